Context: an optimization exercise on an open-source flow, tuned for small area. The choices shown serve that exercise and are no tape-out recipe.
RTL that was checked went through simulation tests only; none was proved equivalent to the original.
The runs stand in the order in which they began. Some may have run side by side, so a run need not build on the results above it, and the first need not be the original design.
Not every run is shown, and edits may drop behaviour that the tests do not exercise.
Only the layout flow was run in runs 2, 4 to 7, 14, 17, 18, 21, 27 and 29; the RTL was not checked for function there.
No driver is modelled on the clock port, so clocking that relies on it looks cheaper here than on a real chip.
Power and IR drop assume default switching activity.

==> design/flow/design.v <==
module  key_scan(
                 clk    ,
                 rst_n  ,
                 key_col,
               key_row,
                 key_out,
                key_vld   
               );
    parameter      KEY_W  =         4 ;
    parameter      CHK_COL  =   0 ;
    parameter      CHK_ROW  =   1 ;
    parameter      DELAY    =   2 ;
   parameter      WAIT_END =   3 ;
    parameter      COL_CNT  =   16;
  parameter      TIME_20MS=   100;
    input               clk    ;
    input               rst_n  ;
    input  [3:0]        key_col;
    output              key_vld;
   output[3:0]         key_out;
  output[KEY_W-1:0]   key_row;
    reg   [3:0]         key_out;
   reg   [KEY_W-1:0]   key_row;
    reg                 key_vld;
   reg [3:0]           key_col_ff0;
    reg [3:0]           key_col_ff1;
    reg [1:0]           key_col_get;
   wire                shake_flag ;
    reg                 shake_flag_ff0;
    reg[3:0]            state_c;
  reg [6:0]           shake_cnt;
    reg[3:0]            state_n;
    reg [1:0]           row_index;
   reg[15:0]           row_cnt;
   wire                chk_col2chk_row ; 
    wire                chk_row2delay   ;
    wire                delay2wait_end  ;
   wire                wait_end2chk_col;
always  @(posedge clk or negedge rst_n)begin
    if(rst_n==1'b0)begin
       key_col_ff0 <= 4'b1111;
       key_col_ff1 <= 4'b1111;
   end
    else begin
        key_col_ff0 <= key_col    ;
       key_col_ff1 <= key_col_ff0;
    end
end
wire        add_shake_cnt ;
always @(posedge clk or negedge rst_n) begin 
   if (rst_n==0) begin
       shake_cnt <= 0; 
   end
   else if(add_shake_cnt) begin
       if(shake_flag)
            shake_cnt <= 0; 
       else
           shake_cnt <= shake_cnt+1 ;
   end
end
assign add_shake_cnt = key_col_ff1!=4'hf;
assign shake_flag = add_shake_cnt  && shake_cnt == TIME_20MS-1 ;
always  @(posedge clk or negedge rst_n)begin
    if(rst_n==1'b0)begin
       state_c <= CHK_COL;
    end
   else begin
        state_c <= state_n;
    end
end
always  @(*)begin
    case(state_c)
        CHK_COL: begin
                    if(shake_flag && shake_flag_ff0==1'b0)begin
                         state_n = CHK_ROW;
                    end
                     else begin
                         state_n = CHK_COL;
                     end
                 end
        CHK_ROW: begin
                   if(row_index==3 && row_cnt==0)begin
                        state_n = DELAY;
                   end
                     else begin
                       state_n = CHK_ROW;
                   end
                end
        DELAY :  begin
                     if(row_cnt==0)begin
                        state_n = WAIT_END;
                     end
                    else begin
                        state_n = DELAY;
                  end
               end
      WAIT_END: begin
                     if(key_col_ff1==4'hf)begin
                        state_n = CHK_COL;
                   end
                     else begin
                         state_n = WAIT_END;
                     end
                end
       default: state_n = CHK_COL;
    endcase
end
assign chk_col2chk_row = shake_flag && shake_flag_ff0 ==1'b0;
assign chk_row2delay   = row_index==3 && row_cnt==0;
assign delay2wait_end  = row_cnt==0;
assign wait_end2chk_col= key_col_ff1==4'hf;
always  @(posedge clk or negedge rst_n)begin
   if(rst_n==1'b0)begin
        key_row <= 4'b0;
    end
   else if(state_c==CHK_ROW)begin
        key_row <= ~(1'b1 << row_index);
    end
    else begin
        key_row <= 4'b0;
   end
end
always  @(posedge clk or negedge rst_n)begin
    if(rst_n==1'b0)begin
        row_index <= 0;
    end
    else if(state_c==CHK_ROW)begin
       if(row_cnt==0)begin
           if(row_index==3)
               row_index <= 0;
           else
               row_index <= row_index + 1;
       end
  end
    else begin
        row_index <= 0;
    end
end
wire        add_row_cnt ;
wire        end_row_cnt ;
always @(posedge clk or negedge rst_n) begin 
    if (rst_n==0) begin
        row_cnt <= COL_CNT; 
    end
    else if(add_row_cnt) begin
        if(end_row_cnt)
            row_cnt <= COL_CNT; 
        else
            row_cnt <= row_cnt-1 ;
   end
   else begin
       row_cnt <= COL_CNT;
  end
end
assign add_row_cnt = state_c==CHK_ROW || state_c==DELAY;
assign end_row_cnt = add_row_cnt  && row_cnt == 0 ;
always  @(posedge clk or negedge rst_n)begin
   if(rst_n==1'b0)begin
        shake_flag_ff0 <= 1'b0;
  end
    else begin
       shake_flag_ff0 <= shake_flag;
    end
end
always  @(posedge clk or negedge rst_n)begin
    if(rst_n==1'b0)begin
       key_col_get <= 0;
   end
    else if(state_c==CHK_COL && shake_flag==1'b1 && shake_flag_ff0==1'b0) begin
        if(key_col_ff1==4'b1110)
           key_col_get <= 0;
      else if(key_col_ff1==4'b1101)
            key_col_get <= 1;
       else if(key_col_ff1==4'b1011)
          key_col_get <= 2;
       else 
            key_col_get <= 3;
    end
end
always  @(posedge clk or negedge rst_n)begin
    if(rst_n==1'b0)begin
        key_out <= 0;
   end
   else if(state_c==CHK_ROW && row_cnt==0)begin
        key_out <= {row_index,key_col_get};
    end
    else begin
       key_out <= 0;
  end
end
always  @(posedge clk or negedge rst_n)begin
    if(rst_n==1'b0)begin
      key_vld <= 1'b0;
    end
   else if(state_c==CHK_ROW && row_cnt==0 && key_col_ff1[key_col_get]==1'b0)begin
        key_vld <= 1'b1;
   end
    else begin
        key_vld <= 1'b0;
    end
end
endmodule
module control(
    clk             ,
    rst_n           ,
    key_num         ,
    key_vld         ,
    seg_dout        , 
    seg_dout_vld     
    );
   parameter PASSWORD_INI     = 16'h2345    ; 
    parameter CHAR_O           = 5'h10       ; 
    parameter CHAR_P           = 5'h11       ; 
    parameter CHAR_E           = 5'h12       ; 
    parameter CHAR_N           = 5'h13       ; 
    parameter CHAR_L           = 5'h14       ; 
    parameter CHAR_C           = 5'h15       ; 
    parameter CHAR_K           = 5'h16       ; 
    parameter CHAR_D           = 5'h17       ; 
    parameter CHAR_R           = 5'h18       ; 
    parameter NONE_DIS         = 5'h1F       ; 
    parameter C_10S_WID        = 16          ;
    parameter C_10S_NUM        = 50_000      ;
    parameter C_2S_WID         = 14          ;
  parameter C_2S_NUM         = 10_000      ;
    parameter C_PWD_WID        = 3           ;
    input               clk                 ;
    input               rst_n               ;
    input [3:0]         key_num             ;
    input               key_vld             ;
    output[6*5-1:0]     seg_dout            ;
    output[5:0]         seg_dout_vld        ;
   reg   [6*5-1:0]     seg_dout            ;
      wire  [5:0]         seg_dout_vld        ;
    reg   [1:0]         state_c              ;
   reg   [1:0]         state_n             ;
    reg                 lock_stata_flag     ;
    reg                 password_correct_twice  ;
   reg   [C_2S_WID-1:0]    cnt_2s          ; 
    reg   [C_10S_WID-1:0]   cnt_10s_nvld    ;
    reg   [C_PWD_WID-1:0]   cnt_password    ;
   reg   [15:0]            password        ;
    parameter LOCKED    = 2'b00             ;
    parameter OPEN      = 2'b01             ;
    parameter PASSWORD  = 2'b10             ;
    parameter ERROR     = 2'b11             ;
    wire                locked2password_switch  ;
    wire                open2password_switch    ;
    wire                password2locked_switch0 ;
    wire                password2locked_switch1 ;
    wire                password2open_switch0   ;
    wire                password2open_switch1   ;
    wire                password2error_switch   ;
    wire                error2locked_switch0    ;
    wire                add_cnt_10s_nvld        ;
    wire                end_cnt_10s_nvld        ;
    wire                confirm                 ;
    wire                add_cnt_2s              ;
    wire                end_cnt_2s              ;
    wire                add_cnt_password        ;
    wire                end_cnt_password        ;
    always@(posedge clk or negedge rst_n)begin
        if(!rst_n)begin
            state_c <= LOCKED;
        end
        else begin
            state_c <= state_n;   
               end
    end
    always@(*)begin
        case(state_c)
            LOCKED:begin
               if(locked2password_switch)begin
                   state_n = PASSWORD;
                end
                else begin
                   state_n = state_c;
                end
            end
            OPEN:begin
                if(open2password_switch)begin
                  state_n = PASSWORD;
                end
                else begin
                    state_n = state_c;
                end
           end            
            PASSWORD:begin
                if(password2locked_switch0)begin
                   state_n = LOCKED;
                end
                else if(password2open_switch0 || password2open_switch1)begin
                    state_n = OPEN;
                end
                else if(password2error_switch || password2locked_switch1)begin
                    state_n = ERROR;
                end
                else begin
                    state_n = state_c;
                end
            end
            ERROR:begin
                if(error2locked_switch0 )begin
                   state_n = LOCKED;
                end
                else begin
                    state_n = state_c;
                end
            end
            default:begin
              state_n = LOCKED;
            end
        endcase
    end
    assign locked2password_switch    = state_c==LOCKED   &&  lock_stata_flag && key_num<10 && key_vld;
    assign open2password_switch      = state_c==OPEN     && !lock_stata_flag && key_num<10 && key_vld;
    assign password2locked_switch0   = state_c==PASSWORD &&  lock_stata_flag && end_cnt_10s_nvld;
    assign password2locked_switch1   = state_c==PASSWORD &&  lock_stata_flag && confirm && password!=PASSWORD_INI ;
   assign password2open_switch0     = state_c==PASSWORD &&  lock_stata_flag && confirm && password==PASSWORD_INI &&  password_correct_twice;
    assign password2open_switch1     = state_c==PASSWORD && !lock_stata_flag && end_cnt_10s_nvld;
   assign password2error_switch     = state_c==PASSWORD && !lock_stata_flag && confirm && password!=PASSWORD_INI;
    assign error2locked_switch0      = state_c==ERROR    &&  end_cnt_2s;
    always  @(posedge clk or negedge rst_n)begin
      if(rst_n==1'b0)begin
           lock_stata_flag <= 1;
       end
       else if(password2locked_switch0 || password2locked_switch1 || error2locked_switch0)begin
            lock_stata_flag <= 1;
        end
        else if(password2open_switch0 || password2open_switch1 )begin
          lock_stata_flag <= 0;
      end
 end
   always  @(posedge clk or negedge rst_n)begin
       if(rst_n==1'b0)begin
           cnt_10s_nvld <= 0;
       end
        else if(end_cnt_10s_nvld)begin
            cnt_10s_nvld <= 0;
      end
        else if(add_cnt_10s_nvld)begin
            cnt_10s_nvld <= cnt_10s_nvld + 1;
        end
   end
   assign add_cnt_10s_nvld = state_c==PASSWORD;
    assign end_cnt_10s_nvld = add_cnt_10s_nvld && cnt_10s_nvld==C_10S_NUM-1;
   assign confirm = key_num==10 && key_vld;
    always  @(posedge clk or negedge rst_n)begin
        if(rst_n==1'b0)begin
           password_correct_twice <= 0;
       end
       else if(state_c==PASSWORD && lock_stata_flag && confirm && password==PASSWORD_INI && !password_correct_twice)begin
           password_correct_twice <= 1;
      end
       else if(password2locked_switch0 || password2locked_switch1 || password2open_switch0 || password2open_switch1 || password2error_switch)begin
            password_correct_twice <= 0;
      end
    end
   always  @(posedge clk or negedge rst_n)begin
        if(rst_n==1'b0)begin
         cnt_2s <= 0;
        end
       else if(end_cnt_2s )begin
           cnt_2s <= 0;
        end
       else if(add_cnt_2s )begin
           cnt_2s <= cnt_2s + 1;
        end
  end
   assign add_cnt_2s = state_c==ERROR;
    assign end_cnt_2s = add_cnt_2s && cnt_2s==C_2S_NUM-1;
   always  @(posedge clk or negedge rst_n)begin
       if(rst_n==1'b0)begin
           seg_dout <= 0;
       end
      else if(state_c==OPEN)begin
           seg_dout <= {NONE_DIS,NONE_DIS,CHAR_O,CHAR_P,CHAR_E,CHAR_N};
        end
        else if(state_c==LOCKED)begin
            seg_dout <= {CHAR_L,CHAR_O,CHAR_C,CHAR_K,CHAR_E,CHAR_D};
        end
        else if(state_c==ERROR)begin
            seg_dout <= {NONE_DIS,CHAR_E,CHAR_R,CHAR_R,CHAR_O,CHAR_R};
        end
        else if(state_c==PASSWORD)begin
           if(cnt_password==0)
                seg_dout <= {NONE_DIS,NONE_DIS,NONE_DIS,NONE_DIS,NONE_DIS,NONE_DIS};
           else if(cnt_password==1)
               seg_dout <= {NONE_DIS,NONE_DIS,NONE_DIS,NONE_DIS,NONE_DIS,{1'b0,password[3:0]}};
           else if(cnt_password==2)
              seg_dout <= {NONE_DIS,NONE_DIS,NONE_DIS,NONE_DIS,{1'b0,password[7:4]},{1'b0,password[3:0]}};
            else if(cnt_password==3)
                seg_dout <= {NONE_DIS,NONE_DIS,NONE_DIS,{1'b0,password[11:8]},{1'b0,password[7:4]},{1'b0,password[3:0]}};
            else if(cnt_password==4)
                seg_dout <= {NONE_DIS,NONE_DIS,{1'b0,password[15:12]},{1'b0,password[11:8]},{1'b0,password[7:4]},{1'b0,password[3:0]}};
        end
    end
  assign seg_dout_vld = 6'b11_1111;
   always  @(posedge clk or negedge rst_n)begin
       if(rst_n==1'b0)begin
          cnt_password <= 0;
       end
       else if(end_cnt_password)begin
           cnt_password <= 0;
        end
       else if(add_cnt_password)begin
            cnt_password <= cnt_password + 1;
       end
   end
   assign add_cnt_password = state_c!=ERROR && key_num<10 && key_vld && cnt_password<4;
   assign end_cnt_password = confirm || end_cnt_10s_nvld;
   always  @(posedge clk or negedge rst_n)begin
        if(rst_n==1'b0)begin
            password <= 16'h0000;
       end
        else if(add_cnt_password)begin
           password <= {password[11:0],key_num};
       end
   end
  endmodule
module seg_display(
    clk     ,       
   rst_n   ,       
    din     ,       
   din_vld ,      
    segment ,       
    seg_sel         
   );
    parameter SEGMENT_NUM   = 6             ;   
    parameter W_DATA        = 5             ;   
    parameter SEGMENT_WID   = 8             ;   
   parameter TIME_300US    = 20             ;   
    parameter SEG_DATA_0    = 7'b100_0000   ;   
    parameter SEG_DATA_1    = 7'b111_1001   ;
    parameter SEG_DATA_2    = 7'b010_0100   ;
    parameter SEG_DATA_3    = 7'b011_0000   ;
    parameter SEG_DATA_4    = 7'b001_1001   ;
       parameter SEG_DATA_5    = 7'b001_0010   ;
    parameter SEG_DATA_6    = 7'b000_0010   ;
    parameter SEG_DATA_7    = 7'b111_1000   ;
    parameter SEG_DATA_8    = 7'b000_0000   ;
   parameter SEG_DATA_9    = 7'b001_0000   ;  
   parameter SEG_CHAR_O    = 7'b010_0011   ;  
   parameter SEG_CHAR_P    = 7'b000_1100   ;  
    parameter SEG_CHAR_E    = 7'b000_0110   ;  
    parameter SEG_CHAR_N    = 7'b010_1011   ;  
    parameter SEG_CHAR_L    = 7'b100_0111   ;  
   parameter SEG_CHAR_C    = 7'b100_0110   ;  
    parameter SEG_CHAR_K    = 7'b000_0101   ;  
    parameter SEG_CHAR_D    = 7'b010_0001   ;  
    parameter SEG_CHAR_R    = 7'b010_1111   ;  
    parameter SEG_NONE_DIS  = 7'b111_1111   ;  
    input                           clk         ;
    input                           rst_n       ;
    input [SEGMENT_NUM*W_DATA-1:0]  din         ;
    input [SEGMENT_NUM-1:0]         din_vld     ;
   output[SEGMENT_WID-1:0]         segment     ;
    output[SEGMENT_NUM-1:0]         seg_sel     ;
   reg   [SEGMENT_WID-1:0]         segment     ;
    reg   [SEGMENT_NUM-1:0]         seg_sel     ;
    reg   [W_DATA-1:0]              segment_pre ;
    reg   [SEGMENT_NUM*W_DATA-1:0]  din_get     ;
        reg   [4:0]                     cnt_300us   ;
        reg   [2:0]                     cnt_sel     ;
   wire                            dot         ;
wire        add_cnt_300us ;
wire        end_cnt_300us ;
always @(posedge clk or negedge rst_n) begin 
    if (rst_n==0) begin
        cnt_300us <= 0; 
    end
    else if(add_cnt_300us) begin
        if(end_cnt_300us)
           cnt_300us <= 0; 
       else
           cnt_300us <= cnt_300us+1 ;
   end
end
assign add_cnt_300us =1;
assign end_cnt_300us = add_cnt_300us  && cnt_300us == TIME_300US-1 ;
wire        add_cnt_sel ;
wire        end_cnt_sel ;
always @(posedge clk or negedge rst_n) begin 
    if (rst_n==0) begin
        cnt_sel <= 0;   
        end
    else if(add_cnt_sel) begin
        if(end_cnt_sel)          
          cnt_sel <= 0; 
       else
            cnt_sel <= cnt_sel+1 ;
   end
end
assign add_cnt_sel = end_cnt_300us;
assign end_cnt_sel = add_cnt_sel  && cnt_sel == SEGMENT_NUM-1 ;
reg     [SEGMENT_NUM-1:0]   din_vvld;
always  @(posedge clk or negedge rst_n)begin
    if(rst_n==1'b0)begin
        din_vvld <= 0 ;
    end
    else begin
        din_vvld <= din_vld ;
   end
end
reg [ 2:0]  cnt     ;
wire        add_cnt ;
wire        end_cnt ;
always @(posedge clk or negedge rst_n) begin 
    if (rst_n==0) begin
        cnt <= 0; 
    end
    else if(add_cnt) begin
       if(end_cnt)
           cnt <= 0; 
       else
            cnt <= cnt+1 ;
   end
end
assign add_cnt = 1;
assign end_cnt = add_cnt  && cnt == SEGMENT_NUM-1 ;
always  @(posedge clk or negedge rst_n)begin
    if(rst_n==1'b0)begin
        din_get <= 0;
    end
   else if(din_vvld[cnt])begin
        din_get[W_DATA*(cnt+1)-1 -:W_DATA] <= din[W_DATA*(cnt+1)-1 -:W_DATA];
    end
end
    always  @(*)begin
        segment_pre = din_get[W_DATA*(cnt_sel+1)-1 -:W_DATA];
    end
   always  @(posedge clk or negedge rst_n)begin
        if(rst_n==1'b0)begin
           segment <= {dot,SEG_NONE_DIS};
       end
        else if(add_cnt_300us  && cnt_300us ==10-1)begin
           case(segment_pre)
                5'h00: segment <= {dot,SEG_DATA_0};
               5'h01: segment <= {dot,SEG_DATA_1};
                5'h02: segment <= {dot,SEG_DATA_2};
                5'h03: segment <= {dot,SEG_DATA_3};
                5'h04: segment <= {dot,SEG_DATA_4};
               5'h05: segment <= {dot,SEG_DATA_5};
               5'h06: segment <= {dot,SEG_DATA_6};
                5'h07: segment <= {dot,SEG_DATA_7};
                5'h08: segment <= {dot,SEG_DATA_8};
                5'h09: segment <= {dot,SEG_DATA_9};
                5'h10: segment <= {dot,SEG_CHAR_O};
                5'h11: segment <= {dot,SEG_CHAR_P};
                5'h12: segment <= {dot,SEG_CHAR_E};
                5'h13: segment <= {dot,SEG_CHAR_N};
                5'h14: segment <= {dot,SEG_CHAR_L};
              5'h15: segment <= {dot,SEG_CHAR_C};
                5'h16: segment <= {dot,SEG_CHAR_K};
               5'h17: segment <= {dot,SEG_CHAR_D};
                5'h18: segment <= {dot,SEG_CHAR_R};
               5'h1F: segment <= {dot,SEG_NONE_DIS};
             default:segment <= {dot,SEG_NONE_DIS};
           endcase
        end
    end
    assign dot = 1'b1; 
    always@(posedge clk or negedge rst_n)begin
        if(rst_n==1'b0)begin
            seg_sel <= {SEGMENT_NUM{1'b0}};
        end
        else begin
            seg_sel <= ~(1'b1<<cnt_sel);
        end
    end
    endmodule
`timescale 1ns / 1ps
module top(
   clk             ,   
    rst_n           ,   
    key_col         ,
    key_row         ,
    seg_sel         ,   
   segment             
      );
    input               clk                 ;
   input               rst_n               ;
    input [3:0]         key_col             ;
    output[5:0]         seg_sel             ;
   output[7:0]         segment             ;
   output[3:0]         key_row             ;
   wire  [5:0]         seg_sel             ;
    wire  [7:0]         segment             ;
    wire  [3:0]         key_row             ;
    wire  [3:0]         key_out             ;
    wire                key_vld             ;
    wire  [6*5-1:0]     seg_dout            ;
    wire  [5:0]         seg_dout_vld        ;
    key_scan u_key_scan(
        .clk                (clk           ),     
        .rst_n              (rst_n         ),     
      .key_col            (key_col       ),
     .key_row            (key_row       ),
       .key_out            (key_out       ),
       .key_vld            (key_vld       )
    );
   control u_ctrl(
        .clk                (clk            ),      
        .rst_n              (rst_n          ),      
        .key_num            (key_out        ),      
        .key_vld            (key_vld        ),       
        .seg_dout           (seg_dout       ),       
       .seg_dout_vld       (seg_dout_vld   )        
    );
    seg_display u_segment(
      .clk                (clk            ),       
        .rst_n              (rst_n          ),       
      .din                (seg_dout       ),       
       .din_vld            (seg_dout_vld   ),       
      .segment            (segment        ),       
     .seg_sel            (seg_sel        )        
  );
    endmodule
==> design/flow/run.sh <==
#!/bin/bash
# synth_recipe.tcl (not shown) runs the flow's synth.tcl, then flattens the netlist and writes it again
# the make line also repeats each setting of config.mk as NAME=value (left out here)
make -C /OpenROAD-flow-scripts/flow DESIGN_CONFIG=/design/flow/config.mk WORK_HOME=/design/flow/orfs CLKGATE_MAP_FILE= SYNTH_SCRIPT=/design/flow/synth_recipe.tcl finish
==> design/flow/config.mk <==
export PLATFORM = sky130hd
export DESIGN_NAME = top
export DESIGN_NICKNAME = top
export VERILOG_FILES = /design/flow/design.v
export SDC_FILE = /design/flow/constraint.sdc
export NUM_CORES = 4
export LEC_CHECK = 0
export CAP_MARGIN = 20
export CORE_MARGIN = 2
export CORE_UTILIZATION = 40
export SLEW_MARGIN = 20
==> design/flow/constraint.sdc <==
create_clock -name core_clock -period 10.0 [get_ports {clk}]
set_input_delay 2.0000 -clock core_clock [delete_from_list [all_inputs] [get_ports {clk}]]
set_output_delay 2.0000 -clock core_clock [all_outputs]
set_load 0.01 [all_outputs]
==> results of run 1 <==
[where the power goes]
group          internal [W]  leakage [nW]  total, W  switching [W]
clock network      0.000365         0.294  0.000691       0.000327
registers          0.000752          2.25  0.000781      0.0000288
logic             0.0000617          3.12  0.000131      0.0000693
total               0.00118          5.66   0.00160       0.000425
[path summary, 6_finish.rpt]
| check | to | slack (ps) | cells after the start | start |
|---|---|---|---|---|
| max reg2reg | u_segment.din_get[3] | 2610 | 19 | u_segment.cnt[0] |
| min in group asynchronous | u_segment.din_vvld[0] | 1580 | 1 | rst_n |
| max in group asynchronous | u_key_scan.key_col_get[1] | 7100 | 2 | rst_n |
| min | u_key_scan.key_col_ff1[2] | 360 | 0 | u_key_scan.key_col_ff0[2] |
| max | u_segment.din_get[3] | 2610 | 19 | u_segment.cnt[0] |
| min reg2reg | u_key_scan.key_col_ff1[2] | 360 | 0 | u_key_scan.key_col_ff0[2] |
[routing by layer]
metal | part of all wire | vias up
li1 | - | 4654
met1 | 0.47 | 4721
met2 | 0.47 | 248
met3 | 0.048 | 46
met4 | 0.020 | 0
met5 | 0 | -
[cells by family after synthesis]
group,share of synthesized area
and+or+nand+nor,0.1807
AOI/OAI and AO/OA,0.1720
DFF,0.3627
buffers and inverters,0.04411
muxes,0.1332
xor gates and xnor gates,0.04594
adders and majority gates,0.06105
other,0.0003039
[placed cells by master, fill, tap and decap left out, types with 11 or more instances in the layout]
cell and n:
o21ai_0 66, ha_1 55, xnor2_1 34, and2_1 11
clkdlybuf4s50_1 21, mux2i_1 28, and3_1 17, nand3_1 47
o22ai_1 11, nand4_1 26, mux2_2 28, nor2b_1 18
dfstp_2 17, a21oi_1 47, nor3_1 28, nor2_1 114
nand2_1 122, mux4_2 46, o21ai_1 14, xor2_1 21
inv_1 48, clkbuf_16 17, o211ai_1 18, dfrtp_1 161
a31oi_1 25, nand2b_1 17
[registers in the layout, indices dropped and copies added (netlist names), 6 cells and up]
signal	flops
u_ctrl.cnt_2s	14
u_segment.seg_sel	6
u_segment.din_get	30
u_ctrl.password	16
u_key_scan.row_cnt	16
u_ctrl.seg_dout	23
u_key_scan.shake_cnt	7
u_segment.segment	7
u_ctrl.cnt_10s_nvld	16
[cell type report]
| type | count | area share |
|---|---|---|
| clock buffers | 18 | 0.03275 |
| clock inverters | 14 | 0.01288 |
| inverters | 51 | 0.01428 |
| multi-input cells | 974 | 0.5474 |
| flip-flops and latches | 178 | 0.3337 |
| well taps | 396 | 0.03695 |
| repair buffers | 31 | 0.02202 |
[stage by stage]
stage               utilization  hold WS (ps)  cells  setup slack (ps)  total power (W)
floorplan                     -         345.2   1267              4040        0.0008789
global placement         0.4189         346.3   1630              2874        0.0009258
detailed placement       0.4192         347.2   1630              2767        0.0009282
CTS                      0.4392         357.6   1662              2755         0.001625
global route             0.4396         361.1   1662              2040         0.001675
finish                   0.4396         356.6   1662              2608         0.001603
==> flow_summary_export.csv, run 1 <==
group,metric,value,unit
die,die_x,179.6,um
yosys,yosysWarnings,3,
outcome,status,"complete, no violations",
min_path,hold_class,"reg -> reg",
global_route,met2_usage,0.2877,
yosys,synthTopCellsByCount,"dfrtp_1 (161), nand2_1 (122), nor2_1 (114), o21ai_0 (66), ha_1 (57)",
setup_path,worst-endpoint-arrival,7690,ps
cells_and_area,ff_latch_area,0.004476,sq mm
timing,finalCritPeriodShare,0.7392,
die,start_util,0.4044,
setup_path,endpoint_kind,"register",
clock_network,post-cts-setup-buffer-count,0,
clock_network,clock_path_buffers,2,
setup_path,crit_family,"adder cells",
yosys,synthFlopType,"dfrtp_1",
setup_path,required,10300,ps
placement,dpl.hpwl,20400,um
setup_path,worst_path_largest_cell_delay,930,ps
yosys,synth_edf_count,0,
timing,rsz0062_at_grt,"no",
yosys,postSynthAreaPerCell,9.746,sq um
clock_network,path_clk_slew,80,ps
pwr,power_density,119.6,mW/mm^2
clock_network,cts_inserted_buffers,17,
drt,vias,9669,
clock_network,cts_root_buf,"clkbuf_16",
yosys,yosysMostFrequentCell,"dfrtp_1",
drt,via_per_inst,5.818,
clock_network,cts_max_level,4,
yosys,synth_seq_area_share,0.3627,
global_route,met3_usage,0.02897,
die,fp.coreArea,0.03051,sq mm
global_route,grt_max_degree,92,
drt,routed_wl,28650,um
yosys,netlist_top_cells_area,"dfrtp_1 (33%), mux4_2 (8.4%), ha_1 (5.8%)",
clock_network,cts-resized-gates,0,
timing,max_freq,0.1353,GHz
global_route,grt_pass1_vias,9596,
yosys,async_reset_ff_frac,1.000,
global_route,grt_pass1_wl,49190,um
job,cap_viol_max_count,0,
timing,min_period,7392,ps
cells_and_area,fin_nets,1318,
drt,first_pass_iters,5,
drt,drt_iter0_drc,867,
yosys,netlist_area,0.01234,sq mm
cells_and_area,layout-drive-gt1-share,0.1461,
placement,place_area,0.01279,sq mm
placement,gp_congestion,0.8921,
global_route,grt.met1_usage,0.2571,
yosys,yosysTopAreaCell,"dfrtp_1",
drt,wl_per_cell,17.24,um
yosys,yosys_register_bits,178,
setup_path,critPathMaxFanout,52,
setup_path,cp_cell_sequence,"buf_4 -> inv_1 -> ha_2 -> buf_4 -> inv_2 -> a21o_1 -> ha_1 -> a21oi_1 -> nor3b_2 -> or2_2 -> ha_1 -> inv_1 -> nand2_1 -> a21o_1 -> a21oi_2 -> and4_1 -> nand2_1 -> o211ai_1 -> o221ai_1",
timing,maxSlewViolCount,0,
placement,port-buffer-count,22,
pwr,ir_worst_vdd,0.0001109,V
cells_and_area,fin_area,0.01341,sq mm
clock_network,cts_hold_buf,0,
timing,worstMarginPinSlew,1020,ps
global_route,busiest_layer,"met2",
die,fp-row-count,64,
pwr,p_leak,5.661,nW
cells_and_area,areaGrowthSynthToFinish,8.691,%
timing,slew_headroom,0.3166,
timing,skew,11.23,ps
clock_network,clock_latency,440,ps
clock_network,cts_tree,"built",
cells_and_area,num-fill-cells,2948,
setup_path,cp.buffers_inverters,5,
setup_path,crit_type,"reg -> reg",
global_route,antenna_found_initial,0,
drt,ant_nets,0,
cells_and_area,num_antenna_cells,0,
cells_and_area,multi_input_area,0.007341,sq mm
setup_path,critPathLaunchType,"register",
setup_path,crit_slowest_cell,"ha_2",
die,io-pin-count,24,
drt,drc,0,
yosys,synth_top_area_frac,0.3265,
global_route,track_usage,0.1821,
timing,hold_viol,0,
yosys,ys_types,103,
timing,setup-tns-final,0,ps
clock_network,cts.sinks,178,
die,die-area,0.03227,sq mm
global_route,overflow,0,
yosys,synthCells,1266,
die,die_h,179.6,um
timing,setup_viol,0,
==> run 2, diff against run 1 <==
==> design/flow/design.v (replaced) <==
module key_scan(
    input            clk,
    input            rst_n,
    input      [3:0] key_col,
    output     [3:0] key_row,
    output     [3:0] key_out,
    output           key_vld
);
    reg [3:0] col_ff0, col_ff1;
    reg [6:0] shake_cnt;
    reg [2:0] r;
    reg [4:0] s;
    reg [1:0] col_get;
    always @(posedge clk or negedge rst_n)
        if (!rst_n) begin
            col_ff0 <= 4'hf;
            col_ff1 <= 4'hf;
        end else begin
            col_ff0 <= key_col;
            col_ff1 <= col_ff0;
        end
    wire any_low    = ~&col_ff1;
    wire shake_flag = any_low & shake_cnt[6] & shake_cnt[5] & shake_cnt[1] & shake_cnt[0];
    always @(posedge clk or negedge rst_n)
        if (!rst_n)
            shake_cnt <= 7'd0;
        else if (any_low)
            shake_cnt <= shake_flag ? 7'd0 : shake_cnt + 7'd1;
    wire s_end = s[4];              
    wire idle  = r[2] & r[0];       
    wire r_is4 = r[2] & ~r[0];
    always @(posedge clk or negedge rst_n)
        if (!rst_n) begin
            r <= 3'd7;
            s <= 5'd0;
        end else if (s_end) begin
            if (r_is4) begin
                if (!any_low) begin
                    r <= 3'd7;
                    s <= 5'd0;
                end
            end else begin
                r <= r + 3'd1;
                s <= 5'd0;
            end
        end else if (idle) begin
            if (shake_flag)
                s <= 5'd16;
        end else
            s <= s + 5'd1;
    always @(posedge clk)
        if (idle & ~s_end)
            col_get <= (col_ff1 == 4'b1110) ? 2'd0 :
                       (col_ff1 == 4'b1101) ? 2'd1 :
                       (col_ff1 == 4'b1011) ? 2'd2 : 2'd3;
    assign key_row = {~r[2] & (r[1:0] != 2'd3), ~r[2] & (r[1:0] != 2'd2),
                      ~r[2] & (r[1:0] != 2'd1), ~r[2] & (r[1:0] != 2'd0)};
    assign key_vld = ~r[2] & (&s[3:0]) & ~col_ff1[col_get];
    assign key_out = {r[1:0], col_get};
endmodule
module control(
    input            clk,
    input            rst_n,
    input      [3:0] key_num,
    input            key_vld,
    input      [2:0] dsel,
    output reg [4:0] dchar
);
    localparam LOCKED = 2'b00, OPEN = 2'b01, PASSWORD = 2'b10, ERROR = 2'b11;
    localparam CHAR_O = 5'h10, CHAR_P = 5'h11, CHAR_E = 5'h12, CHAR_N = 5'h13,
               CHAR_L = 5'h14, CHAR_C = 5'h15, CHAR_K = 5'h16, CHAR_D = 5'h17,
               CHAR_R = 5'h18, NONE = 5'h1f;
    reg [1:0]  state;
    reg        lock, twice;
    reg [2:0]  cnt_pw;
    reg [15:0] password;
    reg [15:0] cnt_10s;
    reg [10:0] cnt_2s_hi;    
    wire in_pw  = state == PASSWORD;
    wire in_err = state == ERROR;
    wire digit   = key_vld & (key_num < 4'd10);
    wire confirm = key_vld & (key_num == 4'd10);
    wire pw_ok   = password == 16'h2345;
    wire end_10s = in_pw & cnt_10s[15] & cnt_10s[14] & cnt_10s[9] & cnt_10s[8] &
                   cnt_10s[6] & cnt_10s[3] & cnt_10s[2] & cnt_10s[1] & cnt_10s[0];
    wire end_2s  = in_err & cnt_2s_hi[10] & cnt_2s_hi[7] & cnt_2s_hi[6] &
                   cnt_2s_hi[5] & cnt_2s_hi[0] & (&cnt_pw);
    wire to_locked = in_pw & lock & end_10s;
    wire to_open   = in_pw & ((lock & confirm & pw_ok & twice) | (~lock & end_10s));
    wire to_error  = in_pw & confirm & ~pw_ok;
    wire set_twice = in_pw & lock & confirm & pw_ok & ~twice;
    always @(posedge clk or negedge rst_n)
        if (!rst_n) begin
            state <= LOCKED;
            lock  <= 1'b1;
            twice <= 1'b0;
        end else begin
            case (state)
                LOCKED:   if (digit) state <= PASSWORD;
                OPEN:     if (digit) state <= PASSWORD;
                PASSWORD: if (to_locked) state <= LOCKED;
                          else if (to_open) state <= OPEN;
                          else if (to_error) state <= ERROR;
                ERROR:    if (end_2s) state <= LOCKED;
            endcase
            if (to_locked | end_2s | (to_error & lock))
                lock <= 1'b1;
            else if (to_open)
                lock <= 1'b0;
            if (set_twice)
                twice <= 1'b1;
            else if (to_locked | to_open | to_error)
                twice <= 1'b0;
        end
    wire add_pw = ~in_err & digit & ~cnt_pw[2];
    wire end_pw = confirm | end_10s;
    always @(posedge clk or negedge rst_n)
        if (!rst_n)
            cnt_pw <= 3'd0;
        else if (in_err)
            cnt_pw <= cnt_pw + 3'd1;
        else if (end_pw)
            cnt_pw <= 3'd0;
        else if (add_pw)
            cnt_pw <= cnt_pw + 3'd1;
    always @(posedge clk)
        cnt_2s_hi <= in_err ? cnt_2s_hi + {10'd0, &cnt_pw} : 11'd0;
    always @(posedge clk or negedge rst_n)
        if (!rst_n)
            cnt_10s <= 16'd0;
        else if (end_10s)
            cnt_10s <= 16'd0;
        else
            cnt_10s <= cnt_10s + {15'd0, in_pw};
    always @(posedge clk or negedge rst_n)
        if (!rst_n)
            password[3] <= 1'b1;
        else if (add_pw)
            password[3] <= key_num[3];
    always @(posedge clk)
        if (add_pw)
            {password[15:4], password[2:0]} <= {password[11:0], key_num[2:0]};
    always @(*) begin
        dchar = NONE;
        case (state)
            LOCKED: case (dsel)
                3'd0: dchar = CHAR_D; 3'd1: dchar = CHAR_E; 3'd2: dchar = CHAR_K;
                3'd3: dchar = CHAR_C; 3'd4: dchar = CHAR_O; default: dchar = CHAR_L;
            endcase
            OPEN: case (dsel)
                3'd0: dchar = CHAR_N; 3'd1: dchar = CHAR_E; 3'd2: dchar = CHAR_P;
                3'd3: dchar = CHAR_O; default: dchar = NONE;
            endcase
            ERROR: case (dsel)
                3'd0: dchar = CHAR_R; 3'd1: dchar = CHAR_O; 3'd2: dchar = CHAR_R;
                3'd3: dchar = CHAR_R; 3'd4: dchar = CHAR_E; default: dchar = NONE;
            endcase
            PASSWORD: case (dsel)
                3'd0: dchar = (cnt_pw > 3'd0) ? {1'b0, password[3:0]}   : NONE;
                3'd1: dchar = (cnt_pw > 3'd1) ? {1'b0, password[7:4]}   : NONE;
                3'd2: dchar = (cnt_pw > 3'd2) ? {1'b0, password[11:8]}  : NONE;
                3'd3: dchar = (cnt_pw > 3'd3) ? {1'b0, password[15:12]} : NONE;
                default: dchar = NONE;
            endcase
        endcase
    end
endmodule
module seg_display(
    input            clk,
    input            rst_n,
    input      [4:0] dchar,
    output     [2:0] dsel,
    output     [7:0] segment,
    output     [5:0] seg_sel
);
    reg [4:0] cnt_300us;
    reg [2:0] sel;        
    reg [4:0] hold;
    reg [4:0] code;
    wire end_300us = cnt_300us[4] & cnt_300us[1] & cnt_300us[0];
    wire load      = cnt_300us[3] & cnt_300us[0] & ~cnt_300us[2] & ~cnt_300us[1];
    always @(posedge clk or negedge rst_n)
        if (!rst_n)
            cnt_300us <= 5'd0;
        else
            cnt_300us <= end_300us ? 5'd0 : cnt_300us + 5'd1;
    always @(posedge clk or negedge rst_n)
        if (!rst_n)
            sel <= 3'd7;
        else if (cnt_300us == 5'd0)
            sel <= (sel == 3'd5) ? 3'd0 : sel + 3'd1;
    reg [4:0] take_at;
    always @(*)
        case (sel)
            3'd0: take_at = 5'd4;
            3'd1: take_at = 5'd3;
            3'd2: take_at = 5'd2;
            3'd3: take_at = 5'd1;
            3'd4: take_at = 5'd6;
            default: take_at = 5'd5;
        endcase
    assign dsel = sel;
    always @(posedge clk)
        if (cnt_300us == take_at)
            hold <= dchar;
    always @(posedge clk or negedge rst_n)
        if (!rst_n)
            code <= 5'h1f;
        else if (load)
            code <= hold;
    reg [6:0] seg;
    always @(*)
        case (code)
            5'h00: seg = 7'b100_0000;
            5'h01: seg = 7'b111_1001;
            5'h02: seg = 7'b010_0100;
            5'h03: seg = 7'b011_0000;
            5'h04: seg = 7'b001_1001;
            5'h05: seg = 7'b001_0010;
            5'h06: seg = 7'b000_0010;
            5'h07: seg = 7'b111_1000;
            5'h08: seg = 7'b000_0000;
            5'h09: seg = 7'b001_0000;
            5'h10: seg = 7'b010_0011;
            5'h11: seg = 7'b000_1100;
            5'h12: seg = 7'b000_0110;
            5'h13: seg = 7'b010_1011;
            5'h14: seg = 7'b100_0111;
            5'h15: seg = 7'b100_0110;
            5'h16: seg = 7'b000_0101;
            5'h17: seg = 7'b010_0001;
            5'h18: seg = 7'b010_1111;
            default: seg = 7'b111_1111;
        endcase
    assign segment = {1'b1, seg};
    assign seg_sel = (sel == 3'd7) ? 6'b000000 : ~(6'b000001 << sel);
endmodule
module top(
    input        clk,
    input        rst_n,
    input  [3:0] key_col,
    output [3:0] key_row,
    output [5:0] seg_sel,
    output [7:0] segment
);
    wire [3:0] key_out;
    wire       key_vld;
    wire [2:0] dsel;
    wire [4:0] dchar;
    key_scan u_key_scan(.clk(clk), .rst_n(rst_n), .key_col(key_col),
                        .key_row(key_row), .key_out(key_out), .key_vld(key_vld));
    control u_ctrl(.clk(clk), .rst_n(rst_n), .key_num(key_out), .key_vld(key_vld),
                   .dsel(dsel), .dchar(dchar));
    seg_display u_segment(.clk(clk), .rst_n(rst_n), .dchar(dchar), .dsel(dsel),
                          .segment(segment), .seg_sel(seg_sel));
endmodule
==> run 2 against run 1 <==
  * Critical path depth shrank 11
  * Synthesized cell count shrank 59%
  * Still clean on timing, DRC and antenna
  * Synthesized area shrank 59%
  * Final cell count shrank 57%
  * Largest cell class unchanged
  * Routed wire length shrank 66%
  * Core utilization grew 1.9 points
  * Cell area shrank 57%
  * Maximum frequency grew 65%
  * Non-clock buffer count shrank 8
==> flow_summary_export.csv, run 2 <==
group,metric,value,unit
outcome,status,"complete, no violations",
min_path,hp-start,"u_key_scan.col_ff0[3]",
cells_and_area,fin_nets,564,
clock_network,path_clk_slew,60,ps
clock_network,post-cts-setup-buffer-count,0,
timing,hold_viol,0,
setup_path,crit_family,"buffers and inverters",
setup_path,crit_type,"reg -> out",
setup_path,worst_path_largest_cell_delay,590,ps
setup_path,cp_cell_sequence,"inv_1 -> ha_1 -> a21oi_1 -> a21oi_1 -> nor2_1 -> nor2_1 -> a21oi_1 -> clkdlybuf4s50_1",
timing,maxSlewViolCount,0,
yosys,synthFlopType,"dfrtp_1",
die,die_h,116.5,um
pwr,ir_worst_vdd,0.0001119,V
cells_and_area,num-fill-cells,1181,
yosys,synthTopCellsByCount,"nand2_1 (47), nor2_1 (46), dfrtp_1 (39), o21ai_0 (39), a21oi_1 (35)",
setup_path,required,8000,ps
timing,slew_headroom,0.4339,
setup_path,crit_slowest_cell,"dfstp_2",
yosys,synth_top_area_frac,0.1927,
global_route,grt_pass1_vias,3723,
timing,setup-tns-final,0,ps
clock_network,cts_max_level,3,
yosys,yosysTopAreaCell,"dfrtp_1",
pwr,power_frac_seq,0.508,
die,fp.coreArea,0.01247,sq mm
clock_network,clock_path_buffers,2,
min_path,hold_depth,0,
pwr,pwr-share-clk,0.396,
min_path,hold_path_end,"u_key_scan.col_ff1[3]",
die,die-area,0.01357,sq mm
timing,setup_viol,0,
pwr,p_comb_frac,0.096,
setup_path,reg2reg_slack,7110,ps
timing,min_period,4485,ps
yosys,netlist_area,0.005064,sq mm
yosys,synth_seq_area_share,0.4757,
placement,place_area,0.005403,sq mm
global_route,track_usage,0.1594,
cells_and_area,layout_common_cells,"nand2_1 (47), nor2_1 (46), o21ai_0 (39), dfrtp_1 (39), a21oi_1 (35)",
min_path,hold_class,"reg -> reg",
drt,first_pass_iters,5,
setup_path,endpoint_kind,"output port",
pwr,internal_power,0.0006745,W
pwr,switching_share,0.2401,
pwr,netSwitchingPower,0.0002131,W
drt,drc,0,
clock_network,cts.sinks,93,
cells_and_area,multi_input_area,0.002451,sq mm
yosys,postSynthAreaPerCell,9.682,sq um
pwr,p_leak,2.315,nW
timing,worstMarginPinSlew,837.4,ps
setup_path,critPathLaunchType,"register",
yosys,synthCells,523,
job,cap_viol_max_count,0,
setup_path,rr_startpoint,"u_segment.sel[2]",
clock_network,cts_root_buf,"clkbuf_16",
drt,ant_nets,0,
timing,finalCritPeriodShare,0.4485,
die,die_x,116.5,um
die,fp-row-count,41,
cells_and_area,num_antenna_cells,0,
die,io-pin-count,24,
yosys,yosysMostFrequentCell,"nand2_1",
yosys,ys_types,64,
drt,wl_per_cell,13.83,um
global_route,grt_pass1_wl,17320,um
placement,port-buffer-count,22,
timing,max_freq,0.2230,GHz
cells_and_area,final_util,0.4585,
setup_path,worst-endpoint-arrival,2480,ps
setup_path,cp_common_cell,"a21oi_1",
placement,dpl.hpwl,6810,um
clock_network,cts_hold_buf,0,
cells_and_area,mostFrequentLayoutCell,"nand2_1",
global_route,overflow,0,
yosys,netlist_top_cells_area,"dfrtp_1 (19%), edfxtp_1 (13%), dfstp_2 (11%)",
clock_network,clock_latency,340,ps
placement,gp_congestion,0.8287,
setup_path,cp.buffers_inverters,2,
clock_network,cts-resized-gates,0,
setup_path,crit_start,"u_segment.code[1]",
global_route,grt_max_degree,61,
cells_and_area,fin_area,0.005715,sq mm
drt,vias,3834,
drt,drt_iter0_drc,254,
cells_and_area,areaGrowthSynthToFinish,12.87,%
drt,via_per_inst,5.408,
clock_network,cts_inserted_buffers,9,
global_route,antenna_found_initial,0,
pwr,power_density,155.3,mW/mm^2
yosys,async_reset_ff_frac,0.6452,
die,start_util,0.4062,
yosys,yosys_register_bits,93,
setup_path,critPathMaxFanout,7,
drt,routed_wl,9806,um
setup_path,r2r_cells,7,
clock_network,cts_tree,"built",
yosys,synth_edf_count,22,
cells_and_area,ff_latch_area,0.002409,sq mm
cells_and_area,layout-drive-gt1-share,0.09497,
timing,rsz0062_at_grt,"no",
setup_path,reg2reg_to,"u_segment.hold[2]",
yosys,yosysWarnings,3,
timing,skew,5.307,ps
[run 2: cell types whose count changed after synthesis, moves of 22 or more]
cell	before	now
buf_2	24	1
dfrtp_1	161	39
edfxtp_1	0	22
ha_1	57	26
mux2_2	28	4
mux4_2	46	1
nand2_1	122	47
nand3_1	47	19
nor2_1	114	46
o21ai_0	66	39
xnor2_1	34	10
[run 2: metrics by stage]
stage | setup WS, ps | hold WS (ps) | total power, W | instances
after floorplan | 6439 | 345.2 | 0.0005174 | 523
final | 5515 | 355.7 | 0.0008876 | 709
after CTS | 5511 | 356.6 | 0.0009000 | 709
after global placement | 5920 | 347.6 | 0.0005399 | 693
after global routing | 5379 | 363.8 | 0.0009366 | 709
after detailed placement | 5889 | 347.8 | 0.0005430 | 693
[run 2: routing by layer]
layer,wire [um],global-route usage,vias to the layer above
met3,320,0.03529,12
met4,137,0.05476,0
li1,-,-,1885
met5,0,0,-
met1,4725,0.2109,1860
met2,4622,0.2597,77
[run 2: layout make-up]
| class | count | share of cell area |
|---|---|---|
| Tap cell | 172 | 0.03765 |
| Multi-Input combinational cell | 377 | 0.4289 |
| Sequential cell | 93 | 0.4214 |
| Inverter | 28 | 0.01839 |
| Clock buffer | 13 | 0.04750 |
| Timing Repair Buffer | 23 | 0.03897 |
| Clock inverter | 3 | 0.007224 |
[run 2: worst max-delay path by stage]
stage / endpoint / slack, ps / cells past startpoint
6_report: segment[3] / 5520 / 8
5_1_grt: segment[3] / 5380 / 8
4_1_cts: segment[3] / 5510 / 8
3_5_place_dp: segment[3] / 5890 / 8
3_3_place_gp: segment[3] / 5920 / 8
2_1_floorplan: segment[3] / 6440 / 7
[run 2: power groups by stage]
stage	sequential [W]	combinational, W	clock, W
floorplan	0.000450	0.0000672	0
global placement	0.000456	0.0000837	0
detailed placement	0.000457	0.0000857	0
CTS	0.000450	0.0000868	0.000363
global route	0.000458	0.000101	0.000378
finish	0.000451	0.0000850	0.000352
[run 2: kinds of logic after synthesis]
group / after synthesis / synth area share
buffers and inverters: 53 / 0.04028
other: 1 / 0.0007406
DFF: 93 / 0.4757
AOI/OAI and AO/OA: 126 / 0.1589
and+or+nand+nor: 183 / 0.1824
muxes: 13 / 0.02940
adders and majority gates: 26 / 0.06424
xor gates and xnor gates: 28 / 0.04843
==> run 3, diff against run 2 <==
==> design/flow/design.v (replaced) <==
module key_scan(
    input            clk,
    input            rst_n,
    input      [3:0] key_col,
    output     [3:0] key_row,
    output     [3:0] key_out,
    output           key_vld
);
    reg [3:0] col_ff0, col_ff1;
    reg [6:0] shake_cnt;
    reg [2:0] r;
    reg [4:0] s;
    reg [1:0] col_get;
    always @(posedge clk or negedge rst_n)
        if (!rst_n) begin
            col_ff0 <= 4'hf;
            col_ff1 <= 4'hf;
        end else begin
            col_ff0 <= key_col;
            col_ff1 <= col_ff0;
        end
    wire any_low    = ~&col_ff1;
    wire shake_flag = any_low & shake_cnt[6] & shake_cnt[5] & shake_cnt[1] & shake_cnt[0];
    wire [7:0] sc;
    wire [6:0] ss;
    assign sc[0] = any_low;
    genvar i;
    generate for (i = 0; i < 7; i = i + 1) begin : g_shake
        assign ss[i]    = shake_cnt[i] ^ sc[i];
        assign sc[i+1]  = shake_cnt[i] & sc[i];
    end endgenerate
    always @(posedge clk or negedge rst_n)
        if (!rst_n)
            shake_cnt <= 7'd0;
        else
            shake_cnt <= {ss[6] & ~shake_flag, ss[5] & ~shake_flag, ss[4:3],
                          ss[2] & ~shake_flag, ss[1:0]};
    wire idle  = r[2] & r[0];       
    wire r_is4 = r[2] & ~r[0];
    wire [4:0] qc;
    wire [3:0] qs;
    assign qc[0] = 1'b1;
    generate for (i = 0; i < 4; i = i + 1) begin : g_s
        assign qs[i]   = s[i] ^ qc[i];
        assign qc[i+1] = s[i] & qc[i];
    end endgenerate
    always @(posedge clk or negedge rst_n)
        if (!rst_n) begin
            r <= 3'd7;
            s <= 5'd0;
        end else if (s[4]) begin
            if (r_is4) begin
                if (!any_low) begin
                    r <= 3'd7;
                    s[4] <= 1'b0;
                end
            end else begin
                r <= r + 3'd1;
                s[4] <= 1'b0;
            end
        end else if (idle) begin
            if (shake_flag)
                s[4] <= 1'b1;
        end else
            s <= {qc[4], qs};
    always @(posedge clk)
        if (idle & ~s[4])
            col_get <= (col_ff1 == 4'b1110) ? 2'd0 :
                       (col_ff1 == 4'b1101) ? 2'd1 :
                       (col_ff1 == 4'b1011) ? 2'd2 : 2'd3;
    assign key_row = {~r[2] & (r[1:0] != 2'd3), ~r[2] & (r[1:0] != 2'd2),
                      ~r[2] & (r[1:0] != 2'd1), ~r[2] & (r[1:0] != 2'd0)};
    assign key_vld = ~r[2] & (&s[3:0]) & ~col_ff1[col_get];
    assign key_out = {r[1:0], col_get};
endmodule
module control(
    input            clk,
    input            rst_n,
    input      [3:0] key_num,
    input            key_vld,
    input      [2:0] dsel,
    output     [4:0] dchar
);
    localparam NONE = 5'd31;
    reg        err, pw, lock, twice;
    reg [3:0]  cnt_pw;       
    reg [15:0] password;
    reg [15:0] cnt_10s;
    reg [7:0]  cnt_2s_hi;
    wire digit   = key_vld & (key_num < 4'd10);
    wire confirm = key_vld & (key_num == 4'd10);
    wire pw_ok   = password == 16'h2345;
    wire [16:0] tc;
    wire [15:0] ts;
    assign tc[0] = pw;
    genvar i;
    generate for (i = 0; i < 16; i = i + 1) begin : g_10s
        assign ts[i]   = cnt_10s[i] ^ tc[i];
        assign tc[i+1] = cnt_10s[i] & tc[i];
    end endgenerate
    wire end_10s = pw & cnt_10s[15] & cnt_10s[14] & cnt_10s[9] & cnt_10s[8] &
                   cnt_10s[6] & cnt_10s[3] & cnt_10s[2] & cnt_10s[1] & cnt_10s[0];
    wire [13:0] e_q = {cnt_2s_hi, twice, lock, cnt_pw};
    wire [14:0] ec;
    wire [13:0] es;
    assign ec[0] = 1'b1;
    generate for (i = 0; i < 14; i = i + 1) begin : g_2s
        assign es[i]   = e_q[i] ^ ec[i];
        assign ec[i+1] = e_q[i] & ec[i];
    end endgenerate
    wire end_2s = err & cnt_2s_hi[7] & cnt_2s_hi[4] & cnt_2s_hi[3] & cnt_2s_hi[2] &
                  (&cnt_pw);
    wire add_pw  = ~err & digit & ~cnt_pw[3];
    wire leave   = end_10s | (confirm & (~pw_ok | (lock & twice)));   
    wire to_err  = pw & confirm & ~pw_ok & ~end_10s;
    always @(posedge clk or negedge rst_n)
        if (!rst_n) begin
            err    <= 1'b0;
            pw     <= 1'b0;
            lock   <= 1'b1;
            twice  <= 1'b0;
            cnt_pw <= 4'd0;
        end else if (err) begin
            err <= ~end_2s;
            {twice, lock, cnt_pw} <= es[5:0];
        end else begin
            err <= to_err;
            pw  <= pw ? ~leave : digit;
            if (pw & confirm & ~end_10s & (~pw_ok | (lock & twice)))
                lock <= 1'b0;
            if (pw)
                twice <= twice ? ~(end_10s | confirm) : (lock & confirm & pw_ok);
            if (confirm | end_10s)
                cnt_pw <= 4'd0;
            else if (add_pw)
                cnt_pw <= {cnt_pw[2:0], 1'b1};
        end
    always @(posedge clk)
        cnt_2s_hi <= es[13:6] & {8{err}};
    always @(posedge clk or negedge rst_n)
        if (!rst_n)
            cnt_10s <= 16'd0;
        else
            cnt_10s <= {ts[15:14] & {2{~end_10s}}, ts[13:10], ts[9:8] & {2{~end_10s}},
                        ts[7], ts[6] & ~end_10s, ts[5], ts[4] & ~end_10s, ts[3:0]};
    always @(posedge clk or negedge rst_n)
        if (!rst_n)
            password[3] <= 1'b1;
        else if (add_pw)
            password[3] <= key_num[3];
    always @(posedge clk)
        if (add_pw)
            {password[15:4], password[2:0]} <= {password[11:0], key_num[2:0]};
    wire [4:0] fixed_char = {1'b1,
        (dsel[0] & dsel[1] & ~err) | (dsel[2] & ~err) | (dsel[0] & ~dsel[1] & err),
        ~((dsel[1] & ~lock) | (~dsel[2] & err) | (~dsel[0] & ~dsel[1] & ~err & lock)),
        (~dsel[1] & ~lock) | (dsel[0] & ~dsel[2]) | (err) | (~dsel[0] & ~dsel[1]),
        ~((dsel[0] & ~dsel[2]) | (dsel[1]) | (~dsel[0] & err) | (~dsel[0] & dsel[2] & lock))};
    reg  [4:0] pw_char;
    always @(*)
        case (dsel)
            3'd0:    pw_char = cnt_pw[0] ? {1'b0, password[3:0]}   : NONE;
            3'd1:    pw_char = cnt_pw[1] ? {1'b0, password[7:4]}   : NONE;
            3'd2:    pw_char = cnt_pw[2] ? {1'b0, password[11:8]}  : NONE;
            3'd3:    pw_char = cnt_pw[3] ? {1'b0, password[15:12]} : NONE;
            default: pw_char = NONE;
        endcase
    assign dchar = pw ? pw_char : fixed_char;
endmodule
module seg_display(
    input            clk,
    input            rst_n,
    input      [4:0] dchar,
    output     [2:0] dsel,
    output     [7:0] segment,
    output     [5:0] seg_sel
);
    reg [4:0] cnt_300us;
    reg [2:0] sel;        
    reg [4:0] hold;
    reg [4:0] code;
    wire end_300us = cnt_300us[4] & cnt_300us[1] & cnt_300us[0];
    wire load      = cnt_300us[3] & cnt_300us[0] & ~cnt_300us[2] & ~cnt_300us[1];
    wire [5:0] pc;
    wire [4:0] ps;
    assign pc[0] = 1'b1;
    genvar i;
    generate for (i = 0; i < 5; i = i + 1) begin : g_p
        assign ps[i]   = cnt_300us[i] ^ pc[i];
        assign pc[i+1] = cnt_300us[i] & pc[i];
    end endgenerate
    always @(posedge clk or negedge rst_n)
        if (!rst_n)
            cnt_300us <= 5'd0;
        else
            cnt_300us <= {ps[4] & ~end_300us, ps[3], ps[2] & ~end_300us, ps[1:0]};
    always @(posedge clk or negedge rst_n)
        if (!rst_n)
            sel <= 3'd7;
        else if (cnt_300us == 5'd0)
            sel <= (sel == 3'd5) ? 3'd0 : sel + 3'd1;
    reg [4:0] take_at;
    always @(*)
        case (sel)
            3'd0: take_at = 5'd4;
            3'd1: take_at = 5'd3;
            3'd2: take_at = 5'd2;
            3'd3: take_at = 5'd1;
            3'd4: take_at = 5'd6;
            default: take_at = 5'd5;
        endcase
    assign dsel = sel;
    always @(posedge clk)
        if (cnt_300us == take_at)
            hold <= dchar;
    always @(posedge clk or negedge rst_n)
        if (!rst_n)
            code <= 5'd31;
        else if (load)
            code <= hold;
    wire [6:0] seg = {(~code[1] & ~code[2] & ~code[3] & ~code[4]) | (code[0] & code[1] & code[2] & ~code[4]) | (code[2] & code[3]),
        (code[0] & ~code[2] & ~code[3]) | (code[1] & ~code[2]) | (code[0] & code[1]),
        (code[0] & ~code[4]) | (~code[1] & code[2] & ~code[4]) | (code[0] & code[1] & code[3]),
        (code[0] & ~code[1] & ~code[2] & ~code[3]) | (~code[0] & ~code[1] & code[2] & ~code[4]) | (code[0] & code[1] & code[2]) | (~code[0] & ~code[2] & ~code[3] & code[4]),
        ~((~code[1] & ~code[4]) | (code[0] & ~code[3]) | (code[2] & ~code[4]) | (~code[2] & code[3])),
        ~((~code[0] & ~code[1]) | (code[0] & ~code[2]) | (~code[2] & ~code[4]) | (code[0] & code[1] & ~code[4])),
        (code[0] & ~code[1] & ~code[2] & ~code[3]) | (~code[0] & ~code[1] & code[2]) | (code[1] & ~code[2] & code[4]) | (code[0] & code[4])};
    assign segment = {1'b1, seg};
    assign seg_sel = (sel == 3'd7) ? 6'b000000 : ~(6'b000001 << sel);
endmodule
module top(
    input        clk,
    input        rst_n,
    input  [3:0] key_col,
    output [3:0] key_row,
    output [5:0] seg_sel,
    output [7:0] segment
);
    wire [3:0] key_out;
    wire       key_vld;
    wire [2:0] dsel;
    wire [4:0] dchar;
    key_scan u_key_scan(.clk(clk), .rst_n(rst_n), .key_col(key_col),
                        .key_row(key_row), .key_out(key_out), .key_vld(key_vld));
    control u_ctrl(.clk(clk), .rst_n(rst_n), .key_num(key_out), .key_vld(key_vld),
                   .dsel(dsel), .dchar(dchar));
    seg_display u_segment(.clk(clk), .rst_n(rst_n), .dchar(dchar), .dsel(dsel),
                          .segment(segment), .seg_sel(seg_sel));
endmodule
--- a/design/flow/config.mk
+++ b/design/flow/config.mk
@@ -6,4 +6,5 @@
 export NUM_CORES = 4
 export LEC_CHECK = 0
+export ABC_AREA = 1
 export CAP_MARGIN = 20
 export CORE_MARGIN = 2
==> run 3 against run 2 <==
  * Final cell count fell by 9.9%
  * Sequential power fell by 5.8%
  * Total power fell by 3.6%
  * Count of clock-buffer cells in the layout fell by 2
  * Still clean
==> flow_summary_export.csv, run 3 <==
group,metric,value,unit
yosys,ys_types,48,
yosys,synth_top_area_frac,0.2182,
drt,first_pass_iters,4,
setup_path,endpoint_kind,"output port",
clock_network,cts_inserted_buffers,9,
clock_network,clock_path_buffers,2,
placement,port-buffer-count,22,
timing,setup-tns-final,0,ps
clock_network,cts-resized-gates,0,
setup_path,r2r_cells,18,
drt,wl_per_cell,13.08,um
outcome,status,"complete, no violations",
setup_path,critPathMaxFanout,5,
yosys,yosys_register_bits,91,
timing,worstMarginPinSlew,770.3,ps
yosys,synthCells,463,
die,die_h,111.1,um
cells_and_area,mostFrequentLayoutCell,"nand2_1",
drt,drt_iter0_drc,195,
clock_network,cts_tree,"built",
yosys,synth_edf_count,22,
yosys,postSynthAreaPerCell,9.907,sq um
setup_path,required,8000,ps
setup_path,critPathLaunchType,"register",
yosys,yosysTopAreaCell,"dfrtp_1",
min_path,hold_class,"reg -> reg",
global_route,grt_pass1_vias,3196,
setup_path,rr_startpoint,"u_ctrl.pw",
clock_network,cts_max_level,3,
yosys,synth_seq_area_share,0.5175,
yosys,netlist_area,0.004587,sq mm
yosys,yosysMostFrequentCell,"nand2_1",
yosys,yosysWarnings,3,
pwr,ir_worst_vdd,0.0001091,V
drt,ant_nets,0,
cells_and_area,fin_area,0.005283,sq mm
placement,gp_congestion,0.9085,
placement,place_area,0.004949,sq mm
cells_and_area,layout_common_cells,"nand2_1 (83), inv_1 (58), ha_1 (47)",
die,fp-row-count,39,
timing,max_freq,0.2507,GHz
global_route,track_usage,0.1488,
timing,min_period,3989,ps
die,die_x,111.1,um
setup_path,crit_type,"reg -> out",
clock_network,cts_root_buf,"clkbuf_16",
timing,maxSlewViolCount,0,
min_path,hp-start,"u_key_scan.col_ff0[1]",
placement,dpl.hpwl,6196,um
yosys,synthTopCellsByCount,"nand2_1 (83), inv_1 (58), ha_1 (47), nor2_1 (43), dfrtp_1 (40)",
setup_path,reg2reg_to,"u_ctrl.cnt_10s[15]",
clock_network,post-cts-setup-buffer-count,0,
cells_and_area,num_antenna_cells,0,
clock_network,path_clk_slew,60,ps
die,fp.coreArea,0.01132,sq mm
yosys,netlist_top_cells_area,"dfrtp_1 (22%), edfxtp_1 (14%), ha_1 (13%)",
timing,slew_headroom,0.4865,
clock_network,cts_hold_buf,0,
global_route,grt_pass1_wl,14750,um
timing,finalCritPeriodShare,0.3989,
global_route,grt_max_degree,62,
job,cap_viol_max_count,0,
clock_network,clock_latency,350,ps
drt,via_per_inst,4.959,
cells_and_area,final_util,0.4666,
timing,setup_viol,0,
die,io-pin-count,24,
min_path,hold_depth,0,
drt,routed_wl,8358,um
setup_path,reg2reg_slack,6250,ps
pwr,power_density,162.0,mW/mm^2
timing,hold_viol,0,
cells_and_area,layout-drive-gt1-share,0.1633,
cells_and_area,fin_nets,544,
pwr,p_leak,2.565,nW
drt,drc,0,
min_path,hold_path_end,"u_key_scan.col_ff1[1]",
timing,rsz0062_at_grt,"no",
timing,skew,3.807,ps
drt,vias,3169,
clock_network,cts.sinks,91,
cells_and_area,num-fill-cells,1101,
die,start_util,0.4052,
cells_and_area,areaGrowthSynthToFinish,15.17,%
die,die-area,0.01234,sq mm
yosys,async_reset_ff_frac,0.6703,
yosys,synthFlopType,"dfrtp_1",
global_route,antenna_found_initial,0,
setup_path,worst-endpoint-arrival,1990,ps
global_route,overflow,0,
==> run 3: changes by cell type after synthesis, moves of 8 or more <==
cell      before  now
inv_1         28   58
o21ai_0       39   22
inv_2          0   12
a21oi_1       35   15
o21ai_1        0    8
clkbuf_1      21    1
ha_1          26   47
nand2_1       47   83
a31oi_1        9    1
xor2_1        18    4
==> run 3: through the flow <==
stage | hold WS [ps] | total power (W) | setup slack, ps | std cells
floorplan | 345.2 | 0.0004654 | 6435 | 463
global placement | 345.5 | 0.0004821 | 6326 | 623
detailed placement | 352.5 | 0.0004869 | 6228 | 623
CTS | 361.3 | 0.0008704 | 5989 | 639
global route | 363.3 | 0.0008988 | 5895 | 639
finish | 357.8 | 0.0008556 | 6011 | 639
==> run 3: where the power goes <==
| part | internal, W | leakage (nW) | switching (W) | total [W] |
|---|---|---|---|---|
| Sequential | 0.000411 | 0.981 | 0.0000139 | 0.000425 |
| Clock | 0.000243 | 0.157 | 0.000135 | 0.000379 |
| Combinational | 0.0000231 | 1.43 | 0.0000293 | 0.0000523 |
==> run 3: area by class of cell <==
type	count	area [sq um]	area share
clock buffer	11	232.7	0.04405
clock inverter	5	101.3	0.01919
inverter	71	269.0	0.05092
multi-input combinational	295	1904	0.3605
sequential	91	2374	0.4493
tap	143	178.9	0.03387
timing repair buffer	23	222.7	0.04216
==> run 3: how the worst max path moves through the flow <==
stage | from | to
6_report | u_segment.sel[0] | seg_sel[5]
5_1_grt | u_segment.sel[0] | seg_sel[5]
4_1_cts | u_segment.sel[0] | seg_sel[5]
3_5_place_dp | u_ctrl.pw | u_ctrl.cnt_10s[15]
3_3_place_gp | u_ctrl.pw | u_ctrl.cnt_10s[15]
2_1_floorplan | u_ctrl.pw | u_ctrl.cnt_10s[15]
==> run 3: logic make-up after synthesis <==
| family | after synthesis | share of synthesized area |
|---|---|---|
| buffers and inverters | 77 | 0.06737 |
| multiplexers | 3 | 0.007364 |
| other | 1 | 0.0008175 |
| flip-flops | 91 | 0.5175 |
| AO/OA/AOI/OAI | 64 | 0.08511 |
| XOR/XNOR | 7 | 0.01337 |
| AND/OR/NAND/NOR | 173 | 0.1803 |
| adder cells (fa/ha/maj) | 47 | 0.1282 |
==> run 3: layer usage <==
metal  track usage  up-vias  part of all wire
met1        0.1781     1505              0.44
met2        0.2552       63              0.49
li1              -     1584                 -
met4       0.07325        0             0.025
met3       0.03116       17             0.044
met5             0        -                 0
==> run 3: worst max-delay path, cell delays in order (launching register included) <==
cell and delay, ps:
dfstp_2 610, nand2_2 100, inv_1 80, ha_1 180
inv_1 70, o21ai_0 80, inv_1 50, clkdlybuf4s50_1 470
==> run 4, diff against run 3 <==
--- a/design/flow/design.v
+++ b/design/flow/design.v
@@ -101,14 +101,15 @@
     wire end_10s = pw & cnt_10s[15] & cnt_10s[14] & cnt_10s[9] & cnt_10s[8] &
                    cnt_10s[6] & cnt_10s[3] & cnt_10s[2] & cnt_10s[1] & cnt_10s[0];
-    wire [13:0] e_q = {cnt_2s_hi, twice, lock, cnt_pw};
-    wire [14:0] ec;
-    wire [13:0] es;
-    assign ec[0] = 1'b1;
-    generate for (i = 0; i < 14; i = i + 1) begin : g_2s
+    wire        fb   = cnt_pw[3] ^ ~(cnt_pw[2] & cnt_pw[1] & ~cnt_pw[0]);
+    wire        wrap = cnt_pw[3] & ~cnt_pw[2] & ~cnt_pw[1] & ~cnt_pw[0];
+    wire [9:0]  e_q  = {cnt_2s_hi, twice, lock};
+    wire [10:0] ec;
+    wire [9:0]  es;
+    assign ec[0] = wrap;
+    generate for (i = 0; i < 10; i = i + 1) begin : g_2s
         assign es[i]   = e_q[i] ^ ec[i];
         assign ec[i+1] = e_q[i] & ec[i];
     end endgenerate
-    wire end_2s = err & cnt_2s_hi[7] & cnt_2s_hi[4] & cnt_2s_hi[3] & cnt_2s_hi[2] &
-                  (&cnt_pw);
+    wire end_2s = err & wrap & cnt_2s_hi[7] & cnt_2s_hi[4] & cnt_2s_hi[3] & cnt_2s_hi[2];
     wire add_pw  = ~err & digit & ~cnt_pw[3];
     wire leave   = end_10s | (confirm & (~pw_ok | (lock & twice)));   
@@ -123,5 +124,6 @@
         end else if (err) begin
             err <= ~end_2s;
-            {twice, lock, cnt_pw} <= es[5:0];
+            {twice, lock} <= es[1:0];
+            cnt_pw <= {cnt_pw[2:0], fb};
         end else begin
             err <= to_err;
@@ -137,5 +139,5 @@
         end
     always @(posedge clk)
-        cnt_2s_hi <= es[13:6] & {8{err}};
+        cnt_2s_hi <= es[9:2] & {8{err}};
     always @(posedge clk or negedge rst_n)
         if (!rst_n)
--- a/design/flow/config.mk
+++ b/design/flow/config.mk
@@ -10,3 +10,6 @@
 export CORE_MARGIN = 2
 export CORE_UTILIZATION = 40
+export CTS_BUF_LIST = sky130_fd_sc_hd__clkbuf_8
+export CTS_CLUSTER_DIAMETER = 100
+export CTS_CLUSTER_SIZE = 30
 export SLEW_MARGIN = 20
==> run 4 against run 3 <==
  * Sequential share of layout area increased by 2.2 points
  * Non-clock buffer count unchanged
  * Register-to-register slack about the same
  * Total power decreased by 15%
  * Clock power decreased by 34%
==> flow_summary_export.csv, run 4 <==
group,metric,value,unit
die,io-pin-count,24,
yosys,synthTopCellsByCount,"nand2_1 (80), inv_1 (63), nor2_1 (45), ha_1 (44), dfrtp_1 (40)",
yosys,yosysWarnings,3,
global_route,grt.met1_usage,0.1845,
global_route,grt_pass1_vias,3106,
cells_and_area,final_util,0.4621,
global_route,overflow,0,
setup_path,cp_common_cell,"inv_1",
die,fp-row-count,38,
timing,setup-tns-final,0,ps
timing,skew,11.73,ps
timing,finalWorstSetupSlack,5956,ps
global_route,antenna_found_initial,0,
clock_network,cts_root_buf,"clkbuf_8",
cells_and_area,mostFrequentLayoutCell,"nand2_1",
setup_path,worst_path_largest_cell_delay,610,ps
timing,hold_viol,0,
global_route,grt_pass1_wl,14030,um
yosys,synthCells,458,
clock_network,path_clk_slew,90,ps
min_path,hold_path_end,"u_key_scan.col_ff1[0]",
drt,wl_per_cell,12.70,um
timing,min_period,4044,ps
pwr,ir_worst_vdd,0.00007517,V
drt,ant_nets,0,
timing,whs,360.4,ps
pwr,power_density,144.4,mW/mm^2
yosys,synthFlopType,"dfrtp_1",
global_route,met3_usage,0.02964,
timing,max_freq,0.2473,GHz
clock_network,clock_latency,360,ps
setup_path,worst-endpoint-arrival,2040,ps
outcome,status,"complete, no violations",
placement,gp_congestion,0.8338,
clock_network,cts-resized-gates,0,
clock_network,post-cts-setup-buffer-count,0,
placement,port-buffer-count,22,
setup_path,critPathLaunchType,"register",
setup_path,cp_cell_sequence,"nand2_1 -> inv_1 -> ha_1 -> inv_1 -> o21ai_0 -> inv_1 -> clkdlybuf4s50_1",
yosys,netlist_top_cells_area,"dfrtp_1 (22%), edfxtp_1 (15%), dfstp_2 (12%)",
job,cap_viol_max_count,0,
timing,finalCritPeriodShare,0.4044,
min_path,hold_depth,0,
yosys,synth_seq_area_share,0.5311,
placement,dpl.hpwl,5898,um
yosys,synth_top_area_frac,0.2240,
drt,first_pass_iters,4,
pwr,p_leak,2.475,nW
yosys,postSynthAreaPerCell,9.758,sq um
setup_path,crit_family,"buffers and inverters",
setup_path,required,8000,ps
min_path,hold_class,"reg -> reg",
die,fp.coreArea,0.01089,sq mm
global_route,met2_usage,0.2593,
die,die_x,109.7,um
min_path,hp-start,"u_key_scan.col_ff0[0]",
clock_network,cts_hold_buf,0,
setup_path,crit_type,"reg -> out",
drt,drc,0,
yosys,synth_edf_count,22,
yosys,ys_types,41,
yosys,netlist_area,0.004469,sq mm
pwr,finalPower,0.0007265,W
setup_path,reg2reg_to,"u_ctrl.cnt_10s[15]",
global_route,track_usage,0.1497,
cells_and_area,areaGrowthSynthToFinish,12.57,%
drt,vias,3130,
yosys,async_reset_ff_frac,0.6703,
die,die-area,0.01204,sq mm
cells_and_area,fin_nets,537,
cells_and_area,num_antenna_cells,0,
yosys,yosys_register_bits,91,
yosys,yosysMostFrequentCell,"nand2_1",
setup_path,r2r_cells,18,
die,start_util,0.4105,
cells_and_area,layout_common_cells,"nand2_1 (80), inv_1 (64), nor2_1 (45)",
global_route,grt_max_degree,62,
yosys,yosysTopAreaCell,"dfrtp_1",
timing,rsz0062_at_grt,"no",
setup_path,rr_startpoint,"u_ctrl.pw",
timing,worstMarginPinSlew,767.6,ps
clock_network,cts_tree,"built",
setup_path,reg2reg_slack,6240,ps
clock_network,cts.sinks,91,
cells_and_area,layout-drive-gt1-share,0.1260,
setup_path,endpoint_kind,"output port",
global_route,busiest_layer,"met2",
clock_network,cts_inserted_buffers,9,
clock_network,clock_path_buffers,2,
timing,maxSlewViolCount,0,
placement,dp_slack,6222,ps
setup_path,cp.buffers_inverters,4,
drt,via_per_inst,4.953,
die,die_h,109.7,um
setup_path,critPathMaxFanout,6,
drt,drt_iter0_drc,196,
setup_path,crit_slowest_cell,"dfstp_2",
clock_network,cts_max_level,3,
timing,setup_viol,0,
drt,routed_wl,8028,um
timing,slew_headroom,0.4883,
## run 4: changes by cell type in the layout (fill, tap and decap cells not counted), moves of 5 or more
cell / previous run / this run
o21ai_0: 22 / 33
inv_2: 12 / 6
clkbuf_8: 0 / 9
inv_1: 58 / 64
o21ai_1: 8 / 3
clkbuf_16: 9 / 0
## run 4: stage by stage
step	instance area [sq um]	cells
after CTS	5031	632
after global routing	5031	632
after global placement	4833	616
final	5031	632
after detailed placement	4833	616
after floorplan	4469	458
## run 4: metal layers
layer,vias to the layer above,wire length (um),share of wire
met5,-,0,0
met1,1477,3737,0.47
met4,0,146,0.018
met3,13,307,0.038
met2,71,3836,0.48
li1,1569,-,-
## run 4: worst max-delay path by stage
| stage | slack, ps | start | end | depth (start not counted) |
|---|---|---|---|---|
| floorplan | 6420 | u_ctrl.pw | u_ctrl.cnt_10s[15] | 18 |
| global placement | 6280 | u_ctrl.pw | u_ctrl.cnt_10s[15] | 18 |
| detailed placement | 6220 | u_ctrl.pw | u_ctrl.cnt_10s[15] | 18 |
| CTS | 5950 | u_segment.sel[0] | seg_sel[5] | 7 |
| global route | 5840 | u_segment.sel[0] | seg_sel[5] | 7 |
| finish | 5960 | u_segment.sel[0] | seg_sel[5] | 7 |
## run 4: layout make-up
class                           instances  area [sq um]
Clock buffer                            9         123.9
Clock inverter                          7         73.82
Fill cell                            1032          5857
Inverter                               70         265.3
Multi-Input combinational cell        292          1797
Sequential cell                        91          2374
Tap cell                              140         175.2
Timing Repair Buffer                   23         222.7
## run 4: worst reg2reg max path: stages, from the launching register on
cell	delay, ps
dfrtp_1	460
ha_1	210
ha_1	190
ha_1	200
ha_1	200
ha_1	190
ha_1	190
ha_1	190
ha_1	190
ha_1	200
ha_1	200
ha_1	200
ha_1	200
ha_1	190
ha_1	190
ha_1	200
xor2_1	140
nand2_1	60
inv_1	50
## run 4: kinds of logic (layout without fill, tap and decap cells)
logic type | after synthesis | after routing | synth area share
flops | 91 | 91 | 0.5311
simple gates | 167 | 167 | 0.1688
other cells | 1 | 1 | 0.0008391
mux | 3 | 3 | 0.007558
compound gates | 70 | 70 | 0.08791
buf+inv | 75 | 109 | 0.06691
fa+ha+maj | 44 | 44 | 0.1232
xor+xnor | 7 | 7 | 0.01372
## run 4: report_power, final
part,total [W],switching (W),internal (W)
combinational,0.0000508,0.0000285,0.0000223
clock,0.000252,0.000134,0.000118
sequential,0.000424,0.0000137,0.000410
==> run 5, diff against run 4 <==
==> design/flow/flow/run.sh (new file) <==
#!/bin/bash
# Own layout flow: the standard flow (standard.sh, unchanged synthesis,
# floorplan, power grid and tap cells) with two knobs that ORFS reads from
# its environment: the port buffers are the smallest buffer, and clock tree
# synthesis uses small clock buffers and no dummy loads.
set -euo pipefail
bash standard.sh \
  "BUFFER_PORTS_ARGS=-buffer_cell sky130_fd_sc_hd__buf_1" \
  "CTS_ARGS=-sink_clustering_enable -repair_clock_nets -dont_use_dummy_load -buf_list sky130_fd_sc_hd__clkbuf_8" \
  finish > standard_make.log 2>&1
==> design/flow/standard.sh (new file) <==
#!/bin/bash
# synth_recipe.tcl (not shown) runs the flow's synth.tcl, then flattens the netlist and writes it again
# the make line also repeats each setting of config.mk as NAME=value (left out here)
make -C /OpenROAD-flow-scripts/flow DESIGN_CONFIG=/design/flow/config.mk WORK_HOME=/design/flow/orfs CLKGATE_MAP_FILE= SYNTH_SCRIPT=/design/flow/synth_recipe.tcl "${@:-finish}"
--- a/design/flow/config.mk
+++ b/design/flow/config.mk
@@ -10,6 +10,3 @@
 export CORE_MARGIN = 2
 export CORE_UTILIZATION = 40
-export CTS_BUF_LIST = sky130_fd_sc_hd__clkbuf_8
-export CTS_CLUSTER_DIAMETER = 100
-export CTS_CLUSTER_SIZE = 30
 export SLEW_MARGIN = 20
removed: design/flow/run.sh
==> run 5 against run 4 <==
  * Still clean
  * Die area is the same
  * Global-route usage shrank 0.43 points
  * Via count shrank 2.7%
  * Combinational power shrank 3%
==> flow_summary_export.csv, run 5 <==
group,metric,value,unit
setup_path,crit_slowest_cell,"dfrtp_1",
timing,setup_viol,0,
timing,skew,21.16,ps
min_path,hold_class,"reg -> reg",
cells_and_area,num_antenna_cells,0,
setup_path,crit_type,"reg -> reg",
yosys,yosys.area_share.simple,0.1688,
pwr,ir_worst_vdd,0.00006678,V
drt,wl_per_cell,12.35,um
yosys,yosys_register_bits,91,
drt,drc,0,
cells_and_area,mostFrequentLayoutCell,"nand2_1",
yosys,yosysTopAreaCell,"dfrtp_1",
yosys,synthCells,458,
pwr,finalPower,0.0006625,W
pwr,netSwitchingPower,0.0001502,W
setup_path,critPathMaxFanout,7,
setup_path,critPathLaunchType,"register",
drt,drt_iter0_drc,161,
outcome,status,"complete, no violations",
yosys,yosysMostFrequentCell,"nand2_1",
drt,vias,3045,
placement,port-buffer-count,22,
die,die_h,109.7,um
yosys,postSynthAreaPerCell,9.758,sq um
pwr,internal_power,0.0005122,W
yosys,synth_xor_area_frac,0.01372,
setup_path,cp_cell_sequence,"ha_1 -> ha_1 -> ha_1 -> ha_1 -> ha_1 -> ha_1 -> ha_1 -> ha_1 -> ha_1 -> ha_1 -> ha_1 -> ha_1 -> ha_1 -> ha_1 -> ha_1 -> xor2_1 -> nand2_1 -> inv_1",
die,io-pin-count,24,
setup_path,required,10240,ps
drt,top_layer,"met4",
clock_network,cts_root_buf,"clkbuf_8",
die,start_util,0.4105,
pwr,power_density,137.3,mW/mm^2
timing,worstMarginPinSlew,762.6,ps
drt,routed_wl,7716,um
clock_network,cts_tree,"built",
timing,hold_viol,0,
yosys,yosysWarnings,3,
cells_and_area,areaGrowthSynthToFinish,7.979,%
die,fp.coreArea,0.01089,sq mm
clock_network,clock_path_buffers,2,
yosys,netlist_top_cells_area,"dfrtp_1 (22%), edfxtp_1 (15%), dfstp_2 (12%)",
placement,place_area,0.004702,sq mm
timing,finalCritPeriodShare,0.3751,
yosys,synthFlopType,"dfrtp_1",
cells_and_area,layout-drive-gt1-share,0.1155,
global_route,antenna_found_initial,0,
pwr,switching_share,0.2268,
yosys,synthTopCellsByCount,"nand2_1 (80), inv_1 (63), nor2_1 (45), ha_1 (44), dfrtp_1 (40)",
timing,setup-tns-final,0,ps
clock_network,clock_latency,350,ps
clock_network,path_clk_slew,80,ps
job,cap_viol_max_count,0,
yosys,synth_top_area_frac,0.2240,
setup_path,endpoint_kind,"register",
setup_path,worst_path_largest_cell_delay,450,ps
clock_network,cts_inserted_buffers,9,
yosys,synthAdderAreaFrac,0.1232,
clock_network,cts_hold_buf,0,
drt,route.met2.wl,3670,um
yosys,synth_edf_count,22,
setup_path,cp.buffers_inverters,1,
clock_network,post-cts-setup-buffer-count,0,
timing,max_freq,0.2666,GHz
drt,routedLengthMet1,3625,um
setup_path,cp_common_cell,"ha_1",
cells_and_area,layout_common_cells,"nand2_1 (80), inv_1 (63), nor2_1 (45)",
timing,rsz0062_at_grt,"no",
placement,dpl.hpwl,5727,um
pwr,pwr-share-clk,0.285,
placement,gp_congestion,0.8136,
global_route,grt_pass1_vias,2991,
global_route,grt_max_degree,62,
timing,whs,356.7,ps
die,fp-row-count,38,
timing,maxSlewViolCount,0,
setup_path,crit_family,"adder cells",
clock_network,cts-resized-gates,0,
cells_and_area,fin_area,0.004826,sq mm
yosys,netlist_area,0.004469,sq mm
yosys,synth-compound-area-share,0.08791,
drt,ant_nets,0,
clock_network,cts_max_level,3,
drt,first_pass_iters,4,
timing,min_period,3751,ps
global_route,track_usage,0.1454,
pwr,power_frac_seq,0.640,
global_route,overflow,0,
die,die-area,0.01204,sq mm
clock_network,cts.sinks,91,
yosys,synthMuxAreaShare,0.007559,
pwr,p_leak,2.374,nW
drt,wl_met3,327,um
yosys,synth_seq_area_share,0.5311,
yosys,async_reset_ff_frac,0.6703,
timing,slew_headroom,0.4916,
cells_and_area,num-fill-cells,1037,
cells_and_area,fin_nets,537,
setup_path,worst-endpoint-arrival,3990,ps
global_route,grt_pass1_wl,13590,um
drt,via_per_inst,4.872,
die,die_x,109.7,um
yosys,ys_types,41,
yosys,synth_top_family_by_area,"simple AND/OR/NAND/NOR gates",
pwr,p_comb_frac,0.075,
## run 5: per-layer routing
layer  GRT usage  vias up
li1            -     1568
met1      0.1816     1414
met2      0.2482       54
met3     0.03557        9
met4     0.04521        0
met5           0        -
## run 5: power by group through the flow
stage / combinational [W] / sequential, W / clock [W]
floorplan: 0.0000364 / 0.000428 / 0
global placement: 0.0000499 / 0.000431 / 0
detailed placement: 0.0000517 / 0.000432 / 0
CTS: 0.0000521 / 0.000425 / 0.000200
global route: 0.0000645 / 0.000428 / 0.000213
finish: 0.0000495 / 0.000424 / 0.000189
## run 5: kinds of logic after synthesis
| kind of cell | after synthesis |
|---|---|
| multiplexers | 3 |
| buffers and inverters | 75 |
| AND/OR/NAND/NOR | 167 |
| adder cells (fa/ha/maj) | 44 |
| XOR/XNOR | 7 |
| AO/OA/AOI/OAI | 70 |
| other | 1 |
| flip-flops | 91 |
## run 5: metrics by stage
step / worst slack (ps) / utilization / std cells
2_1_floorplan: 6419 / - / 458
3_3_place_gp: 6297 / 0.4319 / 616
3_5_place_dp: 6220 / 0.4319 / 616
4_1_cts: 6237 / 0.4432 / 625
5_1_grt: 6109 / 0.4432 / 625
6_report: 6249 / 0.4432 / 625
## run 5: final cells by class
class	instances	area [sq um]	share of cell area
Clock buffer	9	123.9	0.02567
Tap cell	140	175.2	0.03630
Sequential cell	91	2374	0.4918
Multi-Input combinational cell	292	1797	0.3723
Inverter	70	265.3	0.05496
Timing Repair Buffer	23	91.34	0.01893
## run 5: worst paths after layout
kind / start / end / slack (ps) / depth (start not counted)
max reg2reg: u_ctrl.pw / u_ctrl.cnt_10s[15] / 6250 / 18
max in group asynchronous: rst_n / u_ctrl.pw / 7680 / 2
max: u_ctrl.pw / u_ctrl.cnt_10s[15] / 6250 / 18
min in group asynchronous: rst_n / u_key_scan.shake_cnt[3] / 1810 / 2
min: u_key_scan.col_ff0[3] / u_key_scan.col_ff1[3] / 360 / 0
min reg2reg: u_key_scan.col_ff0[3] / u_key_scan.col_ff1[3] / 360 / 0
## run 5: worst reg2reg max path, delay by kind of cell (launching register included)
kind	cells	cell delay [ps]
xor+xnor	1	140
fa+ha+maj	15	2960
buf+inv	1	50
flops	1	450
simple gates	1	60
==> run 6, diff against run 5 <==
--- a/design/flow/flow/run.sh
+++ b/design/flow/flow/run.sh
@@ -8,3 +8,4 @@
   "BUFFER_PORTS_ARGS=-buffer_cell sky130_fd_sc_hd__buf_1" \
   "CTS_ARGS=-sink_clustering_enable -repair_clock_nets -dont_use_dummy_load -buf_list sky130_fd_sc_hd__clkbuf_8" \
+  "POST_FLOORPLAN_TCL=$PWD/flow/downsize.tcl" \
   finish > standard_make.log 2>&1
==> design/flow/flow/downsize.tcl (new file) <==
# After floorplan: put every combinational cell that synthesis sized up back to
# its smallest drive strength (the design has several ns of slack); later
# repair steps size up again wherever slew, capacitance or timing need it.
set count 0
foreach inst [get_cells *] {
  set master [get_property [get_lib_cells -of_objects $inst] name]
  if {![regexp {^(sky130_fd_sc_hd__)([a-z0-9]+)_([0-9]+)$} $master -> pfx base drive]} { continue }
  if {[string match "df*" $base] || [string match "edf*" $base] || [string match "sdf*" $base]} { continue }
  if {[string match "*tap*" $base] || [string match "*fill*" $base] || [string match "*decap*" $base] || [string match "conb" $base]} { continue }
  foreach d {0 1} {
    if {$d >= $drive} { break }
    set cand "${pfx}${base}_${d}"
    if {[llength [get_lib_cells -quiet */$cand]] > 0 || [llength [get_lib_cells -quiet $cand]] > 0} {
      replace_cell $inst $cand
      incr count
      break
    }
  }
}
puts "downsize: replaced $count cells"
==> run 6 against run 5 <==
  * Maximum frequency decreased by 0.13%
  * Largest power group unchanged
  * Count of clock-buffer cells in the layout unchanged
  * Synthesized area unchanged
  * Final cell count unchanged
  * Register-to-register slack about the same
==> flow_summary_export.csv, run 6 <==
group,metric,value,unit
setup_path,worst-endpoint-arrival,4000,ps
die,io-pin-count,24,
setup_path,reg2reg_to,"u_ctrl.cnt_10s[15]",
cells_and_area,layout_common_cells,"nand2_1 (84), inv_1 (70), nor2_1 (49)",
clock_network,cts-resized-gates,0,
yosys,synthTopCellsByCount,"nand2_1 (80), inv_1 (63), nor2_1 (45), ha_1 (44), dfrtp_1 (40)",
timing,skew,32.84,ps
job,cap_viol_max_count,0,
clock_network,clock_path_buffers,2,
drt,routed_wl,7752,um
pwr,power_density,139.3,mW/mm^2
cells_and_area,layout-drive-gt1-share,0.06598,
pwr,p_leak,2.340,nW
setup_path,critPathLaunchType,"register",
setup_path,cp_common_cell,"ha_1",
yosys,yosysTopAreaCell,"dfrtp_1",
cells_and_area,final_cells,625,
die,start_util,0.4105,
yosys,synthCells,458,
timing,max_freq,0.2662,GHz
yosys,synthFlopType,"dfrtp_1",
placement,gp_congestion,0.8206,
timing,finalCritPeriodShare,0.3756,
die,die_h,109.7,um
cells_and_area,mostFrequentLayoutCell,"nand2_1",
yosys,synth_xor_area_frac,0.01372,
placement,place_area,0.004623,sq mm
yosys,async_reset_ff_frac,0.6703,
pwr,ir_worst_vdd,0.00008399,V
timing,whs,360.4,ps
cells_and_area,areaGrowthSynthToFinish,6.215,%
timing,rsz0062_at_grt,"no",
pwr,switching_share,0.2260,
drt,via_per_inst,4.966,
yosys,yosys.area_share.simple,0.1688,
clock_network,cts.sinks,91,
setup_path,rr_startpoint,"u_ctrl.pw",
yosys,synth-compound-area-share,0.08791,
die,fp.coreArea,0.01089,sq mm
global_route,antenna_found_initial,0,
timing,setup_viol,0,
clock_network,cts_inserted_buffers,9,
global_route,track_usage,0.1427,
setup_path,required,10240,ps
yosys,synth_top_family_by_area,"simple AND/OR/NAND/NOR gates",
yosys,synth_edf_count,22,
drt,drt_iter0_drc,198,
min_path,hold_depth,0,
timing,hold_viol,0,
clock_network,cts_hold_buf,0,
cells_and_area,final_util,0.4360,
pwr,p_comb_frac,0.074,
min_path,hp-start,"u_key_scan.col_ff0[2]",
setup_path,crit_type,"reg -> reg",
yosys,netlist_top_cells_area,"dfrtp_1 (22%), edfxtp_1 (15%), dfstp_2 (12%)",
global_route,grt_pass1_wl,13520,um
drt,wl_per_cell,12.40,um
clock_network,cts_max_level,3,
setup_path,worst_path_largest_cell_delay,450,ps
yosys,synth_top_area_frac,0.2240,
clock_network,post-cts-setup-buffer-count,0,
setup_path,crit_slowest_cell,"dfrtp_1",
global_route,grt_pass1_vias,3051,
placement,dpl.hpwl,5748,um
timing,min_period,3756,ps
setup_path,endpoint_kind,"register",
die,die-area,0.01204,sq mm
clock_network,clock_latency,360,ps
cells_and_area,num-fill-cells,1050,
pwr,pwr-share-clk,0.285,
placement,port-buffer-count,22,
yosys,yosysMostFrequentCell,"nand2_1",
drt,drc,0,
pwr,power_frac_seq,0.641,
die,die_x,109.7,um
outcome,status,"complete, no violations",
clock_network,cts_tree,"built",
yosys,synthMuxAreaShare,0.007559,
yosys,synth_seq_area_share,0.5311,
global_route,overflow,0,
pwr,netSwitchingPower,0.0001495,W
timing,slew_headroom,0.4921,
setup_path,reg2reg_slack,6240,ps
cells_and_area,fin_nets,537,
yosys,yosysWarnings,3,
die,fp-row-count,38,
cells_and_area,fin_area,0.004747,sq mm
setup_path,critPathMaxFanout,7,
setup_path,r2r_cells,18,
drt,ant_nets,0,
min_path,hold_class,"reg -> reg",
min_path,hold_path_end,"u_key_scan.col_ff1[2]",
cells_and_area,num_antenna_cells,0,
timing,maxSlewViolCount,0,
timing,worstMarginPinSlew,761.8,ps
placement,dp_cells,616,
yosys,yosys_register_bits,91,
clock_network,cts_root_buf,"clkbuf_8",
clock_network,path_clk_slew,100,ps
yosys,ys_types,41,
global_route,grt_max_degree,62,
drt,first_pass_iters,4,
yosys,netlist_area,0.004469,sq mm
yosys,postSynthAreaPerCell,9.758,sq um
setup_path,cp_cell_sequence,"ha_1 -> ha_1 -> ha_1 -> ha_1 -> ha_1 -> ha_1 -> ha_1 -> ha_1 -> ha_1 -> ha_1 -> ha_1 -> ha_1 -> ha_1 -> ha_1 -> ha_1 -> xor2_1 -> nand2_1 -> inv_1",
timing,setup-tns-final,0,ps
pwr,internal_power,0.0005120,W
yosys,synthAdderAreaFrac,0.1232,
drt,vias,3104,
[run 6: cell count changes in the layout (fill, tap and decap cells not counted), moves of 4 or more]
cell,change
inv_2,-6
nand3_2,-4
inv_1,+7
nand2_1,+4
nor2_1,+4
nand3_1,+4
nor2_4,-4
[run 6: logic make-up after synthesis]
| logic type | count (synthesis) |
|---|---|
| compound gates | 70 |
| xor+xnor | 7 |
| fa+ha+maj | 44 |
| buf+inv | 75 |
| flops | 91 |
| mux | 3 |
| other cells | 1 |
| simple gates | 167 |
[run 6: worst max path at each step]
stage | start | to | slack (ps) | cells after the start
6_report | u_ctrl.pw | u_ctrl.cnt_10s[15] | 6240 | 18
5_1_grt | u_ctrl.pw | u_ctrl.cnt_10s[15] | 6050 | 18
4_1_cts | u_ctrl.pw | u_ctrl.cnt_10s[15] | 6210 | 18
3_5_place_dp | u_ctrl.pw | u_ctrl.cnt_10s[15] | 6210 | 18
3_3_place_gp | u_ctrl.pw | u_ctrl.cnt_10s[15] | 6280 | 18
2_1_floorplan | u_ctrl.pw | u_ctrl.cnt_10s[15] | 6420 | 18
[run 6: final cells by class]
| class | count | area (sq um) | area share |
|---|---|---|---|
| Sequential cell | 91 | 2374 | 0.5000 |
| Multi-Input combinational cell | 292 | 1720 | 0.3624 |
| Clock buffer | 9 | 123.9 | 0.02609 |
| Timing Repair Buffer | 23 | 91.34 | 0.01924 |
| Inverter | 70 | 262.8 | 0.05535 |
| Tap cell | 140 | 175.2 | 0.03690 |
[run 6: power by group through the flow]
| stage | Sequential, W | Clock (W) | Combinational, W |
|---|---|---|---|
| finish | 0.000424 | 0.000189 | 0.0000488 |
| global route | 0.000428 | 0.000212 | 0.0000623 |
| CTS | 0.000424 | 0.000198 | 0.0000520 |
| detailed placement | 0.000432 | 0 | 0.0000518 |
| global placement | 0.000430 | 0 | 0.0000490 |
| floorplan | 0.000428 | 0 | 0.0000364 |
[run 6: critical path: cells and delay by family (launching register included)]
family	cells	cell delay, ps
xor+xnor	1	140
flops	1	450
simple gates	1	60
fa+ha+maj	15	3000
buf+inv	1	50
[run 6: layer usage]
metal / vias to the layer above / global-route usage / routed length [um]
li1: 1558 / - / -
met1: 1481 / 0.1791 / 3667
met2: 63 / 0.2474 / 3719
met3: 2 / 0.03023 / 340
met4: 0 / 0.04159 / 25
met5: - / 0 / 0
[run 6: per-stage QoR]
step | setup slack, ps | power, W
finish | 6244 | 0.0006615
global route | 6048 | 0.0007021
CTS | 6213 | 0.0006748
detailed placement | 6205 | 0.0004836
global placement | 6284 | 0.0004793
floorplan | 6419 | 0.0004646
==> run 7, diff against run 6 <==
--- a/design/flow/flow/run.sh
+++ b/design/flow/flow/run.sh
@@ -7,5 +7,6 @@
 bash standard.sh \
   "BUFFER_PORTS_ARGS=-buffer_cell sky130_fd_sc_hd__buf_1" \
-  "CTS_ARGS=-sink_clustering_enable -repair_clock_nets -dont_use_dummy_load -buf_list sky130_fd_sc_hd__clkbuf_8" \
+  "CTS_ARGS=-sink_clustering_enable -repair_clock_nets -dont_use_dummy_load -buf_list sky130_fd_sc_hd__clkbuf_4" \
   "POST_FLOORPLAN_TCL=$PWD/flow/downsize.tcl" \
+  "POST_CTS_TCL=$PWD/flow/clkfix.tcl" \
   finish > standard_make.log 2>&1
==> design/flow/flow/clkfix.tcl (new file) <==
# After CTS: a clock buffer that drives many flip-flops is made stronger, so
# that every flip-flop clock pin stays well inside the slew limit.
set count 0
foreach inst [get_cells clkbuf_*] {
  set master [get_property [get_lib_cells -of_objects $inst] name]
  if {$master ne "sky130_fd_sc_hd__clkbuf_4"} { continue }
  set net [get_nets -of_objects [get_pins [get_full_name $inst]/X]]
  set loads [llength [get_pins -of_objects $net -filter "direction==input"]]
  if {$loads >= 12} {
    replace_cell [get_full_name $inst] sky130_fd_sc_hd__clkbuf_8
    incr count
  }
}
puts "clkfix: upsized $count clock buffers"
if {$count > 0} {
  detailed_placement
  check_placement -verbose
}
--- a/design/flow/flow/downsize.tcl
+++ b/design/flow/flow/downsize.tcl
@@ -12,5 +12,5 @@
     set cand "${pfx}${base}_${d}"
     if {[llength [get_lib_cells -quiet */$cand]] > 0 || [llength [get_lib_cells -quiet $cand]] > 0} {
-      replace_cell $inst $cand
+      replace_cell [get_full_name $inst] $cand
       incr count
       break
==> run 7 against run 6 <==
  * Clock power shrank 13%
  * Largest cell class unchanged
  * Non-clock buffer count unchanged
  * Critical path type is now reg -> out
  * Sequential cell count is the same
  * Highest routed layer unchanged
  * Sequential power is essentially flat
  * Die area unchanged
  * Via count fell by 0.64%
==> flow_summary_export.csv, run 7 <==
group,metric,value,unit
pwr,p_leak,2.327,nW
pwr,ir_worst_vdd,0.00008257,V
setup_path,rr_startpoint,"u_ctrl.pw",
clock_network,path_clk_slew,100,ps
drt,via_per_inst,4.934,
setup_path,reg2reg_slack,6210,ps
yosys,postSynthAreaPerCell,9.758,sq um
yosys,synthCells,458,
drt,vias,3084,
timing,rsz0062_at_grt,"no",
cells_and_area,areaGrowthSynthToFinish,5.515,%
yosys,synth_seq_area_share,0.5311,
drt,drt_iter0_drc,166,
timing,hold_viol,0,
timing,finalWorstSetupSlack,6190,ps
die,fp-row-count,38,
min_path,hold_class,"reg -> reg",
timing,slew_headroom,0.4950,
placement,dpl.hpwl,5748,um
global_route,antenna_found_initial,0,
yosys,yosysWarnings,3,
pwr,switching_share,0.2306,
clock_network,clock_latency,430,ps
setup_path,cp_cell_sequence,"nand2_1 -> nor2_1 -> inv_1 -> nand2_1 -> inv_1 -> buf_1",
global_route,track_usage,0.1438,
yosys,synthTopCellsByCount,"nand2_1 (80), inv_1 (63), nor2_1 (45), ha_1 (44), dfrtp_1 (40)",
yosys,netlist_top_cells_area,"dfrtp_1 (22%), edfxtp_1 (15%), dfstp_2 (12%)",
min_path,hp-start,"u_key_scan.col_ff0[2]",
setup_path,crit_start,"u_segment.sel[0]",
timing,maxSlewViolCount,0,
clock_network,cts.sinks,91,
setup_path,worst_path_largest_cell_delay,580,ps
placement,dp_slack,6205,ps
pwr,power_density,135.0,mW/mm^2
cells_and_area,mostFrequentLayoutCell,"nand2_1",
pwr,internal_power,0.0004900,W
setup_path,cp.buffers_inverters,3,
yosys,synth_top_area_frac,0.2240,
yosys,async_reset_ff_frac,0.6703,
yosys,yosys_register_bits,91,
drt,drc,0,
placement,gp_congestion,0.8206,
global_route,grt_max_degree,62,
timing,whs,360.2,ps
yosys,ys_types,41,
timing,min_period,3810,ps
cells_and_area,layout_common_cells,"nand2_1 (84), inv_1 (70), nor2_1 (49)",
setup_path,crit_type,"reg -> out",
cells_and_area,fin_nets,537,
die,die_h,109.7,um
timing,worstMarginPinSlew,757.5,ps
drt,first_pass_iters,4,
cells_and_area,num_antenna_cells,0,
cells_and_area,layout-drive-gt1-share,0.06598,
yosys,synthFlopType,"dfrtp_1",
die,start_util,0.4105,
global_route,grt_pass1_wl,13520,um
die,io-pin-count,24,
drt,ant_nets,0,
yosys,netlist_area,0.004469,sq mm
yosys,synth_edf_count,22,
setup_path,required,8000,ps
die,fp.coreArea,0.01089,sq mm
timing,skew,39.97,ps
yosys,yosysMostFrequentCell,"nand2_1",
setup_path,crit_family,"flip-flops",
clock_network,cts_tree,"built",
cells_and_area,num-fill-cells,1057,
pwr,p_comb_frac,0.077,
setup_path,critPathMaxFanout,6,
die,die_x,109.7,um
job,cap_viol_max_count,0,
drt,wl_per_cell,12.33,um
setup_path,crit_slowest_cell,"dfstp_2",
timing,setup-tns-final,0,ps
pwr,netSwitchingPower,0.0001469,W
placement,port-buffer-count,22,
setup_path,critPathLaunchType,"register",
pwr,power_frac_seq,0.665,
timing,max_freq,0.2624,GHz
setup_path,worst-endpoint-arrival,1810,ps
outcome,status,"complete, no violations",
yosys,yosysTopAreaCell,"dfrtp_1",
global_route,overflow,0,
timing,setup_viol,0,
timing,finalCritPeriodShare,0.3810,
die,die-area,0.01204,sq mm
pwr,pwr-share-clk,0.258,
drt,routed_wl,7709,um
setup_path,endpoint_kind,"output port",
global_route,grt_pass1_vias,3037,
==> run 7: worst register-to-register path: stages (launching register included) <==
cell and delay [ps]:
dfrtp_1 460, ha_1 210, ha_1 200, ha_1 200, ha_1 200, ha_1 200
ha_1 200, ha_1 200, ha_1 200, ha_1 200, ha_1 200, ha_1 200
ha_1 200, ha_1 200, ha_1 190, ha_1 200, xor2_1 140, nand2_1 60
inv_1 50
==> run 7: logic make-up after synthesis <==
family,Yosys count,share of synthesized area
and+or+nand+nor,167,0.1688
buffers and inverters,75,0.06691
AOI/OAI and AO/OA,70,0.08791
other,1,0.0008391
DFF,91,0.5311
muxes,3,0.007558
adders and majority gates,44,0.1232
xor gates and xnor gates,7,0.01372
==> run 7: final timing paths <==
check | to | cells after the start
setup / recovery | seg_sel[1] | 6
hold / removal | u_key_scan.col_ff1[2] | 0
setup reg to reg | u_ctrl.cnt_10s[15] | 18
hold reg to reg | u_key_scan.col_ff1[2] | 0
max in group asynchronous | u_ctrl.cnt_10s[3] | 2
min in group asynchronous | u_key_scan.s[0] | 2
==> run 7: layout make-up <==
type	count	area, sq um	share of cell area
Tap cell	140	175.2	0.03715
Sequential cell	91	2374	0.5033
Timing Repair Buffer	23	91.34	0.01937
Clock buffer	9	92.59	0.01963
Inverter	70	262.8	0.05572
Multi-Input combinational cell	292	1720	0.3648
==> run 7: power groups by stage <==
| stage | Sequential [W] | Clock (W) | Combinational, W |
|---|---|---|---|
| finish | 0.000424 | 0.000164 | 0.0000487 |
| global route | 0.000428 | 0.000187 | 0.0000623 |
| detailed placement | 0.000432 | 0 | 0.0000518 |
| global placement | 0.000430 | 0 | 0.0000490 |
| floorplan | 0.000428 | 0 | 0.0000364 |
==> run 7: per-layer routing <==
| metal | global-route usage | vias to the layer above | wire length [um] |
|---|---|---|---|
| met3 | 0.03023 | 9 | 270 |
| met2 | 0.2478 | 61 | 3664 |
| met5 | 0 | - | 0 |
| met1 | 0.1780 | 1457 | 3664 |
| met4 | 0.05154 | 0 | 110 |
| li1 | - | 1557 | - |
==> run 7: metrics by stage <==
stage / power, W / instance area, sq um / std cells / utilization
after floorplan: 0.0004646 / 4469 / 458 / -
after global placement: 0.0004793 / 4623 / 616 / 0.4246
after detailed placement: 0.0004836 / 4623 / 616 / 0.4246
after global routing: 0.0006768 / 4716 / 625 / 0.4331
final: 0.0006368 / 4716 / 625 / 0.4331
==> run 8, diff against run 7 <==
--- a/design/flow/design.v
+++ b/design/flow/design.v
@@ -103,13 +103,8 @@
     wire        fb   = cnt_pw[3] ^ ~(cnt_pw[2] & cnt_pw[1] & ~cnt_pw[0]);
     wire        wrap = cnt_pw[3] & ~cnt_pw[2] & ~cnt_pw[1] & ~cnt_pw[0];
-    wire [9:0]  e_q  = {cnt_2s_hi, twice, lock};
-    wire [10:0] ec;
-    wire [9:0]  es;
-    assign ec[0] = wrap;
-    generate for (i = 0; i < 10; i = i + 1) begin : g_2s
-        assign es[i]   = e_q[i] ^ ec[i];
-        assign ec[i+1] = e_q[i] & ec[i];
-    end endgenerate
-    wire end_2s = err & wrap & cnt_2s_hi[7] & cnt_2s_hi[4] & cnt_2s_hi[3] & cnt_2s_hi[2];
+    wire        carry = wrap & twice & lock;
+    wire        hi_fb = ~(cnt_2s_hi[7] ^ cnt_2s_hi[5] ^ cnt_2s_hi[4] ^ cnt_2s_hi[3]);
+    wire end_2s = err & wrap & cnt_2s_hi[7] & ~cnt_2s_hi[6] & cnt_2s_hi[5] &
+                  cnt_2s_hi[2] & ~cnt_2s_hi[1] & cnt_2s_hi[0];
     wire add_pw  = ~err & digit & ~cnt_pw[3];
     wire leave   = end_10s | (confirm & (~pw_ok | (lock & twice)));   
@@ -124,5 +119,6 @@
         end else if (err) begin
             err <= ~end_2s;
-            {twice, lock} <= es[1:0];
+            lock  <= lock ^ wrap;
+            twice <= twice ^ (wrap & lock);
             cnt_pw <= {cnt_pw[2:0], fb};
         end else begin
@@ -139,5 +135,6 @@
         end
     always @(posedge clk)
-        cnt_2s_hi <= es[9:2] & {8{err}};
+        if (~err | carry)
+            cnt_2s_hi <= {cnt_2s_hi[6:0], err & hi_fb};
     always @(posedge clk or negedge rst_n)
         if (!rst_n)
@@ -182,37 +179,21 @@
     reg [4:0] hold;
     reg [4:0] code;
-    wire end_300us = cnt_300us[4] & cnt_300us[1] & cnt_300us[0];
-    wire load      = cnt_300us[3] & cnt_300us[0] & ~cnt_300us[2] & ~cnt_300us[1];
-    wire [5:0] pc;
-    wire [4:0] ps;
-    assign pc[0] = 1'b1;
-    genvar i;
-    generate for (i = 0; i < 5; i = i + 1) begin : g_p
-        assign ps[i]   = cnt_300us[i] ^ pc[i];
-        assign pc[i+1] = cnt_300us[i] & pc[i];
-    end endgenerate
+    wire at_0 = (~cnt_300us[0] & ~cnt_300us[1] & ~cnt_300us[3] & ~cnt_300us[4]);
+    wire load = (cnt_300us[0] & ~cnt_300us[2] & cnt_300us[4]);
+    wire p_fb = cnt_300us[4] ^ ((~cnt_300us[1]) | (~cnt_300us[2]) | (cnt_300us[3]));
     always @(posedge clk or negedge rst_n)
         if (!rst_n)
             cnt_300us <= 5'd0;
         else
-            cnt_300us <= {ps[4] & ~end_300us, ps[3], ps[2] & ~end_300us, ps[1:0]};
+            cnt_300us <= {cnt_300us[3:0], p_fb};
     always @(posedge clk or negedge rst_n)
         if (!rst_n)
             sel <= 3'd7;
-        else if (cnt_300us == 5'd0)
-            sel <= (sel == 3'd5) ? 3'd0 : sel + 3'd1;
-    reg [4:0] take_at;
-    always @(*)
-        case (sel)
-            3'd0: take_at = 5'd4;
-            3'd1: take_at = 5'd3;
-            3'd2: take_at = 5'd2;
-            3'd3: take_at = 5'd1;
-            3'd4: take_at = 5'd6;
-            default: take_at = 5'd5;
-        endcase
+        else if (at_0)
+            sel <= {(sel[0] & sel[1] & ~sel[2]) | (~sel[0] & sel[2]), (sel[0] & ~sel[1] & ~sel[2]) | (~sel[0] & sel[1]), (~sel[0])};
+    wire take = ~((~cnt_300us[0] & ~cnt_300us[1]) | (cnt_300us[4] & ~sel[2]) | (~cnt_300us[0] & sel[0]) | (cnt_300us[2] & sel[1]) | (cnt_300us[1] & ~cnt_300us[2] & sel[0]) | (~cnt_300us[3] & sel[2]));
     assign dsel = sel;
     always @(posedge clk)
-        if (cnt_300us == take_at)
+        if (take)
             hold <= dchar;
     always @(posedge clk or negedge rst_n)
@@ -229,5 +210,10 @@
         (code[0] & ~code[1] & ~code[2] & ~code[3]) | (~code[0] & ~code[1] & code[2]) | (code[1] & ~code[2] & code[4]) | (code[0] & code[4])};
     assign segment = {1'b1, seg};
-    assign seg_sel = (sel == 3'd7) ? 6'b000000 : ~(6'b000001 << sel);
+    assign seg_sel = {(~sel[2]) | (~sel[0]),
+        (~sel[2]) | (sel[0] & ~sel[1]),
+        (~sel[1]) | (~sel[0]),
+        (~sel[1]) | (sel[0] & ~sel[2]),
+        (~sel[0]) | (sel[1] & ~sel[2]) | (~sel[1] & sel[2]),
+        ~((~sel[0] & ~sel[1] & ~sel[2]) | (sel[1] & sel[2]))};
 endmodule
 module top(
--- a/design/flow/flow/clkfix.tcl
+++ b/design/flow/flow/clkfix.tcl
@@ -7,5 +7,5 @@
   set net [get_nets -of_objects [get_pins [get_full_name $inst]/X]]
   set loads [llength [get_pins -of_objects $net -filter "direction==input"]]
-  if {$loads >= 12} {
+  if {$loads >= 11} {
     replace_cell [get_full_name $inst] sky130_fd_sc_hd__clkbuf_8
     incr count
==> run 8 against run 7 <==
  * First-iteration DRC count increased by 13%
  * Sequential share of layout area is 3.5 points higher
  * Core utilization rose by 0.42 points
  * Largest power group unchanged
  * Highest routed layer unchanged
==> flow_summary_export.csv, run 8 <==
group,metric,value,unit
pwr,ir_worst_vdd,0.0001213,V
global_route,track_usage,0.1463,
yosys,synthCells,424,
drt,wl_per_cell,13.10,um
outcome,status,"complete, no violations",
global_route,grt_max_degree,62,
die,fp.coreArea,0.01042,sq mm
die,fp-row-count,37,
global_route,grt_pass1_vias,2922,
setup_path,critPathLaunchType,"register",
timing,hold_viol,0,
timing,rsz0062_at_grt,"no",
timing,min_period,3785,ps
yosys,yosysWarnings,3,
setup_path,r2r_cells,18,
yosys,async_reset_ff_frac,0.6703,
cells_and_area,num_antenna_cells,0,
cells_and_area,ff_latch_area,0.002454,sq mm
yosys,synthTopCellsByCount,"nand2_1 (72), inv_1 (49), nor2_1 (48), dfrtp_1 (40)",
setup_path,critPathMaxFanout,9,
yosys,netlist_area,0.004328,sq mm
placement,dp_cells,577,
pwr,p_leak,2.132,nW
global_route,grt_pass1_wl,13460,um
setup_path,worst_path_largest_cell_delay,480,ps
setup_path,endpoint_kind,"register",
yosys,netlist_top_cells_area,"dfrtp_1 (23%), edfxtp_1 (21%), dfstp_2 (13%)",
drt,via_per_inst,5.082,
timing,finalCritPeriodShare,0.3785,
timing,skew,32.34,ps
setup_path,crit_type,"reg -> reg",
placement,port-buffer-count,22,
timing,setup_viol,0,
drt,first_pass_iters,5,
cells_and_area,layout_common_cells,"nand2_1 (74), nor2_1 (55), inv_1 (52)",
setup_path,reg2reg_slack,6210,ps
cells_and_area,num-fill-cells,1016,
placement,dp_slack,6193,ps
drt,routed_wl,7675,um
die,die_x,108.0,um
clock_network,cts_tree,"built",
die,start_util,0.4155,
yosys,synth_edf_count,30,
setup_path,cp_cell_sequence,"ha_1 -> ha_1 -> ha_1 -> ha_1 -> ha_1 -> ha_1 -> ha_1 -> ha_1 -> ha_1 -> ha_1 -> ha_1 -> ha_1 -> ha_1 -> ha_1 -> ha_1 -> xor2_1 -> nand2_1 -> inv_1",
global_route,antenna_found_initial,0,
clock_network,path_clk_slew,90,ps
die,die-area,0.01167,sq mm
yosys,synth_top_area_frac,0.2313,
drt,vias,2978,
setup_path,crit_slowest_cell,"dfrtp_1",
setup_path,required,10310,ps
cells_and_area,final_cells,586,
setup_path,worst-endpoint-arrival,4090,ps
cells_and_area,mostFrequentLayoutCell,"nand2_1",
die,io-pin-count,24,
timing,worstMarginPinSlew,762.1,ps
timing,maxSlewViolCount,0,
clock_network,clock_latency,440,ps
setup_path,path_depth,18,
setup_path,cp.buffers_inverters,1,
cells_and_area,multi_input_area,0.001530,sq mm
job,cap_viol_max_count,0,
placement,dpl.hpwl,5547,um
yosys,yosysMostFrequentCell,"nand2_1",
yosys,synthFlopType,"dfrtp_1",
min_path,hold_depth,0,
timing,setup-tns-final,0,ps
cells_and_area,areaGrowthSynthToFinish,5.262,%
timing,finalWorstSetupSlack,6215,ps
cells_and_area,layout-drive-gt1-share,0.07778,
yosys,yosysTopAreaCell,"dfrtp_1",
timing,max_freq,0.2642,GHz
timing,slew_headroom,0.4919,
min_path,hold_class,"reg -> reg",
yosys,yosys_register_bits,91,
drt,drc,0,
setup_path,cp_common_cell,"ha_1",
placement,gp_congestion,0.8690,
global_route,overflow,0,
cells_and_area,fin_nets,488,
yosys,synth_seq_area_share,0.5669,
yosys,postSynthAreaPerCell,10.21,sq um
drt,drt_iter0_drc,187,
pwr,power_density,141.7,mW/mm^2
drt,ant_nets,0,
yosys,ys_types,43,
setup_path,crit_family,"adder cells",
die,die_h,108.0,um
clock_network,cts.sinks,91,
## run 8: per-stage QoR
step	power, W	utilization	cell area [sq um]	hold slack [ps]
final	0.0006457	0.4374	4556	358.8
after global routing	0.0006831	0.4374	4556	362.6
after detailed placement	0.0004895	0.4285	4463	346.9
after global placement	0.0004844	0.4285	4463	345.4
after floorplan	0.0004697	-	4328	345.2
## run 8: path summary, 6_finish.rpt
kind | start | to
worst min register to register | u_key_scan.col_ff0[2] | u_key_scan.col_ff1[2]
worst max-delay path | u_ctrl.pw | u_ctrl.cnt_10s[15]
min in group asynchronous | rst_n | u_key_scan.s[0]
worst max register to register | u_ctrl.pw | u_ctrl.cnt_10s[15]
worst min-delay path | u_key_scan.col_ff0[2] | u_key_scan.col_ff1[2]
max in group asynchronous | rst_n | u_ctrl.err
## run 8: where the power goes
part           total (W)  switching, W  internal (W)
logic          0.0000510     0.0000292     0.0000218
clock network   0.000166      0.000107     0.0000588
registers       0.000429     0.0000142      0.000415
total           0.000646      0.000151      0.000495
## run 8: cells by family after synthesis
family / count (synthesis) / synth area share
and+or+nand+nor: 160 / 0.1717
DFF: 91 / 0.5669
AOI/OAI and AO/OA: 69 / 0.08933
buffers and inverters: 62 / 0.06042
adders and majority gates: 30 / 0.08673
xor gates and xnor gates: 8 / 0.01619
muxes: 3 / 0.007805
other: 1 / 0.0008665
## run 8: area by class of cell
class | instances | share of cell area
multi-input combinational | 271 | 0.3359
tap | 136 | 0.03735
clock buffer | 9 | 0.02032
sequential | 91 | 0.5386
inverter | 54 | 0.04449
timing repair buffer | 25 | 0.02335
## run 8: metal layers
| layer | vias to the layer above | global-route usage | share of wire |
|---|---|---|---|
| met5 | - | 0 | 0 |
| met2 | 87 | 0.2363 | 0.47 |
| met1 | 1414 | 0.1860 | 0.45 |
| met3 | 14 | 0.04159 | 0.054 |
| met4 | 0 | 0.05861 | 0.022 |
| li1 | 1463 | - | - |
## run 8: worst reg2reg max path, stage by stage, from the launching register on
cell     delay [ps]
dfrtp_1         480
ha_1            230
ha_1            200
ha_1            200
ha_1            190
ha_1            190
ha_1            190
ha_1            190
ha_1            200
ha_1            190
ha_1            190
ha_1            190
ha_1            190
ha_1            190
ha_1            200
ha_1            200
xor2_1          140
nand2_1          60
inv_1            50
==> run 9, diff against run 8 <==
--- a/design/flow/config.mk
+++ b/design/flow/config.mk
@@ -6,5 +6,5 @@
 export NUM_CORES = 4
 export LEC_CHECK = 0
-export ABC_AREA = 1
+export ABC_AREA = 0
 export CAP_MARGIN = 20
 export CORE_MARGIN = 2
==> run 9 against run 8 <==
  * Sequential share of layout area grew 0.33 points
  * Largest cell class unchanged
  * Cell area fell by 0.60%
  * Non-clock buffer count unchanged
  * Die area decreased by 1.7%
  * Critical endpoint unchanged
  * Global-route usage down 0.61 points
  * Sequential power about the same
  * Synthesized area fell by 1.7%
==> flow_summary_export.csv, run 9 <==
group,metric,value,unit
outcome,status,"complete, no violations",
drt,wl_per_cell,14.65,um
die,start_util,0.4120,
die,die_x,107.1,um
setup_path,cp_common_cell,"ha_1",
setup_path,worst_path_largest_cell_delay,490,ps
setup_path,critPathMaxFanout,9,
setup_path,endpoint_kind,"register",
yosys,postSynthAreaPerCell,12.36,sq um
placement,dpl.hpwl,5060,um
pwr,ir_worst_vdd,0.00007512,V
cells_and_area,fin_nets,399,
timing,min_period,3790,ps
timing,setup_viol,0,
setup_path,worst-endpoint-arrival,4100,ps
yosys,yosysTopAreaCell,"dfrtp_1",
yosys,yosysWarnings,3,
timing,max_freq,0.2638,GHz
timing,setup-tns-final,0,ps
cells_and_area,multi_input_area,0.001655,sq mm
setup_path,cp.buffers_inverters,0,
setup_path,rr_startpoint,"u_ctrl.pw",
drt,via_per_inst,5.349,
timing,maxSlewViolCount,0,
drt,vias,2664,
pwr,p_leak,1.864,nW
drt,first_pass_iters,4,
die,fp-row-count,37,
die,die-area,0.01147,sq mm
setup_path,reg2reg_slack,6210,ps
clock_network,cts_tree,"built",
yosys,synthCells,344,
global_route,grt_pass1_wl,12510,um
drt,drt_iter0_drc,161,
die,fp.coreArea,0.01032,sq mm
setup_path,crit_type,"reg -> reg",
yosys,ys_types,57,
setup_path,r2r_cells,17,
yosys,netlist_top_cells_area,"dfrtp_1 (24%), edfxtp_1 (21%), dfstp_2 (13%)",
clock_network,path_clk_slew,90,ps
cells_and_area,areaGrowthSynthToFinish,6.472,%
cells_and_area,num-fill-cells,975,
min_path,hp-start,"u_key_scan.col_ff0[2]",
yosys,synth_top_area_frac,0.2354,
setup_path,critPathLaunchType,"register",
job,cap_viol_max_count,0,
pwr,power_density,143.1,mW/mm^2
cells_and_area,layout-drive-gt1-share,0.09695,
drt,drc,0,
setup_path,cp_cell_sequence,"ha_1 -> ha_1 -> ha_1 -> ha_1 -> ha_1 -> ha_1 -> ha_1 -> ha_1 -> ha_1 -> ha_1 -> ha_1 -> ha_1 -> ha_1 -> ha_1 -> ha_1 -> xnor2_1 -> nor2_1",
min_path,hold_depth,0,
global_route,grt_max_degree,62,
yosys,synth_edf_count,30,
timing,skew,34.04,ps
timing,slew_headroom,0.4727,
setup_path,crit_family,"adder cells",
timing,hold_viol,0,
min_path,hold_path_end,"u_key_scan.col_ff1[2]",
drt,routed_wl,7297,um
clock_network,cts.sinks,91,
placement,gp_congestion,0.8376,
cells_and_area,final_util,0.4386,
min_path,hold_class,"reg -> reg",
global_route,antenna_found_initial,1,
drt,ant_nets,0,
timing,rsz0062_at_grt,"no",
yosys,synth_seq_area_share,0.5769,
yosys,yosysMostFrequentCell,"dfrtp_1",
yosys,synthTopCellsByCount,"dfrtp_1 (40), edfxtp_1 (30), ha_1 (30), nand2_1 (26), dfstp_2 (21)",
placement,port-buffer-count,22,
setup_path,crit_slowest_cell,"dfrtp_1",
yosys,netlist_area,0.004253,sq mm
cells_and_area,mostFrequentLayoutCell,"dfrtp_1",
setup_path,reg2reg_to,"u_ctrl.cnt_10s[15]",
global_route,track_usage,0.1402,
global_route,overflow,0,
die,io-pin-count,24,
clock_network,clock_latency,450,ps
timing,worstMarginPinSlew,786.2,ps
yosys,synthFlopType,"dfrtp_1",
cells_and_area,layout_common_cells,"dfrtp_1 (40), ha_1 (30), edfxtp_1 (30)",
yosys,async_reset_ff_frac,0.6703,
global_route,grt_pass1_vias,2607,
die,die_h,107.1,um
timing,finalCritPeriodShare,0.3790,
yosys,yosys_register_bits,91,
cells_and_area,ff_latch_area,0.002454,sq mm
setup_path,required,10310,ps
run 9: per-layer routing:
metal | up-vias | GRT usage | share of wire
met1 | 1300 | 0.1856 | 0.47
li1 | 1285 | - | -
met4 | 0 | 0.06215 | 0.022
met2 | 63 | 0.2165 | 0.46
met5 | - | 0 | 0
met3 | 16 | 0.03708 | 0.046
run 9: logic make-up after synthesis:
group | synth area share
buf+inv | 0.02765
mux | 0.04148
xor+xnor | 0.02677
compound gates | 0.09974
fa+ha+maj | 0.08826
other cells | 0.0008818
flops | 0.5769
simple gates | 0.1383
run 9: power breakdown:
part,total (W),switching [W],internal [W]
sequential,0.000430,0.0000145,0.000415
combinational,0.0000461,0.0000246,0.0000215
clock,0.000172,0.000109,0.0000630
run 9: final cells by class:
type	count	area share
sequential	91	0.5419
multi-input combinational	225	0.3656
tap	136	0.03758
timing repair buffer	25	0.02349
clock buffer	9	0.02183
inverter	11	0.009119
antenna	1	0.0005526
run 9: how the worst max path moves through the flow:
stage	from	to	slack (ps)	depth (start not counted)
final	u_ctrl.pw	u_ctrl.cnt_10s[15]	6210	17
after global routing	u_ctrl.pw	u_ctrl.cnt_10s[15]	5950	17
after detailed placement	u_ctrl.pw	u_ctrl.cnt_10s[15]	6240	17
after global placement	u_ctrl.pw	u_ctrl.cnt_10s[14]	6290	16
after floorplan	u_ctrl.cnt_10s[0]	u_ctrl.cnt_10s[15]	6490	17
run 9: stage by stage:
| step | std cells | setup slack [ps] | hold WS, ps | total power [W] | area [sq um] |
|---|---|---|---|---|---|
| after detailed placement | 488 | 6238 | 347.0 | 0.0004859 | 4427 |
| after global placement | 488 | 6292 | 345.3 | 0.0004828 | 4427 |
| final | 498 | 6210 | 332.1 | 0.0006479 | 4528 |
| after global routing | 498 | 5953 | 344.1 | 0.0006899 | 4528 |
| after floorplan | 344 | 6488 | 345.2 | 0.0004673 | 4253 |
==> run 10, diff against run 9 <==
==> design/flow/flow/run.sh (replaced) <==
#!/bin/bash
# Own layout flow: the standard flow (standard.sh: the unchanged standard
# synthesis, floorplan, power grid, tap cells, placement, CTS, routing) with
# settings ORFS reads from its environment:
#  - every port gets the smallest buffer (buf_1) instead of the default one;
#  - after floorplan, combinational cells that synthesis sized up go back to
#    their smallest drive (flow/downsize.tcl); later repair steps size up
#    again where slew, capacitance or timing need it;
#  - clock tree synthesis with clkbuf_4 and no dummy loads, and clock
#    buffers that drive 11 or more flip-flops made clkbuf_8 (flow/clkfix.tcl).
# The make output (all tools) goes to standard_make.log here; ORFS also keeps
# each step's log under orfs/logs.
set -euo pipefail
bash standard.sh \
  "BUFFER_PORTS_ARGS=-buffer_cell sky130_fd_sc_hd__buf_1" \
  "CTS_ARGS=-sink_clustering_enable -repair_clock_nets -dont_use_dummy_load -buf_list sky130_fd_sc_hd__clkbuf_4" \
  "POST_FLOORPLAN_TCL=$PWD/flow/downsize.tcl" \
  "POST_CTS_TCL=$PWD/flow/clkfix.tcl" \
  finish > standard_make.log 2>&1
--- a/design/flow/flow/clkfix.tcl
+++ b/design/flow/flow/clkfix.tcl
@@ -1,3 +1,3 @@
-# After CTS: a clock buffer that drives many flip-flops is made stronger, so
+# After CTS: a clock buffer that drives 11 or more flip-flops is made stronger, so
 # that every flip-flop clock pin stays well inside the slew limit.
 set count 0
==> run 10 against run 9 <==
  * Sequential power about the same
  * Register-to-register slack about the same
  * Sequential cell count unchanged
  * Die area unchanged
  * Routed wire length unchanged
  * Clock power about the same
  * Via count unchanged
  * Critical path type unchanged
  * Critical endpoint unchanged
==> flow_summary_export.csv, run 10 <==
group,metric,value,unit
timing,min_period,3790,ps
die,die-area,0.01147,sq mm
job,cap_viol_max_count,0,
cells_and_area,final_cells,498,
yosys,async_reset_ff_frac,0.6703,
yosys,yosysMostFrequentCell,"dfrtp_1",
clock_network,clock_latency,450,ps
timing,worstMarginPinSlew,786.2,ps
placement,port-buffer-count,22,
timing,maxSlewViolCount,0,
global_route,overflow,0,
setup_path,critPathLaunchType,"register",
timing,hold_viol,0,
min_path,hp-start,"u_key_scan.col_ff0[2]",
cells_and_area,mostFrequentLayoutCell,"dfrtp_1",
cells_and_area,fin_nets,399,
drt,vias,2664,
die,start_util,0.4120,
die,die_h,107.1,um
global_route,grt_pass1_wl,12510,um
setup_path,worst_path_largest_cell_delay,490,ps
pwr,ir_worst_vdd,0.00007512,V
global_route,grt_pass1_vias,2607,
yosys,synthFlopType,"dfrtp_1",
die,fp.coreArea,0.01032,sq mm
drt,first_pass_iters,4,
yosys,synth_edf_count,30,
timing,rsz0062_at_grt,"no",
pwr,power_density,143.1,mW/mm^2
yosys,synthTopCellsByCount,"dfrtp_1 (40), edfxtp_1 (30), ha_1 (30), nand2_1 (26), dfstp_2 (21)",
outcome,status,"complete, no violations",
yosys,netlist_top_cells_area,"dfrtp_1 (24%), edfxtp_1 (21%), dfstp_2 (13%)",
yosys,yosysWarnings,3,
setup_path,crit_slowest_cell,"dfrtp_1",
die,fp-row-count,37,
yosys,synth_top_area_frac,0.2354,
clock_network,cts.sinks,91,
setup_path,reg2reg_to,"u_ctrl.cnt_10s[15]",
drt,routed_wl,7297,um
timing,whs,332.1,ps
yosys,postSynthAreaPerCell,12.36,sq um
timing,slew_headroom,0.4727,
yosys,yosys_register_bits,91,
setup_path,critPathMaxFanout,9,
global_route,track_usage,0.1402,
drt,via_per_inst,5.349,
min_path,hold_class,"reg -> reg",
yosys,yosysTopAreaCell,"dfrtp_1",
min_path,hold_depth,0,
setup_path,cp_cell_sequence,"ha_1 -> ha_1 -> ha_1 -> ha_1 -> ha_1 -> ha_1 -> ha_1 -> ha_1 -> ha_1 -> ha_1 -> ha_1 -> ha_1 -> ha_1 -> ha_1 -> ha_1 -> xnor2_1 -> nor2_1",
placement,dp_cells,488,
die,io-pin-count,24,
setup_path,crit_start,"u_ctrl.pw",
setup_path,r2r_cells,17,
setup_path,worst-endpoint-arrival,4100,ps
setup_path,rr_startpoint,"u_ctrl.pw",
timing,finalWorstSetupSlack,6210,ps
drt,wl_per_cell,14.65,um
clock_network,cts_tree,"built",
die,die_x,107.1,um
yosys,synthCells,344,
global_route,antenna_found_initial,1,
cells_and_area,num-fill-cells,975,
cells_and_area,layout_common_cells,"dfrtp_1 (40), ha_1 (30), edfxtp_1 (30)",
timing,setup-tns-final,0,ps
global_route,grt_max_degree,62,
timing,finalCritPeriodShare,0.3790,
yosys,synth_seq_area_share,0.5769,
cells_and_area,areaGrowthSynthToFinish,6.472,%
yosys,ys_types,57,
drt,ant_nets,0,
pwr,p_leak,1.864,nW
setup_path,required,10310,ps
clock_network,path_clk_slew,90,ps
timing,max_freq,0.2638,GHz
setup_path,crit_type,"reg -> reg",
setup_path,reg2reg_slack,6210,ps
timing,setup_viol,0,
setup_path,cp_common_cell,"ha_1",
min_path,hold_path_end,"u_key_scan.col_ff1[2]",
placement,dpl.hpwl,5060,um
cells_and_area,layout-drive-gt1-share,0.09695,
placement,dp_slack,6238,ps
setup_path,endpoint_kind,"register",
placement,gp_congestion,0.8376,
timing,skew,34.04,ps
yosys,netlist_area,0.004253,sq mm
drt,drc,0,
drt,drt_iter0_drc,161,
[run 10: power by group]
group / switching (W) / leakage [nW] / internal (W) / total (W)
clock: 0.000109 / 0.0544 / 0.0000630 / 0.000172
sequential: 0.0000145 / 1.02 / 0.000415 / 0.000430
combinational: 0.0000246 / 0.791 / 0.0000215 / 0.0000461
[run 10: final cells by class]
cell class	count	area, sq um	share of cell area
flip-flops and latches	91	2454	0.5419
repair buffers	25	106.4	0.02349
well taps	136	170.2	0.03758
diodes	1	2.502	0.0005526
multi-input cells	225	1655	0.3656
inverters	11	41.29	0.009119
clock buffers	9	98.84	0.02183
[run 10: worst max-delay path by stage]
stage	end	slack [ps]	depth (start not counted)
detailed placement	u_ctrl.cnt_10s[15]	6240	17
global route	u_ctrl.cnt_10s[15]	5950	17
finish	u_ctrl.cnt_10s[15]	6210	17
global placement	u_ctrl.cnt_10s[14]	6290	16
floorplan	u_ctrl.cnt_10s[15]	6490	17
[run 10: layer usage]
metal / track usage / wire [um] / vias up
met4: 0.06215 / 159 / 0
li1: - / - / 1285
met5: 0 / 0 / -
met2: 0.2165 / 3379 / 63
met1: 0.1856 / 3418 / 1300
met3: 0.03708 / 339 / 16
[run 10: metrics by stage]
step                      utilization  power [W]  instance area (sq um)
final                          0.4386  0.0006479                   4528
after global routing           0.4386  0.0006899                   4528
after floorplan                     -  0.0004673                   4253
after detailed placement       0.4288  0.0004859                   4427
after global placement         0.4288  0.0004828                   4427
[run 10: cells by family (layout without fill, tap and decap cells)]
group	count (synthesis)	in the layout	share of synthesized area
compound gates	62	62	0.09974
xor+xnor	13	13	0.02677
fa+ha+maj	30	30	0.08826
buf+inv	28	45	0.02765
flops	91	91	0.5769
mux	15	15	0.04148
other cells	1	2	0.0008818
simple gates	104	104	0.1383
[run 10: worst max-delay path: cells and delay by family, from the launching register on]
| kind | cells | cell delay (ps) |
|---|---|---|
| xor gates and xnor gates | 1 | 160 |
| adders and majority gates | 15 | 2950 |
| DFF | 1 | 490 |
| and+or+nand+nor | 1 | 50 |
==> run 11, diff against run 10 <==
--- a/design/flow/config.mk
+++ b/design/flow/config.mk
@@ -7,6 +7,6 @@
 export LEC_CHECK = 0
 export ABC_AREA = 0
-export CAP_MARGIN = 20
+export CAP_MARGIN = 0
 export CORE_MARGIN = 2
 export CORE_UTILIZATION = 40
-export SLEW_MARGIN = 20
+export SLEW_MARGIN = 0
==> run 11 against run 10 <==
  * Still clean
  * Final cell count stayed put
  * Sequential share of layout area stayed put
  * Cell area stayed put
  * Core utilization stayed put
  * Die area stayed put
  * Clock skew stayed put
  * Critical path depth stayed put
  * Setup slack stayed put
  * Critical endpoint unchanged
==> flow_summary_export.csv, run 11 <==
group,metric,value,unit
timing,setup_viol,0,
setup_path,crit_type,"reg -> reg",
die,fp-row-count,37,
pwr,ir_worst_vdd,0.00007512,V
global_route,track_usage,0.1402,
yosys,netlist_top_cells_area,"dfrtp_1 (24%), edfxtp_1 (21%), dfstp_2 (13%)",
min_path,hold_class,"reg -> reg",
die,die-area,0.01147,sq mm
global_route,overflow,0,
timing,maxSlewViolCount,0,
yosys,synth_seq_area_share,0.5769,
timing,rsz0062_at_grt,"no",
setup_path,required,10310,ps
setup_path,worst_path_largest_cell_delay,490,ps
clock_network,path_clk_slew,90,ps
clock_network,clock_latency,450,ps
placement,port-buffer-count,22,
yosys,netlist_area,0.004253,sq mm
timing,finalCritPeriodShare,0.3790,
die,fp.coreArea,0.01032,sq mm
cells_and_area,final_util,0.4386,
yosys,synth_top_area_frac,0.2354,
cells_and_area,mostFrequentLayoutCell,"dfrtp_1",
timing,min_period,3790,ps
outcome,status,"complete, no violations",
clock_network,cts_tree,"built",
yosys,ys_types,57,
drt,wl_per_cell,14.65,um
yosys,synthFlopType,"dfrtp_1",
yosys,yosysWarnings,3,
min_path,hold_depth,0,
timing,hold_viol,0,
cells_and_area,layout_common_cells,"dfrtp_1 (40), ha_1 (30), edfxtp_1 (30)",
yosys,synthTopCellsByCount,"dfrtp_1 (40), edfxtp_1 (30), ha_1 (30), nand2_1 (26), dfstp_2 (21)",
setup_path,cp_cell_sequence,"ha_1 -> ha_1 -> ha_1 -> ha_1 -> ha_1 -> ha_1 -> ha_1 -> ha_1 -> ha_1 -> ha_1 -> ha_1 -> ha_1 -> ha_1 -> ha_1 -> ha_1 -> xnor2_1 -> nor2_1",
setup_path,crit_slowest_cell,"dfrtp_1",
yosys,yosysMostFrequentCell,"dfrtp_1",
pwr,finalPower,0.0006479,W
global_route,grt_pass1_wl,12510,um
setup_path,critPathLaunchType,"register",
die,io-pin-count,24,
yosys,async_reset_ff_frac,0.6703,
yosys,yosys_register_bits,91,
pwr,p_leak,1.864,nW
timing,skew,34.04,ps
job,cap_viol_max_count,0,
die,die_h,107.1,um
timing,setup-tns-final,0,ps
global_route,grt_max_degree,62,
setup_path,r2r_cells,17,
timing,max_freq,0.2638,GHz
drt,ant_nets,0,
timing,worstMarginPinSlew,786.2,ps
setup_path,worst-endpoint-arrival,4100,ps
placement,dpl.hpwl,5060,um
drt,routed_wl,7297,um
die,start_util,0.4120,
pwr,power_density,143.1,mW/mm^2
timing,slew_headroom,0.4727,
clock_network,cts.sinks,91,
yosys,synthCells,344,
cells_and_area,areaGrowthSynthToFinish,6.472,%
yosys,synth_edf_count,30,
setup_path,cp_common_cell,"ha_1",
drt,drt_iter0_drc,161,
cells_and_area,fin_nets,399,
setup_path,endpoint_kind,"register",
global_route,antenna_found_initial,1,
placement,gp_congestion,0.8376,
drt,drc,0,
drt,vias,2664,
die,die_x,107.1,um
cells_and_area,layout-drive-gt1-share,0.09695,
yosys,yosysTopAreaCell,"dfrtp_1",
placement,dp_cells,488,
drt,via_per_inst,5.349,
global_route,grt_pass1_vias,2607,
cells_and_area,final_cells,498,
yosys,postSynthAreaPerCell,12.36,sq um
setup_path,critPathMaxFanout,9,
drt,first_pass_iters,4,
[run 11: cell counts after synthesis]
No cell type changed its count.
[run 11: per-stage QoR]
step	setup slack, ps	hold slack (ps)	area, sq um
final	6210	332.1	4528
after global routing	5953	344.1	4528
after global placement	6292	345.3	4427
after floorplan	6488	345.2	4253
after detailed placement	6238	347.0	4427
[run 11: kinds of logic after synthesis]
| logic type | share of synthesized area |
|---|---|
| xor+xnor | 0.02677 |
| fa+ha+maj | 0.08826 |
| compound gates | 0.09974 |
| other cells | 0.0008818 |
| mux | 0.04148 |
| simple gates | 0.1383 |
| flops | 0.5769 |
| buf+inv | 0.02765 |
[run 11: layout make-up]
type	count	area, sq um
Antenna cell	1	2.502
Clock buffer	9	98.84
Fill cell	975	5796
Inverter	11	41.29
Multi-Input combinational cell	225	1655
Sequential cell	91	2454
Tap cell	136	170.2
Timing Repair Buffer	25	106.4
[run 11: worst paths after layout]
| kind | end | slack, ps | from |
|---|---|---|---|
| max in group asynchronous | u_ctrl.cnt_10s[9] | 7760 | rst_n |
| hold reg to reg | u_key_scan.col_ff1[2] | 330 | u_key_scan.col_ff0[2] |
| hold / removal | u_key_scan.col_ff1[2] | 330 | u_key_scan.col_ff0[2] |
| min in group asynchronous | u_key_scan.s[3] | 1700 | rst_n |
| setup / recovery | u_ctrl.cnt_10s[15] | 6210 | u_ctrl.pw |
| setup reg to reg | u_ctrl.cnt_10s[15] | 6210 | u_ctrl.pw |
[run 11: routing by layer]
metal	global-route usage	wire (um)	up-vias
met5	0	0	-
met4	0.06215	159	0
li1	-	-	1285
met1	0.1856	3418	1300
met3	0.03708	339	16
met2	0.2165	3379	63
[run 11: power by group]
part,switching [W],total [W],internal [W]
clock,0.000109,0.000172,0.0000630
combinational,0.0000246,0.0000461,0.0000215
sequential,0.0000145,0.000430,0.000415
[run 11: critical path: cells and delay by family (launching register included)]
| family | cells | cell delay [ps] |
|---|---|---|
| AND/OR/NAND/NOR | 1 | 50 |
| adder cells (fa/ha/maj) | 15 | 2950 |
| XOR/XNOR | 1 | 160 |
| flip-flops | 1 | 490 |
==> run 12, diff against run 11 <==
--- a/design/flow/config.mk
+++ b/design/flow/config.mk
@@ -9,4 +9,4 @@
 export CAP_MARGIN = 0
 export CORE_MARGIN = 2
-export CORE_UTILIZATION = 40
+export CORE_UTILIZATION = 60
 export SLEW_MARGIN = 0
==> run 12 against run 11 <==
  * Synthesized cell count unchanged
  * First-iteration DRC count is 19% lower
  * Core utilization up 22 points
  * Clock skew is 0.52 ps lower
  * Still clean
  * Total power down 0.40%
  * Critical path type unchanged
==> flow_summary_export.csv, run 12 <==
group,metric,value,unit
die,die_x,88.19,um
die,start_util,0.6225,
job,cap_viol_max_count,0,
clock_network,path_clk_slew,80,ps
cells_and_area,layout-drive-gt1-share,0.09695,
global_route,overflow,0,
placement,port-buffer-count,22,
yosys,ys_types,57,
pwr,power_density,144.2,mW/mm^2
timing,whs,357.8,ps
cells_and_area,mostFrequentLayoutCell,"dfrtp_1",
cells_and_area,num_antenna_cells,0,
yosys,synth-compound-area-share,0.09974,
timing,setup_viol,0,
setup_path,required,10300,ps
timing,setup-tns-final,0,ps
timing,hold_viol,0,
global_route,track_usage,0.2049,
yosys,yosys_register_bits,91,
yosys,synthFlopType,"dfrtp_1",
setup_path,critPathMaxFanout,9,
setup_path,worst_path_largest_cell_delay,490,ps
placement,dp_slack,6193,ps
cells_and_area,num-fill-cells,552,
cells_and_area,layout_common_cells,"dfrtp_1 (40), ha_1 (30), edfxtp_1 (30)",
yosys,synthAdderAreaFrac,0.08826,
setup_path,cp_cell_sequence,"ha_1 -> ha_1 -> ha_1 -> ha_1 -> ha_1 -> ha_1 -> ha_1 -> ha_1 -> ha_1 -> ha_1 -> ha_1 -> ha_1 -> ha_1 -> ha_1 -> ha_1 -> and2_0",
drt,ant_nets,0,
die,die_h,88.19,um
timing,rsz0062_at_grt,"no",
min_path,hold_class,"reg -> reg",
global_route,grt_pass1_vias,2464,
setup_path,cp_common_cell,"ha_1",
yosys,synth_seq_area_share,0.5769,
yosys,postSynthAreaPerCell,12.36,sq um
pwr,finalPower,0.0006453,W
die,fp.coreArea,0.006832,sq mm
drt,drt_iter0_drc,131,
cells_and_area,ff_latch_area,0.002454,sq mm
cells_and_area,final_cells,457,
timing,worstMarginPinSlew,756.9,ps
timing,min_period,3823,ps
global_route,antenna_found_initial,0,
clock_network,clock_latency,440,ps
yosys,synthTopCellsByCount,"dfrtp_1 (40), edfxtp_1 (30), ha_1 (30), nand2_1 (26), dfstp_2 (21)",
clock_network,cts.sinks,91,
drt,via_per_inst,5.766,
yosys,synth_top_family_by_area,"simple AND/OR/NAND/NOR gates",
yosys,async_reset_ff_frac,0.6703,
drt,routed_wl,7136,um
placement,dpl.hpwl,4972,um
placement,dp_cells,448,
placement,gp_congestion,0.8521,
setup_path,crit_type,"reg -> reg",
drt,vias,2635,
yosys,yosysWarnings,3,
die,die-area,0.007777,sq mm
pwr,p_leak,1.864,nW
die,fp-row-count,30,
yosys,netlist_top_cells_area,"dfrtp_1 (24%), edfxtp_1 (21%), dfstp_2 (13%)",
setup_path,worst-endpoint-arrival,4120,ps
timing,finalWorstSetupSlack,6177,ps
yosys,synth_top_area_frac,0.2354,
timing,maxSlewViolCount,0,
yosys,synth_xor_area_frac,0.02677,
cells_and_area,multi_input_area,0.001655,sq mm
yosys,synthMuxAreaShare,0.04148,
yosys,netlist_area,0.004253,sq mm
cells_and_area,areaGrowthSynthToFinish,5.237,%
clock_network,cts_tree,"built",
setup_path,crit_slowest_cell,"dfrtp_1",
pwr,ir_worst_vdd,0.0001205,V
yosys,yosys.area_share.simple,0.1383,
drt,first_pass_iters,4,
timing,skew,33.53,ps
yosys,yosysTopAreaCell,"dfrtp_1",
yosys,yosysMostFrequentCell,"dfrtp_1",
yosys,synthCells,344,
timing,max_freq,0.2616,GHz
outcome,status,"complete, no violations",
drt,drc,0,
setup_path,critPathLaunchType,"register",
timing,slew_headroom,0.4954,
timing,finalCritPeriodShare,0.3823,
global_route,grt_max_degree,62,
yosys,synth_edf_count,30,
drt,wl_per_cell,15.61,um
die,io-pin-count,24,
cells_and_area,fin_nets,399,
global_route,grt_pass1_wl,11930,um
setup_path,endpoint_kind,"register",
run 12: cell type report:
type | count | area share
Clock buffer | 9 | 0.02209
Inverter | 11 | 0.009226
Multi-Input combinational cell | 225 | 0.3699
Sequential cell | 91 | 0.5482
Tap cell | 96 | 0.02684
Timing Repair Buffer | 25 | 0.02376
run 12: where the power goes:
group          internal, W  switching [W]  leakage (nW)
sequential        0.000415      0.0000148          1.02
combinational    0.0000216      0.0000249         0.791
clock            0.0000630       0.000106        0.0544
total             0.000500       0.000145          1.86
run 12: final timing paths:
path | start | end | slack, ps | cells after the start
max in group asynchronous | rst_n | u_key_scan.s[3] | 7760 | 2
min | u_key_scan.col_ff0[1] | u_key_scan.col_ff1[1] | 360 | 0
min reg2reg | u_key_scan.col_ff0[1] | u_key_scan.col_ff1[1] | 360 | 0
max | u_ctrl.pw | u_ctrl.cnt_10s[14] | 6180 | 16
max reg2reg | u_ctrl.pw | u_ctrl.cnt_10s[14] | 6180 | 16
min in group asynchronous | rst_n | u_ctrl.twice | 1730 | 2
run 12: critical path, delay by kind of cell (launching register included):
family	cells	cell delay [ps]
adders and majority gates	15	3110
and+or+nand+nor	1	130
DFF	1	490
run 12: routing by layer:
metal	GRT usage	vias up	share of wire
met3	0.04053	12	0.035
met2	0.3055	56	0.46
li1	-	1290	-
met5	0	-	0
met1	0.2914	1277	0.48
met4	0.09642	0	0.024
run 12: per-stage QoR:
step	util	instance area, sq um
after global routing	0.6551	4476
after global placement	0.6407	4377
after detailed placement	0.6407	4377
after floorplan	-	4253
final	0.6551	4476
run 12: kinds of logic after synthesis:
| logic type | after synthesis |
|---|---|
| and+or+nand+nor | 104 |
| DFF | 91 |
| AOI/OAI and AO/OA | 62 |
| adders and majority gates | 30 |
| buffers and inverters | 28 |
| muxes | 15 |
| xor gates and xnor gates | 13 |
| other | 1 |
==> run 13, diff against run 12 <==
--- a/design/flow/config.mk
+++ b/design/flow/config.mk
@@ -7,6 +7,7 @@
 export LEC_CHECK = 0
 export ABC_AREA = 0
-export CAP_MARGIN = 0
+export CAP_MARGIN = 20
 export CORE_MARGIN = 2
-export CORE_UTILIZATION = 60
-export SLEW_MARGIN = 0
+export CORE_UTILIZATION = 40
+export GPL_TIMING_DRIVEN = 0
+export SLEW_MARGIN = 20
==> run 13 against run 12 <==
  * Still clean on timing, DRC and antenna
  * Combinational power grew 4%
  * Count of clock-buffer cells in the layout unchanged
  * Routed wire length increased by 3.3%
  * Sequential cell count stayed put
  * Cell area is 2.7% higher
  * Critical path type is now reg -> out
  * Largest cell class unchanged
  * Largest power group unchanged
==> flow_summary_export.csv, run 13 <==
group,metric,value,unit
cells_and_area,areaGrowthSynthToFinish,8.061,%
placement,dp_cells,506,
clock_network,cts_tree,"built",
drt,routedLengthMet1,3539,um
yosys,synth_top_family_by_area,"simple AND/OR/NAND/NOR gates",
timing,max_freq,0.2391,GHz
drt,wl_met3,283,um
yosys,synth_xor_area_frac,0.02677,
setup_path,worst_path_largest_cell_delay,530,ps
die,start_util,0.4120,
outcome,status,"complete, no violations",
drt,top_layer,"met4",
global_route,overflow,0,
placement,dp_slack,6255,ps
yosys,netlist_area,0.004253,sq mm
die,die-area,0.01147,sq mm
drt,route.met2.wl,3455,um
cells_and_area,fin_nets,417,
cells_and_area,mostFrequentLayoutCell,"dfrtp_1",
placement,port-buffer-count,22,
drt,drc,0,
drt,drt_iter0_drc,141,
cells_and_area,final_cells,515,
timing,rsz0062_at_grt,"no",
global_route,antenna_found_initial,0,
yosys,yosys_register_bits,91,
die,fp-row-count,37,
min_path,hold_class,"reg -> reg",
timing,hold_viol,0,
clock_network,cts.sinks,91,
drt,ant_nets,0,
timing,skew,32.50,ps
yosys,yosysWarnings,3,
setup_path,critPathMaxFanout,10,
timing,setup-tns-final,0,ps
cells_and_area,layout-drive-gt1-share,0.09499,
pwr,p_leak,1.888,nW
pwr,ir_worst_vdd,0.00007888,V
timing,maxSlewViolCount,0,
timing,min_period,4182,ps
global_route,track_usage,0.1398,
setup_path,cp_cell_sequence,"clkbuf_1 -> clkbuf_1 -> inv_1 -> o21ai_0 -> buf_1",
setup_path,worst-endpoint-arrival,2180,ps
setup_path,endpoint_kind,"output port",
pwr,power_density,140.2,mW/mm^2
timing,finalCritPeriodShare,0.4182,
placement,gp_congestion,0.8159,
clock_network,path_clk_slew,110,ps
drt,via_per_inst,5.274,
global_route,grt_max_degree,32,
setup_path,crit_slowest_cell,"dfstp_2",
yosys,yosys.area_share.simple,0.1383,
timing,setup_viol,0,
yosys,synthCells,344,
cells_and_area,num_antenna_cells,0,
yosys,synthTopCellsByCount,"dfrtp_1 (40), edfxtp_1 (30), ha_1 (30), nand2_1 (26), dfstp_2 (21)",
job,cap_viol_max_count,0,
cells_and_area,num-fill-cells,965,
cells_and_area,layout_common_cells,"dfrtp_1 (40), ha_1 (30), edfxtp_1 (30)",
timing,worstMarginPinSlew,922.8,ps
drt,vias,2716,
yosys,yosysMostFrequentCell,"dfrtp_1",
yosys,synthMuxAreaShare,0.04148,
yosys,netlist_top_cells_area,"dfrtp_1 (24%), edfxtp_1 (21%), dfstp_2 (13%)",
die,io-pin-count,24,
cells_and_area,ff_latch_area,0.002454,sq mm
pwr,finalPower,0.0006444,W
yosys,async_reset_ff_frac,0.6703,
setup_path,critPathLaunchType,"register",
timing,finalWorstSetupSlack,5818,ps
yosys,yosysTopAreaCell,"dfrtp_1",
yosys,synth_seq_area_share,0.5769,
setup_path,crit_type,"reg -> out",
yosys,postSynthAreaPerCell,12.36,sq um
cells_and_area,multi_input_area,0.001655,sq mm
setup_path,required,8000,ps
clock_network,clock_latency,430,ps
placement,dpl.hpwl,5370,um
drt,wl_per_cell,14.31,um
yosys,synth_top_area_frac,0.2354,
drt,routed_wl,7372,um
global_route,grt_pass1_wl,12540,um
die,die_x,107.1,um
die,die_h,107.1,um
timing,slew_headroom,0.3791,
yosys,synth_edf_count,30,
yosys,synthFlopType,"dfrtp_1",
cells_and_area,final_util,0.4452,
yosys,synthAdderAreaFrac,0.08826,
die,fp.coreArea,0.01032,sq mm
global_route,grt_pass1_vias,2673,
yosys,ys_types,57,
setup_path,cp_common_cell,"clkbuf_1",
yosys,synth-compound-area-share,0.09974,
drt,first_pass_iters,4,
==> run 13: cell counts after synthesis <==
Identical to the previous run, type by type.
==> run 13: worst paths after layout <==
kind                       slack (ps)  cells past startpoint                     to             startpoint
max                              5820                      5             seg_sel[4]       u_segment.sel[0]
min                               350                      0  u_key_scan.col_ff1[2]  u_key_scan.col_ff0[2]
max reg2reg                      6290                     17     u_ctrl.cnt_10s[15]              u_ctrl.pw
min reg2reg                       350                      0  u_key_scan.col_ff1[2]  u_key_scan.col_ff0[2]
max in group asynchronous        7700                      2      u_segment.code[0]                  rst_n
min in group asynchronous        1610                      1        u_key_scan.s[3]                  rst_n
==> run 13: power breakdown <==
part	internal, W	switching [W]
Combinational	0.0000225	0.0000257
Clock	0.0000590	0.000107
Sequential	0.000415	0.0000148
==> run 13: kinds of logic (layout without fill, tap and decap cells) <==
group / count (synthesis) / in the layout
compound gates: 62 / 62
xor+xnor: 13 / 13
fa+ha+maj: 30 / 30
buf+inv: 28 / 63
flops: 91 / 91
mux: 15 / 15
other cells: 1 / 1
simple gates: 104 / 104
==> run 13: worst max-delay path, delay by kind of cell, from the launching register on <==
kind	cells	cell delay [ps]
buf+inv	4	1030
flops	1	530
compound gates	1	190
==> run 13: final cells by class <==
type                    count  area share
plain buffers              17     0.01389
clock buffers               9     0.02015
inverters                  11    0.008984
multi-input cells         225      0.3602
flip-flops and latches     91      0.5339
well taps                 136     0.03703
repair buffers             26     0.02586
==> run 13: through the flow <==
stage	hold slack (ps)	cell area (sq um)
after floorplan	345.2	4253
after global placement	345.6	4461
after detailed placement	346.9	4503
after global routing	342.4	4596
final	346.0	4596
==> run 13: per-layer routing <==
layer  global-route usage  vias up
met5                    0        -
met4              0.06215        0
met3              0.02432        8
met2               0.2247       52
met1               0.1854     1326
li1                     -     1330
==> run 14, diff against run 13 <==
--- a/design/flow/design.v
+++ b/design/flow/design.v
@@ -2,4 +2,5 @@
     input            clk,
     input            rst_n,
+    input            first,      
     input      [3:0] key_col,
     output     [3:0] key_row,
@@ -30,10 +31,8 @@
         assign sc[i+1]  = shake_cnt[i] & sc[i];
     end endgenerate
-    always @(posedge clk or negedge rst_n)
-        if (!rst_n)
-            shake_cnt <= 7'd0;
-        else
-            shake_cnt <= {ss[6] & ~shake_flag, ss[5] & ~shake_flag, ss[4:3],
-                          ss[2] & ~shake_flag, ss[1:0]};
+    wire clr_shake = shake_flag | first;
+    always @(posedge clk)
+        shake_cnt <= {ss[6] & ~clr_shake, ss[5] & ~clr_shake, ss[4:3] & {2{~first}},
+                      ss[2] & ~clr_shake, ss[1:0] & {2{~first}}};
     wire idle  = r[2] & r[0];       
     wire r_is4 = r[2] & ~r[0];
@@ -80,4 +79,5 @@
     input            key_vld,
     input      [2:0] dsel,
+    input            first,      
     output     [4:0] dchar
 );
@@ -137,10 +137,9 @@
         if (~err | carry)
             cnt_2s_hi <= {cnt_2s_hi[6:0], err & hi_fb};
-    always @(posedge clk or negedge rst_n)
-        if (!rst_n)
-            cnt_10s <= 16'd0;
-        else
-            cnt_10s <= {ts[15:14] & {2{~end_10s}}, ts[13:10], ts[9:8] & {2{~end_10s}},
-                        ts[7], ts[6] & ~end_10s, ts[5], ts[4] & ~end_10s, ts[3:0]};
+    wire clr_10s = end_10s | first;
+    always @(posedge clk)
+        cnt_10s <= {ts[15:14] & {2{~clr_10s}}, ts[13:10] & {4{~first}}, ts[9:8] & {2{~clr_10s}},
+                    ts[7] & ~first, ts[6] & ~clr_10s, ts[5] & ~first, ts[4] & ~clr_10s,
+                    ts[3:0] & {4{~first}}};
     always @(posedge clk or negedge rst_n)
         if (!rst_n)
@@ -172,4 +171,5 @@
     input      [4:0] dchar,
     output     [2:0] dsel,
+    output           first,
     output     [7:0] segment,
     output     [5:0] seg_sel
@@ -193,5 +193,6 @@
             sel <= {(sel[0] & sel[1] & ~sel[2]) | (~sel[0] & sel[2]), (sel[0] & ~sel[1] & ~sel[2]) | (~sel[0] & sel[1]), (~sel[0])};
     wire take = ~((~cnt_300us[0] & ~cnt_300us[1]) | (cnt_300us[4] & ~sel[2]) | (~cnt_300us[0] & sel[0]) | (cnt_300us[2] & sel[1]) | (cnt_300us[1] & ~cnt_300us[2] & sel[0]) | (~cnt_300us[3] & sel[2]));
-    assign dsel = sel;
+    assign dsel  = sel;
+    assign first = (sel[1] & sel[2]);
     always @(posedge clk)
         if (take)
@@ -228,10 +229,11 @@
     wire       key_vld;
     wire [2:0] dsel;
+    wire       first;       
     wire [4:0] dchar;
-    key_scan u_key_scan(.clk(clk), .rst_n(rst_n), .key_col(key_col),
+    key_scan u_key_scan(.clk(clk), .rst_n(rst_n), .first(first), .key_col(key_col),
                         .key_row(key_row), .key_out(key_out), .key_vld(key_vld));
     control u_ctrl(.clk(clk), .rst_n(rst_n), .key_num(key_out), .key_vld(key_vld),
-                   .dsel(dsel), .dchar(dchar));
-    seg_display u_segment(.clk(clk), .rst_n(rst_n), .dchar(dchar), .dsel(dsel),
+                   .dsel(dsel), .first(first), .dchar(dchar));
+    seg_display u_segment(.clk(clk), .rst_n(rst_n), .dchar(dchar), .dsel(dsel), .first(first),
                           .segment(segment), .seg_sel(seg_sel));
 endmodule
--- a/design/flow/config.mk
+++ b/design/flow/config.mk
@@ -10,4 +10,3 @@
 export CORE_MARGIN = 2
 export CORE_UTILIZATION = 40
-export GPL_TIMING_DRIVEN = 0
 export SLEW_MARGIN = 20
==> run 14 against run 13 <==
  * Still clean
  * Hold slack gained 15 ps
  * Synthesized area is 0.85% lower
  * Setup slack improved by 290 ps
  * Highest routed layer unchanged
  * Critical endpoint is now seg_sel[1]
==> flow_summary_export.csv, run 14 <==
group,metric,value,unit
cells_and_area,fin_nets,417,
timing,finalCritPeriodShare,0.3890,
drt,ant_nets,0,
yosys,netlist_top_cells_area,"edfxtp_1 (21%), dfstp_2 (13%), dfxtp_1 (11%)",
setup_path,crit_type,"reg -> out",
min_path,hold_depth,0,
die,start_util,0.4103,
yosys,synthCells,361,
die,die_x,106.7,um
timing,setup-tns-final,0,ps
yosys,synthTopCellsByCount,"edfxtp_1 (30), ha_1 (30), nand2_1 (26), and2_1 (25), dfxtp_1 (23)",
timing,slew_headroom,0.4320,
drt,routed_wl,7417,um
yosys,yosys.area_share.simple,0.1635,
setup_path,cp_cell_sequence,"and2_0 -> o21ai_0 -> buf_1",
drt,vias,2722,
global_route,grt_pass1_wl,12850,um
global_route,grt_pass1_vias,2674,
yosys,synth-compound-area-share,0.1056,
pwr,power_density,145.2,mW/mm^2
clock_network,cts_tree,"built",
global_route,track_usage,0.1425,
setup_path,crit_slowest_cell,"dfstp_2",
yosys,synth_edf_count,30,
timing,max_freq,0.2571,GHz
die,io-pin-count,24,
yosys,synth_seq_area_share,0.5546,
outcome,status,"complete, no violations",
timing,setup_viol,0,
setup_path,crit_family,"flip-flops",
clock_network,cts.sinks,91,
setup_path,reg2reg_to,"u_ctrl.cnt_10s[15]",
setup_path,worst-endpoint-arrival,1890,ps
yosys,yosys_register_bits,91,
yosys,yosysWarnings,3,
clock_network,path_clk_slew,100,ps
yosys,netlist_area,0.004217,sq mm
cells_and_area,areaGrowthSynthToFinish,6.083,%
setup_path,r2r_cells,17,
setup_path,reg2reg_slack,6160,ps
pwr,p_leak,1.748,nW
setup_path,rr_startpoint,"u_ctrl.pw",
placement,port-buffer-count,22,
global_route,grt_max_degree,39,
timing,worstMarginPinSlew,852.0,ps
yosys,synth_top_area_frac,0.2136,
setup_path,worst_path_largest_cell_delay,820,ps
timing,min_period,3890,ps
yosys,synthMuxAreaShare,0.03442,
clock_network,clock_latency,410,ps
drt,drt_iter0_drc,231,
cells_and_area,layout_common_cells,"ha_1 (30), edfxtp_1 (30), nand2_1 (26)",
min_path,hold_path_end,"u_key_scan.col_ff1[3]",
setup_path,critPathLaunchType,"register",
global_route,overflow,0,
setup_path,cp.buffers_inverters,1,
drt,first_pass_iters,4,
global_route,antenna_found_initial,0,
yosys,synthAdderAreaFrac,0.08902,
yosys,yosysTopAreaCell,"edfxtp_1",
yosys,synthFlopType,"edfxtp_1",
die,die_h,106.7,um
job,cap_viol_max_count,0,
setup_path,path_depth,3,
placement,dp_slack,6154,ps
yosys,async_reset_ff_frac,0.4176,
timing,rsz0062_at_grt,"no",
placement,gp_congestion,0.7610,
yosys,synth_xor_area_frac,0.02493,
setup_path,required,8000,ps
min_path,hp-start,"u_key_scan.col_ff0[3]",
die,fp.coreArea,0.01028,sq mm
yosys,postSynthAreaPerCell,11.68,sq um
pwr,ir_worst_vdd,0.00007405,V
cells_and_area,layout-drive-gt1-share,0.08443,
setup_path,endpoint_kind,"output port",
min_path,hold_class,"reg -> reg",
placement,dpl.hpwl,5319,um
drt,wl_per_cell,14.40,um
die,fp-row-count,37,
timing,finalWorstSetupSlack,6110,ps
timing,maxSlewViolCount,0,
drt,via_per_inst,5.285,
timing,skew,29.69,ps
drt,drc,0,
die,die-area,0.01138,sq mm
yosys,synth_top_family_by_area,"simple AND/OR/NAND/NOR gates",
cells_and_area,num_antenna_cells,0,
timing,hold_viol,0,
yosys,ys_types,58,
setup_path,critPathMaxFanout,28,
==> run 14: changes by cell type after synthesis, sizes merged, moves of 5 or more <==
| cell | delta |
|---|---|
| and2 | +19 |
| nor2b | -6 |
| dfxtp | +23 |
| nor3 | +5 |
| nand2b | -5 |
| dfrtp | -23 |
==> run 14: worst max path at each step <==
stage | slack, ps | startpoint | to
floorplan | 6500 | u_ctrl.pw | u_ctrl.cnt_10s[15]
global placement | 6250 | u_ctrl.pw | u_ctrl.cnt_10s[14]
detailed placement | 6150 | u_ctrl.pw | u_ctrl.cnt_10s[15]
global route | 5920 | u_ctrl.pw | u_ctrl.cnt_10s[15]
finish | 6110 | u_segment.sel[1] | seg_sel[1]
==> run 14: worst reg2reg max path, stage by stage (launching register included) <==
cell	delay [ps]
dfrtp_1	520
ha_1	240
ha_1	190
ha_1	190
ha_1	190
ha_1	190
ha_1	190
ha_1	190
ha_1	190
ha_1	190
ha_1	190
ha_1	200
ha_1	200
ha_1	200
ha_1	200
ha_1	210
xnor2_1	150
nor3_1	60
==> run 14: area by class of cell <==
cell class / count / area [sq um]
clock buffers: 9 / 86.33
fillers: 992 / 5804
inverters: 15 / 56.30
multi-input cells: 241 / 1730
flip-flops and latches: 91 / 2338
well taps: 136 / 170.2
repair buffers: 23 / 91.34
==> run 14: layer usage <==
layer	up-vias	GRT usage	part of all wire
met2	47	0.2197	0.47
met1	1326	0.1972	0.48
li1	1345	-	-
met3	4	0.03465	0.035
met4	0	0.04824	0.0059
met5	-	0	0
==> run 14: metrics by stage <==
stage	instance area, sq um	total power [W]	util	std cells	hold WS (ps)
5_1_grt	4473	0.0006961	0.4352	515	365.3
3_3_place_gp	4387	0.0004937	0.4268	506	345.7
2_1_floorplan	4217	0.0004820	-	361	345.2
3_5_place_dp	4387	0.0004969	0.4268	506	347.0
6_report	4473	0.0006493	0.4352	515	361.0
==> run 14: cell families after synthesis <==
kind of cell	after synthesis
other	1
multiplexers	12
AO/OA/AOI/OAI	63
adder cells (fa/ha/maj)	30
flip-flops	91
XOR/XNOR	12
AND/OR/NAND/NOR	123
buffers and inverters	29
==> run 14: power breakdown <==
part	internal, W	switching (W)	total, W
Combinational	0.0000305	0.0000265	0.0000570
Sequential	0.000415	0.0000154	0.000431
Clock	0.0000549	0.000107	0.000161
Total	0.000501	0.000148	0.000649
==> run 15, diff against run 14 <==
--- a/design/flow/design.v
+++ b/design/flow/design.v
@@ -116,10 +116,8 @@
             lock   <= 1'b1;
             twice  <= 1'b0;
-            cnt_pw <= 4'd0;
         end else if (err) begin
             err <= ~end_2s;
             lock  <= lock ^ wrap;
             twice <= twice ^ (wrap & lock);
-            cnt_pw <= {cnt_pw[2:0], fb};
         end else begin
             err <= to_err;
@@ -129,9 +127,12 @@
             if (pw)
                 twice <= twice ? ~(end_10s | confirm) : (lock & confirm & pw_ok);
-            if (confirm | end_10s)
-                cnt_pw <= 4'd0;
-            else if (add_pw)
-                cnt_pw <= {cnt_pw[2:0], 1'b1};
         end
+    always @(posedge clk)
+        if (err)
+            cnt_pw <= {cnt_pw[2:0], fb};
+        else if (confirm | end_10s | first)
+            cnt_pw <= 4'd0;
+        else if (add_pw)
+            cnt_pw <= {cnt_pw[2:0], 1'b1};
     always @(posedge clk)
         if (~err | carry)
==> run 15 against run 14 <==
  * Largest cell class unchanged
  * Global-route usage fell by 0.084 points
  * Count of clock-buffer cells in the layout stayed put
  * Still clean
  * Clock skew grew 2.4 ps
  * Register-to-register slack lost 60 ps
==> flow_summary_export.csv, run 15 <==
group,metric,value,unit
clock_network,clock_latency,440,ps
timing,maxSlewViolCount,0,
cells_and_area,mostFrequentLayoutCell,"edfxtp_1",
job,cap_viol_max_count,0,
global_route,antenna_found_initial,1,
die,fp-row-count,37,
yosys,synth_edf_count,34,
placement,dp_slack,6096,ps
pwr,ir_worst_vdd,0.00008348,V
setup_path,critPathMaxFanout,11,
timing,setup_viol,0,
timing,whs,358.9,ps
drt,routed_wl,7376,um
yosys,synthTopCellsByCount,"edfxtp_1 (34), ha_1 (30), and2_1 (24), dfxtp_1 (23), nand2_1 (22)",
global_route,grt_max_degree,35,
cells_and_area,final_util,0.4355,
cells_and_area,areaGrowthSynthToFinish,6.174,%
setup_path,crit_family,"adder cells",
pwr,p_leak,1.755,nW
yosys,yosysWarnings,3,
clock_network,path_clk_slew,100,ps
yosys,async_reset_ff_frac,0.3736,
placement,dpl.hpwl,5297,um
timing,min_period,3903,ps
global_route,overflow,0,
setup_path,required,10340,ps
yosys,yosys_register_bits,91,
min_path,hold_class,"reg -> reg",
pwr,power_density,147.2,mW/mm^2
yosys,synthCells,354,
timing,slew_headroom,0.4295,
placement,gp_congestion,0.7839,
global_route,grt_pass1_wl,12550,um
yosys,netlist_top_cells_area,"edfxtp_1 (24%), dfstp_2 (13%), dfxtp_1 (11%)",
setup_path,cp_common_cell,"ha_1",
drt,via_per_inst,5.226,
timing,rsz0062_at_grt,"no",
timing,worstMarginPinSlew,855.8,ps
die,fp.coreArea,0.01028,sq mm
placement,port-buffer-count,22,
yosys,postSynthAreaPerCell,11.91,sq um
timing,max_freq,0.2562,GHz
yosys,netlist_area,0.004215,sq mm
setup_path,crit_type,"reg -> reg",
drt,first_pass_iters,4,
die,die_x,106.7,um
drt,vias,2660,
global_route,grt_pass1_vias,2646,
yosys,yosysMostFrequentCell,"edfxtp_1",
die,die-area,0.01138,sq mm
timing,setup-tns-final,0,ps
yosys,synthFlopType,"edfxtp_1",
die,io-pin-count,24,
clock_network,cts_tree,"built",
drt,wl_per_cell,14.49,um
setup_path,cp_cell_sequence,"ha_1 -> ha_1 -> ha_1 -> ha_1 -> ha_1 -> ha_1 -> ha_1 -> ha_1 -> ha_1 -> ha_1 -> ha_1 -> ha_1 -> ha_1 -> ha_1 -> ha_1 -> xor2_1 -> and2_0",
pwr,finalPower,0.0006589,W
cells_and_area,num-fill-cells,980,
timing,skew,32.05,ps
cells_and_area,fin_nets,410,
yosys,synth_seq_area_share,0.5595,
setup_path,crit_slowest_cell,"dfrtp_1",
yosys,synth_top_area_frac,0.2422,
cells_and_area,layout-drive-gt1-share,0.08333,
timing,finalWorstSetupSlack,6097,ps
drt,drt_iter0_drc,200,
setup_path,endpoint_kind,"register",
timing,finalCritPeriodShare,0.3903,
global_route,track_usage,0.1417,
yosys,yosysTopAreaCell,"edfxtp_1",
setup_path,worst_path_largest_cell_delay,510,ps
die,die_h,106.7,um
yosys,ys_types,58,
outcome,status,"complete, no violations",
clock_network,cts.sinks,91,
die,start_util,0.4102,
setup_path,cp.buffers_inverters,0,
cells_and_area,layout_common_cells,"edfxtp_1 (34), ha_1 (30), and2_0 (25)",
setup_path,critPathLaunchType,"register",
drt,drc,0,
drt,ant_nets,0,
timing,hold_viol,0,
setup_path,worst-endpoint-arrival,4250,ps
-- run 15: cell type report --
type | instances | area [sq um] | share of cell area
Sequential cell | 91 | 2359 | 0.5270
Multi-Input combinational cell | 238 | 1710 | 0.3822
Tap cell | 136 | 170.2 | 0.03802
Clock buffer | 9 | 105.1 | 0.02348
Timing Repair Buffer | 22 | 83.83 | 0.01873
Inverter | 12 | 45.04 | 0.01006
Antenna cell | 1 | 2.502 | 0.0005591
-- run 15: worst paths after layout --
kind / from / depth (start not counted) / endpoint / slack [ps]
min in group asynchronous: rst_n / 1 / u_ctrl.pw / 1660
worst max register to register: u_ctrl.pw / 17 / u_ctrl.cnt_10s[15] / 6100
worst max-delay path: u_ctrl.pw / 17 / u_ctrl.cnt_10s[15] / 6100
max in group asynchronous: rst_n / 1 / u_ctrl.err / 7780
worst min-delay path: u_key_scan.col_ff0[1] / 0 / u_key_scan.col_ff1[1] / 360
worst min register to register: u_key_scan.col_ff0[1] / 0 / u_key_scan.col_ff1[1] / 360
-- run 15: through the flow --
stage	cell area [sq um]	cells
after global routing	4476	509
after floorplan	4215	354
after global placement	4368	499
after detailed placement	4368	499
final	4476	509
-- run 15: layer usage --
metal	vias up	wire length (um)	track usage	share of wire
li1	1321	-	-	-
met5	-	0	0	0
met1	1262	3414	0.1787	0.46
met2	62	3451	0.2261	0.47
met3	15	359	0.04195	0.049
met4	0	151	0.06215	0.020
-- run 15: report_power, final --
group / internal [W] / switching [W]
clock network: 0.0000672 / 0.000106
registers: 0.000416 / 0.0000162
logic: 0.0000294 / 0.0000238
total: 0.000512 / 0.000147
-- run 15: worst register-to-register path, cell delays in order (launching register included) --
cell,delay (ps)
dfrtp_1,510
ha_1,250
ha_1,200
ha_1,200
ha_1,190
ha_1,190
ha_1,190
ha_1,200
ha_1,200
ha_1,190
ha_1,200
ha_1,190
ha_1,190
ha_1,200
ha_1,210
ha_1,210
xor2_1,140
and2_0,140
-- run 15: logic make-up (layout without fill, tap and decap cells) --
logic type                 after synthesis  after routing  share of synthesized area
AOI/OAI and AO/OA                       61             61                    0.09915
xor gates and xnor gates                13             13                    0.02701
adders and majority gates               30             30                    0.08905
buffers and inverters                   25             43                    0.02404
DFF                                     91             91                     0.5595
muxes                                   15             15                    0.03948
other                                    1              2                  0.0008896
and+or+nand+nor                        118            118                     0.1609
==> run 16, diff against run 15 <==
--- a/design/flow/config.mk
+++ b/design/flow/config.mk
@@ -6,5 +6,5 @@
 export NUM_CORES = 4
 export LEC_CHECK = 0
-export ABC_AREA = 0
+export ABC_AREA = 1
 export CAP_MARGIN = 20
 export CORE_MARGIN = 2
==> run 16 against run 15 <==
  * Clock skew shrank 4.8 ps
  * First-iteration DRC count is 9.5% lower
  * Sequential power hardly changed
  * Combinational power increased by 33%
  * Total power increased by 3.4%
  * Final cell count grew 20%
  * Critical endpoint is now seg_sel[1]
  * Cell area increased by 1.4%
  * Critical path depth down 13
  * Still clean
  * Via count is 9.1% higher
  * Maximum frequency increased by 2.6%
  * Clock power up 3%
  * Hold slack got worse by 2.1 ps
==> flow_summary_export.csv, run 16 <==
group,metric,value,unit
outcome,status,"complete, no violations",
global_route,antenna_found_initial,0,
yosys,synthFlopType,"edfxtp_1",
setup_path,cp_cell_sequence,"nand2_1 -> inv_1 -> o21ai_0 -> buf_1",
min_path,hold_class,"reg -> reg",
yosys,synthCells,446,
yosys,synth_seq_area_share,0.5439,
cells_and_area,layout-drive-gt1-share,0.06780,
timing,rsz0062_at_grt,"no",
timing,maxSlewViolCount,0,
setup_path,endpoint_kind,"output port",
setup_path,reg2reg_to,"u_ctrl.cnt_10s[15]",
timing,max_freq,0.2628,GHz
clock_network,path_clk_slew,80,ps
setup_path,crit_slowest_cell,"dfstp_2",
setup_path,worst_path_largest_cell_delay,630,ps
cells_and_area,layout_common_cells,"nand2_1 (75), nor2_1 (71), inv_1 (70)",
placement,dpl.hpwl,5434,um
cells_and_area,num-fill-cells,1074,
cells_and_area,fin_area,0.004539,sq mm
placement,place_area,0.004428,sq mm
placement,dp_slack,6277,ps
yosys,synthTopCellsByCount,"nand2_1 (70), inv_1 (65), nor2_1 (62), edfxtp_1 (34), ha_1 (30)",
yosys,yosysTopAreaCell,"edfxtp_1",
global_route,grt_pass1_vias,2825,
pwr,ir_worst_vdd,0.00006341,V
die,die-area,0.01169,sq mm
setup_path,rr_startpoint,"u_ctrl.pw",
die,fp-row-count,38,
timing,skew,27.26,ps
setup_path,cp-endpoint,"seg_sel[1]",
drt,routed_wl,7323,um
drt,via_per_inst,4.743,
die,fp.coreArea,0.01070,sq mm
die,die_x,108.1,um
setup_path,crit_type,"reg -> out",
drt,ant_nets,0,
die,die_h,108.1,um
pwr,power_density,150.0,mW/mm^2
pwr,finalPower,0.0006811,W
timing,finalWorstSetupSlack,6195,ps
timing,worstMarginPinSlew,832.5,ps
clock_network,clock_latency,430,ps
global_route,grt_pass1_wl,13000,um
setup_path,reg2reg_slack,6280,ps
clock_network,cts_tree,"built",
yosys,ys_types,42,
pwr,p_leak,2.074,nW
yosys,synth_top_area_frac,0.2354,
yosys,yosysWarnings,3,
placement,dp_cells,603,
drt,drc,0,
timing,slew_headroom,0.4450,
cells_and_area,mostFrequentLayoutCell,"nand2_1",
die,start_util,0.4054,
global_route,grt_max_degree,35,
drt,wl_per_cell,11.97,um
setup_path,critPathLaunchType,"register",
timing,setup-tns-final,0,ps
setup_path,r2r_cells,17,
placement,gp_congestion,0.8099,
drt,drt_iter0_drc,181,
job,cap_viol_max_count,0,
timing,setup_viol,0,
die,io-pin-count,24,
drt,vias,2903,
setup_path,worst-endpoint-arrival,1810,ps
cells_and_area,areaGrowthSynthToFinish,4.674,%
cells_and_area,num_antenna_cells,0,
cells_and_area,final_cells,612,
clock_network,cts.sinks,91,
yosys,yosys_register_bits,91,
yosys,netlist_area,0.004337,sq mm
yosys,netlist_top_cells_area,"edfxtp_1 (24%), dfstp_2 (13%), dfxtp_1 (11%)",
drt,first_pass_iters,5,
yosys,postSynthAreaPerCell,9.723,sq um
cells_and_area,fin_nets,510,
setup_path,crit_start,"u_segment.sel[1]",
global_route,track_usage,0.1427,
yosys,async_reset_ff_frac,0.3736,
global_route,overflow,0,
timing,finalCritPeriodShare,0.3805,
timing,hold_viol,0,
setup_path,critPathMaxFanout,16,
setup_path,required,8000,ps
timing,min_period,3805,ps
placement,port-buffer-count,22,
yosys,yosysMostFrequentCell,"nand2_1",
yosys,synth_edf_count,34,
## run 16: cells by family after synthesis
group,after synthesis,share of synthesized area
AOI/OAI and AO/OA,58,0.07559
and+or+nand+nor,178,0.1930
buffers and inverters,76,0.07414
DFF,91,0.5439
muxes,3,0.007789
xor gates and xnor gates,9,0.01818
other,1,0.0008647
adders and majority gates,30,0.08656
## run 16: metrics by stage
step           hold slack (ps)    util
2_1_floorplan            345.2       -
3_3_place_gp             345.4  0.4139
3_5_place_dp             347.5  0.4139
5_1_grt                  361.7  0.4243
6_report                 356.8  0.4243
## run 16: area by class of cell
class | instances | area (sq um) | area share
well taps | 140 | 175.2 | 0.03859
clock buffers | 9 | 111.4 | 0.02453
flip-flops and latches | 91 | 2359 | 0.5196
multi-input cells | 279 | 1540 | 0.3393
inverters | 70 | 262.8 | 0.05788
repair buffers | 23 | 91.34 | 0.02012
## run 16: power by group
group	internal (W)	total, W	switching (W)
logic	0.0000332	0.0000707	0.0000374
clock network	0.0000714	0.000180	0.000108
registers	0.000417	0.000430	0.0000138
## run 16: how the worst min path moves through the flow
stage,startpoint,to,cells after the start
final,u_key_scan.col_ff0[3],u_key_scan.col_ff1[3],0
after global routing,u_key_scan.col_ff0[3],u_key_scan.col_ff1[3],0
after detailed placement,u_key_scan.col_ff0[0],u_key_scan.col_ff1[0],0
after global placement,u_key_scan.col_ff0[3],u_key_scan.col_ff1[3],0
after floorplan,u_key_scan.col_ff0[0],u_key_scan.col_ff1[0],0
## run 16: layer usage
metal	global-route usage	vias to the layer above	share of wire
li1	-	1502	-
met1	0.1918	1335	0.48
met2	0.2264	55	0.46
met3	0.03436	11	0.045
met4	0.04945	0	0.013
met5	0	-	0
## run 16: worst max-delay path, delay by kind of cell, from the launching register on
family          cells  cell delay [ps]
compound gates      1              130
flops               1              630
simple gates        1              120
buf+inv             2              510
==> run 17, diff against run 16 <==
--- a/design/flow/design.v
+++ b/design/flow/design.v
@@ -32,7 +32,11 @@
     end endgenerate
     wire clr_shake = shake_flag | first;
-    always @(posedge clk)
-        shake_cnt <= {ss[6] & ~clr_shake, ss[5] & ~clr_shake, ss[4:3] & {2{~first}},
-                      ss[2] & ~clr_shake, ss[1:0] & {2{~first}}};
+    always @(posedge clk or negedge rst_n)
+        if (!rst_n)
+            {shake_cnt[4:3], shake_cnt[1:0]} <= 4'd0;
+        else
+            {shake_cnt[4:3], shake_cnt[1:0]} <= {ss[4:3], ss[1:0]};
+    always @(posedge clk)
+        {shake_cnt[6:5], shake_cnt[2]} <= {ss[6:5], ss[2]} & {3{~clr_shake}};
     wire idle  = r[2] & r[0];       
     wire r_is4 = r[2] & ~r[0];
@@ -139,8 +143,13 @@
             cnt_2s_hi <= {cnt_2s_hi[6:0], err & hi_fb};
     wire clr_10s = end_10s | first;
-    always @(posedge clk)
-        cnt_10s <= {ts[15:14] & {2{~clr_10s}}, ts[13:10] & {4{~first}}, ts[9:8] & {2{~clr_10s}},
-                    ts[7] & ~first, ts[6] & ~clr_10s, ts[5] & ~first, ts[4] & ~clr_10s,
-                    ts[3:0] & {4{~first}}};
+    always @(posedge clk or negedge rst_n)
+        if (!rst_n)
+            {cnt_10s[13:10], cnt_10s[7], cnt_10s[5], cnt_10s[3:0]} <= 10'd0;
+        else
+            {cnt_10s[13:10], cnt_10s[7], cnt_10s[5], cnt_10s[3:0]} <=
+                {ts[13:10], ts[7], ts[5], ts[3:0]};
+    always @(posedge clk)
+        {cnt_10s[15:14], cnt_10s[9:8], cnt_10s[6], cnt_10s[4]} <=
+            {ts[15:14], ts[9:8], ts[6], ts[4]} & {6{~clr_10s}};
     always @(posedge clk or negedge rst_n)
         if (!rst_n)
@@ -152,15 +161,15 @@
             {password[15:4], password[2:0]} <= {password[11:0], key_num[2:0]};
     wire [4:0] fixed_char = {1'b1,
-        (dsel[0] & dsel[1] & ~err) | (dsel[2] & ~err) | (dsel[0] & ~dsel[1] & err),
-        ~((dsel[1] & ~lock) | (~dsel[2] & err) | (~dsel[0] & ~dsel[1] & ~err & lock)),
-        (~dsel[1] & ~lock) | (dsel[0] & ~dsel[2]) | (err) | (~dsel[0] & ~dsel[1]),
-        ~((dsel[0] & ~dsel[2]) | (dsel[1]) | (~dsel[0] & err) | (~dsel[0] & dsel[2] & lock))};
+        ~((dsel[0] & ~dsel[1] & ~err) | (dsel[2]) | (~dsel[0] & err)),
+        (dsel[0] & ~err) | (dsel[1] & ~err & ~lock) | (dsel[1] & ~dsel[2] & err) | (~dsel[1] & ~err & lock),
+        (~dsel[1] & ~dsel[2]) | (dsel[1] & ~lock) | (err) | (~dsel[0] & dsel[1]),
+        ~((~dsel[1]) | (~dsel[0] & err) | (~dsel[0] & ~dsel[2] & lock))};
     reg  [4:0] pw_char;
     always @(*)
         case (dsel)
-            3'd0:    pw_char = cnt_pw[0] ? {1'b0, password[3:0]}   : NONE;
+            3'd6:    pw_char = cnt_pw[0] ? {1'b0, password[3:0]}   : NONE;
             3'd1:    pw_char = cnt_pw[1] ? {1'b0, password[7:4]}   : NONE;
-            3'd2:    pw_char = cnt_pw[2] ? {1'b0, password[11:8]}  : NONE;
-            3'd3:    pw_char = cnt_pw[3] ? {1'b0, password[15:12]} : NONE;
+            3'd4:    pw_char = cnt_pw[2] ? {1'b0, password[11:8]}  : NONE;
+            3'd0:    pw_char = cnt_pw[3] ? {1'b0, password[15:12]} : NONE;
             default: pw_char = NONE;
         endcase
@@ -190,10 +199,10 @@
     always @(posedge clk or negedge rst_n)
         if (!rst_n)
-            sel <= 3'd7;
+            sel <= 3'd5;
         else if (at_0)
-            sel <= {(sel[0] & sel[1] & ~sel[2]) | (~sel[0] & sel[2]), (sel[0] & ~sel[1] & ~sel[2]) | (~sel[0] & sel[1]), (~sel[0])};
-    wire take = ~((~cnt_300us[0] & ~cnt_300us[1]) | (cnt_300us[4] & ~sel[2]) | (~cnt_300us[0] & sel[0]) | (cnt_300us[2] & sel[1]) | (cnt_300us[1] & ~cnt_300us[2] & sel[0]) | (~cnt_300us[3] & sel[2]));
+            sel <= {(sel[0]), ~((sel[0] & ~sel[1] & ~sel[2]) | (~sel[0] & sel[2])), (~sel[0] & sel[1])};
+    wire take = ~((cnt_300us[0] & cnt_300us[1] & ~cnt_300us[2] & ~sel[2]) | (cnt_300us[2] & ~sel[0] & ~sel[1]) | (cnt_300us[3] & ~sel[1]) | (~cnt_300us[3] & cnt_300us[4]) | (~cnt_300us[0] & ~cnt_300us[1]) | (~cnt_300us[2] & sel[0]) | (cnt_300us[4] & sel[2]));
     assign dsel  = sel;
-    assign first = (sel[1] & sel[2]);
+    assign first = (sel[0] & sel[2]);
     always @(posedge clk)
         if (take)
@@ -212,10 +221,10 @@
         (code[0] & ~code[1] & ~code[2] & ~code[3]) | (~code[0] & ~code[1] & code[2]) | (code[1] & ~code[2] & code[4]) | (code[0] & code[4])};
     assign segment = {1'b1, seg};
-    assign seg_sel = {(~sel[2]) | (~sel[0]),
-        (~sel[2]) | (sel[0] & ~sel[1]),
-        (~sel[1]) | (~sel[0]),
-        (~sel[1]) | (sel[0] & ~sel[2]),
-        (~sel[0]) | (sel[1] & ~sel[2]) | (~sel[1] & sel[2]),
-        ~((~sel[0] & ~sel[1] & ~sel[2]) | (sel[1] & sel[2]))};
+    assign seg_sel = {(~sel[0]) | (~sel[1] & ~sel[2]),
+        ~((~sel[0] & sel[1] & ~sel[2]) | (sel[0] & sel[2])),
+        (sel[0] & ~sel[2]) | (sel[1]) | (~sel[0] & sel[2]),
+        (~sel[2]) | (sel[1]),
+        (~sel[0]) | (sel[1]),
+        (~sel[2]) | (~sel[0] & ~sel[1])};
 endmodule
 module top(
--- a/design/flow/config.mk
+++ b/design/flow/config.mk
@@ -6,5 +6,5 @@
 export NUM_CORES = 4
 export LEC_CHECK = 0
-export ABC_AREA = 1
+export ABC_AREA = 0
 export CAP_MARGIN = 20
 export CORE_MARGIN = 2
==> run 17 against run 16 <==
  * Still clean on timing, DRC and antenna
  * Critical path depth grew 13
  * Maximum frequency shrank 1.2%
  * Routed wire length grew 1.1%
  * Highest routed layer unchanged
==> flow_summary_export.csv, run 17 <==
group,metric,value,unit
die,die_x,106.1,um
setup_path,crit_start,"u_ctrl.pw",
drt,via_per_inst,5.315,
die,fp.coreArea,0.01023,sq mm
drt,routed_wl,7401,um
placement,dp_cells,489,
global_route,grt_pass1_vias,2511,
die,start_util,0.4075,
setup_path,reg2reg_slack,6150,ps
pwr,p_comb_frac,0.066,
outcome,status,"complete, no violations",
cells_and_area,fin_nets,400,
global_route,overflow,0,
setup_path,critPathLaunchType,"register",
global_route,track_usage,0.1452,
placement,port-buffer-count,22,
die,die_h,106.1,um
clock_network,path_clk_slew,90,ps
setup_path,r2r_cells,17,
pwr,ir_worst_vdd,0.00009331,V
placement,dpl.hpwl,5219,um
drt,drc,0,
global_route,grt_pass1_wl,12560,um
setup_path,crit_type,"reg -> reg",
timing,max_freq,0.2597,GHz
timing,skew,40.12,ps
yosys,yosysWarnings,3,
yosys,ys_types,57,
timing,rsz0062_at_grt,"no",
timing,worstMarginPinSlew,990.6,ps
pwr,power_density,144.3,mW/mm^2
setup_path,rr_startpoint,"u_ctrl.pw",
cells_and_area,areaGrowthSynthToFinish,7.323,%
drt,vias,2647,
cells_and_area,num_antenna_cells,0,
timing,finalCritPeriodShare,0.3851,
setup_path,critPathMaxFanout,11,
global_route,grt_max_degree,49,
yosys,synthCells,342,
clock_network,cts.sinks,91,
pwr,power_frac_seq,0.667,
yosys,netlist_area,0.004169,sq mm
setup_path,required,10310,ps
yosys,synth_top_area_frac,0.2449,
timing,hold_viol,0,
setup_path,cp-endpoint,"u_ctrl.cnt_10s[15]",
yosys,yosysTopAreaCell,"edfxtp_1",
yosys,async_reset_ff_frac,0.5275,
pwr,pwr-share-clk,0.267,
yosys,postSynthAreaPerCell,12.19,sq um
min_path,hold_depth,0,
placement,place_area,0.004375,sq mm
yosys,netlist_top_cells_area,"edfxtp_1 (24%), dfrtp_1 (17%), dfstp_2 (13%)",
placement,gp_congestion,0.8174,
clock_network,clock_latency,450,ps
cells_and_area,final_cells,498,
pwr,p_leak,1.859,nW
pwr,netSwitchingPower,0.0001454,W
cells_and_area,num-fill-cells,951,
cells_and_area,layout_common_cells,"edfxtp_1 (34), ha_1 (30), dfrtp_1 (28)",
yosys,synthFlopType,"edfxtp_1",
drt,ant_nets,0,
pwr,switching_share,0.2252,
yosys,synth_edf_count,34,
setup_path,endpoint_kind,"register",
pwr,internal_power,0.0005001,W
cells_and_area,fin_area,0.004474,sq mm
min_path,hold_class,"reg -> reg",
job,cap_viol_max_count,0,
drt,wl_per_cell,14.86,um
yosys,yosys_register_bits,91,
clock_network,cts_tree,"built",
setup_path,reg2reg_to,"u_ctrl.cnt_10s[15]",
drt,drt_iter0_drc,176,
die,die-area,0.01126,sq mm
timing,setup_viol,0,
cells_and_area,layout-drive-gt1-share,0.08840,
die,fp-row-count,37,
drt,first_pass_iters,4,
global_route,antenna_found_initial,0,
timing,maxSlewViolCount,0,
yosys,synthTopCellsByCount,"edfxtp_1 (34), ha_1 (30), dfrtp_1 (28), nand2_1 (22), dfstp_2 (20)",
setup_path,worst-endpoint-arrival,4160,ps
timing,setup-tns-final,0,ps
timing,slew_headroom,0.3335,
yosys,synth_seq_area_share,0.5822,
yosys,yosysMostFrequentCell,"edfxtp_1",
timing,min_period,3851,ps
die,io-pin-count,24,
cells_and_area,mostFrequentLayoutCell,"edfxtp_1",
run 17: cell count changes in the layout (fill, tap and decap cells not counted), moves of 10 or more:
| cell | delta |
|---|---|
| dfrtp_1 | +15 |
| and2_0 | +11 |
| o21ai_0 | -10 |
| nand3_1 | -10 |
| dfxtp_1 | -14 |
| inv_1 | -56 |
| nand2b_1 | +10 |
| nand2_1 | -53 |
| nor2_1 | -51 |
run 17: cell families after synthesis:
| logic type | count (synthesis) | synth area share |
|---|---|---|
| compound gates | 68 | 0.1102 |
| mux | 12 | 0.03451 |
| buf+inv | 27 | 0.02551 |
| other cells | 1 | 0.0008995 |
| flops | 91 | 0.5822 |
| xor+xnor | 10 | 0.02101 |
| simple gates | 103 | 0.1357 |
| fa+ha+maj | 30 | 0.09004 |
run 17: power by group through the flow:
stage | Sequential [W] | Combinational (W) | Clock, W
2_1_floorplan | 0.000435 | 0.0000315 | 0
3_3_place_gp | 0.000438 | 0.0000416 | 0
3_5_place_dp | 0.000439 | 0.0000447 | 0
5_1_grt | 0.000435 | 0.0000549 | 0.000195
6_report | 0.000431 | 0.0000426 | 0.000172
run 17: how the worst min path moves through the flow:
stage	from	endpoint	slack, ps
after floorplan	u_key_scan.col_ff0[0]	u_key_scan.col_ff1[0]	350
final	u_key_scan.col_ff0[0]	u_key_scan.col_ff1[0]	360
after detailed placement	u_key_scan.col_ff0[0]	u_key_scan.col_ff1[0]	350
after global placement	u_key_scan.col_ff0[2]	u_key_scan.col_ff1[2]	350
after global routing	u_key_scan.col_ff0[0]	u_key_scan.col_ff1[0]	360
run 17: routing by layer:
metal | track usage | vias up | routed length [um]
li1 | - | 1296 | -
met1 | 0.1883 | 1294 | 3411
met2 | 0.2263 | 51 | 3604
met3 | 0.05273 | 6 | 316
met4 | 0.04887 | 0 | 69
met5 | 0 | - | 0
run 17: critical path, cell delays in order (launching register included):
cell and delay [ps]:
dfrtp_1 500, ha_1 240, ha_1 200, ha_1 190, ha_1 200, ha_1 200
ha_1 190, ha_1 190, ha_1 190, ha_1 190, ha_1 200, ha_1 200
ha_1 200, ha_1 190, ha_1 190, ha_1 200, xor2_1 130, and2_0 140
run 17: stage by stage:
stage          power [W]  utilization  setup slack (ps)  hold WS, ps
5_1_grt        0.0006841       0.4373              5967        362.9
3_3_place_gp   0.0004793       0.4277              6192        347.1
6_report       0.0006455       0.4373              6149        359.1
3_5_place_dp   0.0004838       0.4277              6144        346.8
2_1_floorplan  0.0004662            -              6424        345.2
run 17: layout make-up:
class	instances	area, sq um	area share
Sequential cell	91	2427	0.5425
Multi-Input combinational cell	224	1627	0.3635
Timing Repair Buffer	24	98.84	0.02209
Inverter	14	52.55	0.01174
Tap cell	136	170.2	0.03803
Clock buffer	9	98.84	0.02209
==> run 18, diff against run 17 <==
--- a/design/flow/design.v
+++ b/design/flow/design.v
@@ -161,15 +161,15 @@
             {password[15:4], password[2:0]} <= {password[11:0], key_num[2:0]};
     wire [4:0] fixed_char = {1'b1,
-        ~((dsel[0] & ~dsel[1] & ~err) | (dsel[2]) | (~dsel[0] & err)),
-        (dsel[0] & ~err) | (dsel[1] & ~err & ~lock) | (dsel[1] & ~dsel[2] & err) | (~dsel[1] & ~err & lock),
-        (~dsel[1] & ~dsel[2]) | (dsel[1] & ~lock) | (err) | (~dsel[0] & dsel[1]),
-        ~((~dsel[1]) | (~dsel[0] & err) | (~dsel[0] & ~dsel[2] & lock))};
+        ~((dsel[0] & dsel[1]) | (dsel[0] & dsel[2] & ~err) | (dsel[1] & dsel[2]) | (~dsel[2] & err)),
+        ~((dsel[0] & ~dsel[2] & ~lock) | (dsel[0] & err) | (dsel[1] & dsel[2] & err) | (~dsel[0] & dsel[1] & ~err & lock)),
+        (dsel[0] & ~dsel[1]) | (~dsel[0] & dsel[1]) | (~dsel[1] & ~lock) | (err),
+        ~((dsel[0]) | (dsel[1] & err) | (~dsel[2] & lock))};
     reg  [4:0] pw_char;
     always @(*)
         case (dsel)
             3'd6:    pw_char = cnt_pw[0] ? {1'b0, password[3:0]}   : NONE;
-            3'd1:    pw_char = cnt_pw[1] ? {1'b0, password[7:4]}   : NONE;
-            3'd4:    pw_char = cnt_pw[2] ? {1'b0, password[11:8]}  : NONE;
-            3'd0:    pw_char = cnt_pw[3] ? {1'b0, password[15:12]} : NONE;
+            3'd5:    pw_char = cnt_pw[1] ? {1'b0, password[7:4]}   : NONE;
+            3'd3:    pw_char = cnt_pw[2] ? {1'b0, password[11:8]}  : NONE;
+            3'd1:    pw_char = cnt_pw[3] ? {1'b0, password[15:12]} : NONE;
             default: pw_char = NONE;
         endcase
@@ -199,10 +199,10 @@
     always @(posedge clk or negedge rst_n)
         if (!rst_n)
-            sel <= 3'd5;
+            sel <= 3'd0;
         else if (at_0)
-            sel <= {(sel[0]), ~((sel[0] & ~sel[1] & ~sel[2]) | (~sel[0] & sel[2])), (~sel[0] & sel[1])};
-    wire take = ~((cnt_300us[0] & cnt_300us[1] & ~cnt_300us[2] & ~sel[2]) | (cnt_300us[2] & ~sel[0] & ~sel[1]) | (cnt_300us[3] & ~sel[1]) | (~cnt_300us[3] & cnt_300us[4]) | (~cnt_300us[0] & ~cnt_300us[1]) | (~cnt_300us[2] & sel[0]) | (cnt_300us[4] & sel[2]));
+            sel <= {(~sel[0]), (~sel[1]), (sel[0] & sel[1]) | (sel[0] & sel[2]) | (sel[1] & sel[2])};
+    wire take = ~((cnt_300us[1] & ~cnt_300us[2] & ~sel[1]) | (cnt_300us[2] & ~sel[2]) | (cnt_300us[3] & sel[0]) | (~cnt_300us[3] & cnt_300us[4]) | (~cnt_300us[1] & sel[1]) | (~cnt_300us[2] & sel[2]));
     assign dsel  = sel;
-    assign first = (sel[0] & sel[2]);
+    assign first = (~sel[0] & ~sel[1] & ~sel[2]);
     always @(posedge clk)
         if (take)
@@ -221,10 +221,10 @@
         (code[0] & ~code[1] & ~code[2] & ~code[3]) | (~code[0] & ~code[1] & code[2]) | (code[1] & ~code[2] & code[4]) | (code[0] & code[4])};
     assign segment = {1'b1, seg};
-    assign seg_sel = {(~sel[0]) | (~sel[1] & ~sel[2]),
-        ~((~sel[0] & sel[1] & ~sel[2]) | (sel[0] & sel[2])),
+    assign seg_sel = {(sel[0]) | (sel[1]),
+        (sel[0]) | (sel[2]),
+        (sel[1]) | (sel[2]),
+        (sel[0] & ~sel[1]) | (~sel[0] & sel[1]) | (sel[2]),
         (sel[0] & ~sel[2]) | (sel[1]) | (~sel[0] & sel[2]),
-        (~sel[2]) | (sel[1]),
-        (~sel[0]) | (sel[1]),
-        (~sel[2]) | (~sel[0] & ~sel[1])};
+        (sel[0]) | (sel[1] & ~sel[2]) | (~sel[1] & sel[2])};
 endmodule
 module top(
==> run 18 against run 17 <==
  * Still clean on timing, DRC and antenna
  * Total power up 0.22%
  * Sequential power about the same
  * Combinational power decreased by 3%
  * Critical path depth is 13 lower
  * Routed wire length fell by 3.0%
  * Register-to-register slack improved by 20 ps
  * Global-route usage down 0.66 points
  * Critical path type is now reg -> out
  * Largest cell class unchanged
  * Largest power group unchanged
==> flow_summary_export.csv, run 18 <==
group,metric,value,unit
yosys,yosys_register_bits,91,
pwr,p_leak,1.856,nW
clock_network,cts.sinks,91,
yosys,synth_top_area_frac,0.2429,
timing,worstMarginPinSlew,872.2,ps
drt,first_pass_iters,6,
yosys,yosysWarnings,3,
drt,routed_wl,7176,um
placement,gp_congestion,0.7848,
pwr,netSwitchingPower,0.0001433,W
yosys,netlist_area,0.004203,sq mm
yosys,synthTopCellsByCount,"edfxtp_1 (34), ha_1 (34), dfrtp_1 (30), nand2_1 (21), nor2_1 (21)",
die,fp.coreArea,0.01028,sq mm
clock_network,path_clk_slew,80,ps
die,die_x,106.5,um
setup_path,required,8000,ps
placement,dp_cells,490,
yosys,postSynthAreaPerCell,12.40,sq um
pwr,power_frac_seq,0.667,
timing,setup_viol,0,
timing,slew_headroom,0.4035,
setup_path,critPathLaunchType,"register",
yosys,synth_edf_count,34,
yosys,yosysTopAreaCell,"edfxtp_1",
pwr,ir_worst_vdd,0.00007360,V
placement,port-buffer-count,22,
timing,hold_viol,0,
clock_network,cts_tree,"built",
yosys,synthFlopType,"edfxtp_1",
outcome,status,"complete, no violations",
yosys,netlist_top_cells_area,"edfxtp_1 (24%), dfrtp_1 (18%), dfstp_2 (11%)",
drt,wl_per_cell,14.38,um
cells_and_area,fin_nets,405,
drt,ant_nets,0,
cells_and_area,layout-drive-gt1-share,0.08264,
timing,maxSlewViolCount,0,
die,die_h,106.5,um
global_route,grt_pass1_wl,12430,um
pwr,p_comb_frac,0.064,
die,io-pin-count,24,
yosys,ys_types,56,
setup_path,critPathMaxFanout,17,
setup_path,worst-endpoint-arrival,1860,ps
timing,finalCritPeriodShare,0.3858,
timing,max_freq,0.2592,GHz
pwr,switching_share,0.2215,
timing,min_period,3858,ps
global_route,antenna_found_initial,0,
drt,drt_iter0_drc,171,
yosys,synth_seq_area_share,0.5770,
setup_path,r2r_cells,17,
pwr,internal_power,0.0005036,W
timing,rsz0062_at_grt,"no",
pwr,pwr-share-clk,0.270,
timing,setup-tns-final,0,ps
cells_and_area,num_antenna_cells,0,
job,cap_viol_max_count,0,
min_path,hold_depth,0,
global_route,grt_max_degree,49,
die,start_util,0.4089,
min_path,hold_class,"reg -> reg",
cells_and_area,final_cells,499,
clock_network,clock_latency,440,ps
setup_path,endpoint_kind,"output port",
drt,vias,2609,
cells_and_area,areaGrowthSynthToFinish,7.324,%
cells_and_area,layout_common_cells,"ha_1 (34), edfxtp_1 (34), dfrtp_1 (30)",
die,fp-row-count,37,
placement,dpl.hpwl,5078,um
timing,skew,26.11,ps
global_route,track_usage,0.1386,
global_route,grt_pass1_vias,2597,
setup_path,crit_type,"reg -> out",
die,die-area,0.01134,sq mm
pwr,power_density,143.4,mW/mm^2
drt,via_per_inst,5.228,
yosys,async_reset_ff_frac,0.5275,
drt,drc,0,
global_route,overflow,0,
yosys,synthCells,339,
-- run 18: final timing paths --
path | startpoint | end | slack, ps
worst max-delay path | u_segment.sel[2] | seg_sel[0] | 6140
max in group asynchronous | rst_n | u_key_scan.shake_cnt[0] | 7910
worst min register to register | u_key_scan.col_ff0[2] | u_key_scan.col_ff1[2] | 360
worst max register to register | u_ctrl.pw | u_ctrl.cnt_10s[15] | 6170
min in group asynchronous | rst_n | u_ctrl.cnt_10s[10] | 1650
worst min-delay path | u_key_scan.col_ff0[2] | u_key_scan.col_ff1[2] | 360
-- run 18: cell families (layout without fill, tap and decap cells) --
family | Yosys count | count (layout) | share of synthesized area
AO/OA/AOI/OAI | 62 | 62 | 0.1006
XOR/XNOR | 12 | 12 | 0.02501
adder cells (fa/ha/maj) | 34 | 34 | 0.1012
buffers and inverters | 24 | 48 | 0.02263
flip-flops | 91 | 91 | 0.5770
multiplexers | 12 | 12 | 0.03424
other | 1 | 1 | 0.0008923
AND/OR/NAND/NOR | 103 | 103 | 0.1384
-- run 18: final cells by class --
cell class,instances,area [sq um]
fillers,990,5767
multi-input cells,224,1655
clock buffers,9,105.1
inverters,15,56.30
flip-flops and latches,91,2425
well taps,136,170.2
repair buffers,24,98.84
-- run 18: power groups by stage --
stage	logic, W	clock network [W]	registers [W]
2_1_floorplan	0.0000308	0	0.000434
5_1_grt	0.0000520	0.000197	0.000435
6_report	0.0000412	0.000174	0.000431
3_3_place_gp	0.0000403	0	0.000438
3_5_place_dp	0.0000431	0	0.000439
-- run 18: layer usage --
layer / global-route usage / wire length, um
met1: 0.1808 / 3431
met2: 0.2244 / 3396
met3: 0.04047 / 254
met4: 0.04174 / 94
met5: 0 / 0
-- run 18: metrics by stage --
stage	total power [W]	hold WS (ps)	utilization	area (sq um)	worst slack (ps)
floorplan	0.0004653	345.2	-	4203	6494
global placement	0.0004781	345.3	0.4287	4405	6257
detailed placement	0.0004821	347.5	0.4287	4405	6198
global route	0.0006837	362.9	0.4389	4511	5987
finish	0.0006469	358.4	0.4389	4511	6142
-- run 18: worst max-delay path, cell delays in order, from the launching register on --
cell	delay, ps
dfrtp_1	710
inv_1	290
nand2_1	160
a21o_1	120
buf_1	140
==> run 19, diff against run 18 <==
--- a/design/flow/design.v
+++ b/design/flow/design.v
@@ -161,15 +161,15 @@
             {password[15:4], password[2:0]} <= {password[11:0], key_num[2:0]};
     wire [4:0] fixed_char = {1'b1,
-        ~((dsel[0] & dsel[1]) | (dsel[0] & dsel[2] & ~err) | (dsel[1] & dsel[2]) | (~dsel[2] & err)),
-        ~((dsel[0] & ~dsel[2] & ~lock) | (dsel[0] & err) | (dsel[1] & dsel[2] & err) | (~dsel[0] & dsel[1] & ~err & lock)),
-        (dsel[0] & ~dsel[1]) | (~dsel[0] & dsel[1]) | (~dsel[1] & ~lock) | (err),
-        ~((dsel[0]) | (dsel[1] & err) | (~dsel[2] & lock))};
+        (dsel[0] & dsel[1] & ~err) | (dsel[2] & ~err) | (dsel[0] & ~dsel[1] & err),
+        ~((dsel[1] & ~lock) | (~dsel[2] & err) | (~dsel[0] & ~dsel[1] & ~err & lock)),
+        (~dsel[1] & ~lock) | (dsel[0] & ~dsel[2]) | (err) | (~dsel[0] & ~dsel[1]),
+        ~((dsel[0] & ~dsel[2]) | (dsel[1]) | (~dsel[0] & err) | (~dsel[0] & dsel[2] & lock))};
     reg  [4:0] pw_char;
     always @(*)
         case (dsel)
-            3'd6:    pw_char = cnt_pw[0] ? {1'b0, password[3:0]}   : NONE;
-            3'd5:    pw_char = cnt_pw[1] ? {1'b0, password[7:4]}   : NONE;
-            3'd3:    pw_char = cnt_pw[2] ? {1'b0, password[11:8]}  : NONE;
-            3'd1:    pw_char = cnt_pw[3] ? {1'b0, password[15:12]} : NONE;
+            3'd0:    pw_char = cnt_pw[0] ? {1'b0, password[3:0]}   : NONE;
+            3'd1:    pw_char = cnt_pw[1] ? {1'b0, password[7:4]}   : NONE;
+            3'd2:    pw_char = cnt_pw[2] ? {1'b0, password[11:8]}  : NONE;
+            3'd3:    pw_char = cnt_pw[3] ? {1'b0, password[15:12]} : NONE;
             default: pw_char = NONE;
         endcase
@@ -199,10 +199,10 @@
     always @(posedge clk or negedge rst_n)
         if (!rst_n)
-            sel <= 3'd0;
+            sel <= 3'd7;
         else if (at_0)
-            sel <= {(~sel[0]), (~sel[1]), (sel[0] & sel[1]) | (sel[0] & sel[2]) | (sel[1] & sel[2])};
-    wire take = ~((cnt_300us[1] & ~cnt_300us[2] & ~sel[1]) | (cnt_300us[2] & ~sel[2]) | (cnt_300us[3] & sel[0]) | (~cnt_300us[3] & cnt_300us[4]) | (~cnt_300us[1] & sel[1]) | (~cnt_300us[2] & sel[2]));
+            sel <= {(sel[0] & sel[1] & ~sel[2]) | (~sel[0] & sel[2]), (sel[0] & ~sel[1] & ~sel[2]) | (~sel[0] & sel[1]), (~sel[0])};
+    wire take = ~((~cnt_300us[0] & ~cnt_300us[1]) | (cnt_300us[4] & ~sel[2]) | (~cnt_300us[0] & sel[0]) | (cnt_300us[2] & sel[1]) | (cnt_300us[1] & ~cnt_300us[2] & sel[0]) | (~cnt_300us[3] & sel[2]));
     assign dsel  = sel;
-    assign first = (~sel[0] & ~sel[1] & ~sel[2]);
+    assign first = (sel[1] & sel[2]);
     always @(posedge clk)
         if (take)
@@ -221,10 +221,10 @@
         (code[0] & ~code[1] & ~code[2] & ~code[3]) | (~code[0] & ~code[1] & code[2]) | (code[1] & ~code[2] & code[4]) | (code[0] & code[4])};
     assign segment = {1'b1, seg};
-    assign seg_sel = {(sel[0]) | (sel[1]),
-        (sel[0]) | (sel[2]),
-        (sel[1]) | (sel[2]),
-        (sel[0] & ~sel[1]) | (~sel[0] & sel[1]) | (sel[2]),
-        (sel[0] & ~sel[2]) | (sel[1]) | (~sel[0] & sel[2]),
-        (sel[0]) | (sel[1] & ~sel[2]) | (~sel[1] & sel[2])};
+    assign seg_sel = {(~sel[2]) | (~sel[0]),
+        (~sel[2]) | (sel[0] & ~sel[1]),
+        (~sel[1]) | (~sel[0]),
+        (~sel[1]) | (sel[0] & ~sel[2]),
+        (~sel[0]) | (sel[1] & ~sel[2]) | (~sel[1] & sel[2]),
+        ~((~sel[0] & ~sel[1] & ~sel[2]) | (sel[1] & sel[2]))};
 endmodule
 module top(
==> run 19 against run 18 <==
  * Still clean on timing, DRC and antenna
  * Global-route usage is 0.42 points higher
  * Maximum frequency is 1.8% lower
  * Synthesized area is 0.92% lower
  * Hold slack worse by 1.7 ps
  * Register-to-register slack worse by 99 ps
  * Die area is 0.89% lower
  * Non-clock buffer count stayed put
  * Synthesized cell count stayed put
  * Critical path type is now reg -> reg
  * Largest cell class unchanged
  * Largest power group unchanged
==> flow_summary_export.csv, run 19 <==
group,metric,value,unit
outcome,status,"complete, no violations",
yosys,synthFlopType,"edfxtp_1",
min_path,hp-start,"u_key_scan.col_ff0[0]",
cells_and_area,num_antenna_cells,0,
die,die_h,106.0,um
drt,vias,2576,
pwr,switching_share,0.2191,
setup_path,rr_startpoint,"u_ctrl.pw",
yosys,yosys.area_share.simple,0.1418,
setup_path,worst_path_largest_cell_delay,550,ps
placement,port-buffer-count,22,
setup_path,crit_type,"reg -> reg",
yosys,yosysTopAreaCell,"edfxtp_1",
job,cap_viol_max_count,0,
yosys,synth_seq_area_share,0.5832,
placement,place_area,0.004370,sq mm
yosys,synth_xor_area_frac,0.02734,
timing,whs,356.7,ps
die,start_util,0.4070,
timing,setup_viol,0,
drt,drc,0,
yosys,postSynthAreaPerCell,12.28,sq um
pwr,p_leak,1.823,nW
setup_path,r2r_cells,17,
yosys,synthMuxAreaShare,0.03756,
setup_path,reg2reg_slack,6070,ps
pwr,netSwitchingPower,0.0001400,W
drt,route.met2.wl,3495,um
setup_path,crit_slowest_cell,"dfrtp_1",
pwr,pwr-share-clk,0.264,
timing,setup-tns-final,0,ps
pwr,power_density,143.0,mW/mm^2
pwr,finalPower,0.0006392,W
cells_and_area,areaGrowthSynthToFinish,7.332,%
setup_path,cp_cell_sequence,"ha_1 -> ha_1 -> ha_1 -> ha_1 -> ha_1 -> ha_1 -> ha_1 -> ha_1 -> ha_1 -> ha_1 -> ha_1 -> ha_1 -> ha_1 -> ha_1 -> ha_1 -> xor2_1 -> and2_0",
drt,drt_iter0_drc,77,
setup_path,critPathMaxFanout,14,
setup_path,critPathLaunchType,"register",
yosys,yosys_register_bits,91,
drt,via_per_inst,5.215,
timing,slew_headroom,0.4947,
clock_network,clock_latency,450,ps
die,fp-row-count,37,
drt,wl_per_cell,14.64,um
timing,maxSlewViolCount,0,
setup_path,reg2reg_to,"u_ctrl.cnt_10s[15]",
yosys,synthAdderAreaFrac,0.09014,
yosys,netlist_area,0.004164,sq mm
setup_path,crit_start,"u_ctrl.pw",
timing,max_freq,0.2545,GHz
yosys,synth_top_area_frac,0.2452,
cells_and_area,fin_nets,396,
die,die_x,106.0,um
drt,wl_met3,282,um
setup_path,endpoint_kind,"register",
timing,rsz0062_at_grt,"no",
timing,skew,27.96,ps
setup_path,cp_common_cell,"ha_1",
setup_path,worst-endpoint-arrival,4280,ps
clock_network,path_clk_slew,100,ps
yosys,yosysWarnings,3,
cells_and_area,layout-drive-gt1-share,0.09218,
yosys,yosysMostFrequentCell,"edfxtp_1",
cells_and_area,fin_area,0.004469,sq mm
yosys,synth_top_family_by_area,"simple AND/OR/NAND/NOR gates",
clock_network,cts.sinks,91,
global_route,antenna_found_initial,0,
yosys,synthTopCellsByCount,"edfxtp_1 (34), ha_1 (30), dfrtp_1 (27), dfstp_2 (21), nand2_1 (21)",
setup_path,required,10350,ps
clock_network,cts_tree,"built",
drt,top_layer,"met4",
global_route,grt_max_degree,49,
timing,min_period,3929,ps
pwr,internal_power,0.0004992,W
timing,worstMarginPinSlew,753.4,ps
yosys,synthCells,339,
global_route,grt_pass1_vias,2602,
yosys,synth-compound-area-share,0.09435,
global_route,track_usage,0.1428,
cells_and_area,final_cells,494,
min_path,hold_class,"reg -> reg",
drt,first_pass_iters,4,
placement,gp_congestion,0.7868,
setup_path,crit_family,"adder cells",
yosys,ys_types,59,
drt,routedLengthMet1,3333,um
drt,ant_nets,0,
yosys,async_reset_ff_frac,0.5275,
timing,finalCritPeriodShare,0.3929,
global_route,overflow,0,
placement,dpl.hpwl,5263,um
die,die-area,0.01124,sq mm
setup_path,cp-endpoint,"u_ctrl.cnt_10s[15]",
timing,hold_viol,0,
global_route,grt_pass1_wl,12480,um
yosys,netlist_top_cells_area,"edfxtp_1 (25%), dfrtp_1 (16%), dfstp_2 (13%)",
drt,routed_wl,7233,um
placement,dp_cells,485,
cells_and_area,layout_common_cells,"edfxtp_1 (34), ha_1 (30), dfrtp_1 (27)",
die,io-pin-count,24,
cells_and_area,mostFrequentLayoutCell,"edfxtp_1",
pwr,p_comb_frac,0.064,
pwr,power_frac_seq,0.673,
setup_path,cp.buffers_inverters,0,
setup_path,path_depth,17,
yosys,synth_edf_count,34,
pwr,ir_worst_vdd,0.0001028,V
die,fp.coreArea,0.01023,sq mm
==> run 19: changes by cell type in the layout (fill, tap and decap cells not counted), sizes merged, moves of 3 or more <==
cell,before,now
ha,34,30
inv,15,12
and2,10,13
nor2,22,17
a21oi,12,16
dfrtp,30,27
nor2b,7,10
o21ai,18,15
nor3,6,3
dfstp,18,21
==> run 19: kinds of logic (layout without fill, tap and decap cells) <==
family	Yosys count	after routing
AO/OA/AOI/OAI	60	60
XOR/XNOR	13	13
adder cells (fa/ha/maj)	30	30
buffers and inverters	26	45
flip-flops	91	91
multiplexers	13	13
other	1	1
AND/OR/NAND/NOR	105	105
==> run 19: layer usage <==
layer,vias up,global-route usage
met2,41,0.2323
met3,9,0.04231
met1,1253,0.1782
met4,0,0.05921
li1,1273,-
met5,-,0
==> run 19: power groups by stage <==
stage	Sequential (W)	Clock [W]	Combinational, W
6_report	0.000430	0.000169	0.0000407
5_1_grt	0.000434	0.000192	0.0000526
3_5_place_dp	0.000438	0	0.0000431
3_3_place_gp	0.000437	0	0.0000394
2_1_floorplan	0.000434	0	0.0000297
==> run 19: final cells by class <==
cell class                 count  area [sq um]
tap                          136         170.2
inverter                      12         45.04
sequential                    91          2429
multi-input combinational    222          1628
fill                         967          5762
clock buffer                   9         98.84
timing repair buffer          24         98.84
==> run 19: through the flow <==
step / worst slack (ps) / utilization
after floorplan: 6402 / -
after global routing: 5867 / 0.4368
after global placement: 6132 / 0.4272
final: 6071 / 0.4368
after detailed placement: 6074 / 0.4272
==> run 19: worst min path at each step <==
| stage | end | slack (ps) | depth (start not counted) |
|---|---|---|---|
| floorplan | u_key_scan.col_ff1[0] | 350 | 0 |
| global placement | u_key_scan.col_ff1[0] | 350 | 0 |
| detailed placement | u_key_scan.col_ff1[0] | 350 | 0 |
| global route | u_key_scan.col_ff1[0] | 360 | 0 |
| finish | u_key_scan.col_ff1[0] | 360 | 0 |
==> run 20, diff against run 19 <==
--- a/design/flow/design.v
+++ b/design/flow/design.v
@@ -94,4 +94,5 @@
     wire digit   = key_vld & (key_num < 4'd10);
     wire confirm = key_vld & (key_num == 4'd10);
+    wire [3:0] digit_code = {(~key_num[1] & ~key_num[2] & ~key_num[3]) | (key_num[1] & key_num[2]), (~key_num[1] & ~key_num[3]), (~key_num[2] & ~key_num[3]) | (key_num[0] & key_num[1]), (key_num[0])};
     wire pw_ok   = password == 16'h2345;
     wire [16:0] tc;
@@ -156,13 +157,13 @@
             password[3] <= 1'b1;
         else if (add_pw)
-            password[3] <= key_num[3];
+            password[3] <= digit_code[3];
     always @(posedge clk)
         if (add_pw)
-            {password[15:4], password[2:0]} <= {password[11:0], key_num[2:0]};
+            {password[15:4], password[2:0]} <= {password[11:0], digit_code[2:0]};
     wire [4:0] fixed_char = {1'b1,
-        (dsel[0] & dsel[1] & ~err) | (dsel[2] & ~err) | (dsel[0] & ~dsel[1] & err),
-        ~((dsel[1] & ~lock) | (~dsel[2] & err) | (~dsel[0] & ~dsel[1] & ~err & lock)),
-        (~dsel[1] & ~lock) | (dsel[0] & ~dsel[2]) | (err) | (~dsel[0] & ~dsel[1]),
-        ~((dsel[0] & ~dsel[2]) | (dsel[1]) | (~dsel[0] & err) | (~dsel[0] & dsel[2] & lock))};
+        (~dsel[0] & ~err & ~lock) | (dsel[0] & dsel[2]),
+        ~((~dsel[0] & ~dsel[2]) | (dsel[1] & err)),
+        (~dsel[1]) | (dsel[0] & ~lock) | (err),
+        (dsel[1] & ~err) | (dsel[2] & ~err & ~lock) | (dsel[0] & ~dsel[1] & err) | (~dsel[0] & ~err & lock)};
     reg  [4:0] pw_char;
     always @(*)
@@ -213,11 +214,11 @@
         else if (load)
             code <= hold;
-    wire [6:0] seg = {(~code[1] & ~code[2] & ~code[3] & ~code[4]) | (code[0] & code[1] & code[2] & ~code[4]) | (code[2] & code[3]),
-        (code[0] & ~code[2] & ~code[3]) | (code[1] & ~code[2]) | (code[0] & code[1]),
-        (code[0] & ~code[4]) | (~code[1] & code[2] & ~code[4]) | (code[0] & code[1] & code[3]),
-        (code[0] & ~code[1] & ~code[2] & ~code[3]) | (~code[0] & ~code[1] & code[2] & ~code[4]) | (code[0] & code[1] & code[2]) | (~code[0] & ~code[2] & ~code[3] & code[4]),
-        ~((~code[1] & ~code[4]) | (code[0] & ~code[3]) | (code[2] & ~code[4]) | (~code[2] & code[3])),
-        ~((~code[0] & ~code[1]) | (code[0] & ~code[2]) | (~code[2] & ~code[4]) | (code[0] & code[1] & ~code[4])),
-        (code[0] & ~code[1] & ~code[2] & ~code[3]) | (~code[0] & ~code[1] & code[2]) | (code[1] & ~code[2] & code[4]) | (code[0] & code[4])};
+    wire [6:0] seg = {~((~code[1] & ~code[4]) | (code[1] & ~code[3]) | (~code[2] & code[4])),
+        ~((~code[1]) | (~code[0] & code[2])),
+        (code[0] & ~code[4]) | (code[2] & ~code[3] & ~code[4]) | (code[0] & code[1] & code[3]),
+        (~code[0] & ~code[1] & code[2]) | (code[0] & code[3]) | (~code[0] & ~code[2] & code[4]),
+        (~code[0] & code[1] & ~code[3]) | (~code[1] & code[4]) | (code[2] & code[3] & code[4]),
+        ~((~code[0] & ~code[1] & ~code[3]) | (code[0] & ~code[2]) | (code[1] & ~code[4])),
+        (~code[0] & ~code[1] & code[2]) | (code[0] & code[1] & code[2]) | (~code[2] & ~code[3] & code[4]) | (code[1] & code[3] & code[4])};
     assign segment = {1'b1, seg};
     assign seg_sel = {(~sel[2]) | (~sel[0]),
==> run 20 against run 19 <==
  * Highest routed layer unchanged
  * Total power increased by 0.28%
  * Still clean on timing, DRC and antenna
  * Count of clock-buffer cells in the layout unchanged
  * Global-route usage decreased by 0.73 points
  * Synthesized cell count decreased by 3.5%
  * Combinational power increased by 5.2%
  * Setup slack improved by 100 ps
  * Non-clock buffer count unchanged
==> flow_summary_export.csv, run 20 <==
group,metric,value,unit
outcome,status,"complete, no violations",
setup_path,reg2reg_slack,6280,ps
global_route,track_usage,0.1355,
drt,ant_nets,0,
setup_path,endpoint_kind,"output port",
clock_network,cts.sinks,91,
pwr,ir_worst_vdd,0.00007424,V
placement,gp_congestion,0.7817,
cells_and_area,multi_input_area,0.001572,sq mm
yosys,yosysMostFrequentCell,"edfxtp_1",
yosys,synthTopCellsByCount,"edfxtp_1 (34), ha_1 (30), dfrtp_1 (27), nand2_1 (22), dfstp_2 (21)",
pwr,power_density,145.1,mW/mm^2
timing,skew,33.97,ps
job,cap_viol_max_count,0,
setup_path,r2r_cells,17,
yosys,synth_xor_area_frac,0.02774,
cells_and_area,areaGrowthSynthToFinish,7.589,%
setup_path,reg2reg_to,"u_ctrl.cnt_10s[15]",
clock_network,path_clk_slew,80,ps
yosys,yosys_register_bits,91,
yosys,synth_seq_area_share,0.5916,
cells_and_area,mostFrequentLayoutCell,"edfxtp_1",
yosys,yosysTopAreaCell,"edfxtp_1",
yosys,ys_types,52,
yosys,yosys.area_share.simple,0.1216,
die,start_util,0.4162,
yosys,yosysWarnings,3,
drt,drt_iter0_drc,88,
clock_network,cts_tree,"built",
yosys,synth_edf_count,34,
global_route,grt_pass1_wl,12030,um
drt,first_pass_iters,4,
cells_and_area,num_antenna_cells,0,
yosys,synthAdderAreaFrac,0.09144,
min_path,hold_class,"reg -> reg",
timing,hold_viol,0,
min_path,hold_path_end,"u_key_scan.col_ff1[1]",
yosys,postSynthAreaPerCell,12.55,sq um
timing,setup-tns-final,0,ps
yosys,synth-compound-area-share,0.09753,
cells_and_area,final_cells,483,
yosys,synthFlopType,"edfxtp_1",
die,io-pin-count,24,
setup_path,critPathLaunchType,"register",
global_route,grt_max_degree,49,
drt,via_per_inst,5.205,
yosys,synth_top_area_frac,0.2487,
die,die-area,0.01109,sq mm
timing,max_freq,0.2612,GHz
drt,drc,0,
die,die_h,105.3,um
setup_path,required,8000,ps
timing,maxSlewViolCount,0,
clock_network,clock_latency,430,ps
die,fp.coreArea,0.009864,sq mm
setup_path,crit_type,"reg -> out",
cells_and_area,ff_latch_area,0.002429,sq mm
cells_and_area,layout_common_cells,"edfxtp_1 (34), ha_1 (30), dfrtp_1 (27)",
pwr,p_leak,1.816,nW
timing,worstMarginPinSlew,811.2,ps
yosys,netlist_top_cells_area,"edfxtp_1 (25%), dfrtp_1 (16%), dfstp_2 (13%)",
die,fp-row-count,36,
cells_and_area,num-fill-cells,934,
timing,slew_headroom,0.4542,
yosys,synthMuxAreaShare,0.04633,
cells_and_area,final_util,0.4477,
drt,routed_wl,6773,um
setup_path,rr_startpoint,"u_ctrl.pw",
die,die_x,105.3,um
timing,min_period,3829,ps
yosys,netlist_area,0.004105,sq mm
placement,dp_cells,474,
global_route,grt_pass1_vias,2517,
min_path,hp-start,"u_key_scan.col_ff0[1]",
setup_path,critPathMaxFanout,24,
cells_and_area,layout-drive-gt1-share,0.09429,
yosys,synthCells,327,
drt,vias,2514,
placement,dpl.hpwl,4811,um
global_route,antenna_found_initial,0,
timing,finalCritPeriodShare,0.3829,
global_route,overflow,0,
min_path,hold_depth,0,
timing,setup_viol,0,
setup_path,worst-endpoint-arrival,1830,ps
drt,wl_per_cell,14.02,um
timing,rsz0062_at_grt,"no",
yosys,async_reset_ff_frac,0.5275,
yosys,synth_top_family_by_area,"simple AND/OR/NAND/NOR gates",
placement,port-buffer-count,22,
cells_and_area,fin_nets,388,
-- run 20: metal layers --
layer	routed length, um	GRT usage
met2	3228	0.2184
met4	83	0.03905
met1	3191	0.1736
met3	269	0.04576
met5	0	0
-- run 20: worst max-delay path by stage --
stage / start / end / slack (ps)
floorplan: u_ctrl.pw / u_ctrl.cnt_10s[15] / 6420
global placement: u_ctrl.pw / u_ctrl.cnt_10s[15] / 6310
detailed placement: u_ctrl.pw / u_ctrl.cnt_10s[15] / 6260
global route: u_segment.sel[0] / seg_sel[0] / 6040
finish: u_segment.sel[1] / seg_sel[1] / 6170
-- run 20: cell families (layout without fill, tap and decap cells) --
kind of cell    Yosys count  in the layout
xor+xnor                 13             13
fa+ha+maj                30             30
flops                    91             91
compound gates           62             62
simple gates             90             90
other cells               1              1
mux                      16             16
buf+inv                  24             47
-- run 20: final cells by class --
| type | instances | share of cell area |
|---|---|---|
| Clock buffer | 9 | 0.02238 |
| Inverter | 14 | 0.01190 |
| Sequential cell | 91 | 0.5499 |
| Timing Repair Buffer | 24 | 0.02238 |
| Multi-Input combinational cell | 212 | 0.3558 |
| Tap cell | 133 | 0.03768 |
-- run 20: power breakdown --
group / switching (W) / total [W] / internal (W)
Combinational: 0.0000219 / 0.0000428 / 0.0000209
Clock: 0.000105 / 0.000168 / 0.0000631
Sequential: 0.0000136 / 0.000430 / 0.000416
Total: 0.000141 / 0.000641 / 0.000500
-- run 20: critical path: stages, from the launching register on --
cell	delay, ps
dfstp_2	780
and2_0	340
o21ai_0	150
buf_1	150
-- run 20: through the flow --
| step | instance area [sq um] | setup WS (ps) | hold WS, ps | power (W) |
|---|---|---|---|---|
| after floorplan | 4105 | 6420 | 345.2 | 0.0004651 |
| after global placement | 4318 | 6311 | 348.1 | 0.0004782 |
| after detailed placement | 4318 | 6262 | 347.2 | 0.0004816 |
| after global routing | 4417 | 6039 | 364.9 | 0.0006801 |
| final | 4417 | 6171 | 358.7 | 0.0006409 |
==> run 21, diff against run 20 <==
--- a/design/flow/design.v
+++ b/design/flow/design.v
@@ -94,6 +94,6 @@
     wire digit   = key_vld & (key_num < 4'd10);
     wire confirm = key_vld & (key_num == 4'd10);
-    wire [3:0] digit_code = {(~key_num[1] & ~key_num[2] & ~key_num[3]) | (key_num[1] & key_num[2]), (~key_num[1] & ~key_num[3]), (~key_num[2] & ~key_num[3]) | (key_num[0] & key_num[1]), (key_num[0])};
-    wire pw_ok   = password == 16'h2345;
+    wire [3:0] digit_code = {(~key_num[1] & ~key_num[2] & ~key_num[3]) | (key_num[1] & key_num[2]), (~key_num[2]) | (key_num[0] & key_num[1]), (~key_num[1]), (key_num[0])};
+    wire pw_ok   = password == 16'h4523;
     wire [16:0] tc;
     wire [15:0] ts;
@@ -162,8 +162,8 @@
             {password[15:4], password[2:0]} <= {password[11:0], digit_code[2:0]};
     wire [4:0] fixed_char = {1'b1,
-        (~dsel[0] & ~err & ~lock) | (dsel[0] & dsel[2]),
-        ~((~dsel[0] & ~dsel[2]) | (dsel[1] & err)),
-        (~dsel[1]) | (dsel[0] & ~lock) | (err),
-        (dsel[1] & ~err) | (dsel[2] & ~err & ~lock) | (dsel[0] & ~dsel[1] & err) | (~dsel[0] & ~err & lock)};
+        ~((dsel[0] & dsel[1] & ~lock) | (~dsel[2] & err) | (~dsel[0] & ~err & lock)),
+        (dsel[0] & dsel[1] & ~err) | (dsel[2] & ~err) | (dsel[0] & ~dsel[1] & err) | (~dsel[0] & ~dsel[1] & ~err & lock),
+        (~dsel[0] & ~dsel[1] & ~err & ~lock) | (dsel[0] & dsel[2]),
+        ~((dsel[0] & ~dsel[2]) | (~dsel[0] & err) | (dsel[2] & ~err & lock))};
     reg  [4:0] pw_char;
     always @(*)
@@ -214,11 +214,11 @@
         else if (load)
             code <= hold;
-    wire [6:0] seg = {~((~code[1] & ~code[4]) | (code[1] & ~code[3]) | (~code[2] & code[4])),
-        ~((~code[1]) | (~code[0] & code[2])),
-        (code[0] & ~code[4]) | (code[2] & ~code[3] & ~code[4]) | (code[0] & code[1] & code[3]),
-        (~code[0] & ~code[1] & code[2]) | (code[0] & code[3]) | (~code[0] & ~code[2] & code[4]),
-        (~code[0] & code[1] & ~code[3]) | (~code[1] & code[4]) | (code[2] & code[3] & code[4]),
-        ~((~code[0] & ~code[1] & ~code[3]) | (code[0] & ~code[2]) | (code[1] & ~code[4])),
-        (~code[0] & ~code[1] & code[2]) | (code[0] & code[1] & code[2]) | (~code[2] & ~code[3] & code[4]) | (code[1] & code[3] & code[4])};
+    wire [6:0] seg = {(code[2] & code[3]),
+        ~((code[1] & ~code[3]) | (~code[0] & code[3]) | (code[0] & ~code[1] & ~code[2])),
+        ~((~code[0] & code[2]) | (~code[2] & code[3]) | (~code[3] & code[4])),
+        (~code[0] & ~code[2] & ~code[3]) | (code[0] & code[3]),
+        (~code[0] & ~code[1] & ~code[3] & ~code[4]) | (~code[1] & ~code[2] & code[4]) | (code[2] & code[3] & code[4]),
+        ~((~code[0] & code[1] & ~code[2]) | (code[2] & ~code[4]) | (code[0] & ~code[1])),
+        ~((code[0] & ~code[3] & ~code[4]) | (~code[0] & code[2] & ~code[4]) | (~code[1] & code[3]))};
     assign segment = {1'b1, seg};
     assign seg_sel = {(~sel[2]) | (~sel[0]),
==> run 21 against run 20 <==
  * Global-route usage rose by 0.20 points
  * Die area is 0.76% higher
  * Final cell count up 2.9%
  * Clock skew grew 4.0 ps
  * Sequential cell count stayed put
  * Core utilization fell by 1.1 points
  * First-iteration DRC count up 17%
  * Total power increased by 1.5%
  * Register-to-register slack got worse by 140 ps
  * Critical endpoint unchanged
==> flow_summary_export.csv, run 21 <==
group,metric,value,unit
outcome,status,"complete, no violations",
yosys,ys_types,56,
global_route,grt_max_degree,49,
setup_path,cp_cell_sequence,"and2_0 -> o21ai_0 -> buf_1",
cells_and_area,layout-drive-gt1-share,0.09141,
setup_path,critPathLaunchType,"register",
cells_and_area,areaGrowthSynthToFinish,7.590,%
timing,worstMarginPinSlew,725.6,ps
global_route,met3_usage,0.04886,
yosys,synth_seq_area_share,0.5869,
yosys,async_reset_ff_frac,0.5275,
setup_path,endpoint_kind,"output port",
pwr,p_leak,1.822,nW
pwr,ir_worst_vdd,0.00007842,V
timing,hold_viol,0,
clock_network,path_clk_slew,80,ps
drt,vias,2586,
pwr,pwr-share-clk,0.274,
pwr,netSwitchingPower,0.0001463,W
die,die_h,105.7,um
die,die_x,105.7,um
setup_path,rr_startpoint,"u_ctrl.pw",
yosys,synth_top_area_frac,0.2467,
yosys,yosys_register_bits,91,
cells_and_area,fin_nets,399,
setup_path,reg2reg_slack,6140,ps
die,start_util,0.4063,
pwr,internal_power,0.0005045,W
drt,drt_iter0_drc,103,
min_path,hp-start,"u_key_scan.col_ff0[3]",
pwr,power_density,146.2,mW/mm^2
global_route,met2_usage,0.2249,
global_route,overflow,0,
cells_and_area,layout_common_cells,"edfxtp_1 (34), ha_1 (30), dfrtp_1 (27)",
drt,via_per_inst,5.203,
drt,ant_nets,0,
global_route,track_usage,0.1375,
global_route,grt_pass1_vias,2568,
cells_and_area,final_cells,497,
setup_path,reg2reg_to,"u_ctrl.cnt_10s[15]",
timing,min_period,3876,ps
timing,setup-tns-final,0,ps
setup_path,crit_type,"reg -> out",
min_path,hold_path_end,"u_key_scan.col_ff1[3]",
setup_path,crit_slowest_cell,"dfstp_2",
setup_path,worst_path_largest_cell_delay,810,ps
yosys,netlist_top_cells_area,"edfxtp_1 (25%), dfrtp_1 (16%), dfstp_2 (13%)",
min_path,hold_depth,0,
pwr,switching_share,0.2248,
setup_path,required,8000,ps
die,io-pin-count,24,
die,fp.coreArea,0.01018,sq mm
clock_network,cts_tree,"built",
die,fp-row-count,37,
pwr,p_comb_frac,0.063,
drt,drc,0,
drt,wl_per_cell,14.25,um
setup_path,critPathMaxFanout,26,
placement,port-buffer-count,22,
global_route,grt.met1_usage,0.1728,
pwr,power_frac_seq,0.663,
timing,max_freq,0.2580,GHz
global_route,busiest_layer,"met2",
global_route,grt_pass1_wl,12140,um
job,cap_viol_max_count,0,
yosys,synth_edf_count,34,
die,die-area,0.01117,sq mm
clock_network,cts.sinks,91,
timing,maxSlewViolCount,0,
setup_path,r2r_cells,17,
placement,gp_congestion,0.8015,
yosys,synthCells,339,
yosys,yosysTopAreaCell,"edfxtp_1",
min_path,hold_class,"reg -> reg",
yosys,postSynthAreaPerCell,12.21,sq um
timing,rsz0062_at_grt,"no",
cells_and_area,final_util,0.4371,
timing,slew_headroom,0.5118,
yosys,netlist_area,0.004138,sq mm
cells_and_area,num_antenna_cells,0,
yosys,yosysWarnings,3,
yosys,synthFlopType,"edfxtp_1",
placement,dp_cells,488,
yosys,synthTopCellsByCount,"edfxtp_1 (34), ha_1 (30), dfrtp_1 (27), nand2_1 (23), nor2_1 (23)",
drt,first_pass_iters,4,
timing,skew,37.98,ps
setup_path,worst-endpoint-arrival,1880,ps
drt,routed_wl,7084,um
clock_network,clock_latency,450,ps
placement,dpl.hpwl,5012,um
yosys,yosysMostFrequentCell,"edfxtp_1",
timing,finalCritPeriodShare,0.3876,
timing,setup_viol,0,
cells_and_area,mostFrequentLayoutCell,"edfxtp_1",
global_route,antenna_found_initial,0,
## run 21: cell count changes after synthesis, sizes merged, moves of 2 or more
cell	change
o22ai	-8
inv	+5
nand2b	+4
mux2i	-4
or4b	-2
o211ai	+3
nor2	+6
xor2	-2
o21a	-3
o32a	+2
a31oi	+3
## run 21: per-layer routing
metal / up-vias / part of all wire
li1: 1277 / -
met1: 1255 / 0.46
met2: 44 / 0.49
met3: 10 / 0.040
met4: 0 / 0.013
met5: - / 0
## run 21: worst max path at each step
stage,startpoint,to,slack [ps]
3_3_place_gp,u_ctrl.pw,u_ctrl.cnt_10s[15],6180
3_5_place_dp,u_ctrl.pw,u_ctrl.cnt_10s[15],6120
2_1_floorplan,u_ctrl.cnt_10s[0],u_ctrl.cnt_10s[15],6420
5_1_grt,u_ctrl.pw,u_ctrl.cnt_10s[15],5950
6_report,u_segment.sel[1],seg_sel[1],6120
## run 21: kinds of logic (layout without fill, tap and decap cells)
logic type,after synthesis,in the layout,share of synthesized area
compound gates,64,64,0.1022
xor+xnor,12,12,0.02540
fa+ha+maj,30,30,0.09072
buf+inv,29,51,0.02752
flops,91,91,0.5869
mux,12,12,0.03538
other cells,1,1,0.0009063
simple gates,100,100,0.1309
## run 21: final cells by class
| cell class | instances | area (sq um) |
|---|---|---|
| fillers | 959 | 5733 |
| flip-flops and latches | 91 | 2429 |
| multi-input cells | 219 | 1582 |
| well taps | 136 | 170.2 |
| clock buffers | 9 | 105.1 |
| repair buffers | 24 | 98.84 |
| inverters | 18 | 67.56 |
## run 21: metrics by stage
stage	hold WS, ps	setup slack (ps)	area [sq um]	total power [W]
final	357.5	6124	4452	0.0006508
after global routing	362.6	5946	4452	0.0006885
after detailed placement	347.2	6121	4347	0.0004822
after global placement	346.0	6184	4347	0.0004797
after floorplan	345.2	6424	4138	0.0004662
## run 21: power by group through the flow
stage,clock (W),sequential (W),combinational [W]
floorplan,0,0.000435,0.0000308
global placement,0,0.000438,0.0000416
detailed placement,0,0.000439,0.0000431
global route,0.000200,0.000435,0.0000529
finish,0.000178,0.000431,0.0000412
## run 21: critical path: cells and delay by family (launching register included)
kind	cells	cell delay, ps
compound gates	1	170
buf+inv	1	170
flops	1	810
simple gates	1	310
==> run 22, diff against run 21 <==
==> design/flow/design.v: back to that of run 20 <==
--- a/design/flow/flow/downsize.tcl
+++ b/design/flow/flow/downsize.tcl
@@ -1,5 +1,18 @@
-# After floorplan: put every combinational cell that synthesis sized up back to
-# its smallest drive strength (the design has several ns of slack); later
-# repair steps size up again wherever slew, capacitance or timing need it.
+# After floorplan: re-map the combinational logic for area (OpenROAD's
+# restructure, which runs ABC on the logic between registers and ports and
+# keeps every register), then put every combinational cell back to its
+# smallest drive strength (the design has several ns of slack); later repair
+# steps size up again wherever slew, capacitance or timing need it.
+set tielo_cell [lindex $::env(TIELO_CELL_AND_PORT) 0]
+set tiehi_cell [lindex $::env(TIEHI_CELL_AND_PORT) 0]
+set lib_name [get_name [get_property [lindex [get_lib_cell $tielo_cell] 0] library]]
+set rmp_dir $::env(RESULTS_DIR)/rmp
+file mkdir $rmp_dir
+puts "restructure: area before [sta::format_area [rsz::design_area] 0]"
+restructure -liberty_file [lindex $::env(LIB_FILES) 0] -target area \
+  -tielo_port $lib_name/$tielo_cell/[lindex $::env(TIELO_CELL_AND_PORT) 1] \
+  -tiehi_port $lib_name/$tiehi_cell/[lindex $::env(TIEHI_CELL_AND_PORT) 1] \
+  -work_dir $rmp_dir -abc_logfile $rmp_dir/abc.log
+puts "restructure: area after [sta::format_area [rsz::design_area] 0]"
 set count 0
 foreach inst [get_cells *] {
==> run 22 against run 21 <==
  * Core utilization fell by 0.55 points
  * Via count rose by 8.9%
  * Synthesized area is 0.79% lower
  * Total power increased by 4.0%
  * Hold slack got worse by 21 ps
  * Sequential power up 2%
  * Maximum frequency decreased by 3.6%
  * Critical path type unchanged
  * Highest routed layer unchanged
==> flow_summary_export.csv, run 22 <==
group,metric,value,unit
setup_path,crit_type,"reg -> out",
timing,rsz0062_at_grt,"no",
min_path,hold_path_end,"u_key_scan.col_ff1[1]",
timing,max_freq,0.2487,GHz
clock_network,clock_latency,430,ps
setup_path,worst_path_largest_cell_delay,720,ps
global_route,overflow,0,
drt,drc,0,
cells_and_area,multi_input_area,0.001297,sq mm
global_route,track_usage,0.1420,
cells_and_area,mostFrequentLayoutCell,"nor2_1",
drt,via_per_inst,5.384,
die,die_x,105.3,um
cells_and_area,layout-drive-gt1-share,0.08205,
yosys,yosys_register_bits,91,
timing,finalCritPeriodShare,0.4020,
yosys,synth_edf_count,34,
placement,port-buffer-count,22,
placement,dp_slack,6429,ps
cells_and_area,num-fill-cells,930,
setup_path,r2r_cells,8,
pwr,p_comb_frac,0.091,
die,die_h,105.3,um
setup_path,worst-endpoint-arrival,2020,ps
placement,place_area,0.004153,sq mm
pwr,internal_power,0.0005117,W
yosys,postSynthAreaPerCell,12.55,sq um
pwr,switching_share,0.2439,
die,io-pin-count,24,
setup_path,cp_cell_sequence,"clkinv_1 -> nor2_1 -> o21ai_0 -> buf_1",
timing,skew,24.00,ps
pwr,power_density,158.9,mW/mm^2
timing,setup_viol,0,
setup_path,required,8000,ps
min_path,hold_class,"reg -> reg",
timing,hold_viol,0,
setup_path,reg2reg_to,"u_key_scan.shake_cnt[5]",
clock_network,path_clk_slew,90,ps
drt,drt_iter0_drc,226,
drt,vias,2816,
clock_network,cts_tree,"built",
setup_path,critPathMaxFanout,19,
min_path,hold_depth,0,
placement,dp_cells,514,
die,fp.coreArea,0.009864,sq mm
cells_and_area,layout_common_cells,"nor2_1 (57), clkinv_1 (45), edfxtp_1 (34)",
cells_and_area,num_antenna_cells,0,
timing,min_period,4020,ps
yosys,async_reset_ff_frac,0.5275,
cells_and_area,final_cells,523,
cells_and_area,ff_latch_area,0.002429,sq mm
pwr,p_leak,1.576,nW
clock_network,cts.sinks,91,
yosys,ys_types,52,
cells_and_area,final_util,0.4316,
pwr,netSwitchingPower,0.0001650,W
setup_path,crit_slowest_cell,"dfstp_2",
yosys,yosysMostFrequentCell,"edfxtp_1",
cells_and_area,fin_nets,398,
timing,setup-tns-final,0,ps
yosys,synth_top_area_frac,0.2487,
drt,first_pass_iters,7,
pwr,ir_worst_vdd,0.00005697,V
timing,maxSlewViolCount,0,
setup_path,critPathLaunchType,"register",
yosys,netlist_top_cells_area,"edfxtp_1 (25%), dfrtp_1 (16%), dfstp_2 (13%)",
global_route,antenna_found_initial,0,
pwr,pwr-share-clk,0.259,
die,start_util,0.4162,
setup_path,rr_startpoint,"u_key_scan.col_ff1[0]",
yosys,netlist_area,0.004105,sq mm
die,die-area,0.01109,sq mm
outcome,status,"complete, no violations",
yosys,synthCells,327,
job,cap_viol_max_count,0,
yosys,yosysWarnings,3,
timing,finalWorstSetupSlack,5980,ps
setup_path,reg2reg_slack,7340,ps
timing,worstMarginPinSlew,950.3,ps
yosys,synthTopCellsByCount,"edfxtp_1 (34), ha_1 (30), dfrtp_1 (27), nand2_1 (22), dfstp_2 (21)",
cells_and_area,areaGrowthSynthToFinish,3.718,%
global_route,grt_max_degree,49,
global_route,grt_pass1_vias,2580,
timing,slew_headroom,0.3606,
min_path,hp-start,"u_key_scan.col_ff0[1]",
cells_and_area,fin_area,0.004258,sq mm
placement,gp_congestion,0.7880,
pwr,power_frac_seq,0.649,
yosys,synthFlopType,"edfxtp_1",
drt,wl_per_cell,14.18,um
placement,dpl.hpwl,5263,um
yosys,synth_seq_area_share,0.5916,
global_route,grt_pass1_wl,12450,um
drt,ant_nets,0,
drt,routed_wl,7415,um
die,fp-row-count,36,
yosys,yosysTopAreaCell,"edfxtp_1",
setup_path,endpoint_kind,"output port",
==> run 22: how the worst max path moves through the flow <==
stage | startpoint | cells past startpoint | end
2_1_floorplan | u_ctrl.pw | 17 | u_ctrl.cnt_10s[15]
3_3_place_gp | u_segment.sel[1] | 4 | seg_sel[1]
3_5_place_dp | u_segment.sel[1] | 4 | seg_sel[1]
5_1_grt | u_segment.sel[1] | 4 | seg_sel[1]
6_report | u_segment.sel[1] | 4 | seg_sel[1]
==> run 22: layout make-up <==
cell class / instances / share of cell area
sequential: 91 / 0.5704
clock buffer: 9 / 0.02468
timing repair buffer: 23 / 0.02145
inverter: 45 / 0.03967
multi-input combinational: 222 / 0.3047
tap: 133 / 0.03908
==> run 22: power by group through the flow <==
stage / Clock [W] / Combinational (W) / Sequential [W]
5_1_grt: 0.000198 / 0.0000721 / 0.000444
2_1_floorplan: 0 / 0.0000306 / 0.000434
3_3_place_gp: 0 / 0.0000597 / 0.000445
6_report: 0.000175 / 0.0000618 / 0.000440
3_5_place_dp: 0 / 0.0000632 / 0.000446
==> run 22: worst max-delay path, delay by kind of cell, from the launching register on <==
family	cells	cell delay, ps
DFF	1	720
buffers and inverters	2	390
and+or+nand+nor	1	320
AOI/OAI and AO/OA	1	170
==> run 22: cell families after synthesis <==
family / synth area share
flip-flops: 0.5916
AND/OR/NAND/NOR: 0.1216
AO/OA/AOI/OAI: 0.09754
adder cells (fa/ha/maj): 0.09144
buffers and inverters: 0.02286
multiplexers: 0.04633
XOR/XNOR: 0.02774
other: 0.0009135
==> run 22: metrics by stage <==
step / power, W / hold WS [ps]
6_report: 0.0006767 / 336.1
5_1_grt: 0.0007142 / 334.5
3_5_place_dp: 0.0005095 / 346.8
3_3_place_gp: 0.0005047 / 346.9
2_1_floorplan: 0.0004651 / 345.2
==> run 22: routing by layer <==
layer | track usage | routed length [um] | up-vias
li1 | - | - | 1387
met1 | 0.1864 | 3418 | 1325
met2 | 0.2212 | 3455 | 87
met3 | 0.02659 | 335 | 17
met4 | 0.07905 | 205 | 0
met5 | 0 | 0 | -
==> run 23, diff against run 22 <==
--- a/design/flow/flow/run.sh
+++ b/design/flow/flow/run.sh
@@ -4,7 +4,9 @@
 # settings ORFS reads from its environment:
 #  - every port gets the smallest buffer (buf_1) instead of the default one;
-#  - after floorplan, combinational cells that synthesis sized up go back to
-#    their smallest drive (flow/downsize.tcl); later repair steps size up
-#    again where slew, capacitance or timing need it;
+#  - after floorplan, the combinational logic is re-mapped for area by
+#    OpenROAD's restructure (ABC; every register is kept as synthesis made
+#    it), and cells sized up go back to their smallest drive
+#    (flow/downsize.tcl); later repair steps size up again where slew,
+#    capacitance or timing need it;
 #  - clock tree synthesis with clkbuf_4 and no dummy loads, and clock
 #    buffers that drive 11 or more flip-flops made clkbuf_8 (flow/clkfix.tcl).
==> run 23 against run 22 <==
  * First-iteration DRC count unchanged
  * Sequential share of layout area unchanged
  * Total power unchanged
  * Critical path depth unchanged
  * Setup slack unchanged
  * Count of clock-buffer cells in the layout unchanged
  * Synthesized area unchanged
  * Critical endpoint unchanged
  * Maximum frequency unchanged
  * Clock power about the same
  * Sequential power about the same
  * Final cell count unchanged
==> flow_summary_export.csv, run 23 <==
group,metric,value,unit
outcome,status,"complete, no violations",
setup_path,reg2reg_slack,7340,ps
setup_path,critPathMaxFanout,19,
clock_network,path_clk_slew,90,ps
cells_and_area,multi_input_area,0.001297,sq mm
yosys,postSynthAreaPerCell,12.55,sq um
drt,drc,0,
cells_and_area,fin_nets,398,
cells_and_area,final_util,0.4316,
setup_path,crit_type,"reg -> out",
yosys,netlist_top_cells_area,"edfxtp_1 (25%), dfrtp_1 (16%), dfstp_2 (13%)",
setup_path,critPathLaunchType,"register",
die,die-area,0.01109,sq mm
cells_and_area,ff_latch_area,0.002429,sq mm
placement,port-buffer-count,22,
yosys,synthFlopType,"edfxtp_1",
yosys,ys_types,52,
timing,maxSlewViolCount,0,
yosys,yosysWarnings,3,
clock_network,cts_tree,"built",
pwr,finalPower,0.0006767,W
setup_path,required,8000,ps
pwr,switching_share,0.2439,
global_route,antenna_found_initial,0,
pwr,netSwitchingPower,0.0001650,W
clock_network,cts.sinks,91,
yosys,synth_edf_count,34,
placement,place_area,0.004153,sq mm
die,start_util,0.4162,
yosys,yosysMostFrequentCell,"edfxtp_1",
global_route,grt_max_degree,49,
timing,whs,336.1,ps
yosys,async_reset_ff_frac,0.5275,
timing,worstMarginPinSlew,950.3,ps
timing,min_period,4020,ps
cells_and_area,layout_common_cells,"nor2_1 (57), clkinv_1 (45), edfxtp_1 (34)",
drt,routed_wl,7415,um
pwr,internal_power,0.0005117,W
timing,hold_viol,0,
die,die_h,105.3,um
drt,ant_nets,0,
setup_path,worst-endpoint-arrival,2020,ps
global_route,overflow,0,
pwr,power_frac_seq,0.649,
global_route,track_usage,0.1420,
timing,finalCritPeriodShare,0.4020,
cells_and_area,areaGrowthSynthToFinish,3.718,%
cells_and_area,num_antenna_cells,0,
timing,setup-tns-final,0,ps
cells_and_area,layout-drive-gt1-share,0.08205,
min_path,hold_class,"reg -> reg",
global_route,grt_pass1_wl,12450,um
yosys,yosys_register_bits,91,
yosys,synthCells,327,
placement,dpl.hpwl,5263,um
yosys,synth_seq_area_share,0.5916,
cells_and_area,fin_area,0.004258,sq mm
yosys,synthTopCellsByCount,"edfxtp_1 (34), ha_1 (30), dfrtp_1 (27), nand2_1 (22), dfstp_2 (21)",
timing,slew_headroom,0.3606,
drt,vias,2816,
drt,wl_per_cell,14.18,um
pwr,p_leak,1.576,nW
pwr,ir_worst_vdd,0.00005697,V
placement,gp_congestion,0.7880,
cells_and_area,num-fill-cells,930,
timing,skew,24.00,ps
job,cap_viol_max_count,0,
global_route,grt_pass1_vias,2580,
yosys,synth_top_area_frac,0.2487,
cells_and_area,mostFrequentLayoutCell,"nor2_1",
drt,drt_iter0_drc,226,
timing,max_freq,0.2487,GHz
pwr,pwr-share-clk,0.259,
yosys,netlist_area,0.004105,sq mm
timing,rsz0062_at_grt,"no",
die,die_x,105.3,um
pwr,power_density,158.9,mW/mm^2
clock_network,clock_latency,430,ps
die,fp-row-count,36,
drt,first_pass_iters,7,
pwr,p_comb_frac,0.091,
setup_path,endpoint_kind,"output port",
die,fp.coreArea,0.009864,sq mm
timing,setup_viol,0,
drt,via_per_inst,5.384,
die,io-pin-count,24,
yosys,yosysTopAreaCell,"edfxtp_1",
==> run 23: cell counts after synthesis <==
Identical to the previous run, type by type.
==> run 23: kinds of logic (layout without fill, tap and decap cells) <==
group	after synthesis	after routing	share of synthesized area
simple gates	90	114	0.1216
mux	16	0	0.04633
fa+ha+maj	30	0	0.09144
flops	91	91	0.5916
compound gates	62	102	0.09754
other cells	1	2	0.0009135
xor+xnor	13	4	0.02774
buf+inv	24	77	0.02286
==> run 23: worst max-delay path, cell delays in order, from the launching register on <==
cell and delay [ps]:
dfstp_2 720, clkinv_1 240, nor2_1 320, o21ai_0 170, buf_1 150
==> run 23: path summary, 6_finish.rpt <==
| path | depth (start not counted) | from | end |
|---|---|---|---|
| min in group asynchronous | 2 | rst_n | u_key_scan.s[0] |
| max in group asynchronous | 2 | rst_n | u_ctrl.cnt_10s[0] |
| max | 4 | u_segment.sel[1] | seg_sel[1] |
| max reg2reg | 8 | u_key_scan.col_ff1[0] | u_key_scan.shake_cnt[5] |
| min | 0 | u_key_scan.col_ff0[1] | u_key_scan.col_ff1[1] |
| min reg2reg | 0 | u_key_scan.col_ff0[1] | u_key_scan.col_ff1[1] |
==> run 23: layout make-up <==
cell class	instances	area share
Tap cell	133	0.03908
Multi-Input combinational cell	222	0.3047
Sequential cell	91	0.5704
Inverter	45	0.03967
Clock buffer	9	0.02468
Timing Repair Buffer	23	0.02145
==> run 23: layer usage <==
metal | GRT usage | wire length (um) | up-vias
met5 | 0 | 0 | -
met4 | 0.07905 | 205 | 0
met3 | 0.02659 | 335 | 17
met2 | 0.2212 | 3455 | 87
met1 | 0.1864 | 3418 | 1325
li1 | - | - | 1387
==> run 23: power groups by stage <==
| stage | Sequential [W] | Combinational (W) | Clock, W |
|---|---|---|---|
| finish | 0.000440 | 0.0000618 | 0.000175 |
| global placement | 0.000445 | 0.0000597 | 0 |
| floorplan | 0.000434 | 0.0000306 | 0 |
| global route | 0.000444 | 0.0000721 | 0.000198 |
| detailed placement | 0.000446 | 0.0000632 | 0 |
==> run 23: per-stage QoR <==
stage                     std cells  setup slack, ps
after floorplan                 327             6420
after global placement          514             6562
after detailed placement        514             6429
after global routing            523             5776
final                           523             5980
==> run 24, diff against run 23 <==
--- a/design/flow/config.mk
+++ b/design/flow/config.mk
@@ -6,5 +6,5 @@
 export NUM_CORES = 4
 export LEC_CHECK = 0
-export ABC_AREA = 0
+export ABC_AREA = 1
 export CAP_MARGIN = 20
 export CORE_MARGIN = 2
==> run 24 against run 23 <==
  * Clock power shrank 2%
  * Clock skew is 6.1 ps higher
  * Global-route usage fell by 0.51 points
  * Critical path depth unchanged
  * Sequential power decreased by 2%
  * Maximum frequency shrank 0.12%
  * Count of clock-buffer cells in the layout unchanged
  * Final cell count up 2.9%
  * Cell area up 0.68%
  * Register-to-register slack got worse by 220 ps
  * Largest power group unchanged
  * Still clean on timing, DRC and antenna
  * Synthesized cell count increased by 31%
  * Total power fell by 3.9%
==> flow_summary_export.csv, run 24 <==
group,metric,value,unit
outcome,status,"complete, no violations",
die,fp.coreArea,0.01075,sq mm
global_route,antenna_found_initial,0,
placement,gp_congestion,0.8687,
job,cap_viol_max_count,0,
drt,drt_iter0_drc,178,
timing,rsz0062_at_grt,"no",
yosys,netlist_area,0.004358,sq mm
yosys,synthFlopType,"edfxtp_1",
pwr,internal_power,0.0004979,W
setup_path,cp.buffers_inverters,2,
timing,whs,359.1,ps
die,die-area,0.01175,sq mm
global_route,grt_max_degree,49,
clock_network,cts_tree,"built",
drt,ant_nets,0,
yosys,async_reset_ff_frac,0.5275,
die,die_h,108.4,um
die,fp-row-count,38,
cells_and_area,areaGrowthSynthToFinish,-1.637,%
timing,setup_viol,0,
min_path,hold_path_end,"u_key_scan.col_ff1[2]",
setup_path,rr_startpoint,"u_ctrl.pw",
yosys,postSynthAreaPerCell,10.16,sq um
yosys,synthCells,429,
die,io-pin-count,24,
drt,drc,0,
placement,dpl.hpwl,5342,um
pwr,p_leak,1.610,nW
global_route,grt_pass1_wl,12590,um
cells_and_area,final_util,0.3989,
setup_path,cp_cell_sequence,"clkinv_1 -> nor2_1 -> o21ai_0 -> buf_1",
global_route,busiest_layer,"met2",
min_path,hp-start,"u_key_scan.col_ff0[2]",
setup_path,required,8000,ps
drt,first_pass_iters,4,
timing,setup-tns-final,0,ps
yosys,yosysWarnings,3,
global_route,met3_usage,0.04099,
timing,slew_headroom,0.3463,
yosys,ys_types,43,
drt,wl_per_cell,13.71,um
setup_path,worst_path_largest_cell_delay,640,ps
yosys,yosysMostFrequentCell,"nand2_1",
setup_path,crit_family,"flip-flops",
yosys,synthAdderAreaFrac,0.08613,
setup_path,worst-endpoint-arrival,2030,ps
die,die_x,108.4,um
yosys,yosys.area_share.simple,0.1944,
yosys,synth-compound-area-share,0.07436,
yosys,netlist_top_cells_area,"edfxtp_1 (23%), dfrtp_1 (16%), dfstp_2 (13%)",
timing,worstMarginPinSlew,971.6,ps
timing,maxSlewViolCount,0,
yosys,synthTopCellsByCount,"nand2_1 (79), nor2_1 (56), inv_1 (43), edfxtp_1 (34), ha_1 (30)",
pwr,pwr-share-clk,0.263,
yosys,yosys_register_bits,91,
global_route,overflow,0,
yosys,synth_seq_area_share,0.5573,
min_path,hold_class,"reg -> reg",
timing,hold_viol,0,
cells_and_area,fin_nets,406,
global_route,met2_usage,0.2215,
drt,vias,2792,
die,start_util,0.4056,
yosys,yosysTopAreaCell,"edfxtp_1",
pwr,ir_worst_vdd,0.00005463,V
placement,port-buffer-count,22,
setup_path,reg2reg_slack,7120,ps
clock_network,cts.sinks,91,
clock_network,clock_latency,430,ps
setup_path,crit_slowest_cell,"dfstp_2",
pwr,netSwitchingPower,0.0001527,W
yosys,synth_top_area_frac,0.2343,
global_route,track_usage,0.1369,
drt,via_per_inst,5.190,
setup_path,critPathMaxFanout,11,
drt,routed_wl,7376,um
global_route,grt.met1_usage,0.1716,
pwr,p_comb_frac,0.078,
setup_path,reg2reg_to,"u_ctrl.cnt_10s[14]",
global_route,grt_pass1_vias,2631,
cells_and_area,mostFrequentLayoutCell,"nor2_1",
timing,min_period,4025,ps
yosys,synthMuxAreaShare,0.01034,
setup_path,r2r_cells,12,
cells_and_area,layout_common_cells,"nor2_1 (64), clkinv_1 (48), edfxtp_1 (34)",
timing,max_freq,0.2484,GHz
timing,skew,30.06,ps
pwr,switching_share,0.2347,
setup_path,endpoint_kind,"output port",
min_path,hold_depth,0,
yosys,synth_top_family_by_area,"simple AND/OR/NAND/NOR gates",
cells_and_area,num_antenna_cells,0,
cells_and_area,layout-drive-gt1-share,0.08040,
setup_path,critPathLaunchType,"register",
yosys,synth_xor_area_frac,0.01608,
pwr,power_density,151.8,mW/mm^2
clock_network,path_clk_slew,110,ps
yosys,synth_edf_count,34,
setup_path,crit_type,"reg -> out",
pwr,finalPower,0.0006506,W
pwr,power_frac_seq,0.659,
timing,finalCritPeriodShare,0.4025,
==> run 24: changes by cell type in the layout (fill, tap and decap cells not counted), moves of 3 or more <==
| cell | change |
|---|---|
| a21oi_1 | -6 |
| o221ai_1 | -8 |
| or4_1 | +4 |
| clkinv_1 | +3 |
| nor2_1 | +7 |
==> run 24: per-layer routing <==
layer / routed length [um] / vias up
met5: 0 / -
met4: 72 / 0
met3: 335 / 6
met2: 3555 / 60
met1: 3413 / 1310
li1: - / 1416
==> run 24: metrics by stage <==
stage,std cells,setup slack [ps],area [sq um]
after floorplan,429,6447,4358
after global placement,529,6432,4188
after detailed placement,529,6396,4188
after global routing,538,5775,4287
final,538,5975,4287
==> run 24: logic make-up (layout without fill, tap and decap cells) <==
logic type / count (synthesis) / in the layout
other cells: 1 / 2
simple gates: 181 / 125
compound gates: 57 / 98
mux: 4 / 0
buf+inv: 57 / 80
fa+ha+maj: 30 / 0
xor+xnor: 8 / 2
flops: 91 / 91
==> run 24: area by class of cell <==
| cell class | count | area, sq um |
|---|---|---|
| inverters | 48 | 180.2 |
| clock buffers | 9 | 98.84 |
| repair buffers | 23 | 91.34 |
| flip-flops and latches | 91 | 2429 |
| fillers | 1069 | 6459 |
| well taps | 140 | 175.2 |
| multi-input cells | 227 | 1313 |
==> run 24: power by group through the flow <==
stage | combinational (W) | sequential [W] | clock [W]
6_report | 0.0000508 | 0.000429 | 0.000171
5_1_grt | 0.0000595 | 0.000432 | 0.000194
3_5_place_dp | 0.0000523 | 0.000436 | 0
3_3_place_gp | 0.0000500 | 0.000435 | 0
2_1_floorplan | 0.0000334 | 0.000434 | 0
==> run 24: worst max-delay path by stage <==
stage / slack, ps / cells after the start / to / startpoint
global placement: 6430 / 4 / seg_sel[1] / u_segment.sel[2]
floorplan: 6450 / 17 / u_ctrl.cnt_10s[15] / u_ctrl.pw
detailed placement: 6400 / 4 / seg_sel[1] / u_segment.sel[2]
global route: 5770 / 4 / seg_sel[1] / u_segment.sel[2]
finish: 5970 / 4 / seg_sel[1] / u_segment.sel[2]
==> run 25, diff against run 24 <==
==> design/flow/design.v: back to that of run 19 <==
--- a/design/flow/config.mk
+++ b/design/flow/config.mk
@@ -6,5 +6,5 @@
 export NUM_CORES = 4
 export LEC_CHECK = 0
-export ABC_AREA = 1
+export ABC_AREA = 0
 export CAP_MARGIN = 20
 export CORE_MARGIN = 2
==> run 25 against run 24 <==
  * Still clean
  * Clock power up 4%
  * Synthesized cell count down 21%
  * Clock skew grew 8.3 ps
  * Critical path depth unchanged
  * Routed wire length increased by 3.5%
  * First-iteration DRC count is 3.4% lower
  * Setup slack worse by 59 ps
  * Critical path type unchanged
  * Critical endpoint unchanged
  * Largest cell class unchanged
==> flow_summary_export.csv, run 25 <==
group,metric,value,unit
drt,drc,0,
cells_and_area,fin_nets,404,
yosys,synthTopCellsByCount,"edfxtp_1 (34), ha_1 (30), dfrtp_1 (27), dfstp_2 (21), nand2_1 (21)",
pwr,netSwitchingPower,0.0001577,W
yosys,postSynthAreaPerCell,12.28,sq um
timing,skew,38.35,ps
timing,rsz0062_at_grt,"no",
clock_network,clock_latency,460,ps
die,start_util,0.4070,
timing,min_period,4084,ps
die,fp-row-count,37,
setup_path,critPathLaunchType,"register",
cells_and_area,num_antenna_cells,0,
timing,finalWorstSetupSlack,5916,ps
clock_network,cts.sinks,91,
timing,hold_viol,0,
global_route,grt_max_degree,49,
drt,routed_wl,7636,um
setup_path,worst-endpoint-arrival,2080,ps
yosys,yosysTopAreaCell,"edfxtp_1",
global_route,met2_usage,0.2359,
drt,vias,2857,
global_route,antenna_found_initial,0,
drt,ant_nets,0,
setup_path,required,8000,ps
cells_and_area,layout-drive-gt1-share,0.08586,
yosys,netlist_top_cells_area,"edfxtp_1 (25%), dfrtp_1 (16%), dfstp_2 (13%)",
pwr,internal_power,0.0005029,W
yosys,yosys_register_bits,91,
global_route,overflow,0,
global_route,track_usage,0.1461,
yosys,yosysMostFrequentCell,"edfxtp_1",
timing,whs,352.3,ps
setup_path,endpoint_kind,"output port",
job,cap_viol_max_count,0,
pwr,power_density,153.7,mW/mm^2
timing,setup-tns-final,0,ps
global_route,grt_pass1_wl,12790,um
clock_network,cts_tree,"built",
yosys,synth_edf_count,34,
yosys,ys_types,59,
clock_network,path_clk_slew,100,ps
setup_path,crit_type,"reg -> out",
drt,first_pass_iters,4,
global_route,grt.met1_usage,0.1934,
pwr,pwr-share-clk,0.270,
timing,max_freq,0.2448,GHz
die,die_x,106.0,um
pwr,power_frac_seq,0.656,
cells_and_area,mostFrequentLayoutCell,"nor2_1",
yosys,yosysWarnings,3,
timing,maxSlewViolCount,0,
cells_and_area,num-fill-cells,980,
pwr,switching_share,0.2388,
yosys,synth_seq_area_share,0.5832,
min_path,hold_class,"reg -> reg",
placement,dp_slack,6382,ps
yosys,synth_top_area_frac,0.2452,
timing,worstMarginPinSlew,749.8,ps
yosys,netlist_area,0.004164,sq mm
placement,dpl.hpwl,5435,um
cells_and_area,layout_common_cells,"nor2_1 (62), clkinv_1 (45), edfxtp_1 (34)",
global_route,busiest_layer,"met2",
placement,gp_congestion,0.8376,
global_route,grt_pass1_vias,2681,
die,die-area,0.01124,sq mm
drt,wl_per_cell,14.35,um
pwr,p_comb_frac,0.074,
global_route,met3_usage,0.03801,
outcome,status,"complete, no violations",
timing,setup_viol,0,
drt,drt_iter0_drc,172,
die,fp.coreArea,0.01023,sq mm
die,io-pin-count,24,
die,die_h,106.0,um
drt,via_per_inst,5.370,
pwr,ir_worst_vdd,0.00009476,V
setup_path,critPathMaxFanout,15,
placement,port-buffer-count,22,
yosys,synthCells,339,
yosys,synthFlopType,"edfxtp_1",
timing,slew_headroom,0.4971,
pwr,p_leak,1.593,nW
cells_and_area,areaGrowthSynthToFinish,3.245,%
yosys,async_reset_ff_frac,0.5275,
timing,finalCritPeriodShare,0.4084,
## run 25: per-layer routing
metal  routed length, um  vias up
li1                    -     1403
met1                3563     1367
met2                3607       74
met3                 352       13
met4                 112        0
met5                   0        -
## run 25: cell families (layout without fill, tap and decap cells)
family | Yosys count | after routing | synth area share
xor+xnor | 13 | 3 | 0.02734
simple gates | 105 | 121 | 0.1418
fa+ha+maj | 30 | 0 | 0.09014
compound gates | 60 | 101 | 0.09436
other cells | 1 | 2 | 0.0009006
flops | 91 | 91 | 0.5832
buf+inv | 26 | 78 | 0.02464
mux | 13 | 0 | 0.03756
## run 25: area by class of cell
| class | count | area [sq um] | area share |
|---|---|---|---|
| Inverter | 45 | 168.9 | 0.03929 |
| Clock buffer | 9 | 105.1 | 0.02445 |
| Sequential cell | 91 | 2429 | 0.5649 |
| Multi-Input combinational cell | 227 | 1328 | 0.3088 |
| Timing Repair Buffer | 24 | 98.84 | 0.02299 |
| Tap cell | 136 | 170.2 | 0.03958 |
## run 25: critical path: stages (launching register included)
cell and delay, ps:
dfstp_2 690, clkinv_1 320, nor2_1 320, o21ai_0 160, buf_1 150
## run 25: path summary, 6_finish.rpt
kind / start / to / slack [ps] / cells after the start
hold reg to reg: u_key_scan.col_ff0[1] / u_key_scan.col_ff1[1] / 350 / 0
setup / recovery: u_segment.sel[1] / seg_sel[1] / 5920 / 4
setup reg to reg: u_ctrl.pw / u_ctrl.cnt_10s[14] / 7280 / 12
hold / removal: u_key_scan.col_ff0[1] / u_key_scan.col_ff1[1] / 350 / 0
min in group asynchronous: rst_n / u_ctrl.pw / 1640 / 2
max in group asynchronous: rst_n / u_ctrl.twice / 7930 / 2
## run 25: power groups by stage
stage	clock [W]	sequential, W	combinational (W)
final	0.000178	0.000433	0.0000491
after global routing	0.000196	0.000438	0.0000579
after detailed placement	0	0.000440	0.0000499
after global placement	0	0.000438	0.0000478
after floorplan	0	0.000434	0.0000297
## run 25: stage by stage
stage	cell area, sq um	cells	util	total power, W
finish	4299	532	0.4202	0.0006606
detailed placement	4189	523	0.4094	0.0004897
floorplan	4164	339	-	0.0004636
global route	4299	532	0.4202	0.0006920
global placement	4189	523	0.4094	0.0004862
==> run 26, diff against run 25 <==
==> design/flow/design.v: back to that of run 20 <==
--- a/design/flow/config.mk
+++ b/design/flow/config.mk
@@ -9,4 +9,4 @@
 export CAP_MARGIN = 20
 export CORE_MARGIN = 2
-export CORE_UTILIZATION = 40
+export CORE_UTILIZATION = 60
 export SLEW_MARGIN = 20
==> run 26 against run 25 <==
  * Die area down 33%
  * Critical path type unchanged
  * Non-clock buffer count stayed put
  * Core utilization grew 20 points
  * Largest power group unchanged
  * Still clean on timing, DRC and antenna
  * Routed wire length fell by 5.9%
  * Final cell count fell by 11%
  * Highest routed layer unchanged
==> flow_summary_export.csv, run 26 <==
group,metric,value,unit
die,die_x,86.72,um
timing,maxSlewViolCount,0,
yosys,postSynthAreaPerCell,12.55,sq um
timing,slew_headroom,0.5184,
placement,gp_congestion,0.8258,
job,cap_viol_max_count,0,
die,fp.coreArea,0.006719,sq mm
die,fp-row-count,30,
yosys,synthCells,327,
global_route,antenna_found_initial,0,
cells_and_area,multi_input_area,0.001297,sq mm
setup_path,worst_path_largest_cell_delay,730,ps
timing,finalWorstSetupSlack,6026,ps
timing,rsz0062_at_grt,"no",
cells_and_area,final_util,0.6240,
yosys,yosysWarnings,3,
pwr,power_frac_seq,0.658,
yosys,synth_edf_count,34,
global_route,grt_pass1_wl,11810,um
drt,vias,2780,
pwr,internal_power,0.0005077,W
drt,first_pass_iters,5,
cells_and_area,layout-drive-gt1-share,0.08440,
placement,port-buffer-count,22,
setup_path,critPathLaunchType,"register",
setup_path,crit_slowest_cell,"dfstp_2",
setup_path,endpoint_kind,"output port",
yosys,netlist_top_cells_area,"edfxtp_1 (25%), dfrtp_1 (16%), dfstp_2 (13%)",
drt,via_per_inst,5.902,
yosys,synthTopCellsByCount,"edfxtp_1 (34), ha_1 (30), dfrtp_1 (27), nand2_1 (22), dfstp_2 (21)",
drt,ant_nets,0,
timing,min_period,3974,ps
cells_and_area,layout_common_cells,"nor2_1 (57), clkinv_1 (45), edfxtp_1 (34)",
yosys,async_reset_ff_frac,0.5275,
cells_and_area,fin_nets,399,
timing,finalCritPeriodShare,0.3974,
pwr,switching_share,0.2397,
cells_and_area,final_cells,471,
drt,drc,0,
die,io-pin-count,24,
timing,worstMarginPinSlew,715.7,ps
placement,dp_slack,6469,ps
drt,routed_wl,7182,um
pwr,ir_worst_vdd,0.0001086,V
cells_and_area,num_antenna_cells,0,
setup_path,crit_type,"reg -> out",
setup_path,required,8000,ps
drt,drt_iter0_drc,153,
pwr,netSwitchingPower,0.0001600,W
setup_path,cp_cell_sequence,"clkinv_1 -> nor2_1 -> o21ai_0 -> buf_1",
yosys,yosysMostFrequentCell,"edfxtp_1",
cells_and_area,ff_latch_area,0.002429,sq mm
min_path,hold_class,"reg -> reg",
setup_path,rr_startpoint,"u_ctrl.pw",
timing,setup_viol,0,
timing,hold_viol,0,
pwr,p_comb_frac,0.092,
global_route,track_usage,0.2023,
setup_path,worst-endpoint-arrival,1970,ps
yosys,ys_types,52,
pwr,power_density,159.3,mW/mm^2
timing,setup-tns-final,0,ps
clock_network,clock_latency,420,ps
timing,skew,33.90,ps
yosys,yosysTopAreaCell,"edfxtp_1",
min_path,hp-start,"u_key_scan.col_ff0[0]",
outcome,status,"complete, no violations",
die,die-area,0.007519,sq mm
setup_path,critPathMaxFanout,19,
yosys,synth_top_area_frac,0.2487,
cells_and_area,areaGrowthSynthToFinish,2.133,%
cells_and_area,num-fill-cells,552,
global_route,grt_max_degree,49,
yosys,netlist_area,0.004105,sq mm
die,start_util,0.6110,
placement,dpl.hpwl,4996,um
clock_network,cts.sinks,91,
global_route,grt_pass1_vias,2608,
yosys,synth_seq_area_share,0.5916,
timing,max_freq,0.2517,GHz
yosys,yosys_register_bits,91,
cells_and_area,mostFrequentLayoutCell,"nor2_1",
die,die_h,86.72,um
drt,wl_per_cell,15.25,um
clock_network,path_clk_slew,100,ps
yosys,synthFlopType,"edfxtp_1",
pwr,finalPower,0.0006678,W
setup_path,crit_start,"u_segment.sel[1]",
placement,dp_cells,462,
global_route,overflow,0,
pwr,p_leak,1.579,nW
clock_network,cts_tree,"built",
pwr,pwr-share-clk,0.250,
==> run 26: cell count changes after synthesis, moves of 3 or more <==
cell / before / now
a31oi_1: 3 / 0
clkbuf_1: 11 / 8
mux2i_1: 1 / 4
nand2b_1: 9 / 2
nor2b_1: 10 / 5
o21ai_0: 15 / 12
o22ai_1: 1 / 13
o31ai_1: 0 / 3
or4b_1: 0 / 3
or4b_2: 4 / 1
==> run 26: path summary, 6_finish.rpt <==
| kind | to | slack (ps) | cells past startpoint |
|---|---|---|---|
| worst max register to register | u_ctrl.cnt_10s[15] | 7460 | 10 |
| worst max-delay path | seg_sel[1] | 6030 | 4 |
| worst min register to register | u_key_scan.col_ff1[0] | 320 | 0 |
| worst min-delay path | u_key_scan.col_ff1[0] | 320 | 0 |
| min in group asynchronous | u_ctrl.cnt_10s[1] | 1690 | 2 |
| max in group asynchronous | u_key_scan.shake_cnt[1] | 7860 | 2 |
==> run 26: layout make-up <==
class                      count  share of cell area
clock buffer                   9             0.02358
inverter                      45             0.04029
multi-input combinational    222              0.3095
sequential                    91              0.5792
tap                           80             0.02387
timing repair buffer          24             0.02358
==> run 26: worst max-delay path, delay by kind of cell, from the launching register on <==
| family | cells | cell delay [ps] |
|---|---|---|
| simple gates | 1 | 300 |
| flops | 1 | 730 |
| compound gates | 1 | 160 |
| buf+inv | 2 | 380 |
==> run 26: cell families (layout without fill, tap and decap cells) <==
logic type                 count (synthesis)  in the layout  synth area share
DFF                                       91             91            0.5916
and+or+nand+nor                           90            114            0.1216
AOI/OAI and AO/OA                         62            102           0.09754
adders and majority gates                 30              0           0.09144
buffers and inverters                     24             78           0.02286
muxes                                     16              0           0.04633
xor gates and xnor gates                  13              4           0.02774
other                                      1              2         0.0009135
==> run 26: power groups by stage <==
stage	logic, W	clock network, W	registers, W
2_1_floorplan	0.0000306	0	0.000434
3_3_place_gp	0.0000598	0	0.000445
3_5_place_dp	0.0000621	0	0.000446
5_1_grt	0.0000711	0.000189	0.000443
6_report	0.0000614	0.000167	0.000439
==> run 26: through the flow <==
stage | hold slack [ps] | cell area, sq um
3_3_place_gp | 345.6 | 4094
5_1_grt | 323.5 | 4193
6_report | 320.2 | 4193
3_5_place_dp | 346.8 | 4094
2_1_floorplan | 345.2 | 4105
==> run 26: per-layer routing <==
metal  vias to the layer above  wire length, um  GRT usage
met3                         2              287    0.04571
met1                      1332             3455     0.2786
met2                        61             3406     0.3210
met4                         0               32    0.06534
li1                       1385                -          -
met5                         -                0          0
==> run 27, diff against run 26 <==
--- a/design/flow/design.v
+++ b/design/flow/design.v
@@ -10,5 +10,6 @@
     reg [3:0] col_ff0, col_ff1;
     reg [6:0] shake_cnt;
-    reg [2:0] r;
+    reg [2:0] r_n;        
+    wire [2:0] r = ~r_n;
     reg [4:0] s;
     reg [1:0] col_get;
@@ -50,14 +51,14 @@
     always @(posedge clk or negedge rst_n)
         if (!rst_n) begin
-            r <= 3'd7;
+            r_n <= 3'd0;
             s <= 5'd0;
         end else if (s[4]) begin
             if (r_is4) begin
                 if (!any_low) begin
-                    r <= 3'd7;
+                    r_n <= 3'd0;
                     s[4] <= 1'b0;
                 end
             end else begin
-                r <= r + 3'd1;
+                r_n <= ~(r + 3'd1);
                 s[4] <= 1'b0;
             end
@@ -87,7 +88,11 @@
 );
     localparam NONE = 5'd31;
-    reg        err, pw, lock, twice;
+    reg        err, pw, unlock, twice;    
+    wire       lock = ~unlock;
     reg [3:0]  cnt_pw;       
-    reg [15:0] password;
+    reg [15:4] pw_hi;
+    reg        pw3_n;        
+    reg [2:0]  pw_lo;
+    wire [15:0] password = {pw_hi, ~pw3_n, pw_lo};
     reg [15:0] cnt_10s;
     reg [7:0]  cnt_2s_hi;
@@ -119,9 +124,9 @@
             err    <= 1'b0;
             pw     <= 1'b0;
-            lock   <= 1'b1;
+            unlock <= 1'b0;
             twice  <= 1'b0;
         end else if (err) begin
             err <= ~end_2s;
-            lock  <= lock ^ wrap;
+            unlock <= unlock ^ wrap;
             twice <= twice ^ (wrap & lock);
         end else begin
@@ -129,5 +134,5 @@
             pw  <= pw ? ~leave : digit;
             if (pw & confirm & ~end_10s & (~pw_ok | (lock & twice)))
-                lock <= 1'b0;
+                unlock <= 1'b1;
             if (pw)
                 twice <= twice ? ~(end_10s | confirm) : (lock & confirm & pw_ok);
@@ -155,10 +160,10 @@
     always @(posedge clk or negedge rst_n)
         if (!rst_n)
-            password[3] <= 1'b1;
+            pw3_n <= 1'b0;
         else if (add_pw)
-            password[3] <= digit_code[3];
+            pw3_n <= ~digit_code[3];
     always @(posedge clk)
         if (add_pw)
-            {password[15:4], password[2:0]} <= {password[11:0], digit_code[2:0]};
+            {pw_hi, pw_lo} <= {password[11:0], digit_code[2:0]};
     wire [4:0] fixed_char = {1'b1,
         (~dsel[0] & ~err & ~lock) | (dsel[0] & dsel[2]),
--- a/design/flow/config.mk
+++ b/design/flow/config.mk
@@ -9,4 +9,4 @@
 export CAP_MARGIN = 20
 export CORE_MARGIN = 2
-export CORE_UTILIZATION = 60
+export CORE_UTILIZATION = 40
 export SLEW_MARGIN = 20
==> run 27 against run 26 <==
  * Highest routed layer unchanged
  * Clock power hardly changed
  * Still clean on timing, DRC and antenna
  * Global-route usage is 5.9 points lower
  * Final cell count is 12% higher
  * Sequential share of layout area is 0.71 points lower
  * First-iteration DRC count is 18% lower
  * Via count is 0.18% lower
  * Non-clock buffer count is 1 lower
  * Clock skew is 2.2 ps lower
  * Sequential cell count stayed put
  * Sequential power is 7.5% higher
  * Core utilization is 21 points lower
  * Routed wire length is 3.1% higher
==> flow_summary_export.csv, run 27 <==
group,metric,value,unit
yosys,synthFlopType,"edfxtp_1",
setup_path,critPathLaunchType,"register",
yosys,synth_edf_count,34,
placement,dpl.hpwl,5303,um
clock_network,cts.sinks,91,
placement,place_area,0.004141,sq mm
job,cap_viol_max_count,0,
yosys,yosysMostFrequentCell,"edfxtp_1",
global_route,overflow,0,
yosys,yosysWarnings,3,
yosys,yosys_register_bits,91,
die,die_h,105.6,um
min_path,hold_class,"reg -> reg",
timing,slew_headroom,0.3545,
clock_network,cts_tree,"built",
yosys,synthCells,333,
cells_and_area,largest_reg_flops,16,
yosys,synth_top_area_frac,0.2471,
global_route,grt_pass1_wl,12570,um
timing,skew,31.72,ps
clock_network,clock_latency,430,ps
cells_and_area,fin_area,0.004234,sq mm
timing,setup-tns-final,0,ps
cells_and_area,fin_nets,400,
yosys,yosysTopAreaCell,"edfxtp_1",
yosys,synthTopCellsByCount,"edfxtp_1 (34), dfrtp_1 (32), ha_1 (30), nand2_1 (22), nor2_1 (17)",
timing,worstMarginPinSlew,958.2,ps
pwr,ir_worst_vdd,0.0001093,V
cells_and_area,mostFrequentLayoutCell,"nor2_1",
yosys,netlist_area,0.004131,sq mm
timing,min_period,4060,ps
drt,wl_per_cell,14.03,um
global_route,grt_max_degree,49,
setup_path,crit_type,"reg -> out",
drt,routed_wl,7407,um
setup_path,critPathMaxFanout,20,
drt,drt_iter0_drc,126,
timing,rsz0062_at_grt,"no",
global_route,track_usage,0.1433,
timing,hold_viol,0,
yosys,netlist_top_cells_area,"edfxtp_1 (25%), dfrtp_1 (19%), dfstp_2 (10%)",
yosys,async_reset_ff_frac,0.5275,
placement,gp_congestion,0.8089,
cells_and_area,layout-drive-gt1-share,0.06888,
cells_and_area,layout_common_cells,"nor2_1 (60), clkinv_1 (42), edfxtp_1 (34)",
yosys,ys_types,53,
die,die-area,0.01116,sq mm
global_route,antenna_found_initial,0,
timing,finalCritPeriodShare,0.4060,
setup_path,required,8000,ps
drt,first_pass_iters,4,
outcome,status,"complete, no violations",
timing,setup_viol,0,
die,io-pin-count,24,
pwr,power_density,188.8,mW/mm^2
cells_and_area,final_util,0.4157,
pwr,p_leak,1.610,nW
timing,finalWorstSetupSlack,5940,ps
yosys,synth_seq_area_share,0.5863,
global_route,grt_pass1_vias,2686,
placement,dp_slack,6398,ps
setup_path,endpoint_kind,"output port",
cells_and_area,areaGrowthSynthToFinish,2.483,%
placement,port-buffer-count,22,
setup_path,worst-endpoint-arrival,2060,ps
die,fp.coreArea,0.01018,sq mm
die,die_x,105.6,um
cells_and_area,num_antenna_cells,0,
yosys,postSynthAreaPerCell,12.41,sq um
drt,drc,0,
timing,maxSlewViolCount,0,
die,fp-row-count,37,
die,start_util,0.4057,
drt,ant_nets,0,
timing,max_freq,0.2463,GHz
drt,vias,2775,
drt,via_per_inst,5.256,
clock_network,path_clk_slew,100,ps
-- run 27: cell count changes after synthesis, sizes merged, moves of 3 or more --
cell,before,now
dfstp,21,16
nor2b,5,11
nor4b,0,5
a31oi,0,4
dfrtp,27,32
o31ai,3,0
or4b,5,0
nor4,4,1
and4,0,3
-- run 27: final cells by class --
type / instances / area (sq um)
Fill cell: 1020 / 5951
Multi-Input combinational cell: 227 / 1300
Timing Repair Buffer: 23 / 91.34
Tap cell: 136 / 170.2
Sequential cell: 91 / 2422
Clock buffer: 9 / 92.59
Inverter: 42 / 157.7
-- run 27: critical path, stage by stage (launching register included) --
cell and delay [ps]:
dfstp_2 750, clkinv_1 310, nor2_1 300, o21ai_0 140, buf_1 140
-- run 27: final timing paths --
kind / start / endpoint / slack (ps) / depth (start not counted)
max: u_segment.sel[1] / seg_sel[1] / 5940 / 4
min: u_key_scan.col_ff0[2] / u_key_scan.col_ff1[2] / 360 / 0
max reg2reg: u_ctrl.pw / u_ctrl.cnt_10s[14] / 7360 / 11
min reg2reg: u_key_scan.col_ff0[2] / u_key_scan.col_ff1[2] / 360 / 0
max in group asynchronous: rst_n / u_ctrl.cnt_10s[5] / 7890 / 2
min in group asynchronous: rst_n / u_key_scan.s[3] / 1660 / 2
-- run 27: routing by layer --
metal / routed length (um) / share of wire / vias to the layer above / GRT usage
met5: 0 / 0 / - / 0
met4: 116 / 0.016 / 0 / 0.06015
met3: 256 / 0.035 / 9 / 0.03401
met2: 3556 / 0.48 / 47 / 0.2364
met1: 3477 / 0.47 / 1331 / 0.1809
li1: - / - / 1388 / -
-- run 27: per-stage QoR --
stage / total power (W) / std cells / hold WS (ps)
global route: 0.0008592 / 528 / 362.7
global placement: 0.0006395 / 519 / 345.8
floorplan: 0.0005230 / 333 / 345.2
finish: 0.0007992 / 528 / 358.4
detailed placement: 0.0006438 / 519 / 346.8
-- run 27: report_power, final --
group          switching [W]  internal, W
Clock               0.000105    0.0000589
Sequential         0.0000380     0.000434
Combinational       0.000101    0.0000617
-- run 27: cells by family after synthesis --
family,count (synthesis),share of synthesized area
multiplexers,17,0.04876
AO/OA/AOI/OAI,62,0.09509
other,1,0.0009077
AND/OR/NAND/NOR,98,0.1317
flip-flops,91,0.5863
buffers and inverters,22,0.02090
XOR/XNOR,12,0.02544
adder cells (fa/ha/maj),30,0.09085
==> run 28, diff against run 27 <==
--- a/design/flow/design.v
+++ b/design/flow/design.v
@@ -192,7 +192,9 @@
 );
     reg [4:0] cnt_300us;
-    reg [2:0] sel;        
+    reg [2:0] sel_n;      
+    wire [2:0] sel = ~sel_n;  
     reg [4:0] hold;
-    reg [4:0] code;
+    reg [4:0] code_n;     
+    wire [4:0] code = ~code_n;
     wire at_0 = (~cnt_300us[0] & ~cnt_300us[1] & ~cnt_300us[3] & ~cnt_300us[4]);
     wire load = (cnt_300us[0] & ~cnt_300us[2] & cnt_300us[4]);
@@ -205,7 +207,7 @@
     always @(posedge clk or negedge rst_n)
         if (!rst_n)
-            sel <= 3'd7;
+            sel_n <= ~3'd7;
         else if (at_0)
-            sel <= {(sel[0] & sel[1] & ~sel[2]) | (~sel[0] & sel[2]), (sel[0] & ~sel[1] & ~sel[2]) | (~sel[0] & sel[1]), (~sel[0])};
+            sel_n <= ~{(sel[0] & sel[1] & ~sel[2]) | (~sel[0] & sel[2]), (sel[0] & ~sel[1] & ~sel[2]) | (~sel[0] & sel[1]), (~sel[0])};
     wire take = ~((~cnt_300us[0] & ~cnt_300us[1]) | (cnt_300us[4] & ~sel[2]) | (~cnt_300us[0] & sel[0]) | (cnt_300us[2] & sel[1]) | (cnt_300us[1] & ~cnt_300us[2] & sel[0]) | (~cnt_300us[3] & sel[2]));
     assign dsel  = sel;
@@ -216,7 +218,7 @@
     always @(posedge clk or negedge rst_n)
         if (!rst_n)
-            code <= 5'd31;
+            code_n <= ~5'd31;
         else if (load)
-            code <= hold;
+            code_n <= ~hold;
     wire [6:0] seg = {~((~code[1] & ~code[4]) | (code[1] & ~code[3]) | (~code[2] & code[4])),
         ~((~code[1]) | (~code[0] & code[2])),
==> run 28 against run 27 <==
  * Core utilization up 0.066 points
  * Global-route usage about the same
  * Clock power grew 5%
  * Critical endpoint unchanged
  * Via count up 0.58%
  * Setup slack worse by 2.3 ps
  * Highest routed layer unchanged
==> flow_summary_export.csv, run 28 <==
group,metric,value,unit
cells_and_area,layout-drive-gt1-share,0.04847,
cells_and_area,largest_reg_flops,16,
die,die-area,0.01111,sq mm
yosys,yosysMostFrequentCell,"dfrtp_1",
cells_and_area,multi_input_area,0.001280,sq mm
placement,port-buffer-count,22,
die,start_util,0.4057,
cells_and_area,fin_nets,400,
drt,first_pass_iters,4,
timing,whs,359.4,ps
setup_path,required,8000,ps
timing,finalCritPeriodShare,0.4062,
global_route,grt_max_degree,49,
die,fp-row-count,37,
drt,via_per_inst,5.286,
die,die_x,105.4,um
setup_path,critPathLaunchType,"register",
die,die_h,105.4,um
setup_path,worst-endpoint-arrival,2060,ps
yosys,synth_seq_area_share,0.5866,
clock_network,path_clk_slew,100,ps
die,fp.coreArea,0.01014,sq mm
timing,skew,22.57,ps
setup_path,cp_cell_sequence,"clkinv_1 -> nor2_1 -> o21ai_0 -> buf_1",
timing,hold_viol,0,
placement,gp_congestion,0.8374,
setup_path,endpoint_kind,"output port",
timing,rsz0062_at_grt,"no",
yosys,netlist_top_cells_area,"edfxtp_1 (25%), dfrtp_1 (24%), ha_1 (9.1%)",
yosys,yosysTopAreaCell,"edfxtp_1",
timing,finalWorstSetupSlack,5938,ps
cells_and_area,layout_common_cells,"nor2_1 (52), clkinv_1 (45), dfrtp_1 (40)",
setup_path,r2r_cells,10,
global_route,antenna_found_initial,0,
min_path,hold_depth,0,
clock_network,cts_tree,"built",
drt,routed_wl,7506,um
setup_path,critPathMaxFanout,16,
timing,max_freq,0.2462,GHz
yosys,synth_edf_count,34,
min_path,hold_class,"reg -> reg",
pwr,ir_worst_vdd,0.0001080,V
setup_path,reg2reg_slack,7110,ps
global_route,met2_usage,0.2290,
global_route,met3_usage,0.02721,
timing,worstMarginPinSlew,731.0,ps
pwr,p_leak,1.584,nW
cells_and_area,num_antenna_cells,0,
cells_and_area,final_cells,528,
cells_and_area,num-fill-cells,975,
cells_and_area,areaGrowthSynthToFinish,2.647,%
job,cap_viol_max_count,0,
yosys,synthFlopType,"dfrtp_1",
clock_network,clock_latency,420,ps
yosys,yosys_register_bits,91,
timing,maxSlewViolCount,0,
global_route,grt_pass1_vias,2638,
cells_and_area,mostFrequentLayoutCell,"nor2_1",
drt,drc,0,
placement,dp_slack,6404,ps
yosys,synth_top_area_frac,0.2483,
global_route,busiest_layer,"met2",
drt,drt_iter0_drc,147,
drt,wl_per_cell,14.22,um
drt,ant_nets,0,
timing,setup_viol,0,
setup_path,worst_path_largest_cell_delay,620,ps
clock_network,cts.sinks,91,
drt,vias,2791,
setup_path,crit_family,"flip-flops",
placement,dpl.hpwl,5357,um
pwr,power_density,189.1,mW/mm^2
timing,min_period,4062,ps
setup_path,crit_slowest_cell,"dfrtp_1",
placement,dp_cells,519,
setup_path,crit_type,"reg -> out",
yosys,synthCells,337,
cells_and_area,ff_latch_area,0.002412,sq mm
global_route,overflow,0,
setup_path,cp.buffers_inverters,2,
timing,slew_headroom,0.5098,
global_route,grt_pass1_wl,12770,um
yosys,async_reset_ff_frac,0.5275,
global_route,grt.met1_usage,0.1870,
die,io-pin-count,24,
global_route,track_usage,0.1430,
yosys,postSynthAreaPerCell,12.20,sq um
outcome,status,"complete, no violations",
timing,setup-tns-final,0,ps
yosys,netlist_area,0.004113,sq mm
setup_path,path_depth,4,
yosys,yosysWarnings,3,
yosys,ys_types,53,
cells_and_area,final_util,0.4164,
yosys,synthTopCellsByCount,"dfrtp_1 (40), edfxtp_1 (34), ha_1 (30), nand2_1 (25), a21oi_1 (18)",
run 28: cell types whose count changed in the layout (fill, tap and decap cells not counted), sizes merged, moves of 5 or more:
cell | before | now
nand2 | 16 | 11
a22o | 6 | 0
o32ai | 12 | 4
nor2 | 60 | 52
o22ai | 13 | 19
dfstp | 16 | 8
dfrtp | 32 | 40
o21ai | 13 | 20
run 28: per-layer routing:
metal | vias up | routed length [um] | share of wire
li1 | 1403 | - | -
met1 | 1318 | 3484 | 0.46
met2 | 54 | 3596 | 0.48
met3 | 16 | 235 | 0.031
met4 | 0 | 189 | 0.025
met5 | - | 0 | 0
run 28: cell families after synthesis:
kind of cell,after synthesis,share of synthesized area
AO/OA/AOI/OAI,66,0.1007
flip-flops,91,0.5866
adder cells (fa/ha/maj),30,0.09127
XOR/XNOR,13,0.02769
multiplexers,12,0.04076
buffers and inverters,27,0.02617
other,1,0.0009118
AND/OR/NAND/NOR,97,0.1260
run 28: layout make-up:
type                       count  share of cell area
sequential                    91              0.5714
tap                          136             0.04031
clock buffer                   9             0.02341
multi-input combinational    224              0.3032
inverter                      45             0.04001
timing repair buffer          23             0.02164
run 28: worst paths after layout:
path / startpoint / end
min reg2reg: u_key_scan.col_ff0[1] / u_key_scan.col_ff1[1]
max: u_segment.sel_n[1] / seg_sel[1]
max in group asynchronous: rst_n / u_segment.cnt_300us[0]
min in group asynchronous: rst_n / u_key_scan.shake_cnt[4]
max reg2reg: u_ctrl.pw / u_ctrl.cnt_10s[14]
min: u_key_scan.col_ff0[1] / u_key_scan.col_ff1[1]
run 28: through the flow:
stage | area, sq um | total power, W
detailed placement | 4123 | 0.0006358
finish | 4222 | 0.0007982
floorplan | 4113 | 0.0005230
global placement | 4123 | 0.0006294
global route | 4222 | 0.0008551
run 28: report_power, final:
group | switching, W | internal [W]
logic | 0.0000909 | 0.0000600
registers | 0.0000407 | 0.000434
clock network | 0.000109 | 0.0000633
run 28: worst register-to-register path: stages (launching register included):
cell and delay, ps:
dfrtp_1 620, and3_1 310, nand3_1 160, clkinv_1 100, and3_1 230, and3_1 240
and3_1 230, and2_0 200, and3_1 220, nand2_1 110, a2111oi_0 370
==> run 29, diff against run 28 <==
--- a/design/flow/design.v
+++ b/design/flow/design.v
@@ -32,12 +32,10 @@
         assign sc[i+1]  = shake_cnt[i] & sc[i];
     end endgenerate
-    wire clr_shake = shake_flag | first;
-    always @(posedge clk or negedge rst_n)
-        if (!rst_n)
-            {shake_cnt[4:3], shake_cnt[1:0]} <= 4'd0;
+    always @(posedge clk or negedge rst_n)
+        if (!rst_n)
+            shake_cnt <= 7'd0;
         else
-            {shake_cnt[4:3], shake_cnt[1:0]} <= {ss[4:3], ss[1:0]};
-    always @(posedge clk)
-        {shake_cnt[6:5], shake_cnt[2]} <= {ss[6:5], ss[2]} & {3{~clr_shake}};
+            shake_cnt <= {ss[6] & ~shake_flag, ss[5] & ~shake_flag, ss[4:3],
+                          ss[2] & ~shake_flag, ss[1:0]};
     wire idle  = r[2] & r[0];       
     wire r_is4 = r[2] & ~r[0];
@@ -148,14 +146,10 @@
         if (~err | carry)
             cnt_2s_hi <= {cnt_2s_hi[6:0], err & hi_fb};
-    wire clr_10s = end_10s | first;
-    always @(posedge clk or negedge rst_n)
-        if (!rst_n)
-            {cnt_10s[13:10], cnt_10s[7], cnt_10s[5], cnt_10s[3:0]} <= 10'd0;
+    always @(posedge clk or negedge rst_n)
+        if (!rst_n)
+            cnt_10s <= 16'd0;
         else
-            {cnt_10s[13:10], cnt_10s[7], cnt_10s[5], cnt_10s[3:0]} <=
-                {ts[13:10], ts[7], ts[5], ts[3:0]};
-    always @(posedge clk)
-        {cnt_10s[15:14], cnt_10s[9:8], cnt_10s[6], cnt_10s[4]} <=
-            {ts[15:14], ts[9:8], ts[6], ts[4]} & {6{~clr_10s}};
+            cnt_10s <= {ts[15:14] & {2{~end_10s}}, ts[13:10], ts[9:8] & {2{~end_10s}},
+                        ts[7], ts[6] & ~end_10s, ts[5], ts[4] & ~end_10s, ts[3:0]};
     always @(posedge clk or negedge rst_n)
         if (!rst_n)
==> run 29 against run 28 <==
  * Clock skew rose by 6.0 ps
  * Die area up 1.6%
  * Non-clock buffer count increased by 1
==> flow_summary_export.csv, run 29 <==
group,metric,value,unit
outcome,status,"complete, no violations",
timing,maxSlewViolCount,0,
timing,slew_headroom,0.4710,
yosys,yosysWarnings,3,
die,fp-row-count,37,
timing,min_period,3926,ps
timing,whs,361.1,ps
setup_path,worst-endpoint-arrival,1930,ps
drt,drt_iter0_drc,313,
yosys,yosysTopAreaCell,"dfrtp_1",
global_route,antenna_found_initial,0,
setup_path,crit_start,"u_segment.sel_n[0]",
min_path,hold_class,"reg -> reg",
yosys,synthTopCellsByCount,"dfrtp_1 (49), edfxtp_1 (34), ha_1 (30), nand2_1 (26), nor2_1 (24)",
yosys,netlist_area,0.004182,sq mm
setup_path,rr_startpoint,"u_ctrl.pw",
clock_network,cts.sinks,91,
yosys,yosysMostFrequentCell,"dfrtp_1",
global_route,grt_max_degree,58,
yosys,synthFlopType,"dfrtp_1",
job,cap_viol_max_count,0,
cells_and_area,layout-drive-gt1-share,0.05063,
drt,routed_wl,7211,um
drt,first_pass_iters,4,
setup_path,endpoint_kind,"output port",
clock_network,clock_latency,420,ps
pwr,power_density,197.6,mW/mm^2
yosys,postSynthAreaPerCell,12.48,sq um
drt,wl_per_cell,13.58,um
setup_path,crit_type,"reg -> out",
timing,skew,28.61,ps
die,fp.coreArea,0.01023,sq mm
cells_and_area,num_antenna_cells,0,
placement,gp_congestion,0.8407,
cells_and_area,largest_reg_flops,16,
yosys,ys_types,57,
die,io-pin-count,24,
setup_path,required,8000,ps
yosys,synth_edf_count,34,
yosys,netlist_top_cells_area,"dfrtp_1 (29%), edfxtp_1 (24%), ha_1 (9.0%)",
setup_path,critPathLaunchType,"register",
timing,rsz0062_at_grt,"no",
cells_and_area,layout_common_cells,"nor2_1 (52), clkinv_1 (51), dfrtp_1 (49)",
drt,vias,2805,
timing,finalCritPeriodShare,0.3926,
die,die-area,0.01129,sq mm
global_route,overflow,0,
timing,max_freq,0.2547,GHz
die,start_util,0.4087,
yosys,synthCells,335,
cells_and_area,areaGrowthSynthToFinish,2.364,%
placement,port-buffer-count,22,
timing,setup-tns-final,0,ps
die,die_h,106.2,um
global_route,grt_pass1_vias,2548,
drt,ant_nets,0,
placement,dpl.hpwl,5123,um
drt,drc,0,
yosys,async_reset_ff_frac,0.6264,
setup_path,critPathMaxFanout,16,
yosys,synth_seq_area_share,0.5877,
clock_network,cts_tree,"built",
yosys,yosys_register_bits,91,
cells_and_area,mostFrequentLayoutCell,"nor2_1",
yosys,synth_top_area_frac,0.2932,
global_route,track_usage,0.1371,
timing,hold_viol,0,
pwr,p_leak,1.603,nW
timing,setup_viol,0,
pwr,ir_worst_vdd,0.0001206,V
drt,via_per_inst,5.282,
cells_and_area,fin_nets,403,
min_path,hp-start,"u_key_scan.col_ff0[1]",
die,die_x,106.2,um
clock_network,path_clk_slew,100,ps
global_route,grt_pass1_wl,12310,um
timing,worstMarginPinSlew,786.3,ps
-- run 29: where the power goes --
part / switching, W / internal [W] / leakage (nW) / total [W]
Clock: 0.000106 / 0.0000631 / 0.0544 / 0.000169
Sequential: 0.0000502 / 0.000452 / 1.04 / 0.000502
Combinational: 0.000105 / 0.0000704 / 0.511 / 0.000175
Total: 0.000261 / 0.000585 / 1.60 / 0.000846
-- run 29: cell families (layout without fill, tap and decap cells) --
group	after synthesis	count (layout)	synth area share
DFF	91	91	0.5877
and+or+nand+nor	102	109	0.1323
muxes	14	0	0.05027
buffers and inverters	25	84	0.02573
adders and majority gates	30	0	0.08977
AOI/OAI and AO/OA	59	107	0.08618
xor gates and xnor gates	13	2	0.02723
other	1	2	0.0008968
-- run 29: cell type report --
| class | instances | area, sq um |
|---|---|---|
| well taps | 136 | 170.2 |
| fillers | 968 | 5951 |
| inverters | 51 | 191.4 |
| multi-input cells | 220 | 1266 |
| repair buffers | 24 | 96.34 |
| flip-flops and latches | 91 | 2457 |
| clock buffers | 9 | 98.84 |
-- run 29: critical path, stage by stage, from the launching register on --
cell      delay, ps
dfrtp_1         630
clkinv_1        490
o21ai_0         220
buf_1           170
-- run 29: path summary, 6_finish.rpt --
kind,end,slack [ps],cells past startpoint
hold reg to reg,u_key_scan.col_ff1[1],360,0
max in group asynchronous,u_ctrl.cnt_10s[12],7790,2
hold / removal,u_key_scan.col_ff1[1],360,0
min in group asynchronous,u_segment.cnt_300us[2],1700,2
setup reg to reg,u_ctrl.cnt_10s[14],7250,13
setup / recovery,seg_sel[1],6070,3
-- run 29: per-layer routing --
layer	share of wire	global-route usage	vias up
met5	0	0	-
met4	0.015	0.05639	0
met3	0.040	0.02575	12
met2	0.45	0.2047	66
met1	0.50	0.1970	1326
li1	-	-	1401
-- run 29: through the flow --
step / setup slack, ps / total power, W / std cells / utilization / cell area, sq um
after floorplan: 6478 / 0.0005232 / 335 / - / 4182
after global placement: 6600 / 0.0006786 / 521 / 0.4082 / 4177
after detailed placement: 6571 / 0.0006859 / 521 / 0.4082 / 4177
after global routing: 5912 / 0.0009086 / 531 / 0.4184 / 4280
final: 6074 / 0.0008459 / 531 / 0.4184 / 4280

[re-timing with driven ports]
The results above use ideal ports. As a check the final layouts listed here were re-extracted and re-timed, cells and wires unchanged. Step 1 sets driving cells, clkbuf_16 on the clock port and buf_2 on the other inputs (assumed; they add their load-dependent delay and slew). Step 2 also shifts input and output timing later by t, the mid clock arrival at the registers, as if the neighbouring blocks saw the same clock. a / b / c = ideal / step 1 / step 2; a / b = the first two.
run	t (ns)	slack for setup (ns)	worst data-port slew with drivers (ns)	pins driven straight from the clock port
run 1	0.485	2.608 / 2.608 / 2.608	0.04	1
run 2	0.375	5.515 / 5.476 / 5.851	0.03	1
run 3	0.378	6.011 / 5.976 / 6.254	0.03	1
run 4	0.386	5.956 / 5.925 / 6.243	0.03	1
run 5	0.369	6.249 / 6.249 / 6.249	0.03	1
run 6	0.368	6.244 / 6.216 / 6.244	0.03	1
run 7	0.444	6.190 / 6.161 / 6.211	0.03	1
run 8	0.454	6.215 / 6.215 / 6.215	0.03	1
run 9	0.459	6.210 / 6.204 / 6.210	0.03	1
run 10	0.459	6.210 / 6.204 / 6.210	0.03	1
run 11	0.459	6.210 / 6.204 / 6.210	0.03	1
run 12	0.446	6.177 / 6.177 / 6.177	0.03	1
run 13	0.435	5.818 / 5.792 / 6.227	0.03	1
run 14	0.420	6.110 / 6.084 / 6.163	0.03	1
run 15	0.457	6.097 / 6.097 / 6.097	0.03	1
run 16	0.450	6.195 / 6.163 / 6.278	0.03	1
run 17	0.461	6.149 / 6.130 / 6.149	0.03	1
run 18	0.455	6.142 / 6.112 / 6.172	0.03	1
run 19	0.463	6.071 / 6.071 / 6.071	0.03	1
run 20	0.441	6.171 / 6.144 / 6.276	0.03	1
run 21	0.458	6.124 / 6.096 / 6.139	0.03	1
run 22	0.450	5.980 / 5.950 / 6.400	0.03	1
run 23	0.450	5.980 / 5.950 / 6.400	0.03	1
run 24	0.447	5.975 / 5.944 / 6.391	0.03	1
run 25	0.470	5.916 / 5.887 / 6.357	0.03	1
run 26	0.428	6.026 / 5.999 / 6.427	0.03	1
run 27	0.442	5.940 / 5.909 / 6.351	0.03	1
run 28	0.432	5.938 / 5.910 / 6.342	0.03	1
run 29	0.439	6.074 / 6.043 / 6.482	0.03	1
After both steps setup and hold are still met in every run listed.
